What follows belongs to an exercise in optimizing a design on an open flow for small area; a production flow would make more cautious choices.
RTL that was checked went through simulation tests only; none was proved equivalent to the original.
Order is by start time. A run may have started before the one above it ended, and the first run may already hold edits.
The series may have gaps, and a smaller design here may also do less where the tests do not look.
For runs 1 to 3, only the layout was checked, not whether the RTL still works.
No activity file was given, so power comes from the tool's default toggle rates.

==> flow/design.v <==
`timescale 1ns / 1ps
module hCounter(clk, rst, h_count, trig_v);
    input clk;
    input rst;
    output[9:0] h_count;
    output trig_v;
    reg[9:0] h_count;
    reg trig_v;
    always @ (posedge clk)
    begin
        if (rst)
        begin
            h_count <= 0;
            trig_v <= 1'b0;
        end
        else if (h_count < 799)
        begin
            h_count <= h_count + 1;
            trig_v <= 1'b0;       
        end
        else 
        begin
            trig_v <= 1'b1;
            h_count <= 0;        
        end
    end
endmodule
`timescale 1ns / 1ps
module vCounter(clk, rst, enable_v, v_count);
    input clk;
    input rst;
    input enable_v;
    output[9:0] v_count;
    reg[9:0] v_count;
    always @( posedge clk )
    begin
        if (rst)
        begin
            v_count <= 0;
        end
        else if (enable_v & (v_count < 524))
        begin 
                v_count <= v_count + 1;    
        end
        else if (enable_v)
        begin
            v_count <= 0;        
        end
    end
endmodule
`timescale 1ns / 1ps
module vga_sync(
input[9:0] h_count,
input[9:0] v_count,
output[9:0] x_loc,
output [9:0]  y_loc,
output h_sync,v_sync,video_on,animate
    );
    localparam HD = 640;
    localparam HF = 16;
    localparam HB = 48;
    localparam HR = 96;
    localparam VD = 480;
    localparam VF = 10;
    localparam VB = 33;
    localparam VR = 2;
    localparam line = 640;
    assign v_sync = (v_count < (VD+VF)) | (v_count >= (VD+VF+VR)); 
    assign h_sync = (h_count < (HD+HF)) | (h_count >= (HD+HF+HR));
    assign video_on = (h_count < HD) & (v_count<VD);
    assign x_loc = h_count;
    assign y_loc = v_count;
    assign animate = ((v_count == VD-1) & (h_count == line));
endmodule
`timescale 1ns / 1ps
module pixel_gen(
input clk_d,
input rst,
input btn,
input  [9:0] pixel_x,
input  [9:0] pixel_y,
input video_on,
input [9:0] x1,x2,y1,y2,
output reg [3:0] red,
output reg [3:0] green,
output reg [3:0] blue
);
always @(posedge clk_d) begin
if (rst) begin
 red <= 4'h0;
 green <= 4'h0;
 blue <= 4'h0;
end
else if (btn) begin
 red <= video_on ? (
(pixel_x<=x2 & pixel_x>=x1 & pixel_y >=y1 & pixel_y <=y2) ||  
(pixel_x<=463 & pixel_x>=16 & pixel_y >=16 & pixel_y <=23) || 
(pixel_x<=143 & pixel_x>=16 & pixel_y >=56 & pixel_y <=63) || 
(pixel_x<=383 & pixel_x>=256 & pixel_y >=56 & pixel_y <=63) || 
(pixel_x<=103 & pixel_x>=16 & pixel_y >=96 & pixel_y <=103) ||
(pixel_x<=303 & pixel_x>=176 & pixel_y >=96 & pixel_y <=103) || 
(pixel_x<=383 & pixel_x>=336 & pixel_y >=96 & pixel_y <=103)|| 
(pixel_x<=103 & pixel_x>=56 & pixel_y >=136 & pixel_y <=143) || 
(pixel_x<=263 & pixel_x>=136 & pixel_y >=136 & pixel_y <=143) ||
(pixel_x<=343 & pixel_x>=296 & pixel_y >=136 & pixel_y <=143) || 
(pixel_x<=423 & pixel_x>=376 & pixel_y >=136 & pixel_y <=143)|| 
(pixel_x<=103 & pixel_x>=56 & pixel_y >=176 & pixel_y <=183) || 
(pixel_x<=303 & pixel_x>=216 & pixel_y >=176 & pixel_y <=183) ||
(pixel_x<=463 & pixel_x>=416 & pixel_y >=176 & pixel_y <=183) || 
(pixel_x<=183 & pixel_x>=96 & pixel_y >=216 & pixel_y <=223)|| 
(pixel_x<=383 & pixel_x>=336 & pixel_y >=216 & pixel_y <=223) || 
(pixel_x<=63 & pixel_x>=16 & pixel_y >=256 & pixel_y <=263)||
(pixel_x<=223 & pixel_x>=136 & pixel_y >=256 & pixel_y <=263) || 
(pixel_x<=343 & pixel_x>=296 & pixel_y >=256 & pixel_y <=263)|| 
(pixel_x<=423 & pixel_x>=376 & pixel_y >=256 & pixel_y <=263) || 
(pixel_x<=183 & pixel_x>=136 & pixel_y >=296 & pixel_y <=303) ||
(pixel_x<=263 & pixel_x>=216 & pixel_y >=296 & pixel_y <=303) || 
(pixel_x<=463 & pixel_x>=336 & pixel_y >=296 & pixel_y <=303)|| 
(pixel_x<=143 & pixel_x>=96 & pixel_y >=336 & pixel_y <=343) || 
(pixel_x<=343 & pixel_x>=256 & pixel_y >=336 & pixel_y <=343) ||
(pixel_x<=423 & pixel_x>=376 & pixel_y >=336 & pixel_y <=343) || 
(pixel_x<=183 & pixel_x>=96 & pixel_y >=376 & pixel_y <=383)|| 
(pixel_x<=463 & pixel_x>=336 & pixel_y >=376 & pixel_y <=383) || 
(pixel_x<=223 & pixel_x>=136 & pixel_y >=416 & pixel_y <=423) ||
(pixel_x<=303 & pixel_x>=256 & pixel_y >=416 & pixel_y <=423) || 
(pixel_x<=463 & pixel_x>=376 & pixel_y >=416 & pixel_y <=423)|| 
(pixel_x<=463 & pixel_x>=16 & pixel_y >=456 & pixel_y <=463) ||
(pixel_x<=23 & pixel_x>=16 & pixel_y >=16 & pixel_y <=63) || 
(pixel_x<=23 & pixel_x>=16 & pixel_y >=96 & pixel_y <=463) || 
(pixel_x<=63 & pixel_x>=56 & pixel_y >=176 & pixel_y <=263) || 
(pixel_x<=63 & pixel_x>=56 & pixel_y >=296 & pixel_y <=463) ||
(pixel_x<=103 & pixel_x>=96 & pixel_y >=136 & pixel_y <=183) || 
(pixel_x<=103 & pixel_x>=96 & pixel_y >=216 & pixel_y <=343)|| 
(pixel_x<=103 & pixel_x>=96 & pixel_y >=376 & pixel_y <=423) || 
(pixel_x<=143 & pixel_x>=136 & pixel_y >=96 & pixel_y <=183) ||
(pixel_x<=143 & pixel_x>=136 & pixel_y >=256 & pixel_y <=303) || 
(pixel_x<=143 & pixel_x>=136 & pixel_y >=416 & pixel_y <=463)|| 
(pixel_x<=183 & pixel_x>=176 & pixel_y >=56 & pixel_y <=103) || 
(pixel_x<=183 & pixel_x>=176 & pixel_y >=136 & pixel_y <=223) ||
(pixel_x<=183 & pixel_x>=176 & pixel_y >=296 & pixel_y <=423) || 
(pixel_x<=223 & pixel_x>=216 & pixel_y >=16 & pixel_y <=63)|| 
(pixel_x<=223 & pixel_x>=216 & pixel_y >=176 & pixel_y <=223) || 
(pixel_x<=223 & pixel_x>=216 & pixel_y >=256 & pixel_y <=383)||
(pixel_x<=263 & pixel_x>=256 & pixel_y >=56 & pixel_y <=143) || 
(pixel_x<=263 & pixel_x>=256 & pixel_y >=176 & pixel_y <=303)|| 
(pixel_x<=263 & pixel_x>=256 & pixel_y >=336 & pixel_y <=423) || 
(pixel_x<=303 & pixel_x>=296 & pixel_y >=136 & pixel_y <=183) ||
(pixel_x<=303 & pixel_x>=296 & pixel_y >=216 & pixel_y <=303) || 
(pixel_x<=303 & pixel_x>=296 & pixel_y >=336 & pixel_y <=383)|| 
(pixel_x<=343 & pixel_x>=336 & pixel_y >=136 & pixel_y <=183) || 
(pixel_x<=343 & pixel_x>=336 & pixel_y >=256 & pixel_y <=343) ||
(pixel_x<=343 & pixel_x>=336 & pixel_y >=416 & pixel_y <=463) || 
(pixel_x<=383 & pixel_x>=376 & pixel_y >=16 & pixel_y <=63)|| 
(pixel_x<=383 & pixel_x>=376 & pixel_y >=96 & pixel_y <=183) || 
(pixel_x<=383 & pixel_x>=376 & pixel_y >=216 & pixel_y <=263) ||
(pixel_x<=383 & pixel_x>=376 & pixel_y >=336 & pixel_y <=383) || 
(pixel_x<=423 & pixel_x>=416 & pixel_y >=16 & pixel_y <=143) ||
(pixel_x<=423 & pixel_x>=416 & pixel_y >=176 & pixel_y <=263) || 
(pixel_x<=463 & pixel_x>=456 & pixel_y >=16 & pixel_y <=383)|| 
(pixel_x<=463 & pixel_x>=456 & pixel_y >=416 & pixel_y <=463) ||
(pixel_x<=507 & pixel_x>=494 & pixel_y >=106 & pixel_y <=107)|| 
(pixel_x<=503 & pixel_x>=498 & pixel_y >=120 & pixel_y <=121)|| 
(pixel_x<=495 & pixel_x>=494 & pixel_y >=106 & pixel_y <=109)|| 
(pixel_x<=507 & pixel_x>=506 & pixel_y >=106 & pixel_y <=109)|| 
(pixel_x<=501 & pixel_x>=500 & pixel_y >=106 & pixel_y <=121)||
(pixel_x<=515 & pixel_x>=510 & pixel_y >=106 & pixel_y <=107)|| 
(pixel_x<=525 & pixel_x>=520 & pixel_y >=106 & pixel_y <=107)|| 
(pixel_x<=515 & pixel_x>=510 & pixel_y >=120 & pixel_y <=121)|| 
(pixel_x<=525 & pixel_x>=520 & pixel_y >=120 & pixel_y <=121)|| 
(pixel_x<=523 & pixel_x>=512 & pixel_y >=112 & pixel_y <=113)|| 
(pixel_x<=513 & pixel_x>=512 & pixel_y >=106 & pixel_y <=121)|| 
(pixel_x<=523 & pixel_x>=522 & pixel_y >=106 & pixel_y <=121)|| 
(pixel_x<=539 & pixel_x>=528 & pixel_y >=106 & pixel_y <=107)|| 
(pixel_x<=539 & pixel_x>=528 & pixel_y >=120 & pixel_y <=121)|| 
(pixel_x<=537 & pixel_x>=530 & pixel_y >=112 & pixel_y <=113)|| 
(pixel_x<=531 & pixel_x>=530 & pixel_y >=106 & pixel_y <=121)|| 
(pixel_x<=539 & pixel_x>=538 & pixel_y >=106 & pixel_y <=109)|| 
(pixel_x<=539 & pixel_x>=538 & pixel_y >=118 & pixel_y <=121)|| 
(pixel_x<=495 & pixel_x>=492 & pixel_y >=140 & pixel_y <=141)|| 
(pixel_x<=497 & pixel_x>=496 & pixel_y >=142 & pixel_y <=143)|| 
(pixel_x<=491 & pixel_x>=490 & pixel_y >=142 & pixel_y <=143)|| 
(pixel_x<=499 & pixel_x>=498 & pixel_y >=144 & pixel_y <=153)|| 
(pixel_x<=489 & pixel_x>=488 & pixel_y >=144 & pixel_y <=153)|| 
(pixel_x<=499 & pixel_x>=488 & pixel_y >=148 & pixel_y <=149)|| 
(pixel_x<=501 & pixel_x>=496 & pixel_y >=154 & pixel_y <=155)|| 
(pixel_x<=491 & pixel_x>=486 & pixel_y >=154 & pixel_y <=155)|| 
(pixel_x<=507 & pixel_x>=504 & pixel_y >=146 & pixel_y <=147)|| 
(pixel_x<=527 & pixel_x>=522 & pixel_y >=132 & pixel_y <=135)|| 
(pixel_x<=515 & pixel_x>=510 & pixel_y >=132 & pixel_y <=135)|| 
(pixel_x<=527 & pixel_x>=522 & pixel_y >=160 & pixel_y <=163)|| 
(pixel_x<=515 & pixel_x>=510 & pixel_y >=160 & pixel_y <=163)|| 
(pixel_x<=513 & pixel_x>=512 & pixel_y >=132 & pixel_y <=163)|| 
(pixel_x<=525 & pixel_x>=524 & pixel_y >=132 & pixel_y <=163)|| 
(pixel_x<=515 & pixel_x>=514 & pixel_y >=140 & pixel_y <=143)|| 
(pixel_x<=523 & pixel_x>=522 & pixel_y >=140 & pixel_y <=143)|| 
(pixel_x<=517 & pixel_x>=516 & pixel_y >=144 & pixel_y <=147)|| 
(pixel_x<=521 & pixel_x>=520 & pixel_y >=144 & pixel_y <=147)|| 
(pixel_x<=519 & pixel_x>=518 & pixel_y >=148 & pixel_y <=155)|| 
(pixel_x<=539 & pixel_x>=536 & pixel_y >=132 & pixel_y <=135)|| 
(pixel_x<=541 & pixel_x>=540 & pixel_y >=136 & pixel_y <=139)|| 
(pixel_x<=535 & pixel_x>=534 & pixel_y >=136 & pixel_y <=139)|| 
(pixel_x<=543 & pixel_x>=542 & pixel_y >=140 & pixel_y <=163)|| 
(pixel_x<=533 & pixel_x>=532 & pixel_y >=140 & pixel_y <=163)|| 
(pixel_x<=543 & pixel_x>=532 & pixel_y >=148 & pixel_y <=151)|| 
(pixel_x<=545 & pixel_x>=540 & pixel_y >=160 & pixel_y <=163)|| 
(pixel_x<=535 & pixel_x>=530 & pixel_y >=160 & pixel_y <=163)|| 
(pixel_x<=559 & pixel_x>=548 & pixel_y >=132 & pixel_y <=135)|| 
(pixel_x<=559 & pixel_x>=558 & pixel_y >=136 & pixel_y <=139)|| 
(pixel_x<=549 & pixel_x>=548 & pixel_y >=136 & pixel_y <=139)|| 
(pixel_x<=557 & pixel_x>=556 & pixel_y >=140 & pixel_y <=143)|| 
(pixel_x<=555 & pixel_x>=554 & pixel_y >=144 & pixel_y <=147)|| 
(pixel_x<=553 & pixel_x>=552 & pixel_y >=148 & pixel_y <=151)|| 
(pixel_x<=551 & pixel_x>=550 & pixel_y >=152 & pixel_y <=155)|| 
(pixel_x<=549 & pixel_x>=548 & pixel_y >=156 & pixel_y <=159)|| 
(pixel_x<=559 & pixel_x>=558 & pixel_y >=156 & pixel_y <=159)|| 
(pixel_x<=559 & pixel_x>=548 & pixel_y >=160 & pixel_y <=163)|| 
(pixel_x<=573 & pixel_x>=562 & pixel_y >=132 & pixel_y <=135)|| 
(pixel_x<=573 & pixel_x>=562 & pixel_y >=160 & pixel_y <=163)|| 
(pixel_x<=571 & pixel_x>=564 & pixel_y >=144 & pixel_y <=147)|| 
(pixel_x<=573 & pixel_x>=572 & pixel_y >=132 & pixel_y <=139)|| 
(pixel_x<=573 & pixel_x>=572 & pixel_y >=156 & pixel_y <=163)|| 
(pixel_x<=565 & pixel_x>=564 & pixel_y >=132 & pixel_y <=163)|| 
(pixel_x<=579 & pixel_x>=576 & pixel_y >=144 & pixel_y <=145)|| 
(pixel_x<=587 & pixel_x>=582 & pixel_y >=138 & pixel_y <=139)|| 
(pixel_x<=587 & pixel_x>=582 & pixel_y >=152 & pixel_y <=153)|| 
(pixel_x<=585 & pixel_x>=584 & pixel_y >=138 & pixel_y <=153)|| 
(pixel_x<=605 & pixel_x>=600 & pixel_y >=138 & pixel_y <=139)|| 
(pixel_x<=605 & pixel_x>=600 & pixel_y >=152 & pixel_y <=153)|| 
(pixel_x<=595 & pixel_x>=590 & pixel_y >=138 & pixel_y <=139)|| 
(pixel_x<=595 & pixel_x>=590 & pixel_y >=152 & pixel_y <=153)|| 
(pixel_x<=603 & pixel_x>=602 & pixel_y >=138 & pixel_y <=153)|| 
(pixel_x<=593 & pixel_x>=592 & pixel_y >=138 & pixel_y <=153)|| 
(pixel_x<=601 & pixel_x>=600 & pixel_y >=148 & pixel_y <=149)|| 
(pixel_x<=599 & pixel_x>=598 & pixel_y >=146 & pixel_y <=147)|| 
(pixel_x<=597 & pixel_x>=596 & pixel_y >=144 & pixel_y <=145)|| 
(pixel_x<=595 & pixel_x>=594 & pixel_y >=142 & pixel_y <=143)|| 
(pixel_x<=617 & pixel_x>=610 & pixel_y >=138 & pixel_y <=139)|| 
(pixel_x<=617 & pixel_x>=610 & pixel_y >=152 & pixel_y <=153)|| 
(pixel_x<=609 & pixel_x>=608 & pixel_y >=140 & pixel_y <=151)|| 
(pixel_x<=619 & pixel_x>=618 & pixel_y >=140 & pixel_y <=141)|| 
(pixel_x<=619 & pixel_x>=618 & pixel_y >=146 & pixel_y <=151)|| 
(pixel_x<=619 & pixel_x>=616 & pixel_y >=146 & pixel_y <=147)|| 
(pixel_x<=555 & pixel_x>=548 & pixel_y >=174 & pixel_y <=175)|| 
(pixel_x<=555 & pixel_x>=548 & pixel_y >=188 & pixel_y <=189)|| 
(pixel_x<=547 & pixel_x>=546 & pixel_y >=176 & pixel_y <=187)|| 
(pixel_x<=557 & pixel_x>=556 & pixel_y >=176 & pixel_y <=177)|| 
(pixel_x<=557 & pixel_x>=556 & pixel_y >=182 & pixel_y <=187)|| 
(pixel_x<=557 & pixel_x>=554 & pixel_y >=182 & pixel_y <=183)|| 
(pixel_x<=569 & pixel_x>=566 & pixel_y >=174 & pixel_y <=175)|| 
(pixel_x<=571 & pixel_x>=570 & pixel_y >=176 & pixel_y <=177)|| 
(pixel_x<=565 & pixel_x>=564 & pixel_y >=176 & pixel_y <=177)|| 
(pixel_x<=573 & pixel_x>=572 & pixel_y >=178 & pixel_y <=189)|| 
(pixel_x<=563 & pixel_x>=562 & pixel_y >=178 & pixel_y <=189)|| 
(pixel_x<=573 & pixel_x>=562 & pixel_y >=182 & pixel_y <=183)|| 
(pixel_x<=575 & pixel_x>=570 & pixel_y >=188 & pixel_y <=189)|| 
(pixel_x<=565 & pixel_x>=560 & pixel_y >=188 & pixel_y <=189)||
(pixel_x<=595 & pixel_x>=590 & pixel_y >=174 & pixel_y <=175)|| 
(pixel_x<=595 & pixel_x>=590 & pixel_y >=188 & pixel_y <=189)|| 
(pixel_x<=583 & pixel_x>=578 & pixel_y >=174 & pixel_y <=175)|| 
(pixel_x<=583 & pixel_x>=578 & pixel_y >=188 & pixel_y <=189)|| 
(pixel_x<=593 & pixel_x>=592 & pixel_y >=174 & pixel_y <=189)|| 
(pixel_x<=581 & pixel_x>=580 & pixel_y >=174 & pixel_y <=189)|| 
(pixel_x<=591 & pixel_x>=590 & pixel_y >=178 & pixel_y <=179)|| 
(pixel_x<=589 & pixel_x>=588 & pixel_y >=180 & pixel_y <=181)|| 
(pixel_x<=587 & pixel_x>=586 & pixel_y >=182 & pixel_y <=185)|| 
(pixel_x<=585 & pixel_x>=584 & pixel_y >=180 & pixel_y <=181)|| 
(pixel_x<=583 & pixel_x>=582 & pixel_y >=178 & pixel_y <=179)|| 
(pixel_x<=609 & pixel_x>=598 & pixel_y >=174 & pixel_y <=175)|| 
(pixel_x<=609 & pixel_x>=598 & pixel_y >=188 & pixel_y <=189)|| 
(pixel_x<=607 & pixel_x>=600 & pixel_y >=180 & pixel_y <=181)|| 
(pixel_x<=601 & pixel_x>=600 & pixel_y >=174 & pixel_y <=189)|| 
(pixel_x<=609 & pixel_x>=608 & pixel_y >=174 & pixel_y <=177)|| 
(pixel_x<=609 & pixel_x>=608 & pixel_y >=186 & pixel_y <=189)
 ? 4'h0:4'hF):(4'h0);
 green <= video_on ?(
(pixel_x<=463 & pixel_x>=16 & pixel_y >=16 & pixel_y <=23) || 
(pixel_x<=143 & pixel_x>=16 & pixel_y >=56 & pixel_y <=63) || 
(pixel_x<=383 & pixel_x>=256 & pixel_y >=56 & pixel_y <=63) || 
(pixel_x<=103 & pixel_x>=16 & pixel_y >=96 & pixel_y <=103) ||
(pixel_x<=303 & pixel_x>=176 & pixel_y >=96 & pixel_y <=103) || 
(pixel_x<=383 & pixel_x>=336 & pixel_y >=96 & pixel_y <=103)|| 
(pixel_x<=103 & pixel_x>=56 & pixel_y >=136 & pixel_y <=143) || 
(pixel_x<=263 & pixel_x>=136 & pixel_y >=136 & pixel_y <=143) ||
(pixel_x<=343 & pixel_x>=296 & pixel_y >=136 & pixel_y <=143) || 
(pixel_x<=423 & pixel_x>=376 & pixel_y >=136 & pixel_y <=143)|| 
(pixel_x<=103 & pixel_x>=56 & pixel_y >=176 & pixel_y <=183) || 
(pixel_x<=303 & pixel_x>=216 & pixel_y >=176 & pixel_y <=183) ||
(pixel_x<=463 & pixel_x>=416 & pixel_y >=176 & pixel_y <=183) || 
(pixel_x<=183 & pixel_x>=96 & pixel_y >=216 & pixel_y <=223)|| 
(pixel_x<=383 & pixel_x>=336 & pixel_y >=216 & pixel_y <=223) || 
(pixel_x<=63 & pixel_x>=16 & pixel_y >=256 & pixel_y <=263)||
(pixel_x<=223 & pixel_x>=136 & pixel_y >=256 & pixel_y <=263) || 
(pixel_x<=343 & pixel_x>=296 & pixel_y >=256 & pixel_y <=263)|| 
(pixel_x<=423 & pixel_x>=376 & pixel_y >=256 & pixel_y <=263) || 
(pixel_x<=183 & pixel_x>=136 & pixel_y >=296 & pixel_y <=303) ||
(pixel_x<=263 & pixel_x>=216 & pixel_y >=296 & pixel_y <=303) || 
(pixel_x<=463 & pixel_x>=336 & pixel_y >=296 & pixel_y <=303)|| 
(pixel_x<=143 & pixel_x>=96 & pixel_y >=336 & pixel_y <=343) || 
(pixel_x<=343 & pixel_x>=256 & pixel_y >=336 & pixel_y <=343) ||
(pixel_x<=423 & pixel_x>=376 & pixel_y >=336 & pixel_y <=343) || 
(pixel_x<=183 & pixel_x>=96 & pixel_y >=376 & pixel_y <=383)|| 
(pixel_x<=463 & pixel_x>=336 & pixel_y >=376 & pixel_y <=383) || 
(pixel_x<=223 & pixel_x>=136 & pixel_y >=416 & pixel_y <=423) ||
(pixel_x<=303 & pixel_x>=256 & pixel_y >=416 & pixel_y <=423) || 
(pixel_x<=463 & pixel_x>=376 & pixel_y >=416 & pixel_y <=423)|| 
(pixel_x<=463 & pixel_x>=16 & pixel_y >=456 & pixel_y <=463) ||
(pixel_x<=23 & pixel_x>=16 & pixel_y >=16 & pixel_y <=63) || 
(pixel_x<=23 & pixel_x>=16 & pixel_y >=96 & pixel_y <=463) || 
(pixel_x<=63 & pixel_x>=56 & pixel_y >=176 & pixel_y <=263) || 
(pixel_x<=63 & pixel_x>=56 & pixel_y >=296 & pixel_y <=463) ||
(pixel_x<=103 & pixel_x>=96 & pixel_y >=136 & pixel_y <=183) || 
(pixel_x<=103 & pixel_x>=96 & pixel_y >=216 & pixel_y <=343)|| 
(pixel_x<=103 & pixel_x>=96 & pixel_y >=376 & pixel_y <=423) || 
(pixel_x<=143 & pixel_x>=136 & pixel_y >=96 & pixel_y <=183) ||
(pixel_x<=143 & pixel_x>=136 & pixel_y >=256 & pixel_y <=303) || 
(pixel_x<=143 & pixel_x>=136 & pixel_y >=416 & pixel_y <=463)|| 
(pixel_x<=183 & pixel_x>=176 & pixel_y >=56 & pixel_y <=103) || 
(pixel_x<=183 & pixel_x>=176 & pixel_y >=136 & pixel_y <=223) ||
(pixel_x<=183 & pixel_x>=176 & pixel_y >=296 & pixel_y <=423) || 
(pixel_x<=223 & pixel_x>=216 & pixel_y >=16 & pixel_y <=63)|| 
(pixel_x<=223 & pixel_x>=216 & pixel_y >=176 & pixel_y <=223) || 
(pixel_x<=223 & pixel_x>=216 & pixel_y >=256 & pixel_y <=383)||
(pixel_x<=263 & pixel_x>=256 & pixel_y >=56 & pixel_y <=143) || 
(pixel_x<=263 & pixel_x>=256 & pixel_y >=176 & pixel_y <=303)|| 
(pixel_x<=263 & pixel_x>=256 & pixel_y >=336 & pixel_y <=423) || 
(pixel_x<=303 & pixel_x>=296 & pixel_y >=136 & pixel_y <=183) ||
(pixel_x<=303 & pixel_x>=296 & pixel_y >=216 & pixel_y <=303) || 
(pixel_x<=303 & pixel_x>=296 & pixel_y >=336 & pixel_y <=383)|| 
(pixel_x<=343 & pixel_x>=336 & pixel_y >=136 & pixel_y <=183) || 
(pixel_x<=343 & pixel_x>=336 & pixel_y >=256 & pixel_y <=343) ||
(pixel_x<=343 & pixel_x>=336 & pixel_y >=416 & pixel_y <=463) || 
(pixel_x<=383 & pixel_x>=376 & pixel_y >=16 & pixel_y <=63)|| 
(pixel_x<=383 & pixel_x>=376 & pixel_y >=96 & pixel_y <=183) || 
(pixel_x<=383 & pixel_x>=376 & pixel_y >=216 & pixel_y <=263) ||
(pixel_x<=383 & pixel_x>=376 & pixel_y >=336 & pixel_y <=383) || 
(pixel_x<=423 & pixel_x>=416 & pixel_y >=16 & pixel_y <=143) ||
(pixel_x<=423 & pixel_x>=416 & pixel_y >=176 & pixel_y <=263) || 
(pixel_x<=463 & pixel_x>=456 & pixel_y >=16 & pixel_y <=383)|| 
(pixel_x<=463 & pixel_x>=456 & pixel_y >=416 & pixel_y <=463) ||
(pixel_x<=507 & pixel_x>=494 & pixel_y >=106 & pixel_y <=107)|| 
(pixel_x<=503 & pixel_x>=498 & pixel_y >=120 & pixel_y <=121)|| 
(pixel_x<=495 & pixel_x>=494 & pixel_y >=106 & pixel_y <=109)|| 
(pixel_x<=507 & pixel_x>=506 & pixel_y >=106 & pixel_y <=109)|| 
(pixel_x<=501 & pixel_x>=500 & pixel_y >=106 & pixel_y <=121)||
(pixel_x<=515 & pixel_x>=510 & pixel_y >=106 & pixel_y <=107)|| 
(pixel_x<=525 & pixel_x>=520 & pixel_y >=106 & pixel_y <=107)|| 
(pixel_x<=515 & pixel_x>=510 & pixel_y >=120 & pixel_y <=121)|| 
(pixel_x<=525 & pixel_x>=520 & pixel_y >=120 & pixel_y <=121)|| 
(pixel_x<=523 & pixel_x>=512 & pixel_y >=112 & pixel_y <=113)|| 
(pixel_x<=513 & pixel_x>=512 & pixel_y >=106 & pixel_y <=121)|| 
(pixel_x<=523 & pixel_x>=522 & pixel_y >=106 & pixel_y <=121)|| 
(pixel_x<=539 & pixel_x>=528 & pixel_y >=106 & pixel_y <=107)|| 
(pixel_x<=539 & pixel_x>=528 & pixel_y >=120 & pixel_y <=121)|| 
(pixel_x<=537 & pixel_x>=530 & pixel_y >=112 & pixel_y <=113)|| 
(pixel_x<=531 & pixel_x>=530 & pixel_y >=106 & pixel_y <=121)|| 
(pixel_x<=539 & pixel_x>=538 & pixel_y >=106 & pixel_y <=109)|| 
(pixel_x<=539 & pixel_x>=538 & pixel_y >=118 & pixel_y <=121)|| 
(pixel_x<=495 & pixel_x>=492 & pixel_y >=140 & pixel_y <=141)|| 
(pixel_x<=497 & pixel_x>=496 & pixel_y >=142 & pixel_y <=143)|| 
(pixel_x<=491 & pixel_x>=490 & pixel_y >=142 & pixel_y <=143)|| 
(pixel_x<=499 & pixel_x>=498 & pixel_y >=144 & pixel_y <=153)|| 
(pixel_x<=489 & pixel_x>=488 & pixel_y >=144 & pixel_y <=153)|| 
(pixel_x<=499 & pixel_x>=488 & pixel_y >=148 & pixel_y <=149)|| 
(pixel_x<=501 & pixel_x>=496 & pixel_y >=154 & pixel_y <=155)|| 
(pixel_x<=491 & pixel_x>=486 & pixel_y >=154 & pixel_y <=155)|| 
(pixel_x<=507 & pixel_x>=504 & pixel_y >=146 & pixel_y <=147)|| 
(pixel_x<=527 & pixel_x>=522 & pixel_y >=132 & pixel_y <=135)|| 
(pixel_x<=515 & pixel_x>=510 & pixel_y >=132 & pixel_y <=135)|| 
(pixel_x<=527 & pixel_x>=522 & pixel_y >=160 & pixel_y <=163)|| 
(pixel_x<=515 & pixel_x>=510 & pixel_y >=160 & pixel_y <=163)|| 
(pixel_x<=513 & pixel_x>=512 & pixel_y >=132 & pixel_y <=163)|| 
(pixel_x<=525 & pixel_x>=524 & pixel_y >=132 & pixel_y <=163)|| 
(pixel_x<=515 & pixel_x>=514 & pixel_y >=140 & pixel_y <=143)|| 
(pixel_x<=523 & pixel_x>=522 & pixel_y >=140 & pixel_y <=143)|| 
(pixel_x<=517 & pixel_x>=516 & pixel_y >=144 & pixel_y <=147)|| 
(pixel_x<=521 & pixel_x>=520 & pixel_y >=144 & pixel_y <=147)|| 
(pixel_x<=519 & pixel_x>=518 & pixel_y >=148 & pixel_y <=155)|| 
(pixel_x<=539 & pixel_x>=536 & pixel_y >=132 & pixel_y <=135)|| 
(pixel_x<=541 & pixel_x>=540 & pixel_y >=136 & pixel_y <=139)|| 
(pixel_x<=535 & pixel_x>=534 & pixel_y >=136 & pixel_y <=139)|| 
(pixel_x<=543 & pixel_x>=542 & pixel_y >=140 & pixel_y <=163)|| 
(pixel_x<=533 & pixel_x>=532 & pixel_y >=140 & pixel_y <=163)|| 
(pixel_x<=543 & pixel_x>=532 & pixel_y >=148 & pixel_y <=151)|| 
(pixel_x<=545 & pixel_x>=540 & pixel_y >=160 & pixel_y <=163)|| 
(pixel_x<=535 & pixel_x>=530 & pixel_y >=160 & pixel_y <=163)|| 
(pixel_x<=559 & pixel_x>=548 & pixel_y >=132 & pixel_y <=135)|| 
(pixel_x<=559 & pixel_x>=558 & pixel_y >=136 & pixel_y <=139)|| 
(pixel_x<=549 & pixel_x>=548 & pixel_y >=136 & pixel_y <=139)|| 
(pixel_x<=557 & pixel_x>=556 & pixel_y >=140 & pixel_y <=143)|| 
(pixel_x<=555 & pixel_x>=554 & pixel_y >=144 & pixel_y <=147)|| 
(pixel_x<=553 & pixel_x>=552 & pixel_y >=148 & pixel_y <=151)|| 
(pixel_x<=551 & pixel_x>=550 & pixel_y >=152 & pixel_y <=155)|| 
(pixel_x<=549 & pixel_x>=548 & pixel_y >=156 & pixel_y <=159)|| 
(pixel_x<=559 & pixel_x>=558 & pixel_y >=156 & pixel_y <=159)|| 
(pixel_x<=559 & pixel_x>=548 & pixel_y >=160 & pixel_y <=163)|| 
(pixel_x<=573 & pixel_x>=562 & pixel_y >=132 & pixel_y <=135)|| 
(pixel_x<=573 & pixel_x>=562 & pixel_y >=160 & pixel_y <=163)|| 
(pixel_x<=571 & pixel_x>=564 & pixel_y >=144 & pixel_y <=147)|| 
(pixel_x<=573 & pixel_x>=572 & pixel_y >=132 & pixel_y <=139)|| 
(pixel_x<=573 & pixel_x>=572 & pixel_y >=156 & pixel_y <=163)|| 
(pixel_x<=565 & pixel_x>=564 & pixel_y >=132 & pixel_y <=163)|| 
(pixel_x<=579 & pixel_x>=576 & pixel_y >=144 & pixel_y <=145)|| 
(pixel_x<=587 & pixel_x>=582 & pixel_y >=138 & pixel_y <=139)|| 
(pixel_x<=587 & pixel_x>=582 & pixel_y >=152 & pixel_y <=153)|| 
(pixel_x<=585 & pixel_x>=584 & pixel_y >=138 & pixel_y <=153)|| 
(pixel_x<=605 & pixel_x>=600 & pixel_y >=138 & pixel_y <=139)|| 
(pixel_x<=605 & pixel_x>=600 & pixel_y >=152 & pixel_y <=153)|| 
(pixel_x<=595 & pixel_x>=590 & pixel_y >=138 & pixel_y <=139)|| 
(pixel_x<=595 & pixel_x>=590 & pixel_y >=152 & pixel_y <=153)|| 
(pixel_x<=603 & pixel_x>=602 & pixel_y >=138 & pixel_y <=153)|| 
(pixel_x<=593 & pixel_x>=592 & pixel_y >=138 & pixel_y <=153)|| 
(pixel_x<=601 & pixel_x>=600 & pixel_y >=148 & pixel_y <=149)|| 
(pixel_x<=599 & pixel_x>=598 & pixel_y >=146 & pixel_y <=147)|| 
(pixel_x<=597 & pixel_x>=596 & pixel_y >=144 & pixel_y <=145)|| 
(pixel_x<=595 & pixel_x>=594 & pixel_y >=142 & pixel_y <=143)|| 
(pixel_x<=617 & pixel_x>=610 & pixel_y >=138 & pixel_y <=139)|| 
(pixel_x<=617 & pixel_x>=610 & pixel_y >=152 & pixel_y <=153)|| 
(pixel_x<=609 & pixel_x>=608 & pixel_y >=140 & pixel_y <=151)|| 
(pixel_x<=619 & pixel_x>=618 & pixel_y >=140 & pixel_y <=141)|| 
(pixel_x<=619 & pixel_x>=618 & pixel_y >=146 & pixel_y <=151)|| 
(pixel_x<=619 & pixel_x>=616 & pixel_y >=146 & pixel_y <=147)|| 
(pixel_x<=555 & pixel_x>=548 & pixel_y >=174 & pixel_y <=175)|| 
(pixel_x<=555 & pixel_x>=548 & pixel_y >=188 & pixel_y <=189)|| 
(pixel_x<=547 & pixel_x>=546 & pixel_y >=176 & pixel_y <=187)|| 
(pixel_x<=557 & pixel_x>=556 & pixel_y >=176 & pixel_y <=177)|| 
(pixel_x<=557 & pixel_x>=556 & pixel_y >=182 & pixel_y <=187)|| 
(pixel_x<=557 & pixel_x>=554 & pixel_y >=182 & pixel_y <=183)|| 
(pixel_x<=569 & pixel_x>=566 & pixel_y >=174 & pixel_y <=175)|| 
(pixel_x<=571 & pixel_x>=570 & pixel_y >=176 & pixel_y <=177)|| 
(pixel_x<=565 & pixel_x>=564 & pixel_y >=176 & pixel_y <=177)|| 
(pixel_x<=573 & pixel_x>=572 & pixel_y >=178 & pixel_y <=189)|| 
(pixel_x<=563 & pixel_x>=562 & pixel_y >=178 & pixel_y <=189)|| 
(pixel_x<=573 & pixel_x>=562 & pixel_y >=182 & pixel_y <=183)|| 
(pixel_x<=575 & pixel_x>=570 & pixel_y >=188 & pixel_y <=189)|| 
(pixel_x<=565 & pixel_x>=560 & pixel_y >=188 & pixel_y <=189)||
(pixel_x<=595 & pixel_x>=590 & pixel_y >=174 & pixel_y <=175)|| 
(pixel_x<=595 & pixel_x>=590 & pixel_y >=188 & pixel_y <=189)|| 
(pixel_x<=583 & pixel_x>=578 & pixel_y >=174 & pixel_y <=175)|| 
(pixel_x<=583 & pixel_x>=578 & pixel_y >=188 & pixel_y <=189)|| 
(pixel_x<=593 & pixel_x>=592 & pixel_y >=174 & pixel_y <=189)|| 
(pixel_x<=581 & pixel_x>=580 & pixel_y >=174 & pixel_y <=189)|| 
(pixel_x<=591 & pixel_x>=590 & pixel_y >=178 & pixel_y <=179)|| 
(pixel_x<=589 & pixel_x>=588 & pixel_y >=180 & pixel_y <=181)|| 
(pixel_x<=587 & pixel_x>=586 & pixel_y >=182 & pixel_y <=185)|| 
(pixel_x<=585 & pixel_x>=584 & pixel_y >=180 & pixel_y <=181)|| 
(pixel_x<=583 & pixel_x>=582 & pixel_y >=178 & pixel_y <=179)|| 
(pixel_x<=609 & pixel_x>=598 & pixel_y >=174 & pixel_y <=175)|| 
(pixel_x<=609 & pixel_x>=598 & pixel_y >=188 & pixel_y <=189)|| 
(pixel_x<=607 & pixel_x>=600 & pixel_y >=180 & pixel_y <=181)|| 
(pixel_x<=601 & pixel_x>=600 & pixel_y >=174 & pixel_y <=189)|| 
(pixel_x<=609 & pixel_x>=608 & pixel_y >=174 & pixel_y <=177)|| 
(pixel_x<=609 & pixel_x>=608 & pixel_y >=186 & pixel_y <=189)
 ? 4'h0:4'hF):(4'h0);
 blue <= video_on ? (
(pixel_x<=463 & pixel_x>=16 & pixel_y >=16 & pixel_y <=23) || 
(pixel_x<=143 & pixel_x>=16 & pixel_y >=56 & pixel_y <=63) || 
(pixel_x<=383 & pixel_x>=256 & pixel_y >=56 & pixel_y <=63) || 
(pixel_x<=103 & pixel_x>=16 & pixel_y >=96 & pixel_y <=103) ||
(pixel_x<=303 & pixel_x>=176 & pixel_y >=96 & pixel_y <=103) || 
(pixel_x<=383 & pixel_x>=336 & pixel_y >=96 & pixel_y <=103)|| 
(pixel_x<=103 & pixel_x>=56 & pixel_y >=136 & pixel_y <=143) || 
(pixel_x<=263 & pixel_x>=136 & pixel_y >=136 & pixel_y <=143) ||
(pixel_x<=343 & pixel_x>=296 & pixel_y >=136 & pixel_y <=143) || 
(pixel_x<=423 & pixel_x>=376 & pixel_y >=136 & pixel_y <=143)|| 
(pixel_x<=103 & pixel_x>=56 & pixel_y >=176 & pixel_y <=183) || 
(pixel_x<=303 & pixel_x>=216 & pixel_y >=176 & pixel_y <=183) ||
(pixel_x<=463 & pixel_x>=416 & pixel_y >=176 & pixel_y <=183) || 
(pixel_x<=183 & pixel_x>=96 & pixel_y >=216 & pixel_y <=223)|| 
(pixel_x<=383 & pixel_x>=336 & pixel_y >=216 & pixel_y <=223) || 
(pixel_x<=63 & pixel_x>=16 & pixel_y >=256 & pixel_y <=263)||
(pixel_x<=223 & pixel_x>=136 & pixel_y >=256 & pixel_y <=263) || 
(pixel_x<=343 & pixel_x>=296 & pixel_y >=256 & pixel_y <=263)|| 
(pixel_x<=423 & pixel_x>=376 & pixel_y >=256 & pixel_y <=263) || 
(pixel_x<=183 & pixel_x>=136 & pixel_y >=296 & pixel_y <=303) ||
(pixel_x<=263 & pixel_x>=216 & pixel_y >=296 & pixel_y <=303) || 
(pixel_x<=463 & pixel_x>=336 & pixel_y >=296 & pixel_y <=303)|| 
(pixel_x<=143 & pixel_x>=96 & pixel_y >=336 & pixel_y <=343) || 
(pixel_x<=343 & pixel_x>=256 & pixel_y >=336 & pixel_y <=343) ||
(pixel_x<=423 & pixel_x>=376 & pixel_y >=336 & pixel_y <=343) || 
(pixel_x<=183 & pixel_x>=96 & pixel_y >=376 & pixel_y <=383)|| 
(pixel_x<=463 & pixel_x>=336 & pixel_y >=376 & pixel_y <=383) || 
(pixel_x<=223 & pixel_x>=136 & pixel_y >=416 & pixel_y <=423) ||
(pixel_x<=303 & pixel_x>=256 & pixel_y >=416 & pixel_y <=423) || 
(pixel_x<=463 & pixel_x>=376 & pixel_y >=416 & pixel_y <=423)|| 
(pixel_x<=463 & pixel_x>=16 & pixel_y >=456 & pixel_y <=463) ||
(pixel_x<=23 & pixel_x>=16 & pixel_y >=16 & pixel_y <=63) || 
(pixel_x<=23 & pixel_x>=16 & pixel_y >=96 & pixel_y <=463) || 
(pixel_x<=63 & pixel_x>=56 & pixel_y >=176 & pixel_y <=263) || 
(pixel_x<=63 & pixel_x>=56 & pixel_y >=296 & pixel_y <=463) ||
(pixel_x<=103 & pixel_x>=96 & pixel_y >=136 & pixel_y <=183) || 
(pixel_x<=103 & pixel_x>=96 & pixel_y >=216 & pixel_y <=343)|| 
(pixel_x<=103 & pixel_x>=96 & pixel_y >=376 & pixel_y <=423) || 
(pixel_x<=143 & pixel_x>=136 & pixel_y >=96 & pixel_y <=183) ||
(pixel_x<=143 & pixel_x>=136 & pixel_y >=256 & pixel_y <=303) || 
(pixel_x<=143 & pixel_x>=136 & pixel_y >=416 & pixel_y <=463)|| 
(pixel_x<=183 & pixel_x>=176 & pixel_y >=56 & pixel_y <=103) || 
(pixel_x<=183 & pixel_x>=176 & pixel_y >=136 & pixel_y <=223) ||
(pixel_x<=183 & pixel_x>=176 & pixel_y >=296 & pixel_y <=423) || 
(pixel_x<=223 & pixel_x>=216 & pixel_y >=16 & pixel_y <=63)|| 
(pixel_x<=223 & pixel_x>=216 & pixel_y >=176 & pixel_y <=223) || 
(pixel_x<=223 & pixel_x>=216 & pixel_y >=256 & pixel_y <=383)||
(pixel_x<=263 & pixel_x>=256 & pixel_y >=56 & pixel_y <=143) || 
(pixel_x<=263 & pixel_x>=256 & pixel_y >=176 & pixel_y <=303)|| 
(pixel_x<=263 & pixel_x>=256 & pixel_y >=336 & pixel_y <=423) || 
(pixel_x<=303 & pixel_x>=296 & pixel_y >=136 & pixel_y <=183) ||
(pixel_x<=303 & pixel_x>=296 & pixel_y >=216 & pixel_y <=303) || 
(pixel_x<=303 & pixel_x>=296 & pixel_y >=336 & pixel_y <=383)|| 
(pixel_x<=343 & pixel_x>=336 & pixel_y >=136 & pixel_y <=183) || 
(pixel_x<=343 & pixel_x>=336 & pixel_y >=256 & pixel_y <=343) ||
(pixel_x<=343 & pixel_x>=336 & pixel_y >=416 & pixel_y <=463) || 
(pixel_x<=383 & pixel_x>=376 & pixel_y >=16 & pixel_y <=63)|| 
(pixel_x<=383 & pixel_x>=376 & pixel_y >=96 & pixel_y <=183) || 
(pixel_x<=383 & pixel_x>=376 & pixel_y >=216 & pixel_y <=263) ||
(pixel_x<=383 & pixel_x>=376 & pixel_y >=336 & pixel_y <=383) || 
(pixel_x<=423 & pixel_x>=416 & pixel_y >=16 & pixel_y <=143) ||
(pixel_x<=423 & pixel_x>=416 & pixel_y >=176 & pixel_y <=263) || 
(pixel_x<=463 & pixel_x>=456 & pixel_y >=16 & pixel_y <=383)|| 
(pixel_x<=463 & pixel_x>=456 & pixel_y >=416 & pixel_y <=463) ||
(pixel_x<=507 & pixel_x>=494 & pixel_y >=106 & pixel_y <=107)|| 
(pixel_x<=503 & pixel_x>=498 & pixel_y >=120 & pixel_y <=121)|| 
(pixel_x<=495 & pixel_x>=494 & pixel_y >=106 & pixel_y <=109)|| 
(pixel_x<=507 & pixel_x>=506 & pixel_y >=106 & pixel_y <=109)|| 
(pixel_x<=501 & pixel_x>=500 & pixel_y >=106 & pixel_y <=121)||
(pixel_x<=515 & pixel_x>=510 & pixel_y >=106 & pixel_y <=107)|| 
(pixel_x<=525 & pixel_x>=520 & pixel_y >=106 & pixel_y <=107)|| 
(pixel_x<=515 & pixel_x>=510 & pixel_y >=120 & pixel_y <=121)|| 
(pixel_x<=525 & pixel_x>=520 & pixel_y >=120 & pixel_y <=121)|| 
(pixel_x<=523 & pixel_x>=512 & pixel_y >=112 & pixel_y <=113)|| 
(pixel_x<=513 & pixel_x>=512 & pixel_y >=106 & pixel_y <=121)|| 
(pixel_x<=523 & pixel_x>=522 & pixel_y >=106 & pixel_y <=121)|| 
(pixel_x<=539 & pixel_x>=528 & pixel_y >=106 & pixel_y <=107)|| 
(pixel_x<=539 & pixel_x>=528 & pixel_y >=120 & pixel_y <=121)|| 
(pixel_x<=537 & pixel_x>=530 & pixel_y >=112 & pixel_y <=113)|| 
(pixel_x<=531 & pixel_x>=530 & pixel_y >=106 & pixel_y <=121)|| 
(pixel_x<=539 & pixel_x>=538 & pixel_y >=106 & pixel_y <=109)|| 
(pixel_x<=539 & pixel_x>=538 & pixel_y >=118 & pixel_y <=121)|| 
(pixel_x<=495 & pixel_x>=492 & pixel_y >=140 & pixel_y <=141)|| 
(pixel_x<=497 & pixel_x>=496 & pixel_y >=142 & pixel_y <=143)|| 
(pixel_x<=491 & pixel_x>=490 & pixel_y >=142 & pixel_y <=143)|| 
(pixel_x<=499 & pixel_x>=498 & pixel_y >=144 & pixel_y <=153)|| 
(pixel_x<=489 & pixel_x>=488 & pixel_y >=144 & pixel_y <=153)|| 
(pixel_x<=499 & pixel_x>=488 & pixel_y >=148 & pixel_y <=149)|| 
(pixel_x<=501 & pixel_x>=496 & pixel_y >=154 & pixel_y <=155)|| 
(pixel_x<=491 & pixel_x>=486 & pixel_y >=154 & pixel_y <=155)|| 
(pixel_x<=507 & pixel_x>=504 & pixel_y >=146 & pixel_y <=147)|| 
(pixel_x<=527 & pixel_x>=522 & pixel_y >=132 & pixel_y <=135)|| 
(pixel_x<=515 & pixel_x>=510 & pixel_y >=132 & pixel_y <=135)|| 
(pixel_x<=527 & pixel_x>=522 & pixel_y >=160 & pixel_y <=163)|| 
(pixel_x<=515 & pixel_x>=510 & pixel_y >=160 & pixel_y <=163)|| 
(pixel_x<=513 & pixel_x>=512 & pixel_y >=132 & pixel_y <=163)|| 
(pixel_x<=525 & pixel_x>=524 & pixel_y >=132 & pixel_y <=163)|| 
(pixel_x<=515 & pixel_x>=514 & pixel_y >=140 & pixel_y <=143)|| 
(pixel_x<=523 & pixel_x>=522 & pixel_y >=140 & pixel_y <=143)|| 
(pixel_x<=517 & pixel_x>=516 & pixel_y >=144 & pixel_y <=147)|| 
(pixel_x<=521 & pixel_x>=520 & pixel_y >=144 & pixel_y <=147)|| 
(pixel_x<=519 & pixel_x>=518 & pixel_y >=148 & pixel_y <=155)|| 
(pixel_x<=539 & pixel_x>=536 & pixel_y >=132 & pixel_y <=135)|| 
(pixel_x<=541 & pixel_x>=540 & pixel_y >=136 & pixel_y <=139)|| 
(pixel_x<=535 & pixel_x>=534 & pixel_y >=136 & pixel_y <=139)|| 
(pixel_x<=543 & pixel_x>=542 & pixel_y >=140 & pixel_y <=163)|| 
(pixel_x<=533 & pixel_x>=532 & pixel_y >=140 & pixel_y <=163)|| 
(pixel_x<=543 & pixel_x>=532 & pixel_y >=148 & pixel_y <=151)|| 
(pixel_x<=545 & pixel_x>=540 & pixel_y >=160 & pixel_y <=163)|| 
(pixel_x<=535 & pixel_x>=530 & pixel_y >=160 & pixel_y <=163)|| 
(pixel_x<=559 & pixel_x>=548 & pixel_y >=132 & pixel_y <=135)|| 
(pixel_x<=559 & pixel_x>=558 & pixel_y >=136 & pixel_y <=139)|| 
(pixel_x<=549 & pixel_x>=548 & pixel_y >=136 & pixel_y <=139)|| 
(pixel_x<=557 & pixel_x>=556 & pixel_y >=140 & pixel_y <=143)|| 
(pixel_x<=555 & pixel_x>=554 & pixel_y >=144 & pixel_y <=147)|| 
(pixel_x<=553 & pixel_x>=552 & pixel_y >=148 & pixel_y <=151)|| 
(pixel_x<=551 & pixel_x>=550 & pixel_y >=152 & pixel_y <=155)|| 
(pixel_x<=549 & pixel_x>=548 & pixel_y >=156 & pixel_y <=159)|| 
(pixel_x<=559 & pixel_x>=558 & pixel_y >=156 & pixel_y <=159)|| 
(pixel_x<=559 & pixel_x>=548 & pixel_y >=160 & pixel_y <=163)|| 
(pixel_x<=573 & pixel_x>=562 & pixel_y >=132 & pixel_y <=135)|| 
(pixel_x<=573 & pixel_x>=562 & pixel_y >=160 & pixel_y <=163)|| 
(pixel_x<=571 & pixel_x>=564 & pixel_y >=144 & pixel_y <=147)|| 
(pixel_x<=573 & pixel_x>=572 & pixel_y >=132 & pixel_y <=139)|| 
(pixel_x<=573 & pixel_x>=572 & pixel_y >=156 & pixel_y <=163)|| 
(pixel_x<=565 & pixel_x>=564 & pixel_y >=132 & pixel_y <=163)|| 
(pixel_x<=579 & pixel_x>=576 & pixel_y >=144 & pixel_y <=145)|| 
(pixel_x<=587 & pixel_x>=582 & pixel_y >=138 & pixel_y <=139)|| 
(pixel_x<=587 & pixel_x>=582 & pixel_y >=152 & pixel_y <=153)|| 
(pixel_x<=585 & pixel_x>=584 & pixel_y >=138 & pixel_y <=153)|| 
(pixel_x<=605 & pixel_x>=600 & pixel_y >=138 & pixel_y <=139)|| 
(pixel_x<=605 & pixel_x>=600 & pixel_y >=152 & pixel_y <=153)|| 
(pixel_x<=595 & pixel_x>=590 & pixel_y >=138 & pixel_y <=139)|| 
(pixel_x<=595 & pixel_x>=590 & pixel_y >=152 & pixel_y <=153)|| 
(pixel_x<=603 & pixel_x>=602 & pixel_y >=138 & pixel_y <=153)|| 
(pixel_x<=593 & pixel_x>=592 & pixel_y >=138 & pixel_y <=153)|| 
(pixel_x<=601 & pixel_x>=600 & pixel_y >=148 & pixel_y <=149)|| 
(pixel_x<=599 & pixel_x>=598 & pixel_y >=146 & pixel_y <=147)|| 
(pixel_x<=597 & pixel_x>=596 & pixel_y >=144 & pixel_y <=145)|| 
(pixel_x<=595 & pixel_x>=594 & pixel_y >=142 & pixel_y <=143)|| 
(pixel_x<=617 & pixel_x>=610 & pixel_y >=138 & pixel_y <=139)|| 
(pixel_x<=617 & pixel_x>=610 & pixel_y >=152 & pixel_y <=153)|| 
(pixel_x<=609 & pixel_x>=608 & pixel_y >=140 & pixel_y <=151)|| 
(pixel_x<=619 & pixel_x>=618 & pixel_y >=140 & pixel_y <=141)|| 
(pixel_x<=619 & pixel_x>=618 & pixel_y >=146 & pixel_y <=151)|| 
(pixel_x<=619 & pixel_x>=616 & pixel_y >=146 & pixel_y <=147)|| 
(pixel_x<=555 & pixel_x>=548 & pixel_y >=174 & pixel_y <=175)|| 
(pixel_x<=555 & pixel_x>=548 & pixel_y >=188 & pixel_y <=189)|| 
(pixel_x<=547 & pixel_x>=546 & pixel_y >=176 & pixel_y <=187)|| 
(pixel_x<=557 & pixel_x>=556 & pixel_y >=176 & pixel_y <=177)|| 
(pixel_x<=557 & pixel_x>=556 & pixel_y >=182 & pixel_y <=187)|| 
(pixel_x<=557 & pixel_x>=554 & pixel_y >=182 & pixel_y <=183)|| 
(pixel_x<=569 & pixel_x>=566 & pixel_y >=174 & pixel_y <=175)|| 
(pixel_x<=571 & pixel_x>=570 & pixel_y >=176 & pixel_y <=177)|| 
(pixel_x<=565 & pixel_x>=564 & pixel_y >=176 & pixel_y <=177)|| 
(pixel_x<=573 & pixel_x>=572 & pixel_y >=178 & pixel_y <=189)|| 
(pixel_x<=563 & pixel_x>=562 & pixel_y >=178 & pixel_y <=189)|| 
(pixel_x<=573 & pixel_x>=562 & pixel_y >=182 & pixel_y <=183)|| 
(pixel_x<=575 & pixel_x>=570 & pixel_y >=188 & pixel_y <=189)|| 
(pixel_x<=565 & pixel_x>=560 & pixel_y >=188 & pixel_y <=189)||
(pixel_x<=595 & pixel_x>=590 & pixel_y >=174 & pixel_y <=175)|| 
(pixel_x<=595 & pixel_x>=590 & pixel_y >=188 & pixel_y <=189)|| 
(pixel_x<=583 & pixel_x>=578 & pixel_y >=174 & pixel_y <=175)|| 
(pixel_x<=583 & pixel_x>=578 & pixel_y >=188 & pixel_y <=189)|| 
(pixel_x<=593 & pixel_x>=592 & pixel_y >=174 & pixel_y <=189)|| 
(pixel_x<=581 & pixel_x>=580 & pixel_y >=174 & pixel_y <=189)|| 
(pixel_x<=591 & pixel_x>=590 & pixel_y >=178 & pixel_y <=179)|| 
(pixel_x<=589 & pixel_x>=588 & pixel_y >=180 & pixel_y <=181)|| 
(pixel_x<=587 & pixel_x>=586 & pixel_y >=182 & pixel_y <=185)|| 
(pixel_x<=585 & pixel_x>=584 & pixel_y >=180 & pixel_y <=181)|| 
(pixel_x<=583 & pixel_x>=582 & pixel_y >=178 & pixel_y <=179)|| 
(pixel_x<=609 & pixel_x>=598 & pixel_y >=174 & pixel_y <=175)|| 
(pixel_x<=609 & pixel_x>=598 & pixel_y >=188 & pixel_y <=189)|| 
(pixel_x<=607 & pixel_x>=600 & pixel_y >=180 & pixel_y <=181)|| 
(pixel_x<=601 & pixel_x>=600 & pixel_y >=174 & pixel_y <=189)|| 
(pixel_x<=609 & pixel_x>=608 & pixel_y >=174 & pixel_y <=177)|| 
(pixel_x<=609 & pixel_x>=608 & pixel_y >=186 & pixel_y <=189)
 ? 4'h0:4'hF):(4'h0);
 if (x2 >= 464)  
 begin
 red <= video_on ? (
(pixel_x<=463 & pixel_x>=16 & pixel_y >=16 & pixel_y <=23) || 
(pixel_x<=143 & pixel_x>=16 & pixel_y >=56 & pixel_y <=63) || 
(pixel_x<=383 & pixel_x>=256 & pixel_y >=56 & pixel_y <=63) || 
(pixel_x<=103 & pixel_x>=16 & pixel_y >=96 & pixel_y <=103) ||
(pixel_x<=303 & pixel_x>=176 & pixel_y >=96 & pixel_y <=103) || 
(pixel_x<=383 & pixel_x>=336 & pixel_y >=96 & pixel_y <=103)|| 
(pixel_x<=103 & pixel_x>=56 & pixel_y >=136 & pixel_y <=143) || 
(pixel_x<=263 & pixel_x>=136 & pixel_y >=136 & pixel_y <=143) ||
(pixel_x<=343 & pixel_x>=296 & pixel_y >=136 & pixel_y <=143) || 
(pixel_x<=423 & pixel_x>=376 & pixel_y >=136 & pixel_y <=143)|| 
(pixel_x<=103 & pixel_x>=56 & pixel_y >=176 & pixel_y <=183) || 
(pixel_x<=303 & pixel_x>=216 & pixel_y >=176 & pixel_y <=183) ||
(pixel_x<=463 & pixel_x>=416 & pixel_y >=176 & pixel_y <=183) || 
(pixel_x<=183 & pixel_x>=96 & pixel_y >=216 & pixel_y <=223)|| 
(pixel_x<=383 & pixel_x>=336 & pixel_y >=216 & pixel_y <=223) || 
(pixel_x<=63 & pixel_x>=16 & pixel_y >=256 & pixel_y <=263)||
(pixel_x<=223 & pixel_x>=136 & pixel_y >=256 & pixel_y <=263) || 
(pixel_x<=343 & pixel_x>=296 & pixel_y >=256 & pixel_y <=263)|| 
(pixel_x<=423 & pixel_x>=376 & pixel_y >=256 & pixel_y <=263) || 
(pixel_x<=183 & pixel_x>=136 & pixel_y >=296 & pixel_y <=303) ||
(pixel_x<=263 & pixel_x>=216 & pixel_y >=296 & pixel_y <=303) || 
(pixel_x<=463 & pixel_x>=336 & pixel_y >=296 & pixel_y <=303)|| 
(pixel_x<=143 & pixel_x>=96 & pixel_y >=336 & pixel_y <=343) || 
(pixel_x<=343 & pixel_x>=256 & pixel_y >=336 & pixel_y <=343) ||
(pixel_x<=423 & pixel_x>=376 & pixel_y >=336 & pixel_y <=343) || 
(pixel_x<=183 & pixel_x>=96 & pixel_y >=376 & pixel_y <=383)|| 
(pixel_x<=463 & pixel_x>=336 & pixel_y >=376 & pixel_y <=383) || 
(pixel_x<=223 & pixel_x>=136 & pixel_y >=416 & pixel_y <=423) ||
(pixel_x<=303 & pixel_x>=256 & pixel_y >=416 & pixel_y <=423) || 
(pixel_x<=463 & pixel_x>=376 & pixel_y >=416 & pixel_y <=423)|| 
(pixel_x<=463 & pixel_x>=16 & pixel_y >=456 & pixel_y <=463) ||
(pixel_x<=23 & pixel_x>=16 & pixel_y >=16 & pixel_y <=63) || 
(pixel_x<=23 & pixel_x>=16 & pixel_y >=96 & pixel_y <=463) || 
(pixel_x<=63 & pixel_x>=56 & pixel_y >=176 & pixel_y <=263) || 
(pixel_x<=63 & pixel_x>=56 & pixel_y >=296 & pixel_y <=463) ||
(pixel_x<=103 & pixel_x>=96 & pixel_y >=136 & pixel_y <=183) || 
(pixel_x<=103 & pixel_x>=96 & pixel_y >=216 & pixel_y <=343)|| 
(pixel_x<=103 & pixel_x>=96 & pixel_y >=376 & pixel_y <=423) || 
(pixel_x<=143 & pixel_x>=136 & pixel_y >=96 & pixel_y <=183) ||
(pixel_x<=143 & pixel_x>=136 & pixel_y >=256 & pixel_y <=303) || 
(pixel_x<=143 & pixel_x>=136 & pixel_y >=416 & pixel_y <=463)|| 
(pixel_x<=183 & pixel_x>=176 & pixel_y >=56 & pixel_y <=103) || 
(pixel_x<=183 & pixel_x>=176 & pixel_y >=136 & pixel_y <=223) ||
(pixel_x<=183 & pixel_x>=176 & pixel_y >=296 & pixel_y <=423) || 
(pixel_x<=223 & pixel_x>=216 & pixel_y >=16 & pixel_y <=63)|| 
(pixel_x<=223 & pixel_x>=216 & pixel_y >=176 & pixel_y <=223) || 
(pixel_x<=223 & pixel_x>=216 & pixel_y >=256 & pixel_y <=383)||
(pixel_x<=263 & pixel_x>=256 & pixel_y >=56 & pixel_y <=143) || 
(pixel_x<=263 & pixel_x>=256 & pixel_y >=176 & pixel_y <=303)|| 
(pixel_x<=263 & pixel_x>=256 & pixel_y >=336 & pixel_y <=423) || 
(pixel_x<=303 & pixel_x>=296 & pixel_y >=136 & pixel_y <=183) ||
(pixel_x<=303 & pixel_x>=296 & pixel_y >=216 & pixel_y <=303) || 
(pixel_x<=303 & pixel_x>=296 & pixel_y >=336 & pixel_y <=383)|| 
(pixel_x<=343 & pixel_x>=336 & pixel_y >=136 & pixel_y <=183) || 
(pixel_x<=343 & pixel_x>=336 & pixel_y >=256 & pixel_y <=343) ||
(pixel_x<=343 & pixel_x>=336 & pixel_y >=416 & pixel_y <=463) || 
(pixel_x<=383 & pixel_x>=376 & pixel_y >=16 & pixel_y <=63)|| 
(pixel_x<=383 & pixel_x>=376 & pixel_y >=96 & pixel_y <=183) || 
(pixel_x<=383 & pixel_x>=376 & pixel_y >=216 & pixel_y <=263) ||
(pixel_x<=383 & pixel_x>=376 & pixel_y >=336 & pixel_y <=383) || 
(pixel_x<=423 & pixel_x>=416 & pixel_y >=16 & pixel_y <=143) ||
(pixel_x<=423 & pixel_x>=416 & pixel_y >=176 & pixel_y <=263) || 
(pixel_x<=463 & pixel_x>=456 & pixel_y >=16 & pixel_y <=383)|| 
(pixel_x<=463 & pixel_x>=456 & pixel_y >=416 & pixel_y <=463) ||
(pixel_x<=507 & pixel_x>=494 & pixel_y >=106 & pixel_y <=107)|| 
(pixel_x<=503 & pixel_x>=498 & pixel_y >=120 & pixel_y <=121)|| 
(pixel_x<=495 & pixel_x>=494 & pixel_y >=106 & pixel_y <=109)|| 
(pixel_x<=507 & pixel_x>=506 & pixel_y >=106 & pixel_y <=109)|| 
(pixel_x<=501 & pixel_x>=500 & pixel_y >=106 & pixel_y <=121)||
(pixel_x<=515 & pixel_x>=510 & pixel_y >=106 & pixel_y <=107)|| 
(pixel_x<=525 & pixel_x>=520 & pixel_y >=106 & pixel_y <=107)|| 
(pixel_x<=515 & pixel_x>=510 & pixel_y >=120 & pixel_y <=121)|| 
(pixel_x<=525 & pixel_x>=520 & pixel_y >=120 & pixel_y <=121)|| 
(pixel_x<=523 & pixel_x>=512 & pixel_y >=112 & pixel_y <=113)|| 
(pixel_x<=513 & pixel_x>=512 & pixel_y >=106 & pixel_y <=121)|| 
(pixel_x<=523 & pixel_x>=522 & pixel_y >=106 & pixel_y <=121)|| 
(pixel_x<=539 & pixel_x>=528 & pixel_y >=106 & pixel_y <=107)|| 
(pixel_x<=539 & pixel_x>=528 & pixel_y >=120 & pixel_y <=121)|| 
(pixel_x<=537 & pixel_x>=530 & pixel_y >=112 & pixel_y <=113)|| 
(pixel_x<=531 & pixel_x>=530 & pixel_y >=106 & pixel_y <=121)|| 
(pixel_x<=539 & pixel_x>=538 & pixel_y >=106 & pixel_y <=109)|| 
(pixel_x<=539 & pixel_x>=538 & pixel_y >=118 & pixel_y <=121)|| 
(pixel_x<=495 & pixel_x>=492 & pixel_y >=140 & pixel_y <=141)|| 
(pixel_x<=497 & pixel_x>=496 & pixel_y >=142 & pixel_y <=143)|| 
(pixel_x<=491 & pixel_x>=490 & pixel_y >=142 & pixel_y <=143)|| 
(pixel_x<=499 & pixel_x>=498 & pixel_y >=144 & pixel_y <=153)|| 
(pixel_x<=489 & pixel_x>=488 & pixel_y >=144 & pixel_y <=153)|| 
(pixel_x<=499 & pixel_x>=488 & pixel_y >=148 & pixel_y <=149)|| 
(pixel_x<=501 & pixel_x>=496 & pixel_y >=154 & pixel_y <=155)|| 
(pixel_x<=491 & pixel_x>=486 & pixel_y >=154 & pixel_y <=155)|| 
(pixel_x<=507 & pixel_x>=504 & pixel_y >=146 & pixel_y <=147)|| 
(pixel_x<=527 & pixel_x>=522 & pixel_y >=132 & pixel_y <=135)|| 
(pixel_x<=515 & pixel_x>=510 & pixel_y >=132 & pixel_y <=135)|| 
(pixel_x<=527 & pixel_x>=522 & pixel_y >=160 & pixel_y <=163)|| 
(pixel_x<=515 & pixel_x>=510 & pixel_y >=160 & pixel_y <=163)|| 
(pixel_x<=513 & pixel_x>=512 & pixel_y >=132 & pixel_y <=163)|| 
(pixel_x<=525 & pixel_x>=524 & pixel_y >=132 & pixel_y <=163)|| 
(pixel_x<=515 & pixel_x>=514 & pixel_y >=140 & pixel_y <=143)|| 
(pixel_x<=523 & pixel_x>=522 & pixel_y >=140 & pixel_y <=143)|| 
(pixel_x<=517 & pixel_x>=516 & pixel_y >=144 & pixel_y <=147)|| 
(pixel_x<=521 & pixel_x>=520 & pixel_y >=144 & pixel_y <=147)|| 
(pixel_x<=519 & pixel_x>=518 & pixel_y >=148 & pixel_y <=155)|| 
(pixel_x<=539 & pixel_x>=536 & pixel_y >=132 & pixel_y <=135)|| 
(pixel_x<=541 & pixel_x>=540 & pixel_y >=136 & pixel_y <=139)|| 
(pixel_x<=535 & pixel_x>=534 & pixel_y >=136 & pixel_y <=139)|| 
(pixel_x<=543 & pixel_x>=542 & pixel_y >=140 & pixel_y <=163)|| 
(pixel_x<=533 & pixel_x>=532 & pixel_y >=140 & pixel_y <=163)|| 
(pixel_x<=543 & pixel_x>=532 & pixel_y >=148 & pixel_y <=151)|| 
(pixel_x<=545 & pixel_x>=540 & pixel_y >=160 & pixel_y <=163)|| 
(pixel_x<=535 & pixel_x>=530 & pixel_y >=160 & pixel_y <=163)|| 
(pixel_x<=559 & pixel_x>=548 & pixel_y >=132 & pixel_y <=135)|| 
(pixel_x<=559 & pixel_x>=558 & pixel_y >=136 & pixel_y <=139)|| 
(pixel_x<=549 & pixel_x>=548 & pixel_y >=136 & pixel_y <=139)|| 
(pixel_x<=557 & pixel_x>=556 & pixel_y >=140 & pixel_y <=143)|| 
(pixel_x<=555 & pixel_x>=554 & pixel_y >=144 & pixel_y <=147)|| 
(pixel_x<=553 & pixel_x>=552 & pixel_y >=148 & pixel_y <=151)|| 
(pixel_x<=551 & pixel_x>=550 & pixel_y >=152 & pixel_y <=155)|| 
(pixel_x<=549 & pixel_x>=548 & pixel_y >=156 & pixel_y <=159)|| 
(pixel_x<=559 & pixel_x>=558 & pixel_y >=156 & pixel_y <=159)|| 
(pixel_x<=559 & pixel_x>=548 & pixel_y >=160 & pixel_y <=163)|| 
(pixel_x<=573 & pixel_x>=562 & pixel_y >=132 & pixel_y <=135)|| 
(pixel_x<=573 & pixel_x>=562 & pixel_y >=160 & pixel_y <=163)|| 
(pixel_x<=571 & pixel_x>=564 & pixel_y >=144 & pixel_y <=147)|| 
(pixel_x<=573 & pixel_x>=572 & pixel_y >=132 & pixel_y <=139)|| 
(pixel_x<=573 & pixel_x>=572 & pixel_y >=156 & pixel_y <=163)|| 
(pixel_x<=565 & pixel_x>=564 & pixel_y >=132 & pixel_y <=163)|| 
(pixel_x<=579 & pixel_x>=576 & pixel_y >=144 & pixel_y <=145)|| 
(pixel_x<=587 & pixel_x>=582 & pixel_y >=138 & pixel_y <=139)|| 
(pixel_x<=587 & pixel_x>=582 & pixel_y >=152 & pixel_y <=153)|| 
(pixel_x<=585 & pixel_x>=584 & pixel_y >=138 & pixel_y <=153)|| 
(pixel_x<=605 & pixel_x>=600 & pixel_y >=138 & pixel_y <=139)|| 
(pixel_x<=605 & pixel_x>=600 & pixel_y >=152 & pixel_y <=153)|| 
(pixel_x<=595 & pixel_x>=590 & pixel_y >=138 & pixel_y <=139)|| 
(pixel_x<=595 & pixel_x>=590 & pixel_y >=152 & pixel_y <=153)|| 
(pixel_x<=603 & pixel_x>=602 & pixel_y >=138 & pixel_y <=153)|| 
(pixel_x<=593 & pixel_x>=592 & pixel_y >=138 & pixel_y <=153)|| 
(pixel_x<=601 & pixel_x>=600 & pixel_y >=148 & pixel_y <=149)|| 
(pixel_x<=599 & pixel_x>=598 & pixel_y >=146 & pixel_y <=147)|| 
(pixel_x<=597 & pixel_x>=596 & pixel_y >=144 & pixel_y <=145)|| 
(pixel_x<=595 & pixel_x>=594 & pixel_y >=142 & pixel_y <=143)|| 
(pixel_x<=617 & pixel_x>=610 & pixel_y >=138 & pixel_y <=139)|| 
(pixel_x<=617 & pixel_x>=610 & pixel_y >=152 & pixel_y <=153)|| 
(pixel_x<=609 & pixel_x>=608 & pixel_y >=140 & pixel_y <=151)|| 
(pixel_x<=619 & pixel_x>=618 & pixel_y >=140 & pixel_y <=141)|| 
(pixel_x<=619 & pixel_x>=618 & pixel_y >=146 & pixel_y <=151)|| 
(pixel_x<=619 & pixel_x>=616 & pixel_y >=146 & pixel_y <=147)|| 
(pixel_x<=555 & pixel_x>=548 & pixel_y >=174 & pixel_y <=175)|| 
(pixel_x<=555 & pixel_x>=548 & pixel_y >=188 & pixel_y <=189)|| 
(pixel_x<=547 & pixel_x>=546 & pixel_y >=176 & pixel_y <=187)|| 
(pixel_x<=557 & pixel_x>=556 & pixel_y >=176 & pixel_y <=177)|| 
(pixel_x<=557 & pixel_x>=556 & pixel_y >=182 & pixel_y <=187)|| 
(pixel_x<=557 & pixel_x>=554 & pixel_y >=182 & pixel_y <=183)|| 
(pixel_x<=569 & pixel_x>=566 & pixel_y >=174 & pixel_y <=175)|| 
(pixel_x<=571 & pixel_x>=570 & pixel_y >=176 & pixel_y <=177)|| 
(pixel_x<=565 & pixel_x>=564 & pixel_y >=176 & pixel_y <=177)|| 
(pixel_x<=573 & pixel_x>=572 & pixel_y >=178 & pixel_y <=189)|| 
(pixel_x<=563 & pixel_x>=562 & pixel_y >=178 & pixel_y <=189)|| 
(pixel_x<=573 & pixel_x>=562 & pixel_y >=182 & pixel_y <=183)|| 
(pixel_x<=575 & pixel_x>=570 & pixel_y >=188 & pixel_y <=189)|| 
(pixel_x<=565 & pixel_x>=560 & pixel_y >=188 & pixel_y <=189)||
(pixel_x<=595 & pixel_x>=590 & pixel_y >=174 & pixel_y <=175)|| 
(pixel_x<=595 & pixel_x>=590 & pixel_y >=188 & pixel_y <=189)|| 
(pixel_x<=583 & pixel_x>=578 & pixel_y >=174 & pixel_y <=175)|| 
(pixel_x<=583 & pixel_x>=578 & pixel_y >=188 & pixel_y <=189)|| 
(pixel_x<=593 & pixel_x>=592 & pixel_y >=174 & pixel_y <=189)|| 
(pixel_x<=581 & pixel_x>=580 & pixel_y >=174 & pixel_y <=189)|| 
(pixel_x<=591 & pixel_x>=590 & pixel_y >=178 & pixel_y <=179)|| 
(pixel_x<=589 & pixel_x>=588 & pixel_y >=180 & pixel_y <=181)|| 
(pixel_x<=587 & pixel_x>=586 & pixel_y >=182 & pixel_y <=185)|| 
(pixel_x<=585 & pixel_x>=584 & pixel_y >=180 & pixel_y <=181)|| 
(pixel_x<=583 & pixel_x>=582 & pixel_y >=178 & pixel_y <=179)|| 
(pixel_x<=609 & pixel_x>=598 & pixel_y >=174 & pixel_y <=175)|| 
(pixel_x<=609 & pixel_x>=598 & pixel_y >=188 & pixel_y <=189)|| 
(pixel_x<=607 & pixel_x>=600 & pixel_y >=180 & pixel_y <=181)|| 
(pixel_x<=601 & pixel_x>=600 & pixel_y >=174 & pixel_y <=189)|| 
(pixel_x<=609 & pixel_x>=608 & pixel_y >=174 & pixel_y <=177)|| 
(pixel_x<=609 & pixel_x>=608 & pixel_y >=186 & pixel_y <=189)|| 
(pixel_x<=559 & pixel_x>=540 & pixel_y >=258 & pixel_y <=261)|| 
(pixel_x<=567 & pixel_x>=560 & pixel_y >=262 & pixel_y <=265)|| 
(pixel_x<=539 & pixel_x>=532 & pixel_y >=262 & pixel_y <=265)|| 
(pixel_x<=571 & pixel_x>=568 & pixel_y >=266 & pixel_y <=269)|| 
(pixel_x<=531 & pixel_x>=528 & pixel_y >=266 & pixel_y <=269)|| 
(pixel_x<=575 & pixel_x>=572 & pixel_y >=270 & pixel_y <=273)|| 
(pixel_x<=527 & pixel_x>=524 & pixel_y >=270 & pixel_y <=273)|| 
(pixel_x<=579 & pixel_x>=576 & pixel_y >=274 & pixel_y <=277)|| 
(pixel_x<=523 & pixel_x>=520 & pixel_y >=274 & pixel_y <=277)|| 
(pixel_x<=583 & pixel_x>=580 & pixel_y >=278 & pixel_y <=285)|| 
(pixel_x<=519 & pixel_x>=516 & pixel_y >=278 & pixel_y <=285)|| 
(pixel_x<=587 & pixel_x>=584 & pixel_y >=286 & pixel_y <=323)|| 
(pixel_x<=515 & pixel_x>=512 & pixel_y >=286 & pixel_y <=323)|| 
(pixel_x<=583 & pixel_x>=580 & pixel_y >=324 & pixel_y <=331)|| 
(pixel_x<=519 & pixel_x>=516 & pixel_y >=324 & pixel_y <=331)|| 
(pixel_x<=579 & pixel_x>=576 & pixel_y >=332 & pixel_y <=335)|| 
(pixel_x<=523 & pixel_x>=520 & pixel_y >=332 & pixel_y <=335)|| 
(pixel_x<=575 & pixel_x>=572 & pixel_y >=336 & pixel_y <=339)|| 
(pixel_x<=527 & pixel_x>=524 & pixel_y >=336 & pixel_y <=339)|| 
(pixel_x<=571 & pixel_x>=568 & pixel_y >=340 & pixel_y <=343)|| 
(pixel_x<=531 & pixel_x>=528 & pixel_y >=340 & pixel_y <=343)|| 
(pixel_x<=567 & pixel_x>=560 & pixel_y >=344 & pixel_y <=347)|| 
(pixel_x<=539 & pixel_x>=532 & pixel_y >=344 & pixel_y <=347)|| 
(pixel_x<=559 & pixel_x>=540 & pixel_y >=348 & pixel_y <=351)|| 
(pixel_x<=583 & pixel_x>=516 & pixel_y >=286 & pixel_y <=289)|| 
(pixel_x<=579 & pixel_x>=520 & pixel_y >=290 & pixel_y <=293)|| 
(pixel_x<=579 & pixel_x>=552 & pixel_y >=294 & pixel_y <=299)|| 
(pixel_x<=547 & pixel_x>=520 & pixel_y >=294 & pixel_y <=299)|| 
(pixel_x<=577 & pixel_x>=556 & pixel_y >=300 & pixel_y <=305)|| 
(pixel_x<=543 & pixel_x>=522 & pixel_y >=300 & pixel_y <=305)|| 
(pixel_x<=573 & pixel_x>=560 & pixel_y >=306 & pixel_y <=309)|| 
(pixel_x<=539 & pixel_x>=526 & pixel_y >=306 & pixel_y <=309)|| 
(pixel_x<=571 & pixel_x>=568 & pixel_y >=324 & pixel_y <=327)|| 
(pixel_x<=531 & pixel_x>=528 & pixel_y >=324 & pixel_y <=327)|| 
(pixel_x<=567 & pixel_x>=560 & pixel_y >=328 & pixel_y <=331)|| 
(pixel_x<=539 & pixel_x>=532 & pixel_y >=328 & pixel_y <=331)|| 
(pixel_x<=559 & pixel_x>=540 & pixel_y >=332 & pixel_y <=335)
 ? 4'h0:4'hF):(4'h0);
 green <= video_on ?(
(pixel_x<=463 & pixel_x>=16 & pixel_y >=16 & pixel_y <=23) || 
(pixel_x<=143 & pixel_x>=16 & pixel_y >=56 & pixel_y <=63) || 
(pixel_x<=383 & pixel_x>=256 & pixel_y >=56 & pixel_y <=63) || 
(pixel_x<=103 & pixel_x>=16 & pixel_y >=96 & pixel_y <=103) ||
(pixel_x<=303 & pixel_x>=176 & pixel_y >=96 & pixel_y <=103) || 
(pixel_x<=383 & pixel_x>=336 & pixel_y >=96 & pixel_y <=103)|| 
(pixel_x<=103 & pixel_x>=56 & pixel_y >=136 & pixel_y <=143) || 
(pixel_x<=263 & pixel_x>=136 & pixel_y >=136 & pixel_y <=143) ||
(pixel_x<=343 & pixel_x>=296 & pixel_y >=136 & pixel_y <=143) || 
(pixel_x<=423 & pixel_x>=376 & pixel_y >=136 & pixel_y <=143)|| 
(pixel_x<=103 & pixel_x>=56 & pixel_y >=176 & pixel_y <=183) || 
(pixel_x<=303 & pixel_x>=216 & pixel_y >=176 & pixel_y <=183) ||
(pixel_x<=463 & pixel_x>=416 & pixel_y >=176 & pixel_y <=183) || 
(pixel_x<=183 & pixel_x>=96 & pixel_y >=216 & pixel_y <=223)|| 
(pixel_x<=383 & pixel_x>=336 & pixel_y >=216 & pixel_y <=223) || 
(pixel_x<=63 & pixel_x>=16 & pixel_y >=256 & pixel_y <=263)||
(pixel_x<=223 & pixel_x>=136 & pixel_y >=256 & pixel_y <=263) || 
(pixel_x<=343 & pixel_x>=296 & pixel_y >=256 & pixel_y <=263)|| 
(pixel_x<=423 & pixel_x>=376 & pixel_y >=256 & pixel_y <=263) || 
(pixel_x<=183 & pixel_x>=136 & pixel_y >=296 & pixel_y <=303) ||
(pixel_x<=263 & pixel_x>=216 & pixel_y >=296 & pixel_y <=303) || 
(pixel_x<=463 & pixel_x>=336 & pixel_y >=296 & pixel_y <=303)|| 
(pixel_x<=143 & pixel_x>=96 & pixel_y >=336 & pixel_y <=343) || 
(pixel_x<=343 & pixel_x>=256 & pixel_y >=336 & pixel_y <=343) ||
(pixel_x<=423 & pixel_x>=376 & pixel_y >=336 & pixel_y <=343) || 
(pixel_x<=183 & pixel_x>=96 & pixel_y >=376 & pixel_y <=383)|| 
(pixel_x<=463 & pixel_x>=336 & pixel_y >=376 & pixel_y <=383) || 
(pixel_x<=223 & pixel_x>=136 & pixel_y >=416 & pixel_y <=423) ||
(pixel_x<=303 & pixel_x>=256 & pixel_y >=416 & pixel_y <=423) || 
(pixel_x<=463 & pixel_x>=376 & pixel_y >=416 & pixel_y <=423)|| 
(pixel_x<=463 & pixel_x>=16 & pixel_y >=456 & pixel_y <=463) ||
(pixel_x<=23 & pixel_x>=16 & pixel_y >=16 & pixel_y <=63) || 
(pixel_x<=23 & pixel_x>=16 & pixel_y >=96 & pixel_y <=463) || 
(pixel_x<=63 & pixel_x>=56 & pixel_y >=176 & pixel_y <=263) || 
(pixel_x<=63 & pixel_x>=56 & pixel_y >=296 & pixel_y <=463) ||
(pixel_x<=103 & pixel_x>=96 & pixel_y >=136 & pixel_y <=183) || 
(pixel_x<=103 & pixel_x>=96 & pixel_y >=216 & pixel_y <=343)|| 
(pixel_x<=103 & pixel_x>=96 & pixel_y >=376 & pixel_y <=423) || 
(pixel_x<=143 & pixel_x>=136 & pixel_y >=96 & pixel_y <=183) ||
(pixel_x<=143 & pixel_x>=136 & pixel_y >=256 & pixel_y <=303) || 
(pixel_x<=143 & pixel_x>=136 & pixel_y >=416 & pixel_y <=463)|| 
(pixel_x<=183 & pixel_x>=176 & pixel_y >=56 & pixel_y <=103) || 
(pixel_x<=183 & pixel_x>=176 & pixel_y >=136 & pixel_y <=223) ||
(pixel_x<=183 & pixel_x>=176 & pixel_y >=296 & pixel_y <=423) || 
(pixel_x<=223 & pixel_x>=216 & pixel_y >=16 & pixel_y <=63)|| 
(pixel_x<=223 & pixel_x>=216 & pixel_y >=176 & pixel_y <=223) || 
(pixel_x<=223 & pixel_x>=216 & pixel_y >=256 & pixel_y <=383)||
(pixel_x<=263 & pixel_x>=256 & pixel_y >=56 & pixel_y <=143) || 
(pixel_x<=263 & pixel_x>=256 & pixel_y >=176 & pixel_y <=303)|| 
(pixel_x<=263 & pixel_x>=256 & pixel_y >=336 & pixel_y <=423) || 
(pixel_x<=303 & pixel_x>=296 & pixel_y >=136 & pixel_y <=183) ||
(pixel_x<=303 & pixel_x>=296 & pixel_y >=216 & pixel_y <=303) || 
(pixel_x<=303 & pixel_x>=296 & pixel_y >=336 & pixel_y <=383)|| 
(pixel_x<=343 & pixel_x>=336 & pixel_y >=136 & pixel_y <=183) || 
(pixel_x<=343 & pixel_x>=336 & pixel_y >=256 & pixel_y <=343) ||
(pixel_x<=343 & pixel_x>=336 & pixel_y >=416 & pixel_y <=463) || 
(pixel_x<=383 & pixel_x>=376 & pixel_y >=16 & pixel_y <=63)|| 
(pixel_x<=383 & pixel_x>=376 & pixel_y >=96 & pixel_y <=183) || 
(pixel_x<=383 & pixel_x>=376 & pixel_y >=216 & pixel_y <=263) ||
(pixel_x<=383 & pixel_x>=376 & pixel_y >=336 & pixel_y <=383) || 
(pixel_x<=423 & pixel_x>=416 & pixel_y >=16 & pixel_y <=143) ||
(pixel_x<=423 & pixel_x>=416 & pixel_y >=176 & pixel_y <=263) || 
(pixel_x<=463 & pixel_x>=456 & pixel_y >=16 & pixel_y <=383)|| 
(pixel_x<=463 & pixel_x>=456 & pixel_y >=416 & pixel_y <=463) ||
(pixel_x<=507 & pixel_x>=494 & pixel_y >=106 & pixel_y <=107)|| 
(pixel_x<=503 & pixel_x>=498 & pixel_y >=120 & pixel_y <=121)|| 
(pixel_x<=495 & pixel_x>=494 & pixel_y >=106 & pixel_y <=109)|| 
(pixel_x<=507 & pixel_x>=506 & pixel_y >=106 & pixel_y <=109)|| 
(pixel_x<=501 & pixel_x>=500 & pixel_y >=106 & pixel_y <=121)||
(pixel_x<=515 & pixel_x>=510 & pixel_y >=106 & pixel_y <=107)|| 
(pixel_x<=525 & pixel_x>=520 & pixel_y >=106 & pixel_y <=107)|| 
(pixel_x<=515 & pixel_x>=510 & pixel_y >=120 & pixel_y <=121)|| 
(pixel_x<=525 & pixel_x>=520 & pixel_y >=120 & pixel_y <=121)|| 
(pixel_x<=523 & pixel_x>=512 & pixel_y >=112 & pixel_y <=113)|| 
(pixel_x<=513 & pixel_x>=512 & pixel_y >=106 & pixel_y <=121)|| 
(pixel_x<=523 & pixel_x>=522 & pixel_y >=106 & pixel_y <=121)|| 
(pixel_x<=539 & pixel_x>=528 & pixel_y >=106 & pixel_y <=107)|| 
(pixel_x<=539 & pixel_x>=528 & pixel_y >=120 & pixel_y <=121)|| 
(pixel_x<=537 & pixel_x>=530 & pixel_y >=112 & pixel_y <=113)|| 
(pixel_x<=531 & pixel_x>=530 & pixel_y >=106 & pixel_y <=121)|| 
(pixel_x<=539 & pixel_x>=538 & pixel_y >=106 & pixel_y <=109)|| 
(pixel_x<=539 & pixel_x>=538 & pixel_y >=118 & pixel_y <=121)|| 
(pixel_x<=495 & pixel_x>=492 & pixel_y >=140 & pixel_y <=141)|| 
(pixel_x<=497 & pixel_x>=496 & pixel_y >=142 & pixel_y <=143)|| 
(pixel_x<=491 & pixel_x>=490 & pixel_y >=142 & pixel_y <=143)|| 
(pixel_x<=499 & pixel_x>=498 & pixel_y >=144 & pixel_y <=153)|| 
(pixel_x<=489 & pixel_x>=488 & pixel_y >=144 & pixel_y <=153)|| 
(pixel_x<=499 & pixel_x>=488 & pixel_y >=148 & pixel_y <=149)|| 
(pixel_x<=501 & pixel_x>=496 & pixel_y >=154 & pixel_y <=155)|| 
(pixel_x<=491 & pixel_x>=486 & pixel_y >=154 & pixel_y <=155)|| 
(pixel_x<=507 & pixel_x>=504 & pixel_y >=146 & pixel_y <=147)|| 
(pixel_x<=527 & pixel_x>=522 & pixel_y >=132 & pixel_y <=135)|| 
(pixel_x<=515 & pixel_x>=510 & pixel_y >=132 & pixel_y <=135)|| 
(pixel_x<=527 & pixel_x>=522 & pixel_y >=160 & pixel_y <=163)|| 
(pixel_x<=515 & pixel_x>=510 & pixel_y >=160 & pixel_y <=163)|| 
(pixel_x<=513 & pixel_x>=512 & pixel_y >=132 & pixel_y <=163)|| 
(pixel_x<=525 & pixel_x>=524 & pixel_y >=132 & pixel_y <=163)|| 
(pixel_x<=515 & pixel_x>=514 & pixel_y >=140 & pixel_y <=143)|| 
(pixel_x<=523 & pixel_x>=522 & pixel_y >=140 & pixel_y <=143)|| 
(pixel_x<=517 & pixel_x>=516 & pixel_y >=144 & pixel_y <=147)|| 
(pixel_x<=521 & pixel_x>=520 & pixel_y >=144 & pixel_y <=147)|| 
(pixel_x<=519 & pixel_x>=518 & pixel_y >=148 & pixel_y <=155)|| 
(pixel_x<=539 & pixel_x>=536 & pixel_y >=132 & pixel_y <=135)|| 
(pixel_x<=541 & pixel_x>=540 & pixel_y >=136 & pixel_y <=139)|| 
(pixel_x<=535 & pixel_x>=534 & pixel_y >=136 & pixel_y <=139)|| 
(pixel_x<=543 & pixel_x>=542 & pixel_y >=140 & pixel_y <=163)|| 
(pixel_x<=533 & pixel_x>=532 & pixel_y >=140 & pixel_y <=163)|| 
(pixel_x<=543 & pixel_x>=532 & pixel_y >=148 & pixel_y <=151)|| 
(pixel_x<=545 & pixel_x>=540 & pixel_y >=160 & pixel_y <=163)|| 
(pixel_x<=535 & pixel_x>=530 & pixel_y >=160 & pixel_y <=163)|| 
(pixel_x<=559 & pixel_x>=548 & pixel_y >=132 & pixel_y <=135)|| 
(pixel_x<=559 & pixel_x>=558 & pixel_y >=136 & pixel_y <=139)|| 
(pixel_x<=549 & pixel_x>=548 & pixel_y >=136 & pixel_y <=139)|| 
(pixel_x<=557 & pixel_x>=556 & pixel_y >=140 & pixel_y <=143)|| 
(pixel_x<=555 & pixel_x>=554 & pixel_y >=144 & pixel_y <=147)|| 
(pixel_x<=553 & pixel_x>=552 & pixel_y >=148 & pixel_y <=151)|| 
(pixel_x<=551 & pixel_x>=550 & pixel_y >=152 & pixel_y <=155)|| 
(pixel_x<=549 & pixel_x>=548 & pixel_y >=156 & pixel_y <=159)|| 
(pixel_x<=559 & pixel_x>=558 & pixel_y >=156 & pixel_y <=159)|| 
(pixel_x<=559 & pixel_x>=548 & pixel_y >=160 & pixel_y <=163)|| 
(pixel_x<=573 & pixel_x>=562 & pixel_y >=132 & pixel_y <=135)|| 
(pixel_x<=573 & pixel_x>=562 & pixel_y >=160 & pixel_y <=163)|| 
(pixel_x<=571 & pixel_x>=564 & pixel_y >=144 & pixel_y <=147)|| 
(pixel_x<=573 & pixel_x>=572 & pixel_y >=132 & pixel_y <=139)|| 
(pixel_x<=573 & pixel_x>=572 & pixel_y >=156 & pixel_y <=163)|| 
(pixel_x<=565 & pixel_x>=564 & pixel_y >=132 & pixel_y <=163)|| 
(pixel_x<=579 & pixel_x>=576 & pixel_y >=144 & pixel_y <=145)|| 
(pixel_x<=587 & pixel_x>=582 & pixel_y >=138 & pixel_y <=139)|| 
(pixel_x<=587 & pixel_x>=582 & pixel_y >=152 & pixel_y <=153)|| 
(pixel_x<=585 & pixel_x>=584 & pixel_y >=138 & pixel_y <=153)|| 
(pixel_x<=605 & pixel_x>=600 & pixel_y >=138 & pixel_y <=139)|| 
(pixel_x<=605 & pixel_x>=600 & pixel_y >=152 & pixel_y <=153)|| 
(pixel_x<=595 & pixel_x>=590 & pixel_y >=138 & pixel_y <=139)|| 
(pixel_x<=595 & pixel_x>=590 & pixel_y >=152 & pixel_y <=153)|| 
(pixel_x<=603 & pixel_x>=602 & pixel_y >=138 & pixel_y <=153)|| 
(pixel_x<=593 & pixel_x>=592 & pixel_y >=138 & pixel_y <=153)|| 
(pixel_x<=601 & pixel_x>=600 & pixel_y >=148 & pixel_y <=149)|| 
(pixel_x<=599 & pixel_x>=598 & pixel_y >=146 & pixel_y <=147)|| 
(pixel_x<=597 & pixel_x>=596 & pixel_y >=144 & pixel_y <=145)|| 
(pixel_x<=595 & pixel_x>=594 & pixel_y >=142 & pixel_y <=143)|| 
(pixel_x<=617 & pixel_x>=610 & pixel_y >=138 & pixel_y <=139)|| 
(pixel_x<=617 & pixel_x>=610 & pixel_y >=152 & pixel_y <=153)|| 
(pixel_x<=609 & pixel_x>=608 & pixel_y >=140 & pixel_y <=151)|| 
(pixel_x<=619 & pixel_x>=618 & pixel_y >=140 & pixel_y <=141)|| 
(pixel_x<=619 & pixel_x>=618 & pixel_y >=146 & pixel_y <=151)|| 
(pixel_x<=619 & pixel_x>=616 & pixel_y >=146 & pixel_y <=147)|| 
(pixel_x<=555 & pixel_x>=548 & pixel_y >=174 & pixel_y <=175)|| 
(pixel_x<=555 & pixel_x>=548 & pixel_y >=188 & pixel_y <=189)|| 
(pixel_x<=547 & pixel_x>=546 & pixel_y >=176 & pixel_y <=187)|| 
(pixel_x<=557 & pixel_x>=556 & pixel_y >=176 & pixel_y <=177)|| 
(pixel_x<=557 & pixel_x>=556 & pixel_y >=182 & pixel_y <=187)|| 
(pixel_x<=557 & pixel_x>=554 & pixel_y >=182 & pixel_y <=183)|| 
(pixel_x<=569 & pixel_x>=566 & pixel_y >=174 & pixel_y <=175)|| 
(pixel_x<=571 & pixel_x>=570 & pixel_y >=176 & pixel_y <=177)|| 
(pixel_x<=565 & pixel_x>=564 & pixel_y >=176 & pixel_y <=177)|| 
(pixel_x<=573 & pixel_x>=572 & pixel_y >=178 & pixel_y <=189)|| 
(pixel_x<=563 & pixel_x>=562 & pixel_y >=178 & pixel_y <=189)|| 
(pixel_x<=573 & pixel_x>=562 & pixel_y >=182 & pixel_y <=183)|| 
(pixel_x<=575 & pixel_x>=570 & pixel_y >=188 & pixel_y <=189)|| 
(pixel_x<=565 & pixel_x>=560 & pixel_y >=188 & pixel_y <=189)||
(pixel_x<=595 & pixel_x>=590 & pixel_y >=174 & pixel_y <=175)|| 
(pixel_x<=595 & pixel_x>=590 & pixel_y >=188 & pixel_y <=189)|| 
(pixel_x<=583 & pixel_x>=578 & pixel_y >=174 & pixel_y <=175)|| 
(pixel_x<=583 & pixel_x>=578 & pixel_y >=188 & pixel_y <=189)|| 
(pixel_x<=593 & pixel_x>=592 & pixel_y >=174 & pixel_y <=189)|| 
(pixel_x<=581 & pixel_x>=580 & pixel_y >=174 & pixel_y <=189)|| 
(pixel_x<=591 & pixel_x>=590 & pixel_y >=178 & pixel_y <=179)|| 
(pixel_x<=589 & pixel_x>=588 & pixel_y >=180 & pixel_y <=181)|| 
(pixel_x<=587 & pixel_x>=586 & pixel_y >=182 & pixel_y <=185)|| 
(pixel_x<=585 & pixel_x>=584 & pixel_y >=180 & pixel_y <=181)|| 
(pixel_x<=583 & pixel_x>=582 & pixel_y >=178 & pixel_y <=179)|| 
(pixel_x<=609 & pixel_x>=598 & pixel_y >=174 & pixel_y <=175)|| 
(pixel_x<=609 & pixel_x>=598 & pixel_y >=188 & pixel_y <=189)|| 
(pixel_x<=607 & pixel_x>=600 & pixel_y >=180 & pixel_y <=181)|| 
(pixel_x<=601 & pixel_x>=600 & pixel_y >=174 & pixel_y <=189)|| 
(pixel_x<=609 & pixel_x>=608 & pixel_y >=174 & pixel_y <=177)|| 
(pixel_x<=609 & pixel_x>=608 & pixel_y >=186 & pixel_y <=189)|| 
(pixel_x<=559 & pixel_x>=540 & pixel_y >=258 & pixel_y <=261)|| 
(pixel_x<=567 & pixel_x>=560 & pixel_y >=262 & pixel_y <=265)|| 
(pixel_x<=539 & pixel_x>=532 & pixel_y >=262 & pixel_y <=265)|| 
(pixel_x<=571 & pixel_x>=568 & pixel_y >=266 & pixel_y <=269)|| 
(pixel_x<=531 & pixel_x>=528 & pixel_y >=266 & pixel_y <=269)|| 
(pixel_x<=575 & pixel_x>=572 & pixel_y >=270 & pixel_y <=273)|| 
(pixel_x<=527 & pixel_x>=524 & pixel_y >=270 & pixel_y <=273)|| 
(pixel_x<=579 & pixel_x>=576 & pixel_y >=274 & pixel_y <=277)|| 
(pixel_x<=523 & pixel_x>=520 & pixel_y >=274 & pixel_y <=277)|| 
(pixel_x<=583 & pixel_x>=580 & pixel_y >=278 & pixel_y <=285)|| 
(pixel_x<=519 & pixel_x>=516 & pixel_y >=278 & pixel_y <=285)|| 
(pixel_x<=587 & pixel_x>=584 & pixel_y >=286 & pixel_y <=323)|| 
(pixel_x<=515 & pixel_x>=512 & pixel_y >=286 & pixel_y <=323)|| 
(pixel_x<=583 & pixel_x>=580 & pixel_y >=324 & pixel_y <=331)|| 
(pixel_x<=519 & pixel_x>=516 & pixel_y >=324 & pixel_y <=331)|| 
(pixel_x<=579 & pixel_x>=576 & pixel_y >=332 & pixel_y <=335)|| 
(pixel_x<=523 & pixel_x>=520 & pixel_y >=332 & pixel_y <=335)|| 
(pixel_x<=575 & pixel_x>=572 & pixel_y >=336 & pixel_y <=339)|| 
(pixel_x<=527 & pixel_x>=524 & pixel_y >=336 & pixel_y <=339)|| 
(pixel_x<=571 & pixel_x>=568 & pixel_y >=340 & pixel_y <=343)|| 
(pixel_x<=531 & pixel_x>=528 & pixel_y >=340 & pixel_y <=343)|| 
(pixel_x<=567 & pixel_x>=560 & pixel_y >=344 & pixel_y <=347)|| 
(pixel_x<=539 & pixel_x>=532 & pixel_y >=344 & pixel_y <=347)|| 
(pixel_x<=559 & pixel_x>=540 & pixel_y >=348 & pixel_y <=351)|| 
(pixel_x<=583 & pixel_x>=516 & pixel_y >=286 & pixel_y <=289)|| 
(pixel_x<=579 & pixel_x>=520 & pixel_y >=290 & pixel_y <=293)|| 
(pixel_x<=579 & pixel_x>=552 & pixel_y >=294 & pixel_y <=299)|| 
(pixel_x<=547 & pixel_x>=520 & pixel_y >=294 & pixel_y <=299)|| 
(pixel_x<=577 & pixel_x>=556 & pixel_y >=300 & pixel_y <=305)|| 
(pixel_x<=543 & pixel_x>=522 & pixel_y >=300 & pixel_y <=305)|| 
(pixel_x<=573 & pixel_x>=560 & pixel_y >=306 & pixel_y <=309)|| 
(pixel_x<=539 & pixel_x>=526 & pixel_y >=306 & pixel_y <=309)|| 
(pixel_x<=571 & pixel_x>=568 & pixel_y >=324 & pixel_y <=327)|| 
(pixel_x<=531 & pixel_x>=528 & pixel_y >=324 & pixel_y <=327)|| 
(pixel_x<=567 & pixel_x>=560 & pixel_y >=328 & pixel_y <=331)|| 
(pixel_x<=539 & pixel_x>=532 & pixel_y >=328 & pixel_y <=331)|| 
(pixel_x<=559 & pixel_x>=540 & pixel_y >=332 & pixel_y <=335)
 ? 4'h0:4'hF):(4'h0);
 blue <= video_on ? (
(pixel_x<=463 & pixel_x>=16 & pixel_y >=16 & pixel_y <=23) || 
(pixel_x<=143 & pixel_x>=16 & pixel_y >=56 & pixel_y <=63) || 
(pixel_x<=383 & pixel_x>=256 & pixel_y >=56 & pixel_y <=63) || 
(pixel_x<=103 & pixel_x>=16 & pixel_y >=96 & pixel_y <=103) ||
(pixel_x<=303 & pixel_x>=176 & pixel_y >=96 & pixel_y <=103) || 
(pixel_x<=383 & pixel_x>=336 & pixel_y >=96 & pixel_y <=103)|| 
(pixel_x<=103 & pixel_x>=56 & pixel_y >=136 & pixel_y <=143) || 
(pixel_x<=263 & pixel_x>=136 & pixel_y >=136 & pixel_y <=143) ||
(pixel_x<=343 & pixel_x>=296 & pixel_y >=136 & pixel_y <=143) || 
(pixel_x<=423 & pixel_x>=376 & pixel_y >=136 & pixel_y <=143)|| 
(pixel_x<=103 & pixel_x>=56 & pixel_y >=176 & pixel_y <=183) || 
(pixel_x<=303 & pixel_x>=216 & pixel_y >=176 & pixel_y <=183) ||
(pixel_x<=463 & pixel_x>=416 & pixel_y >=176 & pixel_y <=183) || 
(pixel_x<=183 & pixel_x>=96 & pixel_y >=216 & pixel_y <=223)|| 
(pixel_x<=383 & pixel_x>=336 & pixel_y >=216 & pixel_y <=223) || 
(pixel_x<=63 & pixel_x>=16 & pixel_y >=256 & pixel_y <=263)||
(pixel_x<=223 & pixel_x>=136 & pixel_y >=256 & pixel_y <=263) || 
(pixel_x<=343 & pixel_x>=296 & pixel_y >=256 & pixel_y <=263)|| 
(pixel_x<=423 & pixel_x>=376 & pixel_y >=256 & pixel_y <=263) || 
(pixel_x<=183 & pixel_x>=136 & pixel_y >=296 & pixel_y <=303) ||
(pixel_x<=263 & pixel_x>=216 & pixel_y >=296 & pixel_y <=303) || 
(pixel_x<=463 & pixel_x>=336 & pixel_y >=296 & pixel_y <=303)|| 
(pixel_x<=143 & pixel_x>=96 & pixel_y >=336 & pixel_y <=343) || 
(pixel_x<=343 & pixel_x>=256 & pixel_y >=336 & pixel_y <=343) ||
(pixel_x<=423 & pixel_x>=376 & pixel_y >=336 & pixel_y <=343) || 
(pixel_x<=183 & pixel_x>=96 & pixel_y >=376 & pixel_y <=383)|| 
(pixel_x<=463 & pixel_x>=336 & pixel_y >=376 & pixel_y <=383) || 
(pixel_x<=223 & pixel_x>=136 & pixel_y >=416 & pixel_y <=423) ||
(pixel_x<=303 & pixel_x>=256 & pixel_y >=416 & pixel_y <=423) || 
(pixel_x<=463 & pixel_x>=376 & pixel_y >=416 & pixel_y <=423)|| 
(pixel_x<=463 & pixel_x>=16 & pixel_y >=456 & pixel_y <=463) ||
(pixel_x<=23 & pixel_x>=16 & pixel_y >=16 & pixel_y <=63) || 
(pixel_x<=23 & pixel_x>=16 & pixel_y >=96 & pixel_y <=463) || 
(pixel_x<=63 & pixel_x>=56 & pixel_y >=176 & pixel_y <=263) || 
(pixel_x<=63 & pixel_x>=56 & pixel_y >=296 & pixel_y <=463) ||
(pixel_x<=103 & pixel_x>=96 & pixel_y >=136 & pixel_y <=183) || 
(pixel_x<=103 & pixel_x>=96 & pixel_y >=216 & pixel_y <=343)|| 
(pixel_x<=103 & pixel_x>=96 & pixel_y >=376 & pixel_y <=423) || 
(pixel_x<=143 & pixel_x>=136 & pixel_y >=96 & pixel_y <=183) ||
(pixel_x<=143 & pixel_x>=136 & pixel_y >=256 & pixel_y <=303) || 
(pixel_x<=143 & pixel_x>=136 & pixel_y >=416 & pixel_y <=463)|| 
(pixel_x<=183 & pixel_x>=176 & pixel_y >=56 & pixel_y <=103) || 
(pixel_x<=183 & pixel_x>=176 & pixel_y >=136 & pixel_y <=223) ||
(pixel_x<=183 & pixel_x>=176 & pixel_y >=296 & pixel_y <=423) || 
(pixel_x<=223 & pixel_x>=216 & pixel_y >=16 & pixel_y <=63)|| 
(pixel_x<=223 & pixel_x>=216 & pixel_y >=176 & pixel_y <=223) || 
(pixel_x<=223 & pixel_x>=216 & pixel_y >=256 & pixel_y <=383)||
(pixel_x<=263 & pixel_x>=256 & pixel_y >=56 & pixel_y <=143) || 
(pixel_x<=263 & pixel_x>=256 & pixel_y >=176 & pixel_y <=303)|| 
(pixel_x<=263 & pixel_x>=256 & pixel_y >=336 & pixel_y <=423) || 
(pixel_x<=303 & pixel_x>=296 & pixel_y >=136 & pixel_y <=183) ||
(pixel_x<=303 & pixel_x>=296 & pixel_y >=216 & pixel_y <=303) || 
(pixel_x<=303 & pixel_x>=296 & pixel_y >=336 & pixel_y <=383)|| 
(pixel_x<=343 & pixel_x>=336 & pixel_y >=136 & pixel_y <=183) || 
(pixel_x<=343 & pixel_x>=336 & pixel_y >=256 & pixel_y <=343) ||
(pixel_x<=343 & pixel_x>=336 & pixel_y >=416 & pixel_y <=463) || 
(pixel_x<=383 & pixel_x>=376 & pixel_y >=16 & pixel_y <=63)|| 
(pixel_x<=383 & pixel_x>=376 & pixel_y >=96 & pixel_y <=183) || 
(pixel_x<=383 & pixel_x>=376 & pixel_y >=216 & pixel_y <=263) ||
(pixel_x<=383 & pixel_x>=376 & pixel_y >=336 & pixel_y <=383) || 
(pixel_x<=423 & pixel_x>=416 & pixel_y >=16 & pixel_y <=143) ||
(pixel_x<=423 & pixel_x>=416 & pixel_y >=176 & pixel_y <=263) || 
(pixel_x<=463 & pixel_x>=456 & pixel_y >=16 & pixel_y <=383)|| 
(pixel_x<=463 & pixel_x>=456 & pixel_y >=416 & pixel_y <=463) ||
(pixel_x<=507 & pixel_x>=494 & pixel_y >=106 & pixel_y <=107)|| 
(pixel_x<=503 & pixel_x>=498 & pixel_y >=120 & pixel_y <=121)|| 
(pixel_x<=495 & pixel_x>=494 & pixel_y >=106 & pixel_y <=109)|| 
(pixel_x<=507 & pixel_x>=506 & pixel_y >=106 & pixel_y <=109)|| 
(pixel_x<=501 & pixel_x>=500 & pixel_y >=106 & pixel_y <=121)||
(pixel_x<=515 & pixel_x>=510 & pixel_y >=106 & pixel_y <=107)|| 
(pixel_x<=525 & pixel_x>=520 & pixel_y >=106 & pixel_y <=107)|| 
(pixel_x<=515 & pixel_x>=510 & pixel_y >=120 & pixel_y <=121)|| 
(pixel_x<=525 & pixel_x>=520 & pixel_y >=120 & pixel_y <=121)|| 
(pixel_x<=523 & pixel_x>=512 & pixel_y >=112 & pixel_y <=113)|| 
(pixel_x<=513 & pixel_x>=512 & pixel_y >=106 & pixel_y <=121)|| 
(pixel_x<=523 & pixel_x>=522 & pixel_y >=106 & pixel_y <=121)|| 
(pixel_x<=539 & pixel_x>=528 & pixel_y >=106 & pixel_y <=107)|| 
(pixel_x<=539 & pixel_x>=528 & pixel_y >=120 & pixel_y <=121)|| 
(pixel_x<=537 & pixel_x>=530 & pixel_y >=112 & pixel_y <=113)|| 
(pixel_x<=531 & pixel_x>=530 & pixel_y >=106 & pixel_y <=121)|| 
(pixel_x<=539 & pixel_x>=538 & pixel_y >=106 & pixel_y <=109)|| 
(pixel_x<=539 & pixel_x>=538 & pixel_y >=118 & pixel_y <=121)|| 
(pixel_x<=495 & pixel_x>=492 & pixel_y >=140 & pixel_y <=141)|| 
(pixel_x<=497 & pixel_x>=496 & pixel_y >=142 & pixel_y <=143)|| 
(pixel_x<=491 & pixel_x>=490 & pixel_y >=142 & pixel_y <=143)|| 
(pixel_x<=499 & pixel_x>=498 & pixel_y >=144 & pixel_y <=153)|| 
(pixel_x<=489 & pixel_x>=488 & pixel_y >=144 & pixel_y <=153)|| 
(pixel_x<=499 & pixel_x>=488 & pixel_y >=148 & pixel_y <=149)|| 
(pixel_x<=501 & pixel_x>=496 & pixel_y >=154 & pixel_y <=155)|| 
(pixel_x<=491 & pixel_x>=486 & pixel_y >=154 & pixel_y <=155)|| 
(pixel_x<=507 & pixel_x>=504 & pixel_y >=146 & pixel_y <=147)|| 
(pixel_x<=527 & pixel_x>=522 & pixel_y >=132 & pixel_y <=135)|| 
(pixel_x<=515 & pixel_x>=510 & pixel_y >=132 & pixel_y <=135)|| 
(pixel_x<=527 & pixel_x>=522 & pixel_y >=160 & pixel_y <=163)|| 
(pixel_x<=515 & pixel_x>=510 & pixel_y >=160 & pixel_y <=163)|| 
(pixel_x<=513 & pixel_x>=512 & pixel_y >=132 & pixel_y <=163)|| 
(pixel_x<=525 & pixel_x>=524 & pixel_y >=132 & pixel_y <=163)|| 
(pixel_x<=515 & pixel_x>=514 & pixel_y >=140 & pixel_y <=143)|| 
(pixel_x<=523 & pixel_x>=522 & pixel_y >=140 & pixel_y <=143)|| 
(pixel_x<=517 & pixel_x>=516 & pixel_y >=144 & pixel_y <=147)|| 
(pixel_x<=521 & pixel_x>=520 & pixel_y >=144 & pixel_y <=147)|| 
(pixel_x<=519 & pixel_x>=518 & pixel_y >=148 & pixel_y <=155)|| 
(pixel_x<=539 & pixel_x>=536 & pixel_y >=132 & pixel_y <=135)|| 
(pixel_x<=541 & pixel_x>=540 & pixel_y >=136 & pixel_y <=139)|| 
(pixel_x<=535 & pixel_x>=534 & pixel_y >=136 & pixel_y <=139)|| 
(pixel_x<=543 & pixel_x>=542 & pixel_y >=140 & pixel_y <=163)|| 
(pixel_x<=533 & pixel_x>=532 & pixel_y >=140 & pixel_y <=163)|| 
(pixel_x<=543 & pixel_x>=532 & pixel_y >=148 & pixel_y <=151)|| 
(pixel_x<=545 & pixel_x>=540 & pixel_y >=160 & pixel_y <=163)|| 
(pixel_x<=535 & pixel_x>=530 & pixel_y >=160 & pixel_y <=163)|| 
(pixel_x<=559 & pixel_x>=548 & pixel_y >=132 & pixel_y <=135)|| 
(pixel_x<=559 & pixel_x>=558 & pixel_y >=136 & pixel_y <=139)|| 
(pixel_x<=549 & pixel_x>=548 & pixel_y >=136 & pixel_y <=139)|| 
(pixel_x<=557 & pixel_x>=556 & pixel_y >=140 & pixel_y <=143)|| 
(pixel_x<=555 & pixel_x>=554 & pixel_y >=144 & pixel_y <=147)|| 
(pixel_x<=553 & pixel_x>=552 & pixel_y >=148 & pixel_y <=151)|| 
(pixel_x<=551 & pixel_x>=550 & pixel_y >=152 & pixel_y <=155)|| 
(pixel_x<=549 & pixel_x>=548 & pixel_y >=156 & pixel_y <=159)|| 
(pixel_x<=559 & pixel_x>=558 & pixel_y >=156 & pixel_y <=159)|| 
(pixel_x<=559 & pixel_x>=548 & pixel_y >=160 & pixel_y <=163)|| 
(pixel_x<=573 & pixel_x>=562 & pixel_y >=132 & pixel_y <=135)|| 
(pixel_x<=573 & pixel_x>=562 & pixel_y >=160 & pixel_y <=163)|| 
(pixel_x<=571 & pixel_x>=564 & pixel_y >=144 & pixel_y <=147)|| 
(pixel_x<=573 & pixel_x>=572 & pixel_y >=132 & pixel_y <=139)|| 
(pixel_x<=573 & pixel_x>=572 & pixel_y >=156 & pixel_y <=163)|| 
(pixel_x<=565 & pixel_x>=564 & pixel_y >=132 & pixel_y <=163)|| 
(pixel_x<=579 & pixel_x>=576 & pixel_y >=144 & pixel_y <=145)|| 
(pixel_x<=587 & pixel_x>=582 & pixel_y >=138 & pixel_y <=139)|| 
(pixel_x<=587 & pixel_x>=582 & pixel_y >=152 & pixel_y <=153)|| 
(pixel_x<=585 & pixel_x>=584 & pixel_y >=138 & pixel_y <=153)|| 
(pixel_x<=605 & pixel_x>=600 & pixel_y >=138 & pixel_y <=139)|| 
(pixel_x<=605 & pixel_x>=600 & pixel_y >=152 & pixel_y <=153)|| 
(pixel_x<=595 & pixel_x>=590 & pixel_y >=138 & pixel_y <=139)|| 
(pixel_x<=595 & pixel_x>=590 & pixel_y >=152 & pixel_y <=153)|| 
(pixel_x<=603 & pixel_x>=602 & pixel_y >=138 & pixel_y <=153)|| 
(pixel_x<=593 & pixel_x>=592 & pixel_y >=138 & pixel_y <=153)|| 
(pixel_x<=601 & pixel_x>=600 & pixel_y >=148 & pixel_y <=149)|| 
(pixel_x<=599 & pixel_x>=598 & pixel_y >=146 & pixel_y <=147)|| 
(pixel_x<=597 & pixel_x>=596 & pixel_y >=144 & pixel_y <=145)|| 
(pixel_x<=595 & pixel_x>=594 & pixel_y >=142 & pixel_y <=143)|| 
(pixel_x<=617 & pixel_x>=610 & pixel_y >=138 & pixel_y <=139)|| 
(pixel_x<=617 & pixel_x>=610 & pixel_y >=152 & pixel_y <=153)|| 
(pixel_x<=609 & pixel_x>=608 & pixel_y >=140 & pixel_y <=151)|| 
(pixel_x<=619 & pixel_x>=618 & pixel_y >=140 & pixel_y <=141)|| 
(pixel_x<=619 & pixel_x>=618 & pixel_y >=146 & pixel_y <=151)|| 
(pixel_x<=619 & pixel_x>=616 & pixel_y >=146 & pixel_y <=147)|| 
(pixel_x<=555 & pixel_x>=548 & pixel_y >=174 & pixel_y <=175)|| 
(pixel_x<=555 & pixel_x>=548 & pixel_y >=188 & pixel_y <=189)|| 
(pixel_x<=547 & pixel_x>=546 & pixel_y >=176 & pixel_y <=187)|| 
(pixel_x<=557 & pixel_x>=556 & pixel_y >=176 & pixel_y <=177)|| 
(pixel_x<=557 & pixel_x>=556 & pixel_y >=182 & pixel_y <=187)|| 
(pixel_x<=557 & pixel_x>=554 & pixel_y >=182 & pixel_y <=183)|| 
(pixel_x<=569 & pixel_x>=566 & pixel_y >=174 & pixel_y <=175)|| 
(pixel_x<=571 & pixel_x>=570 & pixel_y >=176 & pixel_y <=177)|| 
(pixel_x<=565 & pixel_x>=564 & pixel_y >=176 & pixel_y <=177)|| 
(pixel_x<=573 & pixel_x>=572 & pixel_y >=178 & pixel_y <=189)|| 
(pixel_x<=563 & pixel_x>=562 & pixel_y >=178 & pixel_y <=189)|| 
(pixel_x<=573 & pixel_x>=562 & pixel_y >=182 & pixel_y <=183)|| 
(pixel_x<=575 & pixel_x>=570 & pixel_y >=188 & pixel_y <=189)|| 
(pixel_x<=565 & pixel_x>=560 & pixel_y >=188 & pixel_y <=189)||
(pixel_x<=595 & pixel_x>=590 & pixel_y >=174 & pixel_y <=175)|| 
(pixel_x<=595 & pixel_x>=590 & pixel_y >=188 & pixel_y <=189)|| 
(pixel_x<=583 & pixel_x>=578 & pixel_y >=174 & pixel_y <=175)|| 
(pixel_x<=583 & pixel_x>=578 & pixel_y >=188 & pixel_y <=189)|| 
(pixel_x<=593 & pixel_x>=592 & pixel_y >=174 & pixel_y <=189)|| 
(pixel_x<=581 & pixel_x>=580 & pixel_y >=174 & pixel_y <=189)|| 
(pixel_x<=591 & pixel_x>=590 & pixel_y >=178 & pixel_y <=179)|| 
(pixel_x<=589 & pixel_x>=588 & pixel_y >=180 & pixel_y <=181)|| 
(pixel_x<=587 & pixel_x>=586 & pixel_y >=182 & pixel_y <=185)|| 
(pixel_x<=585 & pixel_x>=584 & pixel_y >=180 & pixel_y <=181)|| 
(pixel_x<=583 & pixel_x>=582 & pixel_y >=178 & pixel_y <=179)|| 
(pixel_x<=609 & pixel_x>=598 & pixel_y >=174 & pixel_y <=175)|| 
(pixel_x<=609 & pixel_x>=598 & pixel_y >=188 & pixel_y <=189)|| 
(pixel_x<=607 & pixel_x>=600 & pixel_y >=180 & pixel_y <=181)|| 
(pixel_x<=601 & pixel_x>=600 & pixel_y >=174 & pixel_y <=189)|| 
(pixel_x<=609 & pixel_x>=608 & pixel_y >=174 & pixel_y <=177)|| 
(pixel_x<=609 & pixel_x>=608 & pixel_y >=186 & pixel_y <=189)|| 
(pixel_x<=559 & pixel_x>=540 & pixel_y >=258 & pixel_y <=261)|| 
(pixel_x<=567 & pixel_x>=560 & pixel_y >=262 & pixel_y <=265)|| 
(pixel_x<=539 & pixel_x>=532 & pixel_y >=262 & pixel_y <=265)|| 
(pixel_x<=571 & pixel_x>=568 & pixel_y >=266 & pixel_y <=269)|| 
(pixel_x<=531 & pixel_x>=528 & pixel_y >=266 & pixel_y <=269)|| 
(pixel_x<=575 & pixel_x>=572 & pixel_y >=270 & pixel_y <=273)|| 
(pixel_x<=527 & pixel_x>=524 & pixel_y >=270 & pixel_y <=273)|| 
(pixel_x<=579 & pixel_x>=576 & pixel_y >=274 & pixel_y <=277)|| 
(pixel_x<=523 & pixel_x>=520 & pixel_y >=274 & pixel_y <=277)|| 
(pixel_x<=583 & pixel_x>=580 & pixel_y >=278 & pixel_y <=285)|| 
(pixel_x<=519 & pixel_x>=516 & pixel_y >=278 & pixel_y <=285)|| 
(pixel_x<=587 & pixel_x>=584 & pixel_y >=286 & pixel_y <=323)|| 
(pixel_x<=515 & pixel_x>=512 & pixel_y >=286 & pixel_y <=323)|| 
(pixel_x<=583 & pixel_x>=580 & pixel_y >=324 & pixel_y <=331)|| 
(pixel_x<=519 & pixel_x>=516 & pixel_y >=324 & pixel_y <=331)|| 
(pixel_x<=579 & pixel_x>=576 & pixel_y >=332 & pixel_y <=335)|| 
(pixel_x<=523 & pixel_x>=520 & pixel_y >=332 & pixel_y <=335)|| 
(pixel_x<=575 & pixel_x>=572 & pixel_y >=336 & pixel_y <=339)|| 
(pixel_x<=527 & pixel_x>=524 & pixel_y >=336 & pixel_y <=339)|| 
(pixel_x<=571 & pixel_x>=568 & pixel_y >=340 & pixel_y <=343)|| 
(pixel_x<=531 & pixel_x>=528 & pixel_y >=340 & pixel_y <=343)|| 
(pixel_x<=567 & pixel_x>=560 & pixel_y >=344 & pixel_y <=347)|| 
(pixel_x<=539 & pixel_x>=532 & pixel_y >=344 & pixel_y <=347)|| 
(pixel_x<=559 & pixel_x>=540 & pixel_y >=348 & pixel_y <=351)|| 
(pixel_x<=583 & pixel_x>=516 & pixel_y >=286 & pixel_y <=289)|| 
(pixel_x<=579 & pixel_x>=520 & pixel_y >=290 & pixel_y <=293)|| 
(pixel_x<=579 & pixel_x>=552 & pixel_y >=294 & pixel_y <=299)|| 
(pixel_x<=547 & pixel_x>=520 & pixel_y >=294 & pixel_y <=299)|| 
(pixel_x<=577 & pixel_x>=556 & pixel_y >=300 & pixel_y <=305)|| 
(pixel_x<=543 & pixel_x>=522 & pixel_y >=300 & pixel_y <=305)|| 
(pixel_x<=573 & pixel_x>=560 & pixel_y >=306 & pixel_y <=309)|| 
(pixel_x<=539 & pixel_x>=526 & pixel_y >=306 & pixel_y <=309)|| 
(pixel_x<=571 & pixel_x>=568 & pixel_y >=324 & pixel_y <=327)|| 
(pixel_x<=531 & pixel_x>=528 & pixel_y >=324 & pixel_y <=327)|| 
(pixel_x<=567 & pixel_x>=560 & pixel_y >=328 & pixel_y <=331)|| 
(pixel_x<=539 & pixel_x>=532 & pixel_y >=328 & pixel_y <=331)|| 
(pixel_x<=559 & pixel_x>=540 & pixel_y >=332 & pixel_y <=335)
 ? 4'h0:4'hF):(4'h0); 
 end
 end 
 else if (~btn)
 begin
 red <= video_on ? ((pixel_x<=140 & pixel_x>=40 & pixel_y >=90 & pixel_y <=120) ||
(pixel_x<=65 & pixel_x>=40 & pixel_y >=120 & pixel_y <=225)|| (pixel_x<=140 & pixel_x>=40 &
pixel_y >=225 & pixel_y <=255) || 
(pixel_x<=140 & pixel_x>=115 & pixel_y >=255 & pixel_y <=360)|| (pixel_x<=140 & pixel_x>=40 &
pixel_y >=360 & pixel_y <=390)|| 
(pixel_x<=255 & pixel_x>=155 & pixel_y >=90 & pixel_y <=120)|| (pixel_x<=220 & pixel_x>=190 &
pixel_y >=120 & pixel_y <=390)|| 
(pixel_x<=370 & pixel_x>=270 & pixel_y >=90 & pixel_y <=120)|| (pixel_x<=290 & pixel_x>=270 &
pixel_y >=120 & pixel_y <=390)|| 
(pixel_x<=370 & pixel_x>=350 & pixel_y >=120 & pixel_y <=390)|| (pixel_x<=350 & pixel_x>=290 &
pixel_y >=240 & pixel_y <=270)|| 
(pixel_x<=485 & pixel_x>=385 & pixel_y >=90 & pixel_y <=120)|| (pixel_x<=405 & pixel_x>=385 &
pixel_y >=120 & pixel_y <=390)|| 
(pixel_x<=485 & pixel_x>=465 & pixel_y >=120 & pixel_y <=220)|| (pixel_x<=455 & pixel_x>=435 &
pixel_y >=250 & pixel_y <=390)|| 
(pixel_x<=485 & pixel_x>=405 & pixel_y >=220 & pixel_y <=250)|| (pixel_x<=600 & pixel_x>=500 &
pixel_y >=90 & pixel_y <=120)|| 
(pixel_x<=570 & pixel_x>=540 & pixel_y >=120 & pixel_y <=390)? 4'h0:4'hF):(4'h0);
 green  <= video_on ? ((pixel_x<=140 & pixel_x>=40 & pixel_y >=90 & pixel_y <=120) ||
(pixel_x<=65 & pixel_x>=40 & pixel_y >=120 & pixel_y <=225)|| (pixel_x<=140 & pixel_x>=40 &
pixel_y >=225 & pixel_y <=255) || 
(pixel_x<=140 & pixel_x>=115 & pixel_y >=255 & pixel_y <=360)|| (pixel_x<=140 & pixel_x>=40 &
pixel_y >=360 & pixel_y <=390)|| 
(pixel_x<=255 & pixel_x>=155 & pixel_y >=90 & pixel_y <=120)|| (pixel_x<=220 & pixel_x>=190 &
pixel_y >=120 & pixel_y <=390)|| 
(pixel_x<=370 & pixel_x>=270 & pixel_y >=90 & pixel_y <=120)|| (pixel_x<=290 & pixel_x>=270 &
pixel_y >=120 & pixel_y <=390)|| 
(pixel_x<=370 & pixel_x>=350 & pixel_y >=120 & pixel_y <=390)|| (pixel_x<=350 & pixel_x>=290 &
pixel_y >=240 & pixel_y <=270)|| 
(pixel_x<=485 & pixel_x>=385 & pixel_y >=90 & pixel_y <=120)|| (pixel_x<=405 & pixel_x>=385 &
pixel_y >=120 & pixel_y <=390)|| 
(pixel_x<=485 & pixel_x>=465 & pixel_y >=120 & pixel_y <=220)|| (pixel_x<=455 & pixel_x>=435 &
pixel_y >=250 & pixel_y <=390)|| 
(pixel_x<=485 & pixel_x>=405 & pixel_y >=220 & pixel_y <=250)|| (pixel_x<=600 & pixel_x>=500 &
pixel_y >=90 & pixel_y <=120)|| 
(pixel_x<=570 & pixel_x>=540 & pixel_y >=120 & pixel_y <=390)? 4'h0:4'hF):(4'h0);
 blue  <= video_on ? ((pixel_x<=140 & pixel_x>=40 & pixel_y >=90 & pixel_y <=120) ||
(pixel_x<=65 & pixel_x>=40 & pixel_y >=120 & pixel_y <=225)|| (pixel_x<=140 & pixel_x>=40 &
pixel_y >=225 & pixel_y <=255) || 
(pixel_x<=140 & pixel_x>=115 & pixel_y >=255 & pixel_y <=360)|| (pixel_x<=140 & pixel_x>=40 &
pixel_y >=360 & pixel_y <=390)|| 
(pixel_x<=255 & pixel_x>=155 & pixel_y >=90 & pixel_y <=120)|| (pixel_x<=220 & pixel_x>=190 &
pixel_y >=120 & pixel_y <=390)|| 
(pixel_x<=370 & pixel_x>=270 & pixel_y >=90 & pixel_y <=120)|| (pixel_x<=290 & pixel_x>=270 &
pixel_y >=120 & pixel_y <=390)|| 
(pixel_x<=370 & pixel_x>=350 & pixel_y >=120 & pixel_y <=390)|| (pixel_x<=350 & pixel_x>=290 &
pixel_y >=240 & pixel_y <=270)|| 
(pixel_x<=485 & pixel_x>=385 & pixel_y >=90 & pixel_y <=120)|| (pixel_x<=405 & pixel_x>=385 &
pixel_y >=120 & pixel_y <=390)|| 
(pixel_x<=485 & pixel_x>=465 & pixel_y >=120 & pixel_y <=220)|| (pixel_x<=455 & pixel_x>=435 &
pixel_y >=250 & pixel_y <=390)|| 
(pixel_x<=485 & pixel_x>=405 & pixel_y >=220 & pixel_y <=250)|| (pixel_x<=600 & pixel_x>=500 &
pixel_y >=90 & pixel_y <=120)|| 
(pixel_x<=570 & pixel_x>=540 & pixel_y >=120 & pixel_y <=390)? 4'h0:4'hF):(4'h0);
 end
 end
endmodule
`timescale 1ns / 1ps
module movement(
input clk,
input rst,
input animate,
input left, right, up, down,
output reg [9:0] x1,x2,y1,y2);
wire step = animate;
    always@(posedge clk)
        begin
            if (rst)
        begin
            x1 <= 16;
            x2 <= 31;
            y1 <= 72;
            y2 <= 87;
        end
            else if (~step)
        begin
        end
            else if (left == 1 & right == 0)
        begin
            if ((x1-10<=463 & x1-10>=16 & y1 >=16 & y1 <=23) || 
(x1-10<=143 & x1-10>=16 & y1 >=56 & y1 <=63) || 
(x1-10<=383 & x1-10>=256 & y1 >=56 & y1 <=63) || 
(x1-10<=103 & x1-10>=16 & y1 >=96 & y1 <=103) ||
(x1-10<=303 & x1-10>=176 & y1 >=96 & y1 <=103) || 
(x1-10<=383 & x1-10>=336 & y1 >=96 & y1 <=103)|| 
(x1-10<=103 & x1-10>=56 & y1 >=136 & y1 <=143) || 
(x1-10<=263 & x1-10>=136 & y1 >=136 & y1 <=143) ||
(x1-10<=343 & x1-10>=296 & y1 >=136 & y1 <=143) || 
(x1-10<=423 & x1-10>=376 & y1 >=136 & y1 <=143)|| 
(x1-10<=103 & x1-10>=56 & y1 >=176 & y1 <=183) || 
(x1-10<=303 & x1-10>=216 & y1 >=176 & y1 <=183) ||
(x1-10<=463 & x1-10>=416 & y1 >=176 & y1 <=183) || 
(x1-10<=183 & x1-10>=96 & y1 >=216 & y1 <=223)|| 
(x1-10<=383 & x1-10>=336 & y1 >=216 & y1 <=223) || 
(x1-10<=63 & x1-10>=16 & y1 >=256 & y1 <=263)||
(x1-10<=223 & x1-10>=136 & y1 >=256 & y1 <=263) || 
(x1-10<=343 & x1-10>=296 & y1 >=256 & y1 <=263)|| 
(x1-10<=423 & x1-10>=376 & y1 >=256 & y1 <=263) || 
(x1-10<=183 & x1-10>=136 & y1 >=296 & y1 <=303) ||
(x1-10<=263 & x1-10>=216 & y1 >=296 & y1 <=303) || 
(x1-10<=463 & x1-10>=336 & y1 >=296 & y1 <=303)|| 
(x1-10<=143 & x1-10>=96 & y1 >=336 & y1 <=343) || 
(x1-10<=343 & x1-10>=256 & y1 >=336 & y1 <=343) ||
(x1-10<=423 & x1-10>=376 & y1 >=336 & y1 <=343) || 
(x1-10<=183 & x1-10>=96 & y1 >=376 & y1 <=383)|| 
(x1-10<=463 & x1-10>=336 & y1 >=376 & y1 <=383) || 
(x1-10<=223 & x1-10>=136 & y1 >=416 & y1 <=423) ||
(x1-10<=303 & x1-10>=256 & y1 >=416 & y1 <=423) || 
(x1-10<=463 & x1-10>=376 & y1 >=416 & y1 <=423)|| 
(x1-10<=463 & x1-10>=16 & y1 >=456 & y1 <=463) ||
(x1-10<=23 & x1-10>=16 & y1 >=16 & y1 <=63) || 
(x1-10<=23 & x1-10>=16 & y1 >=96 & y1 <=463) || 
(x1-10<=63 & x1-10>=56 & y1 >=176 & y1 <=263) || 
(x1-10<=63 & x1-10>=56 & y1 >=296 & y1 <=463) ||
(x1-10<=103 & x1-10>=96 & y1 >=136 & y1 <=183) || 
(x1-10<=103 & x1-10>=96 & y1 >=216 & y1 <=343)|| 
(x1-10<=103 & x1-10>=96 & y1 >=376 & y1 <=423) || 
(x1-10<=143 & x1-10>=136 & y1 >=96 & y1 <=183) ||
(x1-10<=143 & x1-10>=136 & y1 >=256 & y1 <=303) || 
(x1-10<=143 & x1-10>=136 & y1 >=416 & y1 <=463)|| 
(x1-10<=183 & x1-10>=176 & y1 >=56 & y1 <=103) || 
(x1-10<=183 & x1-10>=176 & y1 >=136 & y1 <=223) ||
(x1-10<=183 & x1-10>=176 & y1 >=296 & y1 <=423) || 
(x1-10<=223 & x1-10>=216 & y1 >=16 & y1 <=63)|| 
(x1-10<=223 & x1-10>=216 & y1 >=176 & y1 <=223) || 
(x1-10<=223 & x1-10>=216 & y1 >=256 & y1 <=383)||
(x1-10<=263 & x1-10>=256 & y1 >=56 & y1 <=143) || 
(x1-10<=263 & x1-10>=256 & y1 >=176 & y1 <=303)|| 
(x1-10<=263 & x1-10>=256 & y1 >=336 & y1 <=423) || 
(x1-10<=303 & x1-10>=296 & y1 >=136 & y1 <=183) ||
(x1-10<=303 & x1-10>=296 & y1 >=216 & y1 <=303) || 
(x1-10<=303 & x1-10>=296 & y1 >=336 & y1 <=383)|| 
(x1-10<=343 & x1-10>=336 & y1 >=136 & y1 <=183) || 
(x1-10<=343 & x1-10>=336 & y1 >=256 & y1 <=343) ||
(x1-10<=343 & x1-10>=336 & y1 >=416 & y1 <=463) || 
(x1-10<=383 & x1-10>=376 & y1 >=16 & y1 <=63)|| 
(x1-10<=383 & x1-10>=376 & y1 >=96 & y1 <=183) || 
(x1-10<=383 & x1-10>=376 & y1 >=216 & y1 <=263) ||
(x1-10<=383 & x1-10>=376 & y1 >=336 & y1 <=383) || 
(x1-10<=423 & x1-10>=416 & y1 >=16 & y1 <=143) ||
(x1-10<=423 & x1-10>=416 & y1 >=176 & y1 <=263) || 
(x1-10<=463 & x1-10>=456 & y1 >=16 & y1 <=383)|| 
(x1-10<=463 & x1-10>=456 & y1 >=416 & y1 <=463) ||
(x2-10<=463 & x2-10>=16 & y1 >=16 & y1 <=23) || 
(x2-10<=143 & x2-10>=16 & y1 >=56 & y1 <=63) || 
(x2-10<=383 & x2-10>=256 & y1 >=56 & y1 <=63) || 
(x2-10<=103 & x2-10>=16 & y1 >=96 & y1 <=103) ||
(x2-10<=303 & x2-10>=176 & y1 >=96 & y1 <=103) || 
(x2-10<=383 & x2-10>=336 & y1 >=96 & y1 <=103)|| 
(x2-10<=103 & x2-10>=56 & y1 >=136 & y1 <=143) || 
(x2-10<=263 & x2-10>=136 & y1 >=136 & y1 <=143) ||
(x2-10<=343 & x2-10>=296 & y1 >=136 & y1 <=143) || 
(x2-10<=423 & x2-10>=376 & y1 >=136 & y1 <=143)|| 
(x2-10<=103 & x2-10>=56 & y1 >=176 & y1 <=183) || 
(x2-10<=303 & x2-10>=216 & y1 >=176 & y1 <=183) ||
(x2-10<=463 & x2-10>=416 & y1 >=176 & y1 <=183) || 
(x2-10<=183 & x2-10>=96 & y1 >=216 & y1 <=223)|| 
(x2-10<=383 & x2-10>=336 & y1 >=216 & y1 <=223) || 
(x2-10<=63 & x2-10>=16 & y1 >=256 & y1 <=263)||
(x2-10<=223 & x2-10>=136 & y1 >=256 & y1 <=263) || 
(x2-10<=343 & x2-10>=296 & y1 >=256 & y1 <=263)|| 
(x2-10<=423 & x2-10>=376 & y1 >=256 & y1 <=263) || 
(x2-10<=183 & x2-10>=136 & y1 >=296 & y1 <=303) ||
(x2-10<=263 & x2-10>=216 & y1 >=296 & y1 <=303) || 
(x2-10<=463 & x2-10>=336 & y1 >=296 & y1 <=303)|| 
(x2-10<=143 & x2-10>=96 & y1 >=336 & y1 <=343) || 
(x2-10<=343 & x2-10>=256 & y1 >=336 & y1 <=343) ||
(x2-10<=423 & x2-10>=376 & y1 >=336 & y1 <=343) || 
(x2-10<=183 & x2-10>=96 & y1 >=376 & y1 <=383)|| 
(x2-10<=463 & x2-10>=336 & y1 >=376 & y1 <=383) || 
(x2-10<=223 & x2-10>=136 & y1 >=416 & y1 <=423) ||
(x2-10<=303 & x2-10>=256 & y1 >=416 & y1 <=423) || 
(x2-10<=463 & x2-10>=376 & y1 >=416 & y1 <=423)|| 
(x2-10<=463 & x2-10>=16 & y1 >=456 & y1 <=463) ||
(x2-10<=23 & x2-10>=16 & y1 >=16 & y1 <=63) || 
(x2-10<=23 & x2-10>=16 & y1 >=96 & y1 <=463) || 
(x2-10<=63 & x2-10>=56 & y1 >=176 & y1 <=263) || 
(x2-10<=63 & x2-10>=56 & y1 >=296 & y1 <=463) ||
(x2-10<=103 & x2-10>=96 & y1 >=136 & y1 <=183) || 
(x2-10<=103 & x2-10>=96 & y1 >=216 & y1 <=343)|| 
(x2-10<=103 & x2-10>=96 & y1 >=376 & y1 <=423) || 
(x2-10<=143 & x2-10>=136 & y1 >=96 & y1 <=183) ||
(x2-10<=143 & x2-10>=136 & y1 >=256 & y1 <=303) || 
(x2-10<=143 & x2-10>=136 & y1 >=416 & y1 <=463)|| 
(x2-10<=183 & x2-10>=176 & y1 >=56 & y1 <=103) || 
(x2-10<=183 & x2-10>=176 & y1 >=136 & y1 <=223) ||
(x2-10<=183 & x2-10>=176 & y1 >=296 & y1 <=423) || 
(x2-10<=223 & x2-10>=216 & y1 >=16 & y1 <=63)|| 
(x2-10<=223 & x2-10>=216 & y1 >=176 & y1 <=223) || 
(x2-10<=223 & x2-10>=216 & y1 >=256 & y1 <=383)||
(x2-10<=263 & x2-10>=256 & y1 >=56 & y1 <=143) || 
(x2-10<=263 & x2-10>=256 & y1 >=176 & y1 <=303)|| 
(x2-10<=263 & x2-10>=256 & y1 >=336 & y1 <=423) || 
(x2-10<=303 & x2-10>=296 & y1 >=136 & y1 <=183) ||
(x2-10<=303 & x2-10>=296 & y1 >=216 & y1 <=303) || 
(x2-10<=303 & x2-10>=296 & y1 >=336 & y1 <=383)|| 
(x2-10<=343 & x2-10>=336 & y1 >=136 & y1 <=183) || 
(x2-10<=343 & x2-10>=336 & y1 >=256 & y1 <=343) ||
(x2-10<=343 & x2-10>=336 & y1 >=416 & y1 <=463) || 
(x2-10<=383 & x2-10>=376 & y1 >=16 & y1 <=63)|| 
(x2-10<=383 & x2-10>=376 & y1 >=96 & y1 <=183) || 
(x2-10<=383 & x2-10>=376 & y1 >=216 & y1 <=263) ||
(x2-10<=383 & x2-10>=376 & y1 >=336 & y1 <=383) || 
(x2-10<=423 & x2-10>=416 & y1 >=16 & y1 <=143) ||
(x2-10<=423 & x2-10>=416 & y1 >=176 & y1 <=263) || 
(x2-10<=463 & x2-10>=456 & y1 >=16 & y1 <=383)|| 
(x2-10<=463 & x2-10>=456 & y1 >=416 & y1 <=463)||
(((x1+x2)/2)-10<=463 & ((x1+x2)/2)-10>=16 & y1 >=16 & y1 <=23) || 
(((x1+x2)/2)-10<=143 & ((x1+x2)/2)-10>=16 & y1 >=56 & y1 <=63) || 
(((x1+x2)/2)-10<=383 & ((x1+x2)/2)-10>=256 & y1 >=56 & y1 <=63) || 
(((x1+x2)/2)-10<=103 & ((x1+x2)/2)-10>=16 & y1 >=96 & y1 <=103) ||
(((x1+x2)/2)-10<=303 & ((x1+x2)/2)-10>=176 & y1 >=96 & y1 <=103) || 
(((x1+x2)/2)-10<=383 & ((x1+x2)/2)-10>=336 & y1 >=96 & y1 <=103)|| 
(((x1+x2)/2)-10<=103 & ((x1+x2)/2)-10>=56 & y1 >=136 & y1 <=143) || 
(((x1+x2)/2)-10<=263 & ((x1+x2)/2)-10>=136 & y1 >=136 & y1 <=143) ||
(((x1+x2)/2)-10<=343 & ((x1+x2)/2)-10>=296 & y1 >=136 & y1 <=143) || 
(((x1+x2)/2)-10<=423 & ((x1+x2)/2)-10>=376 & y1 >=136 & y1 <=143)|| 
(((x1+x2)/2)-10<=103 & ((x1+x2)/2)-10>=56 & y1 >=176 & y1 <=183) || 
(((x1+x2)/2)-10<=303 & ((x1+x2)/2)-10>=216 & y1 >=176 & y1 <=183) ||
(((x1+x2)/2)-10<=463 & ((x1+x2)/2)-10>=416 & y1 >=176 & y1 <=183) || 
(((x1+x2)/2)-10<=183 & ((x1+x2)/2)-10>=96 & y1 >=216 & y1 <=223)|| 
(((x1+x2)/2)-10<=383 & ((x1+x2)/2)-10>=336 & y1 >=216 & y1 <=223) || 
(((x1+x2)/2)-10<=63 & ((x1+x2)/2)-10>=16 & y1 >=256 & y1 <=263)||
(((x1+x2)/2)-10<=223 & ((x1+x2)/2)-10>=136 & y1 >=256 & y1 <=263) || 
(((x1+x2)/2)-10<=343 & ((x1+x2)/2)-10>=296 & y1 >=256 & y1 <=263)|| 
(((x1+x2)/2)-10<=423 & ((x1+x2)/2)-10>=376 & y1 >=256 & y1 <=263) || 
(((x1+x2)/2)-10<=183 & ((x1+x2)/2)-10>=136 & y1 >=296 & y1 <=303) ||
(((x1+x2)/2)-10<=263 & ((x1+x2)/2)-10>=216 & y1 >=296 & y1 <=303) || 
(((x1+x2)/2)-10<=463 & ((x1+x2)/2)-10>=336 & y1 >=296 & y1 <=303)|| 
(((x1+x2)/2)-10<=143 & ((x1+x2)/2)-10>=96 & y1 >=336 & y1 <=343) || 
(((x1+x2)/2)-10<=343 & ((x1+x2)/2)-10>=256 & y1 >=336 & y1 <=343) ||
(((x1+x2)/2)-10<=423 & ((x1+x2)/2)-10>=376 & y1 >=336 & y1 <=343) || 
(((x1+x2)/2)-10<=183 & ((x1+x2)/2)-10>=96 & y1 >=376 & y1 <=383)|| 
(((x1+x2)/2)-10<=463 & ((x1+x2)/2)-10>=336 & y1 >=376 & y1 <=383) || 
(((x1+x2)/2)-10<=223 & ((x1+x2)/2)-10>=136 & y1 >=416 & y1 <=423) ||
(((x1+x2)/2)-10<=303 & ((x1+x2)/2)-10>=256 & y1 >=416 & y1 <=423) || 
(((x1+x2)/2)-10<=463 & ((x1+x2)/2)-10>=376 & y1 >=416 & y1 <=423)|| 
(((x1+x2)/2)-10<=463 & ((x1+x2)/2)-10>=16 & y1 >=456 & y1 <=463) ||
(((x1+x2)/2)-10<=23 & ((x1+x2)/2)-10>=16 & y1 >=16 & y1 <=63) || 
(((x1+x2)/2)-10<=23 & ((x1+x2)/2)-10>=16 & y1 >=96 & y1 <=463) || 
(((x1+x2)/2)-10<=63 & ((x1+x2)/2)-10>=56 & y1 >=176 & y1 <=263) || 
(((x1+x2)/2)-10<=63 & ((x1+x2)/2)-10>=56 & y1 >=296 & y1 <=463) ||
(((x1+x2)/2)-10<=103 & ((x1+x2)/2)-10>=96 & y1 >=136 & y1 <=183) || 
(((x1+x2)/2)-10<=103 & ((x1+x2)/2)-10>=96 & y1 >=216 & y1 <=343)|| 
(((x1+x2)/2)-10<=103 & ((x1+x2)/2)-10>=96 & y1 >=376 & y1 <=423) || 
(((x1+x2)/2)-10<=143 & ((x1+x2)/2)-10>=136 & y1 >=96 & y1 <=183) ||
(((x1+x2)/2)-10<=143 & ((x1+x2)/2)-10>=136 & y1 >=256 & y1 <=303) || 
(((x1+x2)/2)-10<=143 & ((x1+x2)/2)-10>=136 & y1 >=416 & y1 <=463)|| 
(((x1+x2)/2)-10<=183 & ((x1+x2)/2)-10>=176 & y1 >=56 & y1 <=103) || 
(((x1+x2)/2)-10<=183 & ((x1+x2)/2)-10>=176 & y1 >=136 & y1 <=223) ||
(((x1+x2)/2)-10<=183 & ((x1+x2)/2)-10>=176 & y1 >=296 & y1 <=423) || 
(((x1+x2)/2)-10<=223 & ((x1+x2)/2)-10>=216 & y1 >=16 & y1 <=63)|| 
(((x1+x2)/2)-10<=223 & ((x1+x2)/2)-10>=216 & y1 >=176 & y1 <=223) || 
(((x1+x2)/2)-10<=223 & ((x1+x2)/2)-10>=216 & y1 >=256 & y1 <=383)||
(((x1+x2)/2)-10<=263 & ((x1+x2)/2)-10>=256 & y1 >=56 & y1 <=143) || 
(((x1+x2)/2)-10<=263 & ((x1+x2)/2)-10>=256 & y1 >=176 & y1 <=303)|| 
(((x1+x2)/2)-10<=263 & ((x1+x2)/2)-10>=256 & y1 >=336 & y1 <=423) || 
(((x1+x2)/2)-10<=303 & ((x1+x2)/2)-10>=296 & y1 >=136 & y1 <=183) ||
(((x1+x2)/2)-10<=303 & ((x1+x2)/2)-10>=296 & y1 >=216 & y1 <=303) || 
(((x1+x2)/2)-10<=303 & ((x1+x2)/2)-10>=296 & y1 >=336 & y1 <=383)|| 
(((x1+x2)/2)-10<=343 & ((x1+x2)/2)-10>=336 & y1 >=136 & y1 <=183) || 
(((x1+x2)/2)-10<=343 & ((x1+x2)/2)-10>=336 & y1 >=256 & y1 <=343) ||
(((x1+x2)/2)-10<=343 & ((x1+x2)/2)-10>=336 & y1 >=416 & y1 <=463) || 
(((x1+x2)/2)-10<=383 & ((x1+x2)/2)-10>=376 & y1 >=16 & y1 <=63)|| 
(((x1+x2)/2)-10<=383 & ((x1+x2)/2)-10>=376 & y1 >=96 & y1 <=183) || 
(((x1+x2)/2)-10<=383 & ((x1+x2)/2)-10>=376 & y1 >=216 & y1 <=263) ||
(((x1+x2)/2)-10<=383 & ((x1+x2)/2)-10>=376 & y1 >=336 & y1 <=383) || 
(((x1+x2)/2)-10<=423 & ((x1+x2)/2)-10>=416 & y1 >=16 & y1 <=143) ||
(((x1+x2)/2)-10<=423 & ((x1+x2)/2)-10>=416 & y1 >=176 & y1 <=263) || 
(((x1+x2)/2)-10<=463 & ((x1+x2)/2)-10>=456 & y1 >=16 & y1 <=383)|| 
(((x1+x2)/2)-10<=463 & ((x1+x2)/2)-10>=456 & y1 >=416 & y1 <=463))
                begin
                x1 <= x1;
                x2 <= x2;
                end
            else
                begin
                x1 <= x1 - 10;
                x2 <= x2 - 10;
                end
        end
            else if (right == 1 & left == 0)
        begin
            if ((x2+10<=463 & x2+10>=16 & y1 >=16 & y1 <=23) || 
(x2+10<=143 & x2+10>=16 & y1 >=56 & y1 <=63) || 
(x2+10<=383 & x2+10>=256 & y1 >=56 & y1 <=63) || 
(x2+10<=103 & x2+10>=16 & y1 >=96 & y1 <=103) ||
(x2+10<=303 & x2+10>=176 & y1 >=96 & y1 <=103) || 
(x2+10<=383 & x2+10>=336 & y1 >=96 & y1 <=103)|| 
(x2+10<=103 & x2+10>=56 & y1 >=136 & y1 <=143) || 
(x2+10<=263 & x2+10>=136 & y1 >=136 & y1 <=143) ||
(x2+10<=343 & x2+10>=296 & y1 >=136 & y1 <=143) || 
(x2+10<=423 & x2+10>=376 & y1 >=136 & y1 <=143)|| 
(x2+10<=103 & x2+10>=56 & y1 >=176 & y1 <=183) || 
(x2+10<=303 & x2+10>=216 & y1 >=176 & y1 <=183) ||
(x2+10<=463 & x2+10>=416 & y1 >=176 & y1 <=183) || 
(x2+10<=183 & x2+10>=96 & y1 >=216 & y1 <=223)|| 
(x2+10<=383 & x2+10>=336 & y1 >=216 & y1 <=223) || 
(x2+10<=63 & x2+10>=16 & y1 >=256 & y1 <=263)||
(x2+10<=223 & x2+10>=136 & y1 >=256 & y1 <=263) || 
(x2+10<=343 & x2+10>=296 & y1 >=256 & y1 <=263)|| 
(x2+10<=423 & x2+10>=376 & y1 >=256 & y1 <=263) || 
(x2+10<=183 & x2+10>=136 & y1 >=296 & y1 <=303) ||
(x2+10<=263 & x2+10>=216 & y1 >=296 & y1 <=303) || 
(x2+10<=463 & x2+10>=336 & y1 >=296 & y1 <=303)|| 
(x2+10<=143 & x2+10>=96 & y1 >=336 & y1 <=343) || 
(x2+10<=343 & x2+10>=256 & y1 >=336 & y1 <=343) ||
(x2+10<=423 & x2+10>=376 & y1 >=336 & y1 <=343) || 
(x2+10<=183 & x2+10>=96 & y1 >=376 & y1 <=383)|| 
(x2+10<=463 & x2+10>=336 & y1 >=376 & y1 <=383) || 
(x2+10<=223 & x2+10>=136 & y1 >=416 & y1 <=423) ||
(x2+10<=303 & x2+10>=256 & y1 >=416 & y1 <=423) || 
(x2+10<=463 & x2+10>=376 & y1 >=416 & y1 <=423)|| 
(x2+10<=463 & x2+10>=16 & y1 >=456 & y1 <=463) ||
(x2+10<=23 & x2+10>=16 & y1 >=16 & y1 <=63) || 
(x2+10<=23 & x2+10>=16 & y1 >=96 & y1 <=463) || 
(x2+10<=63 & x2+10>=56 & y1 >=176 & y1 <=263) || 
(x2+10<=63 & x2+10>=56 & y1 >=296 & y1 <=463) ||
(x2+10<=103 & x2+10>=96 & y1 >=136 & y1 <=183) || 
(x2+10<=103 & x2+10>=96 & y1 >=216 & y1 <=343)|| 
(x2+10<=103 & x2+10>=96 & y1 >=376 & y1 <=423) || 
(x2+10<=143 & x2+10>=136 & y1 >=96 & y1 <=183) ||
(x2+10<=143 & x2+10>=136 & y1 >=256 & y1 <=303) || 
(x2+10<=143 & x2+10>=136 & y1 >=416 & y1 <=463)|| 
(x2+10<=183 & x2+10>=176 & y1 >=56 & y1 <=103) || 
(x2+10<=183 & x2+10>=176 & y1 >=136 & y1 <=223) ||
(x2+10<=183 & x2+10>=176 & y1 >=296 & y1 <=423) || 
(x2+10<=223 & x2+10>=216 & y1 >=16 & y1 <=63)|| 
(x2+10<=223 & x2+10>=216 & y1 >=176 & y1 <=223) || 
(x2+10<=223 & x2+10>=216 & y1 >=256 & y1 <=383)||
(x2+10<=263 & x2+10>=256 & y1 >=56 & y1 <=143) || 
(x2+10<=263 & x2+10>=256 & y1 >=176 & y1 <=303)|| 
(x2+10<=263 & x2+10>=256 & y1 >=336 & y1 <=423) || 
(x2+10<=303 & x2+10>=296 & y1 >=136 & y1 <=183) ||
(x2+10<=303 & x2+10>=296 & y1 >=216 & y1 <=303) || 
(x2+10<=303 & x2+10>=296 & y1 >=336 & y1 <=383)|| 
(x2+10<=343 & x2+10>=336 & y1 >=136 & y1 <=183) || 
(x2+10<=343 & x2+10>=336 & y1 >=256 & y1 <=343) ||
(x2+10<=343 & x2+10>=336 & y1 >=416 & y1 <=463) || 
(x2+10<=383 & x2+10>=376 & y1 >=16 & y1 <=63)|| 
(x2+10<=383 & x2+10>=376 & y1 >=96 & y1 <=183) || 
(x2+10<=383 & x2+10>=376 & y1 >=216 & y1 <=263) ||
(x2+10<=383 & x2+10>=376 & y1 >=336 & y1 <=383) || 
(x2+10<=423 & x2+10>=416 & y1 >=16 & y1 <=143) ||
(x2+10<=423 & x2+10>=416 & y1 >=176 & y1 <=263) || 
(x2+10<=463 & x2+10>=456 & y1 >=16 & y1 <=383)|| 
(x2+10<=463 & x2+10>=456 & y1 >=416 & y1 <=463)||
(((x1+x2)/2)+10<=463 & ((x1+x2)/2)+10>=16 & y1 >=16 & y1 <=23) || 
(((x1+x2)/2)+10<=143 & ((x1+x2)/2)+10>=16 & y1 >=56 & y1 <=63) || 
(((x1+x2)/2)+10<=383 & ((x1+x2)/2)+10>=256 & y1 >=56 & y1 <=63) || 
(((x1+x2)/2)+10<=103 & ((x1+x2)/2)+10>=16 & y1 >=96 & y1 <=103) ||
(((x1+x2)/2)+10<=303 & ((x1+x2)/2)+10>=176 & y1 >=96 & y1 <=103) || 
(((x1+x2)/2)+10<=383 & ((x1+x2)/2)+10>=336 & y1 >=96 & y1 <=103)|| 
(((x1+x2)/2)+10<=103 & ((x1+x2)/2)+10>=56 & y1 >=136 & y1 <=143) || 
(((x1+x2)/2)+10<=263 & ((x1+x2)/2)+10>=136 & y1 >=136 & y1 <=143) ||
(((x1+x2)/2)+10<=343 & ((x1+x2)/2)+10>=296 & y1 >=136 & y1 <=143) || 
(((x1+x2)/2)+10<=423 & ((x1+x2)/2)+10>=376 & y1 >=136 & y1 <=143)|| 
(((x1+x2)/2)+10<=103 & ((x1+x2)/2)+10>=56 & y1 >=176 & y1 <=183) || 
(((x1+x2)/2)+10<=303 & ((x1+x2)/2)+10>=216 & y1 >=176 & y1 <=183) ||
(((x1+x2)/2)+10<=463 & ((x1+x2)/2)+10>=416 & y1 >=176 & y1 <=183) || 
(((x1+x2)/2)+10<=183 & ((x1+x2)/2)+10>=96 & y1 >=216 & y1 <=223)|| 
(((x1+x2)/2)+10<=383 & ((x1+x2)/2)+10>=336 & y1 >=216 & y1 <=223) || 
(((x1+x2)/2)+10<=63 & ((x1+x2)/2)+10>=16 & y1 >=256 & y1 <=263)||
(((x1+x2)/2)+10<=223 & ((x1+x2)/2)+10>=136 & y1 >=256 & y1 <=263) || 
(((x1+x2)/2)+10<=343 & ((x1+x2)/2)+10>=296 & y1 >=256 & y1 <=263)|| 
(((x1+x2)/2)+10<=423 & ((x1+x2)/2)+10>=376 & y1 >=256 & y1 <=263) || 
(((x1+x2)/2)+10<=183 & ((x1+x2)/2)+10>=136 & y1 >=296 & y1 <=303) ||
(((x1+x2)/2)+10<=263 & ((x1+x2)/2)+10>=216 & y1 >=296 & y1 <=303) || 
(((x1+x2)/2)+10<=463 & ((x1+x2)/2)+10>=336 & y1 >=296 & y1 <=303)|| 
(((x1+x2)/2)+10<=143 & ((x1+x2)/2)+10>=96 & y1 >=336 & y1 <=343) || 
(((x1+x2)/2)+10<=343 & ((x1+x2)/2)+10>=256 & y1 >=336 & y1 <=343) ||
(((x1+x2)/2)+10<=423 & ((x1+x2)/2)+10>=376 & y1 >=336 & y1 <=343) || 
(((x1+x2)/2)+10<=183 & ((x1+x2)/2)+10>=96 & y1 >=376 & y1 <=383)|| 
(((x1+x2)/2)+10<=463 & ((x1+x2)/2)+10>=336 & y1 >=376 & y1 <=383) || 
(((x1+x2)/2)+10<=223 & ((x1+x2)/2)+10>=136 & y1 >=416 & y1 <=423) ||
(((x1+x2)/2)+10<=303 & ((x1+x2)/2)+10>=256 & y1 >=416 & y1 <=423) || 
(((x1+x2)/2)+10<=463 & ((x1+x2)/2)+10>=376 & y1 >=416 & y1 <=423)|| 
(((x1+x2)/2)+10<=463 & ((x1+x2)/2)+10>=16 & y1 >=456 & y1 <=463) ||
(((x1+x2)/2)+10<=23 & ((x1+x2)/2)+10>=16 & y1 >=16 & y1 <=63) || 
(((x1+x2)/2)+10<=23 & ((x1+x2)/2)+10>=16 & y1 >=96 & y1 <=463) || 
(((x1+x2)/2)+10<=63 & ((x1+x2)/2)+10>=56 & y1 >=176 & y1 <=263) || 
(((x1+x2)/2)+10<=63 & ((x1+x2)/2)+10>=56 & y1 >=296 & y1 <=463) ||
(((x1+x2)/2)+10<=103 & ((x1+x2)/2)+10>=96 & y1 >=136 & y1 <=183) || 
(((x1+x2)/2)+10<=103 & ((x1+x2)/2)+10>=96 & y1 >=216 & y1 <=343)|| 
(((x1+x2)/2)+10<=103 & ((x1+x2)/2)+10>=96 & y1 >=376 & y1 <=423) || 
(((x1+x2)/2)+10<=143 & ((x1+x2)/2)+10>=136 & y1 >=96 & y1 <=183) ||
(((x1+x2)/2)+10<=143 & ((x1+x2)/2)+10>=136 & y1 >=256 & y1 <=303) || 
(((x1+x2)/2)+10<=143 & ((x1+x2)/2)+10>=136 & y1 >=416 & y1 <=463)|| 
(((x1+x2)/2)+10<=183 & ((x1+x2)/2)+10>=176 & y1 >=56 & y1 <=103) || 
(((x1+x2)/2)+10<=183 & ((x1+x2)/2)+10>=176 & y1 >=136 & y1 <=223) ||
(((x1+x2)/2)+10<=183 & ((x1+x2)/2)+10>=176 & y1 >=296 & y1 <=423) || 
(((x1+x2)/2)+10<=223 & ((x1+x2)/2)+10>=216 & y1 >=16 & y1 <=63)|| 
(((x1+x2)/2)+10<=223 & ((x1+x2)/2)+10>=216 & y1 >=176 & y1 <=223) || 
(((x1+x2)/2)+10<=223 & ((x1+x2)/2)+10>=216 & y1 >=256 & y1 <=383)||
(((x1+x2)/2)+10<=263 & ((x1+x2)/2)+10>=256 & y1 >=56 & y1 <=143) ||
(x1+10<=463 & x1+10>=16 & y1 >=16 & y1 <=23) || 
(x1+10<=143 & x1+10>=16 & y1 >=56 & y1 <=63) || 
(x1+10<=383 & x1+10>=256 & y1 >=56 & y1 <=63) || 
(x1+10<=103 & x1+10>=16 & y1 >=96 & y1 <=103) ||
(x1+10<=303 & x1+10>=176 & y1 >=96 & y1 <=103) || 
(x1+10<=383 & x1+10>=336 & y1 >=96 & y1 <=103)|| 
(x1+10<=103 & x1+10>=56 & y1 >=136 & y1 <=143) || 
(x1+10<=263 & x1+10>=136 & y1 >=136 & y1 <=143) ||
(x1+10<=343 & x1+10>=296 & y1 >=136 & y1 <=143) || 
(x1+10<=423 & x1+10>=376 & y1 >=136 & y1 <=143)|| 
(x1+10<=103 & x1+10>=56 & y1 >=176 & y1 <=183) || 
(x1+10<=303 & x1+10>=216 & y1 >=176 & y1 <=183) ||
(x1+10<=463 & x1+10>=416 & y1 >=176 & y1 <=183) || 
(x1+10<=183 & x1+10>=96 & y1 >=216 & y1 <=223)|| 
(x1+10<=383 & x1+10>=336 & y1 >=216 & y1 <=223) || 
(x1+10<=63 & x1+10>=16 & y1 >=256 & y1 <=263)||
(x1+10<=223 & x1+10>=136 & y1 >=256 & y1 <=263) || 
(x1+10<=343 & x1+10>=296 & y1 >=256 & y1 <=263)|| 
(x1+10<=423 & x1+10>=376 & y1 >=256 & y1 <=263) || 
(x1+10<=183 & x1+10>=136 & y1 >=296 & y1 <=303) ||
(x1+10<=263 & x1+10>=216 & y1 >=296 & y1 <=303) || 
(x1+10<=463 & x1+10>=336 & y1 >=296 & y1 <=303)|| 
(x1+10<=143 & x1+10>=96 & y1 >=336 & y1 <=343) || 
(x1+10<=343 & x1+10>=256 & y1 >=336 & y1 <=343) ||
(x1+10<=423 & x1+10>=376 & y1 >=336 & y1 <=343) || 
(x1+10<=183 & x1+10>=96 & y1 >=376 & y1 <=383)|| 
(x1+10<=463 & x1+10>=336 & y1 >=376 & y1 <=383) || 
(x1+10<=223 & x1+10>=136 & y1 >=416 & y1 <=423) ||
(x1+10<=303 & x1+10>=256 & y1 >=416 & y1 <=423) || 
(x1+10<=463 & x1+10>=376 & y1 >=416 & y1 <=423)|| 
(x1+10<=463 & x1+10>=16 & y1 >=456 & y1 <=463) ||
(x1+10<=23 & x1+10>=16 & y1 >=16 & y1 <=63) || 
(x1+10<=23 & x1+10>=16 & y1 >=96 & y1 <=463) || 
(x1+10<=63 & x1+10>=56 & y1 >=176 & y1 <=263) || 
(x1+10<=63 & x1+10>=56 & y1 >=296 & y1 <=463) ||
(x1+10<=103 & x1+10>=96 & y1 >=136 & y1 <=183) || 
(x1+10<=103 & x1+10>=96 & y1 >=216 & y1 <=343)|| 
(x1+10<=103 & x1+10>=96 & y1 >=376 & y1 <=423) || 
(x1+10<=143 & x1+10>=136 & y1 >=96 & y1 <=183) ||
(x1+10<=143 & x1+10>=136 & y1 >=256 & y1 <=303) || 
(x1+10<=143 & x1+10>=136 & y1 >=416 & y1 <=463)|| 
(x1+10<=183 & x1+10>=176 & y1 >=56 & y1 <=103) || 
(x1+10<=183 & x1+10>=176 & y1 >=136 & y1 <=223) ||
(x1+10<=183 & x1+10>=176 & y1 >=296 & y1 <=423) || 
(x1+10<=223 & x1+10>=216 & y1 >=16 & y1 <=63)|| 
(x1+10<=223 & x1+10>=216 & y1 >=176 & y1 <=223) || 
(x1+10<=223 & x1+10>=216 & y1 >=256 & y1 <=383)||
(x1+10<=263 & x1+10>=256 & y1 >=56 & y1 <=143) || 
(x1+10<=263 & x1+10>=256 & y1 >=176 & y1 <=303)|| 
(x1+10<=263 & x1+10>=256 & y1 >=336 & y1 <=423) || 
(x1+10<=303 & x1+10>=296 & y1 >=136 & y1 <=183) ||
(x1+10<=303 & x1+10>=296 & y1 >=216 & y1 <=303) || 
(x1+10<=303 & x1+10>=296 & y1 >=336 & y1 <=383)|| 
(x1+10<=343 & x1+10>=336 & y1 >=136 & y1 <=183) || 
(x1+10<=343 & x1+10>=336 & y1 >=256 & y1 <=343) ||
(x1+10<=343 & x1+10>=336 & y1 >=416 & y1 <=463) || 
(x1+10<=383 & x1+10>=376 & y1 >=16 & y1 <=63)|| 
(x1+10<=383 & x1+10>=376 & y1 >=96 & y1 <=183) || 
(x1+10<=383 & x1+10>=376 & y1 >=216 & y1 <=263) ||
(x1+10<=383 & x1+10>=376 & y1 >=336 & y1 <=383) || 
(x1+10<=423 & x1+10>=416 & y1 >=16 & y1 <=143) ||
(x1+10<=423 & x1+10>=416 & y1 >=176 & y1 <=263) || 
(x1+10<=463 & x1+10>=456 & y1 >=16 & y1 <=383)|| 
(x1+10<=463 & x1+10>=456 & y1 >=416 & y1 <=463)) 
                begin
                x1 <= x1;
                x2 <= x2;
                end
            else
                begin
                x1 <= x1 + 10;
                x2 <= x2 + 10;
                end
        end
        else if ( up == 1 & down == 0)
        begin
        if ((x1<=463 & x1>=16 & y2+10 >=16 & y2+10 <=23) || 
(x1<=143 & x1>=16 & y2+10 >=56 & y2+10 <=63) || 
(x1<=383 & x1>=256 & y2+10 >=56 & y2+10 <=63) || 
(x1<=103 & x1>=16 & y2+10 >=96 & y2+10 <=103) ||
(x1<=303 & x1>=176 & y2+10 >=96 & y2+10 <=103) || 
(x1<=383 & x1>=336 & y2+10 >=96 & y2+10 <=103)|| 
(x1<=103 & x1>=56 & y2+10 >=136 & y2+10 <=143) || 
(x1<=263 & x1>=136 & y2+10 >=136 & y2+10 <=143) ||
(x1<=343 & x1>=296 & y2+10 >=136 & y2+10 <=143) || 
(x1<=423 & x1>=376 & y2+10 >=136 & y2+10 <=143)|| 
(x1<=103 & x1>=56 & y2+10 >=176 & y2+10 <=183) || 
(x1<=303 & x1>=216 & y2+10 >=176 & y2+10 <=183) ||
(x1<=463 & x1>=416 & y2+10 >=176 & y2+10 <=183) || 
(x1<=183 & x1>=96 & y2+10 >=216 & y2+10 <=223)|| 
(x1<=383 & x1>=336 & y2+10 >=216 & y2+10 <=223) || 
(x1<=63 & x1>=16 & y2+10 >=256 & y2+10 <=263)||
(x1<=223 & x1>=136 & y2+10 >=256 & y2+10 <=263) || 
(x1<=343 & x1>=296 & y2+10 >=256 & y2+10 <=263)|| 
(x1<=423 & x1>=376 & y2+10 >=256 & y2+10 <=263) || 
(x1<=183 & x1>=136 & y2+10 >=296 & y2+10 <=303) ||
(x1<=263 & x1>=216 & y2+10 >=296 & y2+10 <=303) || 
(x1<=463 & x1>=336 & y2+10 >=296 & y2+10 <=303)|| 
(x1<=143 & x1>=96 & y2+10 >=336 & y2+10 <=343) || 
(x1<=343 & x1>=256 & y2+10 >=336 & y2+10 <=343) ||
(x1<=423 & x1>=376 & y2+10 >=336 & y2+10 <=343) || 
(x1<=183 & x1>=96 & y2+10 >=376 & y2+10 <=383)|| 
(x1<=463 & x1>=336 & y2+10 >=376 & y2+10 <=383) || 
(x1<=223 & x1>=136 & y2+10 >=416 & y2+10 <=423) ||
(x1<=303 & x1>=256 & y2+10 >=416 & y2+10 <=423) || 
(x1<=463 & x1>=376 & y2+10 >=416 & y2+10 <=423)|| 
(x1<=463 & x1>=16 & y2+10 >=456 & y2+10 <=463) ||
(x1<=23 & x1>=16 & y2+10 >=16 & y2+10 <=63) || 
(x1<=23 & x1>=16 & y2+10 >=96 & y2+10 <=463) || 
(x1<=63 & x1>=56 & y2+10 >=176 & y2+10 <=263) || 
(x1<=63 & x1>=56 & y2+10 >=296 & y2+10 <=463) ||
(x1<=103 & x1>=96 & y2+10 >=136 & y2+10 <=183) || 
(x1<=103 & x1>=96 & y2+10 >=216 & y2+10 <=343)|| 
(x1<=103 & x1>=96 & y2+10 >=376 & y2+10 <=423) || 
(x1<=143 & x1>=136 & y2+10 >=96 & y2+10 <=183) ||
(x1<=143 & x1>=136 & y2+10 >=256 & y2+10 <=303) || 
(x1<=143 & x1>=136 & y2+10 >=416 & y2+10 <=463)|| 
(x1<=183 & x1>=176 & y2+10 >=56 & y2+10 <=103) || 
(x1<=183 & x1>=176 & y2+10 >=136 & y2+10 <=223) ||
(x1<=183 & x1>=176 & y2+10 >=296 & y2+10 <=423) || 
(x1<=223 & x1>=216 & y2+10 >=16 & y2+10 <=63)|| 
(x1<=223 & x1>=216 & y2+10 >=176 & y2+10 <=223) || 
(x1<=223 & x1>=216 & y2+10 >=256 & y2+10 <=383)||
(x1<=263 & x1>=256 & y2+10 >=56 & y2+10 <=143) || 
(x1<=263 & x1>=256 & y2+10 >=176 & y2+10 <=303)|| 
(x1<=263 & x1>=256 & y2+10 >=336 & y2+10 <=423) || 
(x1<=303 & x1>=296 & y2+10 >=136 & y2+10 <=183) ||
(x1<=303 & x1>=296 & y2+10 >=216 & y2+10 <=303) || 
(x1<=303 & x1>=296 & y2+10 >=336 & y2+10 <=383)|| 
(x1<=343 & x1>=336 & y2+10 >=136 & y2+10 <=183) || 
(x1<=343 & x1>=336 & y2+10 >=256 & y2+10 <=343) ||
(x1<=343 & x1>=336 & y2+10 >=416 & y2+10 <=463) || 
(x1<=383 & x1>=376 & y2+10 >=16 & y2+10 <=63)|| 
(x1<=383 & x1>=376 & y2+10 >=96 & y2+10 <=183) || 
(x1<=383 & x1>=376 & y2+10 >=216 & y2+10 <=263) ||
(x1<=383 & x1>=376 & y2+10 >=336 & y2+10 <=383) || 
(x1<=423 & x1>=416 & y2+10 >=16 & y2+10 <=143) ||
(x1<=423 & x1>=416 & y2+10 >=176 & y2+10 <=263) || 
(x1<=463 & x1>=456 & y2+10 >=16 & y2+10 <=383)|| 
(x1<=463 & x1>=456 & y2+10 >=416 & y2+10 <=463))
            begin
            y1 <= y1;
            y2 <= y2;
            end
        else
            begin
            y1 <= y1 + 10;
            y2 <= y2 + 10;
            end
        end
        else if (down == 1 & up == 0)
        begin
            if ((x1<=463 & x1>=16 & y1-10 >=16 & y1-10 <=23) || 
(x1<=143 & x1>=16 & y1-10 >=56 & y1-10 <=63) || 
(x1<=383 & x1>=256 & y1-10 >=56 & y1-10 <=63) || 
(x1<=103 & x1>=16 & y1-10 >=96 & y1-10 <=103) ||
(x1<=303 & x1>=176 & y1-10 >=96 & y1-10 <=103) || 
(x1<=383 & x1>=336 & y1-10 >=96 & y1-10 <=103)|| 
(x1<=103 & x1>=56 & y1-10 >=136 & y1-10 <=143) || 
(x1<=263 & x1>=136 & y1-10 >=136 & y1-10 <=143) ||
(x1<=343 & x1>=296 & y1-10 >=136 & y1-10 <=143) || 
(x1<=423 & x1>=376 & y1-10 >=136 & y1-10 <=143)|| 
(x1<=103 & x1>=56 & y1-10 >=176 & y1-10 <=183) || 
(x1<=303 & x1>=216 & y1-10 >=176 & y1-10 <=183) ||
(x1<=463 & x1>=416 & y1-10 >=176 & y1-10 <=183) || 
(x1<=183 & x1>=96 & y1-10 >=216 & y1-10 <=223)|| 
(x1<=383 & x1>=336 & y1-10 >=216 & y1-10 <=223) || 
(x1<=63 & x1>=16 & y1-10 >=256 & y1-10 <=263)||
(x1<=223 & x1>=136 & y1-10 >=256 & y1-10 <=263) || 
(x1<=343 & x1>=296 & y1-10 >=256 & y1-10 <=263)|| 
(x1<=423 & x1>=376 & y1-10 >=256 & y1-10 <=263) || 
(x1<=183 & x1>=136 & y1-10 >=296 & y1-10 <=303) ||
(x1<=263 & x1>=216 & y1-10 >=296 & y1-10 <=303) || 
(x1<=463 & x1>=336 & y1-10 >=296 & y1-10 <=303)|| 
(x1<=143 & x1>=96 & y1-10 >=336 & y1-10 <=343) || 
(x1<=343 & x1>=256 & y1-10 >=336 & y1-10 <=343) ||
(x1<=423 & x1>=376 & y1-10 >=336 & y1-10 <=343) || 
(x1<=183 & x1>=96 & y1-10 >=376 & y1-10 <=383)|| 
(x1<=463 & x1>=336 & y1-10 >=376 & y1-10 <=383) || 
(x1<=223 & x1>=136 & y1-10 >=416 & y1-10 <=423) ||
(x1<=303 & x1>=256 & y1-10 >=416 & y1-10 <=423) || 
(x1<=463 & x1>=376 & y1-10 >=416 & y1-10 <=423)|| 
(x1<=463 & x1>=16 & y1-10 >=456 & y1-10 <=463) ||
(x1<=23 & x1>=16 & y1-10 >=16 & y1-10 <=63) || 
(x1<=23 & x1>=16 & y1-10 >=96 & y1-10 <=463) || 
(x1<=63 & x1>=56 & y1-10 >=176 & y1-10 <=263) || 
(x1<=63 & x1>=56 & y1-10 >=296 & y1-10 <=463) ||
(x1<=103 & x1>=96 & y1-10 >=136 & y1-10 <=183) || 
(x1<=103 & x1>=96 & y1-10 >=216 & y1-10 <=343)|| 
(x1<=103 & x1>=96 & y1-10 >=376 & y1-10 <=423) || 
(x1<=143 & x1>=136 & y1-10 >=96 & y1-10 <=183) ||
(x1<=143 & x1>=136 & y1-10 >=256 & y1-10 <=303) || 
(x1<=143 & x1>=136 & y1-10 >=416 & y1-10 <=463)|| 
(x1<=183 & x1>=176 & y1-10 >=56 & y1-10 <=103) || 
(x1<=183 & x1>=176 & y1-10 >=136 & y1-10 <=223) ||
(x1<=183 & x1>=176 & y1-10 >=296 & y1-10 <=423) || 
(x1<=223 & x1>=216 & y1-10 >=16 & y1-10 <=63)|| 
(x1<=223 & x1>=216 & y1-10 >=176 & y1-10 <=223) || 
(x1<=223 & x1>=216 & y1-10 >=256 & y1-10 <=383)||
(x1<=263 & x1>=256 & y1-10 >=56 & y1-10 <=143) || 
(x1<=263 & x1>=256 & y1-10 >=176 & y1-10 <=303)|| 
(x1<=263 & x1>=256 & y1-10 >=336 & y1-10 <=423) || 
(x1<=303 & x1>=296 & y1-10 >=136 & y1-10 <=183) ||
(x1<=303 & x1>=296 & y1-10 >=216 & y1-10 <=303) || 
(x1<=303 & x1>=296 & y1-10 >=336 & y1-10 <=383)|| 
(x1<=343 & x1>=336 & y1-10 >=136 & y1-10 <=183) || 
(x1<=343 & x1>=336 & y1-10 >=256 & y1-10 <=343) ||
(x1<=343 & x1>=336 & y1-10 >=416 & y1-10 <=463) || 
(x1<=383 & x1>=376 & y1-10 >=16 & y1-10 <=63)|| 
(x1<=383 & x1>=376 & y1-10 >=96 & y1-10 <=183) || 
(x1<=383 & x1>=376 & y1-10 >=216 & y1-10 <=263) ||
(x1<=383 & x1>=376 & y1-10 >=336 & y1-10 <=383) || 
(x1<=423 & x1>=416 & y1-10 >=16 & y1-10 <=143) ||
(x1<=423 & x1>=416 & y1-10 >=176 & y1-10 <=263) || 
(x1<=463 & x1>=456 & y1-10 >=16 & y1-10 <=383)|| 
(x1<=463 & x1>=456 & y1-10 >=416 & y1-10 <=463))
            begin
            y1 <= y1;
            y2 <= y2;
            end
        else
            begin
            y1 <= y1 - 10;
            y2 <= y2 - 10;
            end
        end
        else if (up == 0 & down == 0 & left == 0 & right == 0)
        begin
           x1 <= x1;
           x2 <= x2;
           y1 <= y1;
           y2 <= y2;
        end
    end
endmodule
`timescale 1ns / 1ps
module inputs( 
    input clk_d,
    input rst,
    input btn1, btn2, btn3, btn4,
    output reg left, right, up, down
    );
always @(posedge clk_d)
    begin
        if (rst)
            begin
            right <= 0;
            left <= 0;
            up <=0;
            down <=0;
            end
        else if (btn1)
            begin
                left <= 1;
                right <= 0;
            end
        else if (btn2)
            begin
                right <= 1;
                left <= 0;
            end 
        else if (btn3)
            begin
                up <= 1;
                down <=0;
            end
        else if (btn4)
            begin
                up <= 0;
                down <=1;
            end  
        else
            begin
            right <= 0;
            left <= 0;
            up <=0;
            down <=0;
            end
    end         
endmodule
`timescale 1ns / 1ps
module Toplevelmodule(
    input clk,
    input rst,
    input count_x, count_y, btn1, btn2,btn3, btn4, btn5,
    output h_sync,v_sync,
    output [3:0] red,green,blue
    );
    wire clk_d, v_trig, video_on;
    wire [9:0] h_count;
    wire[9:0] v_count;
    wire[9:0] x_loc;
    wire[9:0] y_loc;
    wire [9:0] x1,x2,y1,y2;
    wire animate;
    wire left, right, up, down;
    assign clk_d = clk;
    hCounter hc(clk_d,rst,h_count,v_trig);
    vCounter vc(clk_d,rst,v_trig,v_count);
    vga_sync vgas(h_count,v_count,x_loc,y_loc,h_sync,v_sync,video_on,animate);
    pixel_gen pg(clk_d,rst,btn5,x_loc,y_loc,video_on,x1,x2,y1,y2,red,green,blue);
    movement m1(clk_d,rst,animate,left,right,up,down,x1,x2,y1,y2);
    inputs i(clk_d,rst,btn1,btn2,btn3,btn4,left,right,up,down);
endmodule
==> flow/run.sh <==
#!/bin/bash
# synth_recipe.tcl (not shown) runs the flow's synth.tcl, then flattens the netlist and writes it again
# the make line also repeats each setting of config.mk as NAME=value (left out here)
make -C /OpenROAD-flow-scripts/flow DESIGN_CONFIG=/design/flow/config.mk WORK_HOME=/design/flow/orfs CLKGATE_MAP_FILE= SYNTH_SCRIPT=/design/flow/synth_recipe.tcl finish
==> flow/config.mk <==
export PLATFORM = sky130hd
export DESIGN_NAME = Toplevelmodule
export DESIGN_NICKNAME = Toplevelmodule
export VERILOG_FILES = /design/flow/design.v
export SDC_FILE = /design/flow/constraint.sdc
export NUM_CORES = 4
export LEC_CHECK = 0
export CAP_MARGIN = 20
export CORE_MARGIN = 2
export CORE_UTILIZATION = 40
export SLEW_MARGIN = 20
==> flow/constraint.sdc <==
create_clock -name core_clock -period 20.0 [get_ports {clk}]
set_input_delay 4.0000 -clock core_clock [delete_from_list [all_inputs] [get_ports {clk}]]
set_output_delay 4.0000 -clock core_clock [all_outputs]
set_load 0.01 [all_outputs]
==> results.py, run 1 <==
metrics = {
    "outcome": {
        "outcome": "no timing/DRC/antenna violations",
    },
    "setup_path": {
        "crit_buf_inv": 1,
        "slowest_stage": "dfxtp_1",
        "endpoint_kind": "output port",
        "crit_chain": "nor2b_1, nand2_1, or2_2, clkdlybuf4s50_1",
        "cp.required_ps": 16000,
        "start_kind": "register",
        "cp_top_family": "simple AND/OR/NAND/NOR gates",
        "path_class": "reg2out",
        "max_stage_delay_ps": 840,
        "cp.arrival_ps": 2870,
        "critPathMaxFanout": 19,
    },
    "route": {
        "vias": 29585,
        "remaining_drc_errors": 0,
        "viasPerCell": 7.314,
        "drtIter0Drc": 5341,
        "wl_per_cell_um": 27.89,
        "wirelength_mm": 112.8,
        "firstDrtPassIters": 10,
        "ant_nets": 0,
    },
    "sta": {
        "final.period_utilization_pct": 34.37,
        "setup_viol": 0,
        "final-hold-violation-count": 0,
        "min_period_ps": 6874,
        "slew_viol_final": 0,
        "max_freq_mhz": 145.5,
        "worst_pin_slew_ps": 1196,
        "fin_skew_ps": 18.61,
        "max_slew_margin_pct": 19.63,
        "timing.hold.ws_ps": 513.5,
        "rsz0062_at_grt": "no",
        "setup_tns_ps": 0,
    },
    "placed_design": {
        "gp_congestion": 1.071,
        "io_buffers": 20,
        "dpl.hpwl_mm": 83.39,
    },
    "finish": {
        "mostFrequentLayoutCells": "nor2_1, nand2_1, o21ai_0",
        "layout_commonest_cell": "nor2_1",
        "drive_gt1_share_pct": 6.631,
        "fillers": 5909,
        "nets": 3426,
        "syn2layout_area_growth_pct": 3.486,
    },
    "synth": {
        "async_reset_ff_share_pct": 0,
        "yosysSeqAreaShare_pct": 5.807,
        "syn_area_per_cell_um2": 6.164,
        "ys_ff_latch": 63,
        "synth_ff_type": "dfxtp_1",
        "synth_warnings": 5,
        "synth_cell_types": 112,
        "synthCells": 3523,
        "synth_edf_count": 0,
        "syn_nets": 3606,
        "netlist_area_mm2": 0.02172,
    },
    "clocking": {
        "cts_htree_levels": 3,
        "clk_pin_slew_ps": 70,
        "clk_path_buf_depth": 2,
        "root_buffer": "clkbuf_16",
        "ctsHoldBuffers": 0,
        "cts_tree": "built",
        "clkLatencyLatePin_ps": 380,
        "numCtsBuffers": 9,
        "clkSinkCount": 63,
        "post-cts-setup-buffer-count": 0,
        "cts_resized": 0,
    },
    "grt": {
        "grt_usage_pct": 38.57,
        "grt_pass1_wl_mm": 169.8,
        "grt_pass1_vias": 26687,
        "grt_max_degree": 70,
        "grt_overflow": 0,
        "antenna_found_initial": 3,
    },
    "floorplanning": {
        "start_util_pct": 40.44,
        "row_count": 85,
        "io_pins": 23,
        "die_h_um": 237.0,
        "die_x_um": 237.0,
        "core_area_mm2": 0.05371,
        "die-area_mm2": 0.05617,
    },
    "job": {
        "drv_cap": 0,
    },
    "worst_hold_path": {
        "hold_class": "reg2reg",
    },
}
==> Yosys cell counts, drive strengths merged, types with 51 or more instances <==
cell type | instances | area share, %
nor2 | 380 | 6.6
nand3 | 145 | 3.3
a21oi | 311 | 7.2
inv | 80 | 1.4
buf | 117 | 3.2
dfxtp | 63 | 5.8
a31oi | 79 | 2.3
ha | 73 | 4.2
nor4 | 78 | 2.4
nand4 | 68 | 2.0
nor2b | 54 | 1.6
nand2b | 51 | 1.5
o211ai | 58 | 2.0
o22ai | 62 | 1.8
clkbuf | 178 | 3.1
nand2 | 350 | 6.0
a211oi | 66 | 2.4
nor3 | 150 | 3.5
xnor2 | 76 | 3.2
o21ai | 321 | 7.4
==> metal layers <==
metal	vias to the layer above	wire length (um)	GRT usage (%)
met1	13705	44890	52.16
met4	2	6369	17.64
li1	13097	-	-
met3	469	16020	11.61
met5	-	26	0
met2	2312	45510	55.77
==> state kept, by name, summed over array words and instances (netlist names) <==
signal      cells
m1.y1           9
vc.v_count     10
m1.y2           9
i.down          1
i.up            1
m1.x1           9
pg.red          1
hc.trig_v       1
m1.x2           9
i.right         1
i.left          1
pg.green        1
hc.h_count     10
==> kinds of logic (layout without fill, tap and decap cells) <==
family / count (synthesis) / in the layout / share of synthesized area (%)
AO/OA/AOI/OAI: 1365 / 1365 / 41.96
XOR/XNOR: 95 / 95 / 4.154
adder cells (fa/ha/maj): 75 / 75 / 4.344
buffers and inverters: 390 / 215 / 7.922
flip-flops: 63 / 63 / 5.807
multiplexers: 32 / 32 / 1.521
other: 0 / 1 / 0
AND/OR/NAND/NOR: 1503 / 1503 / 34.29
==> final timing paths <==
path / start / endpoint / slack [ps] / cells after the start
hold reg to reg: i.down / i.down / 510 / 2
setup / recovery: vc.v_count[8] / v_sync / 13130 / 4
hold / removal: i.down / i.down / 510 / 2
setup reg to reg: m1.x2[2] / m1.x1[7] / 13260 / 14
==> per-stage QoR <==
step           utilization [%]  setup slack (ps)  cell area [um^2]  cells
6_report                 41.85             13130             22470   4045
5_1_grt                  41.84             12830             22470   4044
4_1_cts                  41.83             13210             22460   4044
3_5_place_dp             41.17             13300             22110   4028
3_3_place_gp             41.17             13290             22110   4028
2_1_floorplan                -             13820             21720   3523
==> tightest hold or removal path, cell delays in order, from the launching register on <==
cell and delay, ps:
dfxtp_1 330, o21ai_0 80, a21oi_1 60
==> cell type report <==
class                   count  area (um^2)  share of cell area (%)
inverters                  94        352.8                   1.570
flip-flops and latches     63         1267                   5.640
clock buffers               9        225.2                   1.002
multi-input cells        3070        18790                   83.63
repair buffers            105        833.3                   3.708
clock inverters             7        127.6                  0.5679
well taps                 696        870.8                   3.875
diodes                      1        2.502                 0.01113
Power of run 1 is not shown: the default activity estimate is doubtful for this run.
==> run 2, diff against run 1 <==
==> flow/design.v (replaced) <==
module hCounter(clk, rst, h_count, trig_v);
    input clk;
    input rst;
    output reg [9:0] h_count;
    output reg trig_v;
    wire last = h_count[9] & h_count[8] & (&h_count[4:0]);
    always @(posedge clk) begin
        if (rst) begin
            h_count <= 10'd0;
            trig_v <= 1'b0;
        end else begin
            h_count <= last ? 10'd0 : h_count + 10'd1;
            trig_v <= last;
        end
    end
endmodule
module vCounter(clk, rst, enable_v, v_count);
    input clk;
    input rst;
    input enable_v;
    output reg [9:0] v_count;
    wire last = v_count[9] & v_count[3] & v_count[2];
    always @(posedge clk) begin
        if (rst)
            v_count <= 10'd0;
        else if (enable_v)
            v_count <= last ? 10'd0 : v_count + 10'd1;
    end
endmodule
module vga_sync(
    input [9:0] h_count,
    input [9:0] v_count,
    output h_sync, v_sync, video_on, animate
    );
    assign h_sync = ~((h_count >= 10'd656) & (h_count <= 10'd751));
    assign v_sync = ~((v_count >= 10'd490) & (v_count <= 10'd491));
    assign video_on = (h_count < 10'd640) & (v_count < 10'd480);
    assign animate = (v_count == 10'd479) & (h_count == 10'd640);
endmodule
module pixel_gen(
    input clk_d,
    input rst,
    input btn,
    input [9:0] pixel_x,
    input [9:0] pixel_y,
    input video_on,
    input box, win,
    output wall, wall_mr,
    output [3:0] red,
    output [3:0] green,
    output [3:0] blue
    );
    wire [6:0] cx = pixel_x[9:3];
    wire [6:0] cy = pixel_y[9:3];
    wire [8:0] px = pixel_x[9:1];
    wire [8:0] py = pixel_y[9:1];
    assign wall =
        (cx >= 2 && cx <= 2 && cy >= 2 && cy <= 7) ||
        (cx >= 2 && cx <= 2 && cy >= 12 && cy <= 57) ||
        (cx >= 2 && cx <= 7 && cy >= 32 && cy <= 32) ||
        (cx >= 2 && cx <= 12 && cy >= 12 && cy <= 12) ||
        (cx >= 2 && cx <= 17 && cy >= 7 && cy <= 7) ||
        (cx >= 2 && cx <= 57 && cy >= 2 && cy <= 2) ||
        (cx >= 2 && cx <= 57 && cy >= 57 && cy <= 57) ||
        (cx >= 7 && cx <= 7 && cy >= 22 && cy <= 32) ||
        (cx >= 7 && cx <= 7 && cy >= 37 && cy <= 57) ||
        (cx >= 7 && cx <= 12 && cy >= 17 && cy <= 17) ||
        (cx >= 7 && cx <= 12 && cy >= 22 && cy <= 22) ||
        (cx >= 12 && cx <= 12 && cy >= 17 && cy <= 22) ||
        (cx >= 12 && cx <= 12 && cy >= 27 && cy <= 42) ||
        (cx >= 12 && cx <= 12 && cy >= 47 && cy <= 52) ||
        (cx >= 12 && cx <= 17 && cy >= 42 && cy <= 42) ||
        (cx >= 12 && cx <= 22 && cy >= 27 && cy <= 27) ||
        (cx >= 12 && cx <= 22 && cy >= 47 && cy <= 47) ||
        (cx >= 17 && cx <= 17 && cy >= 12 && cy <= 22) ||
        (cx >= 17 && cx <= 17 && cy >= 32 && cy <= 37) ||
        (cx >= 17 && cx <= 17 && cy >= 52 && cy <= 57) ||
        (cx >= 17 && cx <= 22 && cy >= 37 && cy <= 37) ||
        (cx >= 17 && cx <= 27 && cy >= 32 && cy <= 32) ||
        (cx >= 17 && cx <= 27 && cy >= 52 && cy <= 52) ||
        (cx >= 17 && cx <= 32 && cy >= 17 && cy <= 17) ||
        (cx >= 22 && cx <= 22 && cy >= 7 && cy <= 12) ||
        (cx >= 22 && cx <= 22 && cy >= 17 && cy <= 27) ||
        (cx >= 22 && cx <= 22 && cy >= 37 && cy <= 52) ||
        (cx >= 22 && cx <= 37 && cy >= 12 && cy <= 12) ||
        (cx >= 27 && cx <= 27 && cy >= 2 && cy <= 7) ||
        (cx >= 27 && cx <= 27 && cy >= 22 && cy <= 27) ||
        (cx >= 27 && cx <= 27 && cy >= 32 && cy <= 47) ||
        (cx >= 27 && cx <= 32 && cy >= 37 && cy <= 37) ||
        (cx >= 27 && cx <= 37 && cy >= 22 && cy <= 22) ||
        (cx >= 32 && cx <= 32 && cy >= 7 && cy <= 17) ||
        (cx >= 32 && cx <= 32 && cy >= 22 && cy <= 37) ||
        (cx >= 32 && cx <= 32 && cy >= 42 && cy <= 52) ||
        (cx >= 32 && cx <= 37 && cy >= 52 && cy <= 52) ||
        (cx >= 32 && cx <= 42 && cy >= 42 && cy <= 42) ||
        (cx >= 32 && cx <= 47 && cy >= 7 && cy <= 7) ||
        (cx >= 37 && cx <= 37 && cy >= 17 && cy <= 22) ||
        (cx >= 37 && cx <= 37 && cy >= 27 && cy <= 37) ||
        (cx >= 37 && cx <= 37 && cy >= 42 && cy <= 47) ||
        (cx >= 37 && cx <= 42 && cy >= 17 && cy <= 17) ||
        (cx >= 37 && cx <= 42 && cy >= 32 && cy <= 32) ||
        (cx >= 42 && cx <= 42 && cy >= 17 && cy <= 22) ||
        (cx >= 42 && cx <= 42 && cy >= 32 && cy <= 42) ||
        (cx >= 42 && cx <= 42 && cy >= 52 && cy <= 57) ||
        (cx >= 42 && cx <= 47 && cy >= 12 && cy <= 12) ||
        (cx >= 42 && cx <= 47 && cy >= 27 && cy <= 27) ||
        (cx >= 42 && cx <= 57 && cy >= 37 && cy <= 37) ||
        (cx >= 42 && cx <= 57 && cy >= 47 && cy <= 47) ||
        (cx >= 47 && cx <= 47 && cy >= 2 && cy <= 7) ||
        (cx >= 47 && cx <= 47 && cy >= 12 && cy <= 22) ||
        (cx >= 47 && cx <= 47 && cy >= 27 && cy <= 32) ||
        (cx >= 47 && cx <= 47 && cy >= 42 && cy <= 47) ||
        (cx >= 47 && cx <= 52 && cy >= 17 && cy <= 17) ||
        (cx >= 47 && cx <= 52 && cy >= 32 && cy <= 32) ||
        (cx >= 47 && cx <= 52 && cy >= 42 && cy <= 42) ||
        (cx >= 47 && cx <= 57 && cy >= 52 && cy <= 52) ||
        (cx >= 52 && cx <= 52 && cy >= 2 && cy <= 17) ||
        (cx >= 52 && cx <= 52 && cy >= 22 && cy <= 32) ||
        (cx >= 52 && cx <= 57 && cy >= 22 && cy <= 22) ||
        (cx >= 57 && cx <= 57 && cy >= 2 && cy <= 47) ||
        (cx >= 57 && cx <= 57 && cy >= 52 && cy <= 57);
    assign wall_mr =
        (cx >= 2 && cx <= 2 && cy >= 2 && cy <= 7) ||
        (cx >= 2 && cx <= 2 && cy >= 12 && cy <= 57) ||
        (cx >= 2 && cx <= 7 && cy >= 32 && cy <= 32) ||
        (cx >= 2 && cx <= 12 && cy >= 12 && cy <= 12) ||
        (cx >= 2 && cx <= 17 && cy >= 7 && cy <= 7) ||
        (cx >= 2 && cx <= 57 && cy >= 2 && cy <= 2) ||
        (cx >= 2 && cx <= 57 && cy >= 57 && cy <= 57) ||
        (cx >= 7 && cx <= 7 && cy >= 22 && cy <= 32) ||
        (cx >= 7 && cx <= 7 && cy >= 37 && cy <= 57) ||
        (cx >= 7 && cx <= 12 && cy >= 17 && cy <= 17) ||
        (cx >= 7 && cx <= 12 && cy >= 22 && cy <= 22) ||
        (cx >= 12 && cx <= 12 && cy >= 17 && cy <= 22) ||
        (cx >= 12 && cx <= 12 && cy >= 27 && cy <= 42) ||
        (cx >= 12 && cx <= 12 && cy >= 47 && cy <= 52) ||
        (cx >= 12 && cx <= 17 && cy >= 42 && cy <= 42) ||
        (cx >= 12 && cx <= 22 && cy >= 27 && cy <= 27) ||
        (cx >= 12 && cx <= 22 && cy >= 47 && cy <= 47) ||
        (cx >= 17 && cx <= 17 && cy >= 12 && cy <= 22) ||
        (cx >= 17 && cx <= 17 && cy >= 32 && cy <= 37) ||
        (cx >= 17 && cx <= 17 && cy >= 52 && cy <= 57) ||
        (cx >= 17 && cx <= 22 && cy >= 37 && cy <= 37) ||
        (cx >= 17 && cx <= 27 && cy >= 32 && cy <= 32) ||
        (cx >= 17 && cx <= 27 && cy >= 52 && cy <= 52) ||
        (cx >= 17 && cx <= 32 && cy >= 17 && cy <= 17) ||
        (cx >= 22 && cx <= 22 && cy >= 7 && cy <= 12) ||
        (cx >= 22 && cx <= 22 && cy >= 17 && cy <= 27) ||
        (cx >= 22 && cx <= 22 && cy >= 37 && cy <= 52) ||
        (cx >= 22 && cx <= 37 && cy >= 12 && cy <= 12) ||
        (cx >= 27 && cx <= 27 && cy >= 2 && cy <= 7) ||
        (cx >= 27 && cx <= 27 && cy >= 22 && cy <= 27) ||
        (cx >= 27 && cx <= 27 && cy >= 32 && cy <= 47) ||
        (cx >= 27 && cx <= 32 && cy >= 37 && cy <= 37) ||
        (cx >= 27 && cx <= 37 && cy >= 22 && cy <= 22) ||
        (cx >= 32 && cx <= 32 && cy >= 7 && cy <= 17) ||
        (cx >= 32 && cx <= 37 && cy >= 52 && cy <= 52) ||
        (cx >= 32 && cx <= 42 && cy >= 42 && cy <= 42) ||
        (cx >= 32 && cx <= 47 && cy >= 7 && cy <= 7) ||
        (cx >= 37 && cx <= 42 && cy >= 17 && cy <= 17) ||
        (cx >= 37 && cx <= 42 && cy >= 32 && cy <= 32) ||
        (cx >= 42 && cx <= 47 && cy >= 12 && cy <= 12) ||
        (cx >= 42 && cx <= 47 && cy >= 27 && cy <= 27) ||
        (cx >= 42 && cx <= 57 && cy >= 37 && cy <= 37) ||
        (cx >= 42 && cx <= 57 && cy >= 47 && cy <= 47) ||
        (cx >= 47 && cx <= 52 && cy >= 17 && cy <= 17) ||
        (cx >= 47 && cx <= 52 && cy >= 32 && cy <= 32) ||
        (cx >= 47 && cx <= 52 && cy >= 42 && cy <= 42) ||
        (cx >= 47 && cx <= 57 && cy >= 52 && cy <= 52) ||
        (cx >= 52 && cx <= 57 && cy >= 22 && cy <= 22);
    wire banner =
        (px >= 243 && px <= 245 && py >= 77 && py <= 77) ||
        (px >= 244 && px <= 244 && py >= 72 && py <= 76) ||
        (px >= 244 && px <= 249 && py >= 74 && py <= 74) ||
        (px >= 245 && px <= 245 && py >= 71 && py <= 71) ||
        (px >= 246 && px <= 247 && py >= 70 && py <= 70) ||
        (px >= 247 && px <= 247 && py >= 53 && py <= 54) ||
        (px >= 247 && px <= 253 && py >= 53 && py <= 53) ||
        (px >= 248 && px <= 248 && py >= 71 && py <= 71) ||
        (px >= 248 && px <= 250 && py >= 77 && py <= 77) ||
        (px >= 249 && px <= 249 && py >= 72 && py <= 76) ||
        (px >= 249 && px <= 251 && py >= 60 && py <= 60) ||
        (px >= 250 && px <= 250 && py >= 53 && py <= 60) ||
        (px >= 252 && px <= 253 && py >= 73 && py <= 73) ||
        (px >= 253 && px <= 253 && py >= 53 && py <= 54) ||
        (px >= 255 && px <= 257 && py >= 53 && py <= 53) ||
        (px >= 255 && px <= 257 && py >= 60 && py <= 60) ||
        (px >= 255 && px <= 257 && py >= 66 && py <= 67) ||
        (px >= 255 && px <= 257 && py >= 80 && py <= 81) ||
        (px >= 256 && px <= 256 && py >= 53 && py <= 60) ||
        (px >= 256 && px <= 256 && py >= 66 && py <= 81) ||
        (px >= 256 && px <= 261 && py >= 56 && py <= 56) ||
        (px >= 257 && px <= 257 && py >= 70 && py <= 71) ||
        (px >= 258 && px <= 258 && py >= 72 && py <= 73) ||
        (px >= 259 && px <= 259 && py >= 74 && py <= 77) ||
        (px >= 260 && px <= 260 && py >= 72 && py <= 73) ||
        (px >= 260 && px <= 262 && py >= 53 && py <= 53) ||
        (px >= 260 && px <= 262 && py >= 60 && py <= 60) ||
        (px >= 261 && px <= 261 && py >= 53 && py <= 60) ||
        (px >= 261 && px <= 261 && py >= 70 && py <= 71) ||
        (px >= 261 && px <= 263 && py >= 66 && py <= 67) ||
        (px >= 261 && px <= 263 && py >= 80 && py <= 81) ||
        (px >= 262 && px <= 262 && py >= 66 && py <= 81) ||
        (px >= 264 && px <= 269 && py >= 53 && py <= 53) ||
        (px >= 264 && px <= 269 && py >= 60 && py <= 60) ||
        (px >= 265 && px <= 265 && py >= 53 && py <= 60) ||
        (px >= 265 && px <= 267 && py >= 80 && py <= 81) ||
        (px >= 265 && px <= 268 && py >= 56 && py <= 56) ||
        (px >= 266 && px <= 266 && py >= 70 && py <= 81) ||
        (px >= 266 && px <= 271 && py >= 74 && py <= 75) ||
        (px >= 267 && px <= 267 && py >= 68 && py <= 69) ||
        (px >= 268 && px <= 269 && py >= 66 && py <= 67) ||
        (px >= 269 && px <= 269 && py >= 53 && py <= 54) ||
        (px >= 269 && px <= 269 && py >= 59 && py <= 60) ||
        (px >= 270 && px <= 270 && py >= 68 && py <= 69) ||
        (px >= 270 && px <= 272 && py >= 80 && py <= 81) ||
        (px >= 271 && px <= 271 && py >= 70 && py <= 81) ||
        (px >= 273 && px <= 273 && py >= 88 && py <= 93) ||
        (px >= 274 && px <= 274 && py >= 68 && py <= 69) ||
        (px >= 274 && px <= 274 && py >= 78 && py <= 79) ||
        (px >= 274 && px <= 277 && py >= 87 && py <= 87) ||
        (px >= 274 && px <= 277 && py >= 94 && py <= 94) ||
        (px >= 274 && px <= 279 && py >= 66 && py <= 67) ||
        (px >= 274 && px <= 279 && py >= 80 && py <= 81) ||
        (px >= 275 && px <= 275 && py >= 76 && py <= 77) ||
        (px >= 276 && px <= 276 && py >= 74 && py <= 75) ||
        (px >= 277 && px <= 277 && py >= 72 && py <= 73) ||
        (px >= 277 && px <= 278 && py >= 91 && py <= 91) ||
        (px >= 278 && px <= 278 && py >= 70 && py <= 71) ||
        (px >= 278 && px <= 278 && py >= 88 && py <= 88) ||
        (px >= 278 && px <= 278 && py >= 91 && py <= 93) ||
        (px >= 279 && px <= 279 && py >= 68 && py <= 69) ||
        (px >= 279 && px <= 279 && py >= 78 && py <= 79) ||
        (px >= 280 && px <= 282 && py >= 94 && py <= 94) ||
        (px >= 281 && px <= 281 && py >= 89 && py <= 94) ||
        (px >= 281 && px <= 286 && py >= 66 && py <= 67) ||
        (px >= 281 && px <= 286 && py >= 80 && py <= 81) ||
        (px >= 281 && px <= 286 && py >= 91 && py <= 91) ||
        (px >= 282 && px <= 282 && py >= 66 && py <= 81) ||
        (px >= 282 && px <= 282 && py >= 88 && py <= 88) ||
        (px >= 282 && px <= 285 && py >= 72 && py <= 73) ||
        (px >= 283 && px <= 284 && py >= 87 && py <= 87) ||
        (px >= 285 && px <= 285 && py >= 88 && py <= 88) ||
        (px >= 285 && px <= 287 && py >= 94 && py <= 94) ||
        (px >= 286 && px <= 286 && py >= 66 && py <= 69) ||
        (px >= 286 && px <= 286 && py >= 78 && py <= 81) ||
        (px >= 286 && px <= 286 && py >= 89 && py <= 94) ||
        (px >= 288 && px <= 289 && py >= 72 && py <= 72) ||
        (px >= 289 && px <= 291 && py >= 87 && py <= 87) ||
        (px >= 289 && px <= 291 && py >= 94 && py <= 94) ||
        (px >= 290 && px <= 290 && py >= 87 && py <= 94) ||
        (px >= 291 && px <= 291 && py >= 89 && py <= 89) ||
        (px >= 291 && px <= 293 && py >= 69 && py <= 69) ||
        (px >= 291 && px <= 293 && py >= 76 && py <= 76) ||
        (px >= 292 && px <= 292 && py >= 69 && py <= 76) ||
        (px >= 292 && px <= 292 && py >= 90 && py <= 90) ||
        (px >= 293 && px <= 293 && py >= 91 && py <= 92) ||
        (px >= 294 && px <= 294 && py >= 90 && py <= 90) ||
        (px >= 295 && px <= 295 && py >= 89 && py <= 89) ||
        (px >= 295 && px <= 297 && py >= 69 && py <= 69) ||
        (px >= 295 && px <= 297 && py >= 76 && py <= 76) ||
        (px >= 295 && px <= 297 && py >= 87 && py <= 87) ||
        (px >= 295 && px <= 297 && py >= 94 && py <= 94) ||
        (px >= 296 && px <= 296 && py >= 69 && py <= 76) ||
        (px >= 296 && px <= 296 && py >= 87 && py <= 94) ||
        (px >= 297 && px <= 297 && py >= 71 && py <= 71) ||
        (px >= 298 && px <= 298 && py >= 72 && py <= 72) ||
        (px >= 299 && px <= 299 && py >= 73 && py <= 73) ||
        (px >= 299 && px <= 304 && py >= 87 && py <= 87) ||
        (px >= 299 && px <= 304 && py >= 94 && py <= 94) ||
        (px >= 300 && px <= 300 && py >= 74 && py <= 74) ||
        (px >= 300 && px <= 300 && py >= 87 && py <= 94) ||
        (px >= 300 && px <= 302 && py >= 69 && py <= 69) ||
        (px >= 300 && px <= 302 && py >= 76 && py <= 76) ||
        (px >= 300 && px <= 303 && py >= 90 && py <= 90) ||
        (px >= 301 && px <= 301 && py >= 69 && py <= 76) ||
        (px >= 304 && px <= 304 && py >= 70 && py <= 75) ||
        (px >= 304 && px <= 304 && py >= 87 && py <= 88) ||
        (px >= 304 && px <= 304 && py >= 93 && py <= 94) ||
        (px >= 305 && px <= 308 && py >= 69 && py <= 69) ||
        (px >= 305 && px <= 308 && py >= 76 && py <= 76) ||
        (px >= 308 && px <= 309 && py >= 73 && py <= 73) ||
        (px >= 309 && px <= 309 && py >= 70 && py <= 70) ||
        (px >= 309 && px <= 309 && py >= 73 && py <= 75);
    wire face =
        (px >= 256 && px <= 257 && py >= 143 && py <= 161) ||
        (px >= 258 && px <= 259 && py >= 139 && py <= 142) ||
        (px >= 258 && px <= 259 && py >= 162 && py <= 165) ||
        (px >= 258 && px <= 291 && py >= 143 && py <= 144) ||
        (px >= 260 && px <= 261 && py >= 137 && py <= 138) ||
        (px >= 260 && px <= 261 && py >= 166 && py <= 167) ||
        (px >= 260 && px <= 273 && py >= 147 && py <= 149) ||
        (px >= 260 && px <= 289 && py >= 145 && py <= 146) ||
        (px >= 261 && px <= 271 && py >= 150 && py <= 152) ||
        (px >= 262 && px <= 263 && py >= 135 && py <= 136) ||
        (px >= 262 && px <= 263 && py >= 168 && py <= 169) ||
        (px >= 263 && px <= 269 && py >= 153 && py <= 154) ||
        (px >= 264 && px <= 265 && py >= 133 && py <= 134) ||
        (px >= 264 && px <= 265 && py >= 162 && py <= 163) ||
        (px >= 264 && px <= 265 && py >= 170 && py <= 171) ||
        (px >= 266 && px <= 269 && py >= 131 && py <= 132) ||
        (px >= 266 && px <= 269 && py >= 164 && py <= 165) ||
        (px >= 266 && px <= 269 && py >= 172 && py <= 173) ||
        (px >= 270 && px <= 279 && py >= 129 && py <= 130) ||
        (px >= 270 && px <= 279 && py >= 166 && py <= 167) ||
        (px >= 270 && px <= 279 && py >= 174 && py <= 175) ||
        (px >= 276 && px <= 289 && py >= 147 && py <= 149) ||
        (px >= 278 && px <= 288 && py >= 150 && py <= 152) ||
        (px >= 280 && px <= 283 && py >= 131 && py <= 132) ||
        (px >= 280 && px <= 283 && py >= 164 && py <= 165) ||
        (px >= 280 && px <= 283 && py >= 172 && py <= 173) ||
        (px >= 280 && px <= 286 && py >= 153 && py <= 154) ||
        (px >= 284 && px <= 285 && py >= 133 && py <= 134) ||
        (px >= 284 && px <= 285 && py >= 162 && py <= 163) ||
        (px >= 284 && px <= 285 && py >= 170 && py <= 171) ||
        (px >= 286 && px <= 287 && py >= 135 && py <= 136) ||
        (px >= 286 && px <= 287 && py >= 168 && py <= 169) ||
        (px >= 288 && px <= 289 && py >= 137 && py <= 138) ||
        (px >= 288 && px <= 289 && py >= 166 && py <= 167) ||
        (px >= 290 && px <= 291 && py >= 139 && py <= 142) ||
        (px >= 290 && px <= 291 && py >= 162 && py <= 165) ||
        (px >= 292 && px <= 293 && py >= 143 && py <= 161);
    wire start =
        (pixel_x >= 40 && pixel_x <= 65 && pixel_y >= 120 && pixel_y <= 225) ||
        (pixel_x >= 40 && pixel_x <= 140 && pixel_y >= 90 && pixel_y <= 120) ||
        (pixel_x >= 40 && pixel_x <= 140 && pixel_y >= 225 && pixel_y <= 255) ||
        (pixel_x >= 40 && pixel_x <= 140 && pixel_y >= 360 && pixel_y <= 390) ||
        (pixel_x >= 115 && pixel_x <= 140 && pixel_y >= 255 && pixel_y <= 360) ||
        (pixel_x >= 155 && pixel_x <= 255 && pixel_y >= 90 && pixel_y <= 120) ||
        (pixel_x >= 190 && pixel_x <= 220 && pixel_y >= 120 && pixel_y <= 390) ||
        (pixel_x >= 270 && pixel_x <= 290 && pixel_y >= 120 && pixel_y <= 390) ||
        (pixel_x >= 270 && pixel_x <= 370 && pixel_y >= 90 && pixel_y <= 120) ||
        (pixel_x >= 290 && pixel_x <= 350 && pixel_y >= 240 && pixel_y <= 270) ||
        (pixel_x >= 350 && pixel_x <= 370 && pixel_y >= 120 && pixel_y <= 390) ||
        (pixel_x >= 385 && pixel_x <= 405 && pixel_y >= 120 && pixel_y <= 390) ||
        (pixel_x >= 385 && pixel_x <= 485 && pixel_y >= 90 && pixel_y <= 120) ||
        (pixel_x >= 405 && pixel_x <= 485 && pixel_y >= 220 && pixel_y <= 250) ||
        (pixel_x >= 435 && pixel_x <= 455 && pixel_y >= 250 && pixel_y <= 390) ||
        (pixel_x >= 465 && pixel_x <= 485 && pixel_y >= 120 && pixel_y <= 220) ||
        (pixel_x >= 500 && pixel_x <= 600 && pixel_y >= 90 && pixel_y <= 120) ||
        (pixel_x >= 540 && pixel_x <= 570 && pixel_y >= 120 && pixel_y <= 390);
    reg r, gb;
    wire game = wall | banner;
    always @(posedge clk_d) begin
        if (rst) begin
            r <= 1'b0; gb <= 1'b0;
        end else begin
            gb <= video_on & ~(btn ? (game | (win & face)) : start);
            r <= video_on & ~(btn ? (game | (win ? face : box)) : start);
        end
    end
    assign red = {4{r}};
    assign green = {4{gb}};
    assign blue = {4{gb}};
endmodule
module movement(
    input clk,
    input rst,
    input animate,
    input left, right, up, down,
    input [9:0] h_count, v_count,
    input wall, wall_mr,
    output box, win
    );
    reg [9:1] xp, yp;
    reg bl, br, bu, bd;
    wire [10:0] dx = {1'b0, h_count} - {1'b0, xp, 1'b0};
    wire [10:0] dy = {1'b0, v_count} - {1'b0, yp, 1'b0};
    wire [9:0] dxm = dx[9:0];
    wire [9:0] dym = dy[9:0];
    assign box = (dx[10:4] == 7'd0) & (dy[10:4] == 7'd0);
    assign win = (xp >= 9'd225) & (xp <= 9'd504);
    wire row0 = (dym == 10'd0);
    wire col0 = (dxm == 10'd0);
    wire hit_l = row0 & wall & ((dxm == 10'd1014) | (dxm == 10'd5) | (dxm == 10'd1021));
    wire hit_r = row0 & ((wall & ((dxm == 10'd10) | (dxm == 10'd25))) | (wall_mr & (dxm == 10'd17)));
    wire hit_u = col0 & wall & (dym == 10'd25);
    wire hit_d = col0 & wall & (dym == 10'd1014);
    always @(posedge clk) begin
        if (rst | animate) begin
            bl <= 1'b0; br <= 1'b0; bu <= 1'b0; bd <= 1'b0;
        end else begin
            bl <= bl | hit_l; br <= br | hit_r; bu <= bu | hit_u; bd <= bd | hit_d;
        end
    end
    always @(posedge clk) begin
        if (rst) begin
            xp <= 9'd8;
            yp <= 9'd36;
        end else if (animate) begin
            if (left) begin
                if (~bl) xp <= xp - 9'd5;
            end else if (right) begin
                if (~br) xp <= xp + 9'd5;
            end else if (up) begin
                if (~bu) yp <= yp + 9'd5;
            end else if (down) begin
                if (~bd) yp <= yp - 9'd5;
            end
        end
    end
endmodule
module inputs(
    input clk_d,
    input rst,
    input btn1, btn2, btn3, btn4,
    output reg left, right, up, down
    );
    always @(posedge clk_d) begin
        if (rst | ~(btn1 | btn2 | btn3 | btn4)) begin
            left <= 1'b0; right <= 1'b0; up <= 1'b0; down <= 1'b0;
        end else if (btn1 | btn2) begin
            left <= btn1; right <= ~btn1;
        end else begin
            up <= btn3; down <= ~btn3;
        end
    end
endmodule
module Toplevelmodule(
    input clk,
    input rst,
    input count_x, count_y, btn1, btn2, btn3, btn4, btn5,
    output h_sync, v_sync,
    output [3:0] red, green, blue
    );
    wire v_trig, video_on, animate;
    wire [9:0] h_count, v_count;
    wire left, right, up, down;
    wire wall, wall_mr, box, win;
    hCounter hc(clk, rst, h_count, v_trig);
    vCounter vc(clk, rst, v_trig, v_count);
    vga_sync vgas(h_count, v_count, h_sync, v_sync, video_on, animate);
    inputs i(clk, rst, btn1, btn2, btn3, btn4, left, right, up, down);
    movement m1(clk, rst, animate, left, right, up, down, h_count, v_count,
                wall, wall_mr, box, win);
    pixel_gen pg(clk, rst, btn5, h_count, v_count, video_on, box, win,
                 wall, wall_mr, red, green, blue);
endmodule
==> run 2 against run 1 <==
Against the previous run: clock skew decreased by 8.2 ps; critical path depth is 1 higher; critical path type unchanged; via count fell by 63%; synthesized area shrank 59%; sequential share of layout area is 5.0 points higher; setup slack better by 64 ps; cell count down 62%; flip-flop and latch count decreased by 14; largest cell class unchanged; wire length is 61% lower; worst hold slack got worse by 53 ps; maximum frequency is 0.95% higher.
==> results.py, run 2 <==
metrics = {
    "outcome": {
        "outcome": "no timing/DRC/antenna violations",
    },
    "sta": {
        "worst_pin_slew_ps": 1069,
        "final.period_utilization_pct": 34.05,
        "timing.hold.ws_ps": 461.0,
        "setup_viol": 0,
        "min_period_ps": 6810,
        "slew_viol_final": 0,
        "fin_skew_ps": 10.43,
        "max_freq_mhz": 146.9,
        "fin_ws_ps": 13190,
        "final-hold-violation-count": 0,
        "setup_tns_ps": 0,
        "max_slew_margin_pct": 26.89,
        "rsz0062_at_grt": "no",
    },
    "clocking": {
        "clkSinkCount": 49,
        "clkLatencyLatePin_ps": 310,
        "post-cts-setup-buffer-count": 0,
        "ctsHoldBuffers": 0,
        "clk_pin_slew_ps": 80,
        "cts_tree": "built",
        "cts_resized": 0,
        "clk_path_buf_depth": 2,
        "cts_htree_levels": 2,
        "numCtsBuffers": 5,
        "root_buffer": "clkbuf_16",
    },
    "setup_path": {
        "max_stage_delay_ps": 590,
        "start_kind": "register",
        "slowest_stage": "buf_4",
        "path_class": "reg2out",
        "crit_chain": "buf_4, nand2_1, nor2_1, nand4_1, clkdlybuf4s50_1",
        "cp.required_ps": 16000,
        "critPathMaxFanout": 62,
        "rr_worst_depth": 10,
        "r2r-end": "pg.r",
        "r2r_slack_ps": 15660,
        "r2r-start": "hc.h_count[3]",
        "endpoint_kind": "output port",
        "cp.arrival_ps": 2810,
    },
    "synth": {
        "async_reset_ff_share_pct": 0,
        "yosys-top-cells-area": "dfxtp_1, ha_1, nor2_1",
        "yosysSeqAreaShare_pct": 10.97,
        "netlist_area_mm2": 0.008942,
        "synth_cell_types": 93,
        "synth_warnings": 5,
        "yosys.area.top_type": "dfxtp_1",
        "syn_nets": 1365,
        "netlist.area_leader.share_pct": 10.97,
        "synthCells": 1309,
        "yosysMostFrequentCell": "nor2_1",
        "syn_area_per_cell_um2": 6.831,
        "ys_ff_latch": 49,
        "synth_edf_count": 0,
        "synth_ff_type": "dfxtp_1",
        "synthTopCellsByCount": "nor2_1, nand2_1, a21oi_1",
    },
    "route": {
        "wl_met2_mm": 18.18,
        "wirelength_mm": 44.10,
        "vias": 10960,
        "firstDrtPassIters": 8,
        "wl_per_cell_um": 28.99,
        "drtIter0Drc": 1701,
        "drt-met1-wl_mm": 17.80,
        "viasPerCell": 7.206,
        "wl_met3_mm": 5.681,
        "highest_layer": "met4",
        "ant_nets": 0,
        "remaining_drc_errors": 0,
    },
    "worst_hold_path": {
        "worstHoldStart": "m1.yp[9]",
        "hold_class": "reg2reg",
        "hold_path_depth": 2,
        "min_to": "m1.yp[9]",
    },
    "floorplanning": {
        "core_area_mm2": 0.02189,
        "die_h_um": 153.5,
        "start_util_pct": 40.85,
        "die_x_um": 153.5,
        "die-area_mm2": 0.02357,
        "io_pins": 23,
        "row_count": 54,
    },
    "pwr": {
        "power_density_mw_per_mm2": 25.02,
        "power_mw": 0.2321,
        "clock_power_share_pct": 40.8,
        "intPower_mw": 0.1602,
        "swShare_pct": 30.97,
        "power.leakage_nw": 3.187,
        "ir_drop_v": 0.00003059,
        "combPwrFrac_pct": 15.8,
        "p_seq_share_pct": 43.5,
        "p_sw_mw": 0.07188,
    },
    "placed_design": {
        "placed_cell_area_mm2": 0.009114,
        "dp_cells": 1512,
        "place_ws_ps": 13350,
        "io_buffers": 20,
        "gp_congestion": 1.052,
        "dpl.hpwl_mm": 32.28,
    },
    "finish": {
        "drive_gt1_share_pct": 7.339,
        "stdcell_area_mm2": 0.009275,
        "layout_commonest_cell": "nor2_1",
        "nets": 1295,
        "top_regs": "hc.h_count (10), vc.v_count (10)",
        "final_cells": 1521,
        "syn2layout_area_growth_pct": 3.722,
        "finish.utilization_pct": 42.37,
        "mostFrequentLayoutCells": "nor2_1, nand2_1, a21oi_1",
        "fillers": 2376,
    },
    "grt": {
        "grt_pass1_wl_mm": 65.10,
        "grt_pass1_vias": 9784,
        "grt_max_degree": 63,
        "grt_overflow": 0,
        "grt_usage_pct": 36.02,
        "antenna_found_initial": 1,
    },
    "job": {
        "drv_cap": 0,
    },
}
## run 2: cell types whose count changed after synthesis, moves of 88 or more
cell      change
nand2_1     -256
clkbuf_1    -120
nor2_1      -261
a21oi_1     -228
nor3_1      -110
nand3_1      -88
o21ai_0     -242
## run 2: worst max-delay path by stage
| stage | startpoint | end | slack, ps | cells after the start |
|---|---|---|---|---|
| 2_1_floorplan | btn5 | pg.gb | 14550 | 6 |
| 3_3_place_gp | btn5 | pg.gb | 13350 | 7 |
| 3_5_place_dp | btn5 | pg.gb | 13350 | 7 |
| 4_1_cts | vc.v_count[5] | v_sync | 13390 | 5 |
| 5_1_grt | vc.v_count[5] | v_sync | 13250 | 5 |
| 6_report | vc.v_count[5] | v_sync | 13190 | 5 |
## run 2: cell type report
class                      count  area, um^2  area share [%]
timing repair buffer          53       447.9           4.829
antenna                        1       2.502         0.02698
multi-input combinational   1087        7167           77.27
clock inverter                 3       33.78          0.3642
inverter                      43       161.4           1.740
tap                          280       350.3           3.777
sequential                    49       987.2           10.64
clock buffer                   5       125.1           1.349
## run 2: cell families (layout without fill, tap and decap cells)
| family | Yosys count | in the layout | synth area share [%] |
|---|---|---|---|
| and+or+nand+nor | 582 | 582 | 36.48 |
| other | 0 | 1 | 0 |
| xor gates and xnor gates | 45 | 45 | 4.407 |
| buffers and inverters | 173 | 104 | 8.927 |
| adders and majority gates | 47 | 47 | 6.912 |
| muxes | 12 | 12 | 1.371 |
| AOI/OAI and AO/OA | 401 | 401 | 30.94 |
| DFF | 49 | 49 | 10.97 |
## run 2: critical path: cells and delay by family (launching register included)
family / cells / cell delay [ps]
buffers and inverters: 2 / 1150
and+or+nand+nor: 3 / 1020
DFF: 1 / 320
## run 2: power groups by stage
stage / combinational (mW) / sequential [mW] / clock [mW]
global placement: 0.0358 / 0.103 / 0
floorplan: 0.0250 / 0.102 / 0
finish: 0.0366 / 0.101 / 0.0946
detailed placement: 0.0357 / 0.103 / 0
CTS: 0.0358 / 0.101 / 0.0968
global route: 0.0392 / 0.101 / 0.101
## run 2: layer usage
| layer | GRT usage (%) | vias to the layer above |
|---|---|---|
| li1 | - | 4826 |
| met1 | 50.18 | 5126 |
| met2 | 51.77 | 832 |
| met4 | 16.78 | 0 |
| met3 | 9.188 | 176 |
| met5 | 0 | - |
==> run 3, diff against run 2 <==
==> flow/design.v (replaced) <==
module hCounter(clk, rst, h_count, trig_v);
    input clk;
    input rst;
    output reg [9:0] h_count;
    output reg trig_v;
    wire last = h_count[9] & h_count[8] & (&h_count[4:0]);
    always @(posedge clk) begin
        if (rst) begin
            h_count <= 10'd0;
            trig_v <= 1'b0;
        end else begin
            h_count <= last ? 10'd0 : h_count + 10'd1;
            trig_v <= last;
        end
    end
endmodule
module vCounter(clk, rst, enable_v, v_count);
    input clk;
    input rst;
    input enable_v;
    output reg [9:0] v_count;
    wire last = v_count[9] & v_count[3] & v_count[2];
    always @(posedge clk) begin
        if (rst)
            v_count <= 10'd0;
        else if (enable_v)
            v_count <= last ? 10'd0 : v_count + 10'd1;
    end
endmodule
module vga_sync(
    input [9:0] h_count,
    input [9:0] v_count,
    output h_sync, v_sync, animate
    );
    assign h_sync = ~((h_count >= 10'd656) & (h_count <= 10'd751));
    assign v_sync = ~((v_count >= 10'd490) & (v_count <= 10'd491));
    assign animate = (v_count == 10'd479) & (h_count == 10'd640);
endmodule
module pixel_gen(
    input clk_d,
    input rst,
    input btn,
    input [9:0] pixel_x,
    input [9:0] pixel_y,
    input box, win,
    output wall, wall_mr,
    output [3:0] red,
    output [3:0] green,
    output [3:0] blue
    );
    wire r_n, gb_n;
    picture pic(pixel_x, pixel_y, btn, win, box, wall, wall_mr, r_n, gb_n);
    reg r, gb;
    always @(posedge clk_d) begin
        if (rst) begin
            r <= 1'b0; gb <= 1'b0;
        end else begin
            r <= r_n; gb <= gb_n;
        end
    end
    assign red = {4{r}};
    assign green = {4{gb}};
    assign blue = {4{gb}};
endmodule
module picture(
    input [9:0] pixel_x,
    input [9:0] pixel_y,
    input btn,
    input win,
    input box,
    output wall,
    output wall_mr,
    output r_n,
    output gb_n
    );
  wire new_n28, new_n29, new_n30, new_n31, new_n32, new_n33, new_n34, new_n35, new_n36, new_n37;
  wire new_n38, new_n39, new_n40, new_n41, new_n42, new_n43, new_n44, new_n45, new_n46, new_n47;
  wire new_n48, new_n49, new_n50, new_n51, new_n52, new_n53, new_n54, new_n55, new_n56, new_n57;
  wire new_n58, new_n59, new_n60, new_n61, new_n62, new_n63, new_n64, new_n65, new_n66, new_n67;
  wire new_n68, new_n69, new_n70, new_n71, new_n72, new_n73, new_n74, new_n75, new_n76, new_n77;
  wire new_n78, new_n79, new_n80, new_n81, new_n82, new_n83, new_n84, new_n85, new_n86, new_n87;
  wire new_n88, new_n89, new_n90, new_n91, new_n92, new_n93, new_n94, new_n95, new_n96, new_n97;
  wire new_n98, new_n99, new_n100, new_n101, new_n102, new_n103, new_n104, new_n105, new_n106, new_n107;
  wire new_n108, new_n109, new_n110, new_n111, new_n112, new_n113, new_n114, new_n115, new_n116, new_n117;
  wire new_n118, new_n119, new_n120, new_n121, new_n122, new_n123, new_n124, new_n125, new_n126, new_n127;
  wire new_n128, new_n129, new_n130, new_n131, new_n132, new_n133, new_n134, new_n135, new_n136, new_n137;
  wire new_n138, new_n139, new_n140, new_n141, new_n142, new_n143, new_n144, new_n145, new_n146, new_n147;
  wire new_n148, new_n149, new_n150, new_n151, new_n152, new_n153, new_n154, new_n155, new_n156, new_n157;
  wire new_n158, new_n159, new_n160, new_n161, new_n162, new_n163, new_n164, new_n165, new_n166, new_n167;
  wire new_n168, new_n169, new_n170, new_n171, new_n172, new_n173, new_n174, new_n175, new_n176, new_n177;
  wire new_n178, new_n179, new_n180, new_n181, new_n182, new_n183, new_n184, new_n185, new_n186, new_n187;
  wire new_n188, new_n189, new_n190, new_n191, new_n192, new_n193, new_n194, new_n195, new_n196, new_n197;
  wire new_n198, new_n199, new_n200, new_n201, new_n202, new_n203, new_n204, new_n205, new_n206, new_n207;
  wire new_n209, new_n210, new_n211, new_n212, new_n213, new_n214, new_n215, new_n216, new_n217, new_n218;
  wire new_n219, new_n220, new_n221, new_n222, new_n223, new_n224, new_n225, new_n226, new_n227, new_n228;
  wire new_n229, new_n230, new_n231, new_n232, new_n233, new_n234, new_n235, new_n236, new_n237, new_n238;
  wire new_n239, new_n240, new_n241, new_n242, new_n243, new_n245, new_n246, new_n247, new_n248, new_n249;
  wire new_n250, new_n251, new_n252, new_n253, new_n254, new_n255, new_n256, new_n257, new_n258, new_n259;
  wire new_n260, new_n261, new_n262, new_n263, new_n264, new_n265, new_n266, new_n267, new_n268, new_n269;
  wire new_n270, new_n271, new_n272, new_n273, new_n274, new_n275, new_n276, new_n277, new_n278, new_n279;
  wire new_n280, new_n281, new_n282, new_n283, new_n284, new_n285, new_n286, new_n287, new_n288, new_n289;
  wire new_n290, new_n291, new_n292, new_n293, new_n294, new_n295, new_n296, new_n297, new_n298, new_n299;
  wire new_n300, new_n301, new_n302, new_n303, new_n304, new_n305, new_n306, new_n307, new_n308, new_n309;
  wire new_n310, new_n311, new_n312, new_n313, new_n314, new_n315, new_n316, new_n317, new_n318, new_n319;
  wire new_n320, new_n321, new_n322, new_n323, new_n324, new_n325, new_n326, new_n327, new_n328, new_n329;
  wire new_n330, new_n331, new_n332, new_n333, new_n334, new_n335, new_n336, new_n337, new_n338, new_n339;
  wire new_n340, new_n341, new_n342, new_n343, new_n344, new_n345, new_n346, new_n347, new_n348, new_n349;
  wire new_n350, new_n351, new_n352, new_n353, new_n354, new_n355, new_n356, new_n357, new_n358, new_n359;
  wire new_n360, new_n361, new_n362, new_n363, new_n364, new_n365, new_n366, new_n367, new_n368, new_n369;
  wire new_n370, new_n371, new_n372, new_n373, new_n374, new_n375, new_n376, new_n377, new_n378, new_n379;
  wire new_n380, new_n381, new_n382, new_n383, new_n384, new_n385, new_n386, new_n387, new_n388, new_n389;
  wire new_n390, new_n391, new_n392, new_n393, new_n394, new_n395, new_n396, new_n397, new_n398, new_n399;
  wire new_n400, new_n401, new_n402, new_n403, new_n404, new_n405, new_n406, new_n407, new_n408, new_n409;
  wire new_n410, new_n411, new_n412, new_n413, new_n414, new_n415, new_n416, new_n417, new_n418, new_n419;
  wire new_n420, new_n421, new_n422, new_n423, new_n424, new_n425, new_n426, new_n427, new_n428, new_n429;
  wire new_n430, new_n431, new_n432, new_n433, new_n434, new_n435, new_n436, new_n437, new_n438, new_n439;
  wire new_n440, new_n441, new_n442, new_n443, new_n444, new_n445, new_n446, new_n447, new_n448, new_n449;
  wire new_n450, new_n451, new_n452, new_n453, new_n454, new_n455, new_n456, new_n457, new_n458, new_n459;
  wire new_n460, new_n461, new_n462, new_n463, new_n464, new_n465, new_n466, new_n467, new_n468, new_n469;
  wire new_n470, new_n471, new_n472, new_n473, new_n474, new_n475, new_n476, new_n477, new_n478, new_n479;
  wire new_n480, new_n481, new_n482, new_n483, new_n484, new_n485, new_n486, new_n487, new_n488, new_n489;
  wire new_n490, new_n491, new_n492, new_n493, new_n494, new_n495, new_n496, new_n497, new_n498, new_n499;
  wire new_n500, new_n501, new_n502, new_n503, new_n504, new_n505, new_n506, new_n507, new_n508, new_n509;
  wire new_n510, new_n511, new_n512, new_n513, new_n514, new_n515, new_n516, new_n517, new_n518, new_n519;
  wire new_n520, new_n521, new_n522, new_n523, new_n524, new_n525, new_n526, new_n527, new_n528, new_n529;
  wire new_n530, new_n531, new_n532, new_n533, new_n534, new_n535, new_n536, new_n537, new_n538, new_n539;
  wire new_n540, new_n541, new_n542, new_n543, new_n544, new_n545, new_n546, new_n547, new_n548, new_n549;
  wire new_n550, new_n551, new_n552, new_n553, new_n554, new_n555, new_n556, new_n557, new_n558, new_n559;
  wire new_n560, new_n561, new_n562, new_n563, new_n564, new_n565, new_n566, new_n567, new_n568, new_n569;
  wire new_n570, new_n571, new_n572, new_n573, new_n574, new_n575, new_n576, new_n577, new_n578, new_n579;
  wire new_n580, new_n581, new_n582, new_n583, new_n584, new_n585, new_n586, new_n587, new_n588, new_n589;
  wire new_n590, new_n591, new_n592, new_n593, new_n594, new_n595, new_n596, new_n597, new_n598, new_n599;
  wire new_n600, new_n601, new_n602, new_n603, new_n604, new_n605, new_n606, new_n607, new_n608, new_n609;
  wire new_n610, new_n611, new_n612, new_n613, new_n614, new_n615, new_n616, new_n617, new_n618, new_n619;
  wire new_n620, new_n621, new_n622, new_n623, new_n624, new_n625, new_n626, new_n627, new_n628, new_n629;
  wire new_n630, new_n631, new_n632, new_n633, new_n634, new_n635, new_n636, new_n637, new_n638, new_n639;
  wire new_n640, new_n641, new_n642, new_n643, new_n644, new_n645, new_n646, new_n647, new_n648, new_n649;
  wire new_n650, new_n651, new_n652, new_n653, new_n654, new_n655, new_n656, new_n657, new_n658, new_n659;
  wire new_n660, new_n661, new_n662, new_n663, new_n664, new_n665, new_n666, new_n667, new_n668, new_n669;
  wire new_n670, new_n671, new_n672, new_n673, new_n674, new_n675, new_n676, new_n677, new_n678, new_n679;
  wire new_n680, new_n681, new_n682, new_n683, new_n684, new_n685, new_n686, new_n687, new_n688, new_n689;
  wire new_n690, new_n691, new_n692, new_n693, new_n694, new_n695, new_n696, new_n697, new_n698, new_n699;
  wire new_n700, new_n701, new_n702, new_n703, new_n705, new_n706;
  assign new_n28 = ~pixel_y[4] & pixel_y[6];
  assign new_n29 = ~pixel_y[5] & ~new_n28;
  assign new_n30 = pixel_y[7] & pixel_y[8];
  assign new_n31 = new_n29 & new_n30;
  assign new_n32 = ~pixel_y[4] & ~pixel_y[5];
  assign new_n33 = ~pixel_y[6] & new_n32;
  assign new_n34 = ~pixel_y[7] & ~pixel_y[8];
  assign new_n35 = new_n33 & new_n34;
  assign new_n36 = ~new_n31 & ~new_n35;
  assign new_n37 = ~pixel_y[9] & new_n36;
  assign new_n38 = ~pixel_y[3] & ~pixel_y[4];
  assign new_n39 = pixel_y[8] & ~new_n38;
  assign new_n40 = pixel_y[3] & pixel_y[4];
  assign new_n41 = ~pixel_y[6] & new_n40;
  assign new_n42 = ~new_n39 & ~new_n41;
  assign new_n43 = pixel_y[5] & ~new_n42;
  assign new_n44 = pixel_y[5] & ~pixel_y[8];
  assign new_n45 = pixel_y[6] & ~new_n44;
  assign new_n46 = ~new_n43 & ~new_n45;
  assign new_n47 = pixel_y[5] & pixel_y[6];
  assign new_n48 = pixel_y[8] & ~new_n47;
  assign new_n49 = ~new_n46 & ~new_n48;
  assign new_n50 = new_n37 & ~new_n49;
  assign new_n51 = ~pixel_y[3] & ~new_n34;
  assign new_n52 = pixel_y[3] & ~new_n30;
  assign new_n53 = ~new_n51 & ~new_n52;
  assign new_n54 = new_n50 & new_n53;
  assign new_n55 = ~pixel_y[5] & new_n54;
  assign new_n56 = ~pixel_y[6] & pixel_y[7];
  assign new_n57 = pixel_y[4] & pixel_y[5];
  assign new_n58 = new_n56 & ~new_n57;
  assign new_n59 = pixel_y[6] & new_n34;
  assign new_n60 = ~new_n58 & ~new_n59;
  assign new_n61 = pixel_x[4] & pixel_x[5];
  assign new_n62 = pixel_x[3] & new_n61;
  assign new_n63 = ~pixel_x[4] & ~pixel_x[5];
  assign new_n64 = ~pixel_x[3] & ~pixel_x[5];
  assign new_n65 = ~new_n63 & ~new_n64;
  assign new_n66 = ~new_n62 & new_n65;
  assign new_n67 = pixel_x[6] & new_n66;
  assign new_n68 = new_n60 & new_n67;
  assign new_n69 = pixel_y[6] & new_n40;
  assign new_n70 = ~new_n50 & new_n69;
  assign new_n71 = ~pixel_y[4] & ~pixel_y[6];
  assign new_n72 = ~new_n47 & ~new_n71;
  assign new_n73 = ~new_n29 & new_n72;
  assign new_n74 = ~pixel_y[6] & ~pixel_y[8];
  assign new_n75 = pixel_y[6] & new_n30;
  assign new_n76 = ~new_n74 & ~new_n75;
  assign new_n77 = ~new_n73 & ~new_n76;
  assign new_n78 = ~pixel_y[9] & ~new_n34;
  assign new_n79 = ~new_n77 & new_n78;
  assign new_n80 = new_n70 & new_n79;
  assign new_n81 = pixel_y[6] & ~new_n32;
  assign new_n82 = ~new_n32 & new_n58;
  assign new_n83 = ~pixel_y[8] & ~new_n82;
  assign new_n84 = ~new_n30 & ~new_n83;
  assign new_n85 = ~new_n46 & ~new_n70;
  assign new_n86 = new_n79 & ~new_n85;
  assign new_n87 = ~new_n84 & ~new_n86;
  assign new_n88 = new_n37 & ~new_n87;
  assign new_n89 = ~new_n47 & ~new_n69;
  assign new_n90 = new_n88 & new_n89;
  assign new_n91 = new_n81 & new_n90;
  assign new_n92 = ~new_n80 & ~new_n91;
  assign new_n93 = ~pixel_x[3] & ~pixel_x[4];
  assign new_n94 = pixel_x[5] & ~new_n93;
  assign new_n95 = pixel_x[6] & new_n94;
  assign new_n96 = new_n92 & new_n95;
  assign new_n97 = ~pixel_y[7] & new_n46;
  assign new_n98 = ~pixel_x[6] & new_n66;
  assign new_n99 = ~new_n97 & new_n98;
  assign new_n100 = ~new_n96 & ~new_n99;
  assign new_n101 = ~new_n68 & new_n100;
  assign new_n102 = new_n32 & new_n74;
  assign new_n103 = ~pixel_y[9] & ~new_n102;
  assign new_n104 = pixel_y[7] & new_n47;
  assign new_n105 = ~pixel_y[5] & ~pixel_y[6];
  assign new_n106 = new_n30 & ~new_n105;
  assign new_n107 = ~new_n104 & ~new_n106;
  assign new_n108 = new_n103 & new_n107;
  assign new_n109 = ~new_n101 & new_n108;
  assign new_n110 = ~pixel_x[5] & ~pixel_x[6];
  assign new_n111 = new_n28 & new_n54;
  assign new_n112 = ~new_n110 & ~new_n111;
  assign new_n113 = ~new_n109 & new_n112;
  assign new_n114 = new_n43 & new_n71;
  assign new_n115 = new_n88 & new_n114;
  assign new_n116 = ~new_n80 & ~new_n115;
  assign new_n117 = ~pixel_x[6] & ~new_n61;
  assign new_n118 = ~new_n63 & new_n117;
  assign new_n119 = new_n116 & new_n118;
  assign new_n120 = new_n56 & new_n57;
  assign new_n121 = new_n88 & new_n120;
  assign new_n122 = ~new_n111 & ~new_n121;
  assign new_n123 = pixel_x[5] & pixel_x[6];
  assign new_n124 = ~new_n115 & new_n123;
  assign new_n125 = new_n122 & new_n124;
  assign new_n126 = ~new_n119 & ~new_n125;
  assign new_n127 = ~new_n113 & new_n126;
  assign new_n128 = pixel_x[7] & ~pixel_x[8];
  assign new_n129 = ~new_n86 & ~new_n90;
  assign new_n130 = new_n123 & ~new_n129;
  assign new_n131 = pixel_y[3] & ~pixel_y[6];
  assign new_n132 = ~pixel_y[9] & ~new_n60;
  assign new_n133 = new_n83 & new_n132;
  assign new_n134 = new_n131 & new_n133;
  assign new_n135 = ~pixel_y[3] & new_n33;
  assign new_n136 = new_n88 & new_n135;
  assign new_n137 = ~new_n134 & ~new_n136;
  assign new_n138 = new_n30 & new_n88;
  assign new_n139 = new_n137 & ~new_n138;
  assign new_n140 = ~new_n130 & ~new_n139;
  assign new_n141 = new_n128 & ~new_n140;
  assign new_n142 = ~new_n127 & new_n141;
  assign new_n143 = ~pixel_x[6] & ~new_n94;
  assign new_n144 = ~new_n91 & new_n137;
  assign new_n145 = new_n143 & ~new_n144;
  assign new_n146 = pixel_x[6] & ~new_n63;
  assign new_n147 = ~new_n110 & ~new_n146;
  assign new_n148 = new_n121 & new_n147;
  assign new_n149 = ~new_n145 & ~new_n148;
  assign new_n150 = ~new_n137 & new_n149;
  assign new_n151 = new_n117 & ~new_n122;
  assign new_n152 = ~new_n91 & ~new_n151;
  assign new_n153 = ~new_n150 & new_n152;
  assign new_n154 = ~new_n67 & ~new_n153;
  assign new_n155 = ~new_n111 & new_n116;
  assign new_n156 = new_n146 & ~new_n155;
  assign new_n157 = ~new_n115 & ~new_n133;
  assign new_n158 = new_n93 & new_n110;
  assign new_n159 = ~new_n157 & new_n158;
  assign new_n160 = ~pixel_x[7] & pixel_x[8];
  assign new_n161 = pixel_x[3] & pixel_x[6];
  assign new_n162 = new_n61 & new_n161;
  assign new_n163 = ~new_n117 & ~new_n162;
  assign new_n164 = new_n138 & ~new_n163;
  assign new_n165 = new_n160 & ~new_n164;
  assign new_n166 = ~new_n159 & new_n165;
  assign new_n167 = ~new_n156 & new_n166;
  assign new_n168 = ~new_n154 & new_n167;
  assign new_n169 = ~pixel_x[7] & ~pixel_x[8];
  assign new_n170 = new_n97 & ~new_n135;
  assign new_n171 = new_n79 & ~new_n170;
  assign new_n172 = new_n50 & new_n64;
  assign new_n173 = ~new_n171 & ~new_n172;
  assign new_n174 = ~pixel_x[6] & ~new_n173;
  assign new_n175 = ~new_n134 & ~new_n174;
  assign new_n176 = new_n122 & new_n175;
  assign new_n177 = ~new_n130 & new_n176;
  assign new_n178 = new_n100 & ~new_n177;
  assign new_n179 = new_n169 & ~new_n178;
  assign new_n180 = ~pixel_x[6] & ~pixel_x[8];
  assign new_n181 = new_n63 & new_n180;
  assign new_n182 = pixel_y[8] & ~new_n81;
  assign new_n183 = ~new_n73 & new_n182;
  assign new_n184 = ~new_n30 & ~new_n56;
  assign new_n185 = ~new_n59 & new_n184;
  assign new_n186 = ~new_n183 & new_n185;
  assign new_n187 = pixel_x[3] & ~new_n186;
  assign new_n188 = new_n50 & new_n187;
  assign new_n189 = new_n181 & ~new_n188;
  assign new_n190 = new_n92 & new_n189;
  assign new_n191 = ~new_n179 & ~new_n190;
  assign new_n192 = ~new_n168 & new_n191;
  assign new_n193 = ~pixel_y[9] & new_n34;
  assign new_n194 = new_n43 & new_n193;
  assign new_n195 = ~new_n192 & ~new_n194;
  assign new_n196 = ~new_n142 & ~new_n195;
  assign new_n197 = ~new_n55 & ~new_n196;
  assign new_n198 = pixel_y[8] & ~new_n116;
  assign new_n199 = ~new_n55 & ~new_n138;
  assign new_n200 = ~new_n198 & new_n199;
  assign new_n201 = ~new_n146 & ~new_n200;
  assign new_n202 = pixel_x[7] & pixel_x[8];
  assign new_n203 = new_n149 & new_n202;
  assign new_n204 = ~new_n201 & new_n203;
  assign new_n205 = ~pixel_x[7] & new_n181;
  assign new_n206 = ~pixel_x[9] & ~new_n205;
  assign new_n207 = ~new_n204 & new_n206;
  assign wall_mr = ~new_n197 & new_n207;
  assign new_n209 = ~new_n73 & new_n88;
  assign new_n210 = ~pixel_x[5] & ~new_n79;
  assign new_n211 = new_n50 & ~new_n210;
  assign new_n212 = ~new_n110 & ~new_n211;
  assign new_n213 = ~pixel_x[6] & new_n50;
  assign new_n214 = ~new_n212 & ~new_n213;
  assign new_n215 = ~new_n209 & ~new_n214;
  assign new_n216 = new_n161 & ~new_n182;
  assign new_n217 = ~pixel_x[5] & pixel_x[6];
  assign new_n218 = ~new_n81 & new_n217;
  assign new_n219 = ~new_n216 & ~new_n218;
  assign new_n220 = pixel_x[4] & ~new_n219;
  assign new_n221 = pixel_x[3] & ~pixel_x[4];
  assign new_n222 = ~new_n63 & ~new_n221;
  assign new_n223 = ~pixel_x[6] & ~new_n222;
  assign new_n224 = ~new_n210 & new_n223;
  assign new_n225 = ~new_n220 & ~new_n224;
  assign new_n226 = pixel_x[3] & ~pixel_x[5];
  assign new_n227 = ~pixel_x[9] & ~new_n226;
  assign new_n228 = new_n160 & new_n227;
  assign new_n229 = ~new_n225 & new_n228;
  assign new_n230 = ~new_n215 & new_n229;
  assign new_n231 = ~pixel_x[3] & ~pixel_x[6];
  assign new_n232 = new_n83 & new_n231;
  assign new_n233 = ~new_n226 & ~new_n232;
  assign new_n234 = pixel_x[9] & ~new_n169;
  assign new_n235 = new_n30 & new_n47;
  assign new_n236 = ~pixel_y[9] & ~new_n235;
  assign new_n237 = ~new_n234 & new_n236;
  assign new_n238 = ~pixel_x[4] & ~new_n110;
  assign new_n239 = new_n202 & new_n238;
  assign new_n240 = new_n36 & new_n239;
  assign new_n241 = new_n237 & new_n240;
  assign new_n242 = ~new_n233 & new_n241;
  assign new_n243 = ~new_n230 & ~new_n242;
  assign wall = wall_mr | ~new_n243;
  assign new_n245 = pixel_y[4] & new_n104;
  assign new_n246 = pixel_y[1] & pixel_y[2];
  assign new_n247 = pixel_y[0] & new_n246;
  assign new_n248 = pixel_y[3] & new_n247;
  assign new_n249 = new_n33 & ~new_n248;
  assign new_n250 = new_n84 & new_n249;
  assign new_n251 = ~new_n245 & ~new_n250;
  assign new_n252 = new_n166 & ~new_n251;
  assign new_n253 = ~pixel_y[1] & ~pixel_y[2];
  assign new_n254 = ~pixel_y[0] & new_n253;
  assign new_n255 = pixel_y[3] & new_n57;
  assign new_n256 = ~new_n254 & new_n255;
  assign new_n257 = new_n40 & ~new_n253;
  assign new_n258 = ~pixel_y[5] & ~new_n257;
  assign new_n259 = new_n59 & ~new_n258;
  assign new_n260 = ~new_n256 & new_n259;
  assign new_n261 = ~new_n252 & ~new_n260;
  assign new_n262 = pixel_x[1] & pixel_x[2];
  assign new_n263 = pixel_x[3] & new_n262;
  assign new_n264 = new_n63 & ~new_n263;
  assign new_n265 = new_n160 & ~new_n264;
  assign new_n266 = ~pixel_x[9] & ~new_n265;
  assign new_n267 = ~pixel_x[2] & ~pixel_x[5];
  assign new_n268 = ~pixel_x[0] & ~pixel_x[1];
  assign new_n269 = new_n267 & new_n268;
  assign new_n270 = new_n146 & ~new_n269;
  assign new_n271 = ~new_n64 & new_n270;
  assign new_n272 = ~new_n266 & ~new_n271;
  assign new_n273 = ~pixel_x[9] & ~new_n143;
  assign new_n274 = pixel_x[2] & pixel_x[3];
  assign new_n275 = ~new_n268 & new_n274;
  assign new_n276 = ~pixel_x[4] & ~new_n275;
  assign new_n277 = pixel_x[3] & pixel_x[4];
  assign new_n278 = pixel_x[0] & pixel_x[1];
  assign new_n279 = ~pixel_x[2] & ~new_n278;
  assign new_n280 = new_n277 & ~new_n279;
  assign new_n281 = ~new_n276 & ~new_n280;
  assign new_n282 = pixel_x[7] & ~new_n281;
  assign new_n283 = ~new_n273 & ~new_n282;
  assign new_n284 = ~pixel_x[2] & ~pixel_x[3];
  assign new_n285 = new_n61 & ~new_n284;
  assign new_n286 = new_n202 & ~new_n285;
  assign new_n287 = ~pixel_x[3] & new_n279;
  assign new_n288 = new_n61 & ~new_n287;
  assign new_n289 = new_n160 & new_n288;
  assign new_n290 = ~new_n286 & ~new_n289;
  assign new_n291 = ~new_n283 & new_n290;
  assign new_n292 = ~new_n272 & ~new_n291;
  assign new_n293 = ~new_n261 & ~new_n292;
  assign new_n294 = new_n135 & ~new_n247;
  assign new_n295 = new_n30 & ~new_n294;
  assign new_n296 = new_n34 & ~new_n47;
  assign new_n297 = ~new_n295 & ~new_n296;
  assign new_n298 = ~pixel_y[8] & ~new_n104;
  assign new_n299 = pixel_y[2] & pixel_y[3];
  assign new_n300 = pixel_y[7] & new_n299;
  assign new_n301 = new_n81 & new_n300;
  assign new_n302 = ~new_n270 & ~new_n301;
  assign new_n303 = ~new_n67 & new_n302;
  assign new_n304 = new_n298 & ~new_n303;
  assign new_n305 = new_n63 & ~new_n161;
  assign new_n306 = ~new_n288 & ~new_n305;
  assign new_n307 = ~new_n110 & new_n298;
  assign new_n308 = ~new_n306 & ~new_n307;
  assign new_n309 = ~pixel_x[3] & new_n110;
  assign new_n310 = ~new_n262 & new_n309;
  assign new_n311 = ~new_n308 & ~new_n310;
  assign new_n312 = ~new_n304 & new_n311;
  assign new_n313 = new_n297 & ~new_n312;
  assign new_n314 = ~pixel_y[0] & ~pixel_y[2];
  assign new_n315 = new_n257 & ~new_n314;
  assign new_n316 = new_n104 & ~new_n315;
  assign new_n317 = ~new_n260 & ~new_n316;
  assign new_n318 = ~new_n313 & new_n317;
  assign new_n319 = new_n93 & ~new_n262;
  assign new_n320 = new_n123 & ~new_n319;
  assign new_n321 = new_n158 & new_n269;
  assign new_n322 = new_n202 & ~new_n321;
  assign new_n323 = ~new_n320 & new_n322;
  assign new_n324 = ~new_n318 & new_n323;
  assign new_n325 = ~new_n38 & new_n47;
  assign new_n326 = pixel_x[6] & ~new_n288;
  assign new_n327 = pixel_x[5] & ~pixel_x[6];
  assign new_n328 = ~new_n326 & ~new_n327;
  assign new_n329 = ~pixel_y[7] & ~new_n328;
  assign new_n330 = ~new_n295 & ~new_n329;
  assign new_n331 = ~new_n325 & ~new_n330;
  assign new_n332 = pixel_x[2] & ~pixel_x[4];
  assign new_n333 = ~pixel_x[2] & pixel_x[4];
  assign new_n334 = ~new_n332 & ~new_n333;
  assign new_n335 = ~pixel_x[1] & ~new_n221;
  assign new_n336 = new_n334 & new_n335;
  assign new_n337 = ~new_n231 & new_n267;
  assign new_n338 = new_n336 & new_n337;
  assign new_n339 = new_n38 & new_n254;
  assign new_n340 = new_n104 & ~new_n339;
  assign new_n341 = ~pixel_y[8] & ~new_n327;
  assign new_n342 = ~new_n340 & new_n341;
  assign new_n343 = ~new_n338 & new_n342;
  assign new_n344 = pixel_x[7] & ~new_n63;
  assign new_n345 = ~pixel_x[8] & ~new_n344;
  assign new_n346 = ~new_n283 & new_n345;
  assign new_n347 = ~new_n343 & new_n346;
  assign new_n348 = ~new_n331 & new_n347;
  assign new_n349 = ~pixel_x[6] & pixel_x[9];
  assign new_n350 = pixel_x[1] & ~new_n93;
  assign new_n351 = ~new_n65 & new_n350;
  assign new_n352 = ~new_n336 & ~new_n351;
  assign new_n353 = new_n160 & new_n352;
  assign new_n354 = new_n326 & new_n353;
  assign new_n355 = ~new_n349 & ~new_n354;
  assign new_n356 = ~new_n66 & ~new_n279;
  assign new_n357 = ~new_n267 & ~new_n356;
  assign new_n358 = ~new_n355 & new_n357;
  assign new_n359 = pixel_x[4] & new_n275;
  assign new_n360 = new_n217 & ~new_n359;
  assign new_n361 = new_n61 & new_n263;
  assign new_n362 = ~pixel_x[6] & new_n361;
  assign new_n363 = ~new_n360 & ~new_n362;
  assign new_n364 = new_n128 & ~new_n363;
  assign new_n365 = new_n93 & new_n279;
  assign new_n366 = ~new_n110 & ~new_n365;
  assign new_n367 = new_n265 & ~new_n366;
  assign new_n368 = ~new_n364 & ~new_n367;
  assign new_n369 = ~new_n358 & new_n368;
  assign new_n370 = new_n297 & ~new_n369;
  assign new_n371 = ~btn & ~new_n370;
  assign new_n372 = ~new_n348 & new_n371;
  assign new_n373 = ~new_n324 & new_n372;
  assign new_n374 = ~new_n293 & new_n373;
  assign new_n375 = new_n221 & ~new_n262;
  assign new_n376 = pixel_y[1] & pixel_y[4];
  assign new_n377 = ~pixel_y[1] & ~pixel_y[4];
  assign new_n378 = ~new_n376 & ~new_n377;
  assign new_n379 = new_n299 & new_n378;
  assign new_n380 = pixel_y[4] & ~new_n299;
  assign new_n381 = ~pixel_x[1] & pixel_x[6];
  assign new_n382 = new_n380 & new_n381;
  assign new_n383 = ~new_n379 & ~new_n382;
  assign new_n384 = ~pixel_x[1] & ~pixel_x[3];
  assign new_n385 = new_n299 & ~new_n384;
  assign new_n386 = new_n334 & ~new_n385;
  assign new_n387 = ~new_n383 & ~new_n386;
  assign new_n388 = ~pixel_y[2] & ~pixel_y[3];
  assign new_n389 = new_n332 & new_n376;
  assign new_n390 = new_n388 & new_n389;
  assign new_n391 = ~new_n387 & ~new_n390;
  assign new_n392 = ~new_n375 & ~new_n391;
  assign new_n393 = ~pixel_y[1] & pixel_y[2];
  assign new_n394 = ~new_n274 & ~new_n284;
  assign new_n395 = ~pixel_x[4] & new_n394;
  assign new_n396 = ~pixel_x[1] & ~pixel_x[2];
  assign new_n397 = ~new_n262 & ~new_n396;
  assign new_n398 = ~new_n395 & new_n397;
  assign new_n399 = ~new_n393 & ~new_n398;
  assign new_n400 = ~pixel_x[2] & ~new_n399;
  assign new_n401 = ~pixel_x[1] & pixel_x[3];
  assign new_n402 = pixel_y[1] & pixel_y[3];
  assign new_n403 = ~new_n274 & ~new_n402;
  assign new_n404 = ~new_n401 & new_n403;
  assign new_n405 = ~new_n400 & new_n404;
  assign new_n406 = pixel_x[3] & pixel_y[4];
  assign new_n407 = ~new_n388 & new_n406;
  assign new_n408 = new_n405 & new_n407;
  assign new_n409 = ~new_n392 & ~new_n408;
  assign new_n410 = new_n217 & ~new_n409;
  assign new_n411 = ~new_n246 & ~new_n253;
  assign new_n412 = ~pixel_x[1] & ~pixel_x[4];
  assign new_n413 = ~pixel_y[3] & new_n412;
  assign new_n414 = new_n411 & new_n413;
  assign new_n415 = ~new_n299 & ~new_n388;
  assign new_n416 = pixel_x[4] & ~pixel_y[1];
  assign new_n417 = ~new_n415 & new_n416;
  assign new_n418 = ~new_n414 & ~new_n417;
  assign new_n419 = pixel_x[1] & pixel_x[3];
  assign new_n420 = ~new_n384 & ~new_n419;
  assign new_n421 = pixel_x[4] & ~new_n420;
  assign new_n422 = ~new_n380 & ~new_n394;
  assign new_n423 = ~new_n421 & ~new_n422;
  assign new_n424 = pixel_y[4] & ~new_n423;
  assign new_n425 = ~new_n418 & ~new_n424;
  assign new_n426 = ~new_n387 & ~new_n398;
  assign new_n427 = new_n418 & ~new_n423;
  assign new_n428 = new_n327 & ~new_n427;
  assign new_n429 = ~new_n426 & new_n428;
  assign new_n430 = ~new_n425 & new_n429;
  assign new_n431 = ~pixel_x[4] & new_n123;
  assign new_n432 = ~pixel_y[1] & ~pixel_y[3];
  assign new_n433 = ~new_n402 & ~new_n432;
  assign new_n434 = ~pixel_y[2] & pixel_y[4];
  assign new_n435 = ~new_n433 & new_n434;
  assign new_n436 = ~new_n379 & ~new_n435;
  assign new_n437 = new_n431 & ~new_n436;
  assign new_n438 = ~pixel_x[6] & ~pixel_y[4];
  assign new_n439 = new_n388 & new_n438;
  assign new_n440 = ~new_n437 & ~new_n439;
  assign new_n441 = ~new_n352 & ~new_n440;
  assign new_n442 = pixel_y[5] & ~new_n441;
  assign new_n443 = ~new_n430 & new_n442;
  assign new_n444 = ~new_n410 & new_n443;
  assign new_n445 = ~pixel_x[2] & ~new_n420;
  assign new_n446 = ~new_n274 & ~new_n445;
  assign new_n447 = ~pixel_y[2] & new_n378;
  assign new_n448 = pixel_y[3] & new_n447;
  assign new_n449 = new_n446 & new_n448;
  assign new_n450 = ~pixel_y[2] & ~pixel_y[4];
  assign new_n451 = ~new_n40 & ~new_n450;
  assign new_n452 = ~new_n380 & ~new_n451;
  assign new_n453 = pixel_x[4] & ~new_n450;
  assign new_n454 = new_n420 & ~new_n453;
  assign new_n455 = ~new_n420 & new_n453;
  assign new_n456 = ~new_n454 & ~new_n455;
  assign new_n457 = ~new_n452 & new_n456;
  assign new_n458 = ~pixel_x[2] & pixel_y[2];
  assign new_n459 = ~pixel_x[3] & ~pixel_y[3];
  assign new_n460 = ~new_n458 & ~new_n459;
  assign new_n461 = ~new_n387 & ~new_n460;
  assign new_n462 = new_n457 & new_n461;
  assign new_n463 = ~new_n449 & ~new_n462;
  assign new_n464 = new_n431 & ~new_n463;
  assign new_n465 = ~pixel_x[5] & pixel_y[2];
  assign new_n466 = ~pixel_x[4] & pixel_y[3];
  assign new_n467 = pixel_x[2] & ~new_n466;
  assign new_n468 = ~new_n457 & ~new_n467;
  assign new_n469 = ~new_n465 & ~new_n468;
  assign new_n470 = ~new_n263 & ~new_n380;
  assign new_n471 = pixel_x[3] & pixel_y[2];
  assign new_n472 = ~new_n262 & ~new_n471;
  assign new_n473 = new_n118 & ~new_n472;
  assign new_n474 = ~new_n470 & new_n473;
  assign new_n475 = ~new_n469 & new_n474;
  assign new_n476 = ~new_n93 & new_n394;
  assign new_n477 = ~new_n63 & ~new_n476;
  assign new_n478 = new_n388 & ~new_n477;
  assign new_n479 = ~pixel_x[2] & ~pixel_x[4];
  assign new_n480 = new_n64 & new_n479;
  assign new_n481 = ~new_n478 & ~new_n480;
  assign new_n482 = pixel_x[1] & pixel_x[4];
  assign new_n483 = new_n217 & new_n482;
  assign new_n484 = ~new_n431 & ~new_n483;
  assign new_n485 = pixel_y[1] & ~new_n484;
  assign new_n486 = new_n327 & ~new_n412;
  assign new_n487 = new_n110 & new_n412;
  assign new_n488 = ~new_n486 & ~new_n487;
  assign new_n489 = ~new_n485 & new_n488;
  assign new_n490 = ~new_n481 & ~new_n489;
  assign new_n491 = pixel_x[6] & new_n451;
  assign new_n492 = ~pixel_x[2] & ~new_n491;
  assign new_n493 = pixel_x[2] & pixel_x[6];
  assign new_n494 = pixel_x[1] & ~pixel_x[4];
  assign new_n495 = ~pixel_x[5] & ~new_n494;
  assign new_n496 = ~new_n493 & new_n495;
  assign new_n497 = ~new_n456 & new_n496;
  assign new_n498 = ~new_n492 & new_n497;
  assign new_n499 = ~new_n490 & ~new_n498;
  assign new_n500 = ~new_n475 & new_n499;
  assign new_n501 = ~new_n464 & new_n500;
  assign new_n502 = ~new_n38 & ~new_n501;
  assign new_n503 = ~pixel_x[2] & ~new_n93;
  assign new_n504 = ~new_n332 & ~new_n401;
  assign new_n505 = ~new_n412 & ~new_n504;
  assign new_n506 = ~new_n503 & ~new_n505;
  assign new_n507 = new_n448 & ~new_n506;
  assign new_n508 = ~pixel_x[3] & ~pixel_y[2];
  assign new_n509 = new_n401 & new_n458;
  assign new_n510 = ~new_n508 & ~new_n509;
  assign new_n511 = pixel_y[4] & ~new_n332;
  assign new_n512 = new_n432 & ~new_n482;
  assign new_n513 = new_n511 & new_n512;
  assign new_n514 = ~new_n510 & new_n513;
  assign new_n515 = ~new_n507 & ~new_n514;
  assign new_n516 = new_n217 & ~new_n515;
  assign new_n517 = ~pixel_y[5] & ~new_n516;
  assign new_n518 = ~new_n502 & new_n517;
  assign new_n519 = pixel_x[9] & ~new_n518;
  assign new_n520 = ~pixel_x[2] & pixel_x[5];
  assign new_n521 = ~new_n446 & ~new_n520;
  assign new_n522 = ~pixel_x[4] & ~new_n521;
  assign new_n523 = new_n226 & new_n522;
  assign new_n524 = pixel_x[5] & new_n57;
  assign new_n525 = new_n246 & ~new_n332;
  assign new_n526 = ~new_n412 & new_n525;
  assign new_n527 = new_n524 & new_n526;
  assign new_n528 = pixel_y[5] & new_n450;
  assign new_n529 = pixel_y[2] & new_n32;
  assign new_n530 = ~new_n528 & ~new_n529;
  assign new_n531 = ~new_n527 & new_n530;
  assign new_n532 = ~new_n523 & ~new_n531;
  assign new_n533 = new_n349 & ~new_n520;
  assign new_n534 = pixel_x[1] & pixel_x[7];
  assign new_n535 = pixel_x[3] & ~new_n534;
  assign new_n536 = pixel_x[6] & ~new_n93;
  assign new_n537 = pixel_y[1] & new_n536;
  assign new_n538 = ~new_n535 & new_n537;
  assign new_n539 = ~new_n533 & ~new_n538;
  assign new_n540 = ~pixel_x[1] & pixel_x[7];
  assign new_n541 = new_n123 & new_n540;
  assign new_n542 = ~pixel_x[7] & new_n217;
  assign new_n543 = pixel_x[4] & ~new_n542;
  assign new_n544 = ~new_n541 & new_n543;
  assign new_n545 = pixel_x[2] & ~new_n401;
  assign new_n546 = pixel_y[3] & ~new_n545;
  assign new_n547 = ~new_n544 & new_n546;
  assign new_n548 = ~new_n539 & new_n547;
  assign new_n549 = new_n532 & new_n548;
  assign new_n550 = new_n202 & new_n380;
  assign new_n551 = new_n320 & new_n550;
  assign new_n552 = pixel_x[2] & ~new_n393;
  assign new_n553 = ~pixel_x[3] & ~new_n482;
  assign new_n554 = new_n552 & ~new_n553;
  assign new_n555 = pixel_y[1] & new_n388;
  assign new_n556 = new_n277 & ~new_n555;
  assign new_n557 = ~new_n554 & ~new_n556;
  assign new_n558 = new_n551 & new_n557;
  assign new_n559 = ~new_n405 & new_n558;
  assign new_n560 = ~new_n549 & ~new_n559;
  assign new_n561 = ~new_n519 & new_n560;
  assign new_n562 = ~new_n444 & ~new_n561;
  assign new_n563 = ~pixel_x[3] & ~new_n479;
  assign new_n564 = pixel_x[2] & ~pixel_y[2];
  assign new_n565 = pixel_x[4] & ~new_n458;
  assign new_n566 = ~new_n564 & new_n565;
  assign new_n567 = ~new_n563 & ~new_n566;
  assign new_n568 = ~pixel_x[5] & ~new_n567;
  assign new_n569 = ~new_n361 & ~new_n568;
  assign new_n570 = pixel_x[9] & new_n569;
  assign new_n571 = pixel_x[8] & ~pixel_y[4];
  assign new_n572 = ~new_n569 & new_n571;
  assign new_n573 = ~new_n570 & ~new_n572;
  assign new_n574 = pixel_x[8] & new_n123;
  assign new_n575 = ~new_n180 & ~new_n574;
  assign new_n576 = new_n520 & new_n553;
  assign new_n577 = ~pixel_y[3] & ~new_n576;
  assign new_n578 = ~new_n575 & new_n577;
  assign new_n579 = new_n532 & new_n578;
  assign new_n580 = ~new_n573 & new_n579;
  assign new_n581 = ~pixel_x[1] & pixel_x[5];
  assign new_n582 = ~pixel_x[5] & new_n380;
  assign new_n583 = ~new_n581 & ~new_n582;
  assign new_n584 = ~pixel_y[5] & ~new_n388;
  assign new_n585 = pixel_x[2] & ~new_n221;
  assign new_n586 = new_n349 & new_n585;
  assign new_n587 = new_n584 & new_n586;
  assign new_n588 = ~new_n583 & new_n587;
  assign new_n589 = ~new_n457 & new_n588;
  assign new_n590 = ~new_n580 & ~new_n589;
  assign new_n591 = ~new_n562 & new_n590;
  assign new_n592 = pixel_y[7] & new_n74;
  assign new_n593 = ~new_n591 & new_n592;
  assign new_n594 = pixel_x[9] & new_n495;
  assign new_n595 = new_n121 & new_n594;
  assign new_n596 = pixel_x[7] & new_n332;
  assign new_n597 = new_n134 & new_n596;
  assign new_n598 = ~new_n595 & ~new_n597;
  assign new_n599 = new_n161 & new_n393;
  assign new_n600 = ~new_n598 & new_n599;
  assign new_n601 = pixel_x[3] & ~new_n376;
  assign new_n602 = new_n394 & new_n584;
  assign new_n603 = ~new_n601 & new_n602;
  assign new_n604 = ~new_n161 & ~new_n231;
  assign new_n605 = ~pixel_x[2] & ~new_n584;
  assign new_n606 = ~new_n604 & new_n605;
  assign new_n607 = ~new_n603 & ~new_n606;
  assign new_n608 = pixel_y[4] & ~pixel_y[6];
  assign new_n609 = ~new_n299 & ~new_n552;
  assign new_n610 = new_n608 & ~new_n609;
  assign new_n611 = new_n28 & ~new_n299;
  assign new_n612 = ~pixel_y[5] & ~new_n611;
  assign new_n613 = ~new_n610 & new_n612;
  assign new_n614 = new_n63 & ~new_n613;
  assign new_n615 = ~new_n607 & new_n614;
  assign new_n616 = ~pixel_y[4] & new_n337;
  assign new_n617 = pixel_y[2] & pixel_y[6];
  assign new_n618 = ~new_n616 & new_n617;
  assign new_n619 = new_n71 & new_n411;
  assign new_n620 = ~new_n618 & ~new_n619;
  assign new_n621 = ~pixel_y[3] & pixel_y[6];
  assign new_n622 = ~new_n131 & ~new_n253;
  assign new_n623 = ~new_n621 & new_n622;
  assign new_n624 = ~pixel_x[2] & ~new_n623;
  assign new_n625 = ~new_n620 & new_n624;
  assign new_n626 = new_n620 & ~new_n624;
  assign new_n627 = ~new_n66 & ~new_n626;
  assign new_n628 = ~new_n625 & new_n627;
  assign new_n629 = new_n63 & new_n274;
  assign new_n630 = ~new_n62 & ~new_n629;
  assign new_n631 = ~new_n38 & ~new_n630;
  assign new_n632 = pixel_x[4] & ~new_n274;
  assign new_n633 = new_n623 & ~new_n632;
  assign new_n634 = ~new_n66 & new_n333;
  assign new_n635 = ~new_n633 & ~new_n634;
  assign new_n636 = ~new_n631 & new_n635;
  assign new_n637 = ~new_n253 & new_n608;
  assign new_n638 = ~new_n337 & new_n637;
  assign new_n639 = new_n131 & ~new_n253;
  assign new_n640 = ~pixel_y[3] & ~new_n246;
  assign new_n641 = ~new_n617 & ~new_n640;
  assign new_n642 = ~new_n639 & new_n641;
  assign new_n643 = ~new_n638 & ~new_n642;
  assign new_n644 = ~new_n636 & new_n643;
  assign new_n645 = ~new_n628 & new_n644;
  assign new_n646 = ~new_n467 & ~new_n545;
  assign new_n647 = ~new_n466 & new_n508;
  assign new_n648 = ~new_n555 & new_n647;
  assign new_n649 = ~new_n646 & ~new_n648;
  assign new_n650 = ~new_n299 & ~new_n649;
  assign new_n651 = new_n522 & ~new_n650;
  assign new_n652 = pixel_y[5] & ~new_n651;
  assign new_n653 = new_n41 & new_n246;
  assign new_n654 = ~new_n608 & new_n632;
  assign new_n655 = new_n642 & new_n654;
  assign new_n656 = ~new_n634 & new_n655;
  assign new_n657 = ~new_n653 & ~new_n656;
  assign new_n658 = ~new_n652 & new_n657;
  assign new_n659 = ~new_n645 & new_n658;
  assign new_n660 = new_n63 & new_n263;
  assign new_n661 = pixel_x[4] & new_n581;
  assign new_n662 = ~new_n632 & ~new_n661;
  assign new_n663 = ~new_n660 & new_n662;
  assign new_n664 = new_n640 & ~new_n663;
  assign new_n665 = ~pixel_y[3] & new_n253;
  assign new_n666 = new_n521 & new_n665;
  assign new_n667 = ~new_n664 & ~new_n666;
  assign new_n668 = ~new_n57 & ~new_n123;
  assign new_n669 = new_n667 & ~new_n668;
  assign new_n670 = ~new_n536 & ~new_n669;
  assign new_n671 = ~new_n659 & new_n670;
  assign new_n672 = ~new_n615 & ~new_n671;
  assign new_n673 = pixel_x[9] & ~pixel_y[7];
  assign new_n674 = win & new_n673;
  assign new_n675 = new_n48 & new_n674;
  assign new_n676 = ~new_n672 & new_n675;
  assign new_n677 = ~new_n401 & ~new_n667;
  assign new_n678 = new_n447 & ~new_n677;
  assign new_n679 = ~new_n378 & new_n419;
  assign new_n680 = new_n569 & new_n679;
  assign new_n681 = new_n352 & ~new_n680;
  assign new_n682 = new_n451 & ~new_n681;
  assign new_n683 = ~new_n678 & ~new_n682;
  assign new_n684 = pixel_x[9] & new_n110;
  assign new_n685 = ~new_n649 & new_n684;
  assign new_n686 = pixel_x[2] & ~new_n419;
  assign new_n687 = ~pixel_y[4] & ~new_n686;
  assign new_n688 = pixel_x[4] & ~new_n401;
  assign new_n689 = ~new_n445 & new_n688;
  assign new_n690 = ~new_n687 & ~new_n689;
  assign new_n691 = pixel_x[7] & ~new_n479;
  assign new_n692 = new_n574 & new_n691;
  assign new_n693 = ~new_n690 & new_n692;
  assign new_n694 = ~new_n685 & ~new_n693;
  assign new_n695 = new_n34 & new_n325;
  assign new_n696 = ~new_n694 & new_n695;
  assign new_n697 = ~new_n683 & new_n696;
  assign new_n698 = btn & ~new_n697;
  assign new_n699 = ~new_n676 & new_n698;
  assign new_n700 = ~new_n600 & new_n699;
  assign new_n701 = ~new_n593 & new_n700;
  assign new_n702 = ~wall & new_n701;
  assign new_n703 = ~new_n374 & ~new_n702;
  assign gb_n = new_n237 & ~new_n703;
  assign new_n705 = btn & ~win;
  assign new_n706 = box & new_n705;
  assign r_n = gb_n & ~new_n706;
endmodule
module movement(
    input clk,
    input rst,
    input animate,
    input left, right, up, down,
    input [9:0] h_count, v_count,
    input wall, wall_mr,
    output box, win
    );
    reg [9:1] xp, yp;
    reg bl, br, bu, bd;
    wire [10:0] dx = {1'b0, h_count} - {1'b0, xp, 1'b0};
    wire [10:0] dy = {1'b0, v_count} - {1'b0, yp, 1'b0};
    wire [9:0] dxm = dx[9:0];
    wire [9:0] dym = dy[9:0];
    assign box = (dx[10:4] == 7'd0) & (dy[10:4] == 7'd0);
    assign win = (xp >= 9'd225) & (xp <= 9'd504);
    wire row0 = (dym == 10'd0);
    wire col0 = (dxm == 10'd0);
    wire hit_l = row0 & wall & ((dxm == 10'd1014) | (dxm == 10'd5) | (dxm == 10'd1021));
    wire hit_r = row0 & ((wall & ((dxm == 10'd10) | (dxm == 10'd25))) | (wall_mr & (dxm == 10'd17)));
    wire hit_u = col0 & wall & (dym == 10'd25);
    wire hit_d = col0 & wall & (dym == 10'd1014);
    always @(posedge clk) begin
        if (rst | animate) begin
            bl <= 1'b0; br <= 1'b0; bu <= 1'b0; bd <= 1'b0;
        end else begin
            bl <= bl | hit_l; br <= br | hit_r; bu <= bu | hit_u; bd <= bd | hit_d;
        end
    end
    always @(posedge clk) begin
        if (rst) begin
            xp <= 9'd8;
            yp <= 9'd36;
        end else if (animate) begin
            if (left) begin
                if (~bl) xp <= xp - 9'd5;
            end else if (right) begin
                if (~br) xp <= xp + 9'd5;
            end else if (up) begin
                if (~bu) yp <= yp + 9'd5;
            end else if (down) begin
                if (~bd) yp <= yp - 9'd5;
            end
        end
    end
endmodule
module inputs(
    input clk_d,
    input rst,
    input btn1, btn2, btn3, btn4,
    output reg left, right, up, down
    );
    always @(posedge clk_d) begin
        if (rst | ~(btn1 | btn2 | btn3 | btn4)) begin
            left <= 1'b0; right <= 1'b0; up <= 1'b0; down <= 1'b0;
        end else if (btn1 | btn2) begin
            left <= btn1; right <= ~btn1;
        end else begin
            up <= btn3; down <= ~btn3;
        end
    end
endmodule
module Toplevelmodule(
    input clk,
    input rst,
    input count_x, count_y, btn1, btn2, btn3, btn4, btn5,
    output h_sync, v_sync,
    output [3:0] red, green, blue
    );
    wire v_trig, animate;
    wire [9:0] h_count, v_count;
    wire left, right, up, down;
    wire wall, wall_mr, box, win;
    hCounter hc(clk, rst, h_count, v_trig);
    vCounter vc(clk, rst, v_trig, v_count);
    vga_sync vgas(h_count, v_count, h_sync, v_sync, animate);
    inputs i(clk, rst, btn1, btn2, btn3, btn4, left, right, up, down);
    movement m1(clk, rst, animate, left, right, up, down, h_count, v_count,
                wall, wall_mr, box, win);
    pixel_gen pg(clk, rst, btn5, h_count, v_count, box, win,
                 wall, wall_mr, red, green, blue);
endmodule
--- a/flow/config.mk
+++ b/flow/config.mk
@@ -5,6 +5,7 @@
 export SDC_FILE = /design/flow/constraint.sdc
 export NUM_CORES = 4
 export LEC_CHECK = 0
+export ABC_AREA = 1
 export CAP_MARGIN = 20
 export CORE_MARGIN = 2
 export CORE_UTILIZATION = 40
==> run 3 against run 2 <==
Against the previous run: sequential share of layout area is 4.3 points higher; worst hold slack worse by 3.8 ps; cell count is 22% lower; non-clock buffer count is 31 lower; register-to-register slack better by 570 ps; critical path type unchanged; critical endpoint is now h_sync; largest power group unchanged.
==> results.py, run 3 <==
metrics = {
    "outcome": {
        "outcome": "no timing/DRC/antenna violations",
    },
    "synth": {
        "synthCells": 1000,
        "yosys.area.top_type": "dfxtp_1",
        "synth_ff_type": "dfxtp_1",
        "syn_nets": 1072,
        "async_reset_ff_share_pct": 0,
        "yosysMostFrequentCell": "nand2_1",
        "synth_cell_types": 54,
        "yosys-top-cells-area": "dfxtp_1, ha_1, nand2_1",
        "syn_area_per_cell_um2": 6.132,
        "synth_edf_count": 0,
        "netlist.area_leader.share_pct": 16.00,
        "netlist_area_mm2": 0.006132,
        "ys_ff_latch": 49,
        "synthTopCellsByCount": "nand2_1, inv_1, nor2_1",
        "synth_warnings": 5,
        "yosysSeqAreaShare_pct": 16.00,
    },
    "sta": {
        "max_freq_mhz": 145.1,
        "fin_skew_ps": 5.611,
        "rsz0062_at_grt": "no",
        "worst_pin_slew_ps": 1033,
        "max_slew_margin_pct": 30.21,
        "final-hold-violation-count": 0,
        "setup_tns_ps": 0,
        "min_period_ps": 6892,
        "setup_viol": 0,
        "final.period_utilization_pct": 34.46,
        "slew_viol_final": 0,
    },
    "floorplanning": {
        "start_util_pct": 40.64,
        "die_h_um": 127.8,
        "core_area_mm2": 0.01509,
        "row_count": 45,
        "io_pins": 23,
        "die-area_mm2": 0.01634,
        "die_x_um": 127.8,
    },
    "route": {
        "firstDrtPassIters": 5,
        "viasPerCell": 5.763,
        "wl_met2_mm": 9.937,
        "drt-met1-wl_mm": 9.601,
        "ant_nets": 0,
        "drtIter0Drc": 766,
        "highest_layer": "met4",
        "vias": 6829,
        "remaining_drc_errors": 0,
        "wirelength_mm": 22.36,
        "wl_met3_mm": 1.726,
        "wl_per_cell_um": 18.87,
    },
    "grt": {
        "grt_max_degree": 20,
        "grt_overflow": 0,
        "grt_pass1_wl_mm": 35.40,
        "grt_usage_pct": 27.91,
        "antenna_found_initial": 0,
        "grt_pass1_vias": 6582,
    },
    "pwr": {
        "power_density_mw_per_mm2": 34.43,
        "power.leakage_nw": 3.026,
        "power_mw": 0.2258,
        "ir_drop_v": 0.00003474,
    },
    "finish": {
        "drive_gt1_share_pct": 4.514,
        "mostFrequentLayoutCells": "nand2_1, inv_1, nor2_1",
        "layout_commonest_cell": "nand2_1",
        "diodes": 0,
        "top_regs": "hc.h_count (10), vc.v_count (10)",
        "syn2layout_area_growth_pct": 6.978,
        "nets": 1068,
        "fillers": 1647,
    },
    "clocking": {
        "cts_resized": 0,
        "cts_tree": "built",
        "root_buffer": "clkbuf_16",
        "clk_pin_slew_ps": 70,
        "numCtsBuffers": 5,
        "cts_htree_levels": 2,
        "clkLatencyLatePin_ps": 300,
        "ctsHoldBuffers": 0,
        "clkSinkCount": 49,
        "clk_path_buf_depth": 2,
        "post-cts-setup-buffer-count": 0,
    },
    "setup_path": {
        "critPathMaxFanout": 15,
        "cp.arrival_ps": 2890,
        "start_kind": "register",
        "crit_buf_inv": 4,
        "endpoint_kind": "output port",
        "path_class": "reg2out",
        "max_stage_delay_ps": 750,
        "slowest_stage": "dfxtp_1",
        "cp_common_cell": "inv_1",
        "cp.required_ps": 16000,
        "crit_chain": "clkinv_1, nand2_1, inv_1, o22ai_1, inv_1, clkdlybuf4s50_1",
        "cp_top_family": "buffers and inverters",
    },
    "worst_hold_path": {
        "hold_class": "reg2reg",
    },
    "placed_design": {
        "io_buffers": 20,
        "dpl.hpwl_mm": 17.52,
        "gp_congestion": 1.022,
    },
    "job": {
        "drv_cap": 0,
    },
}
[run 3: per-stage QoR]
step | hold WS (ps) | util (%) | cells | setup WS, ps | instance area (um^2)
2_1_floorplan | 422.4 | - | 1000 | 14660 | 6132
3_3_place_gp | 437.8 | 42.40 | 1177 | 13450 | 6397
3_5_place_dp | 452.7 | 42.40 | 1177 | 13490 | 6397
4_1_cts | 461.5 | 43.44 | 1185 | 13150 | 6555
5_1_grt | 497.6 | 43.47 | 1185 | 12960 | 6560
6_report | 457.2 | 43.47 | 1185 | 13110 | 6560
[run 3: report_power, final]
part	switching [mW]	internal, mW
Sequential	0.00319	0.0988
Combinational	0.0198	0.0124
Clock	0.0386	0.0531
[run 3: logic make-up (layout without fill, tap and decap cells)]
group / Yosys count / after routing / share of synthesized area (%)
AND/OR/NAND/NOR: 418 / 418 / 29.95
AO/OA/AOI/OAI: 242 / 242 / 23.71
flip-flops: 49 / 49 / 16.00
buffers and inverters: 203 / 200 / 13.43
XOR/XNOR: 25 / 25 / 3.571
adder cells (fa/ha/maj): 63 / 63 / 13.34
[run 3: metal layers]
layer / global-route usage, % / up-vias
li1: - / 3344
met1: 36.31 / 3113
met2: 44.51 / 303
met3: 4.883 / 69
met4: 14.03 / 0
met5: 0 / -
[run 3: cell type report]
type                    instances  area [um^2]  share of cell area [%]
multi-input cells             748         4333                   66.05
flip-flops and latches         49        980.9                   14.95
clock buffers                   7        152.6                   2.327
repair buffers                 22        215.2                   3.281
well taps                     188        235.2                   3.586
inverters                     170        638.1                   9.727
clock inverters                 1        5.005                 0.07629
[run 3: final timing paths]
| kind | cells after the start | to | slack [ps] | startpoint |
|---|---|---|---|---|
| min | 1 | m1.yp[9] | 460 | m1.yp[9] |
| max reg2reg | 17 | pg.r | 16230 | hc.h_count[6] |
| min reg2reg | 1 | m1.yp[9] | 460 | m1.yp[9] |
| max | 6 | h_sync | 13110 | hc.h_count[5] |
==> run 4, diff against run 3 <==
--- a/flow/design.v
+++ b/flow/design.v
@@ -30,11 +30,13 @@
 module vga_sync(
     input [9:0] h_count,
     input [9:0] v_count,
-    output h_sync, v_sync, animate
+    output h_sync, v_sync, animate, last_row, sync_row
     );
     assign h_sync = ~((h_count >= 10'd656) & (h_count <= 10'd751));
-    assign v_sync = ~((v_count >= 10'd490) & (v_count <= 10'd491));
-    assign animate = (v_count == 10'd479) & (h_count == 10'd640);
+    assign sync_row = (v_count >= 10'd490) & (v_count <= 10'd491);
+    assign v_sync = ~sync_row;
+    assign last_row = (v_count == 10'd479);
+    assign animate = last_row & (h_count == 10'd640);
 endmodule
 module pixel_gen(
     input clk_d,
@@ -826,6 +828,8 @@
     input clk,
     input rst,
     input animate,
+    input last_row,
+    input sync_row,
     input left, right, up, down,
     input [9:0] h_count, v_count,
     input wall, wall_mr,
@@ -833,6 +837,7 @@
     );
     reg [9:1] xp, yp;
     reg bl, br, bu, bd;
+    reg c;
     wire [10:0] dx = {1'b0, h_count} - {1'b0, xp, 1'b0};
     wire [10:0] dy = {1'b0, v_count} - {1'b0, yp, 1'b0};
     wire [9:0] dxm = dx[9:0];
@@ -846,26 +851,32 @@
     wire hit_u = col0 & wall & (dym == 10'd25);
     wire hit_d = col0 & wall & (dym == 10'd1014);
     always @(posedge clk) begin
-        if (rst | animate) begin
+        if (rst | sync_row) begin
             bl <= 1'b0; br <= 1'b0; bu <= 1'b0; bd <= 1'b0;
+        end else if (animate) begin
+            bl <= left & ~bl;
+            br <= ~left & right & ~br;
+            bu <= ~left & ~right & up & ~bu;
+            bd <= ~left & ~right & ~up & down & ~bd;
         end else begin
             bl <= bl | hit_l; br <= br | hit_r; bu <= bu | hit_u; bd <= bd | hit_d;
         end
     end
+    wire [3:0] i = h_count[3:0];
+    wire step = last_row & (h_count[9:4] == 6'b101001) & (i <= 4'd8);
+    wire mx = bl | br;
+    wire neg = bl | bd;
+    wire k = (i == 4'd0) | (neg ? ((i == 4'd1) | (i >= 4'd3)) : (i == 4'd2));
+    wire a = mx ? xp[1] : yp[1];
+    wire s = a ^ k ^ c;
     always @(posedge clk) begin
+        c <= step & ((a & k) | (a & c) | (k & c));
         if (rst) begin
             xp <= 9'd8;
             yp <= 9'd36;
-        end else if (animate) begin
-            if (left) begin
-                if (~bl) xp <= xp - 9'd5;
-            end else if (right) begin
-                if (~br) xp <= xp + 9'd5;
-            end else if (up) begin
-                if (~bu) yp <= yp + 9'd5;
-            end else if (down) begin
-                if (~bd) yp <= yp - 9'd5;
-            end
+        end else if (step) begin
+            if (mx) xp <= {s, xp[9:2]};
+            if (bu | bd) yp <= {s, yp[9:2]};
         end
     end
 endmodule
@@ -892,15 +903,15 @@
     output h_sync, v_sync,
     output [3:0] red, green, blue
     );
-    wire v_trig, animate;
+    wire v_trig, animate, last_row, sync_row;
     wire [9:0] h_count, v_count;
     wire left, right, up, down;
     wire wall, wall_mr, box, win;
     hCounter hc(clk, rst, h_count, v_trig);
     vCounter vc(clk, rst, v_trig, v_count);
-    vga_sync vgas(h_count, v_count, h_sync, v_sync, animate);
+    vga_sync vgas(h_count, v_count, h_sync, v_sync, animate, last_row, sync_row);
     inputs i(clk, rst, btn1, btn2, btn3, btn4, left, right, up, down);
-    movement m1(clk, rst, animate, left, right, up, down, h_count, v_count,
+    movement m1(clk, rst, animate, last_row, sync_row, left, right, up, down, h_count, v_count,
                 wall, wall_mr, box, win);
     pixel_gen pg(clk, rst, btn5, h_count, v_count, box, win,
                  wall, wall_mr, red, green, blue);
==> run 4 against run 3 <==
Against the previous run: clock-buffer cell count decreased by 2; critical path depth did not move; maximum frequency is 4.3% lower; via count is 3.3% lower; combinational power is 12% lower; sequential power is essentially flat; non-clock buffer count is 4 higher; global-route usage increased by 1.6 points; highest routed layer unchanged.
==> results.py, run 4 <==
metrics = {
    "outcome": {
        "outcome": "no timing/DRC/antenna violations",
    },
    "clocking": {
        "numCtsBuffers": 5,
        "cts_htree_levels": 2,
        "cts_tree": "built",
        "clkLatencyLatePin_ps": 310,
        "ctsHoldBuffers": 0,
        "post-cts-setup-buffer-count": 0,
        "clkSinkCount": 50,
        "root_buffer": "clkbuf_16",
        "cts_resized": 0,
        "clk_pin_slew_ps": 70,
        "clk_path_buf_depth": 2,
    },
    "setup_path": {
        "crit_buf_inv": 2,
        "critPathMaxFanout": 19,
        "r2r_slack_ps": 16150,
        "slowest_stage": "dfxtp_1",
        "rr_worst_depth": 16,
        "r2r-start": "hc.h_count[1]",
        "r2r-end": "pg.r",
        "max_stage_delay_ps": 960,
        "start_kind": "register",
        "cp.arrival_ps": 3210,
        "path_class": "reg2out",
        "cp_top_family": "flip-flops",
        "endpoint_kind": "output port",
        "crit_chain": "ha_1, clkinv_1, a21oi_1, nor2_1, o211ai_1, clkdlybuf4s50_1",
        "cp.required_ps": 16000,
    },
    "finish": {
        "fillers": 1550,
        "nets": 988,
        "syn2layout_area_growth_pct": 7.216,
        "mostFrequentLayoutCells": "nand2_1, inv_1, nor2_1",
        "drive_gt1_share_pct": 4.531,
        "top_regs": "hc.h_count (10), vc.v_count (10)",
        "layout_commonest_cell": "nand2_1",
        "diodes": 0,
    },
    "synth": {
        "async_reset_ff_share_pct": 0,
        "ys_ff_latch": 50,
        "yosysMostFrequentCell": "nand2_1",
        "synth_edf_count": 0,
        "netlist.area_leader.share_pct": 17.33,
        "synth_cell_types": 57,
        "netlist_area_mm2": 0.005774,
        "synth_ff_type": "dfxtp_1",
        "synthTopCellsByCount": "nand2_1, inv_1, nor2_1",
        "yosysSeqAreaShare_pct": 17.33,
        "synth_warnings": 5,
        "syn_area_per_cell_um2": 6.202,
        "synthCells": 931,
        "yosys.area.top_type": "dfxtp_1",
        "syn_nets": 992,
        "yosys-top-cells-area": "dfxtp_1, nand2_1, ha_1",
    },
    "pwr": {
        "power_density_mw_per_mm2": 35.82,
        "ir_drop_v": 0.00002973,
        "power.leakage_nw": 2.782,
        "power_mw": 0.2217,
    },
    "sta": {
        "final-hold-violation-count": 0,
        "max_freq_mhz": 138.8,
        "worst_pin_slew_ps": 976.2,
        "rsz0062_at_grt": "no",
        "final.period_utilization_pct": 36.03,
        "max_slew_margin_pct": 34.83,
        "setup_viol": 0,
        "min_period_ps": 7205,
        "fin_skew_ps": 7.486,
        "slew_viol_final": 0,
        "setup_tns_ps": 0,
    },
    "worst_hold_path": {
        "worstHoldStart": "m1.yp[5]",
        "min_to": "m1.yp[4]",
        "hold_class": "reg2reg",
        "hold_path_depth": 2,
    },
    "floorplanning": {
        "row_count": 43,
        "die_h_um": 124.2,
        "io_pins": 23,
        "die-area_mm2": 0.01541,
        "start_util_pct": 41.28,
        "core_area_mm2": 0.01399,
        "die_x_um": 124.2,
    },
    "grt": {
        "grt_max_degree": 22,
        "antenna_found_initial": 0,
        "grt_overflow": 0,
        "grt_usage_pct": 29.49,
        "grt_pass1_vias": 6115,
        "grt_pass1_wl_mm": 34.30,
    },
    "route": {
        "firstDrtPassIters": 6,
        "vias": 6605,
        "ant_nets": 0,
        "remaining_drc_errors": 0,
        "drtIter0Drc": 873,
        "viasPerCell": 5.967,
        "wl_per_cell_um": 19.90,
        "wirelength_mm": 22.03,
    },
    "job": {
        "drv_cap": 0,
    },
    "placed_design": {
        "io_buffers": 20,
        "dpl.hpwl_mm": 16.90,
        "gp_congestion": 1.002,
    },
}
[run 4: report_power, final]
group | total, mW | switching [mW] | internal (mW) | leakage (nW)
registers | 0.103 | 0.00232 | 0.101 | 0.405
clock network | 0.0905 | 0.0443 | 0.0462 | 0.0701
logic | 0.0283 | 0.0175 | 0.0107 | 2.31
[run 4: final cells by class]
type / count / area, um^2 / area share (%)
Clock buffer: 5 / 125.1 / 2.021
Clock inverter: 2 / 13.76 / 0.2223
Tap cell: 180 / 225.2 / 3.638
Timing Repair Buffer: 26 / 245.2 / 3.961
Inverter: 147 / 551.8 / 8.913
Multi-Input combinational cell: 697 / 4029 / 65.08
Sequential cell: 50 / 1001 / 16.17
[run 4: kinds of logic (layout without fill, tap and decap cells)]
group	count (synthesis)	count (layout)	synth area share, %
buffers and inverters	184	180	12.96
xor gates and xnor gates	16	16	2.427
adders and majority gates	52	52	11.66
DFF	50	50	17.33
and+or+nand+nor	396	396	31.07
AOI/OAI and AO/OA	233	233	24.55
[run 4: through the flow]
step                      hold slack (ps)  setup WS (ps)  std cells  util [%]  instance area (um^2)
after floorplan                     446.7          14650        931         -                  5774
after global placement              471.0          13200       1100     43.24                  6048
after detailed placement            465.3          13230       1100     43.24                  6048
after CTS                           477.0          12890       1107     44.23                  6187
after global routing                502.1          12670       1107     44.26                  6191
final                               475.0          12790       1107     44.26                  6191
[run 4: worst max path at each step]
| stage | start | end | slack, ps | cells after the start |
|---|---|---|---|---|
| 2_1_floorplan | vc.v_count[2] | v_sync | 14650 | 6 |
| 3_3_place_gp | vc.v_count[3] | v_sync | 13200 | 6 |
| 3_5_place_dp | vc.v_count[3] | v_sync | 13230 | 6 |
| 4_1_cts | vc.v_count[3] | v_sync | 12890 | 6 |
| 5_1_grt | vc.v_count[3] | v_sync | 12670 | 6 |
| 6_report | vc.v_count[3] | v_sync | 12790 | 6 |
[run 4: layer usage]
layer,vias to the layer above,global-route usage [%],part of all wire (%)
met5,-,0,0
met4,0,12.78,4.3
met3,81,5.082,9.2
met2,377,44.77,42
met1,2987,40.82,45
li1,3160,-,-
[run 4: worst min-delay path: cells and delay by family, from the launching register on]
family / cells / cell delay (ps)
AOI/OAI and AO/OA: 1 / 60
DFF: 1 / 310
buffers and inverters: 1 / 60
==> run 5, diff against run 4 <==
==> flow/flow/run.sh (new file) <==
#!/bin/bash
# The standard layout, with the synthesis of flow/my_synth.tcl (the standard flow's
# synthesis with an area-oriented ABC mapping script, flow/abc_map.script).
set -euo pipefail
HERE=$(pwd)
export FLOW_ABC_SCRIPT=$HERE/flow/abc_map.script
sed -e "s#SYNTH_SCRIPT=[^ ]*synth_recipe.tcl#SYNTH_SCRIPT=$HERE/flow/my_synth.tcl#" standard.sh > my_standard.sh
grep -q "SYNTH_SCRIPT=$HERE/flow/my_synth.tcl" my_standard.sh
bash my_standard.sh > flow.log 2>&1
==> flow/flow/abc_map.script (new file) <==
strash
dch -f
amap
topo
==> flow/flow/my_synth.tcl (new file) <==
# The standard flow's synthesis (synth_recipe.tcl) with one change: ORFS's synth.tcl is run
# with the ABC script flow/abc_map.script for the mapping of the
# combinational logic. Everything else, including the flip-flop mapping,
# flattening and renaming, is as in synth_recipe.tcl.
proc synth {args} { yosys synth -nofsm -noshare {*}$args }
set fh [open $::env(SCRIPTS_DIR)/synth.tcl]
set script [read $fh]
close $fh
set old {log_cmd abc {*}$abc_args}
set new {log_cmd abc -script $::env(FLOW_ABC_SCRIPT) {*}$lib_args {*}$lib_dont_use_args}
if { [string first $old $script] < 0 } { error "abc call not found in synth.tcl" }
set script [string map [list $old $new] $script]
uplevel #0 $script
# left out here: clear keep_hierarchy, flatten, clean up, hide names made inside functions, write 1_2_yosys.v
==> flow/standard.sh (new file) <==
#!/bin/bash
# synth_recipe.tcl (not shown) runs the flow's synth.tcl, then flattens the netlist and writes it again
# the make line also repeats each setting of config.mk as NAME=value (left out here)
make -C /OpenROAD-flow-scripts/flow DESIGN_CONFIG=/design/flow/config.mk WORK_HOME=/design/flow/orfs CLKGATE_MAP_FILE= SYNTH_SCRIPT=/design/flow/synth_recipe.tcl "${@:-finish}"
removed: flow/run.sh
==> run 5 against run 4 <==
Against the previous run: maximum frequency is 6.3% lower; setup slack worse by 480 ps; clock-buffer cell count is the same; power grew 4.5%; global-route usage is 0.96 points lower.
==> results.py, run 5 <==
metrics = {
    "outcome": {
        "outcome": "no timing/DRC/antenna violations",
    },
    "synth": {
        "netlist_area_mm2": 0.005368,
        "yosys.area.top_type": "dfxtp_1",
        "synth_warnings": 5,
        "synth_ff_type": "dfxtp_1",
        "synth_edf_count": 0,
        "synth_cell_types": 50,
        "yosysMostFrequentCell": "nor2_1",
        "async_reset_ff_share_pct": 0,
        "syn_nets": 886,
        "synthCells": 825,
        "netlist.area_leader.share_pct": 18.65,
        "syn_area_per_cell_um2": 6.506,
        "ys_ff_latch": 50,
        "yosysSeqAreaShare_pct": 18.65,
        "yosys-top-cells-area": "dfxtp_1, nor2_1, ha_1",
        "synthTopCellsByCount": "nor2_1, clkinv_1, a21oi_1",
    },
    "setup_path": {
        "max_stage_delay_ps": 770,
        "start_kind": "register",
        "cp.arrival_ps": 3690,
        "path_class": "reg2out",
        "crit_chain": "clkinv_1, nor2_1, clkinv_1, a211oi_1, nor2_1, a31oi_1, clkinv_1, clkdlybuf4s50_1",
        "crit_buf_inv": 4,
        "cp.required_ps": 16000,
        "r2r_slack_ps": 12790,
        "r2r-start": "vc.v_count[3]",
        "r2r-end": "m1.bu",
        "cp_top_family": "buffers and inverters",
        "slowest_stage": "dfxtp_1",
        "endpoint_kind": "output port",
        "cp_common_cell": "clkinv_1",
        "rr_worst_depth": 24,
        "critPathMaxFanout": 16,
    },
    "sta": {
        "setup_tns_ps": 0,
        "slew_viol_final": 0,
        "final-hold-violation-count": 0,
        "worst_pin_slew_ps": 960.7,
        "max_freq_mhz": 130.0,
        "max_slew_margin_pct": 34.30,
        "rsz0062_at_grt": "no",
        "min_period_ps": 7690,
        "fin_skew_ps": 3.180,
        "setup_viol": 0,
        "fin_ws_ps": 12310,
        "final.period_utilization_pct": 38.45,
    },
    "finish": {
        "top_regs": "hc.h_count (10), vc.v_count (10)",
        "diodes": 0,
        "layout_commonest_cell": "nor2_1",
        "mostFrequentLayoutCells": "nor2_1, clkinv_1, a21oi_1",
        "syn2layout_area_growth_pct": 9.720,
        "final_cells": 1020,
        "fillers": 1415,
        "stdcell_area_mm2": 0.005889,
        "drive_gt1_share_pct": 1.303,
        "nets": 904,
    },
    "route": {
        "ant_nets": 0,
        "vias": 6332,
        "wl_per_cell_um": 20.02,
        "firstDrtPassIters": 7,
        "drtIter0Drc": 890,
        "wirelength_mm": 20.42,
        "viasPerCell": 6.208,
        "remaining_drc_errors": 0,
    },
    "clocking": {
        "clk_path_buf_depth": 2,
        "clkLatencyLatePin_ps": 300,
        "post-cts-setup-buffer-count": 0,
        "numCtsBuffers": 5,
        "cts_resized": 0,
        "clkSinkCount": 50,
        "cts_tree": "built",
        "root_buffer": "clkbuf_16",
        "cts_htree_levels": 2,
        "clk_pin_slew_ps": 70,
        "ctsHoldBuffers": 0,
    },
    "pwr": {
        "power_mw": 0.2317,
        "power_density_mw_per_mm2": 39.34,
        "power.leakage_nw": 2.063,
        "ir_drop_v": 0.00003167,
    },
    "grt": {
        "grt_pass1_wl_mm": 32.31,
        "grt_overflow": 0,
        "grt_max_degree": 20,
        "antenna_found_initial": 0,
        "grt_pass1_vias": 5804,
        "grt_usage_pct": 28.53,
    },
    "worst_hold_path": {
        "min_to": "m1.yp[9]",
        "worstHoldStart": "m1.yp[9]",
        "hold_path_depth": 2,
        "hold_class": "reg2reg",
    },
    "floorplanning": {
        "start_util_pct": 40.69,
        "die_h_um": 119.8,
        "io_pins": 23,
        "die_x_um": 119.8,
        "row_count": 42,
        "core_area_mm2": 0.01319,
        "die-area_mm2": 0.01436,
    },
    "job": {
        "drv_cap": 0,
    },
    "placed_design": {
        "dpl.hpwl_mm": 15.67,
        "place_ws_ps": 12740,
        "dp_cells": 1012,
        "io_buffers": 20,
        "placed_cell_area_mm2": 0.005720,
        "gp_congestion": 1.000,
    },
}
run 5: how the worst max path moves through the flow:
stage	startpoint	endpoint	slack, ps	cells after the start
floorplan	vc.v_count[4]	v_sync	14070	7
global placement	vc.v_count[4]	v_sync	12640	8
detailed placement	vc.v_count[4]	v_sync	12740	8
CTS	vc.v_count[4]	v_sync	12390	8
global route	vc.v_count[4]	v_sync	12120	8
finish	vc.v_count[4]	v_sync	12310	8
run 5: power by group:
part / switching [mW] / internal (mW) / leakage [nW]
registers: 0.00286 / 0.101 / 0.405
logic: 0.0169 / 0.0111 / 1.57
clock network: 0.0406 / 0.0593 / 0.0842
run 5: worst min-delay path, cell delays in order, from the launching register on:
cell and delay (ps):
dfxtp_1 300, clkinv_1 70, a21oi_1 60
run 5: area by class of cell:
class	count	area (um^2)	area share, %
Sequential cell	50	1001	17.00
Inverter	116	435.4	7.393
Clock inverter	3	43.79	0.7436
Multi-Input combinational cell	647	3841	65.22
Timing Repair Buffer	23	222.7	3.782
Tap cell	176	220.2	3.739
Clock buffer	5	125.1	2.124
run 5: through the flow:
stage	hold WS (ps)	util [%]
after CTS	470.9	44.65
final	470.3	44.65
after detailed placement	461.3	43.37
after floorplan	437.3	-
after global placement	465.0	43.37
after global routing	510.5	44.65
run 5: cells by family (layout without fill, tap and decap cells):
logic type | count (synthesis) | in the layout | synth area share (%)
simple gates | 350 | 350 | 29.00
flops | 50 | 50 | 18.65
compound gates | 245 | 245 | 30.02
buf+inv | 128 | 147 | 9.790
fa+ha+maj | 52 | 52 | 12.54
run 5: routing by layer:
layer	up-vias	wire length, um	track usage (%)
met5	-	0	0
met2	382	8519	42.32
met3	85	2100	6.369
met4	0	779	11.03
met1	2856	9019	40.08
li1	3009	-	-
==> run 6, diff against run 5 <==
==> flow/flow/run.sh (replaced) <==
#!/bin/bash
# The standard layout (standard.sh) with two changes:
#  - synthesis by flow/my_synth.tcl: the standard flow's synthesis, but the combinational
#    logic is mapped by ABC with the area-oriented script flow/abc_map.script,
#    and adders are not extracted into half/full adder cells first;
#  - clock tree synthesis with clkbuf_8 buffers and no dummy loads.
# Each tool's output goes to flow.log (make) and the ORFS logs under orfs/logs.
set -euo pipefail
HERE=$(pwd)
export FLOW_ABC_SCRIPT=$HERE/flow/abc_map.script
export FLOW_NO_FA=1
export CTS_ARGS="-sink_clustering_enable -repair_clock_nets -buf_list sky130_fd_sc_hd__clkbuf_8 -dont_use_dummy_load"
sed -e "s#SYNTH_SCRIPT=[^ ]*synth_recipe.tcl#SYNTH_SCRIPT=$HERE/flow/my_synth.tcl#" standard.sh > my_standard.sh
grep -q "SYNTH_SCRIPT=$HERE/flow/my_synth.tcl" my_standard.sh
bash my_standard.sh > flow.log 2>&1
==> flow/flow/abc_map.script (replaced) <==
strash
dc2
resub -K 8
dc2
dch -f
amap
topo
--- a/flow/flow/my_synth.tcl
+++ b/flow/flow/my_synth.tcl
@@ -2,6 +2,10 @@
 # with the ABC script flow/abc_map.script for the mapping of the
 # combinational logic. Everything else, including the flip-flop mapping,
 # flattening and renaming, is as in synth_recipe.tcl.
+if { [info exists ::env(FLOW_NO_FA)] && $::env(FLOW_NO_FA) } {
+  # no extraction of adders: ABC maps the arithmetic with the rest
+  set ::env(ADDER_MAP_FILE) ""
+}
 proc synth {args} { yosys synth -nofsm -noshare {*}$args }
 set fh [open $::env(SCRIPTS_DIR)/synth.tcl]
 set script [read $fh]
==> run 6 against run 5 <==
Against the previous run: non-clock buffer count unchanged; via count up 0.13%; core utilization down 0.11 points; clock power down 42%; clock-buffer cell count unchanged; highest routed layer unchanged; setup slack worse by 180 ps; critical path depth unchanged; sequential power about the same.
==> results.py, run 6 <==
metrics = {
    "route": {
        "viasPerCell": 6.745,
        "drtIter0Drc": 760,
        "ant_nets": 0,
        "firstDrtPassIters": 6,
        "remaining_drc_errors": 0,
        "vias": 6340,
        "wl_per_cell_um": 23.09,
        "wirelength_mm": 21.70,
    },
    "synth": {
        "yosys-top-cells-area": "dfxtp_1, nor2_1, o21ai_0",
        "async_reset_ff_share_pct": 0,
        "synth_ff_type": "dfxtp_1",
        "synth_warnings": 5,
        "yosysSeqAreaShare_pct": 21.23,
        "synthTopCellsByCount": "nor2_1, clkinv_1, o21ai_0",
        "synth_edf_count": 0,
        "ys_ff_latch": 50,
        "syn_area_per_cell_um2": 6.038,
        "netlist.area_leader.share_pct": 21.23,
        "synth_cell_types": 47,
        "yosysMostFrequentCell": "nor2_1",
        "yosys.area.top_type": "dfxtp_1",
        "synthCells": 781,
        "netlist_area_mm2": 0.004716,
        "syn_nets": 790,
    },
    "floorplanning": {
        "io_pins": 23,
        "die_h_um": 112.6,
        "row_count": 39,
        "core_area_mm2": 0.01147,
        "die_x_um": 112.6,
        "die-area_mm2": 0.01267,
        "start_util_pct": 41.12,
    },
    "pwr": {
        "power_density_mw_per_mm2": 36.09,
        "combPwrFrac_pct": 12.9,
        "clock_power_share_pct": 31.3,
        "p_seq_share_pct": 55.8,
        "swShare_pct": 28.50,
        "p_sw_mw": 0.05254,
        "power_mw": 0.1843,
        "intPower_mw": 0.1318,
        "ir_drop_v": 0.00003793,
        "power.leakage_nw": 1.592,
    },
    "sta": {
        "max_freq_mhz": 127.0,
        "setup_tns_ps": 0,
        "min_period_ps": 7874,
        "setup_viol": 0,
        "final.period_utilization_pct": 39.37,
        "final-hold-violation-count": 0,
        "rsz0062_at_grt": "no",
        "fin_skew_ps": 26.83,
        "worst_pin_slew_ps": 1060,
        "timing.hold.ws_ps": 500.2,
        "slew_viol_final": 0,
        "max_slew_margin_pct": 28.70,
    },
    "finish": {
        "mostFrequentLayoutCells": "nor2_1, clkinv_1, o21ai_0",
        "diodes": 0,
        "syn2layout_area_growth_pct": 8.305,
        "register_area_mm2": 0.001001,
        "multi_input_area_mm2": 0.003302,
        "nets": 808,
        "fillers": 1198,
        "top_regs": "hc.h_count (10), vc.v_count (10)",
        "drive_gt1_share_pct": 1.255,
        "layout_commonest_cell": "nor2_1",
    },
    "setup_path": {
        "path_class": "reg2out",
        "cp_common_cell": "clkinv_1",
        "r2r_slack_ps": 12260,
        "rr_worst_depth": 23,
        "cp.arrival_ps": 3870,
        "cp.required_ps": 16000,
        "critPathMaxFanout": 9,
        "endpoint_kind": "output port",
        "r2r-end": "m1.bu",
        "max_stage_delay_ps": 810,
        "crit_chain": "clkinv_1, nor2_1, clkinv_1, nor2_1, nand2_1, nor4_1, clkinv_1, clkdlybuf4s50_1",
        "slowest_stage": "nor4_1",
        "crit_path_start": "vc.v_count[7]",
        "r2r-start": "vc.v_count[6]",
        "start_kind": "register",
    },
    "worst_hold_path": {
        "hold_path_depth": 2,
        "min_to": "m1.yp[4]",
        "hold_class": "reg2reg",
        "worstHoldStart": "m1.yp[4]",
    },
    "grt": {
        "grt_usage_pct": 33.81,
        "grt_pass1_wl_mm": 33.15,
        "grt_pass1_vias": 5906,
        "antenna_found_initial": 0,
        "grt_overflow": 0,
        "grt_max_degree": 22,
    },
    "placed_design": {
        "gp_congestion": 1.037,
        "io_buffers": 20,
        "dpl.hpwl_mm": 16.32,
    },
    "clocking": {
        "clkSinkCount": 50,
        "cts_resized": 0,
        "clk_pin_slew_ps": 90,
        "clkLatencyLatePin_ps": 350,
        "numCtsBuffers": 5,
        "clk_path_buf_depth": 2,
        "root_buffer": "clkbuf_8",
        "ctsHoldBuffers": 0,
        "post-cts-setup-buffer-count": 0,
        "cts_tree": "built",
        "cts_htree_levels": 2,
    },
    "outcome": {
        "outcome": "no timing/DRC/antenna violations",
    },
    "job": {
        "drv_cap": 0,
    },
}
-- run 6: cell types whose count changed in the layout (fill, tap and decap cells not counted), moves of 6 or more --
cell      previous run  this run
clkinv_1           116        89
ha_1                49         0
a22oi_1              7        18
or3_1                7         1
a21oi_1             62        42
or2_0               10         3
o21a_1              15         8
nor2_1             178       210
o21ai_0             52        75
nand2_1             59        68
-- run 6: worst max path at each step --
stage                         to  slack (ps)  cells past startpoint
after floorplan           v_sync       14180                      7
after global placement     m1.bu       12400                     23
after detailed placement   m1.bu       12540                     23
after CTS                 v_sync       12160                      8
after global routing      v_sync       11830                      8
final                     v_sync       12130                      8
-- run 6: cell families after synthesis --
kind of cell	share of synthesized area [%]
AOI/OAI and AO/OA	35.92
buffers and inverters	8.994
DFF	21.23
xor gates and xnor gates	0.1858
and+or+nand+nor	33.67
-- run 6: metrics by stage --
step,setup slack [ps],cell area [um^2],util [%],std cells
after floorplan,14180,4716,-,781
after global placement,12400,5027,43.84,935
after detailed placement,12540,5027,43.84,935
after CTS,12160,5096,44.44,940
after global routing,11830,5107,44.54,940
final,12130,5107,44.54,940
-- run 6: power by group through the flow --
stage	Sequential, mW	Clock, mW	Combinational, mW
finish	0.103	0.0576	0.0238
floorplan	0.104	0	0.0151
global route	0.103	0.0615	0.0257
CTS	0.103	0.0584	0.0230
detailed placement	0.105	0	0.0228
global placement	0.105	0	0.0229
-- run 6: metal layers --
| layer | share of wire (%) | global-route usage [%] | wire length [um] | vias to the layer above |
|---|---|---|---|---|
| met5 | 0 | 0 | 0 | - |
| met4 | 6.6 | 19.19 | 1425 | 0 |
| met3 | 11 | 7.451 | 2304 | 110 |
| met2 | 42 | 51.14 | 9101 | 485 |
| met1 | 41 | 44.39 | 8870 | 2857 |
| li1 | - | - | - | 2888 |
-- run 6: layout make-up --
type	instances	area share (%)
timing repair buffer	23	4.361
sequential	50	19.60
multi-input combinational	630	64.65
tap	143	3.503
inverter	89	6.541
clock buffer	5	1.347
-- run 6: worst max-delay path, delay by kind of cell, from the launching register on --
kind,cells,cell delay (ps)
simple gates,4,1570
buf+inv,4,1390
flops,1,560
==> run 7, diff against run 6 <==
--- a/flow/flow/my_synth.tcl
+++ b/flow/flow/my_synth.tcl
@@ -1,4 +1,4 @@
-# The standard flow's synthesis (synth_recipe.tcl) with one change: ORFS's synth.tcl is run
+# The standard flow's synthesis (synth_recipe.tcl), except that ORFS's synth.tcl is run
 # with the ABC script flow/abc_map.script for the mapping of the
 # combinational logic. Everything else, including the flip-flop mapping,
 # flattening and renaming, is as in synth_recipe.tcl.
==> run 7 against run 6 <==
Against the previous run: flip-flop and latch count unchanged; core utilization increased by 0.37 points; non-clock buffer count increased by 6; synthesized cell count unchanged; clock-buffer cell count unchanged; sequential power about the same; die area unchanged; still clean; first-iteration DRC count increased by 17%.
==> results.py, run 7 <==
metrics = {
    "pwr": {
        "power_density_mw_per_mm2": 35.57,
        "ir_drop_v": 0.00004660,
        "power.leakage_nw": 1.618,
        "power_mw": 0.1832,
    },
    "worst_hold_path": {
        "worstHoldStart": "m1.yp[7]",
        "hold_class": "reg2reg",
    },
    "placed_design": {
        "dpl.hpwl_mm": 16.60,
        "io_buffers": 20,
        "gp_congestion": 1.020,
    },
    "synth": {
        "yosysMostFrequentCell": "nor2_1",
        "async_reset_ff_share_pct": 0,
        "synthCells": 781,
        "synth_edf_count": 0,
        "synth_cell_types": 47,
        "netlist_area_mm2": 0.004716,
        "yosys-top-cells-area": "dfxtp_1, nor2_1, o21ai_0",
        "syn_nets": 790,
        "yosys.area.top_type": "dfxtp_1",
        "synth_warnings": 5,
        "syn_area_per_cell_um2": 6.038,
        "ys_ff_latch": 50,
        "synth_ff_type": "dfxtp_1",
        "netlist.area_leader.share_pct": 21.23,
        "yosysSeqAreaShare_pct": 21.23,
        "synthTopCellsByCount": "nor2_1, clkinv_1, o21ai_0",
    },
    "sta": {
        "final.period_utilization_pct": 39.55,
        "timing.hold.ws_ps": 506.8,
        "slew_viol_final": 0,
        "fin_skew_ps": 23.18,
        "max_slew_margin_pct": 34.24,
        "setup_tns_ps": 0,
        "min_period_ps": 7910,
        "worst_pin_slew_ps": 961.5,
        "max_freq_mhz": 126.4,
        "rsz0062_at_grt": "no",
        "setup_viol": 0,
        "final-hold-violation-count": 0,
    },
    "setup_path": {
        "critPathMaxFanout": 11,
        "path_class": "reg2out",
        "crit_path_start": "vc.v_count[8]",
        "cp.required_ps": 16000,
        "start_kind": "register",
        "r2r-start": "vc.v_count[8]",
        "endpoint_kind": "output port",
        "cp.arrival_ps": 3910,
    },
    "finish": {
        "syn2layout_area_growth_pct": 9.207,
        "diodes": 0,
        "top_regs": "hc.h_count (10), vc.v_count (10)",
        "nets": 814,
        "drive_gt1_share_pct": 1.993,
        "layout_commonest_cell": "nor2_1",
        "mostFrequentLayoutCells": "nor2_1, clkinv_1, o21ai_0",
        "finish.utilization_pct": 44.91,
    },
    "clocking": {
        "post-cts-setup-buffer-count": 0,
        "numCtsBuffers": 5,
        "clk_path_buf_depth": 2,
        "cts_resized": 0,
        "root_buffer": "clkbuf_8",
        "clkSinkCount": 50,
        "clk_pin_slew_ps": 80,
        "cts_tree": "built",
        "clkLatencyLatePin_ps": 330,
        "cts_htree_levels": 2,
        "ctsHoldBuffers": 0,
    },
    "grt": {
        "grt_pass1_vias": 6022,
        "grt_max_degree": 21,
        "antenna_found_initial": 0,
        "grt_pass1_wl_mm": 33.88,
        "grt_usage_pct": 34.50,
        "grt_overflow": 0,
    },
    "job": {
        "drv_cap": 0,
    },
    "outcome": {
        "outcome": "no timing/DRC/antenna violations",
    },
    "floorplanning": {
        "row_count": 39,
        "die_h_um": 112.6,
        "io_pins": 23,
        "start_util_pct": 41.12,
        "die-area_mm2": 0.01267,
        "die_x_um": 112.6,
        "core_area_mm2": 0.01147,
    },
    "route": {
        "viasPerCell": 6.732,
        "remaining_drc_errors": 0,
        "wirelength_mm": 22.19,
        "firstDrtPassIters": 5,
        "drtIter0Drc": 892,
        "wl_per_cell_um": 23.46,
        "vias": 6368,
        "ant_nets": 0,
    },
}
## run 7: cell counts after synthesis
Identical to the previous run, type by type.
## run 7: worst max-delay path: stages (launching register included)
cell,delay (ps)
dfxtp_1,610
clkinv_1,440
nor2_1,350
clkinv_1,300
nor2_1,330
nand2_1,110
nor4_1,730
clkinv_1,210
clkdlybuf4s50_1,530
## run 7: cell families after synthesis
family / after synthesis / synth area share [%]
simple gates: 373 / 33.67
compound gates: 256 / 35.92
flops: 50 / 21.23
xor+xnor: 1 / 0.1858
buf+inv: 101 / 8.994
## run 7: final timing paths
| kind | to | slack (ps) | cells after the start |
|---|---|---|---|
| worst max register to register | m1.bu | 12490 | 25 |
| worst max-delay path | v_sync | 12090 | 8 |
| worst min register to register | m1.yp[7] | 510 | 2 |
| worst min-delay path | m1.yp[7] | 510 | 2 |
## run 7: layer usage
layer | routed length (um) | global-route usage, % | vias to the layer above
met5 | 0 | 0 | -
met4 | 1433 | 21.06 | 0
met3 | 2262 | 5.184 | 108
met2 | 9633 | 54.25 | 461
met1 | 8860 | 44.45 | 2901
li1 | - | - | 2898
## run 7: power breakdown
part | switching (mW) | internal [mW] | total (mW)
Combinational | 0.0156 | 0.00875 | 0.0244
Clock | 0.0333 | 0.0226 | 0.0559
Sequential | 0.00226 | 0.101 | 0.103
## run 7: final cells by class
type / count / area (um^2)
fillers: 1267 / 6317
multi-input cells: 630 / 3302
flip-flops and latches: 50 / 1001
inverters: 89 / 334.1
repair buffers: 29 / 265.3
well taps: 143 / 178.9
clock buffers: 5 / 68.82
## run 7: metrics by stage
step / cell area [um^2] / instances / worst slack, ps
CTS: 5139 / 946 / 12230
floorplan: 4716 / 781 / 14180
detailed placement: 5070 / 941 / 12610
global route: 5150 / 946 / 11790
global placement: 5065 / 940 / 12690
finish: 5150 / 946 / 12090
==> run 8, diff against run 7 <==
==> flow/design.v (replaced) <==
module hCounter(clk, rst, h_count, trig_v);
    input clk;
    input rst;
    output reg [9:0] h_count;
    output reg trig_v;
    wire last = h_count[9] & h_count[8] & (&h_count[4:0]);
    always @(posedge clk) begin
        if (rst) begin
            h_count <= 10'd0;
            trig_v <= 1'b0;
        end else begin
            h_count <= last ? 10'd0 : h_count + 10'd1;
            trig_v <= last;
        end
    end
endmodule
module vCounter(clk, rst, enable_v, v_count);
    input clk;
    input rst;
    input enable_v;
    output reg [9:0] v_count;
    wire last = v_count[9] & v_count[3] & v_count[2];
    always @(posedge clk) begin
        if (rst)
            v_count <= 10'd0;
        else if (enable_v)
            v_count <= last ? 10'd0 : v_count + 10'd1;
    end
endmodule
module vga_sync(
    input [9:0] h_count,
    input [9:0] v_count,
    output h_sync, v_sync, animate, last_row, sync_row
    );
    assign h_sync = ~((h_count >= 10'd656) & (h_count <= 10'd751));
    assign sync_row = (v_count >= 10'd490) & (v_count <= 10'd491);
    assign v_sync = ~sync_row;
    assign last_row = (v_count == 10'd479);
    assign animate = last_row & (h_count == 10'd640);
endmodule
module pixel_gen(
    input clk_d,
    input rst,
    input btn,
    input [9:0] pixel_x,
    input [9:0] pixel_y,
    input box, win,
    output wall, wall_mr,
    output [3:0] red,
    output [3:0] green,
    output [3:0] blue
    );
    wire r_n, gb_n;
    picture pic(pixel_x, pixel_y, btn, win, box, wall, wall_mr, r_n, gb_n);
    reg r, gb;
    always @(posedge clk_d) begin
        if (rst) begin
            r <= 1'b0; gb <= 1'b0;
        end else begin
            r <= r_n; gb <= gb_n;
        end
    end
    assign red = {4{r}};
    assign green = {4{gb}};
    assign blue = {4{gb}};
endmodule
module picture(
    input [9:0] pixel_x,
    input [9:0] pixel_y,
    input btn,
    input win,
    input box,
    output wall,
    output wall_mr,
    output r_n,
    output gb_n
    );
  wire new_n28, new_n29, new_n30, new_n31, new_n32, new_n33, new_n34, new_n35, new_n36, new_n37;
  wire new_n38, new_n39, new_n40, new_n41, new_n42, new_n43, new_n44, new_n45, new_n46, new_n47;
  wire new_n48, new_n49, new_n50, new_n51, new_n52, new_n53, new_n54, new_n55, new_n56, new_n57;
  wire new_n58, new_n59, new_n60, new_n61, new_n62, new_n63, new_n64, new_n65, new_n66, new_n67;
  wire new_n68, new_n69, new_n70, new_n71, new_n72, new_n73, new_n74, new_n75, new_n76, new_n77;
  wire new_n78, new_n79, new_n80, new_n81, new_n82, new_n83, new_n84, new_n85, new_n86, new_n87;
  wire new_n88, new_n89, new_n90, new_n91, new_n92, new_n93, new_n94, new_n95, new_n96, new_n97;
  wire new_n98, new_n99, new_n100, new_n101, new_n102, new_n103, new_n104, new_n105, new_n106, new_n107;
  wire new_n108, new_n109, new_n110, new_n111, new_n112, new_n113, new_n114, new_n115, new_n116, new_n117;
  wire new_n118, new_n119, new_n120, new_n121, new_n122, new_n123, new_n124, new_n125, new_n126, new_n127;
  wire new_n128, new_n129, new_n130, new_n131, new_n132, new_n133, new_n134, new_n135, new_n136, new_n137;
  wire new_n138, new_n139, new_n140, new_n141, new_n142, new_n143, new_n144, new_n145, new_n146, new_n147;
  wire new_n148, new_n149, new_n150, new_n151, new_n152, new_n153, new_n154, new_n155, new_n156, new_n157;
  wire new_n158, new_n159, new_n160, new_n161, new_n162, new_n163, new_n164, new_n165, new_n166, new_n167;
  wire new_n168, new_n169, new_n170, new_n171, new_n172, new_n173, new_n174, new_n175, new_n176, new_n177;
  wire new_n178, new_n179, new_n180, new_n181, new_n182, new_n183, new_n184, new_n185, new_n186, new_n187;
  wire new_n188, new_n189, new_n190, new_n191, new_n192, new_n193, new_n194, new_n195, new_n196, new_n197;
  wire new_n198, new_n199, new_n200, new_n201, new_n202, new_n203, new_n204, new_n206, new_n207, new_n208;
  wire new_n209, new_n210, new_n211, new_n212, new_n213, new_n214, new_n215, new_n216, new_n217, new_n218;
  wire new_n219, new_n220, new_n221, new_n222, new_n223, new_n224, new_n225, new_n226, new_n227, new_n228;
  wire new_n229, new_n230, new_n231, new_n232, new_n233, new_n234, new_n235, new_n236, new_n237, new_n238;
  wire new_n239, new_n240, new_n241, new_n243, new_n244, new_n245, new_n246, new_n247, new_n248, new_n249;
  wire new_n250, new_n251, new_n252, new_n253, new_n254, new_n255, new_n256, new_n257, new_n258, new_n259;
  wire new_n260, new_n261, new_n262, new_n263, new_n264, new_n265, new_n266, new_n267, new_n268, new_n269;
  wire new_n270, new_n271, new_n272, new_n273, new_n274, new_n275, new_n276, new_n277, new_n278, new_n279;
  wire new_n280, new_n281, new_n282, new_n283, new_n284, new_n285, new_n286, new_n287, new_n288, new_n289;
  wire new_n290, new_n291, new_n292, new_n293, new_n294, new_n295, new_n296, new_n297, new_n298, new_n299;
  wire new_n300, new_n301, new_n302, new_n303, new_n304, new_n305, new_n306, new_n307, new_n308, new_n309;
  wire new_n310, new_n311, new_n312, new_n313, new_n314, new_n315, new_n316, new_n317, new_n318, new_n319;
  wire new_n320, new_n321, new_n322, new_n323, new_n324, new_n325, new_n326, new_n327, new_n328, new_n329;
  wire new_n330, new_n331, new_n332, new_n333, new_n334, new_n335, new_n336, new_n337, new_n338, new_n339;
  wire new_n340, new_n341, new_n342, new_n343, new_n344, new_n345, new_n346, new_n347, new_n348, new_n349;
  wire new_n350, new_n351, new_n352, new_n353, new_n354, new_n355, new_n356, new_n357, new_n358, new_n359;
  wire new_n360, new_n361, new_n362, new_n363, new_n364, new_n365, new_n366, new_n367, new_n368, new_n369;
  wire new_n370, new_n371, new_n372, new_n373, new_n374, new_n375, new_n376, new_n377, new_n378, new_n379;
  wire new_n380, new_n381, new_n382, new_n383, new_n384, new_n385, new_n386, new_n387, new_n388, new_n389;
  wire new_n390, new_n391, new_n392, new_n393, new_n394, new_n395, new_n396, new_n397, new_n398, new_n399;
  wire new_n400, new_n401, new_n402, new_n403, new_n404, new_n405, new_n406, new_n407, new_n408, new_n409;
  wire new_n410, new_n411, new_n412, new_n413, new_n414, new_n415, new_n416, new_n417, new_n418, new_n419;
  wire new_n420, new_n421, new_n422, new_n423, new_n424, new_n425, new_n426, new_n427, new_n428, new_n429;
  wire new_n430, new_n431, new_n432, new_n433, new_n434, new_n435, new_n436, new_n437, new_n438, new_n439;
  wire new_n440, new_n441, new_n442, new_n443, new_n444, new_n445, new_n446, new_n447, new_n448, new_n449;
  wire new_n450, new_n451, new_n452, new_n453, new_n454, new_n455, new_n456, new_n457, new_n458, new_n459;
  wire new_n460, new_n461, new_n462, new_n463, new_n464, new_n465, new_n466, new_n467, new_n468, new_n469;
  wire new_n470, new_n471, new_n472, new_n473, new_n474, new_n475, new_n476, new_n477, new_n478, new_n479;
  wire new_n480, new_n481, new_n482, new_n483, new_n484, new_n485, new_n486, new_n487, new_n488, new_n489;
  wire new_n490, new_n491, new_n492, new_n493, new_n494, new_n495, new_n496, new_n497, new_n498, new_n499;
  wire new_n500, new_n501, new_n502, new_n503, new_n504, new_n505, new_n506, new_n507, new_n508, new_n509;
  wire new_n510, new_n511, new_n512, new_n513, new_n514, new_n515, new_n516, new_n517, new_n518, new_n519;
  wire new_n520, new_n521, new_n522, new_n523, new_n524, new_n525, new_n526, new_n527, new_n528, new_n529;
  wire new_n530, new_n531, new_n532, new_n533, new_n534, new_n535, new_n536, new_n537, new_n538, new_n539;
  wire new_n540, new_n541, new_n542, new_n543, new_n544, new_n545, new_n546, new_n547, new_n548, new_n549;
  wire new_n550, new_n551, new_n552, new_n553, new_n554, new_n555, new_n556, new_n557, new_n558, new_n559;
  wire new_n560, new_n561, new_n562, new_n563, new_n564, new_n565, new_n566, new_n567, new_n568, new_n569;
  wire new_n570, new_n571, new_n572, new_n573, new_n574, new_n575, new_n576, new_n577, new_n578, new_n579;
  wire new_n580, new_n581, new_n582, new_n583, new_n584, new_n585, new_n586, new_n587, new_n588, new_n589;
  wire new_n590, new_n591, new_n592, new_n593, new_n594, new_n595, new_n596, new_n597, new_n598, new_n599;
  wire new_n600, new_n601, new_n602, new_n603, new_n604, new_n605, new_n606, new_n607, new_n608, new_n609;
  wire new_n610, new_n611, new_n612, new_n613, new_n614, new_n615, new_n616, new_n617, new_n618, new_n619;
  wire new_n620, new_n621, new_n622, new_n623, new_n624, new_n625, new_n626, new_n627, new_n628, new_n629;
  wire new_n630, new_n631, new_n632, new_n633, new_n634, new_n635, new_n636, new_n637, new_n638, new_n639;
  wire new_n640, new_n641, new_n642, new_n643, new_n644, new_n645, new_n646, new_n647, new_n648, new_n649;
  wire new_n650, new_n651, new_n652, new_n653, new_n654, new_n655, new_n656, new_n657, new_n658, new_n659;
  wire new_n660, new_n661, new_n662, new_n663, new_n664, new_n665, new_n666, new_n667, new_n668, new_n669;
  wire new_n670, new_n671, new_n672, new_n673, new_n674, new_n675, new_n676, new_n677, new_n678, new_n679;
  wire new_n680, new_n681, new_n682, new_n683, new_n684, new_n685, new_n686, new_n687, new_n688, new_n689;
  wire new_n690, new_n691, new_n692, new_n693, new_n694, new_n695, new_n696, new_n697, new_n699, new_n700;
  assign new_n28 = pixel_y[4] & pixel_y[5];
  assign new_n29 = ~pixel_y[6] & pixel_y[7];
  assign new_n30 = ~new_n28 & new_n29;
  assign new_n31 = ~pixel_y[7] & ~pixel_y[8];
  assign new_n32 = pixel_y[6] & new_n31;
  assign new_n33 = ~new_n30 & ~new_n32;
  assign new_n34 = pixel_x[4] & pixel_x[5];
  assign new_n35 = pixel_x[3] & new_n34;
  assign new_n36 = ~pixel_x[4] & ~pixel_x[5];
  assign new_n37 = ~pixel_x[3] & ~pixel_x[5];
  assign new_n38 = ~new_n36 & ~new_n37;
  assign new_n39 = ~new_n35 & new_n38;
  assign new_n40 = pixel_x[6] & new_n39;
  assign new_n41 = new_n33 & new_n40;
  assign new_n42 = pixel_y[7] & pixel_y[8];
  assign new_n43 = ~pixel_y[4] & new_n31;
  assign new_n44 = ~new_n42 & ~new_n43;
  assign new_n45 = ~pixel_y[4] & pixel_y[6];
  assign new_n46 = ~pixel_y[5] & ~new_n45;
  assign new_n47 = ~new_n44 & new_n46;
  assign new_n48 = ~pixel_y[9] & ~new_n47;
  assign new_n49 = ~pixel_y[3] & ~pixel_y[4];
  assign new_n50 = pixel_y[8] & ~new_n49;
  assign new_n51 = pixel_y[4] & ~pixel_y[6];
  assign new_n52 = pixel_y[3] & new_n51;
  assign new_n53 = ~new_n50 & ~new_n52;
  assign new_n54 = pixel_y[5] & ~new_n53;
  assign new_n55 = pixel_y[5] & ~pixel_y[8];
  assign new_n56 = pixel_y[6] & ~new_n55;
  assign new_n57 = ~new_n54 & ~new_n56;
  assign new_n58 = pixel_y[5] & pixel_y[6];
  assign new_n59 = pixel_y[8] & ~new_n58;
  assign new_n60 = ~new_n57 & ~new_n59;
  assign new_n61 = new_n48 & ~new_n60;
  assign new_n62 = pixel_y[3] & pixel_y[4];
  assign new_n63 = pixel_y[6] & new_n62;
  assign new_n64 = ~new_n61 & new_n63;
  assign new_n65 = ~pixel_y[4] & ~pixel_y[5];
  assign new_n66 = pixel_y[6] & ~new_n65;
  assign new_n67 = pixel_y[8] & ~new_n66;
  assign new_n68 = ~pixel_y[6] & ~new_n28;
  assign new_n69 = ~new_n42 & ~new_n68;
  assign new_n70 = ~new_n67 & ~new_n69;
  assign new_n71 = ~pixel_y[9] & ~new_n31;
  assign new_n72 = ~new_n70 & new_n71;
  assign new_n73 = new_n64 & new_n72;
  assign new_n74 = ~new_n57 & ~new_n64;
  assign new_n75 = new_n72 & ~new_n74;
  assign new_n76 = new_n30 & ~new_n65;
  assign new_n77 = ~pixel_y[8] & ~new_n76;
  assign new_n78 = ~new_n42 & ~new_n77;
  assign new_n79 = ~new_n75 & ~new_n78;
  assign new_n80 = new_n48 & ~new_n79;
  assign new_n81 = ~new_n58 & ~new_n63;
  assign new_n82 = new_n80 & new_n81;
  assign new_n83 = new_n66 & new_n82;
  assign new_n84 = ~new_n73 & ~new_n83;
  assign new_n85 = ~pixel_x[3] & ~pixel_x[4];
  assign new_n86 = pixel_x[5] & ~new_n85;
  assign new_n87 = pixel_x[6] & new_n86;
  assign new_n88 = new_n84 & new_n87;
  assign new_n89 = ~pixel_y[7] & new_n57;
  assign new_n90 = ~pixel_x[6] & new_n39;
  assign new_n91 = ~new_n89 & new_n90;
  assign new_n92 = ~new_n88 & ~new_n91;
  assign new_n93 = ~new_n41 & new_n92;
  assign new_n94 = ~pixel_y[4] & ~pixel_y[6];
  assign new_n95 = ~pixel_y[5] & new_n94;
  assign new_n96 = ~pixel_y[8] & new_n95;
  assign new_n97 = ~pixel_y[5] & ~pixel_y[6];
  assign new_n98 = new_n42 & ~new_n97;
  assign new_n99 = pixel_y[7] & new_n58;
  assign new_n100 = ~pixel_y[9] & ~new_n99;
  assign new_n101 = ~new_n98 & new_n100;
  assign new_n102 = ~new_n96 & new_n101;
  assign new_n103 = ~new_n93 & new_n102;
  assign new_n104 = ~pixel_x[5] & ~pixel_x[6];
  assign new_n105 = ~pixel_y[3] & ~new_n31;
  assign new_n106 = pixel_y[3] & ~new_n42;
  assign new_n107 = ~new_n105 & ~new_n106;
  assign new_n108 = new_n61 & new_n107;
  assign new_n109 = new_n45 & new_n108;
  assign new_n110 = ~new_n104 & ~new_n109;
  assign new_n111 = ~new_n103 & new_n110;
  assign new_n112 = new_n54 & new_n94;
  assign new_n113 = new_n80 & new_n112;
  assign new_n114 = ~new_n73 & ~new_n113;
  assign new_n115 = ~pixel_x[6] & ~new_n34;
  assign new_n116 = ~new_n36 & new_n115;
  assign new_n117 = new_n114 & new_n116;
  assign new_n118 = pixel_x[5] & pixel_x[6];
  assign new_n119 = ~pixel_y[8] & new_n29;
  assign new_n120 = new_n75 & new_n119;
  assign new_n121 = ~new_n109 & ~new_n120;
  assign new_n122 = new_n118 & new_n121;
  assign new_n123 = ~new_n113 & new_n122;
  assign new_n124 = ~new_n117 & ~new_n123;
  assign new_n125 = ~new_n111 & new_n124;
  assign new_n126 = pixel_x[7] & ~pixel_x[8];
  assign new_n127 = ~new_n75 & ~new_n82;
  assign new_n128 = new_n118 & ~new_n127;
  assign new_n129 = pixel_y[3] & ~pixel_y[6];
  assign new_n130 = ~pixel_y[9] & ~new_n33;
  assign new_n131 = new_n77 & new_n130;
  assign new_n132 = new_n129 & new_n131;
  assign new_n133 = ~pixel_y[3] & new_n95;
  assign new_n134 = new_n80 & new_n133;
  assign new_n135 = ~new_n132 & ~new_n134;
  assign new_n136 = new_n42 & new_n80;
  assign new_n137 = new_n135 & ~new_n136;
  assign new_n138 = ~new_n128 & ~new_n137;
  assign new_n139 = new_n126 & ~new_n138;
  assign new_n140 = ~new_n125 & new_n139;
  assign new_n141 = ~pixel_x[6] & ~new_n86;
  assign new_n142 = ~new_n83 & new_n135;
  assign new_n143 = new_n141 & ~new_n142;
  assign new_n144 = pixel_x[6] & ~new_n36;
  assign new_n145 = ~new_n104 & ~new_n144;
  assign new_n146 = new_n120 & new_n145;
  assign new_n147 = ~new_n143 & ~new_n146;
  assign new_n148 = ~new_n135 & new_n147;
  assign new_n149 = new_n115 & ~new_n121;
  assign new_n150 = ~new_n83 & ~new_n149;
  assign new_n151 = ~new_n148 & new_n150;
  assign new_n152 = ~new_n40 & ~new_n151;
  assign new_n153 = ~new_n109 & new_n114;
  assign new_n154 = new_n144 & ~new_n153;
  assign new_n155 = ~new_n113 & ~new_n131;
  assign new_n156 = new_n85 & new_n104;
  assign new_n157 = ~new_n155 & new_n156;
  assign new_n158 = ~pixel_x[7] & pixel_x[8];
  assign new_n159 = pixel_x[3] & pixel_x[6];
  assign new_n160 = new_n34 & new_n159;
  assign new_n161 = ~new_n115 & ~new_n160;
  assign new_n162 = new_n136 & ~new_n161;
  assign new_n163 = new_n158 & ~new_n162;
  assign new_n164 = ~new_n157 & new_n163;
  assign new_n165 = ~new_n154 & new_n164;
  assign new_n166 = ~new_n152 & new_n165;
  assign new_n167 = ~pixel_x[7] & ~pixel_x[8];
  assign new_n168 = new_n37 & new_n61;
  assign new_n169 = new_n89 & ~new_n133;
  assign new_n170 = new_n72 & ~new_n169;
  assign new_n171 = ~new_n168 & ~new_n170;
  assign new_n172 = ~pixel_x[6] & ~new_n171;
  assign new_n173 = ~new_n132 & ~new_n172;
  assign new_n174 = new_n121 & new_n173;
  assign new_n175 = ~new_n128 & new_n174;
  assign new_n176 = new_n92 & ~new_n175;
  assign new_n177 = new_n167 & ~new_n176;
  assign new_n178 = ~pixel_x[6] & ~pixel_x[8];
  assign new_n179 = new_n36 & new_n178;
  assign new_n180 = pixel_y[8] & ~new_n69;
  assign new_n181 = ~new_n29 & ~new_n32;
  assign new_n182 = ~new_n180 & new_n181;
  assign new_n183 = pixel_x[3] & ~new_n182;
  assign new_n184 = new_n61 & new_n183;
  assign new_n185 = new_n179 & ~new_n184;
  assign new_n186 = new_n84 & new_n185;
  assign new_n187 = ~new_n177 & ~new_n186;
  assign new_n188 = ~new_n166 & new_n187;
  assign new_n189 = ~pixel_y[9] & new_n31;
  assign new_n190 = new_n54 & new_n189;
  assign new_n191 = ~new_n188 & ~new_n190;
  assign new_n192 = ~new_n140 & ~new_n191;
  assign new_n193 = ~pixel_y[5] & new_n108;
  assign new_n194 = ~new_n192 & ~new_n193;
  assign new_n195 = pixel_y[8] & ~new_n114;
  assign new_n196 = ~new_n136 & ~new_n193;
  assign new_n197 = ~new_n195 & new_n196;
  assign new_n198 = ~new_n144 & ~new_n197;
  assign new_n199 = pixel_x[7] & pixel_x[8];
  assign new_n200 = new_n147 & new_n199;
  assign new_n201 = ~new_n198 & new_n200;
  assign new_n202 = ~pixel_x[7] & new_n179;
  assign new_n203 = ~pixel_x[9] & ~new_n202;
  assign new_n204 = ~new_n201 & new_n203;
  assign wall_mr = ~new_n194 & new_n204;
  assign new_n206 = pixel_x[3] & ~pixel_x[5];
  assign new_n207 = ~pixel_x[3] & ~pixel_x[6];
  assign new_n208 = new_n77 & new_n207;
  assign new_n209 = ~new_n206 & ~new_n208;
  assign new_n210 = pixel_x[9] & ~new_n167;
  assign new_n211 = new_n42 & new_n58;
  assign new_n212 = ~pixel_y[9] & ~new_n211;
  assign new_n213 = ~new_n210 & new_n212;
  assign new_n214 = ~pixel_x[4] & ~new_n104;
  assign new_n215 = new_n199 & new_n214;
  assign new_n216 = new_n213 & new_n215;
  assign new_n217 = ~new_n47 & new_n216;
  assign new_n218 = ~new_n209 & new_n217;
  assign new_n219 = ~new_n66 & ~new_n68;
  assign new_n220 = new_n80 & ~new_n219;
  assign new_n221 = ~new_n61 & new_n104;
  assign new_n222 = ~pixel_x[5] & ~new_n72;
  assign new_n223 = pixel_x[6] & ~new_n222;
  assign new_n224 = new_n61 & new_n223;
  assign new_n225 = ~new_n221 & ~new_n224;
  assign new_n226 = ~new_n220 & new_n225;
  assign new_n227 = ~new_n67 & new_n159;
  assign new_n228 = ~pixel_x[5] & pixel_x[6];
  assign new_n229 = ~new_n66 & new_n228;
  assign new_n230 = ~new_n227 & ~new_n229;
  assign new_n231 = pixel_x[4] & ~new_n230;
  assign new_n232 = pixel_x[3] & ~pixel_x[4];
  assign new_n233 = ~new_n36 & ~new_n232;
  assign new_n234 = ~pixel_x[6] & ~new_n233;
  assign new_n235 = ~new_n222 & new_n234;
  assign new_n236 = ~new_n231 & ~new_n235;
  assign new_n237 = ~pixel_x[9] & ~new_n206;
  assign new_n238 = new_n158 & new_n237;
  assign new_n239 = ~new_n236 & new_n238;
  assign new_n240 = ~new_n226 & new_n239;
  assign new_n241 = ~new_n218 & ~new_n240;
  assign wall = wall_mr | ~new_n241;
  assign new_n243 = pixel_y[4] & new_n99;
  assign new_n244 = pixel_y[1] & pixel_y[2];
  assign new_n245 = pixel_y[0] & new_n244;
  assign new_n246 = pixel_y[3] & new_n245;
  assign new_n247 = new_n95 & ~new_n246;
  assign new_n248 = new_n78 & new_n247;
  assign new_n249 = ~new_n243 & ~new_n248;
  assign new_n250 = new_n164 & ~new_n249;
  assign new_n251 = ~pixel_y[1] & ~pixel_y[2];
  assign new_n252 = new_n62 & ~new_n251;
  assign new_n253 = ~pixel_y[5] & ~new_n252;
  assign new_n254 = ~pixel_y[0] & new_n251;
  assign new_n255 = pixel_y[3] & new_n28;
  assign new_n256 = ~new_n254 & new_n255;
  assign new_n257 = new_n32 & ~new_n256;
  assign new_n258 = ~new_n253 & new_n257;
  assign new_n259 = ~new_n250 & ~new_n258;
  assign new_n260 = ~pixel_x[2] & ~pixel_x[5];
  assign new_n261 = ~pixel_x[0] & ~pixel_x[1];
  assign new_n262 = new_n260 & new_n261;
  assign new_n263 = new_n144 & ~new_n262;
  assign new_n264 = ~new_n37 & new_n263;
  assign new_n265 = pixel_x[1] & pixel_x[2];
  assign new_n266 = pixel_x[3] & new_n265;
  assign new_n267 = new_n36 & ~new_n266;
  assign new_n268 = new_n158 & ~new_n267;
  assign new_n269 = ~pixel_x[9] & ~new_n268;
  assign new_n270 = ~new_n264 & ~new_n269;
  assign new_n271 = ~pixel_x[9] & ~new_n141;
  assign new_n272 = pixel_x[0] & pixel_x[1];
  assign new_n273 = ~pixel_x[2] & ~new_n272;
  assign new_n274 = pixel_x[3] & pixel_x[4];
  assign new_n275 = ~new_n273 & new_n274;
  assign new_n276 = pixel_x[2] & pixel_x[3];
  assign new_n277 = ~new_n261 & new_n276;
  assign new_n278 = ~pixel_x[4] & ~new_n277;
  assign new_n279 = ~new_n275 & ~new_n278;
  assign new_n280 = pixel_x[7] & ~new_n279;
  assign new_n281 = ~new_n271 & ~new_n280;
  assign new_n282 = ~pixel_x[3] & new_n273;
  assign new_n283 = new_n34 & ~new_n282;
  assign new_n284 = new_n158 & new_n283;
  assign new_n285 = ~pixel_x[2] & ~pixel_x[3];
  assign new_n286 = new_n34 & ~new_n285;
  assign new_n287 = new_n199 & ~new_n286;
  assign new_n288 = ~new_n284 & ~new_n287;
  assign new_n289 = ~new_n281 & new_n288;
  assign new_n290 = ~new_n270 & ~new_n289;
  assign new_n291 = ~new_n259 & ~new_n290;
  assign new_n292 = new_n133 & ~new_n245;
  assign new_n293 = new_n42 & ~new_n292;
  assign new_n294 = new_n31 & ~new_n58;
  assign new_n295 = ~new_n293 & ~new_n294;
  assign new_n296 = ~pixel_x[6] & pixel_x[9];
  assign new_n297 = pixel_x[2] & ~pixel_x[4];
  assign new_n298 = ~pixel_x[2] & pixel_x[4];
  assign new_n299 = ~new_n297 & ~new_n298;
  assign new_n300 = ~pixel_x[1] & ~new_n232;
  assign new_n301 = new_n299 & new_n300;
  assign new_n302 = pixel_x[1] & ~new_n38;
  assign new_n303 = ~new_n85 & new_n302;
  assign new_n304 = ~new_n301 & ~new_n303;
  assign new_n305 = pixel_x[6] & ~new_n283;
  assign new_n306 = new_n158 & new_n305;
  assign new_n307 = new_n304 & new_n306;
  assign new_n308 = ~new_n296 & ~new_n307;
  assign new_n309 = ~new_n39 & ~new_n273;
  assign new_n310 = ~new_n260 & ~new_n309;
  assign new_n311 = ~new_n308 & new_n310;
  assign new_n312 = new_n85 & new_n273;
  assign new_n313 = ~new_n104 & ~new_n312;
  assign new_n314 = new_n268 & ~new_n313;
  assign new_n315 = pixel_x[4] & new_n277;
  assign new_n316 = new_n228 & ~new_n315;
  assign new_n317 = new_n35 & new_n265;
  assign new_n318 = ~pixel_x[6] & new_n317;
  assign new_n319 = ~new_n316 & ~new_n318;
  assign new_n320 = new_n126 & ~new_n319;
  assign new_n321 = ~new_n314 & ~new_n320;
  assign new_n322 = ~new_n311 & new_n321;
  assign new_n323 = new_n295 & ~new_n322;
  assign new_n324 = ~pixel_y[8] & ~new_n99;
  assign new_n325 = pixel_y[2] & pixel_y[3];
  assign new_n326 = pixel_y[7] & new_n325;
  assign new_n327 = new_n66 & new_n326;
  assign new_n328 = ~new_n263 & ~new_n327;
  assign new_n329 = ~new_n40 & new_n328;
  assign new_n330 = new_n324 & ~new_n329;
  assign new_n331 = ~pixel_x[3] & ~new_n265;
  assign new_n332 = new_n104 & new_n331;
  assign new_n333 = new_n36 & ~new_n159;
  assign new_n334 = ~new_n283 & ~new_n333;
  assign new_n335 = ~new_n104 & new_n324;
  assign new_n336 = ~new_n334 & ~new_n335;
  assign new_n337 = ~new_n332 & ~new_n336;
  assign new_n338 = ~new_n330 & new_n337;
  assign new_n339 = new_n295 & ~new_n338;
  assign new_n340 = ~pixel_y[0] & ~pixel_y[2];
  assign new_n341 = new_n252 & ~new_n340;
  assign new_n342 = new_n99 & ~new_n341;
  assign new_n343 = ~new_n258 & ~new_n342;
  assign new_n344 = ~new_n339 & new_n343;
  assign new_n345 = new_n85 & ~new_n265;
  assign new_n346 = new_n118 & ~new_n345;
  assign new_n347 = new_n156 & new_n262;
  assign new_n348 = new_n199 & ~new_n347;
  assign new_n349 = ~new_n346 & new_n348;
  assign new_n350 = ~new_n344 & new_n349;
  assign new_n351 = ~new_n49 & new_n58;
  assign new_n352 = pixel_x[5] & ~pixel_x[6];
  assign new_n353 = ~new_n305 & ~new_n352;
  assign new_n354 = ~pixel_y[7] & ~new_n353;
  assign new_n355 = ~new_n293 & ~new_n354;
  assign new_n356 = ~new_n351 & ~new_n355;
  assign new_n357 = ~new_n207 & new_n260;
  assign new_n358 = new_n301 & new_n357;
  assign new_n359 = new_n49 & new_n254;
  assign new_n360 = new_n99 & ~new_n359;
  assign new_n361 = ~pixel_y[8] & ~new_n352;
  assign new_n362 = ~new_n360 & new_n361;
  assign new_n363 = ~new_n358 & new_n362;
  assign new_n364 = pixel_x[7] & ~new_n36;
  assign new_n365 = ~pixel_x[8] & ~new_n364;
  assign new_n366 = ~new_n281 & new_n365;
  assign new_n367 = ~new_n363 & new_n366;
  assign new_n368 = ~new_n356 & new_n367;
  assign new_n369 = ~btn & ~new_n368;
  assign new_n370 = ~new_n350 & new_n369;
  assign new_n371 = ~new_n323 & new_n370;
  assign new_n372 = ~new_n291 & new_n371;
  assign new_n373 = ~pixel_x[1] & ~pixel_x[3];
  assign new_n374 = new_n325 & ~new_n373;
  assign new_n375 = new_n299 & ~new_n374;
  assign new_n376 = pixel_y[1] & pixel_y[4];
  assign new_n377 = ~pixel_y[1] & ~pixel_y[4];
  assign new_n378 = ~new_n376 & ~new_n377;
  assign new_n379 = new_n325 & new_n378;
  assign new_n380 = pixel_y[4] & ~new_n325;
  assign new_n381 = ~pixel_x[1] & pixel_x[6];
  assign new_n382 = new_n380 & new_n381;
  assign new_n383 = ~new_n379 & ~new_n382;
  assign new_n384 = ~new_n375 & ~new_n383;
  assign new_n385 = ~pixel_y[2] & ~pixel_y[3];
  assign new_n386 = pixel_y[1] & new_n385;
  assign new_n387 = pixel_y[4] & new_n297;
  assign new_n388 = new_n386 & new_n387;
  assign new_n389 = ~new_n384 & ~new_n388;
  assign new_n390 = new_n232 & ~new_n265;
  assign new_n391 = ~new_n389 & ~new_n390;
  assign new_n392 = ~pixel_y[1] & pixel_y[2];
  assign new_n393 = ~new_n276 & ~new_n285;
  assign new_n394 = ~pixel_x[4] & new_n393;
  assign new_n395 = ~pixel_x[1] & ~pixel_x[2];
  assign new_n396 = ~new_n265 & ~new_n395;
  assign new_n397 = ~new_n394 & new_n396;
  assign new_n398 = ~new_n392 & ~new_n397;
  assign new_n399 = ~pixel_x[2] & ~new_n398;
  assign new_n400 = ~pixel_x[1] & pixel_x[3];
  assign new_n401 = pixel_y[1] & pixel_y[3];
  assign new_n402 = ~new_n276 & ~new_n401;
  assign new_n403 = ~new_n400 & new_n402;
  assign new_n404 = ~new_n399 & new_n403;
  assign new_n405 = pixel_x[3] & pixel_y[4];
  assign new_n406 = ~new_n385 & new_n405;
  assign new_n407 = new_n404 & new_n406;
  assign new_n408 = ~new_n391 & ~new_n407;
  assign new_n409 = new_n228 & ~new_n408;
  assign new_n410 = ~pixel_y[3] & ~new_n244;
  assign new_n411 = ~pixel_x[1] & ~pixel_x[4];
  assign new_n412 = ~new_n251 & new_n411;
  assign new_n413 = new_n410 & new_n412;
  assign new_n414 = ~new_n325 & ~new_n385;
  assign new_n415 = pixel_x[4] & ~pixel_y[1];
  assign new_n416 = ~new_n414 & new_n415;
  assign new_n417 = ~new_n413 & ~new_n416;
  assign new_n418 = ~new_n380 & ~new_n393;
  assign new_n419 = new_n393 & new_n397;
  assign new_n420 = ~new_n418 & ~new_n419;
  assign new_n421 = pixel_y[4] & ~new_n420;
  assign new_n422 = ~new_n417 & ~new_n421;
  assign new_n423 = new_n417 & ~new_n420;
  assign new_n424 = ~new_n384 & ~new_n397;
  assign new_n425 = new_n352 & ~new_n424;
  assign new_n426 = ~new_n423 & new_n425;
  assign new_n427 = ~new_n422 & new_n426;
  assign new_n428 = ~pixel_x[4] & new_n118;
  assign new_n429 = ~pixel_y[1] & ~pixel_y[3];
  assign new_n430 = ~new_n401 & ~new_n429;
  assign new_n431 = ~pixel_y[2] & pixel_y[4];
  assign new_n432 = ~new_n430 & new_n431;
  assign new_n433 = ~new_n379 & ~new_n432;
  assign new_n434 = new_n428 & ~new_n433;
  assign new_n435 = ~pixel_x[6] & ~pixel_y[4];
  assign new_n436 = new_n385 & new_n435;
  assign new_n437 = ~new_n434 & ~new_n436;
  assign new_n438 = ~new_n304 & ~new_n437;
  assign new_n439 = pixel_y[5] & ~new_n438;
  assign new_n440 = ~new_n427 & new_n439;
  assign new_n441 = ~new_n409 & new_n440;
  assign new_n442 = ~pixel_y[2] & new_n378;
  assign new_n443 = pixel_y[3] & new_n442;
  assign new_n444 = pixel_x[1] & pixel_x[3];
  assign new_n445 = ~new_n373 & ~new_n444;
  assign new_n446 = ~pixel_x[2] & ~new_n445;
  assign new_n447 = ~new_n276 & ~new_n446;
  assign new_n448 = new_n443 & new_n447;
  assign new_n449 = ~pixel_y[2] & ~pixel_y[4];
  assign new_n450 = ~new_n62 & ~new_n449;
  assign new_n451 = ~new_n380 & ~new_n450;
  assign new_n452 = pixel_x[4] & ~new_n449;
  assign new_n453 = new_n445 & ~new_n452;
  assign new_n454 = ~new_n445 & new_n452;
  assign new_n455 = ~new_n453 & ~new_n454;
  assign new_n456 = ~new_n451 & new_n455;
  assign new_n457 = ~pixel_x[2] & pixel_y[2];
  assign new_n458 = ~pixel_x[3] & ~pixel_y[3];
  assign new_n459 = ~new_n457 & ~new_n458;
  assign new_n460 = ~new_n384 & ~new_n459;
  assign new_n461 = new_n456 & new_n460;
  assign new_n462 = ~new_n448 & ~new_n461;
  assign new_n463 = new_n428 & ~new_n462;
  assign new_n464 = ~pixel_x[4] & pixel_y[3];
  assign new_n465 = pixel_x[2] & ~new_n464;
  assign new_n466 = ~new_n456 & ~new_n465;
  assign new_n467 = ~pixel_x[5] & pixel_y[2];
  assign new_n468 = ~new_n466 & ~new_n467;
  assign new_n469 = ~new_n266 & ~new_n380;
  assign new_n470 = ~pixel_y[2] & ~new_n265;
  assign new_n471 = ~new_n331 & ~new_n470;
  assign new_n472 = new_n116 & new_n471;
  assign new_n473 = ~new_n469 & new_n472;
  assign new_n474 = ~new_n468 & new_n473;
  assign new_n475 = pixel_x[5] & ~new_n411;
  assign new_n476 = ~pixel_x[5] & new_n411;
  assign new_n477 = ~new_n475 & ~new_n476;
  assign new_n478 = ~pixel_x[6] & ~new_n477;
  assign new_n479 = pixel_x[1] & pixel_x[4];
  assign new_n480 = new_n228 & new_n479;
  assign new_n481 = ~new_n428 & ~new_n480;
  assign new_n482 = pixel_y[1] & ~new_n481;
  assign new_n483 = ~new_n478 & ~new_n482;
  assign new_n484 = ~new_n85 & new_n393;
  assign new_n485 = ~new_n36 & ~new_n484;
  assign new_n486 = ~new_n385 & new_n393;
  assign new_n487 = ~new_n485 & ~new_n486;
  assign new_n488 = ~new_n483 & new_n487;
  assign new_n489 = pixel_x[6] & new_n450;
  assign new_n490 = ~pixel_x[2] & ~new_n489;
  assign new_n491 = pixel_x[2] & pixel_x[6];
  assign new_n492 = pixel_x[1] & ~pixel_x[4];
  assign new_n493 = ~pixel_x[5] & ~new_n492;
  assign new_n494 = ~new_n491 & new_n493;
  assign new_n495 = ~new_n455 & new_n494;
  assign new_n496 = ~new_n490 & new_n495;
  assign new_n497 = ~new_n488 & ~new_n496;
  assign new_n498 = ~new_n474 & new_n497;
  assign new_n499 = ~new_n463 & new_n498;
  assign new_n500 = ~new_n49 & ~new_n499;
  assign new_n501 = ~pixel_x[2] & ~new_n85;
  assign new_n502 = ~new_n297 & ~new_n400;
  assign new_n503 = ~new_n411 & ~new_n502;
  assign new_n504 = ~new_n501 & ~new_n503;
  assign new_n505 = new_n443 & ~new_n504;
  assign new_n506 = ~pixel_x[3] & ~pixel_y[2];
  assign new_n507 = new_n400 & new_n457;
  assign new_n508 = ~new_n506 & ~new_n507;
  assign new_n509 = pixel_y[4] & ~new_n297;
  assign new_n510 = new_n429 & ~new_n479;
  assign new_n511 = new_n509 & new_n510;
  assign new_n512 = ~new_n508 & new_n511;
  assign new_n513 = ~new_n505 & ~new_n512;
  assign new_n514 = new_n228 & ~new_n513;
  assign new_n515 = ~pixel_y[5] & ~new_n514;
  assign new_n516 = ~new_n500 & new_n515;
  assign new_n517 = pixel_x[9] & ~new_n516;
  assign new_n518 = new_n199 & new_n380;
  assign new_n519 = new_n346 & new_n518;
  assign new_n520 = ~pixel_x[3] & ~new_n479;
  assign new_n521 = pixel_x[2] & ~new_n392;
  assign new_n522 = ~new_n520 & new_n521;
  assign new_n523 = new_n274 & ~new_n386;
  assign new_n524 = ~new_n522 & ~new_n523;
  assign new_n525 = new_n519 & new_n524;
  assign new_n526 = ~new_n404 & new_n525;
  assign new_n527 = ~pixel_x[2] & pixel_x[5];
  assign new_n528 = ~new_n447 & ~new_n527;
  assign new_n529 = ~pixel_x[4] & ~new_n528;
  assign new_n530 = new_n206 & new_n529;
  assign new_n531 = pixel_y[2] & ~pixel_y[5];
  assign new_n532 = ~pixel_y[2] & pixel_y[5];
  assign new_n533 = ~new_n531 & ~new_n532;
  assign new_n534 = ~pixel_y[4] & ~new_n533;
  assign new_n535 = pixel_y[5] & new_n244;
  assign new_n536 = new_n509 & new_n535;
  assign new_n537 = new_n475 & new_n536;
  assign new_n538 = ~new_n534 & ~new_n537;
  assign new_n539 = ~new_n530 & ~new_n538;
  assign new_n540 = new_n296 & ~new_n527;
  assign new_n541 = pixel_x[1] & pixel_x[7];
  assign new_n542 = pixel_x[3] & ~new_n541;
  assign new_n543 = pixel_x[6] & ~new_n85;
  assign new_n544 = pixel_y[1] & new_n543;
  assign new_n545 = ~new_n542 & new_n544;
  assign new_n546 = ~new_n540 & ~new_n545;
  assign new_n547 = ~pixel_x[1] & pixel_x[7];
  assign new_n548 = ~new_n228 & new_n547;
  assign new_n549 = ~pixel_x[7] & new_n228;
  assign new_n550 = pixel_x[4] & ~new_n549;
  assign new_n551 = ~new_n548 & new_n550;
  assign new_n552 = new_n400 & new_n464;
  assign new_n553 = pixel_x[2] & ~new_n552;
  assign new_n554 = pixel_y[3] & ~new_n553;
  assign new_n555 = ~new_n551 & new_n554;
  assign new_n556 = ~new_n546 & new_n555;
  assign new_n557 = new_n539 & new_n556;
  assign new_n558 = ~new_n526 & ~new_n557;
  assign new_n559 = ~new_n517 & new_n558;
  assign new_n560 = ~new_n441 & ~new_n559;
  assign new_n561 = ~pixel_x[3] & ~new_n299;
  assign new_n562 = pixel_x[2] & ~pixel_y[2];
  assign new_n563 = pixel_x[4] & ~new_n457;
  assign new_n564 = ~new_n562 & new_n563;
  assign new_n565 = ~new_n561 & ~new_n564;
  assign new_n566 = ~pixel_x[5] & ~new_n565;
  assign new_n567 = ~new_n317 & ~new_n566;
  assign new_n568 = pixel_x[8] & ~pixel_y[4];
  assign new_n569 = ~new_n567 & ~new_n568;
  assign new_n570 = ~pixel_x[9] & new_n567;
  assign new_n571 = new_n520 & new_n527;
  assign new_n572 = pixel_x[8] & new_n118;
  assign new_n573 = ~new_n178 & ~new_n572;
  assign new_n574 = ~pixel_y[3] & ~new_n573;
  assign new_n575 = ~new_n571 & new_n574;
  assign new_n576 = ~new_n570 & new_n575;
  assign new_n577 = ~new_n569 & new_n576;
  assign new_n578 = new_n539 & new_n577;
  assign new_n579 = ~pixel_x[1] & pixel_x[5];
  assign new_n580 = ~pixel_x[5] & new_n380;
  assign new_n581 = ~new_n579 & ~new_n580;
  assign new_n582 = ~pixel_y[5] & ~new_n385;
  assign new_n583 = pixel_x[2] & ~new_n232;
  assign new_n584 = new_n296 & new_n583;
  assign new_n585 = new_n582 & new_n584;
  assign new_n586 = ~new_n581 & new_n585;
  assign new_n587 = ~new_n456 & new_n586;
  assign new_n588 = ~new_n578 & ~new_n587;
  assign new_n589 = ~new_n560 & new_n588;
  assign new_n590 = new_n119 & ~new_n589;
  assign new_n591 = pixel_x[9] & new_n493;
  assign new_n592 = new_n120 & new_n591;
  assign new_n593 = pixel_x[7] & new_n297;
  assign new_n594 = new_n132 & new_n593;
  assign new_n595 = ~new_n592 & ~new_n594;
  assign new_n596 = new_n159 & new_n392;
  assign new_n597 = ~new_n595 & new_n596;
  assign new_n598 = ~new_n159 & ~new_n207;
  assign new_n599 = ~pixel_x[2] & ~new_n582;
  assign new_n600 = ~new_n598 & new_n599;
  assign new_n601 = ~pixel_x[2] & ~new_n376;
  assign new_n602 = new_n393 & new_n582;
  assign new_n603 = ~new_n601 & new_n602;
  assign new_n604 = ~new_n600 & ~new_n603;
  assign new_n605 = ~new_n325 & ~new_n521;
  assign new_n606 = new_n51 & ~new_n605;
  assign new_n607 = new_n45 & ~new_n325;
  assign new_n608 = ~pixel_y[5] & ~new_n607;
  assign new_n609 = ~new_n606 & new_n608;
  assign new_n610 = new_n36 & ~new_n609;
  assign new_n611 = ~new_n604 & new_n610;
  assign new_n612 = ~pixel_y[3] & pixel_y[6];
  assign new_n613 = ~new_n129 & ~new_n251;
  assign new_n614 = ~new_n612 & new_n613;
  assign new_n615 = ~pixel_x[2] & ~new_n614;
  assign new_n616 = ~pixel_y[4] & new_n357;
  assign new_n617 = pixel_y[2] & pixel_y[6];
  assign new_n618 = ~new_n616 & new_n617;
  assign new_n619 = new_n94 & ~new_n244;
  assign new_n620 = ~new_n251 & new_n619;
  assign new_n621 = ~new_n618 & ~new_n620;
  assign new_n622 = ~new_n615 & new_n621;
  assign new_n623 = new_n615 & ~new_n621;
  assign new_n624 = ~new_n39 & ~new_n623;
  assign new_n625 = ~new_n622 & new_n624;
  assign new_n626 = pixel_x[4] & ~new_n276;
  assign new_n627 = new_n614 & ~new_n626;
  assign new_n628 = ~new_n39 & new_n298;
  assign new_n629 = new_n36 & new_n276;
  assign new_n630 = ~new_n35 & ~new_n629;
  assign new_n631 = ~new_n49 & ~new_n630;
  assign new_n632 = ~new_n628 & ~new_n631;
  assign new_n633 = ~new_n627 & new_n632;
  assign new_n634 = new_n51 & ~new_n251;
  assign new_n635 = ~new_n357 & new_n634;
  assign new_n636 = new_n129 & ~new_n251;
  assign new_n637 = ~new_n410 & ~new_n617;
  assign new_n638 = ~new_n636 & new_n637;
  assign new_n639 = ~new_n635 & ~new_n638;
  assign new_n640 = ~new_n633 & new_n639;
  assign new_n641 = ~new_n625 & new_n640;
  assign new_n642 = ~new_n464 & new_n506;
  assign new_n643 = ~new_n386 & new_n642;
  assign new_n644 = new_n553 & ~new_n643;
  assign new_n645 = ~new_n325 & ~new_n644;
  assign new_n646 = new_n529 & ~new_n645;
  assign new_n647 = pixel_y[5] & ~new_n646;
  assign new_n648 = new_n52 & new_n244;
  assign new_n649 = ~new_n51 & new_n626;
  assign new_n650 = new_n638 & new_n649;
  assign new_n651 = ~new_n628 & new_n650;
  assign new_n652 = ~new_n648 & ~new_n651;
  assign new_n653 = ~new_n647 & new_n652;
  assign new_n654 = ~new_n641 & new_n653;
  assign new_n655 = new_n276 & ~new_n579;
  assign new_n656 = ~new_n302 & new_n655;
  assign new_n657 = ~pixel_x[4] & ~new_n655;
  assign new_n658 = new_n410 & ~new_n657;
  assign new_n659 = ~new_n656 & new_n658;
  assign new_n660 = ~pixel_y[3] & new_n251;
  assign new_n661 = new_n528 & new_n660;
  assign new_n662 = ~new_n659 & ~new_n661;
  assign new_n663 = ~new_n28 & ~new_n118;
  assign new_n664 = new_n662 & ~new_n663;
  assign new_n665 = ~new_n543 & ~new_n664;
  assign new_n666 = ~new_n654 & new_n665;
  assign new_n667 = ~new_n611 & ~new_n666;
  assign new_n668 = pixel_x[9] & ~pixel_y[7];
  assign new_n669 = win & new_n668;
  assign new_n670 = new_n59 & new_n669;
  assign new_n671 = ~new_n667 & new_n670;
  assign new_n672 = ~new_n378 & new_n444;
  assign new_n673 = new_n567 & new_n672;
  assign new_n674 = new_n304 & ~new_n673;
  assign new_n675 = new_n450 & ~new_n674;
  assign new_n676 = ~new_n400 & ~new_n662;
  assign new_n677 = new_n442 & ~new_n676;
  assign new_n678 = ~new_n675 & ~new_n677;
  assign new_n679 = pixel_x[9] & new_n104;
  assign new_n680 = ~new_n644 & new_n679;
  assign new_n681 = ~new_n266 & ~new_n298;
  assign new_n682 = ~pixel_y[4] & ~new_n681;
  assign new_n683 = pixel_x[4] & ~new_n400;
  assign new_n684 = ~new_n446 & new_n683;
  assign new_n685 = ~new_n682 & ~new_n684;
  assign new_n686 = pixel_x[7] & new_n572;
  assign new_n687 = ~new_n685 & new_n686;
  assign new_n688 = ~new_n680 & ~new_n687;
  assign new_n689 = new_n31 & new_n351;
  assign new_n690 = ~new_n688 & new_n689;
  assign new_n691 = ~new_n678 & new_n690;
  assign new_n692 = btn & ~new_n691;
  assign new_n693 = ~new_n671 & new_n692;
  assign new_n694 = ~new_n597 & new_n693;
  assign new_n695 = ~new_n590 & new_n694;
  assign new_n696 = ~wall & new_n695;
  assign new_n697 = ~new_n372 & ~new_n696;
  assign gb_n = new_n213 & ~new_n697;
  assign new_n699 = btn & ~win;
  assign new_n700 = box & new_n699;
  assign r_n = gb_n & ~new_n700;
endmodule
module movement(
    input clk,
    input rst,
    input animate,
    input last_row,
    input sync_row,
    input left, right, up, down,
    input [9:0] h_count, v_count,
    input wall, wall_mr,
    output box, win
    );
    reg [9:1] xp, yp;
    reg bl, br, bu, bd;
    reg c;
    wire [10:0] dx = {1'b0, h_count} - {1'b0, xp, 1'b0};
    wire [10:0] dy = {1'b0, v_count} - {1'b0, yp, 1'b0};
    wire [9:0] dxm = dx[9:0];
    wire [9:0] dym = dy[9:0];
    assign box = (dx[10:4] == 7'd0) & (dy[10:4] == 7'd0);
    assign win = (xp >= 9'd225) & (xp <= 9'd504);
    wire row0 = (dym == 10'd0);
    wire col0 = (dxm == 10'd0);
    wire hit_l = row0 & wall & ((dxm == 10'd1014) | (dxm == 10'd5) | (dxm == 10'd1021));
    wire hit_r = row0 & ((wall & ((dxm == 10'd10) | (dxm == 10'd25))) | (wall_mr & (dxm == 10'd17)));
    wire hit_u = col0 & wall & (dym == 10'd25);
    wire hit_d = col0 & wall & (dym == 10'd1014);
    always @(posedge clk) begin
        if (rst | sync_row) begin
            bl <= 1'b0; br <= 1'b0; bu <= 1'b0; bd <= 1'b0;
        end else if (animate) begin
            bl <= left & ~bl;
            br <= ~left & right & ~br;
            bu <= ~left & ~right & up & ~bu;
            bd <= ~left & ~right & ~up & down & ~bd;
        end else begin
            bl <= bl | hit_l; br <= br | hit_r; bu <= bu | hit_u; bd <= bd | hit_d;
        end
    end
    wire [3:0] i = h_count[3:0];
    wire step = last_row & (h_count[9:4] == 6'b101001) & (i <= 4'd8);
    wire mx = bl | br;
    wire neg = bl | bd;
    wire k = (i == 4'd0) | (neg ? ((i == 4'd1) | (i >= 4'd3)) : (i == 4'd2));
    wire a = mx ? xp[1] : yp[1];
    wire s = a ^ k ^ c;
    always @(posedge clk) begin
        c <= step & ((a & k) | (a & c) | (k & c));
        if (rst) begin
            xp <= 9'd8;
            yp <= 9'd36;
        end else if (step) begin
            if (mx) xp <= {s, xp[9:2]};
            if (bu | bd) yp <= {s, yp[9:2]};
        end
    end
endmodule
module inputs(
    input clk_d,
    input rst,
    input btn1, btn2, btn3, btn4,
    output reg left, right, up, down
    );
    always @(posedge clk_d) begin
        if (rst | ~(btn1 | btn2 | btn3 | btn4)) begin
            left <= 1'b0; right <= 1'b0; up <= 1'b0; down <= 1'b0;
        end else if (btn1 | btn2) begin
            left <= btn1; right <= ~btn1;
        end else begin
            up <= btn3; down <= ~btn3;
        end
    end
endmodule
module Toplevelmodule(
    input clk,
    input rst,
    input count_x, count_y, btn1, btn2, btn3, btn4, btn5,
    output h_sync, v_sync,
    output [3:0] red, green, blue
    );
    wire v_trig, animate, last_row, sync_row;
    wire [9:0] h_count, v_count;
    wire left, right, up, down;
    wire wall, wall_mr, box, win;
    hCounter hc(clk, rst, h_count, v_trig);
    vCounter vc(clk, rst, v_trig, v_count);
    vga_sync vgas(h_count, v_count, h_sync, v_sync, animate, last_row, sync_row);
    inputs i(clk, rst, btn1, btn2, btn3, btn4, left, right, up, down);
    movement m1(clk, rst, animate, last_row, sync_row, left, right, up, down, h_count, v_count,
                wall, wall_mr, box, win);
    pixel_gen pg(clk, rst, btn5, h_count, v_count, box, win,
                 wall, wall_mr, red, green, blue);
endmodule
==> flow/flow/run.sh (replaced) <==
#!/bin/bash
# The standard layout (standard.sh) with these changes:
#  - synthesis by flow/my_synth.tcl: the standard flow's synthesis, but the combinational
#    logic is mapped by ABC (deepsyn, then area-oriented mapping) with the script flow/abc_map.script,
#    and adders are not extracted into half/full adder cells first;
#  - clock tree synthesis with clkbuf_8 buffers and no dummy loads;
#  - port buffers (every input and output still gets one) of cell buf_1.
# Each tool's output goes to flow.log (make) and the ORFS logs under orfs/logs.
set -euo pipefail
HERE=$(pwd)
export FLOW_ABC_SCRIPT=$HERE/flow/abc_map.script
export FLOW_NO_FA=1
export BUFFER_PORTS_ARGS="-buffer_cell sky130_fd_sc_hd__buf_1"
export CTS_ARGS="-sink_clustering_enable -repair_clock_nets -buf_list sky130_fd_sc_hd__clkbuf_8 -dont_use_dummy_load"
sed -e "s#SYNTH_SCRIPT=[^ ]*synth_recipe.tcl#SYNTH_SCRIPT=$HERE/flow/my_synth.tcl#" standard.sh > my_standard.sh
grep -q "SYNTH_SCRIPT=$HERE/flow/my_synth.tcl" my_standard.sh
bash my_standard.sh > flow.log 2>&1
==> flow/flow/abc_map.script (replaced) <==
strash
&get -n
&deepsyn -T 300 -S 2
&put
dc2
resub -K 8
dc2
dch -f
amap -m
topo
==> run 8 against run 7 <==
Against the previous run: die area is 2.3% lower; flip-flop and latch count stayed put; synthesized area decreased by 2.4%; global-route usage shrank 0.92 points; critical path depth increased by 19; combinational power down 18%; sequential power barely moved; power decreased by 1.9%; register-to-register slack gained 20 ps; sequential share of layout area increased by 1.1 points; wire length decreased by 5.7%; critical path type is now reg2reg; largest cell class unchanged; largest power group unchanged.
==> results.py, run 8 <==
metrics = {
    "grt": {
        "grt_overflow": 0,
        "grt_max_degree": 23,
        "antenna_found_initial": 0,
        "grt_pass1_wl_mm": 32.63,
        "grt_usage_pct": 33.58,
        "grt_pass1_vias": 5690,
    },
    "job": {
        "drv_cap": 0,
    },
    "route": {
        "drtIter0Drc": 780,
        "ant_nets": 0,
        "wl_per_cell_um": 22.91,
        "vias": 6154,
        "firstDrtPassIters": 6,
        "wirelength_mm": 20.94,
        "remaining_drc_errors": 0,
        "viasPerCell": 6.733,
    },
    "finish": {
        "layout_commonest_cell": "nor2_1",
        "syn2layout_area_growth_pct": 6.034,
        "drive_gt1_share_pct": 1.427,
        "diodes": 0,
        "finish.utilization_pct": 43.11,
        "mostFrequentLayoutCells": "nor2_1, clkinv_1, o21ai_0",
        "nets": 782,
        "top_regs": "hc.h_count (10), vc.v_count (10)",
        "fillers": 1272,
    },
    "clocking": {
        "cts_htree_levels": 2,
        "numCtsBuffers": 5,
        "clk_path_buf_depth": 2,
        "clkLatencyLatePin_ps": 330,
        "post-cts-setup-buffer-count": 0,
        "ctsHoldBuffers": 0,
        "cts_resized": 0,
        "root_buffer": "clkbuf_8",
        "clkSinkCount": 50,
        "clk_pin_slew_ps": 90,
        "cts_tree": "built",
    },
    "setup_path": {
        "endpoint_kind": "register",
        "start_kind": "register",
        "r2r-start": "vc.v_count[3]",
        "path_class": "reg2reg",
        "rr_worst_depth": 27,
        "cp.arrival_ps": 7720,
        "r2r-end": "m1.br",
        "r2r_slack_ps": 12510,
        "critPathMaxFanout": 19,
        "crit_end": "m1.br",
        "crit_path_start": "vc.v_count[3]",
        "cp.required_ps": 20220,
    },
    "sta": {
        "timing.hold.ws_ps": 474.9,
        "setup_tns_ps": 0,
        "min_period_ps": 7495,
        "final-hold-violation-count": 0,
        "max_slew_margin_pct": 38.54,
        "setup_viol": 0,
        "worst_pin_slew_ps": 921.9,
        "rsz0062_at_grt": "no",
        "final.period_utilization_pct": 37.47,
        "slew_viol_final": 0,
        "max_freq_mhz": 133.4,
        "fin_skew_ps": 21.29,
    },
    "pwr": {
        "power.leakage_nw": 1.478,
        "swShare_pct": 28.22,
        "p_seq_share_pct": 57.3,
        "ir_drop_v": 0.00004805,
        "clock_power_share_pct": 31.5,
        "intPower_mw": 0.1290,
        "p_sw_mw": 0.05072,
        "power_mw": 0.1797,
        "combPwrFrac_pct": 11.2,
        "power_density_mw_per_mm2": 36.82,
    },
    "synth": {
        "async_reset_ff_share_pct": 0,
        "yosys.area.top_type": "dfxtp_1",
        "synthCells": 752,
        "synth_cell_types": 48,
        "ys_ff_latch": 50,
        "synth_warnings": 5,
        "synthTopCellsByCount": "nor2_1, clkinv_1, o21ai_0",
        "syn_nets": 761,
        "syn_area_per_cell_um2": 6.121,
        "synth_edf_count": 0,
        "yosysSeqAreaShare_pct": 21.75,
        "netlist_area_mm2": 0.004603,
        "netlist.area_leader.share_pct": 21.75,
        "yosysMostFrequentCell": "nor2_1",
        "yosys-top-cells-area": "dfxtp_1, nor2_1, o21ai_0",
        "synth_ff_type": "dfxtp_1",
    },
    "floorplanning": {
        "die_h_um": 111.3,
        "io_pins": 23,
        "die_x_um": 111.3,
        "core_area_mm2": 0.01132,
        "start_util_pct": 40.66,
        "row_count": 39,
        "die-area_mm2": 0.01238,
    },
    "placed_design": {
        "io_buffers": 20,
        "dpl.hpwl_mm": 15.80,
        "gp_congestion": 1.019,
    },
    "outcome": {
        "outcome": "no timing/DRC/antenna violations",
    },
    "worst_hold_path": {
        "hold_class": "reg2reg",
    },
}
## run 8: how the worst min path moves through the flow
stage	startpoint	to	slack, ps	cells after the start
after floorplan	i.down	i.down	440	2
after global placement	i.down	i.down	470	2
after detailed placement	i.down	i.down	470	2
after CTS	i.down	i.down	480	2
after global routing	i.down	i.down	520	2
final	i.down	i.down	470	2
## run 8: layout make-up
| class | count | area, um^2 | area share [%] |
|---|---|---|---|
| clock buffers | 5 | 68.82 | 1.410 |
| well taps | 143 | 178.9 | 3.666 |
| inverters | 93 | 349.1 | 7.152 |
| flip-flops and latches | 50 | 1001 | 20.51 |
| multi-input cells | 597 | 3163 | 64.80 |
| repair buffers | 26 | 120.1 | 2.461 |
## run 8: logic make-up (layout without fill, tap and decap cells)
logic type | after synthesis | in the layout | share of synthesized area [%]
simple gates | 334 | 334 | 31.29
buf+inv | 105 | 124 | 9.541
flops | 50 | 50 | 21.75
mux | 1 | 1 | 0.2175
compound gates | 262 | 262 | 37.21
## run 8: through the flow
stage	setup WS, ps	instance area (um^2)	std cells
final	12510	4881	914
after global routing	12030	4881	914
after CTS	12840	4881	914
after detailed placement	12890	4812	909
after global placement	12770	4812	909
after floorplan	14240	4603	752
## run 8: routing by layer
layer	track usage (%)	part of all wire (%)	up-vias
li1	-	-	2804
met1	44.10	40	2821
met2	50.45	42	436
met3	8.857	12	93
met4	17.45	5.6	0
met5	0	0	-
## run 8: power groups by stage
stage / clock network, mW / logic (mW) / registers (mW)
6_report: 0.0566 / 0.0200 / 0.103
5_1_grt: 0.0621 / 0.0217 / 0.103
4_1_cts: 0.0582 / 0.0192 / 0.103
3_5_place_dp: 0 / 0.0191 / 0.105
3_3_place_gp: 0 / 0.0192 / 0.105
2_1_floorplan: 0 / 0.0148 / 0.104
## run 8: critical path, cell delays in order, from the launching register on
cell and delay, ps:
dfxtp_1 880, clkinv_1 690, nor2_1 550, nand2_1 180, a211oi_1 390, clkinv_1 150
o21ai_0 180, clkinv_1 110, o211ai_1 390, nand3_1 180, o21ai_0 170, o211ai_1 290
nor3_1 320, and3_1 280, a31oi_1 80, nand4_1 110, o21ai_0 170, a21oi_1 170
o31ai_1 100, a31oi_1 280, a31oi_1 120, a31oi_1 170, nor2_1 80, a2111o_1 330
o311ai_0 210, nor4bb_1 370, a311oi_1 160, nor4_1 270
==> run 9, diff against run 8 <==
==> flow/design.v (replaced) <==
module hCounter(clk, rst, h_count, trig_v);
    input clk;
    input rst;
    output reg [9:0] h_count;
    output reg trig_v;
    wire last = h_count[9] & h_count[8] & (&h_count[4:0]);
    always @(posedge clk) begin
        if (rst) begin
            h_count <= 10'd0;
            trig_v <= 1'b0;
        end else begin
            h_count <= last ? 10'd0 : h_count + 10'd1;
            trig_v <= last;
        end
    end
endmodule
module vCounter(clk, rst, enable_v, v_count);
    input clk;
    input rst;
    input enable_v;
    output reg [9:0] v_count;
    wire last = v_count[9] & v_count[3] & v_count[2];
    always @(posedge clk) begin
        if (rst)
            v_count <= 10'd0;
        else if (enable_v)
            v_count <= last ? 10'd0 : v_count + 10'd1;
    end
endmodule
module vga_sync(
    input [9:0] h_count,
    input [9:0] v_count,
    output h_sync, v_sync, animate, last_row, sync_row
    );
    assign h_sync = ~((h_count >= 10'd656) & (h_count <= 10'd751));
    assign sync_row = (v_count >= 10'd490) & (v_count <= 10'd491);
    assign v_sync = ~sync_row;
    assign last_row = (v_count == 10'd479);
    assign animate = last_row & (h_count == 10'd640);
endmodule
module pixel_gen(
    input clk_d,
    input rst,
    input btn,
    input [9:0] pixel_x,
    input [9:0] pixel_y,
    input box, win,
    output wall, wall_mr,
    output [3:0] red,
    output [3:0] green,
    output [3:0] blue
    );
    wire r_n, gb_n;
    picture pic(pixel_x, pixel_y, btn, win, box, wall, wall_mr, r_n, gb_n);
    reg r, gb;
    always @(posedge clk_d) begin
        if (rst) begin
            r <= 1'b0; gb <= 1'b0;
        end else begin
            r <= r_n; gb <= gb_n;
        end
    end
    assign red = {4{r}};
    assign green = {4{gb}};
    assign blue = {4{gb}};
endmodule
module picture(
    input [9:0] pixel_x,
    input [9:0] pixel_y,
    input btn,
    input win,
    input box,
    output wall,
    output wall_mr,
    output r_n,
    output gb_n
    );
  wire new_n28, new_n29, new_n30, new_n31, new_n32, new_n33, new_n34, new_n35, new_n36, new_n37;
  wire new_n38, new_n39, new_n40, new_n41, new_n42, new_n43, new_n44, new_n45, new_n46, new_n47;
  wire new_n48, new_n49, new_n50, new_n51, new_n52, new_n53, new_n54, new_n55, new_n56, new_n57;
  wire new_n58, new_n59, new_n60, new_n61, new_n62, new_n63, new_n64, new_n65, new_n66, new_n67;
  wire new_n68, new_n69, new_n70, new_n71, new_n72, new_n73, new_n74, new_n75, new_n76, new_n77;
  wire new_n78, new_n79, new_n80, new_n81, new_n82, new_n83, new_n84, new_n85, new_n86, new_n87;
  wire new_n88, new_n89, new_n90, new_n91, new_n92, new_n93, new_n94, new_n95, new_n96, new_n97;
  wire new_n98, new_n99, new_n100, new_n101, new_n102, new_n103, new_n104, new_n105, new_n106, new_n107;
  wire new_n108, new_n109, new_n110, new_n111, new_n112, new_n113, new_n114, new_n115, new_n116, new_n117;
  wire new_n118, new_n119, new_n120, new_n121, new_n122, new_n123, new_n124, new_n125, new_n126, new_n127;
  wire new_n128, new_n129, new_n130, new_n131, new_n132, new_n133, new_n134, new_n135, new_n136, new_n137;
  wire new_n138, new_n139, new_n140, new_n141, new_n142, new_n143, new_n144, new_n145, new_n146, new_n147;
  wire new_n148, new_n149, new_n150, new_n151, new_n152, new_n153, new_n154, new_n155, new_n156, new_n157;
  wire new_n158, new_n159, new_n160, new_n161, new_n162, new_n163, new_n164, new_n165, new_n166, new_n167;
  wire new_n168, new_n169, new_n170, new_n171, new_n172, new_n173, new_n174, new_n175, new_n176, new_n177;
  wire new_n178, new_n179, new_n180, new_n181, new_n182, new_n183, new_n184, new_n185, new_n186, new_n187;
  wire new_n188, new_n189, new_n190, new_n191, new_n192, new_n193, new_n194, new_n195, new_n196, new_n197;
  wire new_n198, new_n199, new_n200, new_n201, new_n202, new_n203, new_n204, new_n205, new_n206, new_n207;
  wire new_n208, new_n209, new_n210, new_n211, new_n212, new_n213, new_n214, new_n215, new_n216, new_n217;
  wire new_n219, new_n220, new_n221, new_n222, new_n223, new_n224, new_n225, new_n226, new_n227, new_n228;
  wire new_n229, new_n230, new_n231, new_n232, new_n233, new_n234, new_n235, new_n236, new_n237, new_n238;
  wire new_n239, new_n240, new_n241, new_n242, new_n243, new_n244, new_n246, new_n247, new_n248, new_n249;
  wire new_n250, new_n251, new_n252, new_n253, new_n254, new_n255, new_n256, new_n257, new_n258, new_n259;
  wire new_n260, new_n261, new_n262, new_n263, new_n264, new_n265, new_n266, new_n267, new_n268, new_n269;
  wire new_n270, new_n271, new_n272, new_n273, new_n274, new_n275, new_n276, new_n277, new_n278, new_n279;
  wire new_n280, new_n281, new_n282, new_n283, new_n284, new_n285, new_n286, new_n287, new_n288, new_n289;
  wire new_n290, new_n291, new_n292, new_n293, new_n294, new_n295, new_n296, new_n297, new_n298, new_n299;
  wire new_n300, new_n301, new_n302, new_n303, new_n304, new_n305, new_n306, new_n307, new_n308, new_n309;
  wire new_n310, new_n311, new_n312, new_n313, new_n314, new_n315, new_n316, new_n317, new_n318, new_n319;
  wire new_n320, new_n321, new_n322, new_n323, new_n324, new_n325, new_n326, new_n327, new_n328, new_n329;
  wire new_n330, new_n331, new_n332, new_n333, new_n334, new_n335, new_n336, new_n337, new_n338, new_n339;
  wire new_n340, new_n341, new_n342, new_n343, new_n344, new_n345, new_n346, new_n347, new_n348, new_n349;
  wire new_n350, new_n351, new_n352, new_n353, new_n354, new_n355, new_n356, new_n357, new_n358, new_n359;
  wire new_n360, new_n361, new_n362, new_n363, new_n364, new_n365, new_n366, new_n367, new_n368, new_n369;
  wire new_n370, new_n371, new_n372, new_n373, new_n374, new_n375, new_n376, new_n377, new_n378, new_n379;
  wire new_n380, new_n381, new_n382, new_n383, new_n384, new_n385, new_n386, new_n387, new_n388, new_n389;
  wire new_n390, new_n391, new_n392, new_n393, new_n394, new_n395, new_n396, new_n397, new_n398, new_n399;
  wire new_n400, new_n401, new_n402, new_n403, new_n404, new_n405, new_n406, new_n407, new_n408, new_n409;
  wire new_n410, new_n411, new_n412, new_n413, new_n414, new_n415, new_n416, new_n417, new_n418, new_n419;
  wire new_n420, new_n421, new_n422, new_n423, new_n424, new_n425, new_n426, new_n427, new_n428, new_n429;
  wire new_n430, new_n431, new_n432, new_n433, new_n434, new_n435, new_n436, new_n437, new_n438, new_n439;
  wire new_n440, new_n441, new_n442, new_n443, new_n444, new_n445, new_n446, new_n447, new_n448, new_n449;
  wire new_n450, new_n451, new_n452, new_n453, new_n454, new_n455, new_n456, new_n457, new_n458, new_n459;
  wire new_n460, new_n461, new_n462, new_n463, new_n464, new_n465, new_n466, new_n467, new_n468, new_n469;
  wire new_n470, new_n471, new_n472, new_n473, new_n474, new_n475, new_n476, new_n477, new_n478, new_n479;
  wire new_n480, new_n481, new_n482, new_n483, new_n484, new_n485, new_n486, new_n487, new_n488, new_n489;
  wire new_n490, new_n491, new_n492, new_n493, new_n494, new_n495, new_n496, new_n497, new_n498, new_n499;
  wire new_n500, new_n501, new_n502, new_n503, new_n504, new_n505, new_n506, new_n507, new_n508, new_n509;
  wire new_n510, new_n511, new_n512, new_n513, new_n514, new_n515, new_n516, new_n517, new_n518, new_n519;
  wire new_n520, new_n521, new_n522, new_n523, new_n524, new_n525, new_n526, new_n527, new_n528, new_n529;
  wire new_n530, new_n531, new_n532, new_n533, new_n534, new_n535, new_n536, new_n537, new_n538, new_n539;
  wire new_n540, new_n541, new_n542, new_n543, new_n544, new_n545, new_n546, new_n547, new_n548, new_n549;
  wire new_n550, new_n551, new_n552, new_n553, new_n554, new_n555, new_n556, new_n557, new_n558, new_n559;
  wire new_n560, new_n561, new_n562, new_n563, new_n564, new_n565, new_n566, new_n567, new_n568, new_n569;
  wire new_n570, new_n571, new_n572, new_n573, new_n574, new_n575, new_n576, new_n577, new_n578, new_n579;
  wire new_n580, new_n581, new_n582, new_n583, new_n584, new_n585, new_n586, new_n587, new_n588, new_n589;
  wire new_n590, new_n591, new_n592, new_n593, new_n594, new_n595, new_n596, new_n597, new_n598, new_n599;
  wire new_n600, new_n601, new_n602, new_n603, new_n604, new_n605, new_n606, new_n607, new_n608, new_n609;
  wire new_n610, new_n611, new_n612, new_n613, new_n614, new_n615, new_n616, new_n617, new_n618, new_n619;
  wire new_n620, new_n621, new_n622, new_n623, new_n624, new_n625, new_n626, new_n627, new_n628, new_n629;
  wire new_n630, new_n631, new_n632, new_n633, new_n634, new_n635, new_n636, new_n637, new_n638, new_n639;
  wire new_n640, new_n641, new_n642, new_n643, new_n644, new_n645, new_n646, new_n647, new_n648, new_n649;
  wire new_n650, new_n651, new_n652, new_n653, new_n654, new_n655, new_n656, new_n657, new_n658, new_n659;
  wire new_n660, new_n661, new_n662, new_n663, new_n664, new_n665, new_n666, new_n667, new_n668, new_n669;
  wire new_n670, new_n671, new_n672, new_n673, new_n674, new_n675, new_n676, new_n677, new_n678, new_n679;
  wire new_n680, new_n681, new_n682, new_n683, new_n684, new_n685, new_n686, new_n687, new_n688, new_n689;
  wire new_n691, new_n692;
  assign new_n28 = ~pixel_y[7] & ~pixel_y[8];
  assign new_n29 = pixel_y[7] & pixel_y[8];
  assign new_n30 = ~new_n28 & ~new_n29;
  assign new_n31 = ~pixel_y[5] & ~new_n30;
  assign new_n32 = ~pixel_y[4] & ~pixel_y[6];
  assign new_n33 = pixel_y[4] & pixel_y[7];
  assign new_n34 = ~new_n32 & ~new_n33;
  assign new_n35 = new_n31 & ~new_n34;
  assign new_n36 = pixel_y[5] & pixel_y[6];
  assign new_n37 = pixel_y[7] & new_n36;
  assign new_n38 = pixel_y[8] & new_n37;
  assign new_n39 = ~pixel_y[9] & ~new_n38;
  assign new_n40 = ~new_n35 & new_n39;
  assign new_n41 = ~pixel_y[4] & ~pixel_y[5];
  assign new_n42 = pixel_y[6] & ~new_n41;
  assign new_n43 = pixel_y[8] & ~new_n42;
  assign new_n44 = ~pixel_y[5] & ~pixel_y[6];
  assign new_n45 = ~new_n32 & ~new_n44;
  assign new_n46 = new_n30 & new_n45;
  assign new_n47 = ~new_n43 & ~new_n46;
  assign new_n48 = ~pixel_y[9] & ~new_n47;
  assign new_n49 = pixel_y[5] & ~pixel_y[8];
  assign new_n50 = pixel_y[6] & ~new_n49;
  assign new_n51 = ~pixel_y[3] & ~pixel_y[4];
  assign new_n52 = pixel_y[8] & ~new_n51;
  assign new_n53 = pixel_y[3] & pixel_y[4];
  assign new_n54 = ~pixel_y[6] & new_n53;
  assign new_n55 = ~new_n52 & ~new_n54;
  assign new_n56 = pixel_y[5] & ~new_n55;
  assign new_n57 = ~new_n50 & ~new_n56;
  assign new_n58 = pixel_y[3] & pixel_y[6];
  assign new_n59 = ~pixel_y[5] & pixel_y[8];
  assign new_n60 = pixel_y[4] & ~new_n59;
  assign new_n61 = new_n58 & new_n60;
  assign new_n62 = ~new_n57 & ~new_n61;
  assign new_n63 = new_n48 & ~new_n62;
  assign new_n64 = ~pixel_y[6] & pixel_y[7];
  assign new_n65 = pixel_y[4] & pixel_y[5];
  assign new_n66 = new_n64 & ~new_n65;
  assign new_n67 = ~new_n41 & new_n66;
  assign new_n68 = ~pixel_y[8] & ~new_n67;
  assign new_n69 = ~new_n29 & ~new_n68;
  assign new_n70 = ~new_n63 & ~new_n69;
  assign new_n71 = new_n40 & ~new_n70;
  assign new_n72 = ~new_n42 & new_n45;
  assign new_n73 = new_n71 & ~new_n72;
  assign new_n74 = ~pixel_y[6] & pixel_y[8];
  assign new_n75 = pixel_y[3] & pixel_y[5];
  assign new_n76 = new_n74 & new_n75;
  assign new_n77 = new_n73 & new_n76;
  assign new_n78 = pixel_x[5] & pixel_x[6];
  assign new_n79 = ~pixel_y[8] & new_n64;
  assign new_n80 = new_n41 & new_n79;
  assign new_n81 = pixel_y[6] & new_n28;
  assign new_n82 = ~new_n80 & ~new_n81;
  assign new_n83 = ~pixel_y[9] & ~new_n82;
  assign new_n84 = pixel_y[5] & new_n51;
  assign new_n85 = new_n83 & new_n84;
  assign new_n86 = new_n63 & new_n72;
  assign new_n87 = ~new_n85 & ~new_n86;
  assign new_n88 = new_n78 & new_n87;
  assign new_n89 = pixel_y[3] & ~pixel_y[9];
  assign new_n90 = new_n80 & new_n89;
  assign new_n91 = ~pixel_y[3] & ~pixel_y[5];
  assign new_n92 = ~pixel_y[7] & new_n57;
  assign new_n93 = new_n32 & new_n91;
  assign new_n94 = new_n92 & ~new_n93;
  assign new_n95 = new_n48 & ~new_n94;
  assign new_n96 = new_n91 & new_n95;
  assign new_n97 = new_n73 & new_n96;
  assign new_n98 = ~new_n90 & ~new_n97;
  assign new_n99 = ~new_n63 & new_n98;
  assign new_n100 = new_n50 & ~new_n99;
  assign new_n101 = pixel_y[3] & new_n100;
  assign new_n102 = ~pixel_x[4] & ~pixel_x[5];
  assign new_n103 = pixel_x[4] & pixel_x[5];
  assign new_n104 = ~pixel_x[6] & ~new_n103;
  assign new_n105 = ~new_n102 & new_n104;
  assign new_n106 = ~new_n101 & new_n105;
  assign new_n107 = ~new_n88 & ~new_n106;
  assign new_n108 = ~new_n77 & ~new_n107;
  assign new_n109 = ~pixel_x[3] & ~pixel_x[5];
  assign new_n110 = pixel_x[3] & pixel_x[5];
  assign new_n111 = ~new_n109 & ~new_n110;
  assign new_n112 = pixel_x[4] & ~new_n111;
  assign new_n113 = ~pixel_x[6] & ~new_n109;
  assign new_n114 = ~new_n112 & new_n113;
  assign new_n115 = ~new_n92 & new_n114;
  assign new_n116 = ~pixel_x[3] & ~pixel_x[4];
  assign new_n117 = pixel_x[6] & ~new_n116;
  assign new_n118 = pixel_x[5] & new_n117;
  assign new_n119 = ~new_n100 & new_n118;
  assign new_n120 = ~new_n115 & ~new_n119;
  assign new_n121 = pixel_x[6] & ~new_n102;
  assign new_n122 = ~new_n112 & new_n121;
  assign new_n123 = ~new_n66 & ~new_n81;
  assign new_n124 = new_n122 & new_n123;
  assign new_n125 = new_n120 & ~new_n124;
  assign new_n126 = ~pixel_y[9] & ~new_n37;
  assign new_n127 = new_n29 & ~new_n44;
  assign new_n128 = ~pixel_y[5] & ~pixel_y[8];
  assign new_n129 = new_n32 & new_n128;
  assign new_n130 = ~new_n127 & ~new_n129;
  assign new_n131 = new_n126 & new_n130;
  assign new_n132 = ~new_n125 & new_n131;
  assign new_n133 = ~pixel_x[5] & ~pixel_x[6];
  assign new_n134 = ~new_n85 & ~new_n133;
  assign new_n135 = ~new_n132 & new_n134;
  assign new_n136 = ~new_n108 & ~new_n135;
  assign new_n137 = ~new_n29 & ~new_n93;
  assign new_n138 = ~new_n78 & ~new_n137;
  assign new_n139 = new_n71 & new_n138;
  assign new_n140 = pixel_x[7] & ~pixel_x[8];
  assign new_n141 = ~new_n90 & new_n140;
  assign new_n142 = ~new_n139 & new_n141;
  assign new_n143 = ~new_n136 & new_n142;
  assign new_n144 = ~pixel_x[7] & ~pixel_x[8];
  assign new_n145 = ~new_n42 & new_n71;
  assign new_n146 = new_n99 & ~new_n145;
  assign new_n147 = new_n78 & ~new_n146;
  assign new_n148 = ~pixel_y[8] & ~new_n57;
  assign new_n149 = new_n40 & ~new_n148;
  assign new_n150 = new_n109 & new_n149;
  assign new_n151 = ~new_n95 & ~new_n150;
  assign new_n152 = ~pixel_x[6] & ~new_n151;
  assign new_n153 = new_n87 & ~new_n90;
  assign new_n154 = ~new_n152 & new_n153;
  assign new_n155 = ~new_n147 & new_n154;
  assign new_n156 = new_n120 & ~new_n155;
  assign new_n157 = new_n144 & ~new_n156;
  assign new_n158 = ~new_n77 & ~new_n101;
  assign new_n159 = ~new_n85 & new_n158;
  assign new_n160 = new_n121 & ~new_n159;
  assign new_n161 = pixel_x[8] & ~new_n149;
  assign new_n162 = new_n100 & new_n161;
  assign new_n163 = ~new_n77 & ~new_n83;
  assign new_n164 = new_n116 & new_n133;
  assign new_n165 = ~new_n163 & new_n164;
  assign new_n166 = ~pixel_x[7] & pixel_x[8];
  assign new_n167 = new_n29 & new_n71;
  assign new_n168 = pixel_x[3] & pixel_x[6];
  assign new_n169 = new_n103 & new_n168;
  assign new_n170 = ~new_n104 & ~new_n169;
  assign new_n171 = new_n167 & ~new_n170;
  assign new_n172 = new_n166 & ~new_n171;
  assign new_n173 = ~new_n165 & new_n172;
  assign new_n174 = pixel_x[5] & ~new_n116;
  assign new_n175 = ~pixel_x[6] & ~new_n174;
  assign new_n176 = ~pixel_y[6] & new_n175;
  assign new_n177 = ~new_n122 & ~new_n176;
  assign new_n178 = ~new_n98 & new_n177;
  assign new_n179 = ~new_n87 & new_n104;
  assign new_n180 = ~new_n178 & ~new_n179;
  assign new_n181 = new_n173 & new_n180;
  assign new_n182 = ~pixel_x[8] & new_n102;
  assign new_n183 = ~pixel_x[3] & ~pixel_x[6];
  assign new_n184 = pixel_y[8] & ~new_n46;
  assign new_n185 = ~new_n64 & ~new_n81;
  assign new_n186 = ~new_n184 & new_n185;
  assign new_n187 = ~new_n183 & ~new_n186;
  assign new_n188 = new_n149 & new_n187;
  assign new_n189 = new_n182 & ~new_n188;
  assign new_n190 = ~new_n100 & new_n189;
  assign new_n191 = ~new_n181 & ~new_n190;
  assign new_n192 = ~new_n162 & new_n191;
  assign new_n193 = ~new_n160 & ~new_n192;
  assign new_n194 = ~new_n157 & ~new_n193;
  assign new_n195 = new_n28 & ~new_n36;
  assign new_n196 = new_n65 & new_n89;
  assign new_n197 = new_n195 & new_n196;
  assign new_n198 = ~new_n194 & ~new_n197;
  assign new_n199 = ~new_n98 & new_n175;
  assign new_n200 = pixel_x[7] & pixel_x[8];
  assign new_n201 = new_n86 & ~new_n133;
  assign new_n202 = new_n200 & ~new_n201;
  assign new_n203 = ~new_n167 & new_n202;
  assign new_n204 = ~new_n199 & new_n203;
  assign new_n205 = new_n158 & new_n204;
  assign new_n206 = ~new_n198 & ~new_n205;
  assign new_n207 = ~new_n143 & new_n206;
  assign new_n208 = ~pixel_y[3] & ~pixel_y[6];
  assign new_n209 = ~new_n58 & ~new_n208;
  assign new_n210 = new_n31 & ~new_n209;
  assign new_n211 = new_n149 & new_n210;
  assign new_n212 = ~new_n207 & ~new_n211;
  assign new_n213 = new_n121 & new_n200;
  assign new_n214 = ~pixel_x[6] & new_n144;
  assign new_n215 = new_n102 & new_n214;
  assign new_n216 = ~pixel_x[9] & ~new_n215;
  assign new_n217 = ~new_n213 & new_n216;
  assign wall_mr = ~new_n212 & new_n217;
  assign new_n219 = new_n102 & new_n168;
  assign new_n220 = pixel_x[5] & ~pixel_x[6];
  assign new_n221 = new_n116 & new_n220;
  assign new_n222 = new_n68 & new_n221;
  assign new_n223 = ~new_n219 & ~new_n222;
  assign new_n224 = new_n40 & new_n200;
  assign new_n225 = ~new_n223 & new_n224;
  assign new_n226 = ~pixel_x[5] & new_n48;
  assign new_n227 = ~new_n78 & ~new_n226;
  assign new_n228 = ~new_n73 & new_n227;
  assign new_n229 = ~pixel_x[5] & ~new_n42;
  assign new_n230 = ~new_n92 & new_n229;
  assign new_n231 = new_n149 & new_n230;
  assign new_n232 = ~pixel_x[6] & ~new_n231;
  assign new_n233 = pixel_x[5] & ~new_n43;
  assign new_n234 = ~new_n229 & ~new_n233;
  assign new_n235 = pixel_x[4] & ~new_n234;
  assign new_n236 = new_n149 & new_n235;
  assign new_n237 = ~new_n232 & ~new_n236;
  assign new_n238 = pixel_x[4] & ~pixel_x[6];
  assign new_n239 = new_n166 & ~new_n238;
  assign new_n240 = ~new_n111 & new_n239;
  assign new_n241 = ~new_n237 & new_n240;
  assign new_n242 = ~new_n228 & new_n241;
  assign new_n243 = ~new_n225 & ~new_n242;
  assign new_n244 = ~pixel_x[9] & ~new_n243;
  assign wall = wall_mr | new_n244;
  assign new_n246 = pixel_y[2] & pixel_y[3];
  assign new_n247 = pixel_y[1] & new_n246;
  assign new_n248 = pixel_y[0] & new_n247;
  assign new_n249 = ~pixel_y[7] & new_n41;
  assign new_n250 = new_n74 & new_n249;
  assign new_n251 = ~new_n248 & new_n250;
  assign new_n252 = pixel_y[4] & new_n37;
  assign new_n253 = ~new_n251 & ~new_n252;
  assign new_n254 = new_n173 & ~new_n253;
  assign new_n255 = ~pixel_y[1] & ~pixel_y[2];
  assign new_n256 = ~pixel_y[0] & new_n255;
  assign new_n257 = new_n53 & ~new_n256;
  assign new_n258 = pixel_y[5] & new_n81;
  assign new_n259 = ~new_n257 & new_n258;
  assign new_n260 = new_n53 & ~new_n255;
  assign new_n261 = ~pixel_y[5] & new_n81;
  assign new_n262 = new_n260 & new_n261;
  assign new_n263 = ~new_n259 & ~new_n262;
  assign new_n264 = ~new_n254 & new_n263;
  assign new_n265 = ~pixel_x[9] & ~new_n175;
  assign new_n266 = pixel_x[3] & pixel_x[4];
  assign new_n267 = pixel_x[0] & pixel_x[1];
  assign new_n268 = ~pixel_x[2] & ~new_n267;
  assign new_n269 = new_n266 & ~new_n268;
  assign new_n270 = pixel_x[2] & pixel_x[3];
  assign new_n271 = ~pixel_x[0] & ~pixel_x[1];
  assign new_n272 = new_n270 & ~new_n271;
  assign new_n273 = ~pixel_x[4] & ~new_n272;
  assign new_n274 = ~new_n269 & ~new_n273;
  assign new_n275 = pixel_x[7] & ~new_n274;
  assign new_n276 = ~new_n265 & ~new_n275;
  assign new_n277 = ~pixel_x[2] & ~pixel_x[3];
  assign new_n278 = ~new_n267 & new_n277;
  assign new_n279 = new_n103 & ~new_n278;
  assign new_n280 = ~pixel_x[7] & ~new_n279;
  assign new_n281 = pixel_x[7] & new_n103;
  assign new_n282 = ~new_n277 & new_n281;
  assign new_n283 = pixel_x[8] & ~new_n282;
  assign new_n284 = ~new_n280 & new_n283;
  assign new_n285 = ~new_n276 & ~new_n284;
  assign new_n286 = ~pixel_x[1] & ~pixel_x[2];
  assign new_n287 = ~pixel_x[0] & new_n286;
  assign new_n288 = new_n122 & ~new_n287;
  assign new_n289 = pixel_x[1] & pixel_x[2];
  assign new_n290 = pixel_x[3] & new_n289;
  assign new_n291 = pixel_x[8] & new_n102;
  assign new_n292 = ~new_n290 & new_n291;
  assign new_n293 = ~pixel_x[8] & ~pixel_x[9];
  assign new_n294 = ~new_n78 & ~new_n293;
  assign new_n295 = ~new_n292 & new_n294;
  assign new_n296 = ~new_n288 & new_n295;
  assign new_n297 = ~new_n285 & ~new_n296;
  assign new_n298 = ~new_n264 & ~new_n297;
  assign new_n299 = pixel_x[5] & ~new_n269;
  assign new_n300 = pixel_x[4] & ~new_n270;
  assign new_n301 = ~new_n102 & ~new_n103;
  assign new_n302 = ~new_n300 & new_n301;
  assign new_n303 = ~new_n299 & ~new_n302;
  assign new_n304 = ~pixel_x[6] & pixel_x[9];
  assign new_n305 = new_n169 & new_n289;
  assign new_n306 = ~new_n304 & ~new_n305;
  assign new_n307 = ~new_n116 & ~new_n266;
  assign new_n308 = ~pixel_x[5] & new_n307;
  assign new_n309 = pixel_x[1] & new_n308;
  assign new_n310 = new_n116 & new_n286;
  assign new_n311 = ~pixel_x[1] & pixel_x[2];
  assign new_n312 = pixel_x[4] & new_n311;
  assign new_n313 = ~new_n310 & ~new_n312;
  assign new_n314 = ~new_n309 & new_n313;
  assign new_n315 = pixel_x[6] & ~new_n279;
  assign new_n316 = new_n166 & new_n315;
  assign new_n317 = new_n314 & new_n316;
  assign new_n318 = new_n306 & ~new_n317;
  assign new_n319 = ~new_n303 & ~new_n318;
  assign new_n320 = new_n164 & new_n287;
  assign new_n321 = new_n116 & ~new_n289;
  assign new_n322 = new_n78 & new_n200;
  assign new_n323 = ~new_n321 & new_n322;
  assign new_n324 = new_n200 & ~new_n323;
  assign new_n325 = ~new_n320 & new_n324;
  assign new_n326 = ~pixel_y[8] & ~new_n37;
  assign new_n327 = new_n109 & new_n287;
  assign new_n328 = new_n121 & ~new_n327;
  assign new_n329 = pixel_y[2] & new_n53;
  assign new_n330 = pixel_y[6] & pixel_y[7];
  assign new_n331 = new_n329 & new_n330;
  assign new_n332 = ~new_n328 & ~new_n331;
  assign new_n333 = new_n326 & ~new_n332;
  assign new_n334 = pixel_x[1] & pixel_x[4];
  assign new_n335 = pixel_x[2] & new_n334;
  assign new_n336 = ~new_n266 & ~new_n335;
  assign new_n337 = new_n133 & new_n336;
  assign new_n338 = ~pixel_x[4] & new_n109;
  assign new_n339 = ~new_n279 & ~new_n338;
  assign new_n340 = ~new_n326 & ~new_n339;
  assign new_n341 = ~new_n337 & ~new_n340;
  assign new_n342 = ~new_n333 & new_n341;
  assign new_n343 = new_n325 & ~new_n342;
  assign new_n344 = ~pixel_x[4] & ~new_n290;
  assign new_n345 = new_n133 & ~new_n344;
  assign new_n346 = ~pixel_x[2] & pixel_x[5];
  assign new_n347 = new_n116 & new_n346;
  assign new_n348 = ~new_n267 & new_n347;
  assign new_n349 = ~new_n345 & ~new_n348;
  assign new_n350 = new_n166 & ~new_n349;
  assign new_n351 = ~new_n271 & ~new_n303;
  assign new_n352 = ~pixel_x[5] & pixel_x[6];
  assign new_n353 = new_n220 & new_n289;
  assign new_n354 = ~new_n352 & ~new_n353;
  assign new_n355 = new_n140 & ~new_n354;
  assign new_n356 = ~new_n351 & new_n355;
  assign new_n357 = ~new_n350 & ~new_n356;
  assign new_n358 = ~new_n343 & new_n357;
  assign new_n359 = ~new_n319 & new_n358;
  assign new_n360 = pixel_y[1] & pixel_y[2];
  assign new_n361 = pixel_y[0] & new_n360;
  assign new_n362 = new_n93 & ~new_n361;
  assign new_n363 = new_n29 & ~new_n362;
  assign new_n364 = ~new_n195 & ~new_n363;
  assign new_n365 = ~new_n359 & new_n364;
  assign new_n366 = ~new_n220 & ~new_n315;
  assign new_n367 = ~pixel_y[7] & ~new_n366;
  assign new_n368 = ~new_n363 & ~new_n367;
  assign new_n369 = new_n36 & ~new_n51;
  assign new_n370 = ~new_n368 & ~new_n369;
  assign new_n371 = ~new_n144 & ~new_n182;
  assign new_n372 = new_n51 & new_n256;
  assign new_n373 = new_n37 & ~new_n372;
  assign new_n374 = new_n310 & new_n352;
  assign new_n375 = ~pixel_y[8] & ~new_n220;
  assign new_n376 = ~new_n374 & new_n375;
  assign new_n377 = ~new_n373 & new_n376;
  assign new_n378 = ~new_n371 & ~new_n377;
  assign new_n379 = ~new_n276 & new_n378;
  assign new_n380 = ~new_n370 & new_n379;
  assign new_n381 = ~new_n247 & new_n260;
  assign new_n382 = pixel_y[0] & new_n381;
  assign new_n383 = new_n37 & ~new_n329;
  assign new_n384 = ~new_n382 & new_n383;
  assign new_n385 = new_n263 & ~new_n384;
  assign new_n386 = new_n325 & ~new_n385;
  assign new_n387 = ~btn & ~new_n386;
  assign new_n388 = ~new_n380 & new_n387;
  assign new_n389 = ~new_n365 & new_n388;
  assign new_n390 = ~new_n298 & new_n389;
  assign new_n391 = pixel_y[4] & ~new_n247;
  assign new_n392 = pixel_y[1] & ~pixel_y[4];
  assign new_n393 = new_n246 & new_n392;
  assign new_n394 = ~new_n391 & ~new_n393;
  assign new_n395 = ~pixel_y[1] & pixel_y[2];
  assign new_n396 = pixel_y[1] & pixel_y[3];
  assign new_n397 = ~pixel_x[1] & pixel_x[3];
  assign new_n398 = ~new_n334 & ~new_n397;
  assign new_n399 = ~new_n396 & new_n398;
  assign new_n400 = ~new_n270 & ~new_n399;
  assign new_n401 = ~new_n395 & ~new_n400;
  assign new_n402 = ~pixel_y[3] & ~new_n360;
  assign new_n403 = ~pixel_x[2] & pixel_x[3];
  assign new_n404 = ~new_n396 & new_n403;
  assign new_n405 = ~new_n402 & new_n404;
  assign new_n406 = new_n401 & new_n405;
  assign new_n407 = ~pixel_x[3] & ~new_n286;
  assign new_n408 = new_n344 & ~new_n407;
  assign new_n409 = pixel_x[1] & ~pixel_x[2];
  assign new_n410 = ~pixel_x[4] & ~new_n409;
  assign new_n411 = ~pixel_y[2] & ~pixel_y[3];
  assign new_n412 = pixel_y[1] & new_n411;
  assign new_n413 = pixel_x[1] & ~new_n412;
  assign new_n414 = new_n410 & ~new_n413;
  assign new_n415 = ~new_n246 & ~new_n286;
  assign new_n416 = ~new_n414 & new_n415;
  assign new_n417 = ~new_n408 & ~new_n416;
  assign new_n418 = ~new_n406 & ~new_n417;
  assign new_n419 = new_n300 & new_n311;
  assign new_n420 = new_n352 & ~new_n419;
  assign new_n421 = ~new_n418 & new_n420;
  assign new_n422 = ~pixel_y[3] & new_n255;
  assign new_n423 = ~pixel_x[4] & ~new_n422;
  assign new_n424 = new_n402 & new_n423;
  assign new_n425 = new_n311 & ~new_n424;
  assign new_n426 = ~new_n246 & ~new_n409;
  assign new_n427 = ~new_n425 & new_n426;
  assign new_n428 = pixel_x[2] & ~pixel_x[3];
  assign new_n429 = ~new_n403 & ~new_n428;
  assign new_n430 = pixel_x[4] & ~new_n397;
  assign new_n431 = pixel_x[1] & ~pixel_x[3];
  assign new_n432 = new_n246 & ~new_n431;
  assign new_n433 = new_n430 & new_n432;
  assign new_n434 = ~new_n429 & ~new_n433;
  assign new_n435 = pixel_x[4] & ~pixel_y[1];
  assign new_n436 = new_n246 & ~new_n435;
  assign new_n437 = new_n411 & new_n435;
  assign new_n438 = ~new_n436 & ~new_n437;
  assign new_n439 = new_n434 & new_n438;
  assign new_n440 = ~new_n434 & ~new_n438;
  assign new_n441 = new_n220 & ~new_n440;
  assign new_n442 = ~new_n439 & new_n441;
  assign new_n443 = ~new_n427 & new_n442;
  assign new_n444 = ~new_n421 & ~new_n443;
  assign new_n445 = ~new_n394 & ~new_n444;
  assign new_n446 = pixel_y[5] & ~new_n445;
  assign new_n447 = ~pixel_y[2] & ~pixel_y[4];
  assign new_n448 = ~pixel_y[3] & new_n447;
  assign new_n449 = ~pixel_x[6] & new_n448;
  assign new_n450 = pixel_y[4] & new_n422;
  assign new_n451 = ~new_n381 & ~new_n393;
  assign new_n452 = ~new_n450 & new_n451;
  assign new_n453 = pixel_x[6] & new_n346;
  assign new_n454 = ~new_n452 & new_n453;
  assign new_n455 = ~new_n449 & ~new_n454;
  assign new_n456 = ~new_n314 & ~new_n455;
  assign new_n457 = new_n446 & ~new_n456;
  assign new_n458 = ~pixel_x[5] & new_n430;
  assign new_n459 = new_n452 & ~new_n458;
  assign new_n460 = ~pixel_x[1] & new_n458;
  assign new_n461 = ~new_n452 & new_n460;
  assign new_n462 = pixel_x[1] & pixel_x[5];
  assign new_n463 = ~pixel_x[2] & ~new_n462;
  assign new_n464 = ~new_n461 & ~new_n463;
  assign new_n465 = ~new_n459 & new_n464;
  assign new_n466 = pixel_x[4] & ~new_n465;
  assign new_n467 = new_n400 & new_n412;
  assign new_n468 = ~new_n466 & new_n467;
  assign new_n469 = ~pixel_x[5] & ~new_n311;
  assign new_n470 = ~new_n301 & ~new_n469;
  assign new_n471 = pixel_y[3] & ~new_n116;
  assign new_n472 = ~pixel_y[3] & new_n116;
  assign new_n473 = new_n463 & ~new_n472;
  assign new_n474 = ~new_n471 & new_n473;
  assign new_n475 = new_n174 & ~new_n286;
  assign new_n476 = ~pixel_y[1] & pixel_y[4];
  assign new_n477 = ~new_n392 & ~new_n476;
  assign new_n478 = ~pixel_y[2] & ~new_n477;
  assign new_n479 = ~new_n475 & new_n478;
  assign new_n480 = ~new_n474 & new_n479;
  assign new_n481 = ~new_n397 & ~new_n431;
  assign new_n482 = ~new_n102 & ~new_n481;
  assign new_n483 = new_n102 & ~new_n397;
  assign new_n484 = ~new_n482 & ~new_n483;
  assign new_n485 = ~pixel_x[2] & ~new_n53;
  assign new_n486 = ~new_n447 & new_n485;
  assign new_n487 = new_n484 & new_n486;
  assign new_n488 = ~new_n480 & ~new_n487;
  assign new_n489 = ~new_n470 & ~new_n488;
  assign new_n490 = ~new_n465 & new_n489;
  assign new_n491 = pixel_y[2] & ~pixel_y[3];
  assign new_n492 = new_n403 & new_n491;
  assign new_n493 = new_n301 & new_n492;
  assign new_n494 = new_n435 & new_n493;
  assign new_n495 = pixel_x[6] & ~new_n494;
  assign new_n496 = ~new_n490 & new_n495;
  assign new_n497 = ~new_n468 & new_n496;
  assign new_n498 = ~new_n116 & new_n447;
  assign new_n499 = ~new_n491 & ~new_n498;
  assign new_n500 = ~pixel_x[5] & ~new_n499;
  assign new_n501 = ~pixel_y[2] & new_n53;
  assign new_n502 = new_n116 & new_n501;
  assign new_n503 = ~new_n500 & ~new_n502;
  assign new_n504 = ~new_n481 & ~new_n503;
  assign new_n505 = ~new_n103 & ~new_n484;
  assign new_n506 = new_n430 & ~new_n447;
  assign new_n507 = pixel_x[5] & new_n447;
  assign new_n508 = ~new_n329 & ~new_n507;
  assign new_n509 = ~new_n506 & new_n508;
  assign new_n510 = ~new_n505 & ~new_n509;
  assign new_n511 = pixel_x[4] & new_n462;
  assign new_n512 = new_n510 & ~new_n511;
  assign new_n513 = ~new_n504 & ~new_n512;
  assign new_n514 = ~pixel_x[2] & ~new_n493;
  assign new_n515 = ~new_n513 & ~new_n514;
  assign new_n516 = ~new_n411 & ~new_n429;
  assign new_n517 = new_n102 & ~new_n516;
  assign new_n518 = ~new_n493 & ~new_n517;
  assign new_n519 = ~pixel_x[1] & ~new_n518;
  assign new_n520 = pixel_x[5] & ~new_n410;
  assign new_n521 = new_n411 & ~new_n429;
  assign new_n522 = new_n520 & new_n521;
  assign new_n523 = ~pixel_x[6] & ~new_n522;
  assign new_n524 = ~new_n519 & new_n523;
  assign new_n525 = ~new_n515 & new_n524;
  assign new_n526 = ~new_n51 & ~new_n525;
  assign new_n527 = ~new_n497 & new_n526;
  assign new_n528 = ~pixel_y[5] & ~new_n527;
  assign new_n529 = pixel_x[9] & ~new_n528;
  assign new_n530 = ~new_n336 & ~new_n412;
  assign new_n531 = pixel_y[4] & ~new_n428;
  assign new_n532 = ~new_n53 & ~new_n531;
  assign new_n533 = ~new_n246 & new_n323;
  assign new_n534 = ~new_n532 & new_n533;
  assign new_n535 = ~new_n530 & new_n534;
  assign new_n536 = ~new_n401 & new_n535;
  assign new_n537 = ~new_n529 & ~new_n536;
  assign new_n538 = ~new_n457 & ~new_n537;
  assign new_n539 = ~new_n84 & ~new_n491;
  assign new_n540 = pixel_x[4] & ~pixel_x[5];
  assign new_n541 = ~pixel_y[5] & new_n540;
  assign new_n542 = ~new_n403 & new_n541;
  assign new_n543 = ~new_n347 & ~new_n542;
  assign new_n544 = ~new_n539 & new_n543;
  assign new_n545 = pixel_y[5] & new_n403;
  assign new_n546 = ~new_n428 & ~new_n545;
  assign new_n547 = ~pixel_x[5] & ~new_n546;
  assign new_n548 = pixel_x[3] & ~new_n335;
  assign new_n549 = pixel_x[8] & ~pixel_y[4];
  assign new_n550 = pixel_x[5] & ~new_n549;
  assign new_n551 = ~new_n407 & new_n550;
  assign new_n552 = ~new_n548 & new_n551;
  assign new_n553 = ~new_n306 & ~new_n552;
  assign new_n554 = ~new_n547 & new_n553;
  assign new_n555 = new_n544 & new_n554;
  assign new_n556 = ~pixel_x[6] & ~new_n346;
  assign new_n557 = ~pixel_x[7] & ~new_n109;
  assign new_n558 = pixel_y[1] & ~new_n116;
  assign new_n559 = ~new_n557 & new_n558;
  assign new_n560 = ~new_n556 & ~new_n559;
  assign new_n561 = pixel_x[6] & new_n398;
  assign new_n562 = ~pixel_x[9] & ~new_n561;
  assign new_n563 = ~new_n238 & new_n246;
  assign new_n564 = ~new_n289 & ~new_n428;
  assign new_n565 = new_n563 & new_n564;
  assign new_n566 = ~new_n562 & new_n565;
  assign new_n567 = ~new_n560 & new_n566;
  assign new_n568 = ~new_n446 & new_n567;
  assign new_n569 = ~new_n555 & ~new_n568;
  assign new_n570 = new_n286 & new_n308;
  assign new_n571 = pixel_y[2] & ~new_n41;
  assign new_n572 = ~new_n570 & ~new_n571;
  assign new_n573 = pixel_y[1] & new_n65;
  assign new_n574 = new_n520 & new_n573;
  assign new_n575 = ~new_n572 & ~new_n574;
  assign new_n576 = ~new_n569 & ~new_n575;
  assign new_n577 = ~new_n538 & ~new_n576;
  assign new_n578 = new_n79 & ~new_n577;
  assign new_n579 = pixel_y[1] & ~pixel_y[6];
  assign new_n580 = new_n329 & new_n579;
  assign new_n581 = ~pixel_y[5] & ~new_n580;
  assign new_n582 = pixel_y[6] & new_n448;
  assign new_n583 = new_n581 & ~new_n582;
  assign new_n584 = ~new_n168 & ~new_n183;
  assign new_n585 = ~pixel_x[2] & ~new_n584;
  assign new_n586 = ~new_n583 & ~new_n585;
  assign new_n587 = ~pixel_y[6] & ~new_n402;
  assign new_n588 = ~pixel_y[4] & ~new_n246;
  assign new_n589 = ~new_n587 & ~new_n588;
  assign new_n590 = ~new_n32 & new_n428;
  assign new_n591 = ~new_n589 & new_n590;
  assign new_n592 = new_n583 & ~new_n591;
  assign new_n593 = new_n102 & ~new_n592;
  assign new_n594 = ~new_n586 & new_n593;
  assign new_n595 = ~new_n183 & ~new_n238;
  assign new_n596 = ~new_n209 & ~new_n595;
  assign new_n597 = new_n485 & ~new_n596;
  assign new_n598 = ~new_n302 & ~new_n597;
  assign new_n599 = ~pixel_y[6] & new_n360;
  assign new_n600 = ~pixel_y[2] & ~new_n579;
  assign new_n601 = ~new_n599 & ~new_n600;
  assign new_n602 = ~pixel_y[4] & new_n102;
  assign new_n603 = ~new_n51 & ~new_n102;
  assign new_n604 = ~pixel_y[6] & ~new_n603;
  assign new_n605 = ~new_n602 & new_n604;
  assign new_n606 = ~new_n58 & ~new_n112;
  assign new_n607 = ~new_n605 & new_n606;
  assign new_n608 = new_n601 & ~new_n607;
  assign new_n609 = ~new_n598 & new_n608;
  assign new_n610 = ~pixel_x[2] & ~new_n111;
  assign new_n611 = ~new_n246 & ~new_n411;
  assign new_n612 = pixel_y[4] & ~pixel_y[6];
  assign new_n613 = new_n300 & ~new_n612;
  assign new_n614 = new_n611 & new_n613;
  assign new_n615 = ~new_n610 & new_n614;
  assign new_n616 = ~new_n51 & new_n270;
  assign new_n617 = ~new_n301 & new_n616;
  assign new_n618 = ~new_n611 & new_n617;
  assign new_n619 = ~new_n615 & ~new_n618;
  assign new_n620 = ~new_n601 & ~new_n619;
  assign new_n621 = new_n469 & new_n481;
  assign new_n622 = ~new_n270 & ~new_n621;
  assign new_n623 = ~pixel_x[2] & ~new_n246;
  assign new_n624 = new_n423 & ~new_n623;
  assign new_n625 = ~new_n580 & new_n624;
  assign new_n626 = new_n622 & new_n625;
  assign new_n627 = ~new_n581 & ~new_n626;
  assign new_n628 = ~new_n620 & ~new_n627;
  assign new_n629 = ~new_n609 & new_n628;
  assign new_n630 = ~new_n290 & ~new_n300;
  assign new_n631 = ~new_n103 & new_n630;
  assign new_n632 = ~new_n102 & new_n290;
  assign new_n633 = new_n402 & ~new_n632;
  assign new_n634 = ~new_n631 & new_n633;
  assign new_n635 = new_n422 & ~new_n622;
  assign new_n636 = ~new_n65 & ~new_n78;
  assign new_n637 = ~new_n635 & ~new_n636;
  assign new_n638 = ~new_n634 & new_n637;
  assign new_n639 = ~new_n117 & ~new_n638;
  assign new_n640 = ~new_n629 & new_n639;
  assign new_n641 = ~new_n594 & ~new_n640;
  assign new_n642 = pixel_x[9] & ~pixel_y[7];
  assign new_n643 = pixel_y[8] & win;
  assign new_n644 = new_n642 & new_n643;
  assign new_n645 = ~new_n36 & new_n644;
  assign new_n646 = ~new_n641 & new_n645;
  assign new_n647 = pixel_x[1] & ~pixel_x[4];
  assign new_n648 = ~pixel_x[5] & pixel_x[9];
  assign new_n649 = ~new_n647 & new_n648;
  assign new_n650 = new_n86 & new_n649;
  assign new_n651 = pixel_x[2] & ~pixel_x[4];
  assign new_n652 = pixel_x[7] & new_n651;
  assign new_n653 = new_n90 & new_n652;
  assign new_n654 = ~new_n650 & ~new_n653;
  assign new_n655 = new_n168 & new_n395;
  assign new_n656 = ~new_n654 & new_n655;
  assign new_n657 = ~pixel_x[2] & pixel_y[2];
  assign new_n658 = ~pixel_y[1] & ~new_n657;
  assign new_n659 = ~new_n510 & new_n658;
  assign new_n660 = new_n405 & new_n510;
  assign new_n661 = ~pixel_y[2] & pixel_y[3];
  assign new_n662 = new_n314 & ~new_n661;
  assign new_n663 = ~new_n660 & new_n662;
  assign new_n664 = ~new_n659 & new_n663;
  assign new_n665 = new_n334 & ~new_n403;
  assign new_n666 = ~new_n531 & ~new_n630;
  assign new_n667 = ~new_n665 & ~new_n666;
  assign new_n668 = new_n322 & ~new_n667;
  assign new_n669 = new_n307 & new_n661;
  assign new_n670 = ~pixel_x[3] & new_n422;
  assign new_n671 = pixel_x[2] & ~new_n670;
  assign new_n672 = ~new_n669 & new_n671;
  assign new_n673 = pixel_x[9] & new_n133;
  assign new_n674 = ~new_n290 & new_n673;
  assign new_n675 = ~new_n672 & new_n674;
  assign new_n676 = ~new_n668 & ~new_n675;
  assign new_n677 = ~new_n396 & new_n588;
  assign new_n678 = new_n258 & ~new_n260;
  assign new_n679 = ~new_n677 & new_n678;
  assign new_n680 = ~new_n676 & new_n679;
  assign new_n681 = ~new_n664 & new_n680;
  assign new_n682 = btn & ~new_n681;
  assign new_n683 = ~new_n656 & new_n682;
  assign new_n684 = ~new_n646 & new_n683;
  assign new_n685 = ~new_n578 & new_n684;
  assign new_n686 = ~wall & new_n685;
  assign new_n687 = ~new_n390 & ~new_n686;
  assign new_n688 = pixel_x[9] & ~new_n144;
  assign new_n689 = new_n39 & ~new_n688;
  assign gb_n = ~new_n687 & new_n689;
  assign new_n691 = btn & ~win;
  assign new_n692 = box & new_n691;
  assign r_n = gb_n & ~new_n692;
endmodule
module movement(
    input clk,
    input rst,
    input animate,
    input last_row,
    input sync_row,
    input left, right, up, down,
    input [9:0] h_count, v_count,
    input wall, wall_mr,
    output box, win
    );
    reg [9:1] xn, yn;
    wire [9:1] xp = ~xn;
    wire [9:1] yp = ~yn;
    reg bl, br, bu, bd;
    reg c;
    wire [10:0] dx = {1'b0, h_count} - {1'b0, xp, 1'b0};
    wire [10:0] dy = {1'b0, v_count} - {1'b0, yp, 1'b0};
    wire [9:0] dxm = dx[9:0];
    wire [9:0] dym = dy[9:0];
    assign box = (dx[10:4] == 7'd0) & (dy[10:4] == 7'd0);
    assign win = (xp >= 9'd225) & (xp <= 9'd504);
    wire row0 = (dym == 10'd0);
    wire col0 = (dxm == 10'd0);
    wire hit_l = row0 & wall & ((dxm == 10'd1014) | (dxm == 10'd5) | (dxm == 10'd1021));
    wire hit_r = row0 & ((wall & ((dxm == 10'd10) | (dxm == 10'd25))) | (wall_mr & (dxm == 10'd17)));
    wire hit_u = col0 & wall & (dym == 10'd25);
    wire hit_d = col0 & wall & (dym == 10'd1014);
    always @(posedge clk) begin
        if (rst | sync_row) begin
            bl <= 1'b0; br <= 1'b0; bu <= 1'b0; bd <= 1'b0;
        end else if (animate) begin
            bl <= left & ~bl;
            br <= ~left & right & ~br;
            bu <= ~left & ~right & up & ~bu;
            bd <= ~left & ~right & ~up & down & ~bd;
        end else begin
            bl <= bl | hit_l; br <= br | hit_r; bu <= bu | hit_u; bd <= bd | hit_d;
        end
    end
    wire [3:0] i = h_count[3:0];
    wire step = last_row & (h_count[9:4] == 6'b101001) & (i <= 4'd8);
    wire mx = bl | br;
    wire neg = br | bu;
    wire k = (i == 4'd0) | (neg ? ((i == 4'd1) | (i >= 4'd3)) : (i == 4'd2));
    wire a = mx ? xn[1] : yn[1];
    wire s = a ^ k ^ c;
    always @(posedge clk) begin
        c <= step & ((a & k) | (a & c) | (k & c));
        if (rst) begin
            xn <= ~9'd8;
            yn <= ~9'd36;
        end else if (step) begin
            if (mx) xn <= {s, xn[9:2]};
            if (bu | bd) yn <= {s, yn[9:2]};
        end
    end
endmodule
module inputs(
    input clk_d,
    input rst,
    input btn1, btn2, btn3, btn4,
    output reg left, right, up, down
    );
    always @(posedge clk_d) begin
        if (rst | ~(btn1 | btn2 | btn3 | btn4)) begin
            left <= 1'b0; right <= 1'b0; up <= 1'b0; down <= 1'b0;
        end else if (btn1 | btn2) begin
            left <= btn1; right <= ~btn1;
        end else begin
            up <= btn3; down <= ~btn3;
        end
    end
endmodule
module Toplevelmodule(
    input clk,
    input rst,
    input count_x, count_y, btn1, btn2, btn3, btn4, btn5,
    output h_sync, v_sync,
    output [3:0] red, green, blue
    );
    wire v_trig, animate, last_row, sync_row;
    wire [9:0] h_count, v_count;
    wire left, right, up, down;
    wire wall, wall_mr, box, win;
    hCounter hc(clk, rst, h_count, v_trig);
    vCounter vc(clk, rst, v_trig, v_count);
    vga_sync vgas(h_count, v_count, h_sync, v_sync, animate, last_row, sync_row);
    inputs i(clk, rst, btn1, btn2, btn3, btn4, left, right, up, down);
    movement m1(clk, rst, animate, last_row, sync_row, left, right, up, down, h_count, v_count,
                wall, wall_mr, box, win);
    pixel_gen pg(clk, rst, btn5, h_count, v_count, box, win,
                 wall, wall_mr, red, green, blue);
endmodule
==> run 9 against run 8 <==
Against the previous run: critical path type unchanged; largest cell class unchanged; critical endpoint is now pg.r; critical path depth fell by 3; still clean; die area increased by 0.52%; clock power decreased by 1%; final area up 0.38%; global-route usage fell by 0.53 points; synthesized area up 0.54%.
==> results.py, run 9 <==
metrics = {
    "setup_path": {
        "cp.arrival_ps": 7390,
        "critPathMaxFanout": 17,
        "cp.required_ps": 20250,
        "path_class": "reg2reg",
        "start_kind": "register",
        "endpoint_kind": "register",
    },
    "floorplanning": {
        "die-area_mm2": 0.01245,
        "die_h_um": 111.6,
        "start_util_pct": 40.71,
        "row_count": 39,
        "io_pins": 23,
        "die_x_um": 111.6,
        "core_area_mm2": 0.01137,
    },
    "synth": {
        "synthTopCellsByCount": "nor2_1, clkinv_1, o21ai_0",
        "netlist_area_mm2": 0.004628,
        "syn_area_per_cell_um2": 6.163,
        "yosysMostFrequentCell": "nor2_1",
        "ys_ff_latch": 50,
        "syn_nets": 760,
        "synthCells": 751,
        "yosys-top-cells-area": "dfxtp_1, nor2_1, clkinv_1",
        "synth_cell_types": 47,
        "async_reset_ff_share_pct": 0,
        "yosysSeqAreaShare_pct": 21.63,
        "yosys.area.top_type": "dfxtp_1",
        "synth_edf_count": 0,
        "synth_ff_type": "dfxtp_1",
        "synth_warnings": 5,
        "netlist.area_leader.share_pct": 21.63,
    },
    "job": {
        "drv_cap": 0,
    },
    "pwr": {
        "power.leakage_nw": 1.446,
        "ir_drop_v": 0.00003687,
        "power_density_mw_per_mm2": 36.39,
    },
    "grt": {
        "met2_usage_pct": 52.68,
        "grt_busiest_layer": "met2",
        "grt_overflow": 0,
        "grt_max_degree": 24,
        "grt_pass1_vias": 5671,
        "antenna_found_initial": 0,
        "use_met3_pct": 8.655,
        "grt_pass1_wl_mm": 31.86,
        "grt_usage_pct": 33.06,
        "gr-usage-met1_pct": 41.78,
    },
    "route": {
        "ant_nets": 0,
        "vias": 5969,
        "wl_per_cell_um": 22.89,
        "remaining_drc_errors": 0,
        "firstDrtPassIters": 5,
        "viasPerCell": 6.545,
        "wirelength_mm": 20.88,
        "drtIter0Drc": 688,
    },
    "clocking": {
        "root_buffer": "clkbuf_8",
        "clkLatencyLatePin_ps": 340,
        "clk_path_buf_depth": 2,
        "cts_htree_levels": 2,
        "numCtsBuffers": 5,
        "clk_pin_slew_ps": 110,
        "post-cts-setup-buffer-count": 0,
        "cts_resized": 0,
        "cts_tree": "built",
        "ctsHoldBuffers": 0,
        "clkSinkCount": 50,
    },
    "worst_hold_path": {
        "hold_class": "reg2reg",
    },
    "sta": {
        "rsz0062_at_grt": "no",
        "min_period_ps": 7140,
        "final-hold-violation-count": 0,
        "fin_skew_ps": 35.41,
        "timing.hold.ws_ps": 492.6,
        "setup_tns_ps": 0,
        "max_freq_mhz": 140.0,
        "worst_pin_slew_ps": 867.1,
        "max_slew_margin_pct": 40.70,
        "slew_viol_final": 0,
        "setup_viol": 0,
        "final.period_utilization_pct": 35.70,
    },
    "finish": {
        "diodes": 0,
        "mostFrequentLayoutCells": "nor2_1, clkinv_1, o21ai_0",
        "top_regs": "hc.h_count (10), vc.v_count (10)",
        "drive_gt1_share_pct": 1.300,
        "layout_commonest_cell": "nor2_1",
        "nets": 780,
        "syn2layout_area_growth_pct": 5.866,
    },
    "outcome": {
        "outcome": "no timing/DRC/antenna violations",
    },
    "placed_design": {
        "dpl.hpwl_mm": 15.98,
        "io_buffers": 20,
        "gp_congestion": 1.038,
    },
}
[run 9: final timing paths]
check	startpoint	end	slack, ps	cells after the start
max	vc.v_count[4]	pg.r	12860	24
min	hc.trig_v	vc.v_count[0]	490	2
max reg2reg	vc.v_count[4]	pg.r	12860	24
min reg2reg	hc.trig_v	vc.v_count[0]	490	2
[run 9: cell type report]
cell class	count	area, um^2
sequential	50	1001
fill	1249	6470
timing repair buffer	25	112.6
multi-input combinational	594	3182
tap	143	178.9
clock buffer	5	68.82
inverter	95	356.6
[run 9: where the power goes]
group	internal [mW]	switching, mW
Clock	0.0226	0.0334
Combinational	0.00569	0.0133
Sequential	0.101	0.00259
Total	0.129	0.0493
[run 9: cell families after synthesis]
| logic type | Yosys count | share of synthesized area, % |
|---|---|---|
| AND/OR/NAND/NOR | 342 | 31.85 |
| buffers and inverters | 107 | 9.651 |
| AO/OA/AOI/OAI | 252 | 36.88 |
| flip-flops | 50 | 21.63 |
[run 9: metal layers]
metal	share of wire (%)	wire length, um	up-vias
met1	40	8447	2739
met3	9.7	2019	86
met4	5.2	1077	0
li1	-	-	2803
met2	45	9333	341
met5	0	0	-
[run 9: per-stage QoR]
stage / area [um^2] / util, % / setup slack, ps / power, mW / cells
5_1_grt: 4900 / 43.09 / 12370 / 0.1850 / 912
3_3_place_gp: 4830 / 42.48 / 13060 / 0.1240 / 907
6_report: 4900 / 43.09 / 12860 / 0.1783 / 912
4_1_cts: 4900 / 43.09 / 12980 / 0.1794 / 912
2_1_floorplan: 4628 / - / 14190 / 0.1188 / 751
3_5_place_dp: 4831 / 42.49 / 13030 / 0.1240 / 907
[run 9: critical path, stage by stage, from the launching register on]
cell	delay [ps]
dfxtp_1	730
clkinv_1	690
nor2_1	380
clkinv_1	300
nor3_1	250
o21a_1	220
a21oi_1	50
or2_0	260
or2_0	300
o41ai_1	550
nor2_1	140
nor2_1	230
clkinv_1	200
a32o_1	330
a21oi_1	120
nor4_1	80
o32a_1	290
o41a_1	310
a31oi_1	180
a2111oi_0	120
o21bai_1	250
nor2b_1	140
nor2b_1	50
a2111oi_0	580
a21boi_0	260

==> static timing again, ports no longer ideal <==
The flow's constraints put no driver on any port. The routed layouts listed below were extracted and timed again, unchanged, in two steps. Step 1 sets driving cells, clkbuf_16 on the clock port and buf_2 on the other inputs (assumed; they add their load-dependent delay and slew). Step 2 adds t to the input delays and takes it off the output delays; t is the mean of the earliest and latest rising clock arrival at the registers after step 1. Input paths then give back, and output paths get back, about the clock's delay inside the block. Slacks: ideal ports / drivers / drivers and shift; pairs: ideal ports / drivers.
| run | t (ns) | setup slack, ns | slew at the worst register clock pin (ns) | worst slew at a driven data input, ns | pins driven straight from the clock port |
|---|---|---|---|---|---|
| run 1 | 0.423 | 13.126 / 13.072 / 13.256 | 0.07 / 0.07 | 0.03 | 1 |
| run 2 | 0.355 | 13.190 / 13.142 / 13.255 | 0.08 / 0.08 | 0.03 | 1 |
| run 3 | 0.339 | 13.108 / 13.068 / 13.406 | 0.07 / 0.07 | 0.03 | 1 |
| run 4 | 0.347 | 12.795 / 12.755 / 13.102 | 0.08 / 0.08 | 0.03 | 1 |
| run 5 | 0.341 | 12.310 / 12.266 / 12.606 | 0.07 / 0.07 | 0.03 | 1 |
| run 6 | 0.376 | 12.126 / 12.087 / 12.264 | 0.10 / 0.10 | 0.04 | 1 |
| run 7 | 0.356 | 12.090 / 12.054 / 12.410 | 0.09 / 0.09 | 0.04 | 1 |
| run 8 | 0.359 | 12.505 / 12.505 / 12.505 | 0.10 / 0.10 | 0.03 | 1 |
| run 9 | 0.357 | 12.860 / 12.860 / 12.860 | 0.11 / 0.11 | 0.03 | 1 |
After both steps every run listed still meets setup and hold.
